Source: an optimization exercise on an open RTL-to-GDS flow (aim: small area). Production flows keep margins and buffers that such runs may drop. At most, simulation tests tie the RTL to the original design; equivalence was not proved. Order is by start time. A run may have started before the one above it ended, and the first run may already hold edits. The series may have gaps, and a smaller design here may also do less where the tests do not look. For runs 1 to 4, 7, 11, 15, 17, 18, 27, 34, 36 and 41, only the layout was checked, not whether the RTL still works. Power and IR drop assume default switching activity.

$ cat flow/design.v
module exponent_subtractor(input [7:0] first_ex, input [7:0] second_ex, output [7:0] max_ex, output [7:0] ex_subtract, output p_is_greater);
    assign max_ex = first_ex > second_ex ? first_ex : second_ex;
    assign ex_subtract = first_ex > second_ex ? first_ex - second_ex : second_ex - first_ex;
    assign p_is_greater = first_ex > second_ex;
endmodule
module add_leading_one(input [22:0] my_number, output reg [23:0] result);
  always @(*) begin
    result = {1'b1, my_number};  
  end
endmodule
module mantissa_selector(input [22:0] first_man, input [22:0] second_man, input p_is_greater, output [23:0] min_man, output [23:0] max_man);
    wire [23:0] first, second;
    add_leading_one f(first_man, first);
    add_leading_one s(second_man, second);
    assign max_man = p_is_greater ? first : second;
    assign min_man = p_is_greater ? second : first;
endmodule
module right_shifter(input [23:0] num, input [7:0] amount, output [23:0] shifter_out);
    assign shifter_out = num >> amount;
endmodule
module dff_23bit(input clk, input rst, input [22:0] d, output reg [22:0] out);
    always @(posedge clk) begin
        if (rst) begin
            out <= 0;
        end else begin
            out <= d;
        end
    end
endmodule
module dff_24bit(input clk, input rst, input [23:0] d, output reg [23:0] out);
    always @(posedge clk) begin
        if (rst) begin
            out <= 0;
        end else begin
            out <= d;
        end
    end
endmodule
module dff_8bit(input clk, input rst, input [7:0] d, output reg [7:0] out);
    always @(posedge clk) begin
        if (rst) begin
            out <= 0;
        end else begin
            out <= d;
        end
    end
endmodule
module dff_1bit(input clk, input rst, input d, output reg out);
    always @(posedge clk) begin
        if (rst) begin
            out <= 0;
        end else begin
            out <= d;
        end
    end
endmodule
module first_stage(
    input clk,
    input rst,
    input [22:0] a,
    input [7:0] p,
    input [22:0] b,
    input [7:0] q,
    output [7:0] max_exponent_out,
    output [23:0] max_mantissa_out,
    output [23:0] shifted_mantissa_out
);
    wire [7:0] exponent_subtract;
    wire p_is_greater;
    wire [7:0] max_exponent;
    exponent_subtractor ex_sub(p, q, max_exponent, exponent_subtract, p_is_greater);
    wire [23:0] min_mantissa;
    wire [23:0] max_mantissa;
    mantissa_selector man_sel(a, b, p_is_greater, min_mantissa, max_mantissa);
    wire [23:0] shifted_mantissa;
    right_shifter shifter(min_mantissa, exponent_subtract, shifted_mantissa);
    dff_8bit max_ex(clk, rst, max_exponent, max_exponent_out);
    dff_24bit max_mnt(clk, rst, max_mantissa, max_mantissa_out);
    dff_24bit shift_mnt(clk, rst, shifted_mantissa, shifted_mantissa_out);
endmodule
module adder (
    input [23:0] a,
    input [23:0] b,
    input m,
    output reg [23:0] sum,
    output reg carry
);
    always @* begin
        {carry, sum} = m ? a - b : a + b;
    end
endmodule
module mantissa_adder(input [23:0] max_man, input [23:0] shifted_man, input m, output [23:0] man_sum, output carry);
    adder add(max_man, shifted_man, m, man_sum, carry);
endmodule
module second_stage(
    input clk,
    input rst,
    input [7:0] max_ex,
    input [23:0] max_man,
    input [23:0] shifted_man,
    input m,
    output [7:0] max_exponent_out,
    output [23:0] mantissa_sum_out,
    output carry_out
);
    wire [23:0] mantissa_sum;
    wire carry;
    mantissa_adder man_sum(max_man, shifted_man, m, mantissa_sum, carry);
    dff_8bit max_exponent(clk, rst, max_ex, max_exponent_out);
    dff_24bit sum_mantissa(clk, rst, mantissa_sum, mantissa_sum_out);
    dff_1bit carry_o(clk, rst, carry, carry_out);
endmodule
module leading_zero_counter(input [23:0] num, output [7:0] count);
    assign count = (num[23] == 1) ? 0 :
                (num[22] == 1) ? 1 :
                (num[21] == 1) ? 2 :
                (num[20] == 1) ? 3 :
                (num[19] == 1) ? 4 :
                (num[18] == 1) ? 5 :
                (num[17] == 1) ? 6 :
                (num[16] == 1) ? 7 :
                (num[15] == 1) ? 8 :
                (num[14] == 1) ? 9 :
                (num[13] == 1) ? 10 :
                (num[12] == 1) ? 11 :
                (num[11] == 1) ? 12 :
                (num[10] == 1) ? 13 :
                (num[9] == 1) ? 14 :
                (num[8] == 1) ? 15 :
                (num[7] == 1) ? 16 :
                (num[6] == 1) ? 17 :
                (num[5] == 1) ? 18 :
                (num[4] == 1) ? 19 :
                (num[3] == 1) ? 20 :
                (num[2] == 1) ? 21 :
                (num[1] == 1) ? 22 :
                (num[0] == 1) ? 23 : 24;
endmodule
module left_shifter(input [23:0] num, input [7:0] amount, output [23:0] shifter_out);
    assign shifter_out = num << amount;
endmodule
module get_one(output [7:0] out);
    assign out = 8'b00000001;
endmodule
module third_stage(
    input clk,
    input rst,
    input [7:0] max_exponent,
    input [23:0] mantissa_sum,
    input carry,
    output [7:0] max_exponent_out,
    output [7:0] shift_count_out,
    output [23:0] shifted_mantissa_sum_out
);
    wire [7:0] count_of_zero;
    leading_zero_counter lzc(mantissa_sum, count_of_zero);
    wire [7:0] shift_count;
    wire [7:0] one;
    get_one o(one);
    assign shift_count = carry ? one : count_of_zero;
    wire [23:0] shifted_mantissa_sum;
    left_shifter shifter(mantissa_sum, shift_count, shifted_mantissa_sum);
    dff_8bit max_exp(clk, rst, max_exponent, max_exponent_out);
    dff_8bit count_zero(clk, rst, shift_count, shift_count_out);
    dff_24bit shift_mnt_sum(clk, rst, shifted_mantissa_sum, shifted_mantissa_sum_out);
endmodule
module exponent_adder(input [7:0] first_ex, input [7:0] second_ex, input carry, output [7:0] ex_sum);
    assign ex_sum = carry ? first_ex + second_ex : first_ex - second_ex;
endmodule
module number_modifier (
    input [23:0] inputNumber,
    output [22:0] outputNumber
);
    assign outputNumber = inputNumber[22:0];
endmodule
module fourth_stage(
    input clk,
    input rst,
    input [7:0] max_exponent,
    input [7:0] shift_amount,
    input [23:0] shifted_mantissa_sum,
    input carry,
    output [7:0] exponent_sum_out,
    output [22:0] shifted_mantissa_sum_out
);
    wire [7:0] exponent_sum;
    exponent_adder ex_sum(max_exponent, shift_amount, carry, exponent_sum);
    wire [22:0] bit_22_sum;
    number_modifier out(shifted_mantissa_sum, bit_22_sum);
    dff_8bit max_exp(clk, rst, exponent_sum, exponent_sum_out);
    dff_23bit shift_mnt_sum(clk, rst, bit_22_sum, shifted_mantissa_sum_out);
endmodule
module twos_complement (
    input signed [22:0] num,
    output signed [22:0] twos_comp
);
    wire [23:0] inverted_num;
    assign inverted_num = ~num;
    assign twos_comp = inverted_num + 1;
endmodule
module pipeline(
    input clk,
    input rst,
    input [22:0] a,
    input [7:0] p,
    input [22:0] b,
    input [7:0] q,
    input m,
    output [7:0] final_exponent,
    output [22:0] normal_mantissa_sum
);
    wire [7:0] max_ex1;
    wire [7:0] max_ex2;
    wire [7:0] max_ex3;
    wire [23:0] max_man;
    wire [23:0] shifted_man;
    wire [23:0] mantissa_sum;
    wire [7:0] shift_amount;
    wire [23:0] shifted_mantissa_sum;
    wire [22:0] a_dff;
    dff_23bit dffa(clk, rst, a, a_dff);
    wire [7:0] p_dff;
    dff_8bit dffp(clk, rst, p, p_dff);
    wire [22:0] b_dff, b_temp, b_comp;
    twos_complement twos_comp(b, b_comp);
    assign b_temp = m ? b_comp : b;
    dff_23bit dffb(clk, rst, b_temp, b_dff);
    wire [7:0] q_dff;
    dff_8bit dffq(clk, rst, q, q_dff);
    wire carry;
    first_stage s1(clk, rst, a_dff, p_dff, b_dff, q_dff, max_ex1, max_man, shifted_man);
    second_stage s2(clk, rst, max_ex1, max_man, shifted_man, m, max_ex2, mantissa_sum, carry);
    third_stage s3(clk, rst, max_ex2, mantissa_sum, carry, max_ex3, shift_amount, shifted_mantissa_sum);
    fourth_stage s4(clk, rst, max_ex3, shift_amount, shifted_mantissa_sum, carry, final_exponent, normal_mantissa_sum);
endmodule
$ cat flow/run.sh
#!/bin/bash
# synth_recipe.tcl (not shown) runs the flow's synth.tcl, then flattens the netlist and writes it again
# the make line also repeats each setting of config.mk as NAME=value (left out here)
make -C /OpenROAD-flow-scripts/flow DESIGN_CONFIG=/design/flow/config.mk WORK_HOME=/design/flow/orfs CLKGATE_MAP_FILE= SYNTH_SCRIPT=/design/flow/synth_recipe.tcl finish
$ cat flow/config.mk
export PLATFORM = sky130hd
export DESIGN_NAME = pipeline
export DESIGN_NICKNAME = pipeline
export VERILOG_FILES = /design/flow/design.v
export SDC_FILE = /design/flow/constraint.sdc
export NUM_CORES = 4
export LEC_CHECK = 0
export CAP_MARGIN = 20
export CORE_MARGIN = 2
export CORE_UTILIZATION = 40
export SLEW_MARGIN = 20
$ cat flow/constraint.sdc
create_clock -name core_clock -period 4.0 [get_ports {clk}]
set_input_delay 0.8000 -clock core_clock [delete_from_list [all_inputs] [get_ports {clk}]]
set_output_delay 0.8000 -clock core_clock [all_outputs]
set_load 0.01 [all_outputs]
==> results.json, run 1 <==
{
  "status": "finished clean",
  "via_per_inst": 5.15,
  "wl_per_cell_um": 14.9,
  "holdPathStages": 1,
  "reg2reg_slack_ns": 0.37,
  "total_power_mw": 9.74,
  "rows": 62,
  "async_flop_share_pct": 0,
  "swShare_pct": 38.2,
  "synth_cell_types": 77,
  "fin_nets": 1593,
  "yosysWarnings": 6,
  "synth_area_leader_cell": "dfxtp_1",
  "cpPeakStageDelay_ns": 0.46,
  "ys.flop_type": "dfxtp_1",
  "worst_setup_path_start_kind": "input port",
  "start_util_pct": 40.6,
  "clock_sinks": 218,
  "grt_pass1_vias": 9258,
  "gp_congestion": 0.990,
  "place_hpwl_um": 21800,
  "cts_tree": "built",
  "pwr-share-clk_pct": 23.5,
  "cts.htree.levels": 1,
  "grt_overflow": 0,
  "maxSlewHeadroom_pct": 52.2,
  "seq_power_share_pct": 28.2,
  "drc": 0,
  "grt_max_degree": 84,
  "track_usage_pct": 18.2,
  "ys_seq_elements": 218,
  "first_pass_iters": 6,
  "cts.path.max_buffers": 3,
  "cts_buffers": 25,
  "drt_iter0_markers": 559,
  "netlist_instances": 1326,
  "die-area_mm2": 0.0305,
  "core_mm2": 0.0287,
  "antenna_found_initial": 0,
  "drtAntennaViolNets": 0,
  "fin_crit_ns": 3.65,
  "insertedDiodeCount": 0,
  "worstMarginPinSlew_ns": 0.710,
  "fillers": 2749,
  "r2r-end": "s1.shift_mnt.out[4]$_SDFF_PP0_",
  "power_density_mw_per_mm2": 679,
  "synth.avg_cell_area_um2": 8.79,
  "grt_pass1_wl_um": 46200,
  "min_period_over_period_pct": 91.4,
  "areaGrowthSynthToFinish_pct": 23.0,
  "synth_top_area_share_pct": 37.4,
  "worstPathCellList": "clkdlybuf4s50_1 -> buf_4 -> mux2i_1 -> ha_1 -> nor2b_1 -> o21ai_0 -> a21boi_0 -> o311ai_0 -> buf_4 -> a31oi_1 -> o31a_1 -> o211ai_1 -> o21ai_0 -> mux2_2",
  "cts_root_buf": "clkbuf_16",
  "peakVddDrop_uv": 408,
  "hold_end": "s4.shift_mnt_sum.out[7]$_SDFF_PP0_",
  "p_leak_nw": 5.69,
  "hp-class": "reg -> reg",
  "arrival_ns": 4.05,
  "regArea_mm2": 0.00436,
  "die_h_um": 175,
  "max_cap_viol_count": 0,
  "cp.required_ns": 4.40,
  "reg2reg_depth": 12,
  "synth_edf_count": 0,
  "hold_viol_final": 0,
  "clk_pin_slew_worst_paths_ns": 0.06,
  "fin_skew_ns": 0.0115,
  "holdWs_ns": 0.430,
  "synthTopCellsByArea": "dfxtp_1 37%, ha_1 5.3%, nor2b_1 5.0%, mux2i_1 4.9%, nand2_1 4.2%",
  "max_freq_ghz": 0.274,
  "clock_latency_ns": 0.52,
  "io_buffer_count": 95,
  "pwr-share-comb_pct": 48.3,
  "power.internal_mw": 6.02,
  "critPathMaxFanout": 3,
  "end_kind": "register",
  "syn_area_mm2": 0.0117,
  "p_switching_mw": 3.72,
  "drive_gt1_share_pct": 12.7,
  "setup_viol": 0,
  "die_w_um": 175,
  "hold_start": "s3.shift_mnt_sum.out[7]$_SDFF_PP0_",
  "path_class": "in -> reg",
  "multi_input_area_mm2": 0.00679,
  "rsz0062_at_grt": "no",
  "slowest_stage": "clkdlybuf4s50_1",
  "drv_slew": 0,
  "ys_seq_area_share_pct": 37.4,
  "vias": 9650,
  "pin_count": 96,
  "wl_um": 27800,
  "path_buf_inv": 3,
  "regToRegStartpoint": "dffq.out[7]$_SDFF_PP0_",
  "crit_family": "compound AO/OA/AOI/OAI gates",
  "ctsHoldBuffers": 0
}
[state kept, by name, indices dropped and copies added, names as in the netlist]
name and flops:
dffb.out 23, s3.shift_mnt_sum.out 23, s2.sum_mantissa.out 24, dffq.out 8, s3.max_exp.out 8, dffp.out 8
s2.carry_o.out 1, dffa.out 23, s1.max_ex.out 8, s4.max_exp.out 8, s4.shift_mnt_sum.out 23, s2.max_exponent.out 8
s1.shift_mnt.out 24, s3.count_zero.out 5, s1.max_mnt.out 24
[logic make-up after synthesis]
group	Yosys count	share of synthesized area (%)
AOI/OAI and AO/OA	290	16.4
buffers and inverters	120	4.60
adders and majority gates	53	5.94
and+or+nand+nor	484	19.9
xor gates and xnor gates	74	5.75
DFF	218	37.4
muxes	87	9.92
[power by group through the flow]
stage / logic, mW / clock network [mW] / registers, mW
2_1_floorplan: 3.26 / 0 / 2.74
3_3_place_gp: 4.67 / 0 / 2.78
3_5_place_dp: 4.68 / 0 / 2.79
4_1_cts: 4.71 / 2.36 / 2.74
5_1_grt: 5.20 / 2.46 / 2.79
6_report: 4.71 / 2.29 / 2.74
[cell usage in the layout, fill, tap and decap left out, types with 5 or more instances in the layout]
master / instances
a211oi_1: 24
dfxtp_1: 218
a21o_1: 12
inv_1: 54
a22oi_1: 7
nand2b_1: 7
nor3b_1: 5
or3_1: 8
clkinv_2: 5
nor3_1: 42
a21oi_1: 93
nor2_1: 131
clkbuf_16: 25
mux2_2: 8
xor2_1: 31
mux2i_1: 57
nand2_1: 131
nor2b_1: 94
a311oi_1: 11
xnor2_1: 40
o22ai_1: 9
buf_4: 92
nand3_1: 19
o21a_1: 7
o21bai_1: 9
mux4_2: 20
nand3b_1: 5
ha_1: 49
nor4_1: 14
clkdlybuf4s50_1: 94
o31ai_1: 13
nand4_1: 5
a31oi_1: 18
o21ai_0: 39
[per-layer routing]
| metal | vias up | share of wire (%) | track usage (%) |
|---|---|---|---|
| met5 | - | 0 | 0 |
| met4 | 0 | 3.8 | 7.29 |
| met3 | 61 | 4.3 | 2.46 |
| met2 | 240 | 47 | 31.4 |
| met1 | 4374 | 45 | 23.0 |
| li1 | 4975 | - | - |
[metrics by stage]
| step | cells | TNS, ns | cell area, µm² | setup WS [ns] | util (%) |
|---|---|---|---|---|---|
| 4_1_cts | 1875 | 0 | 14300 | 0.228 | 49.9 |
| 6_report | 1875 | 0 | 14300 | 0.346 | 50.0 |
| 3_3_place_gp | 1832 | -0.618 | 13500 | -0.170 | 47.0 |
| 3_5_place_dp | 1832 | -1.10 | 13500 | -0.224 | 47.0 |
| 5_1_grt | 1875 | 0 | 14300 | 0.0751 | 50.0 |
| 2_1_floorplan | 1326 | 0 | 11700 | 0.0551 | - |
[final cells by class]
cell class / instances / area share [%]
multi-input combinational: 988 / 47.3
sequential: 218 / 30.4
timing repair buffer: 188 / 11.6
clock buffer: 28 / 4.51
tap: 384 / 3.35
inverter: 54 / 1.41
clock inverter: 15 / 1.34
[how the worst max path moves through the flow]
| stage | start | to | slack [ns] | cells after the start |
|---|---|---|---|---|
| floorplan | m | s2.sum_mantissa.out[21]$_SDFF_PP0_ | 0.06 | 13 |
| global placement | m | s2.sum_mantissa.out[23]$_SDFF_PP0_ | -0.17 | 14 |
| detailed placement | m | s2.sum_mantissa.out[23]$_SDFF_PP0_ | -0.22 | 14 |
| CTS | dffq.out[7]$_SDFF_PP0_ | s1.shift_mnt.out[10]$_SDFF_PP0_ | 0.23 | 12 |
| global route | m | s2.sum_mantissa.out[23]$_SDFF_PP0_ | 0.08 | 14 |
| finish | m | s2.sum_mantissa.out[23]$_SDFF_PP0_ | 0.35 | 14 |
[synthesized netlist by cell type, types with 4 or more instances]
library cell	instances
buf_2	10
a22oi_1	7
dfxtp_1	218
fa_1	4
o31ai_1	13
o211ai_1	4
mux2i_1	57
nor2b_1	94
xor2_1	31
nand2_1	131
o21bai_1	9
a21o_1	12
a311oi_1	11
o21a_1	7
xnor2_1	40
nand4_1	5
inv_1	54
buf_4	4
nor3b_1	5
o22ai_1	9
a21oi_1	93
nor2_1	131
a211oi_1	24
o21ai_0	40
or3_1	8
o311ai_0	4
nand3b_1	5
o221ai_1	4
mux2_2	8
buf_6	4
nand3_1	19
clkbuf_1	41
nor4_1	16
nand2b_1	7
mux4_2	20
buf_1	4
and2_1	4
ha_1	49
nor3_1	42
a31oi_1	18
[repair_timing]
item | CTS | global route
buffers inserted | 0 | 0
setup endpoints to repair | 0 | 6
endpoints found under the hold margin | 0 | 0
resized for setup | 0 | 4
==> run 2: changes to the inputs <==
==> flow/design.v (replaced) <==
module pipeline(
    input clk,
    input rst,
    input [22:0] a,
    input [7:0] p,
    input [22:0] b,
    input [7:0] q,
    input m,
    output reg [7:0] final_exponent,
    output reg [22:0] normal_mantissa_sum
);
    wire [22:0] orp;
    assign orp[0] = 1'b0;
    genvar i;
    generate
        for (i = 1; i < 23; i = i + 1) begin : g_orp
            assign orp[i] = orp[i-1] | b[i-1];
        end
    endgenerate
    wire [22:0] bn = b ^ ({23{m}} & orp);
    wire       g   = p > q;
    wire [7:0] d   = g ? p - q : q - p;
    wire [7:0] e   = g ? p : q;
    wire [22:0] mx = g ? a : bn;
    wire [22:0] mn = g ? bn : a;
    wire [23:0] sh = {1'b1, mn} >> d;
    reg [7:0]  e0;
    reg [22:0] m0;
    reg [23:0] s0;
    always @(posedge clk) begin
        e0 <= e;
        m0 <= mx;
        s0 <= sh;
    end
    reg [7:0]  e1;
    reg [22:0] m1;
    reg [23:0] s1;
    always @(posedge clk) begin
        e1 <= e0;
        m1 <= m0;
        s1 <= s0;
    end
    reg r1, r2;
    always @(posedge clk) begin
        r1 <= rst;
        r2 <= r1;
    end
    wire [24:0] sum = {2'b01, m1} + ({1'b0, s1} ^ {25{m}}) + {24'd0, m};
    wire c2n = (rst | r1) ? 1'b0 : (r2 ? ~m : sum[24]);
    reg        c2;
    reg [23:0] r2v;
    reg [7:0]  e2;
    always @(posedge clk) begin
        c2 <= c2n;
        if (rst | r1 | r2) begin
            r2v <= 24'd0;
            e2  <= 8'd0;
        end else begin
            r2v <= sum[23:0];
            e2  <= e1;
        end
    end
    wire z16 = ~|r2v[23:8];
    wire k16 = ~c2 & z16;
    wire [23:0] t16 = k16 ? {r2v[7:0], 16'd0} : r2v;
    wire z8 = ~|t16[23:16];
    wire k8 = ~c2 & z8;
    wire [23:0] t8 = k8 ? {t16[15:0], 8'd0} : t16;
    wire z4 = ~|t8[23:20];
    wire k4 = ~c2 & z4;
    wire [23:0] t4 = k4 ? {t8[19:0], 4'd0} : t8;
    wire z2 = ~|t4[23:22];
    wire k2 = ~c2 & z2;
    wire [23:0] t2 = k2 ? {t4[21:0], 2'd0} : t4;
    wire k1 = c2 | ~t2[23];
    wire [22:0] t1 = k1 ? {t2[21:0], 1'b0} : t2[22:0];
    wire zz = k16 & k8;
    wire [7:0] n = {3'd0, k16, k8, k4 & ~zz, k2 & ~zz, k1 & ~zz};
    wire [7:0] fn = c2n ? e2 + n : e2 - n;
    reg [7:0]  f3;
    reg [22:0] r3;
    always @(posedge clk) begin
        if (rst) begin
            f3 <= 8'd0;
            r3 <= 23'd0;
        end else begin
            f3 <= fn;
            r3 <= t1;
        end
    end
    always @(posedge clk) begin
        if (rst) begin
            final_exponent <= 8'd0;
            normal_mantissa_sum <= 23'd0;
        end else begin
            final_exponent <= f3;
            normal_mantissa_sum <= r3;
        end
    end
endmodule
==> run 2 against run 1 <==
Against the previous run: the layout now fails its checks (setup timing); clock power decreased by 15%; utilization increased by 6.7 points; register-to-register slack got worse by 0.66 ns; synthesized cell count decreased by 9.4%; hold slack got worse by 0.11 ns; die area decreased by 6.5%; combinational power decreased by about 20%; largest cell class unchanged.
==> results.json, run 2 <==
{
  "status": "failed layout checks",
  "so_faults": "setup timing",
  "clk_pin_slew_worst_paths_ns": 0.07,
  "synth_cell_types": 86,
  "synth_top_area_share_pct": 38.1,
  "setup_viol": 2,
  "cpPeakStageDelay_ns": 0.33,
  "setup_ws_ns": -0.306,
  "p_leak_nw": 6.64,
  "gp_congestion": 0.903,
  "synth_top_family_by_area": "compound AO/OA/AOI/OAI gates",
  "drt_iter0_markers": 595,
  "synthMuxAreaShare_pct": 8.95,
  "arrival_ns": 4.66,
  "place_hpwl_um": 22300,
  "rows": 60,
  "yosysWarnings": 1,
  "synth-simple-area-share_pct": 17.5,
  "synth_most_common_cell": "dfxtp_1",
  "ys_seq_elements": 207,
  "grt_max_degree": 58,
  "maxSlewHeadroom_pct": 61.8,
  "worst_setup_path_start_kind": "input port",
  "wl_per_cell_um": 15.0,
  "antenna_found_initial": 0,
  "synth_compound_gate_area_share_pct": 18.9,
  "final_cell_area_mm2": 0.0152,
  "worstMarginPinSlew_ns": 0.568,
  "slowest_stage": "ha_1",
  "cts.htree.levels": 1,
  "reg2reg_slack_ns": -0.29,
  "cp.required_ns": 4.36,
  "tns_ns": -0.419,
  "die_h_um": 169,
  "first_pass_iters": 5,
  "max_cap_viol_count": 0,
  "ys.flop_type": "dfxtp_1",
  "min_period_over_period_pct": 108,
  "insertedDiodeCount": 0,
  "fin_nets": 1659,
  "grt_pass1_vias": 9411,
  "pin_count": 96,
  "final_cell_mix": "277 x buf_4, 206 x dfxtp_1, 115 x nand2_1",
  "swShare_pct": 33.1,
  "ys_seq_area_share_pct": 38.1,
  "pwr-share-comb_pct": 46.2,
  "die-area_mm2": 0.0285,
  "synth-xor-area-share_pct": 6.52,
  "p_switching_mw": 2.71,
  "drc": 0,
  "power_density_mw_per_mm2": 539,
  "reg_top3": "r2v (24), s0 (24), s1 (24)",
  "synth_area_leader_cell": "dfxtp_1",
  "max_freq_ghz": 0.232,
  "peakVddDrop_uv": 255,
  "crit_family": "compound AO/OA/AOI/OAI gates",
  "track_usage_pct": 19.6,
  "holdWs_ns": 0.323,
  "hp-class": "reg -> reg",
  "fin_util_pct": 56.7,
  "rsz0062_at_grt": "yes",
  "fin_skew_ns": 0.00809,
  "cts_tree": "built",
  "via_per_inst": 5.14,
  "final_common_cell": "buf_4",
  "ctsHoldBuffers": 0,
  "grt_pass1_wl_um": 45900,
  "synth_fa_ha_area_share_pct": 6.03,
  "areaGrowthSynthToFinish_pct": 39.7,
  "core_mm2": 0.0268,
  "fin_crit_ns": 4.31,
  "critPathMaxFanout": 7,
  "synth.avg_cell_area_um2": 9.06,
  "drive_gt1_share_pct": 27.5,
  "place_area_mm2": 0.0140,
  "clock_sinks": 207,
  "end_kind": "register",
  "path_class": "in -> reg",
  "cts_buffers": 19,
  "synth_common_cells": "207 x dfxtp_1, 115 x nand2_1, 92 x nor2_1",
  "io_buffer_count": 95,
  "synthTopCellsByArea": "dfxtp_1 38%, ha_1 5.3%, nand2_1 4.0%, mux2i_1 3.8%, xor2_1 3.4%",
  "drtAntennaViolNets": 0,
  "power.internal_mw": 5.48,
  "hold_viol_final": 0,
  "die_w_um": 169,
  "netlist_instances": 1201,
  "async_flop_share_pct": 0,
  "syn_area_mm2": 0.0109,
  "seq_power_share_pct": 30.0,
  "synth_edf_count": 0,
  "path_buf_inv": 3,
  "vias": 9754,
  "cts.path.max_buffers": 3,
  "grt_overflow": 0,
  "cts_root_buf": "clkbuf_16",
  "pwr-share-clk_pct": 23.8,
  "clock_latency_ns": 0.48,
  "wl_um": 28400,
  "start_util_pct": 40.6,
  "total_power_mw": 8.20,
  "worstPathCellList": "buf_12 -> buf_8 -> xor2_2 -> ha_1 -> a21o_1 -> a21oi_2 -> a21boi_2 -> o31a_1 -> a221oi_2 -> buf_4 -> o21ai_4 -> and3_4 -> nor2_4 -> mux2i_1 -> ha_1 -> a21boi_2 -> o21ai_1 -> nand2b_1 -> a21o_1 -> a21oi_2 -> xnor2_1 -> xnor2_1 -> nor2_1",
  "drv_slew": 0
}
run 2: worst paths after layout:
check | startpoint | end | depth (start not counted)
setup / recovery | m | f3[7]$_SDFF_PP0_ | 23
hold / removal | m0[19]$_DFF_P_ | m1[19]$_DFF_P_ | 0
setup reg to reg | s1[0]$_DFF_P_ | f3[7]$_SDFF_PP0_ | 22
hold reg to reg | m0[19]$_DFF_P_ | m1[19]$_DFF_P_ | 0
run 2: through the flow:
step,instances,worst slack [ns]
floorplan,1201,-1.01
global placement,1824,-0.870
detailed placement,1824,-1.00
CTS,1897,-0.264
global route,1897,-0.488
finish,1897,-0.306
run 2: routing by layer:
layer	track usage (%)	wire [µm]
met1	23.1	12400
met5	0	0
met2	36.4	14100
met3	1.89	887
met4	7.91	975
run 2: final cells by class:
cell class                      instances  area [µm²]
Clock buffer                           26         552
Tap cell                              341         427
Fill cell                            2394       11600
Multi-Input combinational cell        889        6540
Sequential cell                       207        4150
Timing Repair Buffer                  389        3250
Clock inverter                          7         139
Inverter                               38         143
run 2: timing repair:
item                       CTS  global route
pin swaps                   22            37
setup endpoints to repair    5            17
setup buffers               40             8
gates resized for setup     25            33
gates cloned                 0             0
run 2: power groups by stage:
stage	clock, mW	combinational (mW)	sequential, mW
floorplan	0	2.13	2.50
global placement	0	3.45	2.50
detailed placement	0	3.47	2.50
CTS	2.00	3.66	2.46
global route	2.08	4.13	2.48
finish	1.95	3.79	2.46
run 2: logic make-up after synthesis:
family,after synthesis
adders and majority gates,50
AOI/OAI and AO/OA,294
buffers and inverters,105
muxes,77
xor gates and xnor gates,81
and+or+nand+nor,387
DFF,207
==> run 3: changes to the inputs <==
==> flow/design.v: back to that of run 1 <==
--- a/flow/config.mk
+++ b/flow/config.mk
@@ -10,2 +10,3 @@
 export CORE_UTILIZATION = 40
+export GPL_TIMING_DRIVEN = 0
 export SLEW_MARGIN = 20
==> run 3 against run 2 <==
Against the previous run: now clean on timing, DRC and antenna; via count is 0.35% lower; register-to-register slack improved by 0.40 ns; routed wire length increased by 13%; clock-buffer cell count increased by 4; area after synthesis rose by 7.2%; clock skew increased by 0.010 ns; sequential power grew 11%; utilization shrank 7.9 points; critical path depth down 8; design area down 7.8%.
==> results.json, run 3 <==
{
  "fin_util_pct": 48.8,
  "clock_sinks": 218,
  "total_power_mw": 9.66,
  "hold_viol_final": 0,
  "gp_congestion": 0.916,
  "die-area_mm2": 0.0305,
  "fin_nets": 1563,
  "drtAntennaViolNets": 0,
  "worstMarginPinSlew_ns": 0.994,
  "clock_latency_ns": 0.53,
  "synth_most_common_cell": "dfxtp_1",
  "reg2reg_slack_ns": 0.11,
  "areaGrowthSynthToFinish_pct": 20.1,
  "synth_area_leader_cell": "dfxtp_1",
  "ys_seq_area_share_pct": 37.4,
  "final_common_cell": "dfxtp_1",
  "yosysWarnings": 6,
  "max_cap_viol_count": 0,
  "peakVddDrop_uv": 368,
  "fin_skew_ns": 0.0181,
  "core_mm2": 0.0287,
  "grt_pass1_vias": 9727,
  "clk_pin_slew_worst_paths_ns": 0.06,
  "p_leak_nw": 5.43,
  "met1_usage_pct": 24.4,
  "crit_family": "compound AO/OA/AOI/OAI gates",
  "cts.path.max_buffers": 3,
  "grt_pass1_wl_um": 51000,
  "drv_slew": 0,
  "cts_root_buf": "clkbuf_16",
  "netlist_instances": 1326,
  "final_cell_mix": "218 x dfxtp_1, 131 x nor2_1, 131 x nand2_1",
  "ys_seq_elements": 218,
  "maxSlewHeadroom_pct": 33.4,
  "cp.required_ns": 4.38,
  "grt_most_used_layer": "met2",
  "vias": 9720,
  "wl_um": 32000,
  "synth_top_area_share_pct": 37.4,
  "path_buf_inv": 4,
  "antenna_found_initial": 0,
  "path_class": "reg -> reg",
  "status": "finished clean",
  "cp-endpoint": "s1.shift_mnt.out[2]$_SDFF_PP0_",
  "rows": 62,
  "insertedDiodeCount": 0,
  "p_switching_mw": 3.86,
  "worst_setup_path_start_kind": "register",
  "cts_tree": "built",
  "cpPeakStageDelay_ns": 0.44,
  "worstPathCellList": "inv_1 -> ha_1 -> inv_1 -> fa_1 -> nand3_1 -> a21boi_4 -> o31ai_2 -> buf_4 -> mux2i_2 -> xnor2_2 -> o21ai_2 -> buf_2 -> nor3_1 -> nand3_1 -> a31oi_1",
  "syn_area_mm2": 0.0117,
  "critPathMaxFanout": 10,
  "reg2reg_depth": 15,
  "holdWs_ns": 0.434,
  "grtUsageMet3_pct": 2.37,
  "min_period_over_period_pct": 97.2,
  "wl_per_cell_um": 17.3,
  "cts_buffers": 24,
  "drive_gt1_share_pct": 8.54,
  "synth_edf_count": 0,
  "max_freq_ghz": 0.257,
  "r2r-end": "s1.shift_mnt.out[2]$_SDFF_PP0_",
  "swShare_pct": 39.9,
  "cts.htree.levels": 1,
  "end_kind": "register",
  "slowest_stage": "fa_1",
  "async_flop_share_pct": 0,
  "grt_max_degree": 15,
  "rsz0062_at_grt": "no",
  "ys.flop_type": "dfxtp_1",
  "fin_crit_ns": 3.89,
  "drt_iter0_markers": 587,
  "first_pass_iters": 5,
  "reg_top3": "s1.max_mnt.out (24), s1.shift_mnt.out (24), s2.sum_mantissa.out (24)",
  "setup_ws_ns": 0.111,
  "power_density_mw_per_mm2": 689,
  "ctsHoldBuffers": 0,
  "synth_cell_types": 77,
  "setup_viol": 0,
  "synthTopCellsByArea": "dfxtp_1 37%, ha_1 5.3%, nor2b_1 5.0%, mux2i_1 4.9%, nand2_1 4.2%",
  "pwr-share-clk_pct": 24.6,
  "dp_slack_ns": -1.21,
  "via_per_inst": 5.26,
  "synth.avg_cell_area_um2": 8.79,
  "pin_count": 96,
  "regToRegStartpoint": "dffp.out[0]$_SDFF_PP0_",
  "die_h_um": 175,
  "die_w_um": 175,
  "power.internal_mw": 5.80,
  "grt_overflow": 0,
  "track_usage_pct": 20.9,
  "place_hpwl_um": 25700,
  "arrival_ns": 4.27,
  "seq_power_share_pct": 28.4,
  "crit_start": "dffp.out[0]$_SDFF_PP0_",
  "io_buffer_count": 93,
  "synth_common_cells": "218 x dfxtp_1, 131 x nand2_1, 131 x nor2_1",
  "start_util_pct": 40.6,
  "pwr-share-comb_pct": 47.0,
  "post_cts_buffers": 0,
  "hp-class": "reg -> reg",
  "use_met2_pct": 38.2,
  "drc": 0,
  "ctsResizeCount": 5,
  "crit_cells": 15
}
run 3: cell types whose count changed after synthesis, sizes merged, moves of 11 or more:
cell | before | now
dfxtp | 207 | 218
mux2 | 22 | 8
nor2 | 92 | 133
nor2b | 39 | 94
and2 | 19 | 4
o21ai | 58 | 42
a21oi | 64 | 94
nor3 | 27 | 42
inv | 38 | 54
mux2i | 41 | 59
nand2 | 117 | 132
run 3: worst min-delay path by stage:
stage | slack, ns | startpoint | cells after the start | endpoint
global placement | 0.42 | s3.shift_mnt_sum.out[12]$_SDFF_PP0_ | 1 | s4.shift_mnt_sum.out[12]$_SDFF_PP0_
detailed placement | 0.42 | s3.shift_mnt_sum.out[17]$_SDFF_PP0_ | 1 | s4.shift_mnt_sum.out[17]$_SDFF_PP0_
floorplan | 0.41 | s1.max_ex.out[0]$_SDFF_PP0_ | 1 | s2.max_exponent.out[0]$_SDFF_PP0_
CTS | 0.44 | s3.shift_mnt_sum.out[17]$_SDFF_PP0_ | 1 | s4.shift_mnt_sum.out[17]$_SDFF_PP0_
global route | 0.45 | s3.shift_mnt_sum.out[14]$_SDFF_PP0_ | 1 | s4.shift_mnt_sum.out[14]$_SDFF_PP0_
finish | 0.43 | s3.shift_mnt_sum.out[17]$_SDFF_PP0_ | 1 | s4.shift_mnt_sum.out[17]$_SDFF_PP0_
run 3: power by group through the flow:
stage | registers (mW) | logic (mW) | clock network [mW]
after global placement | 2.77 | 4.47 | 0
after CTS | 2.73 | 4.50 | 2.44
after detailed placement | 2.78 | 4.47 | 0
after global routing | 2.78 | 5.01 | 2.54
final | 2.74 | 4.54 | 2.38
after floorplan | 2.74 | 3.26 | 0
run 3: layer usage:
layer  vias up  part of all wire, %
met5         -                    0
met4         0                  4.3
met3        76                  3.8
met2       272                   49
met1      4464                   43
li1       4908                    -
run 3: cells by family (layout without fill, tap and decap cells):
family | count (synthesis) | count (layout) | synth area share [%]
muxes | 87 | 87 | 9.92
DFF | 218 | 218 | 37.4
xor gates and xnor gates | 74 | 74 | 5.75
and+or+nand+nor | 484 | 484 | 19.9
AOI/OAI and AO/OA | 290 | 290 | 16.4
adders and majority gates | 53 | 53 | 5.94
buffers and inverters | 120 | 257 | 4.60
run 3: layout make-up:
type	count	area, µm²
Sequential cell	218	4360
Multi-Input combinational cell	988	6810
Buffer	66	339
Tap cell	384	480
Inverter	54	203
Fill cell	2801	14700
Clock inverter	14	191
Clock buffer	30	684
Timing Repair Buffer	93	931
run 3: per-stage QoR:
| step | cells | TNS [ns] | area, µm² |
|---|---|---|---|
| after CTS | 1847 | 0 | 14000 |
| after global placement | 1803 | -10.28 | 13100 |
| after detailed placement | 1803 | -10.55 | 13100 |
| after floorplan | 1326 | 0 | 11700 |
| after global routing | 1847 | 0 | 14000 |
| final | 1847 | 0 | 14000 |
run 3: worst reg2reg max path: stages, from the launching register on:
cell      delay, ns
dfxtp_1        0.32
inv_1          0.06
ha_1           0.17
inv_1          0.06
fa_1           0.44
nand3_1        0.19
a21boi_4       0.09
o31ai_2        0.28
buf_4          0.25
mux2i_2        0.33
xnor2_2        0.27
o21ai_2        0.21
buf_2          0.25
nor3_1         0.27
nand3_1        0.14
a31oi_1        0.42
==> run 4: changes to the inputs <==
==> flow/design.v (replaced) <==
module pipeline(
    input clk,
    input rst,
    input [22:0] a,
    input [7:0] p,
    input [22:0] b,
    input [7:0] q,
    input m,
    output reg [7:0] final_exponent,
    output reg [22:0] normal_mantissa_sum
);
    wire [22:0] orp;
    assign orp[0] = 1'b0;
    genvar i;
    generate
        for (i = 1; i < 23; i = i + 1) begin : g_orp
            assign orp[i] = orp[i-1] | b[i-1];
        end
    endgenerate
    wire [22:0] bn = b ^ ({23{m}} & orp);
    wire       g   = p > q;
    wire [7:0] d   = g ? p - q : q - p;
    wire [7:0] e   = g ? p : q;
    wire [22:0] mx = g ? a : bn;
    wire [22:0] mn = g ? bn : a;
    wire [23:0] sh = {1'b1, mn} >> d;
    reg [7:0]  e0;
    reg [22:0] m0;
    reg [23:0] s0;
    always @(posedge clk) begin
        e0 <= e;
        m0 <= mx;
        s0 <= sh;
    end
    reg [7:0]  e1;
    reg [22:0] m1;
    reg [23:0] s1;
    always @(posedge clk) begin
        e1 <= e0;
        m1 <= m0;
        s1 <= s0;
    end
    reg r1, r2;
    always @(posedge clk) begin
        r1 <= rst;
        r2 <= r1;
    end
    wire [24:0] sum = {2'b01, m1} + ({1'b0, s1} ^ {25{m}}) + {24'd0, m};
    wire c2n = (rst | r1) ? 1'b0 : (r2 ? ~m : sum[24]);
    reg        c2;
    reg [23:0] r2v;
    reg [7:0]  e2;
    always @(posedge clk) begin
        c2 <= c2n;
        if (rst | r1 | r2) begin
            r2v <= 24'd0;
            e2  <= 8'd0;
        end else begin
            r2v <= sum[23:0];
            e2  <= e1;
        end
    end
    wire z16 = ~|r2v[23:8];
    wire k16 = ~c2 & z16;
    wire [23:0] t16 = k16 ? {r2v[7:0], 16'd0} : r2v;
    wire z8 = ~|t16[23:16];
    wire k8 = ~c2 & z8;
    wire [23:0] t8 = k8 ? {t16[15:0], 8'd0} : t16;
    wire z4 = ~|t8[23:20];
    wire k4 = ~c2 & z4;
    wire [23:0] t4 = k4 ? {t8[19:0], 4'd0} : t8;
    wire z2 = ~|t4[23:22];
    wire k2 = ~c2 & z2;
    wire [23:0] t2 = k2 ? {t4[21:0], 2'd0} : t4;
    wire k1 = c2 | ~t2[23];
    wire [22:0] t1 = k1 ? {t2[21:0], 1'b0} : t2[22:0];
    wire zz = k16 & k8;
    wire [7:0] n = {3'd0, k16, k8, k4 & ~zz, k2 & ~zz, k1 & ~zz};
    wire [7:0] fa = e2 + n;
    wire [7:0] fs = e2 - n;
    wire [7:0] fn = ({8{c2n}} & fa) | ({8{~c2n}} & fs);
    reg [7:0]  f3;
    reg [22:0] r3;
    always @(posedge clk) begin
        if (rst) begin
            f3 <= 8'd0;
            r3 <= 23'd0;
        end else begin
            f3 <= fn;
            r3 <= t1;
        end
    end
    always @(posedge clk) begin
        if (rst) begin
            final_exponent <= 8'd0;
            normal_mantissa_sum <= 23'd0;
        end else begin
            final_exponent <= f3;
            normal_mantissa_sum <= r3;
        end
    end
endmodule
==> run 4 against run 3 <==
Against the previous run: the layout now fails its checks (setup timing); first-iteration DRC count shrank 32%; register-to-register slack lost 0.23 ns; clock skew shrank 0.0081 ns; largest power group unchanged.
==> results.json, run 4 <==
{
  "setup_ws_ns": -0.121,
  "synth.avg_cell_area_um2": 8.92,
  "start_util_pct": 40.6,
  "maxSlewHeadroom_pct": 53.7,
  "wl_um": 28200,
  "cts_root_buf": "clkbuf_16",
  "vias": 8945,
  "final_cell_mix": "205 x dfxtp_1, 134 x nor2_1, 88 x nand2_1",
  "ys_seq_area_share_pct": 39.4,
  "critPathMaxFanout": 6,
  "reg2reg_depth": 19,
  "netlist_instances": 1179,
  "drc": 0,
  "max_freq_ghz": 0.243,
  "reg2reg_slack_ns": -0.12,
  "path_class": "reg -> reg",
  "grt_pass1_vias": 8740,
  "async_flop_share_pct": 0,
  "so_faults": "setup timing",
  "hold_start": "s0[18]$_SDFF_PP0_",
  "clock_latency_ns": 0.49,
  "worstMarginPinSlew_ns": 0.687,
  "rsz0062_at_grt": "yes",
  "critPathMostFrequentCell": "nor2_1",
  "synth_top_area_share_pct": 39.4,
  "syn_area_mm2": 0.0105,
  "use_met2_pct": 36.3,
  "areaGrowthSynthToFinish_pct": 31.9,
  "regToRegStartpoint": "r2v[11]$_SDFF_PP0_",
  "via_per_inst": 5.26,
  "max_cap_viol_count": 0,
  "clk_pin_slew_worst_paths_ns": 0.06,
  "holdPathStages": 0,
  "track_usage_pct": 19.5,
  "synth_top_family_by_area": "compound AO/OA/AOI/OAI gates",
  "synth_common_cells": "207 x dfxtp_1, 138 x nor2_1, 92 x nand2_1",
  "grt_max_degree": 16,
  "grt_pass1_wl_um": 44400,
  "yosysWarnings": 1,
  "dp_slack_ns": -1.33,
  "synth_most_common_cell": "dfxtp_1",
  "first_pass_iters": 5,
  "drv_slew": 0,
  "grt_overflow": 0,
  "drtAntennaViolNets": 0,
  "antenna_found_initial": 0,
  "ctsHoldBuffers": 0,
  "place_hpwl_um": 21700,
  "reg_top3": "r2v (24), s0 (24), s1 (24)",
  "gp_congestion": 0.907,
  "drive_gt1_share_pct": 18.0,
  "worstPathCellList": "or4_4 -> nor3_4 -> nand3_2 -> o211a_1 -> buf_6 -> a221o_1 -> buf_6 -> a211oi_4 -> nand3_2 -> ha_4 -> inv_4 -> a21oi_2 -> o21bai_1 -> a21oi_1 -> nor2_1 -> nor2_1 -> nor2_1 -> mux2i_2 -> mux2_4",
  "hp-class": "reg -> reg",
  "worst_setup_path_start_kind": "register",
  "hold_viol_final": 0,
  "synth-simple-area-share_pct": 17.8,
  "power_density_mw_per_mm2": 586,
  "tns_ns": -0.328,
  "r2r-end": "f3[7]$_SDFF_PP0_",
  "synthMuxAreaShare_pct": 8.13,
  "peakVddDrop_uv": 471,
  "cts.htree.levels": 1,
  "io_buffer_count": 95,
  "status": "failed layout checks",
  "slowest_stage": "or4_4",
  "pin_count": 96,
  "grt_most_used_layer": "met2",
  "fin_skew_ns": 0.00996,
  "ys_seq_elements": 207,
  "fin_crit_ns": 4.12,
  "die_h_um": 166,
  "synth-xor-area-share_pct": 5.83,
  "synth_area_leader_cell": "dfxtp_1",
  "cts.path.max_buffers": 3,
  "synthTopCellsByArea": "dfxtp_1 39%, ha_1 5.6%, mux2i_1 5.4%, nor2_1 4.9%, xor2_1 4.1%",
  "final_common_cell": "dfxtp_1",
  "end_kind": "register",
  "cpPeakStageDelay_ns": 0.54,
  "setup_viol": 3,
  "wl_per_cell_um": 16.6,
  "cp.required_ns": 4.38,
  "ys.flop_type": "dfxtp_1",
  "min_period_over_period_pct": 103,
  "synth_cell_types": 85,
  "synth_fa_ha_area_share_pct": 6.54,
  "cts_tree": "built",
  "total_power_mw": 8.13,
  "fin_nets": 1465,
  "hold_end": "s1[18]$_DFF_P_",
  "grtUsageMet3_pct": 2.29,
  "met1_usage_pct": 22.9,
  "rows": 59,
  "synth_edf_count": 0,
  "die_w_um": 166,
  "clock_sinks": 207,
  "synth_compound_gate_area_share_pct": 18.4,
  "drt_iter0_markers": 397,
  "core_mm2": 0.0259,
  "cts_buffers": 22,
  "p_leak_nw": 5.78,
  "holdWs_ns": 0.321,
  "die-area_mm2": 0.0276,
  "arrival_ns": 4.50
}
-- run 4: where the power goes --
| part | internal [mW] | switching [mW] |
|---|---|---|
| Sequential | 2.39 | 0.125 |
| Combinational | 1.55 | 1.92 |
| Clock | 1.33 | 0.814 |
| Total | 5.27 | 2.86 |
-- run 4: timing repair --
action,CTS,global route
pin swaps,29,23
endpoints found under the setup margin,63,42
buffers inserted,43,11
gates resized for setup,70,78
-- run 4: layout make-up --
class	instances	area, µm²
Fill cell	2376	12000
Multi-Input combinational cell	873	6590
Sequential cell	207	4150
Timing Repair Buffer	148	1390
Clock buffer	27	631
Tap cell	335	419
Buffer	59	368
Clock inverter	13	175
Inverter	37	141
Antenna cell	1	2.50
-- run 4: logic make-up (layout without fill, tap and decap cells) --
kind of cell,count (synthesis),count (layout)
buffers and inverters,99,284
adder cells (fa/ha/maj),52,52
AND/OR/NAND/NOR,396,396
other,0,1
XOR/XNOR,70,70
multiplexers,77,77
AO/OA/AOI/OAI,278,278
flip-flops,207,207
-- run 4: metrics by stage --
| stage | instance area [µm²] | instances | utilization (%) |
|---|---|---|---|
| detailed placement | 12100 | 1609 | 46.6 |
| CTS | 13500 | 1689 | 52.0 |
| global route | 13900 | 1699 | 53.5 |
| global placement | 12100 | 1609 | 46.6 |
| finish | 13900 | 1700 | 53.5 |
| floorplan | 10700 | 1179 | - |
-- run 4: routing by layer --
| metal | vias to the layer above | routed length [µm] |
|---|---|---|
| li1 | 4505 | - |
| met1 | 4098 | 12000 |
| met2 | 269 | 14100 |
| met3 | 73 | 1170 |
| met4 | 0 | 974 |
| met5 | - | 0 |
-- run 4: worst max-delay path: cells and delay by family, from the launching register on --
| kind | cells | cell delay (ns) |
|---|---|---|
| flip-flops | 1 | 0.34 |
| multiplexers | 2 | 0.55 |
| AND/OR/NAND/NOR | 7 | 1.26 |
| adder cells (fa/ha/maj) | 1 | 0.31 |
| buffers and inverters | 3 | 0.30 |
| AO/OA/AOI/OAI | 6 | 1.26 |
-- run 4: worst max path at each step --
| stage | cells after the start | to | from |
|---|---|---|---|
| 2_1_floorplan | 19 | f3[6]$_SDFF_PP0_ | r2v[23]$_SDFF_PP0_ |
| 4_1_cts | 19 | f3[7]$_SDFF_PP0_ | r2v[11]$_SDFF_PP0_ |
| 3_5_place_dp | 13 | s0[7]$_SDFF_PP0_ | p[4] |
| 3_3_place_gp | 13 | s0[7]$_SDFF_PP0_ | p[4] |
| 5_1_grt | 19 | f3[7]$_SDFF_PP0_ | r2v[11]$_SDFF_PP0_ |
| 6_report | 19 | f3[7]$_SDFF_PP0_ | r2v[11]$_SDFF_PP0_ |
==> run 5: changes to the inputs <==
--- a/flow/design.v
+++ b/flow/design.v
@@ -78,6 +78,4 @@
     wire [7:0] n = {3'd0, k16, k8, k4 & ~zz, k2 & ~zz, k1 & ~zz};
-    wire [7:0] fa = e2 + n;
-    wire [7:0] fs = e2 - n;
-    wire [7:0] fn = ({8{c2n}} & fa) | ({8{~c2n}} & fs);
-    reg [7:0]  f3;
+    reg [7:0]  e3;
+    reg [4:0]  n3;
     reg [22:0] r3;
@@ -85,6 +83,8 @@
         if (rst) begin
-            f3 <= 8'd0;
+            e3 <= 8'd0;
+            n3 <= 5'd0;
             r3 <= 23'd0;
         end else begin
-            f3 <= fn;
+            e3 <= e2;
+            n3 <= n[4:0];
             r3 <= t1;
@@ -97,3 +97,3 @@
         end else begin
-            final_exponent <= f3;
+            final_exponent <= c2 ? e3 + {3'd0, n3} : e3 - {3'd0, n3};
             normal_mantissa_sum <= r3;
--- a/flow/config.mk
+++ b/flow/config.mk
@@ -7,2 +7,3 @@
 export LEC_CHECK = 0
+export ABC_AREA = 1
 export CAP_MARGIN = 20
==> run 5 against run 4 <==
Against the previous run: critical path type is now in -> reg; global-route usage increased by 1.2 points; die area grew 0.73%; non-clock buffer count is 45 lower; hold slack worse by 0.0034 ns; clock-buffer cell count unchanged; clock skew increased by 0.0043 ns; the run now finishes clean.
==> results.json, run 5 <==
{
  "status": "finished clean",
  "cts.path.max_buffers": 3,
  "start_util_pct": 40.7,
  "antenna_found_initial": 0,
  "wl_per_cell_um": 15.0,
  "synth_common_cells": "319 x nand2_1, 212 x dfxtp_1, 193 x inv_1",
  "die_h_um": 167,
  "holdPathStages": 0,
  "cts.htree.levels": 1,
  "drive_gt1_share_pct": 9.41,
  "worst_setup_path_start_kind": "input port",
  "vias": 9413,
  "p_switching_mw": 3.24,
  "insertedDiodeCount": 0,
  "reg2reg_slack_ns": 0.83,
  "track_usage_pct": 20.7,
  "clock_sinks": 212,
  "clock_latency_ns": 0.50,
  "grt_overflow": 0,
  "areaGrowthSynthToFinish_pct": 23.3,
  "fin_skew_ns": 0.0143,
  "hold_end": "m1[9]$_DFF_P_",
  "drv_slew": 0,
  "synth_cell_types": 52,
  "rows": 59,
  "hp-class": "reg -> reg",
  "pwr-share-comb_pct": 42.3,
  "ys_seq_elements": 212,
  "place_hpwl_um": 23400,
  "power.internal_mw": 5.34,
  "drt_iter0_markers": 649,
  "die-area_mm2": 0.0278,
  "synth_most_common_cell": "nand2_1",
  "ys_seq_area_share_pct": 40.1,
  "maxSlewHeadroom_pct": 57.5,
  "drtAntennaViolNets": 0,
  "die_w_um": 167,
  "crit_start": "p[5]",
  "reg2reg_depth": 20,
  "clk_pin_slew_worst_paths_ns": 0.06,
  "drc": 0,
  "max_freq_ghz": 0.262,
  "max_cap_viol_count": 0,
  "path_class": "in -> reg",
  "pin_count": 96,
  "synth.avg_cell_area_um2": 7.31,
  "hold_viol_final": 0,
  "synth_edf_count": 0,
  "cts_buffers": 23,
  "first_pass_iters": 4,
  "async_flop_share_pct": 0,
  "synth_top_area_share_pct": 40.1,
  "regToRegStartpoint": "c2$_SDFF_PP0_",
  "peakVddDrop_uv": 412,
  "ys.flop_type": "dfxtp_1",
  "dp_cells": 1880,
  "r2r-end": "r3[8]$_SDFF_PP0_",
  "fin_nets": 1693,
  "synthTopCellsByArea": "dfxtp_1 40%, nand2_1 11%, inv_1 6.8%, ha_1 5.3%, a21oi_1 5.3%",
  "pwr-share-clk_pct": 26.3,
  "grt_pass1_vias": 9078,
  "fillers": 2600,
  "synth_area_leader_cell": "dfxtp_1",
  "syn_area_mm2": 0.0106,
  "gp_congestion": 0.939,
  "place_area_mm2": 0.0120,
  "cp.required_ns": 4.42,
  "swShare_pct": 37.8,
  "yosysWarnings": 1,
  "fin_crit_ns": 3.81,
  "grt_pass1_wl_um": 46400,
  "p_leak_nw": 6.19,
  "core_mm2": 0.0261,
  "fin_cells": 1929,
  "hold_start": "m0[9]$_DFF_P_",
  "cts_tree": "built",
  "final_common_cell": "nand2_1",
  "final_cell_mix": "318 x nand2_1, 212 x dfxtp_1, 192 x inv_1",
  "io_buffer_count": 95,
  "netlist_instances": 1450,
  "reg_top3": "r2v (24), s0 (24), s1 (24)",
  "final_cell_area_mm2": 0.0131,
  "power_density_mw_per_mm2": 657,
  "min_period_over_period_pct": 95.3,
  "seq_power_share_pct": 31.5,
  "end_kind": "register",
  "via_per_inst": 4.88,
  "critPathMaxFanout": 10,
  "grt_max_degree": 16,
  "setup_viol": 0,
  "wl_um": 28900,
  "cts_root_buf": "clkbuf_16",
  "worstMarginPinSlew_ns": 0.638,
  "arrival_ns": 4.23
}
[run 5: cell count changes in the layout (fill, tap and decap cells not counted), sizes merged, moves of 42 or more]
cell / change
nand2: +231
inv: +165
o21ai: +82
mux2i: -54
a21oi: +52
nor2b: -42
[run 5: metrics by stage]
step                      hold WS [ns]  setup slack, ns  power [mW]  utilization [%]  setup TNS (ns)
after global placement           0.310            -1.72        6.18             45.9          -36.33
final                            0.318            0.189        8.58             50.1               0
after detailed placement         0.312            -1.77        6.21             45.9          -36.84
after CTS                        0.319          -0.0451        8.52             49.3          -0.163
after global routing             0.321          -0.0373        9.23             50.1         -0.0417
after floorplan                  0.310           0.0162        5.23                -               0
[run 5: cells by family after synthesis]
family	share of synthesized area [%]
mux	0.378
flops	40.1
buf+inv	10.3
fa+ha+maj	6.07
simple gates	22.5
xor+xnor	4.53
compound gates	16.1
[run 5: worst max path at each step]
stage / end / slack (ns) / depth (start not counted)
detailed placement: c2$_SDFF_PP0_ / -1.77 / 20
global route: s0[2]$_SDFF_PP0_ / -0.04 / 23
global placement: c2$_SDFF_PP0_ / -1.72 / 20
finish: s0[3]$_SDFF_PP0_ / 0.19 / 22
floorplan: c2$_SDFF_PP0_ / 0.02 / 19
CTS: s0[3]$_SDFF_PP0_ / -0.05 / 22
[run 5: cell type report]
type	instances	area, µm²	area share (%)
clock inverters	13	219	1.68
repair buffers	104	1010	7.76
clock buffers	27	611	4.67
flip-flops and latches	212	4240	32.5
plain buffers	58	389	2.98
well taps	335	419	3.21
multi-input cells	979	5410	41.4
inverters	201	759	5.81
[run 5: power by group through the flow]
stage          sequential [mW]  combinational [mW]  clock (mW)
2_1_floorplan             2.73                2.50           0
3_3_place_gp              2.74                3.45           0
4_1_cts                   2.71                3.51        2.30
5_1_grt                   2.74                4.09        2.41
3_5_place_dp              2.75                3.46           0
6_report                  2.70                3.62        2.25
[run 5: layer usage]
metal  wire (µm)  up-vias  part of all wire [%]  GRT usage (%)
met5           0        -                     0              0
met2       14400      242                    50           37.5
met4        1380        0                   4.8           10.1
met1       12100     4185                    42           24.3
li1            -     4918                     -              -
met3        1060       68                   3.7           2.31
[run 5: timing repair]
item,in CTS,in global routing
pin swaps,0,9
hold buffers,0,0
endpoints found under the setup margin,22,48
buffers inserted,0,9
gates resized for setup,16,53
[run 5: worst max-delay path, stage by stage]
cell,delay [ns]
clkdlybuf4s50_1,0.49
inv_1,0.07
ha_1,0.44
nand2_1,0.16
nor2_1,0.13
nand2_1,0.06
o211ai_1,0.10
nand2_2,0.12
inv_4,0.13
nand2_1,0.07
nand2_1,0.10
nand3_4,0.13
nor2_4,0.21
inv_1,0.13
o22ai_1,0.18
inv_1,0.07
nand2_1,0.06
o21ai_1,0.12
or2_1,0.26
nand3_1,0.09
nand3_1,0.09
a21oi_2,0.21
==> run 6: changes to the inputs <==
==> flow/flow/run.sh (new file) <==
#!/bin/bash
set -euo pipefail
bash standard.sh "BUFFER_PORTS_ARGS=-buffer_cell sky130_fd_sc_hd__buf_1" finish > standard_flow.log 2>&1
==> flow/standard.sh (new file) <==
#!/bin/bash
# synth_recipe.tcl (not shown) runs the flow's synth.tcl, then flattens the netlist and writes it again
# the make line also repeats each setting of config.mk as NAME=value (left out here)
make -C /OpenROAD-flow-scripts/flow DESIGN_CONFIG=/design/flow/config.mk WORK_HOME=/design/flow/orfs CLKGATE_MAP_FILE= SYNTH_SCRIPT=/design/flow/synth_recipe.tcl "${@:-finish}"
--- a/flow/config.mk
+++ b/flow/config.mk
@@ -11,2 +11,3 @@
 export CORE_UTILIZATION = 40
+export CTS_BUF_LIST = sky130_fd_sc_hd__clkbuf_4 sky130_fd_sc_hd__clkbuf_8
 export GPL_TIMING_DRIVEN = 0
removed: flow/run.sh
==> run 6 against run 5 <==
Against the previous run: still clean on timing, DRC and antenna; utilization down 3.4 points; via count is 0.19% higher; global-route usage is 0.70 points lower; critical path type unchanged; largest cell class unchanged.
==> results.json, run 6 <==
{
  "power_density_mw_per_mm2": 656,
  "worstMarginPinSlew_ns": 0.623,
  "seq_power_share_pct": 33.7,
  "arrival_ns": 4.16,
  "reg2reg_slack_ns": 0.80,
  "synth.avg_cell_area_um2": 7.31,
  "first_pass_iters": 5,
  "final_cell_area_mm2": 0.0122,
  "path_class": "in -> reg",
  "die-area_mm2": 0.0278,
  "via_per_inst": 4.87,
  "cts.path.max_buffers": 3,
  "core_mm2": 0.0261,
  "fin_cells": 1937,
  "post_cts_buffers": 0,
  "insertedDiodeCount": 0,
  "hp-class": "reg -> reg",
  "max_freq_ghz": 0.266,
  "drtAntennaViolNets": 0,
  "peakVddDrop_uv": 363,
  "synth_most_common_cell": "nand2_1",
  "grt_overflow": 0,
  "wl_um": 28200,
  "setup_ws_ns": 0.241,
  "vias": 9431,
  "grt_pass1_wl_um": 45000,
  "fin_nets": 1695,
  "p_leak_nw": 5.84,
  "io_buffer_count": 95,
  "clock_sinks": 212,
  "track_usage_pct": 20.0,
  "place_hpwl_um": 23000,
  "ctsHoldBuffers": 0,
  "final_cell_mix": "319 x nand2_1, 212 x dfxtp_1, 193 x inv_1",
  "power.internal_mw": 4.86,
  "cts_buffers": 34,
  "drc": 0,
  "dp_slack_ns": -1.37,
  "ys.flop_type": "dfxtp_1",
  "dp_cells": 1880,
  "grt_max_degree": 11,
  "synth_area_leader_cell": "dfxtp_1",
  "clock_latency_ns": 0.53,
  "cts_tree": "built",
  "synth_edf_count": 0,
  "yosysWarnings": 1,
  "ys_seq_elements": 212,
  "synthTopCellsByArea": "dfxtp_1 40%, nand2_1 11%, inv_1 6.8%, ha_1 5.3%, a21oi_1 5.3%",
  "drv_slew": 0,
  "syn_area_mm2": 0.0106,
  "p_switching_mw": 3.13,
  "pin_count": 96,
  "cts.htree.levels": 2,
  "critPathMaxFanout": 10,
  "swShare_pct": 39.2,
  "grt_pass1_vias": 9016,
  "pwr-share-comb_pct": 42.2,
  "areaGrowthSynthToFinish_pct": 15.0,
  "min_period_over_period_pct": 94.0,
  "status": "finished clean",
  "async_flop_share_pct": 0,
  "start_util_pct": 40.7,
  "reg_top3": "r2v (24), s0 (24), s1 (24)",
  "max_cap_viol_count": 0,
  "antenna_found_initial": 0,
  "fin_crit_ns": 3.76,
  "end_kind": "register",
  "synth_top_area_share_pct": 40.1,
  "fin_skew_ns": 0.0371,
  "place_area_mm2": 0.0114,
  "ctsResizeCount": 9,
  "holdWs_ns": 0.307,
  "synth_cell_types": 52,
  "die_w_um": 167,
  "hold_viol_final": 0,
  "rows": 59,
  "die_h_um": 167,
  "wl_per_cell_um": 14.6,
  "synth_common_cells": "319 x nand2_1, 212 x dfxtp_1, 193 x inv_1",
  "clk_pin_slew_worst_paths_ns": 0.06,
  "rsz0062_at_grt": "yes",
  "cts_root_buf": "clkbuf_8",
  "final_common_cell": "nand2_1",
  "gp_congestion": 0.943,
  "drive_gt1_share_pct": 8.36,
  "cp.required_ns": 4.40,
  "ys_seq_area_share_pct": 40.1,
  "worst_setup_path_start_kind": "input port",
  "drt_iter0_markers": 501,
  "maxSlewHeadroom_pct": 58.2,
  "pwr-share-clk_pct": 24.1,
  "netlist_instances": 1450,
  "setup_viol": 0
}
[run 6: cell count changes in the layout (fill, tap and decap cells not counted), sizes merged]
cell / before / now
clkdlybuf4s50: 94 / 0
buf: 36 / 123
clkbuf: 59 / 79
bufinv: 5 / 2
inv: 203 / 201
[run 6: cells by family (layout without fill, tap and decap cells)]
logic type,count (synthesis),after routing,share of synthesized area [%]
DFF,212,212,40.1
and+or+nand+nor,561,561,22.5
xor gates and xnor gates,54,54,4.53
adders and majority gates,49,49,6.07
AOI/OAI and AO/OA,311,311,16.1
buffers and inverters,259,411,10.3
muxes,4,4,0.378
[run 6: per-layer routing]
layer	vias to the layer above	GRT usage, %	part of all wire [%]
li1	4912	-	-
met1	4216	22.6	43
met2	231	36.7	49
met3	72	2.92	3.8
met4	0	10.0	4.4
met5	-	0	0
[run 6: layout make-up]
type | count | area (µm²)
multi-input cells | 979 | 5320
inverters | 201 | 757
clock inverters | 8 | 98.8
plain buffers | 58 | 359
clock buffers | 49 | 631
well taps | 335 | 419
repair buffers | 95 | 358
fillers | 2766 | 13900
flip-flops and latches | 212 | 4240
[run 6: path summary, 6_finish.rpt]
kind | from | endpoint | cells after the start
max | p[0] | s0[21]$_SDFF_PP0_ | 18
min | s0[4]$_SDFF_PP0_ | s1[4]$_DFF_P_ | 0
max reg2reg | c2$_SDFF_PP0_ | r3[8]$_SDFF_PP0_ | 20
min reg2reg | s0[4]$_SDFF_PP0_ | s1[4]$_DFF_P_ | 0
[run 6: critical path, stage by stage]
cell	delay (ns)
buf_1	0.09
inv_1	0.07
ha_1	0.18
inv_1	0.06
fa_1	0.36
inv_1	0.11
o21ai_1	0.10
nand2_1	0.07
o211ai_1	0.07
nand2_1	0.12
buf_4	0.19
mux2i_1	0.36
o21ai_0	0.19
xor2_2	0.23
nor2_1	0.51
inv_1	0.15
buf_2	0.22
nor3_1	0.27
[run 6: metrics by stage]
| step | setup TNS [ns] | util [%] | power, mW |
|---|---|---|---|
| floorplan | 0 | - | 5.23 |
| global placement | -14.60 | 43.7 | 6.04 |
| detailed placement | -15.38 | 43.7 | 6.06 |
| CTS | 0 | 46.6 | 8.03 |
| global route | -0.0956 | 46.7 | 8.66 |
| finish | 0 | 46.7 | 7.99 |
[run 6: power groups by stage]
stage / clock [mW] / sequential, mW / combinational [mW]
2_1_floorplan: 0 / 2.73 / 2.50
3_3_place_gp: 0 / 2.74 / 3.30
3_5_place_dp: 0 / 2.74 / 3.32
4_1_cts: 1.98 / 2.70 / 3.35
5_1_grt: 2.08 / 2.74 / 3.84
6_report: 1.93 / 2.69 / 3.37
==> run 7: changes to the inputs <==
--- a/flow/design.v
+++ b/flow/design.v
@@ -11,5 +11,5 @@
 );
+    genvar i;
     wire [22:0] orp;
     assign orp[0] = 1'b0;
-    genvar i;
     generate
@@ -20,11 +20,24 @@
     wire [22:0] bn = b ^ ({23{m}} & orp);
-    wire       g   = p > q;
-    wire [7:0] d   = g ? p - q : q - p;
-    wire [7:0] e   = g ? p : q;
+    wire [7:0] eh = ~(p ^ q);
+    wire [7:0] eg = p & ~q;
+    wire [8:0] c0, c1;
+    assign c0[0] = 1'b0;
+    assign c1[0] = 1'b1;
+    generate
+        for (i = 0; i < 8; i = i + 1) begin : g_exc
+            assign c0[i+1] = eg[i] | (eh[i] & c0[i]);
+            assign c1[i+1] = eg[i] | (eh[i] & c1[i]);
+        end
+    endgenerate
+    wire       g  = c0[8];                        
+    wire [7:0] d  = g ? (eh ^ c1[7:0]) : ~(eh ^ c0[7:0]);    
+    wire       dz = |d[7:5];                      
+    wire [4:0] ds = {d[4:3] | {2{dz}}, d[2:0]};   
+    wire [7:0] e  = g ? p : q;
     wire [22:0] mx = g ? a : bn;
     wire [22:0] mn = g ? bn : a;
-    wire [23:0] sh = {1'b1, mn} >> d;
     reg [7:0]  e0;
     reg [22:0] m0;
-    reg [23:0] s0;
+    reg [22:0] n0;
+    reg [4:0]  d0;
     always @(posedge clk) begin
@@ -32,4 +45,11 @@
         m0 <= mx;
-        s0 <= sh;
-    end
+        n0 <= mn;
+        d0 <= ds;
+    end
+    wire [23:0] a0 = {1'b1, n0};
+    wire [23:0] a1 = d0[0] ? {1'b0, a0[23:1]}  : a0;
+    wire [23:0] a2 = d0[1] ? {2'b0, a1[23:2]}  : a1;
+    wire [23:0] a4 = d0[2] ? {4'b0, a2[23:4]}  : a2;
+    wire [23:0] a8 = d0[3] ? {8'b0, a4[23:8]}  : a4;
+    wire [23:0] sh = d0[4] ? {16'b0, a8[23:16]} : a8;
     reg [7:0]  e1;
@@ -40,3 +60,3 @@
         m1 <= m0;
-        s1 <= s0;
+        s1 <= sh;
     end
@@ -47,4 +67,6 @@
     end
-    wire [24:0] sum = {2'b01, m1} + ({1'b0, s1} ^ {25{m}}) + {24'd0, m};
-    wire c2n = (rst | r1) ? 1'b0 : (r2 ? ~m : sum[24]);
+    wire [23:0] sum;
+    wire co;
+    bk_add24 add(.x({1'b1, m1}), .y(s1 ^ {24{m}}), .ci(m), .s(sum), .co(co));
+    wire c2n = (rst | r1) ? 1'b0 : (r2 ? ~m : co ^ m);
     reg        c2;
@@ -58,3 +80,3 @@
         end else begin
-            r2v <= sum[23:0];
+            r2v <= sum;
             e2  <= e1;
@@ -76,4 +98,4 @@
     wire [22:0] t1 = k1 ? {t2[21:0], 1'b0} : t2[22:0];
-    wire zz = k16 & k8;
-    wire [7:0] n = {3'd0, k16, k8, k4 & ~zz, k2 & ~zz, k1 & ~zz};
+    wire zz = k16 & k8;                           
+    wire [4:0] n = {k16, k8, k4 & ~zz, k2 & ~zz, k1 & ~zz};
     reg [7:0]  e3;
@@ -88,3 +110,3 @@
             e3 <= e2;
-            n3 <= n[4:0];
+            n3 <= n;
             r3 <= t1;
@@ -92,2 +114,11 @@
     end
+    wire [7:0] fy = {3'd0, n3} ^ {8{~c2}};
+    wire [8:0] fc;
+    assign fc[0] = ~c2;
+    generate
+        for (i = 0; i < 8; i = i + 1) begin : g_fe
+            assign fc[i+1] = (e3[i] & fy[i]) | ((e3[i] ^ fy[i]) & fc[i]);
+        end
+    endgenerate
+    wire [7:0] fe = e3 ^ fy ^ fc[7:0];
     always @(posedge clk) begin
@@ -97,3 +128,3 @@
         end else begin
-            final_exponent <= c2 ? e3 + {3'd0, n3} : e3 - {3'd0, n3};
+            final_exponent <= fe;
             normal_mantissa_sum <= r3;
@@ -102 +133,90 @@
 endmodule
+module bk_add24(input [23:0] x, input [23:0] y, input ci, output [23:0] s, output co);
+    wire [23:0] hp = x ^ y;
+    wire [23:0] hg = x & y;
+    wire g_1 = hg[0] | (hp[0] & ci);
+    wire g_2 = hg[2] | (hp[2] & hg[1]);
+    wire p_2 = hp[2] & hp[1];
+    wire g_3 = hg[4] | (hp[4] & hg[3]);
+    wire p_3 = hp[4] & hp[3];
+    wire g_4 = hg[6] | (hp[6] & hg[5]);
+    wire p_4 = hp[6] & hp[5];
+    wire g_5 = hg[8] | (hp[8] & hg[7]);
+    wire p_5 = hp[8] & hp[7];
+    wire g_6 = hg[10] | (hp[10] & hg[9]);
+    wire p_6 = hp[10] & hp[9];
+    wire g_7 = hg[12] | (hp[12] & hg[11]);
+    wire p_7 = hp[12] & hp[11];
+    wire g_8 = hg[14] | (hp[14] & hg[13]);
+    wire p_8 = hp[14] & hp[13];
+    wire g_9 = hg[16] | (hp[16] & hg[15]);
+    wire p_9 = hp[16] & hp[15];
+    wire g_10 = hg[18] | (hp[18] & hg[17]);
+    wire p_10 = hp[18] & hp[17];
+    wire g_11 = hg[20] | (hp[20] & hg[19]);
+    wire p_11 = hp[20] & hp[19];
+    wire g_12 = hg[22] | (hp[22] & hg[21]);
+    wire p_12 = hp[22] & hp[21];
+    wire g_13 = g_2 | (p_2 & g_1);
+    wire g_14 = g_4 | (p_4 & g_3);
+    wire p_14 = p_4 & p_3;
+    wire g_15 = g_6 | (p_6 & g_5);
+    wire p_15 = p_6 & p_5;
+    wire g_16 = g_8 | (p_8 & g_7);
+    wire p_16 = p_8 & p_7;
+    wire g_17 = g_10 | (p_10 & g_9);
+    wire p_17 = p_10 & p_9;
+    wire g_18 = g_12 | (p_12 & g_11);
+    wire p_18 = p_12 & p_11;
+    wire g_19 = g_14 | (p_14 & g_13);
+    wire g_20 = g_16 | (p_16 & g_15);
+    wire p_20 = p_16 & p_15;
+    wire g_21 = g_18 | (p_18 & g_17);
+    wire p_21 = p_18 & p_17;
+    wire g_22 = g_20 | (p_20 & g_19);
+    wire g_23 = g_21 | (p_21 & g_22);
+    wire g_24 = g_15 | (p_15 & g_19);
+    wire g_25 = g_17 | (p_17 & g_22);
+    wire g_26 = g_3 | (p_3 & g_13);
+    wire g_27 = g_5 | (p_5 & g_19);
+    wire g_28 = g_7 | (p_7 & g_24);
+    wire g_29 = g_9 | (p_9 & g_22);
+    wire g_30 = g_11 | (p_11 & g_25);
+    wire g_31 = hg[1] | (hp[1] & g_1);
+    wire g_32 = hg[3] | (hp[3] & g_13);
+    wire g_33 = hg[5] | (hp[5] & g_26);
+    wire g_34 = hg[7] | (hp[7] & g_19);
+    wire g_35 = hg[9] | (hp[9] & g_27);
+    wire g_36 = hg[11] | (hp[11] & g_24);
+    wire g_37 = hg[13] | (hp[13] & g_28);
+    wire g_38 = hg[15] | (hp[15] & g_22);
+    wire g_39 = hg[17] | (hp[17] & g_29);
+    wire g_40 = hg[19] | (hp[19] & g_25);
+    wire g_41 = hg[21] | (hp[21] & g_30);
+    wire g_42 = hg[23] | (hp[23] & g_23);
+    assign s[0] = hp[0] ^ ci;
+    assign s[1] = hp[1] ^ g_1;
+    assign s[2] = hp[2] ^ g_31;
+    assign s[3] = hp[3] ^ g_13;
+    assign s[4] = hp[4] ^ g_32;
+    assign s[5] = hp[5] ^ g_26;
+    assign s[6] = hp[6] ^ g_33;
+    assign s[7] = hp[7] ^ g_19;
+    assign s[8] = hp[8] ^ g_34;
+    assign s[9] = hp[9] ^ g_27;
+    assign s[10] = hp[10] ^ g_35;
+    assign s[11] = hp[11] ^ g_24;
+    assign s[12] = hp[12] ^ g_36;
+    assign s[13] = hp[13] ^ g_28;
+    assign s[14] = hp[14] ^ g_37;
+    assign s[15] = hp[15] ^ g_22;
+    assign s[16] = hp[16] ^ g_38;
+    assign s[17] = hp[17] ^ g_29;
+    assign s[18] = hp[18] ^ g_39;
+    assign s[19] = hp[19] ^ g_25;
+    assign s[20] = hp[20] ^ g_40;
+    assign s[21] = hp[21] ^ g_30;
+    assign s[22] = hp[22] ^ g_41;
+    assign s[23] = hp[23] ^ g_23;
+    assign co = g_42;
+endmodule
--- a/flow/config.mk
+++ b/flow/config.mk
@@ -7,3 +7,2 @@
 export LEC_CHECK = 0
-export ABC_AREA = 1
 export CAP_MARGIN = 20
@@ -11,3 +10,5 @@
 export CORE_UTILIZATION = 40
-export CTS_BUF_LIST = sky130_fd_sc_hd__clkbuf_4 sky130_fd_sc_hd__clkbuf_8
+export CTS_BUF_LIST = sky130_fd_sc_hd__clkbuf_16
+export CTS_CLUSTER_DIAMETER = 80
+export CTS_CLUSTER_SIZE = 30
 export GPL_TIMING_DRIVEN = 0
==> run 7 against run 6 <==
Against the previous run: still clean; area after synthesis shrank 3.0%; combinational power shrank 34%; first-iteration DRC count shrank 17%; global-route usage shrank 1.6 points; clock skew shrank 0.016 ns; maximum frequency shrank 2.1%; clock-buffer cell count shrank 36; flip-flop and latch count grew 4; critical endpoint is now m0[13]$_DFF_P_.
==> results.json, run 7 <==
{
  "grt_overflow": 0,
  "clock_latency_ns": 0.49,
  "place_hpwl_um": 19200,
  "ctsHoldBuffers": 0,
  "hold_end": "m1[1]$_DFF_P_",
  "drt_iter0_markers": 414,
  "cpPeakStageDelay_ns": 0.41,
  "io_buffer_count": 95,
  "core_mm2": 0.0252,
  "insertedDiodeCount": 0,
  "hp-class": "reg -> reg",
  "met2_length_um": 11900,
  "ys.flop_type": "dfxtp_1",
  "min_period_over_period_pct": 96.0,
  "worst_setup_path_start_kind": "input port",
  "synth_area_leader_cell": "dfxtp_1",
  "max_cap_viol_count": 0,
  "hold_viol_final": 0,
  "cts_tree": "built",
  "met3_length_um": 956,
  "critPathMaxFanout": 10,
  "met1_length_um": 10300,
  "fin_nets": 1315,
  "reg2reg_depth": 12,
  "cts_buffers": 13,
  "rsz0062_at_grt": "no",
  "worstPathCellList": "buf_1 -> inv_1 -> ha_1 -> inv_1 -> fa_1 -> inv_1 -> fa_2 -> fa_2 -> fa_2 -> fa_2 -> fa_2 -> fa_2 -> clkbuf_8 -> buf_8 -> mux2i_1",
  "path_buf_inv": 6,
  "syn_area_mm2": 0.0103,
  "holdPathStages": 0,
  "end_kind": "register",
  "first_pass_iters": 5,
  "pin_count": 96,
  "start_util_pct": 40.8,
  "path_class": "in -> reg",
  "ys_seq_area_share_pct": 42.1,
  "hold_start": "m0[1]$_DFF_P_",
  "power_density_mw_per_mm2": 538,
  "synth_top_area_share_pct": 42.1,
  "rows": 58,
  "reg_top3": "r2v (24), s1 (24)",
  "cts.path.max_buffers": 3,
  "grt_pass1_wl_um": 39800,
  "slowest_stage": "fa_2",
  "yosysWarnings": 1,
  "wl_per_cell_um": 15.7,
  "drive_gt1_share_pct": 8.32,
  "final_cell_area_mm2": 0.0116,
  "areaGrowthSynthToFinish_pct": 13.0,
  "fillers": 2492,
  "grt_pass1_vias": 7651,
  "peakVddDrop_uv": 410,
  "die-area_mm2": 0.0270,
  "synth.avg_cell_area_um2": 9.47,
  "regToRegStartpoint": "c2$_SDFF_PP0_",
  "netlist_instances": 1085,
  "gp_congestion": 0.945,
  "max_freq_ghz": 0.260,
  "status": "finished clean",
  "setup_viol": 0,
  "synth_cell_types": 71,
  "worstMarginPinSlew_ns": 0.853,
  "wl_um": 24000,
  "drtAntennaViolNets": 0,
  "crit_family": "adder cells",
  "total_power_mw": 6.25,
  "synth_edf_count": 0,
  "track_usage_pct": 18.5,
  "cts.htree.levels": 1,
  "antenna_found_initial": 0,
  "fin_crit_ns": 3.84,
  "drc": 0,
  "ys_seq_elements": 216,
  "synth_most_common_cell": "dfxtp_1",
  "vias": 7630,
  "synthTopCellsByArea": "dfxtp_1 42%, mux2i_1 6.0%, fa_1 5.8%, xor2_1 4.7%, nor2_1 3.8%",
  "via_per_inst": 4.98,
  "p_leak_nw": 4.84,
  "die_w_um": 164,
  "async_flop_share_pct": 0,
  "die_h_um": 164,
  "maxSlewHeadroom_pct": 42.8,
  "highest_layer": "met4",
  "cp.required_ns": 4.38,
  "clock_sinks": 216,
  "final_common_cell": "dfxtp_1",
  "grt_max_degree": 31,
  "reg2reg_slack_ns": 0.29,
  "place_area_mm2": 0.0111,
  "arrival_ns": 4.22,
  "final_cell_mix": "215 x dfxtp_1, 105 x nor2_1, 102 x buf_1",
  "fin_skew_ns": 0.0213,
  "synth_common_cells": "216 x dfxtp_1, 105 x nor2_1, 71 x inv_1",
  "drv_slew": 0,
  "critPathMostFrequentCell": "fa_2",
  "cts_root_buf": "clkbuf_16",
  "r2r-end": "final_exponent[7]$_SDFF_PP0_",
  "clk_pin_slew_worst_paths_ns": 0.10
}
[run 7: changes by cell type after synthesis, sizes merged, moves of 20 or more]
cell    previous run  this run
inv              200        71
fa                 4        30
o21ai            143        50
nand2            324        62
ha                45        25
nor2b              0        35
a211oi             0        20
mux2i              4        62
a21oi            117        64
and2               1        21
nand3             71        13
[run 7: layer usage]
metal / track usage [%] / vias to the layer above
li1: - / 3917
met5: 0 / -
met2: 33.4 / 208
met4: 6.38 / 0
met1: 22.5 / 3451
met3: 2.35 / 54
[run 7: kinds of logic (layout without fill, tap and decap cells)]
kind of cell	count (synthesis)	in the layout	share of synthesized area, %
AO/OA/AOI/OAI	213	213	13.7
XOR/XNOR	65	65	5.54
adder cells (fa/ha/maj)	55	55	8.89
flip-flops	216	216	42.1
AND/OR/NAND/NOR	316	316	15.5
multiplexers	86	86	9.21
buffers and inverters	134	251	5.15
[run 7: layout make-up]
cell class / instances / area, µm² / share of cell area [%]
Multi-Input combinational cell: 735 / 5470 / 47.0
Buffer: 59 / 334 / 2.88
Inverter: 73 / 274 / 2.36
Tap cell: 330 / 413 / 3.55
Clock inverter: 9 / 109 / 0.937
Sequential cell: 216 / 4330 / 37.2
Clock buffer: 13 / 325 / 2.80
Timing Repair Buffer: 97 / 372 / 3.20
[run 7: timing repair]
item                       in CTS  in global routing
gates resized for setup         8                 13
pin swaps                       0                  1
setup endpoints to repair      10                 27
setup buffers                   0                  2
[run 7: worst max-delay path by stage]
stage	endpoint	cells past startpoint	slack [ns]	start
2_1_floorplan	r2v[21]$_SDFF_PP0_	15	-0.03	m
3_3_place_gp	r2v[21]$_SDFF_PP0_	16	-0.90	m
3_5_place_dp	r2v[21]$_SDFF_PP0_	16	-0.95	m
4_1_cts	e0[5]$_DFF_P_	16	0.001	q[0]
5_1_grt	final_exponent[7]$_SDFF_PP0_	12	0.05	c2$_SDFF_PP0_
6_report	m0[13]$_DFF_P_	15	0.16	q[0]
[run 7: worst reg2reg max path, stage by stage, from the launching register on]
cell and delay [ns]:
dfxtp_2 0.38, clkbuf_4 0.22, nor2_1 0.12, a21oi_1 0.06
fa_1 0.41, fa_1 0.42, fa_1 0.42, fa_1 0.42
fa_1 0.39, fa_1 0.39, xor2_1 0.17, xnor2_1 0.13
nor2_1 0.06
[run 7: power by group]
part           internal [mW]  switching (mW)
registers               2.45           0.133
logic                  0.865            1.36
clock network          0.652           0.778
[run 7: metrics by stage]
step	TNS, ns	setup slack (ns)	util, %	std cells	hold slack (ns)
finish	0	0.160	46.1	1532	0.334
global route	0	0.0470	46.1	1532	0.341
CTS	0	0.00133	46.0	1531	0.336
detailed placement	-28.15	-0.952	44.2	1510	0.312
global placement	-24.33	-0.898	44.2	1510	0.310
floorplan	-0.0347	-0.0347	-	1085	0.310
==> run 8: changes to the inputs <==
--- a/flow/design.v
+++ b/flow/design.v
@@ -62,3 +62,3 @@
     end
-    reg r1, r2;
+    reg r1, r2, r3, r4;
     always @(posedge clk) begin
@@ -66,2 +66,4 @@
         r2 <= r1;
+        r3 <= r2;
+        r4 <= r3;
     end
@@ -75,10 +77,5 @@
     always @(posedge clk) begin
-        c2 <= c2n;
-        if (rst | r1 | r2) begin
-            r2v <= 24'd0;
-            e2  <= 8'd0;
-        end else begin
-            r2v <= sum;
-            e2  <= e1;
-        end
+        c2  <= c2n;
+        r2v <= sum;
+        e2  <= e1;
     end
@@ -100,15 +97,10 @@
     wire [4:0] n = {k16, k8, k4 & ~zz, k2 & ~zz, k1 & ~zz};
+    wire z2r = r1 | r2 | r3;
     reg [7:0]  e3;
     reg [4:0]  n3;
-    reg [22:0] r3;
-    always @(posedge clk) begin
-        if (rst) begin
-            e3 <= 8'd0;
-            n3 <= 5'd0;
-            r3 <= 23'd0;
-        end else begin
-            e3 <= e2;
-            n3 <= n;
-            r3 <= t1;
-        end
+    reg [22:0] m3;
+    always @(posedge clk) begin
+        e3 <= z2r ? 8'd0 : e2;
+        n3 <= (z2r & ~c2) ? 5'd24 : n;
+        m3 <= t1;
     end
@@ -124,9 +116,4 @@
     always @(posedge clk) begin
-        if (rst) begin
-            final_exponent <= 8'd0;
-            normal_mantissa_sum <= 23'd0;
-        end else begin
-            final_exponent <= fe;
-            normal_mantissa_sum <= r3;
-        end
+        final_exponent <= (rst | r1) ? 8'd0 : fe;
+        normal_mantissa_sum <= (rst | r1 | r2 | r3 | r4) ? 23'd0 : m3;
     end
==> flow/flow/run.sh (replaced) <==
#!/bin/bash
set -euo pipefail
bash standard.sh \
  "BUFFER_PORTS_ARGS=-buffer_cell sky130_fd_sc_hd__buf_1" \
  "CTS_ARGS=-sink_clustering_enable -repair_clock_nets -sink_clustering_size 30 -sink_clustering_max_diameter 80 -buf_list sky130_fd_sc_hd__clkbuf_16 -dont_use_dummy_load" \
  "RECOVER_POWER=100" \
  finish > standard_flow.log 2>&1
--- a/flow/config.mk
+++ b/flow/config.mk
@@ -10,5 +10,2 @@
 export CORE_UTILIZATION = 40
-export CTS_BUF_LIST = sky130_fd_sc_hd__clkbuf_16
-export CTS_CLUSTER_DIAMETER = 80
-export CTS_CLUSTER_SIZE = 30
 export GPL_TIMING_DRIVEN = 0
==> run 8 against run 7 <==
Against the previous run: maximum frequency fell by 0.72%; worst setup slack got worse by 0.028 ns; sequential power increased by 12%; utilization decreased by 0.55 points; power is 1.4% lower; clock-buffer cell count unchanged; non-clock buffer count decreased by 13; clock skew rose by 0.038 ns; still clean on timing, DRC and antenna; critical path depth grew 1; via count down 9.8%.
==> results.json, run 8 <==
{
  "arrival_ns": 4.24,
  "core_mm2": 0.0243,
  "rsz0062_at_grt": "yes",
  "die_h_um": 161,
  "cts.htree.levels": 1,
  "drt_iter0_markers": 281,
  "grt_overflow": 0,
  "path_class": "in -> reg",
  "cts_buffers": 13,
  "dp_cells": 1421,
  "hp-class": "reg -> reg",
  "antenna_found_initial": 0,
  "ys_seq_area_share_pct": 44.1,
  "setup_ws_ns": 0.132,
  "worstPathCellList": "buf_1 -> inv_1 -> ha_1 -> inv_1 -> fa_1 -> inv_1 -> fa_2 -> fa_2 -> fa_2 -> fa_2 -> fa_2 -> fa_2 -> clkbuf_2 -> clkbuf_8 -> buf_4 -> mux2i_1",
  "rows": 57,
  "die-area_mm2": 0.0260,
  "async_flop_share_pct": 0,
  "fin_util_pct": 45.6,
  "via_per_inst": 4.80,
  "peakVddDrop_uv": 227,
  "synth.avg_cell_area_um2": 9.88,
  "cts.path.max_buffers": 3,
  "fin_skew_ns": 0.0589,
  "min_period_over_period_pct": 96.7,
  "drc": 0,
  "grt_pass1_wl_um": 34700,
  "synth_edf_count": 0,
  "synth_area_leader_cell": "dfxtp_1",
  "clk_pin_slew_worst_paths_ns": 0.10,
  "max_cap_viol_count": 0,
  "crit_family": "adder cells",
  "netlist_instances": 1002,
  "final_common_cell": "dfxtp_1",
  "dp_slack_ns": -1.14,
  "grt_max_degree": 31,
  "setup_viol": 0,
  "regArea_mm2": 0.00437,
  "regToRegStartpoint": "c2$_SDFF_PP0_",
  "crit_cells": 16,
  "drive_gt1_share_pct": 8.38,
  "maxSlewHeadroom_pct": 45.8,
  "syn_area_mm2": 0.00990,
  "cp.required_ns": 4.38,
  "reg2reg_depth": 11,
  "path_buf_inv": 7,
  "ys.flop_type": "dfxtp_1",
  "reg2reg_slack_ns": 0.28,
  "met3_length_um": 722,
  "tns_ns": 0,
  "io_buffer_count": 95,
  "synth_cell_types": 59,
  "critPathMostFrequentCell": "fa_2",
  "cpPeakStageDelay_ns": 0.34,
  "cp-endpoint": "m0[15]$_DFF_P_",
  "gp_congestion": 0.873,
  "drtAntennaViolNets": 0,
  "multi_input_area_mm2": 0.00509,
  "track_usage_pct": 16.6,
  "met2_length_um": 10200,
  "clock_latency_ns": 0.49,
  "fin_crit_ns": 3.87,
  "cts_root_buf": "clkbuf_16",
  "fillers": 2364,
  "fin_nets": 1232,
  "synth_most_common_cell": "dfxtp_1",
  "die_w_um": 161,
  "reg_top3": "r2v (24), s1 (24)",
  "place_hpwl_um": 17000,
  "worstMarginPinSlew_ns": 0.805,
  "insertedDiodeCount": 0,
  "pin_count": 96,
  "cts_tree": "built",
  "final_cell_mix": "217 x dfxtp_1, 100 x buf_1, 81 x nor2_1",
  "total_power_mw": 6.16,
  "slowest_stage": "fa_2",
  "power_density_mw_per_mm2": 555,
  "met1_length_um": 9770,
  "clock_sinks": 218,
  "critPathMaxFanout": 10,
  "synth_common_cells": "218 x dfxtp_1, 83 x nor2_1, 77 x inv_1",
  "wl_um": 21400,
  "synth_top_area_share_pct": 44.1,
  "grt_pass1_vias": 6700,
  "highest_layer": "met4",
  "vias": 6880,
  "max_freq_ghz": 0.259,
  "worst_setup_path_start_kind": "input port",
  "p_leak_nw": 4.74,
  "end_kind": "register",
  "fin_cells": 1434,
  "r2r-end": "final_exponent[7]$_SDFF_PP0_",
  "drv_slew": 0,
  "status": "finished clean",
  "yosysWarnings": 1,
  "crit_start": "q[0]",
  "first_pass_iters": 4,
  "synthTopCellsByArea": "dfxtp_1 44%, mux2i_1 7.7%, fa_1 6.1%, xor2_1 4.6%, mux2_2 3.6%",
  "ys_seq_elements": 218,
  "start_util_pct": 40.7,
  "ctsHoldBuffers": 0,
  "wl_per_cell_um": 14.9,
  "hold_viol_final": 0,
  "areaGrowthSynthToFinish_pct": 12.0
}
[run 8: changes by cell type after synthesis, sizes merged, moves of 10 or more]
cell	previous run	this run
nor2b	35	8
mux2i	62	76
nor2	106	83
mux2	19	32
and2	21	37
a21oi	64	54
nor3	25	8
a211oi	20	10
[run 8: worst reg2reg max path, stage by stage, from the launching register on]
cell	delay, ns
dfxtp_2	0.44
buf_2	0.27
xor2_1	0.11
fa_1	0.40
fa_1	0.43
fa_1	0.42
fa_1	0.42
fa_1	0.39
fa_1	0.38
xor2_1	0.16
xnor2_1	0.13
nor2_1	0.05
[run 8: metrics by stage]
stage	hold WS, ns	area (µm²)
2_1_floorplan	0.310	9970
3_3_place_gp	0.311	10700
3_5_place_dp	0.312	10700
4_1_cts	0.297	11100
5_1_grt	0.300	11100
6_report	0.293	11100
[run 8: timing repair]
action,CTS,global route
setup buffers,1,0
pin swaps,1,0
setup endpoints to repair,16,24
gates resized for setup,5,17
[run 8: area by class of cell]
type	instances	area share [%]
multi-input cells	657	45.9
flip-flops and latches	218	39.4
well taps	324	3.66
repair buffers	96	3.28
clock buffers	13	2.93
inverters	79	2.67
plain buffers	47	2.13
[run 8: how the worst min path moves through the flow]
stage               slack [ns]            from              to  depth (start not counted)
floorplan                 0.31   e0[0]$_DFF_P_   e1[0]$_DFF_P_                          0
global placement          0.31  m0[21]$_DFF_P_  m1[21]$_DFF_P_                          0
detailed placement        0.31   m0[2]$_DFF_P_   m1[2]$_DFF_P_                          0
CTS                       0.30   e0[7]$_DFF_P_   e1[7]$_DFF_P_                          0
global route              0.30   e0[5]$_DFF_P_   e1[5]$_DFF_P_                          0
finish                    0.29   e0[5]$_DFF_P_   e1[5]$_DFF_P_                          0
[run 8: report_power, final]
part           total (mW)  switching (mW)  internal (mW)
clock                1.25           0.668          0.583
combinational        2.02            1.12          0.901
sequential           2.89           0.295           2.59
total                6.16            2.08           4.08
[run 8: logic make-up (layout without fill, tap and decap cells)]
kind of cell    Yosys count  count (layout)  share of synthesized area (%)
flops                   218             218                           44.1
xor+xnor                 66              66                           5.84
compound gates          174             174                           10.9
buf+inv                 127             235                           4.85
mux                     113             113                           12.5
simple gates            249             249                           12.6
fa+ha+maj                55              55                           9.23
[run 8: layer usage]
metal | up-vias | global-route usage [%]
li1 | 3587 | -
met1 | 3104 | 21.1
met2 | 147 | 29.1
met3 | 42 | 2.16
met4 | 0 | 5.93
met5 | - | 0
==> run 9: changes to the inputs <==
--- a/flow/flow/run.sh
+++ b/flow/flow/run.sh
@@ -5,3 +5,2 @@
   "CTS_ARGS=-sink_clustering_enable -repair_clock_nets -sink_clustering_size 30 -sink_clustering_max_diameter 80 -buf_list sky130_fd_sc_hd__clkbuf_16 -dont_use_dummy_load" \
-  "RECOVER_POWER=100" \
   finish > standard_flow.log 2>&1
==> run 9 against run 8 <==
Against the previous run: still clean on timing, DRC and antenna; register-to-register slack about the same; sequential share of layout area hardly changed; area after synthesis did not move; die area stayed put; synthesized cell count did not move; final cell count unchanged; clock skew decreased by 0.0017 ns; routed wire length is essentially flat; power is essentially flat; clock power barely moved; largest cell class unchanged.
==> results.json, run 9 <==
{
  "place_hpwl_um": 17000,
  "cpPeakStageDelay_ns": 0.34,
  "cts_tree": "built",
  "hold_viol_final": 0,
  "fin_skew_ns": 0.0572,
  "slowest_stage": "fa_2",
  "drc": 0,
  "min_period_over_period_pct": 97.2,
  "synth.avg_cell_area_um2": 9.88,
  "fin_crit_ns": 3.89,
  "power_density_mw_per_mm2": 555,
  "seq_power_share_pct": 46.9,
  "drive_gt1_share_pct": 8.56,
  "dp_slack_ns": -1.14,
  "swShare_pct": 33.8,
  "die_w_um": 161,
  "ys_seq_area_share_pct": 44.1,
  "crit_family": "adder cells",
  "vias": 6873,
  "p_switching_mw": 2.08,
  "gp_congestion": 0.873,
  "rsz0062_at_grt": "yes",
  "hold_end": "e1[5]$_DFF_P_",
  "final_common_cell": "dfxtp_1",
  "track_usage_pct": 16.6,
  "cts_root_buf": "clkbuf_16",
  "areaGrowthSynthToFinish_pct": 12.0,
  "grt_pass1_wl_um": 34700,
  "io_buffer_count": 95,
  "wl_per_cell_um": 14.9,
  "setup_viol": 0,
  "reg2reg_depth": 11,
  "drt_iter0_markers": 279,
  "synthTopCellsByArea": "dfxtp_1 44%, mux2i_1 7.7%, fa_1 6.1%, xor2_1 4.6%, mux2_2 3.6%",
  "max_cap_viol_count": 0,
  "grt_max_degree": 31,
  "worst_setup_path_start_kind": "input port",
  "max_freq_ghz": 0.257,
  "total_power_mw": 6.16,
  "clock_sinks": 218,
  "pwr-share-comb_pct": 32.8,
  "die-area_mm2": 0.0260,
  "cts.htree.levels": 1,
  "path_class": "in -> reg",
  "maxSlewHeadroom_pct": 45.1,
  "ys_seq_elements": 218,
  "tns_ns": 0,
  "synth_cell_types": 59,
  "worstMarginPinSlew_ns": 0.817,
  "wl_um": 21300,
  "status": "finished clean",
  "power.internal_mw": 4.08,
  "hp-class": "reg -> reg",
  "grt_overflow": 0,
  "cts_buffers": 13,
  "clk_pin_slew_worst_paths_ns": 0.10,
  "reg_top3": "r2v (24), s1 (24)",
  "insertedDiodeCount": 0,
  "via_per_inst": 4.79,
  "critPathMaxFanout": 10,
  "drv_slew": 0,
  "synth_top_area_share_pct": 44.1,
  "fin_nets": 1232,
  "holdWs_ns": 0.294,
  "pwr-share-clk_pct": 20.3,
  "synth_most_common_cell": "dfxtp_1",
  "grt_pass1_vias": 6700,
  "die_h_um": 161,
  "r2r-end": "final_exponent[7]$_SDFF_PP0_",
  "hold_start": "e0[5]$_DFF_P_",
  "setup_ws_ns": 0.113,
  "reg2reg_slack_ns": 0.28,
  "netlist_instances": 1002,
  "peakVddDrop_uv": 227,
  "ctsHoldBuffers": 0,
  "path_buf_inv": 7,
  "synth_common_cells": "218 x dfxtp_1, 83 x nor2_1, 77 x inv_1",
  "rows": 57,
  "first_pass_iters": 4,
  "worstPathCellList": "buf_1 -> inv_1 -> ha_1 -> inv_1 -> fa_1 -> inv_1 -> fa_2 -> fa_2 -> fa_2 -> fa_2 -> fa_2 -> fa_2 -> clkbuf_2 -> clkbuf_8 -> buf_4 -> mux2i_1",
  "drtAntennaViolNets": 0,
  "core_mm2": 0.0243,
  "start_util_pct": 40.7,
  "cts.path.max_buffers": 3,
  "syn_area_mm2": 0.00990,
  "p_leak_nw": 4.76,
  "arrival_ns": 4.26,
  "ys.flop_type": "dfxtp_1",
  "final_cell_mix": "217 x dfxtp_1, 101 x buf_1, 81 x nor2_1",
  "critPathMostFrequentCell": "fa_2",
  "end_kind": "register",
  "holdPathStages": 0,
  "pin_count": 96,
  "synth_area_leader_cell": "dfxtp_1",
  "regToRegStartpoint": "c2$_SDFF_PP0_",
  "yosysWarnings": 1,
  "antenna_found_initial": 0,
  "synth_edf_count": 0,
  "cp.required_ns": 4.37,
  "clock_latency_ns": 0.48,
  "async_flop_share_pct": 0,
  "fin_util_pct": 45.6
}
==> run 9: final cells by class <==
cell class | count | area [µm²]
Fill cell | 2366 | 13200
Multi-Input combinational cell | 657 | 5090
Sequential cell | 218 | 4370
Tap cell | 324 | 405
Timing Repair Buffer | 96 | 364
Clock buffer | 13 | 325
Inverter | 79 | 297
Buffer | 47 | 238
==> run 9: cell families after synthesis <==
family                   Yosys count  share of synthesized area [%]
AND/OR/NAND/NOR                  249                           12.6
XOR/XNOR                          66                           5.84
AO/OA/AOI/OAI                    174                           10.9
buffers and inverters            127                           4.85
flip-flops                       218                           44.1
multiplexers                     113                           12.5
adder cells (fa/ha/maj)           55                           9.23
==> run 9: per-stage QoR <==
step                      std cells  area [µm²]
after floorplan                1002        9970
after global placement         1421       10700
after detailed placement       1421       10700
after CTS                      1435       11100
after global routing           1434       11100
final                          1434       11100
==> run 9: worst max-delay path by stage <==
| stage | startpoint | end | cells after the start |
|---|---|---|---|
| after global routing | q[0] | d0[3]$_DFF_P_ | 17 |
| after global placement | m | r2v[21]$_DFF_P_ | 15 |
| after floorplan | m | r2v[16]$_DFF_P_ | 13 |
| after CTS | m | r2v[21]$_DFF_P_ | 15 |
| after detailed placement | m | c2$_SDFF_PP0_ | 14 |
| final | q[0] | m0[15]$_DFF_P_ | 16 |
==> run 9: metal layers <==
layer / vias to the layer above / share of wire, % / GRT usage [%]
met5: - / 0 / 0
met3: 46 / 3.0 / 2.16
met2: 138 / 47 / 29.1
met1: 3099 / 46 / 21.1
met4: 0 / 3.6 / 5.93
li1: 3590 / - / -
==> run 9: timing repair <==
action / CTS / global route
endpoints found under the hold margin: 0 / 0
setup endpoints to repair: 16 / 24
pin swaps: 1 / 0
gates cloned: 0 / 0
resized for setup: 5 / 17
setup buffers: 1 / 0
==> run 9: worst register-to-register path, stage by stage, from the launching register on <==
cell     delay (ns)
dfxtp_2        0.44
buf_2          0.27
xor2_1         0.11
fa_1           0.40
fa_1           0.43
fa_1           0.42
fa_1           0.42
fa_1           0.39
fa_1           0.38
xor2_1         0.16
xnor2_1        0.13
nor2_1         0.05
==> run 9: power groups by stage <==
| stage | Combinational [mW] | Clock [mW] | Sequential (mW) |
|---|---|---|---|
| 2_1_floorplan | 1.55 | 0 | 2.81 |
| 3_3_place_gp | 2.00 | 0 | 2.93 |
| 3_5_place_dp | 2.00 | 0 | 2.94 |
| 4_1_cts | 2.03 | 1.30 | 2.88 |
| 5_1_grt | 2.28 | 1.38 | 2.93 |
| 6_report | 2.02 | 1.25 | 2.89 |
==> run 10: changes to the inputs <==
--- a/flow/config.mk
+++ b/flow/config.mk
@@ -7,2 +7,3 @@
 export LEC_CHECK = 0
+export ABC_AREA = 1
 export CAP_MARGIN = 20
==> run 10 against run 9 <==
Against the previous run: power rose by 3.1%; sequential share of layout area fell by 1.1 points; hold slack improved by 0.038 ns; design area rose by 2.8%; largest power group unchanged.
==> results.json, run 10 <==
{
  "synth_top_family_by_area": "simple AND/OR/NAND/NOR gates",
  "ys.flop_type": "dfxtp_1",
  "place_area_mm2": 0.0110,
  "regToRegStartpoint": "c2$_SDFF_PP0_",
  "synth-xor-area-share_pct": 5.24,
  "critPathMaxFanout": 10,
  "synth_compound_gate_area_share_pct": 9.21,
  "wl_per_cell_um": 12.8,
  "pwr-share-clk_pct": 19.4,
  "vias": 7961,
  "gp_congestion": 0.937,
  "reg_top3": "r2v (24), s1 (24)",
  "final_cell_mix": "384 x nand2_1, 218 x dfxtp_1, 160 x inv_1",
  "pin_count": 96,
  "synth_common_cells": "384 x nand2_1, 218 x dfxtp_1, 161 x inv_1",
  "reg2reg_slack_ns": 0.20,
  "cts.path.max_buffers": 3,
  "fin_skew_ns": 0.0675,
  "peakVddDrop_uv": 373,
  "synth_fa_ha_area_share_pct": 8.96,
  "cts.htree.levels": 1,
  "drt_iter0_markers": 374,
  "clock_sinks": 218,
  "die_w_um": 164,
  "synth_most_common_cell": "nand2_1",
  "insertedDiodeCount": 0,
  "synthTopCellsByArea": "dfxtp_1 43%, nand2_1 14%, inv_1 5.9%, fa_1 5.9%, o21ai_0 5.4%",
  "path_class": "in -> reg",
  "crit_start": "q[0]",
  "holdWs_ns": 0.333,
  "io_buffer_count": 94,
  "arrival_ns": 4.29,
  "max_cap_viol_count": 0,
  "final_common_cell": "nand2_1",
  "place_hpwl_um": 18500,
  "status": "finished clean",
  "wl_um": 22500,
  "max_freq_ghz": 0.254,
  "hp-class": "reg -> reg",
  "start_util_pct": 40.6,
  "clk_pin_slew_worst_paths_ns": 0.10,
  "min_period_over_period_pct": 98.3,
  "synth_edf_count": 0,
  "antenna_found_initial": 0,
  "end_kind": "register",
  "final_cell_area_mm2": 0.0114,
  "async_flop_share_pct": 0,
  "synth-simple-area-share_pct": 24.5,
  "drtAntennaViolNets": 0,
  "power_density_mw_per_mm2": 557,
  "worstMarginPinSlew_ns": 0.615,
  "rows": 58,
  "holdPathStages": 0,
  "core_mm2": 0.0251,
  "total_power_mw": 6.35,
  "worst_setup_path_start_kind": "input port",
  "via_per_inst": 4.54,
  "synth.avg_cell_area_um2": 7.76,
  "grt_overflow": 0,
  "clock_latency_ns": 0.49,
  "reg2reg_depth": 12,
  "drv_slew": 0,
  "yosysWarnings": 1,
  "grt_pass1_wl_um": 36600,
  "cp-endpoint": "m0[11]$_DFF_P_",
  "rsz0062_at_grt": "yes",
  "grt_max_degree": 30,
  "hold_viol_final": 0,
  "maxSlewHeadroom_pct": 58.6,
  "syn_area_mm2": 0.0102,
  "pwr-share-comb_pct": 36.9,
  "ys_seq_elements": 218,
  "die-area_mm2": 0.0268,
  "r2r-end": "final_exponent[7]$_SDFF_PP0_",
  "grt_pass1_vias": 7506,
  "synthMuxAreaShare_pct": 0.687,
  "synth_area_leader_cell": "dfxtp_1",
  "p_leak_nw": 5.47,
  "synth_cell_types": 47,
  "cts_root_buf": "clkbuf_16",
  "seq_power_share_pct": 43.7,
  "die_h_um": 164,
  "track_usage_pct": 17.1,
  "power.internal_mw": 4.01,
  "cts_buffers": 13,
  "drc": 0,
  "areaGrowthSynthToFinish_pct": 11.9,
  "netlist_instances": 1313,
  "ys_seq_area_share_pct": 42.8,
  "synth_top_area_share_pct": 42.8,
  "fin_nets": 1544,
  "swShare_pct": 36.9,
  "p_switching_mw": 2.34,
  "fin_crit_ns": 3.93,
  "drive_gt1_share_pct": 6.26,
  "setup_viol": 0,
  "cp.required_ns": 4.35,
  "first_pass_iters": 5,
  "cts_tree": "built"
}
==> run 10: layer usage <==
metal	part of all wire (%)	GRT usage, %	vias to the layer above
met5	0	0	-
li1	-	-	4274
met4	2.5	4.39	0
met2	51	32.6	160
met3	3.8	2.01	32
met1	43	20.3	3495
==> run 10: cell families (layout without fill, tap and decap cells) <==
group                      after synthesis  count (layout)
AOI/OAI and AO/OA                      167             167
xor gates and xnor gates                61              61
adders and majority gates               55              55
buffers and inverters                  218             327
DFF                                    218             218
muxes                                    7               7
and+or+nand+nor                        587             587
==> run 10: power by group through the flow <==
stage / logic, mW / clock network (mW) / registers, mW
after floorplan: 1.78 / 0 / 2.77
after global placement: 2.30 / 0 / 2.83
after detailed placement: 2.33 / 0 / 2.83
after CTS: 2.34 / 1.29 / 2.78
after global routing: 2.70 / 1.37 / 2.82
final: 2.34 / 1.23 / 2.78
==> run 10: final cells by class <==
type,count,area [µm²]
Inverter,167,634
Sequential cell,218,4360
Tap cell,330,413
Multi-Input combinational cell,877,5010
Buffer,51,292
Clock buffer,13,325
Fill cell,2635,13700
Timing Repair Buffer,96,368
==> run 10: through the flow <==
step	setup TNS (ns)	util (%)	cells	worst slack [ns]
2_1_floorplan	0	-	1313	0.0159
3_3_place_gp	-23.56	43.8	1737	-0.545
3_5_place_dp	-26.70	43.8	1737	-0.616
4_1_cts	0	45.2	1750	0.00895
5_1_grt	-0.247	45.4	1752	-0.0394
6_report	0	45.4	1752	0.0661
==> run 10: worst min path at each step <==
stage,startpoint,endpoint
final,m0[1]$_DFF_P_,m1[1]$_DFF_P_
after floorplan,e0[0]$_DFF_P_,e1[0]$_DFF_P_
after global placement,m0[5]$_DFF_P_,m1[5]$_DFF_P_
after global routing,e1[4]$_DFF_P_,e2[4]$_DFF_P_
after detailed placement,m0[12]$_DFF_P_,m1[12]$_DFF_P_
after CTS,m0[1]$_DFF_P_,m1[1]$_DFF_P_
==> run 10: what timing repair did <==
item                                    CTS  global route
endpoints found under the setup margin    7            44
hold buffers                              0             0
buffers inserted                          0             2
gates resized for setup                   2            34
==> run 10: critical path, stage by stage <==
cell and delay, ns:
buf_1 0.09, inv_1 0.06, ha_1 0.17, inv_1 0.06, fa_1 0.16, inv_1 0.05, fa_2 0.36, fa_2 0.40
fa_2 0.35, fa_2 0.35, fa_2 0.34, fa_2 0.34, clkbuf_8 0.18, clkbuf_1 0.23, o21ai_1 0.33
==> run 11: changes to the inputs <==
--- a/flow/design.v
+++ b/flow/design.v
@@ -36,7 +36,6 @@
     wire [7:0] e  = g ? p : q;
-    wire [22:0] mx = g ? a : bn;
-    wire [22:0] mn = g ? bn : a;
     reg [7:0]  e0;
-    reg [22:0] m0;
-    reg [22:0] n0;
+    reg [22:0] a0;
+    reg [22:0] b0;
+    reg        g0;
     reg [4:0]  d0;
@@ -44,8 +43,11 @@
         e0 <= e;
-        m0 <= mx;
-        n0 <= mn;
+        a0 <= a;
+        b0 <= bn;
+        g0 <= g;
         d0 <= ds;
     end
-    wire [23:0] a0 = {1'b1, n0};
-    wire [23:0] a1 = d0[0] ? {1'b0, a0[23:1]}  : a0;
+    wire [22:0] mx = g0 ? a0 : b0;
+    wire [22:0] mn = g0 ? b0 : a0;
+    wire [23:0] x0 = {1'b1, mn};
+    wire [23:0] a1 = d0[0] ? {1'b0, x0[23:1]}  : x0;
     wire [23:0] a2 = d0[1] ? {2'b0, a1[23:2]}  : a1;
@@ -59,3 +61,3 @@
         e1 <= e0;
-        m1 <= m0;
+        m1 <= mx;
         s1 <= sh;
--- a/flow/config.mk
+++ b/flow/config.mk
@@ -7,3 +7,2 @@
 export LEC_CHECK = 0
-export ABC_AREA = 1
 export CAP_MARGIN = 20
==> run 11 against run 10 <==
Against the previous run: hold slack hardly changed; critical path depth decreased by 1; routed wire length is 1.5% lower; clock skew down 0.032 ns; sequential share of layout area up 0.92 points; clock power hardly changed; worst setup slack better by 0.12 ns.
==> results.json, run 11 <==
{
  "status": "finished clean",
  "min_period_over_period_pct": 95.5,
  "fin_crit_ns": 3.82,
  "syn_area_mm2": 0.0100,
  "use_met2_pct": 29.9,
  "end_kind": "register",
  "ys_seq_area_share_pct": 43.8,
  "grt_pass1_wl_um": 35600,
  "rows": 57,
  "fin_skew_ns": 0.0360,
  "final_cell_area_mm2": 0.0112,
  "pin_count": 96,
  "die-area_mm2": 0.0263,
  "track_usage_pct": 16.9,
  "synth_most_common_cell": "dfxtp_1",
  "path_class": "in -> reg",
  "grt_max_degree": 31,
  "vias": 6797,
  "synth.avg_cell_area_um2": 10.7,
  "cp.required_ns": 4.36,
  "cts_root_buf": "clkbuf_16",
  "p_leak_nw": 4.50,
  "cts.path.max_buffers": 3,
  "start_util_pct": 40.9,
  "final_common_cell": "dfxtp_1",
  "hp-class": "reg -> reg",
  "cts.htree.levels": 1,
  "worstMarginPinSlew_ns": 0.871,
  "drc": 0,
  "maxSlewHeadroom_pct": 41.9,
  "final_cell_mix": "218 x dfxtp_1, 101 x buf_1, 58 x inv_1",
  "ys_seq_elements": 219,
  "grt_pass1_vias": 6844,
  "gp_congestion": 0.925,
  "clock_latency_ns": 0.48,
  "synth_top_area_share_pct": 43.8,
  "met1_usage_pct": 20.8,
  "synth_cell_types": 61,
  "async_flop_share_pct": 0,
  "grt_overflow": 0,
  "synth_area_leader_cell": "dfxtp_1",
  "wl_um": 22100,
  "drive_gt1_share_pct": 12.2,
  "power_density_mw_per_mm2": 547,
  "fin_nets": 1167,
  "insertedDiodeCount": 0,
  "wl_per_cell_um": 16.2,
  "dp_slack_ns": -0.963,
  "grt_most_used_layer": "met2",
  "yosysWarnings": 1,
  "critPathMaxFanout": 10,
  "setup_viol": 0,
  "synthTopCellsByArea": "dfxtp_1 44%, fa_1 6.0%, mux2_2 5.6%, mux2i_1 5.5%, mux4_2 4.7%",
  "drv_slew": 0,
  "ys.flop_type": "dfxtp_1",
  "ctsHoldBuffers": 0,
  "synth_edf_count": 0,
  "arrival_ns": 4.18,
  "total_power_mw": 6.13,
  "via_per_inst": 4.96,
  "areaGrowthSynthToFinish_pct": 11.7,
  "hold_viol_final": 0,
  "cts_tree": "built",
  "drt_iter0_markers": 344,
  "grtUsageMet3_pct": 2.30,
  "place_hpwl_um": 17500,
  "first_pass_iters": 6,
  "reg_top3": "r2v (24), s1 (24)",
  "die_h_um": 162,
  "max_freq_ghz": 0.262,
  "antenna_found_initial": 0,
  "max_cap_viol_count": 0,
  "synth_common_cells": "219 x dfxtp_1, 59 x inv_1, 55 x mux2i_1",
  "clock_sinks": 219,
  "peakVddDrop_uv": 342,
  "cts_buffers": 13,
  "setup_ws_ns": 0.182,
  "netlist_instances": 936,
  "io_buffer_count": 95,
  "die_w_um": 162,
  "core_mm2": 0.0245,
  "rsz0062_at_grt": "no",
  "worst_setup_path_start_kind": "input port",
  "drtAntennaViolNets": 0,
  "clk_pin_slew_worst_paths_ns": 0.10,
  "place_area_mm2": 0.0108
}
## run 11: cell count changes in the layout (fill, tap and decap cells not counted), sizes merged, moves of 50 or more
cell | previous run | this run
mux2 | 0 | 50
inv | 164 | 59
nor2 | 116 | 50
nand2 | 392 | 39
o21ai | 116 | 43
## run 11: area by class of cell
cell class,count,area (µm²)
fillers,2376,13300
multi-input cells,609,5270
flip-flops and latches,219,4390
well taps,324,405
repair buffers,96,365
clock buffers,13,325
inverters,60,228
plain buffers,48,215
## run 11: report_power, final
part           switching (mW)  internal, mW
clock network           0.665         0.583
logic                    1.13         0.901
registers               0.266          2.58
## run 11: critical path: stages
cell,delay [ns]
clkbuf_2,0.12
inv_4,0.04
ha_4,0.15
fa_2,0.33
fa_2,0.34
fa_2,0.35
fa_2,0.35
fa_2,0.34
fa_2,0.36
fa_2,0.43
clkbuf_8,0.19
nand4b_1,0.19
o31ai_2,0.09
nand2_1,0.09
## run 11: logic make-up (layout without fill, tap and decap cells)
kind of cell	after synthesis	after routing	synth area share, %
flops	219	219	43.8
mux	126	126	15.8
fa+ha+maj	55	55	9.12
compound gates	162	162	10.7
simple gates	201	201	10.8
xor+xnor	65	65	5.68
buf+inv	108	217	4.12
## run 11: stage by stage
stage          hold slack, ns  util [%]  cells  setup TNS [ns]
2_1_floorplan           0.310         -    936               0
3_3_place_gp            0.311      44.3   1355          -11.52
3_5_place_dp            0.312      44.3   1355          -12.41
4_1_cts                 0.331      45.7   1369               0
5_1_grt                 0.333      45.7   1369               0
6_report                0.333      45.7   1369               0
## run 11: worst paths after layout
kind                                  end          start  slack, ns  depth (start not counted)
max reg2reg  final_exponent[7]$_SDFF_PP0_  c2$_SDFF_PP0_       0.20                         11
min                         e1[3]$_DFF_P_  e0[3]$_DFF_P_       0.33                          0
min reg2reg                 e1[3]$_DFF_P_  e0[3]$_DFF_P_       0.33                          0
max                         d0[4]$_DFF_P_           q[0]       0.18                         14
## run 11: per-layer routing
metal  vias to the layer above  wire [µm]
met5                         -          0
met4                         0        882
met3                        64        886
met2                       181      10800
met1                      3075       9600
li1                       3477          -
## run 11: what timing repair did
item / in CTS / in global routing
pin swaps: 1 / 0
resized for setup: 5 / 5
endpoints found under the hold margin: 0 / 0
setup endpoints to repair: 11 / 2
buffers inserted: 1 / 0
gates cloned: 0 / 0
==> run 12: changes to the inputs <==
--- a/flow/design.v
+++ b/flow/design.v
@@ -36,6 +36,7 @@
     wire [7:0] e  = g ? p : q;
+    wire [22:0] mx = g ? a : bn;
+    wire [22:0] mn = g ? bn : a;
     reg [7:0]  e0;
-    reg [22:0] a0;
-    reg [22:0] b0;
-    reg        g0;
+    reg [22:0] m0;
+    reg [22:0] n0;
     reg [4:0]  d0;
@@ -43,11 +44,8 @@
         e0 <= e;
-        a0 <= a;
-        b0 <= bn;
-        g0 <= g;
+        m0 <= mx;
+        n0 <= mn;
         d0 <= ds;
     end
-    wire [22:0] mx = g0 ? a0 : b0;
-    wire [22:0] mn = g0 ? b0 : a0;
-    wire [23:0] x0 = {1'b1, mn};
-    wire [23:0] a1 = d0[0] ? {1'b0, x0[23:1]}  : x0;
+    wire [23:0] a0 = {1'b1, n0};
+    wire [23:0] a1 = d0[0] ? {1'b0, a0[23:1]}  : a0;
     wire [23:0] a2 = d0[1] ? {2'b0, a1[23:2]}  : a1;
@@ -61,3 +59,3 @@
         e1 <= e0;
-        m1 <= mx;
+        m1 <= m0;
         s1 <= sh;
==> flow/flow/run.sh (replaced) <==
#!/bin/bash
set -euo pipefail
bash standard.sh \
  "BUFFER_PORTS_ARGS=-buffer_cell sky130_fd_sc_hd__buf_1" \
  "CTS_ARGS=-sink_clustering_enable -repair_clock_nets -sink_clustering_size 35 -sink_clustering_max_diameter 90 -buf_list sky130_fd_sc_hd__clkbuf_16 -dont_use_dummy_load" \
  finish > standard_flow.log 2>&1
==> run 12 against run 11 <==
Against the previous run: non-clock buffer count down 1; critical path depth grew 2; critical endpoint is now m0[11]$_DFF_P_; register-to-register slack improved by 0.08 ns; clock power shrank 14%; highest routed layer unchanged; final cell count rose by 4.5%; routed wire length is 5.0% lower.
==> results.json, run 12 <==
{
  "synth_top_area_share_pct": 44.1,
  "cts.htree.levels": 1,
  "grt_pass1_wl_um": 34300,
  "die_h_um": 161,
  "fillers": 2363,
  "die-area_mm2": 0.0260,
  "end_kind": "register",
  "syn_area_mm2": 0.00990,
  "hold_viol_final": 0,
  "wl_per_cell_um": 14.7,
  "power_density_mw_per_mm2": 543,
  "synth_edf_count": 0,
  "clock_sinks": 218,
  "place_hpwl_um": 17000,
  "arrival_ns": 4.27,
  "hp-class": "reg -> reg",
  "min_period_over_period_pct": 97.2,
  "areaGrowthSynthToFinish_pct": 11.1,
  "ctsHoldBuffers": 0,
  "max_freq_ghz": 0.257,
  "final_cell_mix": "217 x dfxtp_1, 101 x buf_1, 83 x nor2_1",
  "drc": 0,
  "drive_gt1_share_pct": 8.04,
  "crit_start": "q[0]",
  "fin_crit_ns": 3.89,
  "drv_slew": 0,
  "regToRegStartpoint": "c2$_SDFF_PP0_",
  "antenna_found_initial": 0,
  "wl_um": 21000,
  "first_pass_iters": 4,
  "insertedDiodeCount": 0,
  "grt_max_degree": 36,
  "synth_cell_types": 59,
  "synth.avg_cell_area_um2": 9.88,
  "grt_overflow": 0,
  "status": "finished clean",
  "yosysWarnings": 1,
  "track_usage_pct": 16.4,
  "synth_area_leader_cell": "dfxtp_1",
  "ys.flop_type": "dfxtp_1",
  "worst_setup_path_start_kind": "input port",
  "fin_nets": 1229,
  "start_util_pct": 40.7,
  "reg2reg_slack_ns": 0.28,
  "peakVddDrop_uv": 272,
  "netlist_instances": 1002,
  "maxSlewHeadroom_pct": 47.3,
  "cts_tree": "built",
  "cts.path.max_buffers": 3,
  "final_common_cell": "dfxtp_1",
  "ys_seq_elements": 218,
  "core_mm2": 0.0243,
  "vias": 6811,
  "path_class": "in -> reg",
  "setup_ws_ns": 0.113,
  "synth_most_common_cell": "dfxtp_1",
  "grt_pass1_vias": 6650,
  "setup_viol": 0,
  "reg_top3": "r2v (24), s1 (24)",
  "async_flop_share_pct": 0,
  "dp_slack_ns": -1.14,
  "synth_common_cells": "218 x dfxtp_1, 83 x nor2_1, 77 x inv_1",
  "cp.required_ns": 4.38,
  "rsz0062_at_grt": "no",
  "p_leak_nw": 4.72,
  "tns_ns": 0,
  "io_buffer_count": 95,
  "synthTopCellsByArea": "dfxtp_1 44%, mux2i_1 7.7%, fa_1 6.1%, xor2_1 4.6%, mux2_2 3.6%",
  "pin_count": 96,
  "rows": 57,
  "max_cap_viol_count": 0,
  "cts_root_buf": "clkbuf_16",
  "cts_buffers": 10,
  "clock_latency_ns": 0.47,
  "critPathMaxFanout": 10,
  "clk_pin_slew_worst_paths_ns": 0.11,
  "hold_start": "m0[1]$_DFF_P_",
  "fin_skew_ns": 0.0245,
  "gp_congestion": 0.873,
  "via_per_inst": 4.76,
  "ys_seq_area_share_pct": 44.1,
  "worstMarginPinSlew_ns": 0.784,
  "drtAntennaViolNets": 0,
  "die_w_um": 161,
  "drt_iter0_markers": 293
}
## run 12: cell types whose count changed in the layout (fill, tap and decap cells not counted), sizes merged, moves of 19 or more
cell   previous run  this run
nor2             50        83
mux2i            55        76
xor2             32        52
xnor2            33        14
## run 12: kinds of logic after synthesis
logic type	after synthesis	share of synthesized area, %
AOI/OAI and AO/OA	174	10.9
xor gates and xnor gates	66	5.84
adders and majority gates	55	9.23
buffers and inverters	127	4.85
DFF	218	44.1
muxes	113	12.5
and+or+nand+nor	249	12.6
## run 12: cell type report
type                       count  area, µm²  share of cell area [%]
clock buffer                  10        250                    2.28
tap                          324        405                    3.69
buffer                        47        233                    2.12
multi-input combinational    657       5080                    46.2
inverter                      79        297                    2.70
timing repair buffer          96        364                    3.31
sequential                   218       4370                    39.7
## run 12: final timing paths
check	endpoint	depth (start not counted)
worst max-delay path	m0[11]$_DFF_P_	16
worst max register to register	final_exponent[7]$_SDFF_PP0_	11
worst min-delay path	m1[1]$_DFF_P_	0
worst min register to register	m1[1]$_DFF_P_	0
## run 12: what timing repair did
| item | CTS | global route |
|---|---|---|
| gates resized for setup | 4 | 11 |
| setup endpoints to repair | 16 | 24 |
| pin swaps | 1 | 0 |
| setup buffers | 1 | 0 |
| cloned | 0 | 0 |
## run 12: stage by stage
| step | utilization [%] | hold WS [ns] | cells | instance area (µm²) | power [mW] |
|---|---|---|---|---|---|
| detailed placement | 44.1 | 0.312 | 1421 | 10700 | 4.94 |
| finish | 45.2 | 0.337 | 1431 | 11000 | 5.97 |
| floorplan | - | 0.310 | 1002 | 9970 | 4.36 |
| global placement | 44.1 | 0.311 | 1421 | 10700 | 4.93 |
| CTS | 45.2 | 0.338 | 1432 | 11000 | 6.02 |
| global route | 45.2 | 0.344 | 1431 | 11000 | 6.39 |
## run 12: layer usage
metal,vias up,GRT usage (%),part of all wire (%)
li1,3581,-,-
met1,3059,20.7,45
met2,135,29.1,48
met3,36,2.08,3.0
met4,0,5.15,3.1
met5,-,0,0
## run 12: worst max-delay path: stages
cell and delay, ns:
buf_1 0.12, inv_1 0.07, ha_1 0.17, inv_1 0.06, fa_1 0.16, inv_1 0.05, fa_2 0.33, fa_2 0.34
fa_2 0.34, fa_2 0.34, fa_2 0.34, fa_2 0.32, clkbuf_2 0.15, clkbuf_8 0.19, buf_4 0.21, mux2i_1 0.24
## run 12: report_power, final
part | switching (mW) | leakage [nW] | total (mW) | internal, mW
registers | 0.295 | 1.82 | 2.89 | 2.59
logic | 1.11 | 2.78 | 2.01 | 0.901
clock network | 0.615 | 0.123 | 1.07 | 0.454
total | 2.02 | 4.72 | 5.97 | 3.95
==> run 13: changes to the inputs <==
==> flow/flow/run.sh (replaced) <==
#!/bin/bash
set -euo pipefail
bash standard.sh \
  "BUFFER_PORTS_ARGS=-buffer_cell sky130_fd_sc_hd__buf_1" \
  "CTS_ARGS=-sink_clustering_enable -repair_clock_nets -sink_clustering_size 18 -sink_clustering_max_diameter 60 -buf_list sky130_fd_sc_hd__clkbuf_8 -dont_use_dummy_load" \
  finish > standard_flow.log 2>&1
==> run 13 against run 12 <==
Against the previous run: maximum frequency rose by 1.6%; synthesized cell count unchanged; clock skew grew 0.052 ns; largest power group unchanged; routed wire length up 1.0%; combinational power about the same; clock power hardly changed; largest cell class unchanged; still clean; first-iteration DRC count decreased by 7.2%; critical path type unchanged; non-clock buffer count did not move; power is 0.46% higher; global-route usage rose by 0.20 points; design area increased by 0.22%.
==> results.json, run 13 <==
{
  "status": "finished clean",
  "first_pass_iters": 4,
  "wl_per_cell_um": 14.7,
  "die-area_mm2": 0.0260,
  "track_usage_pct": 16.6,
  "cts_tree": "built",
  "syn_area_mm2": 0.00990,
  "synth_edf_count": 0,
  "synth_top_family_by_area": "simple AND/OR/NAND/NOR gates",
  "synth.avg_cell_area_um2": 9.88,
  "drv_slew": 0,
  "hp-class": "reg -> reg",
  "end_kind": "register",
  "worstMarginPinSlew_ns": 0.794,
  "regToRegStartpoint": "c2$_SDFF_PP0_",
  "gp_congestion": 0.873,
  "p_switching_mw": 2.06,
  "pwr-share-comb_pct": 33.6,
  "fin_skew_ns": 0.0764,
  "fin_util_pct": 45.3,
  "async_flop_share_pct": 0,
  "worstPathCellList": "buf_1 -> inv_1 -> ha_1 -> inv_1 -> fa_1 -> inv_1 -> fa_2 -> fa_2 -> fa_2 -> fa_2 -> fa_2 -> fa_2 -> clkbuf_2 -> clkbuf_8 -> buf_2 -> o21ai_1",
  "areaGrowthSynthToFinish_pct": 11.4,
  "cpPeakStageDelay_ns": 0.34,
  "core_mm2": 0.0243,
  "antenna_found_initial": 0,
  "max_cap_viol_count": 0,
  "synth-simple-area-share_pct": 12.6,
  "drive_gt1_share_pct": 8.77,
  "yosysWarnings": 1,
  "path_class": "in -> reg",
  "cts.path.max_buffers": 3,
  "synth_most_common_cell": "dfxtp_1",
  "max_freq_ghz": 0.261,
  "fillers": 2373,
  "power_density_mw_per_mm2": 544,
  "start_util_pct": 40.7,
  "cp.required_ns": 4.42,
  "r2r-end": "final_exponent[7]$_SDFF_PP0_",
  "clock_sinks": 218,
  "cts.htree.levels": 1,
  "insertedDiodeCount": 0,
  "multi_input_area_mm2": 0.00508,
  "slowest_stage": "fa_2",
  "synth_area_leader_cell": "dfxtp_1",
  "drtAntennaViolNets": 0,
  "cts_buffers": 20,
  "ys_seq_elements": 218,
  "reg2reg_slack_ns": 0.25,
  "seq_power_share_pct": 48.1,
  "place_hpwl_um": 17000,
  "fin_crit_ns": 3.83,
  "synth_fa_ha_area_share_pct": 9.23,
  "ys_seq_area_share_pct": 44.1,
  "critPathMostFrequentCell": "fa_2",
  "synthTopCellsByArea": "dfxtp_1 44%, mux2i_1 7.7%, fa_1 6.1%, xor2_1 4.6%, mux2_2 3.6%",
  "rsz0062_at_grt": "no",
  "reg2reg_depth": 12,
  "p_leak_nw": 4.74,
  "dp_slack_ns": -1.14,
  "die_h_um": 161,
  "maxSlewHeadroom_pct": 46.6,
  "final_cell_mix": "217 x dfxtp_1, 101 x buf_1, 83 x nor2_1",
  "drc": 0,
  "drt_iter0_markers": 272,
  "grt_max_degree": 19,
  "clock_latency_ns": 0.54,
  "synth_common_cells": "218 x dfxtp_1, 83 x nor2_1, 77 x inv_1",
  "final_common_cell": "dfxtp_1",
  "crit_start": "q[0]",
  "synth_top_area_share_pct": 44.1,
  "netlist_instances": 1002,
  "grt_overflow": 0,
  "synth_cell_types": 59,
  "vias": 6859,
  "cp-endpoint": "e0[6]$_DFF_P_",
  "fin_nets": 1239,
  "hold_viol_final": 0,
  "final_cell_area_mm2": 0.0110,
  "critPathMaxFanout": 10,
  "grt_pass1_wl_um": 34700,
  "peakVddDrop_uv": 235,
  "regArea_mm2": 0.00437,
  "cts_root_buf": "clkbuf_8",
  "io_buffer_count": 95,
  "pin_count": 96,
  "worst_setup_path_start_kind": "input port",
  "wl_um": 21200,
  "power.internal_mw": 3.94,
  "pwr-share-clk_pct": 18.3,
  "arrival_ns": 4.25,
  "min_period_over_period_pct": 95.7,
  "tns_ns": 0,
  "via_per_inst": 4.76,
  "synth_compound_gate_area_share_pct": 10.9,
  "ys.flop_type": "dfxtp_1",
  "die_w_um": 161,
  "rows": 57,
  "clk_pin_slew_worst_paths_ns": 0.10,
  "place_area_mm2": 0.0107,
  "synth-xor-area-share_pct": 5.84,
  "synthMuxAreaShare_pct": 12.5,
  "grt_pass1_vias": 6766,
  "swShare_pct": 34.3,
  "setup_viol": 0,
  "reg_top3": "r2v (24), s1 (24)",
  "holdPathStages": 0,
  "setup_ws_ns": 0.173
}
-- run 13: cell counts after synthesis --
Identical to the previous run, type by type.
-- run 13: what timing repair did --
| action | CTS | global route |
|---|---|---|
| setup buffers | 1 | 0 |
| resized for setup | 3 | 10 |
| pin swaps | 1 | 0 |
| hold buffers | 0 | 0 |
| setup endpoints to repair | 15 | 13 |
-- run 13: power by group through the flow --
stage | clock [mW] | combinational [mW] | sequential, mW
after floorplan | 0 | 1.55 | 2.81
after global placement | 0 | 2.00 | 2.93
after detailed placement | 0 | 2.00 | 2.94
after CTS | 1.14 | 2.02 | 2.88
after global routing | 1.23 | 2.27 | 2.93
final | 1.10 | 2.01 | 2.89
-- run 13: worst min-delay path by stage --
stage / slack (ns) / end / start
after CTS: 0.29 / e1[7]$_DFF_P_ / e0[7]$_DFF_P_
after floorplan: 0.31 / e1[0]$_DFF_P_ / e0[0]$_DFF_P_
after detailed placement: 0.31 / m1[2]$_DFF_P_ / m0[2]$_DFF_P_
after global placement: 0.31 / m1[21]$_DFF_P_ / m0[21]$_DFF_P_
after global routing: 0.28 / m1[22]$_DFF_P_ / m0[22]$_DFF_P_
final: 0.29 / e1[5]$_DFF_P_ / e0[5]$_DFF_P_
-- run 13: kinds of logic after synthesis --
kind of cell	Yosys count
AND/OR/NAND/NOR	249
AO/OA/AOI/OAI	174
flip-flops	218
adder cells (fa/ha/maj)	55
buffers and inverters	127
XOR/XNOR	66
multiplexers	113
-- run 13: through the flow --
step                      hold slack, ns  cells  power [mW]
after floorplan                    0.310   1002        4.36
after global placement             0.311   1421        4.93
after detailed placement           0.312   1421        4.94
after CTS                          0.290   1442        6.05
after global routing               0.280   1441        6.43
final                              0.292   1441        6.00
-- run 13: metal layers --
metal  share of wire (%)  track usage, %
met1                  45            20.6
met2                  47            29.0
met3                 4.0            2.59
met4                 3.6            5.93
met5                   0               0
-- run 13: final cells by class --
cell class | count | area share [%]
Sequential cell | 218 | 39.6
Buffer | 47 | 2.13
Inverter | 79 | 2.69
Tap cell | 324 | 3.68
Timing Repair Buffer | 96 | 3.30
Clock buffer | 20 | 2.50
Multi-Input combinational cell | 657 | 46.1
-- run 13: critical path: cells and delay by family --
kind                     cells  cell delay, ns
buffers and inverters        7            0.85
adder cells (fa/ha/maj)      8            2.34
AO/OA/AOI/OAI                1            0.23
==> run 14: changes to the inputs <==
--- a/flow/design.v
+++ b/flow/design.v
@@ -39,12 +39,12 @@
     reg [7:0]  e0;
-    reg [22:0] m0;
-    reg [22:0] n0;
+    reg [22:0] m0n;
+    reg [22:0] n0n;
     reg [4:0]  d0;
     always @(posedge clk) begin
-        e0 <= e;
-        m0 <= mx;
-        n0 <= mn;
-        d0 <= ds;
-    end
-    wire [23:0] a0 = {1'b1, n0};
+        e0  <= e;
+        m0n <= ~mx;
+        n0n <= ~mn;
+        d0  <= ds;
+    end
+    wire [23:0] a0 = {1'b1, ~n0n};
     wire [23:0] a1 = d0[0] ? {1'b0, a0[23:1]}  : a0;
@@ -55,8 +55,8 @@
     reg [7:0]  e1;
-    reg [22:0] m1;
+    reg [22:0] m1n;
     reg [23:0] s1;
     always @(posedge clk) begin
-        e1 <= e0;
-        m1 <= m0;
-        s1 <= sh;
+        e1  <= e0;
+        m1n <= m0n;
+        s1  <= sh;
     end
@@ -71,3 +71,3 @@
     wire co;
-    bk_add24 add(.x({1'b1, m1}), .y(s1 ^ {24{m}}), .ci(m), .s(sum), .co(co));
+    bk_add24 add(.x({1'b1, ~m1n}), .y(s1 ^ {24{m}}), .ci(m), .s(sum), .co(co));
     wire c2n = (rst | r1) ? 1'b0 : (r2 ? ~m : co ^ m);
@@ -100,7 +100,7 @@
     reg [4:0]  n3;
-    reg [22:0] m3;
-    always @(posedge clk) begin
-        e3 <= z2r ? 8'd0 : e2;
-        n3 <= (z2r & ~c2) ? 5'd24 : n;
-        m3 <= t1;
+    reg [22:0] m3n;                               
+    always @(posedge clk) begin
+        e3  <= z2r ? 8'd0 : e2;
+        n3  <= (z2r & ~c2) ? 5'd24 : n;
+        m3n <= ~t1;
     end
@@ -117,3 +117,3 @@
         final_exponent <= (rst | r1) ? 8'd0 : fe;
-        normal_mantissa_sum <= (rst | r1 | r2 | r3 | r4) ? 23'd0 : m3;
+        normal_mantissa_sum <= ~(m3n | {23{rst | r1 | r2 | r3 | r4}});
     end
==> flow/flow/run.sh (replaced) <==
#!/bin/bash
set -euo pipefail
bash standard.sh \
  "BUFFER_PORTS_ARGS=-buffer_cell sky130_fd_sc_hd__buf_1" \
  "CTS_ARGS=-sink_clustering_enable -repair_clock_nets -sink_clustering_size 30 -sink_clustering_max_diameter 80 -buf_list sky130_fd_sc_hd__clkbuf_16 -dont_use_dummy_load" \
  finish > standard_flow.log 2>&1
==> run 14 against run 13 <==
Against the previous run: final cell count down 0.83%; clock power grew 12%; power grew 0.47%; non-clock buffer count grew 7; via count increased by 0.42%; area after synthesis is 2.1% lower; design area shrank 0.89%; largest cell class unchanged; worst setup slack got worse by 0.053 ns; global-route usage shrank 0.46 points; sequential share of layout area grew 0.34 points; critical endpoint is now m0n[7]$_DFF_P_.
==> results.json, run 14 <==
{
  "cts_root_buf": "clkbuf_16",
  "hold_viol_final": 0,
  "tns_ns": 0,
  "worst_setup_path_start_kind": "input port",
  "cts.htree.levels": 1,
  "clock_sinks": 218,
  "maxSlewHeadroom_pct": 54.7,
  "setup_viol": 0,
  "critPathMaxFanout": 10,
  "gp_congestion": 0.893,
  "path_class": "in -> reg",
  "clk_pin_slew_worst_paths_ns": 0.10,
  "cp.required_ns": 4.39,
  "fillers": 2357,
  "die-area_mm2": 0.0255,
  "p_leak_nw": 4.70,
  "holdWs_ns": 0.293,
  "start_util_pct": 41.0,
  "place_hpwl_um": 16500,
  "place_area_mm2": 0.0105,
  "ys_seq_elements": 218,
  "grt_overflow": 0,
  "peakVddDrop_uv": 295,
  "drc": 0,
  "min_period_over_period_pct": 97.0,
  "synth_area_leader_cell": "dfxtp_1",
  "wl_um": 20800,
  "synth_edf_count": 0,
  "power_density_mw_per_mm2": 551,
  "fin_crit_ns": 3.88,
  "cts_tree": "built",
  "die_h_um": 160,
  "end_kind": "register",
  "syn_area_mm2": 0.00969,
  "via_per_inst": 4.82,
  "rows": 56,
  "vias": 6888,
  "cts.path.max_buffers": 3,
  "areaGrowthSynthToFinish_pct": 12.8,
  "core_mm2": 0.0236,
  "drv_slew": 0,
  "antenna_found_initial": 0,
  "max_cap_viol_count": 0,
  "track_usage_pct": 16.1,
  "synthTopCellsByArea": "dfxtp_1 45%, mux2i_1 8.0%, fa_1 6.2%, xor2_1 4.4%, nand2_1 3.9%",
  "arrival_ns": 4.27,
  "insertedDiodeCount": 0,
  "ys_seq_area_share_pct": 45.1,
  "final_common_cell": "dfxtp_1",
  "ctsHoldBuffers": 0,
  "async_flop_share_pct": 0,
  "fin_skew_ns": 0.0663,
  "drive_gt1_share_pct": 7.75,
  "grt_pass1_wl_um": 33700,
  "synth_most_common_cell": "dfxtp_1",
  "synth.avg_cell_area_um2": 9.70,
  "max_freq_ghz": 0.258,
  "drtAntennaViolNets": 0,
  "first_pass_iters": 5,
  "pin_count": 96,
  "ys.flop_type": "dfxtp_1",
  "yosysWarnings": 1,
  "final_cell_mix": "218 x dfxtp_1, 100 x nand2_1, 98 x buf_1",
  "cts_buffers": 13,
  "hp-class": "reg -> reg",
  "netlist_instances": 999,
  "fin_nets": 1232,
  "clock_latency_ns": 0.50,
  "die_w_um": 160,
  "wl_per_cell_um": 14.5,
  "final_cell_area_mm2": 0.0109,
  "io_buffer_count": 95,
  "drt_iter0_markers": 293,
  "synth_top_area_share_pct": 45.1,
  "worstMarginPinSlew_ns": 0.680,
  "grt_pass1_vias": 6699,
  "synth_cell_types": 66,
  "reg_top3": "r2v (24), s1 (24)",
  "total_power_mw": 6.02,
  "synth_common_cells": "218 x dfxtp_1, 100 x nand2_1, 93 x nor2_1",
  "grt_max_degree": 31,
  "status": "finished clean"
}
run 14: cell count changes after synthesis, moves of 6 or more:
cell	previous run	this run
a31oi_1	2	8
nor3_1	8	15
buf_1	11	4
nor2_1	83	93
and2_1	37	12
a211oi_1	10	4
nand2_1	57	100
inv_1	77	58
mux2_2	32	21
run 14: worst paths after layout:
kind | from | to | slack, ns | depth (start not counted)
setup / recovery | q[0] | m0n[7]$_DFF_P_ | 0.12 | 16
hold / removal | e0[7]$_DFF_P_ | e1[7]$_DFF_P_ | 0.29 | 0
setup reg to reg | c2$_SDFF_PP0_ | final_exponent[7]$_SDFF_PP0_ | 0.21 | 11
hold reg to reg | e0[7]$_DFF_P_ | e1[7]$_DFF_P_ | 0.29 | 0
run 14: kinds of logic after synthesis:
kind of cell	after synthesis	synth area share [%]
compound gates	177	11.5
simple gates	269	12.3
xor+xnor	66	5.97
mux	102	11.1
fa+ha+maj	55	9.43
flops	218	45.1
buf+inv	112	4.55
run 14: per-layer routing:
layer  track usage (%)  part of all wire [%]
met5                 0                     0
met4              5.33                   3.0
met2              28.4                    48
met1              20.3                    45
met3              2.21                   3.5
run 14: area by class of cell:
class	count	area (µm²)	area share, %
plain buffers	52	303	2.77
clock buffers	13	325	2.98
inverters	60	230	2.11
multi-input cells	669	4920	45.0
flip-flops and latches	218	4360	39.9
well taps	319	399	3.65
repair buffers	98	384	3.52
run 14: report_power, final:
part,internal [mW],switching [mW]
logic,0.838,1.12
clock network,0.582,0.652
registers,2.59,0.243
total,4.01,2.02
run 14: per-stage QoR:
step | setup WS, ns | utilization (%) | std cells
2_1_floorplan | -0.0217 | - | 999
3_3_place_gp | -1.15 | 44.5 | 1413
3_5_place_dp | -1.17 | 44.5 | 1413
4_1_cts | 0.00584 | 46.0 | 1426
5_1_grt | -0.00128 | 46.3 | 1429
6_report | 0.120 | 46.3 | 1429
run 14: worst max-delay path, stage by stage:
cell and delay, ns:
clkbuf_2 0.10, inv_1 0.05, ha_1 0.17, inv_1 0.07, fa_1 0.16, inv_1 0.06, fa_2 0.37, fa_2 0.38
fa_2 0.35, fa_2 0.35, fa_2 0.34, fa_2 0.35, buf_8 0.16, inv_6 0.09, clkbuf_16 0.16, mux2i_2 0.30
run 14: timing repair:
action | in CTS | in global routing
gates resized for setup | 9 | 20
endpoints found under the setup margin | 19 | 48
pin swaps | 0 | 2
buffers inserted | 0 | 2
gates cloned | 0 | 1
==> run 15: changes to the inputs <==
--- a/flow/design.v
+++ b/flow/design.v
@@ -69,6 +69,8 @@
     end
-    wire [23:0] sum;
-    wire co;
-    bk_add24 add(.x({1'b1, ~m1n}), .y(s1 ^ {24{m}}), .ci(m), .s(sum), .co(co));
-    wire c2n = (rst | r1) ? 1'b0 : (r2 ? ~m : co ^ m);
+    wire [23:0] tsum;
+    wire tco;
+    bk_add24 add(.x({1'b0, m1n}), .y(s1 ^ {24{~m}}), .ci(~m), .s(tsum), .co(tco));
+    wire [23:0] sum = ~tsum;
+    wire co_m = ~(m ^ tco);                       
+    wire c2n = (rst | r1) ? 1'b0 : (r2 ? ~m : co_m);
     reg        c2;
@@ -98,3 +100,3 @@
     wire z2r = r1 | r2 | r3;
-    reg [7:0]  e3;
+    reg [7:0]  e3n;                               
     reg [4:0]  n3;
@@ -102,3 +104,3 @@
     always @(posedge clk) begin
-        e3  <= z2r ? 8'd0 : e2;
+        e3n <= z2r ? 8'hff : ~e2;
         n3  <= (z2r & ~c2) ? 5'd24 : n;
@@ -106,13 +108,13 @@
     end
-    wire [7:0] fy = {3'd0, n3} ^ {8{~c2}};
+    wire [7:0] fy = {3'd0, n3} ^ {8{c2}};
     wire [8:0] fc;
-    assign fc[0] = ~c2;
+    assign fc[0] = c2;
     generate
         for (i = 0; i < 8; i = i + 1) begin : g_fe
-            assign fc[i+1] = (e3[i] & fy[i]) | ((e3[i] ^ fy[i]) & fc[i]);
+            assign fc[i+1] = (e3n[i] & fy[i]) | ((e3n[i] ^ fy[i]) & fc[i]);
         end
     endgenerate
-    wire [7:0] fe = e3 ^ fy ^ fc[7:0];
-    always @(posedge clk) begin
-        final_exponent <= (rst | r1) ? 8'd0 : fe;
+    wire [7:0] fen = e3n ^ fy ^ fc[7:0];           
+    always @(posedge clk) begin
+        final_exponent <= ~(fen | {8{rst | r1}});
         normal_mantissa_sum <= ~(m3n | {23{rst | r1 | r2 | r3 | r4}});
==> flow/flow/run.sh (replaced) <==
#!/bin/bash
set -euo pipefail
bash standard.sh \
  "BUFFER_PORTS_ARGS=-buffer_cell sky130_fd_sc_hd__buf_1" \
  "CTS_ARGS=-sink_clustering_enable -repair_clock_nets -sink_clustering_size 35 -sink_clustering_max_diameter 90 -buf_list sky130_fd_sc_hd__clkbuf_16 -dont_use_dummy_load" \
  finish > standard_flow.log 2>&1
==> run 15 against run 14 <==
Against the previous run: still clean on timing, DRC and antenna; power fell by 1.5%; largest cell class unchanged; final cell count fell by 1.8%; critical path type unchanged; die area rose by 0.51%; critical endpoint is now m0n[9]$_DFF_P_.
==> results.json, run 15 <==
{
  "grt_max_degree": 36,
  "place_area_mm2": 0.0106,
  "io_buffer_count": 95,
  "synth-xor-area-share_pct": 5.94,
  "drv_slew": 0,
  "max_freq_ghz": 0.259,
  "clock_latency_ns": 0.48,
  "total_power_mw": 5.94,
  "final_cell_mix": "218 x dfxtp_1, 99 x buf_1, 89 x nand2_1",
  "areaGrowthSynthToFinish_pct": 12.1,
  "cpPeakStageDelay_ns": 0.40,
  "met1_length_um": 9430,
  "gp_congestion": 0.884,
  "synth-simple-area-share_pct": 11.6,
  "drive_gt1_share_pct": 8.53,
  "clock_sinks": 218,
  "vias": 6672,
  "die_h_um": 160,
  "worstPathCellList": "buf_1 -> inv_1 -> ha_1 -> inv_1 -> fa_1 -> inv_1 -> fa_2 -> fa_2 -> fa_2 -> fa_2 -> fa_2 -> fa_2 -> clkbuf_8 -> clkinv_4 -> clkbuf_16 -> mux2i_4",
  "min_period_over_period_pct": 96.6,
  "worstMarginPinSlew_ns": 0.689,
  "tns_ns": 0,
  "peakVddDrop_uv": 258,
  "synth_compound_gate_area_share_pct": 11.0,
  "core_mm2": 0.0241,
  "cts_buffers": 11,
  "die-area_mm2": 0.0256,
  "hp-class": "reg -> reg",
  "final_cell_area_mm2": 0.0109,
  "cts.path.max_buffers": 3,
  "rows": 57,
  "first_pass_iters": 5,
  "path_class": "in -> reg",
  "insertedDiodeCount": 0,
  "synth_area_leader_cell": "dfxtp_1",
  "critPathMaxFanout": 10,
  "track_usage_pct": 16.2,
  "worst_setup_path_start_kind": "input port",
  "arrival_ns": 4.23,
  "netlist_instances": 974,
  "holdWs_ns": 0.310,
  "place_hpwl_um": 16400,
  "cp.required_ns": 4.36,
  "pin_count": 96,
  "cts_root_buf": "clkbuf_16",
  "async_flop_share_pct": 0,
  "clk_pin_slew_worst_paths_ns": 0.11,
  "synthMuxAreaShare_pct": 12.9,
  "highest_layer": "met4",
  "maxSlewHeadroom_pct": 54.0,
  "drtAntennaViolNets": 0,
  "max_cap_viol_count": 0,
  "setup_viol": 0,
  "final_common_cell": "dfxtp_1",
  "synth_top_area_share_pct": 44.8,
  "ys_seq_elements": 218,
  "grt_pass1_wl_um": 34000,
  "ys.flop_type": "dfxtp_1",
  "fin_crit_ns": 3.87,
  "hold_viol_final": 0,
  "grt_overflow": 0,
  "wl_per_cell_um": 14.5,
  "synth_most_common_cell": "dfxtp_1",
  "power_density_mw_per_mm2": 544,
  "grt_pass1_vias": 6677,
  "synth_edf_count": 0,
  "syn_area_mm2": 0.00974,
  "synth_common_cells": "218 x dfxtp_1, 89 x nand2_1, 88 x mux2i_1",
  "yosysWarnings": 1,
  "reg2reg_slack_ns": 0.64,
  "cts.htree.levels": 1,
  "start_util_pct": 40.4,
  "antenna_found_initial": 0,
  "met2_length_um": 9830,
  "fin_skew_ns": 0.0415,
  "drc": 0,
  "fin_nets": 1201,
  "ys_seq_area_share_pct": 44.8,
  "synth.avg_cell_area_um2": 10.0,
  "wl_um": 20300,
  "reg_top3": "r2v (24), s1 (24)",
  "met3_length_um": 631,
  "cts_tree": "built",
  "critPathMostFrequentCell": "fa_2",
  "slowest_stage": "fa_2",
  "synth_fa_ha_area_share_pct": 9.38,
  "die_w_um": 160,
  "synth_cell_types": 68,
  "status": "finished clean",
  "synth_top_family_by_area": "multiplexers",
  "synthTopCellsByArea": "dfxtp_1 45%, mux2i_1 9.0%, fa_1 6.2%, xnor2_1 3.8%, nand2_1 3.4%",
  "via_per_inst": 4.76,
  "fin_util_pct": 45.3,
  "p_leak_nw": 4.54,
  "end_kind": "register",
  "drt_iter0_markers": 288
}
[run 15: worst paths after layout]
kind / startpoint / cells past startpoint / end
worst min register to register: m0n[22]$_DFF_P_ / 0 / m1n[22]$_DFF_P_
worst max register to register: c2$_SDFF_PN0_ / 10 / final_exponent[6]$_DFF_P_
worst max-delay path: q[0] / 16 / m0n[9]$_DFF_P_
worst min-delay path: m0n[22]$_DFF_P_ / 0 / m1n[22]$_DFF_P_
[run 15: what timing repair did]
action / CTS / global route
resized for setup: 7 / 13
hold buffers: 0 / 0
pin swaps: 1 / 1
setup endpoints to repair: 13 / 21
setup buffers: 1 / 0
[run 15: per-stage QoR]
stage	setup WS (ns)	instances
floorplan	-0.00461	974
detailed placement	-1.07	1393
global route	-0.000597	1403
CTS	0.000561	1405
finish	0.134	1403
global placement	-1.05	1393
[run 15: worst max-delay path: cells and delay by family]
| family | cells | cell delay, ns |
|---|---|---|
| buffers and inverters | 7 | 0.72 |
| muxes | 1 | 0.26 |
| adders and majority gates | 8 | 2.45 |
[run 15: area by class of cell]
cell class                 instances  area [µm²]
clock buffer                      11         275
inverter                          54         208
tap                              324         405
buffer                            47         295
timing repair buffer              96         364
sequential                       218        4360
fill                            2415       13200
multi-input combinational        653        5000
[run 15: kinds of logic (layout without fill, tap and decap cells)]
family                     count (synthesis)  in the layout
AOI/OAI and AO/OA                        163            163
xor gates and xnor gates                  66             66
adders and majority gates                 55             55
buffers and inverters                    103            208
and+or+nand+nor                          250            250
DFF                                      218            218
muxes                                    119            119
[run 15: power by group]
group	leakage, nW	internal (mW)	switching (mW)
combinational	2.59	0.869	1.08
sequential	1.82	2.59	0.279
clock	0.136	0.497	0.627
total	4.54	3.95	1.98
[run 15: per-layer routing]
| metal | global-route usage [%] | up-vias |
|---|---|---|
| li1 | - | 3509 |
| met1 | 20.9 | 3022 |
| met2 | 28.7 | 119 |
| met3 | 1.97 | 22 |
| met4 | 4.59 | 0 |
| met5 | 0 | - |
==> run 16: changes to the inputs <==
--- a/flow/design.v
+++ b/flow/design.v
@@ -69,8 +69,6 @@
     end
-    wire [23:0] tsum;
-    wire tco;
-    bk_add24 add(.x({1'b0, m1n}), .y(s1 ^ {24{~m}}), .ci(~m), .s(tsum), .co(tco));
-    wire [23:0] sum = ~tsum;
-    wire co_m = ~(m ^ tco);                       
-    wire c2n = (rst | r1) ? 1'b0 : (r2 ? ~m : co_m);
+    wire [23:0] sum;
+    wire co;
+    bk_add24 add(.x({1'b1, ~m1n}), .y(s1 ^ {24{m}}), .ci(m), .s(sum), .co(co));
+    wire c2n = (rst | r1) ? 1'b0 : (r2 ? ~m : co ^ m);
     reg        c2;
@@ -100,3 +98,3 @@
     wire z2r = r1 | r2 | r3;
-    reg [7:0]  e3n;                               
+    reg [7:0]  e3;
     reg [4:0]  n3;
@@ -104,3 +102,3 @@
     always @(posedge clk) begin
-        e3n <= z2r ? 8'hff : ~e2;
+        e3  <= z2r ? 8'd0 : e2;
         n3  <= (z2r & ~c2) ? 5'd24 : n;
@@ -108,13 +106,13 @@
     end
-    wire [7:0] fy = {3'd0, n3} ^ {8{c2}};
+    wire [7:0] fy = {3'd0, n3} ^ {8{~c2}};
     wire [8:0] fc;
-    assign fc[0] = c2;
+    assign fc[0] = ~c2;
     generate
         for (i = 0; i < 8; i = i + 1) begin : g_fe
-            assign fc[i+1] = (e3n[i] & fy[i]) | ((e3n[i] ^ fy[i]) & fc[i]);
+            assign fc[i+1] = (e3[i] & fy[i]) | ((e3[i] ^ fy[i]) & fc[i]);
         end
     endgenerate
-    wire [7:0] fen = e3n ^ fy ^ fc[7:0];           
-    always @(posedge clk) begin
-        final_exponent <= ~(fen | {8{rst | r1}});
+    wire [7:0] fe = e3 ^ fy ^ fc[7:0];
+    always @(posedge clk) begin
+        final_exponent <= (rst | r1) ? 8'd0 : fe;
         normal_mantissa_sum <= ~(m3n | {23{rst | r1 | r2 | r3 | r4}});
==> run 16 against run 15 <==
Against the previous run: still clean on timing, DRC and antenna; area after synthesis is 0.51% lower; maximum frequency hardly changed; utilization is 0.88 points higher; register-to-register slack worse by 0.42 ns; clock power hardly changed; flip-flop and latch count stayed put; final cell count is 1.7% higher; critical path depth stayed put; critical endpoint is now m0n[7]$_DFF_P_; largest cell class unchanged; largest power group unchanged.
==> results.json, run 16 <==
{
  "fillers": 2372,
  "drtAntennaViolNets": 0,
  "place_area_mm2": 0.0105,
  "grt_pass1_vias": 6677,
  "drive_gt1_share_pct": 7.85,
  "cp.required_ns": 4.37,
  "drt_iter0_markers": 329,
  "netlist_instances": 999,
  "fin_skew_ns": 0.0522,
  "cts_tree": "built",
  "cts.htree.levels": 1,
  "peakVddDrop_uv": 333,
  "wl_per_cell_um": 14.5,
  "grt_pass1_wl_um": 33500,
  "track_usage_pct": 16.1,
  "synth_area_leader_cell": "dfxtp_1",
  "first_pass_iters": 5,
  "yosysWarnings": 1,
  "synth_most_common_cell": "dfxtp_1",
  "drc": 0,
  "min_period_over_period_pct": 96.7,
  "fin_crit_ns": 3.87,
  "place_hpwl_um": 16500,
  "final_cell_area_mm2": 0.0109,
  "synthTopCellsByArea": "dfxtp_1 45%, mux2i_1 8.0%, fa_1 6.2%, xor2_1 4.4%, nand2_1 3.9%",
  "gp_congestion": 0.893,
  "setup_viol": 0,
  "die_h_um": 160,
  "clk_pin_slew_worst_paths_ns": 0.11,
  "die_w_um": 160,
  "p_leak_nw": 4.67,
  "rsz0062_at_grt": "yes",
  "path_class": "in -> reg",
  "cts_root_buf": "clkbuf_16",
  "insertedDiodeCount": 0,
  "synth_cell_types": 66,
  "synth.avg_cell_area_um2": 9.70,
  "grt_most_used_layer": "met2",
  "grt_max_degree": 36,
  "drv_slew": 0,
  "reg_top3": "r2v (24), s1 (24)",
  "ys_seq_area_share_pct": 45.1,
  "power_density_mw_per_mm2": 544,
  "cpPeakStageDelay_ns": 0.38,
  "hold_viol_final": 0,
  "tns_ns": 0,
  "via_per_inst": 4.85,
  "arrival_ns": 4.23,
  "areaGrowthSynthToFinish_pct": 12.5,
  "synth_top_area_share_pct": 45.1,
  "start_util_pct": 41.0,
  "critPathMostFrequentCell": "fa_2",
  "met1_usage_pct": 20.4,
  "worst_setup_path_start_kind": "input port",
  "rows": 56,
  "io_buffer_count": 95,
  "async_flop_share_pct": 0,
  "wl_um": 20700,
  "grt_overflow": 0,
  "antenna_found_initial": 0,
  "clock_sinks": 218,
  "ys_seq_elements": 218,
  "grtUsageMet3_pct": 2.08,
  "use_met2_pct": 28.3,
  "max_freq_ghz": 0.259,
  "critPathMaxFanout": 10,
  "clock_latency_ns": 0.48,
  "core_mm2": 0.0236,
  "final_common_cell": "dfxtp_1",
  "vias": 6923,
  "worstPathCellList": "clkbuf_2 -> inv_1 -> ha_1 -> inv_1 -> fa_1 -> inv_1 -> fa_2 -> fa_2 -> fa_2 -> fa_2 -> fa_2 -> fa_2 -> buf_8 -> inv_8 -> clkbuf_16 -> mux2i_4",
  "dp_cells": 1413,
  "slowest_stage": "fa_2",
  "cts.path.max_buffers": 3,
  "maxSlewHeadroom_pct": 53.5,
  "pin_count": 96,
  "final_cell_mix": "218 x dfxtp_1, 100 x nand2_1, 98 x buf_1",
  "end_kind": "register",
  "synth_edf_count": 0,
  "cts_buffers": 11,
  "hp-class": "reg -> reg",
  "fin_nets": 1230,
  "max_cap_viol_count": 0,
  "worstMarginPinSlew_ns": 0.698,
  "status": "finished clean",
  "syn_area_mm2": 0.00969,
  "ys.flop_type": "dfxtp_1",
  "die-area_mm2": 0.0255,
  "fin_cells": 1427,
  "synth_common_cells": "218 x dfxtp_1, 100 x nand2_1, 93 x nor2_1"
}
==> run 16: cell type report <==
| type | count | area, µm² | area share [%] |
|---|---|---|---|
| plain buffers | 52 | 303 | 2.78 |
| clock buffers | 11 | 275 | 2.53 |
| inverters | 60 | 233 | 2.14 |
| multi-input cells | 669 | 4940 | 45.3 |
| flip-flops and latches | 218 | 4360 | 40.0 |
| well taps | 319 | 399 | 3.66 |
| repair buffers | 98 | 384 | 3.52 |
==> run 16: metrics by stage <==
| step | hold WS [ns] | power, mW | utilization [%] | setup slack, ns |
|---|---|---|---|---|
| 2_1_floorplan | 0.310 | 4.27 | - | -0.0217 |
| 3_3_place_gp | 0.310 | 4.81 | 44.5 | -1.15 |
| 3_5_place_dp | 0.312 | 4.81 | 44.5 | -1.17 |
| 4_1_cts | 0.308 | 5.95 | 45.8 | -0.00740 |
| 5_1_grt | 0.312 | 6.34 | 46.2 | -0.00210 |
| 6_report | 0.308 | 5.93 | 46.2 | 0.134 |
==> run 16: worst paths after layout <==
kind	startpoint	slack [ns]	cells past startpoint	end
worst max register to register	c2$_SDFF_PP0_	0.22	11	final_exponent[7]$_SDFF_PP0_
worst min-delay path	m0n[21]$_DFF_P_	0.31	0	m1n[21]$_DFF_P_
worst min register to register	m0n[21]$_DFF_P_	0.31	0	m1n[21]$_DFF_P_
worst max-delay path	q[0]	0.13	16	m0n[7]$_DFF_P_
==> run 16: report_power, final <==
| part | internal, mW | switching, mW |
|---|---|---|
| combinational | 0.843 | 1.13 |
| clock | 0.497 | 0.635 |
| sequential | 2.59 | 0.242 |
| total | 3.92 | 2.00 |
==> run 16: what timing repair did <==
| action | CTS | global route |
|---|---|---|
| buffers inserted | 0 | 2 |
| hold buffers | 0 | 0 |
| pin swaps | 0 | 2 |
| cloned | 0 | 1 |
| setup endpoints to repair | 21 | 57 |
| gates resized for setup | 8 | 29 |
==> run 16: cell families (layout without fill, tap and decap cells) <==
family / Yosys count / in the layout / synth area share (%)
DFF: 218 / 218 / 45.1
adders and majority gates: 55 / 55 / 9.43
and+or+nand+nor: 269 / 269 / 12.3
xor gates and xnor gates: 66 / 66 / 5.97
muxes: 102 / 102 / 11.1
AOI/OAI and AO/OA: 177 / 177 / 11.5
buffers and inverters: 112 / 221 / 4.55
==> run 16: metal layers <==
metal	wire [µm]	vias to the layer above
met3	759	37
met4	570	0
met5	0	-
li1	-	3581
met2	9980	173
met1	9420	3132
==> run 16: critical path, delay by kind of cell <==
| family | cells | cell delay, ns |
|---|---|---|
| buf+inv | 7 | 0.68 |
| fa+ha+maj | 8 | 2.47 |
| mux | 1 | 0.26 |
==> run 17: changes to the inputs <==
--- a/flow/design.v
+++ b/flow/design.v
@@ -62,3 +62,3 @@
     end
-    reg r1, r2, r3, r4;
+    reg r1, r2, r3;
     always @(posedge clk) begin
@@ -67,8 +67,9 @@
         r3 <= r2;
-        r4 <= r3;
-    end
-    wire [23:0] sum;
-    wire co;
-    bk_add24 add(.x({1'b1, ~m1n}), .y(s1 ^ {24{m}}), .ci(m), .s(sum), .co(co));
-    wire c2n = (rst | r1) ? 1'b0 : (r2 ? ~m : co ^ m);
+    end
+    wire [23:0] tsum;
+    wire tco;
+    bk_add24 add(.x({1'b0, m1n}), .y(s1 ^ {24{~m}}), .ci(~m), .s(tsum), .co(tco));
+    wire [23:0] sum = ~tsum;
+    wire co_m = ~(m ^ tco);                       
+    wire c2n = (rst | r1) ? 1'b0 : (r2 ? ~m : co_m);
     reg        c2;
@@ -81,8 +82,9 @@
     end
+    wire z2r = r1 | r2 | r3;
     wire z16 = ~|r2v[23:8];
     wire k16 = ~c2 & z16;
-    wire [23:0] t16 = k16 ? {r2v[7:0], 16'd0} : r2v;
+    wire [23:0] t16 = (k16 | z2r) ? {r2v[7:0], 16'd0} : r2v;
     wire z8 = ~|t16[23:16];
     wire k8 = ~c2 & z8;
-    wire [23:0] t8 = k8 ? {t16[15:0], 8'd0} : t16;
+    wire [23:0] t8 = (k8 | z2r) ? {t16[15:0], 8'd0} : t16;
     wire z4 = ~|t8[23:20];
@@ -97,4 +99,3 @@
     wire [4:0] n = {k16, k8, k4 & ~zz, k2 & ~zz, k1 & ~zz};
-    wire z2r = r1 | r2 | r3;
-    reg [7:0]  e3;
+    reg [7:0]  e3n;                               
     reg [4:0]  n3;
@@ -102,3 +103,3 @@
     always @(posedge clk) begin
-        e3  <= z2r ? 8'd0 : e2;
+        e3n <= z2r ? 8'hff : ~e2;
         n3  <= (z2r & ~c2) ? 5'd24 : n;
@@ -106,14 +107,14 @@
     end
-    wire [7:0] fy = {3'd0, n3} ^ {8{~c2}};
+    wire [7:0] fy = {3'd0, n3} ^ {8{c2}};
     wire [8:0] fc;
-    assign fc[0] = ~c2;
+    assign fc[0] = c2;
     generate
         for (i = 0; i < 8; i = i + 1) begin : g_fe
-            assign fc[i+1] = (e3[i] & fy[i]) | ((e3[i] ^ fy[i]) & fc[i]);
+            assign fc[i+1] = (e3n[i] & fy[i]) | ((e3n[i] ^ fy[i]) & fc[i]);
         end
     endgenerate
-    wire [7:0] fe = e3 ^ fy ^ fc[7:0];
-    always @(posedge clk) begin
-        final_exponent <= (rst | r1) ? 8'd0 : fe;
-        normal_mantissa_sum <= ~(m3n | {23{rst | r1 | r2 | r3 | r4}});
+    wire [7:0] fen = e3n ^ fy ^ fc[7:0];           
+    always @(posedge clk) begin
+        final_exponent <= ~(fen | {8{rst | r1}});
+        normal_mantissa_sum <= ~(m3n | {23{rst | r1}});
     end
==> run 17 against run 16 <==
Against the previous run: highest routed layer unchanged; clock power about the same; still clean on timing, DRC and antenna; global-route usage up 0.68 points; register-to-register slack gained 0.02 ns; routed wire length increased by 3.3%; sequential power decreased by 5%; critical path type unchanged.
==> results.json, run 17 <==
{
  "fin_util_pct": 46.0,
  "holdPathStages": 0,
  "p_leak_nw": 4.67,
  "hp-class": "reg -> reg",
  "synth_cell_types": 73,
  "grt_overflow": 0,
  "fin_crit_ns": 3.86,
  "cpPeakStageDelay_ns": 0.40,
  "drc": 0,
  "multi_input_area_mm2": 0.00523,
  "die_h_um": 162,
  "worstPathCellList": "buf_1 -> inv_1 -> ha_1 -> inv_1 -> fa_1 -> inv_1 -> fa_2 -> fa_2 -> fa_2 -> fa_2 -> fa_2 -> fa_2 -> buf_8 -> clkinv_4 -> clkbuf_16 -> mux2i_2",
  "antenna_found_initial": 0,
  "via_per_inst": 4.91,
  "async_flop_share_pct": 0,
  "grt_pass1_vias": 6963,
  "cts_tree": "built",
  "yosysWarnings": 1,
  "reg2reg_depth": 13,
  "cts_buffers": 11,
  "synthTopCellsByArea": "dfxtp_1 44%, mux2i_1 8.7%, fa_1 6.1%, xnor2_1 3.9%, nand2_1 3.6%",
  "synth_edf_count": 0,
  "arrival_ns": 4.24,
  "hold_end": "e2[4]$_DFF_P_",
  "maxSlewHeadroom_pct": 56.6,
  "r2r-end": "m3n[22]$_DFF_P_",
  "final_common_cell": "dfxtp_1",
  "cp.required_ns": 4.38,
  "pin_count": 96,
  "drv_slew": 0,
  "fin_nets": 1246,
  "regArea_mm2": 0.00434,
  "fin_skew_ns": 0.0411,
  "synth.avg_cell_area_um2": 9.78,
  "drt_iter0_markers": 365,
  "reg2reg_slack_ns": 0.24,
  "max_freq_ghz": 0.259,
  "die-area_mm2": 0.0261,
  "slowest_stage": "fa_2",
  "worstMarginPinSlew_ns": 0.652,
  "grt_pass1_wl_um": 35600,
  "place_hpwl_um": 17100,
  "drtAntennaViolNets": 0,
  "clk_pin_slew_worst_paths_ns": 0.12,
  "max_cap_viol_count": 0,
  "ys_seq_elements": 217,
  "crit_family": "adder cells",
  "final_cell_mix": "217 x dfxtp_1, 100 x buf_1, 96 x nand2_1",
  "hold_start": "e1[4]$_DFF_P_",
  "first_pass_iters": 5,
  "holdWs_ns": 0.296,
  "swShare_pct": 33.0,
  "ctsHoldBuffers": 0,
  "synth_most_common_cell": "dfxtp_1",
  "power.internal_mw": 3.67,
  "path_buf_inv": 7,
  "insertedDiodeCount": 0,
  "dp_cells": 1434,
  "vias": 7112,
  "clock_latency_ns": 0.47,
  "die_w_um": 162,
  "track_usage_pct": 16.7,
  "critPathMostFrequentCell": "fa_2",
  "rsz0062_at_grt": "no",
  "power_density_mw_per_mm2": 490,
  "netlist_instances": 1015,
  "areaGrowthSynthToFinish_pct": 12.6,
  "worst_setup_path_start_kind": "input port",
  "cts_root_buf": "clkbuf_16",
  "status": "finished clean",
  "synth_common_cells": "217 x dfxtp_1, 96 x nand2_1, 95 x nor2_1",
  "ys.flop_type": "dfxtp_1",
  "cts.htree.levels": 1,
  "clock_sinks": 217,
  "peakVddDrop_uv": 286,
  "setup_viol": 0,
  "pwr-share-comb_pct": 30.1,
  "reg_top3": "r2v (24), s1 (24)",
  "fillers": 2406,
  "regToRegStartpoint": "c2$_SDFF_PN0_",
  "wl_per_cell_um": 14.8,
  "syn_area_mm2": 0.00992,
  "cts.path.max_buffers": 3,
  "min_period_over_period_pct": 96.5,
  "gp_congestion": 0.884,
  "grt_max_degree": 36,
  "path_class": "in -> reg",
  "end_kind": "register",
  "crit_start": "q[0]",
  "critPathMaxFanout": 10,
  "ys_seq_area_share_pct": 43.8,
  "fin_cells": 1448,
  "hold_viol_final": 0,
  "pwr-share-clk_pct": 20.6,
  "p_switching_mw": 1.80,
  "io_buffer_count": 95,
  "wl_um": 21400,
  "synth_top_area_share_pct": 43.8,
  "synth_area_leader_cell": "dfxtp_1",
  "drive_gt1_share_pct": 8.72,
  "seq_power_share_pct": 49.3,
  "core_mm2": 0.0243,
  "rows": 57,
  "start_util_pct": 40.8
}
## run 17: cell types whose count changed in the layout (fill, tap and decap cells not counted), sizes merged, moves of 4 or more
cell / before / now
xnor2: 17 / 44
xor2: 49 / 22
o211ai: 1 / 5
mux2i: 77 / 86
o21ai: 49 / 44
a21o: 12 / 6
inv: 59 / 54
a221o: 4 / 0
buf: 115 / 119
a21oi: 52 / 46
and2: 13 / 9
nand3: 7 / 14
nand2: 100 / 96
## run 17: final cells by class
cell class | instances | area share, %
Buffer | 54 | 2.84
Clock buffer | 11 | 2.46
Inverter | 56 | 1.93
Multi-Input combinational cell | 687 | 46.8
Sequential cell | 217 | 38.9
Tap cell | 324 | 3.63
Timing Repair Buffer | 99 | 3.46
## run 17: timing repair
action	4_1_cts	5_1_grt
endpoints found under the setup margin	13	47
setup buffers	0	4
pin swaps	0	3
hold endpoints to repair	0	0
gates resized for setup	7	24
## run 17: logic make-up (layout without fill, tap and decap cells)
kind of cell | count (synthesis) | in the layout | share of synthesized area [%]
XOR/XNOR | 66 | 66 | 5.82
multiplexers | 114 | 114 | 12.3
buffers and inverters | 111 | 220 | 4.58
adder cells (fa/ha/maj) | 55 | 55 | 9.20
AO/OA/AOI/OAI | 172 | 172 | 11.5
AND/OR/NAND/NOR | 280 | 280 | 12.8
flip-flops | 217 | 217 | 43.8
## run 17: stage by stage
| step | instance area (µm²) | setup slack [ns] | setup TNS (ns) | power (mW) |
|---|---|---|---|---|
| CTS | 11100 | 0.0469 | 0 | 5.49 |
| global placement | 10800 | -1.04 | -25.44 | 4.33 |
| floorplan | 10000 | -0.00461 | -0.00461 | 3.88 |
| global route | 11200 | 0.0160 | 0 | 5.82 |
| finish | 11200 | 0.139 | 0 | 5.47 |
| detailed placement | 10800 | -1.09 | -31.14 | 4.35 |
## run 17: per-layer routing
metal,GRT usage [%],share of wire [%],up-vias,wire [µm]
met4,4.63,1.9,0,403
met1,21.9,46,3262,9910
met3,2.11,3.6,36,777
li1,-,-,3662,-
met2,29.1,48,152,10300
met5,0,0,-,0
## run 17: power by group through the flow
stage / sequential, mW / clock, mW / combinational [mW]
4_1_cts: 2.69 / 1.17 / 1.62
5_1_grt: 2.74 / 1.25 / 1.84
3_3_place_gp: 2.74 / 0 / 1.59
2_1_floorplan: 2.66 / 0 / 1.22
6_report: 2.70 / 1.13 / 1.65
3_5_place_dp: 2.74 / 0 / 1.61
## run 17: worst max-delay path by stage
stage / to / cells past startpoint
detailed placement: r2v[22]$_DFF_P_ / 15
finish: m0n[9]$_DFF_P_ / 16
floorplan: d0[1]$_DFF_P_ / 16
global placement: r2v[22]$_DFF_P_ / 15
global route: m0n[5]$_DFF_P_ / 18
CTS: m3n[8]$_DFF_P_ / 10
==> run 18: changes to the inputs <==
--- a/flow/design.v
+++ b/flow/design.v
@@ -36,16 +36,18 @@
     wire [7:0] e  = g ? p : q;
-    wire [22:0] mx = g ? a : bn;
-    wire [22:0] mn = g ? bn : a;
     reg [7:0]  e0;
-    reg [22:0] m0n;
-    reg [22:0] n0n;
+    reg [22:0] a0;
+    reg [22:0] b0;
+    reg        g0;
     reg [4:0]  d0;
     always @(posedge clk) begin
-        e0  <= e;
-        m0n <= ~mx;
-        n0n <= ~mn;
-        d0  <= ds;
-    end
-    wire [23:0] a0 = {1'b1, ~n0n};
-    wire [23:0] a1 = d0[0] ? {1'b0, a0[23:1]}  : a0;
+        e0 <= e;
+        a0 <= a;
+        b0 <= bn;
+        g0 <= g;
+        d0 <= ds;
+    end
+    wire [22:0] mx = g0 ? a0 : b0;
+    wire [22:0] mn = g0 ? b0 : a0;
+    wire [23:0] x0 = {1'b1, mn};
+    wire [23:0] a1 = d0[0] ? {1'b0, x0[23:1]}  : x0;
     wire [23:0] a2 = d0[1] ? {2'b0, a1[23:2]}  : a1;
@@ -59,6 +61,6 @@
         e1  <= e0;
-        m1n <= m0n;
+        m1n <= ~mx;
         s1  <= sh;
     end
-    reg r1, r2, r3;
+    reg r1, r2, r3, r4;
     always @(posedge clk) begin
@@ -67,2 +69,3 @@
         r3 <= r2;
+        r4 <= r3;
     end
@@ -82,9 +85,8 @@
     end
-    wire z2r = r1 | r2 | r3;
     wire z16 = ~|r2v[23:8];
     wire k16 = ~c2 & z16;
-    wire [23:0] t16 = (k16 | z2r) ? {r2v[7:0], 16'd0} : r2v;
+    wire [23:0] t16 = k16 ? {r2v[7:0], 16'd0} : r2v;
     wire z8 = ~|t16[23:16];
     wire k8 = ~c2 & z8;
-    wire [23:0] t8 = (k8 | z2r) ? {t16[15:0], 8'd0} : t16;
+    wire [23:0] t8 = k8 ? {t16[15:0], 8'd0} : t16;
     wire z4 = ~|t8[23:20];
@@ -99,2 +101,3 @@
     wire [4:0] n = {k16, k8, k4 & ~zz, k2 & ~zz, k1 & ~zz};
+    wire z2r = r1 | r2 | r3;
     reg [7:0]  e3n;                               
@@ -118,3 +121,3 @@
         final_exponent <= ~(fen | {8{rst | r1}});
-        normal_mantissa_sum <= ~(m3n | {23{rst | r1}});
+        normal_mantissa_sum <= ~(m3n | {23{rst | r1 | r2 | r3 | r4}});
     end
==> run 18 against run 17 <==
Against the previous run: still clean; via count is 7.9% lower; area after synthesis is 2.7% lower; worst setup slack better by 0.031 ns; register-to-register slack improved by 0.04 ns; utilization down 0.28 points; sequential power rose by 6%; clock power increased by 9.7%; clock-buffer cell count rose by 2; synthesized cell count decreased by 11%; non-clock buffer count is 12 lower; sequential share of layout area up 1.8 points; largest cell class unchanged; highest routed layer unchanged.
==> results.json, run 18 <==
{
  "status": "finished clean",
  "post_cts_buffers": 0,
  "final_common_cell": "dfxtp_1",
  "grt_most_used_layer": "met2",
  "hold_start": "e1[4]$_DFF_P_",
  "place_hpwl_um": 17100,
  "max_freq_ghz": 0.261,
  "synth_area_leader_cell": "dfxtp_1",
  "ys_seq_elements": 219,
  "via_per_inst": 4.91,
  "p_switching_mw": 2.00,
  "tns_ns": 0,
  "worstPathCellList": "buf_1 -> inv_1 -> ha_1 -> fa_1 -> fa_2 -> fa_2 -> fa_2 -> fa_2 -> fa_2 -> fa_2 -> clkbuf_8 -> nand4b_1 -> o31ai_1 -> nand2_1",
  "core_mm2": 0.0236,
  "ys_seq_area_share_pct": 45.4,
  "arrival_ns": 4.17,
  "wl_per_cell_um": 16.1,
  "synthTopCellsByArea": "dfxtp_1 45%, mux2i_1 8.1%, fa_1 6.2%, mux4_2 5.4%, xnor2_1 5.0%",
  "grt_pass1_vias": 6534,
  "fin_crit_ns": 3.83,
  "reg_top3": "r2v (24), s1 (24)",
  "drc": 0,
  "reg2reg_depth": 12,
  "pwr-share-clk_pct": 20.8,
  "first_pass_iters": 4,
  "synth_cell_types": 62,
  "worstMarginPinSlew_ns": 0.937,
  "cp.required_ns": 4.35,
  "peakVddDrop_uv": 323,
  "pin_count": 96,
  "synth_most_common_cell": "dfxtp_1",
  "cts_tree": "built",
  "holdPathStages": 0,
  "hp-class": "reg -> reg",
  "critPathMostFrequentCell": "fa_2",
  "p_leak_nw": 4.35,
  "reg2reg_slack_ns": 0.28,
  "cpPeakStageDelay_ns": 0.38,
  "track_usage_pct": 16.8,
  "met1_usage_pct": 20.5,
  "hold_viol_final": 0,
  "drt_iter0_markers": 295,
  "hold_end": "e2[4]$_DFF_P_",
  "rsz0062_at_grt": "no",
  "r2r-end": "final_exponent[7]$_DFF_P_",
  "power.internal_mw": 3.97,
  "max_cap_viol_count": 0,
  "clock_sinks": 219,
  "yosysWarnings": 1,
  "grt_overflow": 0,
  "setup_viol": 0,
  "insertedDiodeCount": 0,
  "synth_top_area_share_pct": 45.4,
  "regToRegStartpoint": "c2$_SDFF_PN0_",
  "die-area_mm2": 0.0254,
  "rows": 56,
  "drtAntennaViolNets": 0,
  "async_flop_share_pct": 0,
  "fin_util_pct": 45.7,
  "maxSlewHeadroom_pct": 37.5,
  "pwr-share-comb_pct": 31.1,
  "gp_congestion": 0.897,
  "synth.avg_cell_area_um2": 10.6,
  "min_period_over_period_pct": 95.7,
  "slowest_stage": "fa_1",
  "die_h_um": 159,
  "critPathMaxFanout": 10,
  "drive_gt1_share_pct": 7.88,
  "synth_edf_count": 0,
  "grt_max_degree": 36,
  "ys.flop_type": "dfxtp_1",
  "antenna_found_initial": 0,
  "wl_um": 21500,
  "seq_power_share_pct": 48.1,
  "fillers": 2300,
  "netlist_instances": 907,
  "final_cell_mix": "219 x dfxtp_1, 98 x buf_1, 78 x mux2i_1",
  "swShare_pct": 33.5,
  "start_util_pct": 40.9,
  "ctsHoldBuffers": 0,
  "cts.path.max_buffers": 3,
  "syn_area_mm2": 0.00966,
  "fin_skew_ns": 0.0563,
  "io_buffer_count": 95,
  "die_w_um": 159,
  "path_class": "in -> reg",
  "cts.htree.levels": 1,
  "vias": 6551,
  "clock_latency_ns": 0.49,
  "grtUsageMet3_pct": 2.40,
  "grt_pass1_wl_um": 34400,
  "power_density_mw_per_mm2": 554,
  "clk_pin_slew_worst_paths_ns": 0.12,
  "cts_root_buf": "clkbuf_16",
  "synth_common_cells": "219 x dfxtp_1, 78 x mux2i_1, 77 x nor2_1",
  "cts_buffers": 13,
  "end_kind": "register",
  "areaGrowthSynthToFinish_pct": 11.7,
  "worst_setup_path_start_kind": "input port",
  "use_met2_pct": 30.4,
  "fin_nets": 1137,
  "drv_slew": 0
}
==> run 18: worst max-delay path, delay by kind of cell <==
kind	cells	cell delay [ns]
buf+inv	3	0.33
compound gates	1	0.12
fa+ha+maj	8	2.66
simple gates	2	0.26
==> run 18: cell families (layout without fill, tap and decap cells) <==
kind of cell,count (synthesis),in the layout,synth area share [%]
buf+inv,98,206,3.86
simple gates,209,209,10.4
mux,112,112,14.7
fa+ha+maj,55,55,9.46
compound gates,149,149,10.2
flops,219,219,45.4
xor+xnor,65,65,5.90
==> run 18: power groups by stage <==
stage          clock network [mW]  logic, mW  registers (mW)
2_1_floorplan                   0       1.41            2.80
3_3_place_gp                    0       1.85            2.92
3_5_place_dp                    0       1.86            2.92
4_1_cts                      1.30       1.87            2.87
5_1_grt                      1.36       2.10            2.92
6_report                     1.24       1.86            2.87
==> run 18: routing by layer <==
metal | wire, µm | part of all wire, %
met3 | 802 | 3.7
met2 | 10600 | 49
met5 | 0 | 0
met1 | 9410 | 44
met4 | 667 | 3.1
==> run 18: cell type report <==
cell class	instances	area [µm²]	area share (%)
inverters	52	195	1.81
clock buffers	13	325	3.02
plain buffers	46	195	1.81
flip-flops and latches	219	4380	40.6
repair buffers	95	357	3.31
multi-input cells	590	4930	45.7
well taps	319	399	3.70
==> run 18: worst max-delay path by stage <==
stage / from / end / slack (ns) / cells past startpoint
global placement: m / r2v[21]$_DFF_P_ / -0.94 / 13
floorplan: q[0] / d0[3]$_DFF_P_ / -0.03 / 13
CTS: m / r2v[21]$_DFF_P_ / 0.13 / 13
detailed placement: m / r2v[21]$_DFF_P_ / -0.95 / 13
finish: q[0] / d0[4]$_DFF_P_ / 0.17 / 14
global route: q[0] / d0[4]$_DFF_P_ / 0.03 / 14
==> run 18: metrics by stage <==
step	cells	total power, mW	cell area [µm²]	worst slack [ns]	hold slack (ns)
after floorplan	907	4.20	9680	-0.0290	0.310
after global placement	1321	4.77	10400	-0.941	0.312
after detailed placement	1321	4.78	10400	-0.952	0.312
after CTS	1334	6.04	10800	0.129	0.303
after global routing	1334	6.38	10800	0.0280	0.307
final	1334	5.97	10800	0.170	0.308
==> run 18: what timing repair did <==
| action | 4_1_cts | 5_1_grt |
|---|---|---|
| setup endpoints to repair | 11 | 19 |
| gates resized for setup | 3 | 4 |
| gates cloned | 0 | 0 |
==> run 19: changes to the inputs <==
--- a/flow/design.v
+++ b/flow/design.v
@@ -22,5 +22,4 @@
     wire [7:0] eg = p & ~q;
-    wire [8:0] c0, c1;
+    wire [8:0] c0;
     assign c0[0] = 1'b0;
-    assign c1[0] = 1'b1;
     generate
@@ -28,3 +27,2 @@
             assign c0[i+1] = eg[i] | (eh[i] & c0[i]);
-            assign c1[i+1] = eg[i] | (eh[i] & c1[i]);
         end
@@ -32,3 +30,11 @@
     wire       g  = c0[8];                        
-    wire [7:0] d  = g ? (eh ^ c1[7:0]) : ~(eh ^ c0[7:0]);    
+    wire [7:0] t0 = eh ^ c0[7:0];
+    wire [7:0] ta;                                
+    assign ta[0] = 1'b1;
+    generate
+        for (i = 1; i < 8; i = i + 1) begin : g_inc
+            assign ta[i] = ta[i-1] & t0[i-1];
+        end
+    endgenerate
+    wire [7:0] d  = ~(t0 ^ ({8{g}} & ~ta));       
     wire       dz = |d[7:5];                      
@@ -36,18 +42,16 @@
     wire [7:0] e  = g ? p : q;
+    wire [22:0] mx = g ? a : bn;
+    wire [22:0] mn = g ? bn : a;
     reg [7:0]  e0;
-    reg [22:0] a0;
-    reg [22:0] b0;
-    reg        g0;
+    reg [22:0] m0n;
+    reg [22:0] n0n;
     reg [4:0]  d0;
     always @(posedge clk) begin
-        e0 <= e;
-        a0 <= a;
-        b0 <= bn;
-        g0 <= g;
-        d0 <= ds;
-    end
-    wire [22:0] mx = g0 ? a0 : b0;
-    wire [22:0] mn = g0 ? b0 : a0;
-    wire [23:0] x0 = {1'b1, mn};
-    wire [23:0] a1 = d0[0] ? {1'b0, x0[23:1]}  : x0;
+        e0  <= e;
+        m0n <= ~mx;
+        n0n <= ~mn;
+        d0  <= ds;
+    end
+    wire [23:0] a0 = {1'b1, ~n0n};
+    wire [23:0] a1 = d0[0] ? {1'b0, a0[23:1]}  : a0;
     wire [23:0] a2 = d0[1] ? {2'b0, a1[23:2]}  : a1;
@@ -61,3 +65,3 @@
         e1  <= e0;
-        m1n <= ~mx;
+        m1n <= m0n;
         s1  <= sh;
==> run 19 against run 18 <==
Against the previous run: still clean; clock power fell by 9%; final cell count rose by 4.9%; register-to-register slack got worse by 0.02 ns; utilization fell by 0.56 points; sequential power barely moved; non-clock buffer count rose by 1; critical path depth did not move.
==> results.json, run 19 <==
{
  "place_hpwl_um": 16400,
  "final_cell_mix": "218 x dfxtp_1, 100 x mux2i_1, 100 x buf_1",
  "synth.avg_cell_area_um2": 10.1,
  "rsz0062_at_grt": "no",
  "drc": 0,
  "grt_pass1_wl_um": 34100,
  "hold_end": "m1n[21]$_DFF_P_",
  "holdPathStages": 0,
  "hold_viol_final": 0,
  "yosysWarnings": 1,
  "r2r-end": "m3n[21]$_DFF_P_",
  "cts_buffers": 11,
  "hp-class": "reg -> reg",
  "final_cell_area_mm2": 0.0109,
  "critPathMaxFanout": 10,
  "track_usage_pct": 16.3,
  "fin_skew_ns": 0.0591,
  "drtAntennaViolNets": 0,
  "synth_cell_types": 69,
  "synthTopCellsByArea": "dfxtp_1 45%, mux2i_1 10%, fa_1 4.9%, xnor2_1 4.4%, mux2_2 3.6%",
  "min_period_over_period_pct": 98.2,
  "max_freq_ghz": 0.255,
  "cts.path.max_buffers": 3,
  "hold_start": "m0n[21]$_DFF_P_",
  "grt_max_degree": 36,
  "netlist_instances": 969,
  "cts.htree.levels": 1,
  "clock_latency_ns": 0.48,
  "cp.required_ns": 4.37,
  "start_util_pct": 40.5,
  "die_w_um": 160,
  "synth_area_leader_cell": "dfxtp_1",
  "setup_ws_ns": 0.0739,
  "fin_cells": 1399,
  "io_buffer_count": 95,
  "regToRegStartpoint": "c2$_SDFF_PN0_",
  "wl_per_cell_um": 14.8,
  "grt_pass1_vias": 6674,
  "areaGrowthSynthToFinish_pct": 11.4,
  "setup_viol": 0,
  "path_class": "in -> reg",
  "slowest_stage": "fa_1",
  "p_leak_nw": 4.53,
  "path_buf_inv": 5,
  "power_density_mw_per_mm2": 567,
  "fin_nets": 1190,
  "cts_root_buf": "clkbuf_16",
  "clock_sinks": 218,
  "wl_um": 20700,
  "vias": 6816,
  "status": "finished clean",
  "ctsHoldBuffers": 0,
  "ys_seq_area_share_pct": 44.7,
  "crit_family": "adder cells",
  "max_cap_viol_count": 0,
  "tns_ns": 0,
  "die-area_mm2": 0.0257,
  "first_pass_iters": 5,
  "dp_cells": 1388,
  "via_per_inst": 4.87,
  "ys.flop_type": "dfxtp_1",
  "core_mm2": 0.0241,
  "peakVddDrop_uv": 269,
  "synth_common_cells": "218 x dfxtp_1, 100 x mux2i_1, 88 x nor2_1",
  "drive_gt1_share_pct": 8.65,
  "crit_start": "q[0]",
  "drv_slew": 0,
  "place_area_mm2": 0.0106,
  "holdWs_ns": 0.278,
  "reg_top3": "r2v (24), s1 (24)",
  "dp_slack_ns": -1.33,
  "async_flop_share_pct": 0,
  "cpPeakStageDelay_ns": 0.36,
  "reg2reg_slack_ns": 0.26,
  "total_power_mw": 6.16,
  "final_common_cell": "dfxtp_1",
  "drt_iter0_markers": 322,
  "antenna_found_initial": 0,
  "worst_setup_path_start_kind": "input port",
  "synth_most_common_cell": "dfxtp_1",
  "worstMarginPinSlew_ns": 0.939,
  "clk_pin_slew_worst_paths_ns": 0.12,
  "synth_top_area_share_pct": 44.7,
  "gp_congestion": 0.911,
  "critPathMostFrequentCell": "fa_2",
  "maxSlewHeadroom_pct": 36.9,
  "die_h_um": 160,
  "grt_overflow": 0,
  "ys_seq_elements": 218,
  "end_kind": "register",
  "cts_tree": "built",
  "syn_area_mm2": 0.00976,
  "worstPathCellList": "buf_1 -> inv_1 -> ha_1 -> fa_2 -> fa_2 -> fa_2 -> fa_2 -> fa_2 -> fa_1 -> inv_1 -> fa_2 -> buf_8 -> buf_4 -> mux2i_1",
  "arrival_ns": 4.30,
  "pin_count": 96,
  "synth_edf_count": 0,
  "fin_util_pct": 45.1,
  "reg2reg_depth": 8,
  "insertedDiodeCount": 0,
  "fillers": 2374,
  "fin_crit_ns": 3.93,
  "rows": 57
}
==> run 19: power breakdown <==
group	total [mW]	internal, mW	leakage [nW]	switching, mW
sequential	2.87	2.59	1.82	0.276
clock	1.13	0.497	0.136	0.630
combinational	2.17	0.943	2.58	1.23
==> run 19: what timing repair did <==
item | 4_1_cts | 5_1_grt
endpoints found under the setup margin | 19 | 12
resized for setup | 11 | 6
pin swaps | 0 | 1
buffers inserted | 0 | 1
==> run 19: worst max-delay path by stage <==
stage | endpoint | slack (ns) | cells after the start
floorplan | e0[5]$_DFF_P_ | -0.06 | 13
global route | m0n[15]$_DFF_P_ | 0.007 | 14
global placement | r2v[21]$_DFF_P_ | -1.28 | 14
finish | m0n[15]$_DFF_P_ | 0.07 | 14
detailed placement | r2v[21]$_DFF_P_ | -1.33 | 14
CTS | r2v[21]$_DFF_P_ | 0.02 | 14
==> run 19: logic make-up (layout without fill, tap and decap cells) <==
kind of cell | Yosys count | after routing | share of synthesized area, %
AND/OR/NAND/NOR | 235 | 235 | 11.0
flip-flops | 218 | 218 | 44.7
AO/OA/AOI/OAI | 169 | 169 | 11.7
multiplexers | 134 | 134 | 14.4
buffers and inverters | 96 | 202 | 3.92
XOR/XNOR | 69 | 69 | 6.19
adder cells (fa/ha/maj) | 48 | 48 | 8.00
==> run 19: routing by layer <==
| metal | vias up | wire length [µm] | GRT usage (%) |
|---|---|---|---|
| met1 | 3078 | 9460 | 20.5 |
| li1 | 3528 | - | - |
| met4 | 0 | 665 | 5.41 |
| met2 | 164 | 9760 | 28.6 |
| met3 | 46 | 860 | 2.52 |
| met5 | - | 0 | 0 |
==> run 19: area by class of cell <==
cell class	count	area, µm²	share of cell area, %
Sequential cell	218	4360	40.1
Inverter	49	184	1.69
Buffer	46	244	2.24
Tap cell	324	405	3.73
Clock buffer	11	275	2.53
Timing Repair Buffer	96	364	3.35
Multi-Input combinational cell	655	5040	46.3
==> run 20: changes to the inputs <==
--- a/flow/design.v
+++ b/flow/design.v
@@ -42,20 +42,28 @@
     wire [7:0] e  = g ? p : q;
-    wire [22:0] mx = g ? a : bn;
-    wire [22:0] mn = g ? bn : a;
     reg [7:0]  e0;
-    reg [22:0] m0n;
-    reg [22:0] n0n;
-    reg [4:0]  d0;
+    reg [22:0] a0;
+    reg [22:0] b0;
+    reg        g0, g0n;
+    reg [4:0]  d0, d0n;
     always @(posedge clk) begin
         e0  <= e;
-        m0n <= ~mx;
-        n0n <= ~mn;
+        a0  <= a;
+        b0  <= bn;
+        g0  <= g;
+        g0n <= ~g;
         d0  <= ds;
-    end
-    wire [23:0] a0 = {1'b1, ~n0n};
-    wire [23:0] a1 = d0[0] ? {1'b0, a0[23:1]}  : a0;
-    wire [23:0] a2 = d0[1] ? {2'b0, a1[23:2]}  : a1;
-    wire [23:0] a4 = d0[2] ? {4'b0, a2[23:4]}  : a2;
-    wire [23:0] a8 = d0[3] ? {8'b0, a4[23:8]}  : a4;
-    wire [23:0] sh = d0[4] ? {16'b0, a8[23:16]} : a8;
+        d0n <= ~ds;
+    end
+    wire [22:0] m1d = ~((a0 | {23{g0n}}) & (b0 | {23{g0}}));
+    wire [23:0] v0  = {1'b0, ~((b0 | {23{g0n}}) & (a0 | {23{g0}}))};
+    wire [23:0] v1 = {~(v0[23] | d0[0]),
+                      ~((v0[22:0] | {23{d0[0]}}) & (v0[23:1] | {23{d0n[0]}}))};
+    wire [23:0] v2 = {~(v1[23:22] & {2{d0n[1]}}),
+                      ~((v1[21:0] | {22{d0[1]}}) & (v1[23:2] | {22{d0n[1]}}))};
+    wire [23:0] v4 = {~(v2[23:20] | {4{d0[2]}}),
+                      ~((v2[19:0] | {20{d0[2]}}) & (v2[23:4] | {20{d0n[2]}}))};
+    wire [23:0] v8 = {~(v4[23:16] & {8{d0n[3]}}),
+                      ~((v4[15:0] | {16{d0[3]}}) & (v4[23:8] | {16{d0n[3]}}))};
+    wire [23:0] sh = {~(v8[23:8] | {16{d0[4]}}),
+                      ~((v8[7:0] | {8{d0[4]}}) & (v8[23:16] | {8{d0n[4]}}))};
     reg [7:0]  e1;
@@ -65,3 +73,3 @@
         e1  <= e0;
-        m1n <= m0n;
+        m1n <= m1d;
         s1  <= sh;
==> run 20 against run 19 <==
Against the previous run: power up 0.60%; die area decreased by 3.3%; hold slack better by 0.017 ns; register-to-register slack about the same; critical endpoint is now e0[6]$_DFF_P_; largest cell class unchanged.
==> results.json, run 20 <==
{
  "slowest_stage": "mux2_2",
  "syn_area_mm2": 0.00943,
  "via_per_inst": 4.98,
  "drtAntennaViolNets": 0,
  "drt_iter0_markers": 369,
  "first_pass_iters": 5,
  "arrival_ns": 4.18,
  "worst_setup_path_start_kind": "input port",
  "maxSlewHeadroom_pct": 37.4,
  "pin_count": 96,
  "io_buffer_count": 95,
  "cts_tree": "built",
  "cp.required_ns": 4.36,
  "rsz0062_at_grt": "no",
  "synth_cell_types": 62,
  "setup_ws_ns": 0.183,
  "drive_gt1_share_pct": 6.58,
  "cts_buffers": 12,
  "post_cts_buffers": 0,
  "grt_pass1_wl_um": 34100,
  "cpPeakStageDelay_ns": 0.37,
  "synth_common_cells": "225 x dfxtp_1, 109 x o22ai_1, 95 x nor2_1",
  "tns_ns": 0,
  "clock_sinks": 225,
  "pwr-share-comb_pct": 33.0,
  "path_class": "in -> reg",
  "max_cap_viol_count": 0,
  "drv_slew": 0,
  "areaGrowthSynthToFinish_pct": 11.8,
  "vias": 6894,
  "synthTopCellsByArea": "dfxtp_1 48%, o22ai_1 7.2%, xnor2_1 5.3%, fa_1 5.1%, mux2i_1 3.8%",
  "worstMarginPinSlew_ns": 0.931,
  "end_kind": "register",
  "ctsResizeCount": 4,
  "final_common_cell": "dfxtp_1",
  "core_mm2": 0.0233,
  "power.internal_mw": 4.06,
  "fin_crit_ns": 3.82,
  "p_leak_nw": 4.11,
  "wl_um": 21300,
  "hold_viol_final": 0,
  "async_flop_share_pct": 0,
  "seq_power_share_pct": 47.7,
  "power_density_mw_per_mm2": 588,
  "place_hpwl_um": 16800,
  "peakVddDrop_uv": 373,
  "pwr-share-clk_pct": 19.4,
  "synth_top_area_share_pct": 47.8,
  "yosysWarnings": 1,
  "clk_pin_slew_worst_paths_ns": 0.12,
  "swShare_pct": 34.6,
  "die_h_um": 158,
  "antenna_found_initial": 0,
  "dp_slack_ns": -0.826,
  "drc": 0,
  "die-area_mm2": 0.0248,
  "final_cell_mix": "225 x dfxtp_1, 109 x o22ai_1, 103 x buf_1",
  "min_period_over_period_pct": 95.4,
  "clock_latency_ns": 0.50,
  "track_usage_pct": 17.3,
  "synth.avg_cell_area_um2": 9.86,
  "hp-class": "reg -> reg",
  "setup_viol": 0,
  "critPathMostFrequentCell": "fa_2",
  "die_w_um": 158,
  "gp_congestion": 0.943,
  "reg_top3": "r2v (24), s1 (24)",
  "grt_pass1_vias": 6682,
  "grt_max_degree": 36,
  "rows": 56,
  "start_util_pct": 40.4,
  "ys_seq_elements": 225,
  "fin_nets": 1179,
  "synth_edf_count": 0,
  "max_freq_ghz": 0.262,
  "insertedDiodeCount": 0,
  "fin_skew_ns": 0.0875,
  "ctsHoldBuffers": 0,
  "status": "finished clean",
  "critPathMaxFanout": 10,
  "cts_root_buf": "clkbuf_16",
  "grt_overflow": 0,
  "p_switching_mw": 2.14,
  "wl_per_cell_um": 15.4,
  "netlist_instances": 957,
  "synth_area_leader_cell": "dfxtp_1",
  "ys_seq_area_share_pct": 47.8,
  "cts.path.max_buffers": 3,
  "cts.htree.levels": 1,
  "worstPathCellList": "buf_1 -> inv_6 -> ha_4 -> fa_2 -> fa_2 -> fa_2 -> fa_2 -> fa_2 -> fa_2 -> inv_2 -> fa_1 -> buf_2 -> mux2_2",
  "ys.flop_type": "dfxtp_1",
  "synth_most_common_cell": "dfxtp_1"
}
-- run 20: final cells by class --
cell class	count	area, µm²
Clock buffer	12	300
Tap cell	319	399
Multi-Input combinational cell	625	4560
Fill cell	2294	12800
Buffer	54	218
Inverter	53	204
Sequential cell	225	4500
Timing Repair Buffer	95	357
-- run 20: per-layer routing --
| layer | track usage (%) | vias to the layer above | routed length [µm] |
|---|---|---|---|
| met5 | 0 | - | 0 |
| met4 | 4.50 | 0 | 512 |
| met3 | 2.31 | 33 | 838 |
| met2 | 31.8 | 172 | 10400 |
| met1 | 21.1 | 3113 | 9550 |
| li1 | - | 3576 | - |
-- run 20: kinds of logic (layout without fill, tap and decap cells) --
group                      count (synthesis)  in the layout  synth area share (%)
and+or+nand+nor                          220            220                  10.9
xor gates and xnor gates                  69             69                  6.41
adders and majority gates                 48             48                  8.28
AOI/OAI and AO/OA                        234            234                  16.4
buffers and inverters                    107            214                  4.34
DFF                                      225            225                  47.8
muxes                                     54             54                  5.97
-- run 20: final timing paths --
kind | depth (start not counted) | slack (ns) | start | endpoint
max | 13 | 0.18 | q[0] | e0[6]$_DFF_P_
min | 0 | 0.30 | e0[6]$_DFF_P_ | e1[6]$_DFF_P_
max reg2reg | 7 | 0.25 | c2$_SDFF_PN0_ | m3n[13]$_DFF_P_
min reg2reg | 0 | 0.30 | e0[6]$_DFF_P_ | e1[6]$_DFF_P_
-- run 20: stage by stage --
step | power (mW) | utilization, % | hold slack [ns] | cells | cell area (µm²)
after global placement | 5.01 | 43.8 | 0.311 | 1371 | 10200
after detailed placement | 5.03 | 43.8 | 0.312 | 1371 | 10200
after global routing | 6.62 | 45.2 | 0.305 | 1383 | 10500
after floorplan | 4.44 | - | 0.310 | 957 | 9470
after CTS | 6.24 | 45.1 | 0.301 | 1383 | 10500
final | 6.20 | 45.2 | 0.296 | 1383 | 10500
-- run 20: worst max-delay path, delay by kind of cell --
family / cells / cell delay (ns)
adders and majority gates: 8 / 2.46
buffers and inverters: 4 / 0.55
muxes: 1 / 0.37
-- run 20: power by group through the flow --
stage               registers, mW  clock network, mW  logic [mW]
floorplan                    2.88                  0        1.56
detailed placement           3.00                  0        2.03
global placement             3.00                  0        2.01
CTS                          2.95               1.25        2.04
global route                 3.00               1.33        2.30
finish                       2.96               1.20        2.04
==> run 21: changes to the inputs <==
--- a/flow/design.v
+++ b/flow/design.v
@@ -105,8 +105,8 @@
     wire k4 = ~c2 & z4;
-    wire [23:0] t4 = k4 ? {t8[19:0], 4'd0} : t8;
-    wire z2 = ~|t4[23:22];
+    wire [1:0] t4h = k4 ? t8[19:18] : t8[23:22];   
+    wire t4l = k4 ? t8[17] : t8[21];
+    wire z2 = ~|t4h;
     wire k2 = ~c2 & z2;
-    wire [23:0] t2 = k2 ? {t4[21:0], 2'd0} : t4;
-    wire k1 = c2 | ~t2[23];
-    wire [22:0] t1 = k1 ? {t2[21:0], 1'b0} : t2[22:0];
+    wire t2h = k2 ? t4l : t4h[1];                  
+    wire k1 = c2 | ~t2h;
     wire zz = k16 & k8;                           
@@ -116,3 +116,4 @@
     reg [4:0]  n3;
-    reg [22:0] m3n;                               
+    reg [2:0]  n3n;                               
+    reg [23:0] t3;                                
     always @(posedge clk) begin
@@ -120,3 +121,4 @@
         n3  <= (z2r & ~c2) ? 5'd24 : n;
-        m3n <= ~t1;
+        n3n <= ~n[2:0];
+        t3  <= t8;
     end
@@ -131,5 +133,8 @@
     wire [7:0] fen = e3n ^ fy ^ fc[7:0];           
+    wire [22:0] u4 = ~((t3[22:0] | {23{n3[2]}}) & ({t3[18:0], 4'h0} | {23{n3n[2]}}));   
+    wire [22:0] u2 = ~((u4 | {23{n3[1]}}) & ({u4[20:0], 2'b11} | {23{n3n[1]}}));        
+    wire [22:0] u1 = ~((u2 | {23{n3[0]}}) & ({u2[21:0], 1'b0} | {23{n3n[0]}}));         
     always @(posedge clk) begin
         final_exponent <= ~(fen | {8{rst | r1}});
-        normal_mantissa_sum <= ~(m3n | {23{rst | r1 | r2 | r3 | r4}});
+        normal_mantissa_sum <= ~(u1 | {23{rst | r1 | r2 | r3 | r4}});
     end
==> run 21 against run 20 <==
Against the previous run: global-route usage rose by 0.24 points; non-clock buffer count grew 6; sequential share of layout area is 1.8 points higher; clock skew shrank 0.039 ns; clock-buffer cell count unchanged; final cell count shrank 2.7%; routed wire length down 1.7%; worst setup slack lost 0.057 ns; sequential power about the same; flip-flop and latch count grew 3; utilization grew 0.14 points; critical path type unchanged; critical endpoint is now d0[4]$_DFF_P_; highest routed layer unchanged.
==> results.json, run 21 <==
{
  "syn_area_mm2": 0.00921,
  "regArea_mm2": 0.00456,
  "track_usage_pct": 17.5,
  "synth.avg_cell_area_um2": 9.65,
  "vias": 6936,
  "total_power_mw": 6.02,
  "drtAntennaViolNets": 0,
  "drv_slew": 0,
  "end_kind": "register",
  "drt_iter0_markers": 285,
  "cts_buffers": 12,
  "synth_area_leader_cell": "dfxtp_1",
  "worstMarginPinSlew_ns": 0.811,
  "place_area_mm2": 0.00996,
  "areaGrowthSynthToFinish_pct": 11.5,
  "fin_cells": 1346,
  "final_cell_mix": "228 x dfxtp_1, 166 x o22ai_1, 106 x nor2_1, 106 x buf_1, 57 x xnor2_1",
  "hp-class": "reg -> reg",
  "synth_top_area_share_pct": 49.6,
  "synth_cell_types": 51,
  "grt_max_degree": 36,
  "final_cell_area_mm2": 0.0103,
  "cts.htree.levels": 1,
  "max_freq_ghz": 0.258,
  "grt_overflow": 0,
  "setup_ws_ns": 0.126,
  "cts_tree": "built",
  "arrival_ns": 4.22,
  "critPathMaxFanout": 2,
  "worst_setup_path_start_kind": "input port",
  "cts.path.max_buffers": 3,
  "rsz0062_at_grt": "no",
  "fillers": 2195,
  "p_leak_nw": 3.98,
  "setup_viol": 0,
  "die_w_um": 156,
  "maxSlewHeadroom_pct": 45.9,
  "path_class": "in -> reg",
  "status": "finished clean",
  "antenna_found_initial": 0,
  "ys.flop_type": "dfxtp_1",
  "synthMuxAreaShare_pct": 1.07,
  "die_h_um": 156,
  "first_pass_iters": 5,
  "slowest_stage": "fa_1",
  "wl_um": 21000,
  "insertedDiodeCount": 0,
  "grt_pass1_wl_um": 34300,
  "dp_slack_ns": -0.766,
  "dp_cells": 1334,
  "via_per_inst": 5.15,
  "tns_ns": 0,
  "reg_top3": "r2v (24), s1 (24)",
  "multi_input_area_mm2": 0.00427,
  "critPathMostFrequentCell": "fa_2",
  "fin_nets": 1176,
  "synth_top_family_by_area": "compound AO/OA/AOI/OAI gates",
  "grt_pass1_vias": 6869,
  "io_buffer_count": 95,
  "synthTopCellsByArea": "dfxtp_1 50%, o22ai_1 11%, xnor2_1 5.4%, fa_1 5.2%, nor2_1 4.3%",
  "clock_sinks": 228,
  "cpPeakStageDelay_ns": 0.42,
  "holdWs_ns": 0.292,
  "fin_skew_ns": 0.0485,
  "async_flop_share_pct": 0,
  "post_cts_buffers": 0,
  "worstPathCellList": "buf_1 -> inv_6 -> ha_4 -> fa_2 -> fa_2 -> fa_2 -> fa_2 -> fa_2 -> fa_2 -> inv_2 -> fa_1 -> nor3_1 -> a31oi_1 -> or2_4",
  "synth-xor-area-share_pct": 6.56,
  "yosysWarnings": 1,
  "cts_root_buf": "clkbuf_16",
  "drive_gt1_share_pct": 4.43,
  "max_cap_viol_count": 0,
  "path_buf_inv": 3,
  "synth_edf_count": 0,
  "die-area_mm2": 0.0243,
  "rows": 55,
  "fin_util_pct": 45.3,
  "hold_viol_final": 0,
  "clock_latency_ns": 0.49,
  "clk_pin_slew_worst_paths_ns": 0.12,
  "synth_fa_ha_area_share_pct": 8.48,
  "pin_count": 96,
  "cp.required_ns": 4.34,
  "wl_per_cell_um": 15.6,
  "synth_most_common_cell": "dfxtp_1",
  "fin_crit_ns": 3.87,
  "core_mm2": 0.0226,
  "crit_family": "adder cells",
  "peakVddDrop_uv": 355,
  "drc": 0,
  "ys_seq_area_share_pct": 49.6,
  "gp_congestion": 0.943,
  "power_density_mw_per_mm2": 586,
  "synth-simple-area-share_pct": 11.7,
  "start_util_pct": 40.7,
  "netlist_instances": 954,
  "synth_compound_gate_area_share_pct": 18.2,
  "place_hpwl_um": 16900,
  "ys_seq_elements": 228,
  "final_common_cell": "dfxtp_1",
  "synth_common_cells": "228 x dfxtp_1, 166 x o22ai_1, 106 x nor2_1",
  "min_period_over_period_pct": 96.9
}
## run 21: cell type report
type                            count  share of cell area [%]
Inverter                           49                    1.84
Buffer                             60                    2.24
Tap cell                          285                    3.47
Sequential cell                   228                    44.5
Timing Repair Buffer               95                    3.47
Multi-Input combinational cell    617                    41.6
Clock buffer                       12                    2.93
## run 21: cells by family (layout without fill, tap and decap cells)
group,count (synthesis),after routing
AOI/OAI and AO/OA,257,257
xor gates and xnor gates,69,69
adders and majority gates,48,48
buffers and inverters,109,216
DFF,228,228
muxes,9,9
and+or+nand+nor,234,234
## run 21: timing repair
action,in CTS,in global routing
endpoints found under the setup margin,4,3
resized for setup,1,4
hold buffers,0,0
## run 21: per-layer routing
metal  track usage (%)  part of all wire [%]  vias up  wire [µm]
met3              2.03                   3.0       35        635
met4              5.20                   2.9        0        605
met2              32.6                    50      153      10500
li1                  -                     -     3587          -
met5                 0                     0        -          0
met1              21.2                    44     3161       9240
## run 21: path summary, 6_finish.rpt
| check | end | slack [ns] | depth (start not counted) | startpoint |
|---|---|---|---|---|
| setup / recovery | d0[4]$_DFF_P_ | 0.13 | 14 | q[0] |
| hold / removal | e1[6]$_DFF_P_ | 0.29 | 0 | e0[6]$_DFF_P_ |
| setup reg to reg | final_exponent[7]$_DFF_P_ | 0.31 | 13 | n3[0]$_SDFF_PP0_ |
| hold reg to reg | e1[6]$_DFF_P_ | 0.29 | 0 | e0[6]$_DFF_P_ |
## run 21: power by group
part	internal (mW)	switching, mW
sequential	2.68	0.315
combinational	0.771	1.04
clock	0.541	0.670
==> run 22: changes to the inputs <==
--- a/flow/flow/run.sh
+++ b/flow/flow/run.sh
@@ -2,3 +2,7 @@
 set -euo pipefail
+rm -rf scripts_abc
+cp -r "$FLOW_HOME/scripts" scripts_abc
+cp flow/abc_area_nf.script scripts_abc/abc_speed.script
 bash standard.sh \
+  "SCRIPTS_DIR=$PWD/scripts_abc" \
   "BUFFER_PORTS_ARGS=-buffer_cell sky130_fd_sc_hd__buf_1" \
==> flow/flow/abc_area_nf.script (new file) <==
&get -n
&st
&dch
&nf -R 1000 -p -F 8 -C 32
&st
&syn2
&if -g -K 6
&synch2
&nf -R 1000 -p -F 8 -C 32
&st
&syn2
&if -g -K 6
&synch2
&nf -R 1000 -p -F 8 -C 32
&put
buffer -c
topo
stime -c
upsize -c
dnsize -c
==> run 22 against run 21 <==
Against the previous run: non-clock buffer count up 10; critical path type unchanged; clock skew up 0.021 ns; sequential power about the same; highest routed layer unchanged; combinational power up 2%; maximum frequency down 2.5%.
==> results.json, run 22 <==
{
  "syn_area_mm2": 0.00912,
  "hp-class": "reg -> reg",
  "rows": 55,
  "io_buffer_count": 95,
  "vias": 6757,
  "drt_iter0_markers": 276,
  "cts.path.max_buffers": 3,
  "max_freq_ghz": 0.252,
  "clock_sinks": 228,
  "cts_root_buf": "clkbuf_16",
  "cts.htree.levels": 1,
  "worst_setup_path_start_kind": "input port",
  "synthTopCellsByArea": "dfxtp_1 50%, o22ai_1 12%, xnor2_1 5.5%, fa_1 5.3%, nor2_1 4.2%",
  "setup_viol": 0,
  "wl_per_cell_um": 15.0,
  "min_period_over_period_pct": 99.4,
  "track_usage_pct": 16.6,
  "reg2reg_slack_ns": 0.29,
  "die-area_mm2": 0.0240,
  "dp_cells": 1321,
  "peakVddDrop_uv": 329,
  "fin_cells": 1343,
  "async_flop_share_pct": 0,
  "arrival_ns": 4.37,
  "synth_top_area_share_pct": 50.1,
  "place_area_mm2": 0.00994,
  "antenna_found_initial": 0,
  "critPathMaxFanout": 4,
  "synth_common_cells": "228 x dfxtp_1, 169 x o22ai_1, 102 x nor2_1",
  "synth_area_leader_cell": "dfxtp_1",
  "clk_pin_slew_worst_paths_ns": 0.11,
  "synth_edf_count": 0,
  "r2r-end": "c2$_SDFF_PN0_",
  "drive_gt1_share_pct": 7.47,
  "hold_viol_final": 0,
  "cp.required_ns": 4.39,
  "max_cap_viol_count": 0,
  "first_pass_iters": 4,
  "path_class": "in -> reg",
  "via_per_inst": 5.03,
  "grt_overflow": 0,
  "drtAntennaViolNets": 0,
  "final_cell_mix": "228 x dfxtp_1, 169 x o22ai_1, 100 x nor2_1",
  "drv_slew": 0,
  "setup_ws_ns": 0.0254,
  "maxSlewHeadroom_pct": 49.1,
  "core_mm2": 0.0225,
  "wl_um": 20200,
  "synth.avg_cell_area_um2": 9.69,
  "die_h_um": 155,
  "crit_start": "b[3]",
  "power_density_mw_per_mm2": 573,
  "dp_slack_ns": -0.890,
  "ys.flop_type": "dfxtp_1",
  "holdPathStages": 0,
  "grt_pass1_vias": 6611,
  "cp-endpoint": "b0[22]$_DFF_P_",
  "grt_pass1_wl_um": 32400,
  "areaGrowthSynthToFinish_pct": 14.1,
  "status": "finished clean",
  "final_common_cell": "dfxtp_1",
  "fin_crit_ns": 3.97,
  "rsz0062_at_grt": "yes",
  "fin_skew_ns": 0.0699,
  "gp_congestion": 0.921,
  "fin_nets": 1173,
  "synth_most_common_cell": "dfxtp_1",
  "end_kind": "register",
  "ys_seq_area_share_pct": 50.1,
  "pin_count": 96,
  "cts_buffers": 11,
  "ys_seq_elements": 228,
  "die_w_um": 155,
  "grt_max_degree": 36,
  "worstMarginPinSlew_ns": 0.764,
  "drc": 0,
  "p_leak_nw": 3.96,
  "ctsHoldBuffers": 0,
  "regToRegStartpoint": "s1[2]$_DFF_P_",
  "reg_top3": "r2v (24), s1 (24)",
  "cts_tree": "built",
  "total_power_mw": 5.96,
  "final_cell_area_mm2": 0.0104,
  "yosysWarnings": 1,
  "place_hpwl_um": 16100,
  "synth_cell_types": 52,
  "reg2reg_depth": 21,
  "netlist_instances": 941,
  "start_util_pct": 40.5,
  "insertedDiodeCount": 0,
  "clock_latency_ns": 0.47
}
run 22: cell types whose count changed in the layout (fill, tap and decap cells not counted), sizes merged, moves of 5 or more:
| cell | before | now |
|---|---|---|
| nand3 | 17 | 12 |
| buf | 107 | 114 |
| inv | 49 | 55 |
| o21ai | 21 | 29 |
| a211oi | 7 | 1 |
| and3 | 10 | 2 |
| nand2 | 52 | 37 |
| nor2b | 2 | 12 |
run 22: logic make-up after synthesis:
group	synth area share [%]
buffers and inverters	4.69
AND/OR/NAND/NOR	11.3
multiplexers	0.974
XOR/XNOR	6.63
adder cells (fa/ha/maj)	8.56
AO/OA/AOI/OAI	17.8
flip-flops	50.1
run 22: how the worst min path moves through the flow:
| stage | from | to | slack, ns |
|---|---|---|---|
| after floorplan | e0[0]$_DFF_P_ | e1[0]$_DFF_P_ | 0.31 |
| after global placement | e0[7]$_DFF_P_ | e1[7]$_DFF_P_ | 0.32 |
| after detailed placement | e1[1]$_DFF_P_ | e2[1]$_DFF_P_ | 0.31 |
| after CTS | e1[1]$_DFF_P_ | e2[1]$_DFF_P_ | 0.34 |
| after global routing | e1[2]$_DFF_P_ | e2[2]$_DFF_P_ | 0.35 |
| final | e1[2]$_DFF_P_ | e2[2]$_DFF_P_ | 0.34 |
run 22: what timing repair did:
action,in CTS,in global routing
resized for setup,10,21
buffers inserted,6,7
pin swaps,6,22
setup endpoints to repair,6,8
cloned,0,0
run 22: area by class of cell:
type | instances | area (µm²)
repair buffers | 107 | 478
multi-input cells | 599 | 4280
inverters | 55 | 206
plain buffers | 58 | 248
flip-flops and latches | 228 | 4560
well taps | 285 | 357
fillers | 2237 | 12100
clock buffers | 11 | 275
run 22: layer usage:
layer | vias up | GRT usage [%] | wire length, µm
met4 | 0 | 7.28 | 888
met1 | 2992 | 19.6 | 8760
met2 | 178 | 30.0 | 9740
li1 | 3538 | - | -
met3 | 49 | 2.48 | 773
met5 | - | 0 | 0
run 22: power by group:
group	switching, mW	leakage (nW)	internal, mW	total [mW]
Combinational	1.03	1.93	0.813	1.85
Clock	0.636	0.136	0.497	1.13
Sequential	0.312	1.90	2.67	2.99
run 22: worst max-delay path, cell delays in order:
cell and delay, ns:
buf_6 0.09, or4_4 0.54, or3_4 0.36, or4_4 0.43
or4_4 0.43, or2_1 0.24, or3_4 0.35, or4_4 0.43
or3_4 0.37, o31ai_4 0.18, xnor2_1 0.14
run 22: per-stage QoR:
stage               TNS, ns  utilization (%)  hold slack (ns)
CTS                 -0.0360             45.9            0.340
global route         -0.200             46.2            0.345
floorplan            -0.894                -            0.310
global placement      -7.26             44.2            0.316
finish                    0             46.2            0.338
detailed placement    -8.73             44.2            0.312
==> run 23: changes to the inputs <==
==> flow/flow/run.sh (replaced) <==
#!/bin/bash
set -euo pipefail
bash standard.sh \
  "BUFFER_PORTS_ARGS=-buffer_cell sky130_fd_sc_hd__buf_1" \
  "CTS_ARGS=-sink_clustering_enable -repair_clock_nets -sink_clustering_size 32 -sink_clustering_max_diameter 150 -buf_list sky130_fd_sc_hd__clkbuf_16 -dont_use_dummy_load" \
  finish > standard_flow.log 2>&1
removed: flow/flow/abc_area_nf.script
==> run 23 against run 22 <==
Against the previous run: sequential power about the same; register-to-register slack hardly changed; final cell count rose by 0.15%; sequential share of layout area increased by 0.72 points; area after synthesis up 0.99%; non-clock buffer count is 10 lower; clock-buffer cell count stayed put; largest power group unchanged.
==> results.json, run 23 <==
{
  "final_cell_mix": "228 x dfxtp_1, 166 x o22ai_1, 106 x nor2_1, 106 x buf_1, 57 x xnor2_1",
  "rows": 55,
  "synth.avg_cell_area_um2": 9.65,
  "netlist_instances": 954,
  "cpPeakStageDelay_ns": 0.37,
  "final_common_cell": "dfxtp_1",
  "synth_most_common_cell": "dfxtp_1",
  "hp-class": "reg -> reg",
  "r2r-end": "final_exponent[7]$_DFF_P_",
  "slowest_stage": "mux2_2",
  "ys_seq_area_share_pct": 49.6,
  "drive_gt1_share_pct": 4.34,
  "io_buffer_count": 95,
  "antenna_found_initial": 0,
  "drv_slew": 0,
  "hold_start": "e1[5]$_DFF_P_",
  "wl_um": 21000,
  "core_mm2": 0.0226,
  "total_power_mw": 5.97,
  "fin_cells": 1345,
  "end_kind": "register",
  "start_util_pct": 40.7,
  "critPathMostFrequentCell": "fa_2",
  "setup_viol": 0,
  "synthTopCellsByArea": "dfxtp_1 50%, o22ai_1 11%, xnor2_1 5.4%, fa_1 5.2%, nor2_1 4.3%",
  "clock_latency_ns": 0.48,
  "tns_ns": 0,
  "grt_max_degree": 33,
  "setup_ws_ns": 0.163,
  "hold_viol_final": 0,
  "arrival_ns": 4.19,
  "insertedDiodeCount": 0,
  "p_leak_nw": 3.97,
  "synth_area_leader_cell": "dfxtp_1",
  "final_cell_area_mm2": 0.0102,
  "via_per_inst": 5.20,
  "areaGrowthSynthToFinish_pct": 11.2,
  "clk_pin_slew_worst_paths_ns": 0.10,
  "reg_top3": "r2v (24), s1 (24)",
  "rsz0062_at_grt": "no",
  "worstMarginPinSlew_ns": 0.834,
  "fin_crit_ns": 3.84,
  "ctsResizeCount": 1,
  "cts_tree": "built",
  "min_period_over_period_pct": 95.9,
  "fin_skew_ns": 0.0742,
  "dp_cells": 1334,
  "synth_cell_types": 51,
  "power_density_mw_per_mm2": 583,
  "holdPathStages": 0,
  "die-area_mm2": 0.0243,
  "gp_congestion": 0.943,
  "drt_iter0_markers": 360,
  "cts.path.max_buffers": 3,
  "drc": 0,
  "first_pass_iters": 5,
  "fin_nets": 1175,
  "ys.flop_type": "dfxtp_1",
  "synth_edf_count": 0,
  "pin_count": 96,
  "vias": 6993,
  "drtAntennaViolNets": 0,
  "grt_overflow": 0,
  "syn_area_mm2": 0.00921,
  "die_h_um": 156,
  "multi_input_area_mm2": 0.00427,
  "grt_pass1_wl_um": 34400,
  "max_freq_ghz": 0.261,
  "cts.htree.levels": 1,
  "reg2reg_slack_ns": 0.29,
  "cts_root_buf": "clkbuf_16",
  "synth_top_area_share_pct": 49.6,
  "clock_sinks": 228,
  "fin_util_pct": 45.2,
  "place_area_mm2": 0.00996,
  "status": "finished clean",
  "yosysWarnings": 1,
  "die_w_um": 156,
  "synth_common_cells": "228 x dfxtp_1, 166 x o22ai_1, 106 x nor2_1",
  "holdWs_ns": 0.337,
  "track_usage_pct": 17.6,
  "path_class": "in -> reg",
  "wl_per_cell_um": 15.6,
  "regArea_mm2": 0.00456,
  "reg2reg_depth": 13,
  "worstPathCellList": "buf_1 -> inv_6 -> ha_4 -> fa_2 -> fa_2 -> fa_2 -> fa_2 -> fa_2 -> fa_2 -> inv_2 -> fa_1 -> buf_2 -> mux2_2",
  "post_cts_buffers": 0,
  "place_hpwl_um": 16900,
  "grt_pass1_vias": 6871,
  "ys_seq_elements": 228,
  "max_cap_viol_count": 0,
  "worst_setup_path_start_kind": "input port",
  "regToRegStartpoint": "n3[0]$_SDFF_PP0_",
  "cp.required_ns": 4.36,
  "cts_buffers": 11,
  "critPathMaxFanout": 10,
  "peakVddDrop_uv": 338,
  "maxSlewHeadroom_pct": 44.4,
  "fillers": 2194,
  "async_flop_share_pct": 0,
  "dp_slack_ns": -0.766,
  "ctsHoldBuffers": 0,
  "hold_end": "e2[5]$_DFF_P_"
}
[run 23: layer usage]
| layer | track usage [%] | part of all wire [%] |
|---|---|---|
| met5 | 0 | 0 |
| met4 | 5.50 | 2.8 |
| met3 | 2.08 | 3.5 |
| met2 | 32.8 | 50 |
| met1 | 21.2 | 43 |
[run 23: worst max-delay path by stage]
stage                           from                   endpoint  slack, ns  cells past startpoint
floorplan                       q[0]              d0[3]$_DFF_P_     -0.005                     13
global placement                   m            r2v[14]$_DFF_P_      -0.77                     15
CTS                                m            r2v[14]$_DFF_P_       0.04                     15
global route        n3[0]$_SDFF_PP0_  final_exponent[7]$_DFF_P_       0.02                     13
finish                          q[0]              e0[4]$_DFF_P_       0.16                     13
detailed placement                 m            r2v[14]$_DFF_P_      -0.77                     15
[run 23: kinds of logic after synthesis]
kind of cell / Yosys count / synth area share, %
fa+ha+maj: 48 / 8.48
flops: 228 / 49.6
mux: 9 / 1.07
xor+xnor: 69 / 6.56
simple gates: 234 / 11.7
compound gates: 257 / 18.2
buf+inv: 109 / 4.44
[run 23: power breakdown]
group / internal, mW / switching [mW] / leakage [nW]
sequential: 2.68 / 0.312 / 1.90
combinational: 0.771 / 1.04 / 1.93
clock: 0.498 / 0.667 / 0.136
[run 23: final cells by class]
| class | instances | area share [%] |
|---|---|---|
| Clock buffer | 11 | 2.69 |
| Inverter | 49 | 1.85 |
| Timing Repair Buffer | 95 | 3.48 |
| Sequential cell | 228 | 44.6 |
| Tap cell | 285 | 3.48 |
| Multi-Input combinational cell | 617 | 41.7 |
| Buffer | 60 | 2.25 |
[run 23: critical path, delay by kind of cell]
kind,cells,cell delay [ns]
adder cells (fa/ha/maj),8,2.44
buffers and inverters,4,0.57
multiplexers,1,0.37
==> run 24: changes to the inputs <==
==> flow/flow/run.sh (replaced) <==
#!/bin/bash
set -euo pipefail
bash standard.sh \
  "BUFFER_PORTS_ARGS=-buffer_cell sky130_fd_sc_hd__buf_1" \
  "CTS_ARGS=-sink_clustering_enable -repair_clock_nets -sink_clustering_size 32 -sink_clustering_max_diameter 150 -buf_list {sky130_fd_sc_hd__clkbuf_8 sky130_fd_sc_hd__clkbuf_16} -dont_use_dummy_load" \
  finish > standard_flow.log 2>&1
==> run 24 against run 23 <==
Against the previous run: largest power group unchanged; critical path depth unchanged; clock power about the same; register-to-register slack about the same; synthesized cell count unchanged; routed wire length unchanged; worst setup slack unchanged; sequential power about the same; global-route usage unchanged; critical endpoint unchanged; highest routed layer unchanged; utilization unchanged.
==> results.json, run 24 <==
{
  "status": "finished clean",
  "clock_sinks": 228,
  "place_hpwl_um": 16900,
  "io_buffer_count": 95,
  "worst_setup_path_start_kind": "input port",
  "holdWs_ns": 0.337,
  "fin_nets": 1175,
  "hold_start": "e1[5]$_DFF_P_",
  "maxSlewHeadroom_pct": 44.4,
  "antenna_found_initial": 0,
  "setup_viol": 0,
  "die_w_um": 156,
  "synth_edf_count": 0,
  "arrival_ns": 4.19,
  "drive_gt1_share_pct": 4.34,
  "max_cap_viol_count": 0,
  "synth_top_area_share_pct": 49.6,
  "synthTopCellsByArea": "dfxtp_1 50%, o22ai_1 11%, xnor2_1 5.4%, fa_1 5.2%, nor2_1 4.3%",
  "max_freq_ghz": 0.261,
  "fin_skew_ns": 0.0742,
  "multi_input_area_mm2": 0.00427,
  "cts_tree": "built",
  "ys_seq_area_share_pct": 49.6,
  "final_cell_mix": "228 x dfxtp_1, 166 x o22ai_1, 106 x nor2_1, 106 x buf_1, 57 x xnor2_1",
  "reg2reg_depth": 13,
  "hold_end": "e2[5]$_DFF_P_",
  "worstMarginPinSlew_ns": 0.834,
  "cts_root_buf": "clkbuf_16",
  "path_class": "in -> reg",
  "r2r-end": "final_exponent[7]$_DFF_P_",
  "fin_crit_ns": 3.84,
  "peakVddDrop_uv": 338,
  "die-area_mm2": 0.0243,
  "synth_most_common_cell": "dfxtp_1",
  "grt_pass1_vias": 6871,
  "start_util_pct": 40.7,
  "clock_latency_ns": 0.48,
  "drc": 0,
  "fillers": 2194,
  "synth.avg_cell_area_um2": 9.65,
  "wl_um": 21000,
  "regToRegStartpoint": "n3[0]$_SDFF_PP0_",
  "power_density_mw_per_mm2": 583,
  "grt_overflow": 0,
  "track_usage_pct": 17.6,
  "end_kind": "register",
  "cts.path.max_buffers": 3,
  "drtAntennaViolNets": 0,
  "setup_ws_ns": 0.163,
  "first_pass_iters": 5,
  "core_mm2": 0.0226,
  "insertedDiodeCount": 0,
  "cts_buffers": 11,
  "cts.htree.levels": 1,
  "critPathMaxFanout": 10,
  "holdPathStages": 0,
  "hp-class": "reg -> reg",
  "final_common_cell": "dfxtp_1",
  "rows": 55,
  "grt_pass1_wl_um": 34400,
  "drt_iter0_markers": 360,
  "reg_top3": "r2v (24), s1 (24)",
  "async_flop_share_pct": 0,
  "ys.flop_type": "dfxtp_1",
  "gp_congestion": 0.943,
  "ctsResizeCount": 1,
  "cp.required_ns": 4.36,
  "synth_common_cells": "228 x dfxtp_1, 166 x o22ai_1, 106 x nor2_1",
  "clk_pin_slew_worst_paths_ns": 0.10,
  "rsz0062_at_grt": "no",
  "min_period_over_period_pct": 95.9,
  "synth_area_leader_cell": "dfxtp_1",
  "yosysWarnings": 1,
  "vias": 6993,
  "drv_slew": 0,
  "pin_count": 96,
  "wl_per_cell_um": 15.6,
  "hold_viol_final": 0,
  "p_leak_nw": 3.97,
  "areaGrowthSynthToFinish_pct": 11.2,
  "synth_cell_types": 51,
  "ctsHoldBuffers": 0,
  "syn_area_mm2": 0.00921,
  "die_h_um": 156,
  "via_per_inst": 5.20,
  "post_cts_buffers": 0,
  "netlist_instances": 954,
  "dp_slack_ns": -0.766,
  "ys_seq_elements": 228,
  "grt_max_degree": 33,
  "regArea_mm2": 0.00456,
  "reg2reg_slack_ns": 0.29
}
==> run 24: cell type report <==
class	instances	share of cell area (%)
sequential	228	44.6
multi-input combinational	617	41.7
timing repair buffer	95	3.48
tap	285	3.48
clock buffer	11	2.69
buffer	60	2.25
inverter	49	1.85
==> run 24: logic make-up (layout without fill, tap and decap cells) <==
| family | Yosys count | after routing | synth area share [%] |
|---|---|---|---|
| xor gates and xnor gates | 69 | 69 | 6.56 |
| muxes | 9 | 9 | 1.07 |
| AOI/OAI and AO/OA | 257 | 257 | 18.2 |
| adders and majority gates | 48 | 48 | 8.48 |
| and+or+nand+nor | 234 | 234 | 11.7 |
| DFF | 228 | 228 | 49.6 |
| buffers and inverters | 109 | 215 | 4.44 |
==> run 24: layer usage <==
layer	track usage, %	routed length (µm)	up-vias
li1	-	-	3584
met1	21.2	9090	3206
met2	32.8	10600	168
met3	2.08	724	35
met4	5.50	595	0
met5	0	0	-
==> run 24: power breakdown <==
group | internal [mW] | switching [mW]
Sequential | 2.68 | 0.312
Combinational | 0.771 | 1.04
Clock | 0.498 | 0.667
==> run 24: worst max-delay path, cell delays in order <==
cell and delay (ns):
buf_1 0.19, inv_6 0.04, ha_4 0.15, fa_2 0.33, fa_2 0.34, fa_2 0.34
fa_2 0.34, fa_2 0.35, fa_2 0.35, inv_2 0.06, fa_1 0.24, buf_2 0.28
mux2_2 0.37
==> run 24: how the worst max path moves through the flow <==
stage | start | to
floorplan | q[0] | d0[3]$_DFF_P_
global placement | m | r2v[14]$_DFF_P_
detailed placement | m | r2v[14]$_DFF_P_
CTS | m | r2v[14]$_DFF_P_
global route | n3[0]$_SDFF_PP0_ | final_exponent[7]$_DFF_P_
finish | q[0] | e0[4]$_DFF_P_
==> run 24: metrics by stage <==
stage	setup TNS (ns)	instances	util, %	area [µm²]	power, mW
after floorplan	-0.0106	954	-	9250	4.31
after global placement	-11.68	1334	44.0	9960	4.83
after detailed placement	-12.70	1334	44.0	9960	4.84
after CTS	0	1345	45.2	10200	6.01
after global routing	0	1345	45.2	10200	6.37
final	0	1345	45.2	10200	5.97
==> run 25: changes to the inputs <==
--- a/flow/design.v
+++ b/flow/design.v
@@ -117,3 +117,3 @@
     reg [2:0]  n3n;                               
-    reg [23:0] t3;                                
+    reg [22:0] t3n;                               
     always @(posedge clk) begin
@@ -122,3 +122,3 @@
         n3n <= ~n[2:0];
-        t3  <= t8;
+        t3n <= ~t8[22:0];
     end
@@ -133,8 +133,11 @@
     wire [7:0] fen = e3n ^ fy ^ fc[7:0];           
-    wire [22:0] u4 = ~((t3[22:0] | {23{n3[2]}}) & ({t3[18:0], 4'h0} | {23{n3n[2]}}));   
-    wire [22:0] u2 = ~((u4 | {23{n3[1]}}) & ({u4[20:0], 2'b11} | {23{n3n[1]}}));        
-    wire [22:0] u1 = ~((u2 | {23{n3[0]}}) & ({u2[21:0], 1'b0} | {23{n3n[0]}}));         
+    wire zo = rst | r1 | r2 | r3 | r4;
+    wire s1e  = n3[0] | zo;
+    wire s1en = n3n[0] | zo;
+    wire [22:0] u4 = ~((t3n | {23{n3[2]}}) & ({t3n[18:0], 4'hf} | {23{n3n[2]}}));   
+    wire [22:0] u2 = ~((u4 | {23{n3[1]}}) & ({u4[20:0], 2'b00} | {23{n3n[1]}}));     
+    wire [22:0] u1 = ~((u2 | {23{s1e}}) & ({u2[21:0], 1'b1} | {23{s1en}}));          
     always @(posedge clk) begin
         final_exponent <= ~(fen | {8{rst | r1}});
-        normal_mantissa_sum <= ~(u1 | {23{rst | r1 | r2 | r3 | r4}});
+        normal_mantissa_sum <= u1;
     end
==> flow/flow/run.sh (replaced) <==
#!/bin/bash
set -euo pipefail
bash standard.sh \
  "BUFFER_PORTS_ARGS=-buffer_cell sky130_fd_sc_hd__buf_1" \
  "CTS_ARGS=-sink_clustering_enable -repair_clock_nets -sink_clustering_size 32 -sink_clustering_max_diameter 150 -buf_list sky130_fd_sc_hd__clkbuf_16 -dont_use_dummy_load" \
  finish > standard_flow.log 2>&1
==> run 25 against run 24 <==
Against the previous run: clock power barely moved; area after synthesis down 1.1%; clock-buffer cell count unchanged; synthesized cell count decreased by 3.4%; hold slack improved by 0.0016 ns; sequential power about the same; global-route usage is 0.90 points lower; largest cell class unchanged; largest power group unchanged; highest routed layer unchanged.
==> results.json, run 25 <==
{
  "worstMarginPinSlew_ns": 0.795,
  "synthTopCellsByArea": "dfxtp_1 50%, o22ai_1 11%, xnor2_1 5.5%, fa_1 5.3%, ha_1 3.3%",
  "synth.avg_cell_area_um2": 9.88,
  "via_per_inst": 5.16,
  "fin_nets": 1143,
  "vias": 6773,
  "wl_per_cell_um": 15.5,
  "max_freq_ghz": 0.265,
  "p_leak_nw": 3.90,
  "hold_end": "e1[7]$_DFF_P_",
  "final_cell_mix": "228 x dfxtp_1, 167 x o22ai_1, 100 x buf_1",
  "grt_most_used_layer": "met2",
  "reg2reg_slack_ns": 0.28,
  "netlist_instances": 922,
  "ys_seq_elements": 228,
  "total_power_mw": 5.79,
  "synth_area_leader_cell": "dfxtp_1",
  "clk_pin_slew_worst_paths_ns": 0.11,
  "hold_start": "e0[7]$_DFF_P_",
  "clock_sinks": 228,
  "grtUsageMet3_pct": 2.45,
  "use_met2_pct": 31.0,
  "yosysWarnings": 1,
  "drive_gt1_share_pct": 5.35,
  "fin_skew_ns": 0.0705,
  "regToRegStartpoint": "n3[1]$_SDFF_PP0_",
  "ys_seq_area_share_pct": 50.1,
  "die_h_um": 155,
  "pin_count": 96,
  "grt_max_degree": 33,
  "fillers": 2210,
  "worst_setup_path_start_kind": "input port",
  "fin_crit_ns": 3.77,
  "synth_common_cells": "228 x dfxtp_1, 167 x o22ai_1, 75 x nor2_1",
  "final_common_cell": "dfxtp_1",
  "grt_pass1_wl_um": 32500,
  "drc": 0,
  "power_density_mw_per_mm2": 570,
  "path_class": "in -> reg",
  "drt_iter0_markers": 335,
  "gp_congestion": 0.958,
  "cts_tree": "built",
  "worstPathCellList": "buf_1 -> clkbuf_4 -> clkbuf_4 -> xnor2_1 -> ha_1 -> a2111oi_2 -> nand3b_1 -> a32o_1 -> a21o_1 -> a41o_1 -> or2_2 -> a31oi_1 -> fa_1",
  "setup_viol": 0,
  "grt_pass1_vias": 6516,
  "holdPathStages": 0,
  "slowest_stage": "fa_1",
  "maxSlewHeadroom_pct": 47.0,
  "end_kind": "register",
  "cts.htree.levels": 1,
  "cp.required_ns": 4.36,
  "drv_slew": 0,
  "die_w_um": 155,
  "async_flop_share_pct": 0,
  "cts.path.max_buffers": 3,
  "critPathMaxFanout": 10,
  "synth_cell_types": 54,
  "critPathMostFrequentCell": "clkbuf_4",
  "areaGrowthSynthToFinish_pct": 11.4,
  "ys.flop_type": "dfxtp_1",
  "arrival_ns": 4.13,
  "cts_root_buf": "clkbuf_16",
  "first_pass_iters": 4,
  "r2r-end": "final_exponent[7]$_DFF_P_",
  "min_period_over_period_pct": 94.4,
  "post_cts_buffers": 0,
  "grt_overflow": 0,
  "cpPeakStageDelay_ns": 0.44,
  "met1_usage_pct": 20.0,
  "place_hpwl_um": 16400,
  "track_usage_pct": 16.7,
  "drtAntennaViolNets": 0,
  "io_buffer_count": 95,
  "clock_latency_ns": 0.48,
  "synth_top_area_share_pct": 50.1,
  "status": "finished clean",
  "core_mm2": 0.0225,
  "hp-class": "reg -> reg",
  "peakVddDrop_uv": 247,
  "insertedDiodeCount": 0,
  "synth_edf_count": 0,
  "setup_ws_ns": 0.225,
  "die-area_mm2": 0.0240,
  "reg_top3": "r2v (24), s1 (24)",
  "cts_buffers": 11,
  "dp_slack_ns": -1.06,
  "rsz0062_at_grt": "no",
  "reg2reg_depth": 14,
  "wl_um": 20400,
  "synth_most_common_cell": "dfxtp_1",
  "rows": 55,
  "hold_viol_final": 0,
  "start_util_pct": 40.5,
  "syn_area_mm2": 0.00910,
  "antenna_found_initial": 0,
  "max_cap_viol_count": 0
}
## run 25: cell count changes after synthesis, moves of 7 or more
cell and change:
nor2_1 -31, inv_1 +10, nand2_1 -8, nand3_1 -12, a22oi_1 +8, o21ai_0 +7
## run 25: worst max path at each step
| stage | to | startpoint |
|---|---|---|
| global route | final_exponent[7]$_DFF_P_ | n3[1]$_SDFF_PP0_ |
| global placement | r2v[21]$_DFF_P_ | m |
| finish | r2v[21]$_DFF_P_ | m |
| floorplan | d0[4]$_DFF_P_ | q[0] |
| detailed placement | r2v[21]$_DFF_P_ | m |
| CTS | final_exponent[7]$_DFF_P_ | n3[1]$_SDFF_PP0_ |
## run 25: report_power, final
part,switching (mW),leakage (nW),total (mW),internal [mW]
logic,0.951,1.87,1.64,0.689
registers,0.311,1.90,2.99,2.68
clock network,0.659,0.136,1.16,0.497
total,1.92,3.90,5.79,3.87
## run 25: cell type report
class | count | area (µm²) | share of cell area (%)
Inverter | 59 | 221 | 2.18
Multi-Input combinational cell | 581 | 4160 | 41.0
Clock buffer | 11 | 275 | 2.71
Sequential cell | 228 | 4560 | 45.0
Buffer | 54 | 216 | 2.13
Tap cell | 285 | 357 | 3.51
Timing Repair Buffer | 95 | 357 | 3.51
## run 25: routing by layer
| layer | up-vias | part of all wire, % |
|---|---|---|
| met5 | - | 0 |
| met4 | 0 | 3.0 |
| met3 | 40 | 4.0 |
| met2 | 166 | 49 |
| met1 | 3071 | 44 |
| li1 | 3496 | - |
## run 25: repair_timing
| item | CTS | global route |
|---|---|---|
| hold buffers | 0 | 0 |
| resized for setup | 5 | 6 |
| pin swaps | 0 | 0 |
| endpoints found under the setup margin | 5 | 3 |
## run 25: kinds of logic after synthesis
kind of cell / after synthesis / share of synthesized area [%]
xor+xnor: 69 / 6.64
compound gates: 273 / 19.3
fa+ha+maj: 48 / 8.57
simple gates: 182 / 9.58
buf+inv: 113 / 4.66
mux: 9 / 1.09
flops: 228 / 50.1
## run 25: critical path: cells and delay by family
kind                       cells  cell delay, ns
AOI/OAI and AO/OA              5            1.35
xor gates and xnor gates       1            0.10
adders and majority gates      2            0.77
buffers and inverters          3            0.67
and+or+nand+nor                2            0.44
## run 25: through the flow
step	util (%)	cells	TNS, ns	hold slack (ns)	area [µm²]
final	45.1	1313	0	0.338	10100
after global routing	45.1	1313	0	0.346	10100
after CTS	45.0	1313	0	0.339	10100
after detailed placement	43.8	1302	-11.95	0.312	9850
after global placement	43.8	1302	-10.59	0.312	9850
after floorplan	-	922	-0.0238	0.310	9140
==> run 26: changes to the inputs <==
==> flow/flow/run.sh (replaced) <==
#!/bin/bash
set -euo pipefail
bash standard.sh \
  "BUFFER_PORTS_ARGS=-buffer_cell sky130_fd_sc_hd__buf_1" \
  "CTS_ARGS=-sink_clustering_enable -repair_clock_nets -sink_clustering_size 30 -sink_clustering_max_diameter 300 -buf_list sky130_fd_sc_hd__clkbuf_16 -dont_use_dummy_load" \
  finish > standard_flow.log 2>&1
==> run 26 against run 25 <==
Against the previous run: area after synthesis unchanged; synthesized cell count unchanged; combinational power about the same; global-route usage about the same; utilization unchanged; still clean; final cell count unchanged; clock-buffer cell count unchanged; register-to-register slack about the same.
==> results.json, run 26 <==
{
  "worstMarginPinSlew_ns": 0.766,
  "reg_top3": "r2v (24), s1 (24)",
  "synth_top_area_share_pct": 50.1,
  "total_power_mw": 5.78,
  "cts_buffers": 11,
  "io_buffer_count": 95,
  "setup_viol": 0,
  "synth.avg_cell_area_um2": 9.88,
  "maxSlewHeadroom_pct": 48.5,
  "yosysWarnings": 1,
  "clk_pin_slew_worst_paths_ns": 0.10,
  "grt_pass1_vias": 6534,
  "fin_nets": 1143,
  "drive_gt1_share_pct": 5.35,
  "tns_ns": 0,
  "vias": 6763,
  "peakVddDrop_uv": 258,
  "ys_seq_elements": 228,
  "max_freq_ghz": 0.264,
  "die-area_mm2": 0.0240,
  "gp_congestion": 0.958,
  "async_flop_share_pct": 0,
  "drv_slew": 0,
  "hold_viol_final": 0,
  "rows": 55,
  "status": "finished clean",
  "start_util_pct": 40.5,
  "min_period_over_period_pct": 94.8,
  "synth_area_leader_cell": "dfxtp_1",
  "cp.required_ns": 4.33,
  "antenna_found_initial": 0,
  "power_density_mw_per_mm2": 570,
  "synth_common_cells": "228 x dfxtp_1, 167 x o22ai_1, 75 x nor2_1",
  "ys_seq_area_share_pct": 50.1,
  "pin_count": 96,
  "rsz0062_at_grt": "no",
  "ctsHoldBuffers": 0,
  "max_cap_viol_count": 0,
  "die_w_um": 155,
  "track_usage_pct": 16.7,
  "end_kind": "register",
  "grt_max_degree": 31,
  "first_pass_iters": 4,
  "wl_um": 20400,
  "cts.htree.levels": 1,
  "critPathMaxFanout": 2,
  "synth_cell_types": 54,
  "fin_crit_ns": 3.79,
  "fin_skew_ns": 0.0378,
  "worst_setup_path_start_kind": "input port",
  "final_common_cell": "dfxtp_1",
  "die_h_um": 155,
  "wl_per_cell_um": 15.5,
  "ys.flop_type": "dfxtp_1",
  "syn_area_mm2": 0.00910,
  "cts_tree": "built",
  "synth_edf_count": 0,
  "hp-class": "reg -> reg",
  "core_mm2": 0.0225,
  "clock_sinks": 228,
  "place_hpwl_um": 16400,
  "post_cts_buffers": 0,
  "drtAntennaViolNets": 0,
  "synth_most_common_cell": "dfxtp_1",
  "drc": 0,
  "insertedDiodeCount": 0,
  "netlist_instances": 922,
  "p_leak_nw": 3.90,
  "final_cell_mix": "228 x dfxtp_1, 167 x o22ai_1, 100 x buf_1",
  "path_class": "in -> reg",
  "grt_pass1_wl_um": 32400,
  "grt_overflow": 0,
  "areaGrowthSynthToFinish_pct": 11.4,
  "reg2reg_slack_ns": 0.27,
  "holdWs_ns": 0.309,
  "via_per_inst": 5.15,
  "clock_latency_ns": 0.47,
  "synthTopCellsByArea": "dfxtp_1 50%, o22ai_1 11%, xnor2_1 5.5%, fa_1 5.3%, ha_1 3.3%",
  "cts.path.max_buffers": 3,
  "drt_iter0_markers": 314,
  "cts_root_buf": "clkbuf_16",
  "arrival_ns": 4.12
}
==> run 26: cell counts in the layout (fill, tap and decap cells not counted) <==
No cell type changed its count.
==> run 26: repair_timing <==
action | 4_1_cts | 5_1_grt
pin swaps | 0 | 0
gates resized for setup | 5 | 6
setup endpoints to repair | 5 | 3
==> run 26: worst max-delay path, stage by stage <==
cell,delay (ns)
buf_1,0.11
inv_2,0.05
ha_4,0.15
fa_2,0.33
fa_2,0.34
fa_2,0.35
fa_2,0.35
fa_2,0.34
fa_2,0.34
inv_2,0.06
fa_1,0.41
nor3_1,0.14
a31oi_1,0.08
or2_4,0.27
==> run 26: area by class of cell <==
class / count / area, µm²
inverter: 59 / 221
tap: 285 / 357
sequential: 228 / 4560
buffer: 54 / 216
timing repair buffer: 95 / 357
clock buffer: 11 / 275
fill: 2209 / 12400
multi-input combinational: 581 / 4160
==> run 26: per-stage QoR <==
step / setup WS, ns / std cells / instance area [µm²] / utilization [%]
finish: 0.209 / 1313 / 10100 / 45.1
detailed placement: -1.06 / 1302 / 9850 / 43.8
floorplan: -0.0238 / 922 / 9140 / -
CTS: 0.0404 / 1313 / 10100 / 45.0
global route: 0.00718 / 1313 / 10100 / 45.1
global placement: -1.03 / 1302 / 9850 / 43.8
==> run 26: logic make-up (layout without fill, tap and decap cells) <==
logic type	count (synthesis)	after routing	synth area share (%)
muxes	9	9	1.09
buffers and inverters	113	219	4.66
DFF	228	228	50.1
AOI/OAI and AO/OA	273	273	19.3
xor gates and xnor gates	69	69	6.64
adders and majority gates	48	48	8.57
and+or+nand+nor	182	182	9.58
==> run 26: worst paths after layout <==
kind,end,depth (start not counted),start
setup / recovery,d0[4]$_DFF_P_,14,q[0]
hold / removal,e1[5]$_DFF_P_,0,e0[5]$_DFF_P_
setup reg to reg,final_exponent[7]$_DFF_P_,14,n3[1]$_SDFF_PP0_
hold reg to reg,e1[5]$_DFF_P_,0,e0[5]$_DFF_P_
==> run 26: power breakdown <==
| group | switching, mW | leakage [nW] | internal (mW) |
|---|---|---|---|
| sequential | 0.313 | 1.90 | 2.68 |
| combinational | 0.950 | 1.87 | 0.689 |
| clock | 0.654 | 0.136 | 0.498 |
| total | 1.92 | 3.90 | 3.87 |
==> run 26: per-layer routing <==
| metal | GRT usage (%) | vias to the layer above | wire, µm | part of all wire [%] |
|---|---|---|---|---|
| met5 | 0 | - | 0 | 0 |
| met2 | 30.9 | 159 | 9980 | 49 |
| met1 | 19.9 | 3069 | 8990 | 44 |
| met4 | 5.56 | 0 | 679 | 3.3 |
| met3 | 2.45 | 42 | 714 | 3.5 |
| li1 | - | 3493 | - | - |
==> run 27: changes to the inputs <==
--- a/flow/design.v
+++ b/flow/design.v
@@ -76,3 +76,3 @@
     end
-    reg r1, r2, r3, r4;
+    reg r1, r2, r3;
     always @(posedge clk) begin
@@ -81,3 +81,2 @@
         r3 <= r2;
-        r4 <= r3;
     end
@@ -97,8 +96,9 @@
     end
+    wire z2r = r1 | r2 | r3;
     wire z16 = ~|r2v[23:8];
     wire k16 = ~c2 & z16;
-    wire [23:0] t16 = k16 ? {r2v[7:0], 16'd0} : r2v;
+    wire [23:0] t16 = (k16 | z2r) ? {r2v[7:0], 16'd0} : r2v;
     wire z8 = ~|t16[23:16];
     wire k8 = ~c2 & z8;
-    wire [23:0] t8 = k8 ? {t16[15:0], 8'd0} : t16;
+    wire [23:0] t8 = (k8 | z2r) ? {t16[15:0], 8'd0} : t16;
     wire z4 = ~|t8[23:20];
@@ -113,3 +113,2 @@
     wire [4:0] n = {k16, k8, k4 & ~zz, k2 & ~zz, k1 & ~zz};
-    wire z2r = r1 | r2 | r3;
     reg [7:0]  e3n;                               
@@ -133,3 +132,3 @@
     wire [7:0] fen = e3n ^ fy ^ fc[7:0];           
-    wire zo = rst | r1 | r2 | r3 | r4;
+    wire zo = rst | r1;
     wire s1e  = n3[0] | zo;
==> flow/flow/run.sh (replaced) <==
#!/bin/bash
set -euo pipefail
bash standard.sh \
  "BUFFER_PORTS_ARGS=-buffer_cell sky130_fd_sc_hd__buf_1" \
  "CTS_ARGS=-sink_clustering_enable -repair_clock_nets -sink_clustering_size 32 -sink_clustering_max_diameter 150 -buf_list sky130_fd_sc_hd__clkbuf_16 -dont_use_dummy_load" \
  finish > standard_flow.log 2>&1
==> run 27 against run 26 <==
Against the previous run: utilization increased by 0.22 points; die area increased by 1.2%; global-route usage increased by 0.28 points; design area increased by 1.1%; final cell count increased by 2.6%; clock-buffer cell count unchanged; routed wire length increased by 1.1%; clock power about the same; clock skew increased by 0.036 ns; area after synthesis increased by 1.3%; critical path type unchanged; largest cell class unchanged.
==> results.json, run 27 <==
{
  "synth.avg_cell_area_um2": 9.63,
  "insertedDiodeCount": 0,
  "maxSlewHeadroom_pct": 43.3,
  "hold_start": "e1[0]$_DFF_P_",
  "rsz0062_at_grt": "no",
  "fillers": 2217,
  "fin_crit_ns": 3.85,
  "hp-class": "reg -> reg",
  "synth_common_cells": "227 x dfxtp_1, 170 x o22ai_1, 78 x nand2_1",
  "netlist_instances": 957,
  "synthTopCellsByArea": "dfxtp_1 49%, o22ai_1 12%, xnor2_1 5.4%, fa_1 5.2%, ha_1 3.3%",
  "synth_top_area_share_pct": 49.3,
  "final_common_cell": "dfxtp_1",
  "reg2reg_slack_ns": 0.29,
  "dp_cells": 1337,
  "power.internal_mw": 3.67,
  "place_hpwl_um": 16400,
  "die_h_um": 156,
  "yosysWarnings": 1,
  "hold_viol_final": 0,
  "track_usage_pct": 17.0,
  "ys_seq_elements": 227,
  "r2r-end": "final_exponent[7]$_DFF_P_",
  "fin_nets": 1177,
  "critPathMaxFanout": 2,
  "p_leak_nw": 3.90,
  "swShare_pct": 32.6,
  "clk_pin_slew_worst_paths_ns": 0.12,
  "clock_sinks": 227,
  "min_period_over_period_pct": 96.3,
  "synth_cell_types": 50,
  "p_switching_mw": 1.77,
  "cts.htree.levels": 1,
  "arrival_ns": 4.22,
  "die_w_um": 156,
  "core_mm2": 0.0226,
  "pwr-share-clk_pct": 21.3,
  "die-area_mm2": 0.0243,
  "synth_most_common_cell": "dfxtp_1",
  "regToRegStartpoint": "c2$_SDFF_PN0_",
  "synth_edf_count": 0,
  "worst_setup_path_start_kind": "input port",
  "wl_per_cell_um": 15.3,
  "pwr-share-comb_pct": 26.5,
  "async_flop_share_pct": 0,
  "clock_latency_ns": 0.48,
  "reg2reg_depth": 13,
  "grt_overflow": 0,
  "cts_tree": "built",
  "drv_slew": 0,
  "drt_iter0_markers": 274,
  "drtAntennaViolNets": 0,
  "post_cts_buffers": 0,
  "final_cell_mix": "227 x dfxtp_1, 170 x o22ai_1, 104 x buf_1",
  "end_kind": "register",
  "reg_top3": "r2v (24), s1 (24)",
  "io_buffer_count": 95,
  "drive_gt1_share_pct": 5.46,
  "cts.path.max_buffers": 3,
  "pin_count": 96,
  "cts_root_buf": "clkbuf_16",
  "drc": 0,
  "peakVddDrop_uv": 235,
  "worstMarginPinSlew_ns": 0.845,
  "seq_power_share_pct": 52.2,
  "ctsHoldBuffers": 0,
  "power_density_mw_per_mm2": 530,
  "fin_cells": 1347,
  "wl_um": 20600,
  "antenna_found_initial": 0,
  "rows": 55,
  "path_class": "in -> reg",
  "cp.required_ns": 4.37,
  "grt_max_degree": 33,
  "total_power_mw": 5.44,
  "setup_viol": 0,
  "first_pass_iters": 5,
  "vias": 6971,
  "ys_seq_area_share_pct": 49.3,
  "synth_area_leader_cell": "dfxtp_1",
  "ys.flop_type": "dfxtp_1",
  "grt_pass1_vias": 6707,
  "grt_pass1_wl_um": 33300,
  "holdPathStages": 0,
  "status": "finished clean",
  "max_freq_ghz": 0.260,
  "via_per_inst": 5.18,
  "syn_area_mm2": 0.00922,
  "max_cap_viol_count": 0,
  "areaGrowthSynthToFinish_pct": 11.3,
  "gp_congestion": 0.911,
  "start_util_pct": 40.7,
  "cts_buffers": 11,
  "fin_skew_ns": 0.0736,
  "hold_end": "e2[0]$_DFF_P_"
}
[run 27: power groups by stage]
stage | sequential [mW] | clock, mW | combinational [mW]
floorplan | 2.78 | 0 | 1.08
global placement | 2.88 | 0 | 1.42
detailed placement | 2.88 | 0 | 1.43
CTS | 2.83 | 1.20 | 1.44
global route | 2.86 | 1.27 | 1.63
finish | 2.84 | 1.16 | 1.44
[run 27: cell type report]
| class | count | area (µm²) | area share, % |
|---|---|---|---|
| Buffer | 59 | 234 | 2.28 |
| Sequential cell | 227 | 4540 | 44.3 |
| Clock buffer | 11 | 275 | 2.68 |
| Multi-Input combinational cell | 614 | 4280 | 41.7 |
| Tap cell | 285 | 357 | 3.48 |
| Timing Repair Buffer | 95 | 357 | 3.48 |
| Inverter | 56 | 215 | 2.10 |
[run 27: cell families (layout without fill, tap and decap cells)]
group / count (synthesis) / in the layout / synth area share, %
AOI/OAI and AO/OA: 273 / 273 / 18.9
xor gates and xnor gates: 69 / 69 / 6.56
adders and majority gates: 48 / 48 / 8.47
buffers and inverters: 116 / 221 / 4.72
DFF: 227 / 227 / 49.3
muxes: 9 / 9 / 1.07
and+or+nand+nor: 215 / 215 / 11.0
[run 27: critical path, stage by stage]
cell and delay [ns]:
buf_1 0.19, inv_6 0.04, ha_4 0.16, fa_2 0.33
fa_2 0.34, fa_2 0.35, fa_2 0.34, fa_2 0.34
fa_2 0.34, inv_2 0.06, fa_1 0.41, nor3_1 0.15
a31oi_1 0.08, or2_4 0.27
[run 27: stage by stage]
| step | setup TNS (ns) | hold WS [ns] | setup slack, ns | instance area, µm² | utilization (%) |
|---|---|---|---|---|---|
| finish | 0 | 0.323 | 0.147 | 10300 | 45.3 |
| global route | 0 | 0.328 | 0.00814 | 10300 | 45.3 |
| CTS | 0 | 0.324 | 0.0951 | 10300 | 45.3 |
| detailed placement | -15.33 | 0.312 | -1.00 | 9970 | 44.0 |
| global placement | -13.46 | 0.314 | -0.958 | 9970 | 44.0 |
| floorplan | -0.0106 | 0.310 | -0.00529 | 9260 | - |
[run 27: what timing repair did]
action / CTS / global route
endpoints found under the setup margin: 12 / 4
resized for setup: 5 / 4
hold endpoints to repair: 0 / 0
[run 27: how the worst max path moves through the flow]
stage          start              end  depth (start not counted)
6_report        q[0]    d0[4]$_DFF_P_                         14
5_1_grt         q[0]    d0[1]$_DFF_P_                         15
4_1_cts            m  r2v[17]$_DFF_P_                         13
3_5_place_dp       m  r2v[17]$_DFF_P_                         13
3_3_place_gp       m  r2v[17]$_DFF_P_                         13
2_1_floorplan   q[0]    d0[3]$_DFF_P_                         13
[run 27: metal layers]
metal / track usage [%] / vias to the layer above / part of all wire [%]
li1: - / 3594 / -
met1: 20.5 / 3123 / 44
met4: 5.68 / 0 / 3.5
met5: 0 / - / 0
met2: 31.2 / 202 / 48
met3: 2.25 / 52 / 3.8
==> run 28: changes to the inputs <==
--- a/flow/design.v
+++ b/flow/design.v
@@ -76,3 +76,3 @@
     end
-    reg r1, r2, r3;
+    reg r1, r2, r3, r4;
     always @(posedge clk) begin
@@ -81,2 +81,3 @@
         r3 <= r2;
+        r4 <= r3;
     end
@@ -96,9 +97,8 @@
     end
-    wire z2r = r1 | r2 | r3;
     wire z16 = ~|r2v[23:8];
     wire k16 = ~c2 & z16;
-    wire [23:0] t16 = (k16 | z2r) ? {r2v[7:0], 16'd0} : r2v;
+    wire [23:0] t16 = k16 ? {r2v[7:0], 16'd0} : r2v;
     wire z8 = ~|t16[23:16];
     wire k8 = ~c2 & z8;
-    wire [23:0] t8 = (k8 | z2r) ? {t16[15:0], 8'd0} : t16;
+    wire [23:0] t8 = k8 ? {t16[15:0], 8'd0} : t16;
     wire z4 = ~|t8[23:20];
@@ -113,2 +113,3 @@
     wire [4:0] n = {k16, k8, k4 & ~zz, k2 & ~zz, k1 & ~zz};
+    wire z2r = r1 | r2 | r3;
     reg [7:0]  e3n;                               
@@ -132,3 +133,3 @@
     wire [7:0] fen = e3n ^ fy ^ fc[7:0];           
-    wire zo = rst | r1;
+    wire zo = rst | r1 | r2 | r3 | r4;
     wire s1e  = n3[0] | zo;
==> flow/flow/run.sh (replaced) <==
#!/bin/bash
set -euo pipefail
bash standard.sh \
  "BUFFER_PORTS_ARGS=-buffer_cell sky130_fd_sc_hd__buf_1" \
  "CTS_ARGS=-sink_clustering_enable -repair_clock_nets -sink_clustering_size 30 -sink_clustering_max_diameter 300 -distance_between_buffers 2000 -branching_point_buffers_distance 2000 -buf_list sky130_fd_sc_hd__clkbuf_16 -dont_use_dummy_load" \
  finish > standard_flow.log 2>&1
==> run 28 against run 27 <==
Against the previous run: still clean on timing, DRC and antenna; flip-flop and latch count rose by 1; maximum frequency rose by 1.6%; clock-buffer cell count is the same; final cell count fell by 2.5%; global-route usage decreased by 0.28 points; largest cell class unchanged.
==> results.json, run 28 <==
{
  "status": "finished clean",
  "die_w_um": 155,
  "die-area_mm2": 0.0240,
  "drtAntennaViolNets": 0,
  "rsz0062_at_grt": "no",
  "synth.avg_cell_area_um2": 9.88,
  "crit_family": "adder cells",
  "p_leak_nw": 3.90,
  "grt_max_degree": 31,
  "cts_root_buf": "clkbuf_16",
  "highest_layer": "met4",
  "drt_iter0_markers": 314,
  "vias": 6763,
  "max_freq_ghz": 0.264,
  "met2_length_um": 9980,
  "via_per_inst": 5.15,
  "power.internal_mw": 3.87,
  "die_h_um": 155,
  "insertedDiodeCount": 0,
  "synthTopCellsByArea": "dfxtp_1 50%, o22ai_1 11%, xnor2_1 5.5%, fa_1 5.3%, ha_1 3.3%",
  "core_mm2": 0.0225,
  "drive_gt1_share_pct": 5.35,
  "pwr-share-comb_pct": 28.3,
  "syn_area_mm2": 0.00910,
  "cts.path.max_buffers": 3,
  "peakVddDrop_uv": 258,
  "hold_viol_final": 0,
  "cts.htree.levels": 1,
  "fin_skew_ns": 0.0378,
  "cts_tree": "built",
  "clock_sinks": 228,
  "synth_common_cells": "228 x dfxtp_1, 167 x o22ai_1, 75 x nor2_1",
  "cpPeakStageDelay_ns": 0.41,
  "ys_seq_area_share_pct": 50.1,
  "tns_ns": 0,
  "max_cap_viol_count": 0,
  "p_switching_mw": 1.92,
  "worstMarginPinSlew_ns": 0.766,
  "met1_length_um": 8990,
  "antenna_found_initial": 0,
  "synth_most_common_cell": "dfxtp_1",
  "async_flop_share_pct": 0,
  "synth_top_area_share_pct": 50.1,
  "clock_latency_ns": 0.47,
  "reg_top3": "r2v (24), s1 (24)",
  "ys.flop_type": "dfxtp_1",
  "end_kind": "register",
  "final_cell_mix": "228 x dfxtp_1, 167 x o22ai_1, 100 x buf_1",
  "areaGrowthSynthToFinish_pct": 11.4,
  "ys_seq_elements": 228,
  "worstPathCellList": "buf_1 -> inv_2 -> ha_4 -> fa_2 -> fa_2 -> fa_2 -> fa_2 -> fa_2 -> fa_2 -> inv_2 -> fa_1 -> nor3_1 -> a31oi_1 -> or2_4",
  "start_util_pct": 40.5,
  "synth_area_leader_cell": "dfxtp_1",
  "worst_setup_path_start_kind": "input port",
  "critPathMaxFanout": 2,
  "place_area_mm2": 0.00985,
  "slowest_stage": "fa_1",
  "cts_buffers": 11,
  "min_period_over_period_pct": 94.8,
  "wl_um": 20400,
  "fin_crit_ns": 3.79,
  "yosysWarnings": 1,
  "maxSlewHeadroom_pct": 48.5,
  "clk_pin_slew_worst_paths_ns": 0.10,
  "critPathMostFrequentCell": "fa_2",
  "synth_edf_count": 0,
  "synth_cell_types": 54,
  "pwr-share-clk_pct": 19.9,
  "ctsResizeCount": 5,
  "first_pass_iters": 4,
  "place_hpwl_um": 16400,
  "met3_length_um": 714,
  "wl_per_cell_um": 15.5,
  "track_usage_pct": 16.7,
  "final_cell_area_mm2": 0.0101,
  "rows": 55,
  "drv_slew": 0,
  "path_buf_inv": 3,
  "seq_power_share_pct": 51.8,
  "drc": 0,
  "grt_pass1_vias": 6534,
  "grt_pass1_wl_um": 32400,
  "gp_congestion": 0.958,
  "hp-class": "reg -> reg",
  "io_buffer_count": 95,
  "arrival_ns": 4.12,
  "ctsHoldBuffers": 0,
  "netlist_instances": 922,
  "pin_count": 96,
  "setup_viol": 0,
  "grt_overflow": 0,
  "final_common_cell": "dfxtp_1",
  "cp.required_ns": 4.33,
  "path_class": "in -> reg",
  "swShare_pct": 33.1,
  "power_density_mw_per_mm2": 570,
  "fin_nets": 1143,
  "post_cts_buffers": 0
}
[run 28: cell types whose count changed after synthesis, sizes merged, moves of 5 or more]
cell,previous run,this run
a211oi,1,6
a21oi,29,20
a22oi,0,8
nand2,78,44
nor2,55,75
nor3,20,6
o21ba,7,0
[run 28: metrics by stage]
step                setup WS [ns]  hold WS [ns]  util (%)  power, mW  instances
detailed placement          -1.06         0.312      43.8       4.66       1302
CTS                        0.0404         0.303      45.0       5.82       1313
floorplan                 -0.0238         0.310         -       4.16        922
global route              0.00718         0.311      45.1       6.15       1313
finish                      0.209         0.309      45.1       5.78       1313
global placement            -1.03         0.312      43.8       4.65       1302
[run 28: cells by family (layout without fill, tap and decap cells)]
family / Yosys count / after routing / share of synthesized area [%]
compound gates: 273 / 273 / 19.3
xor+xnor: 69 / 69 / 6.64
simple gates: 182 / 182 / 9.58
buf+inv: 113 / 219 / 4.66
flops: 228 / 228 / 50.1
mux: 9 / 9 / 1.09
fa+ha+maj: 48 / 48 / 8.57
[run 28: power groups by stage]
stage | sequential [mW] | combinational [mW] | clock, mW
2_1_floorplan | 2.92 | 1.24 | 0
5_1_grt | 3.03 | 1.84 | 1.28
4_1_cts | 2.99 | 1.63 | 1.20
3_5_place_dp | 3.04 | 1.62 | 0
6_report | 2.99 | 1.64 | 1.15
3_3_place_gp | 3.04 | 1.61 | 0
[run 28: routing by layer]
| layer | vias up | GRT usage [%] |
|---|---|---|
| li1 | 3493 | - |
| met1 | 3069 | 19.9 |
| met2 | 159 | 30.9 |
| met3 | 42 | 2.45 |
| met4 | 0 | 5.56 |
| met5 | - | 0 |
[run 28: worst paths after layout]
check | start | endpoint | slack [ns] | depth (start not counted)
worst min register to register | e0[5]$_DFF_P_ | e1[5]$_DFF_P_ | 0.31 | 0
worst min-delay path | e0[5]$_DFF_P_ | e1[5]$_DFF_P_ | 0.31 | 0
worst max register to register | n3[1]$_SDFF_PP0_ | final_exponent[7]$_DFF_P_ | 0.27 | 14
worst max-delay path | q[0] | d0[4]$_DFF_P_ | 0.21 | 14
[run 28: area by class of cell]
cell class,instances,area [µm²]
Sequential cell,228,4560
Fill cell,2209,12400
Inverter,59,221
Multi-Input combinational cell,581,4160
Timing Repair Buffer,95,357
Clock buffer,11,275
Buffer,54,216
Tap cell,285,357
==> run 29: changes to the inputs <==
--- a/flow/design.v
+++ b/flow/design.v
@@ -31,10 +31,3 @@
     wire [7:0] t0 = eh ^ c0[7:0];
-    wire [7:0] ta;                                
-    assign ta[0] = 1'b1;
-    generate
-        for (i = 1; i < 8; i = i + 1) begin : g_inc
-            assign ta[i] = ta[i-1] & t0[i-1];
-        end
-    endgenerate
-    wire [7:0] d  = ~(t0 ^ ({8{g}} & ~ta));       
+    wire [7:0] d  = t0 ^ {8{~g}};                 
     wire       dz = |d[7:5];                      
@@ -57,3 +50,4 @@
     wire [22:0] m1d = ~((a0 | {23{g0n}}) & (b0 | {23{g0}}));
-    wire [23:0] v0  = {1'b0, ~((b0 | {23{g0n}}) & (a0 | {23{g0}}))};
+    wire [23:0] v0  = {g0, ~(g0 | a0[22]),
+                       ~((b0[22:1] | {22{g0n}}) & (a0[21:0] | {22{g0}}))};
     wire [23:0] v1 = {~(v0[23] | d0[0]),
==> flow/flow/run.sh (replaced) <==
#!/bin/bash
set -euo pipefail
bash standard.sh \
  "BUFFER_PORTS_ARGS=-buffer_cell sky130_fd_sc_hd__buf_1" \
  "CTS_ARGS=-sink_clustering_enable -repair_clock_nets -sink_clustering_size 32 -sink_clustering_max_diameter 150 -buf_list sky130_fd_sc_hd__clkbuf_16 -dont_use_dummy_load" \
  finish > standard_flow.log 2>&1
==> run 29 against run 28 <==
Against the previous run: die area down 0.37%; clock skew grew 0.023 ns; global-route usage is 0.14 points lower; power decreased by 0.29%; final cell count grew 0.23%; combinational power hardly changed; utilization down 0.068 points; maximum frequency is 0.25% higher; design area decreased by 0.46%; flip-flop and latch count unchanged; clock-buffer cell count did not move; critical endpoint is now r2v[21]$_DFF_P_.
==> results.json, run 29 <==
{
  "tns_ns": 0,
  "cts.path.max_buffers": 3,
  "worstMarginPinSlew_ns": 0.743,
  "synth_top_area_share_pct": 50.3,
  "setup_ws_ns": 0.218,
  "place_area_mm2": 0.00981,
  "cp.required_ns": 4.35,
  "pin_count": 96,
  "via_per_inst": 5.13,
  "io_buffer_count": 95,
  "synth_most_common_cell": "dfxtp_1",
  "p_switching_mw": 1.91,
  "hold_viol_final": 0,
  "fin_crit_ns": 3.78,
  "max_freq_ghz": 0.264,
  "end_kind": "register",
  "cts.htree.levels": 1,
  "pwr-share-clk_pct": 19.9,
  "status": "finished clean",
  "synth_cell_types": 48,
  "holdWs_ns": 0.337,
  "wl_um": 20100,
  "areaGrowthSynthToFinish_pct": 11.4,
  "pwr-share-comb_pct": 28.3,
  "first_pass_iters": 4,
  "total_power_mw": 5.77,
  "clock_latency_ns": 0.47,
  "dp_slack_ns": -1.05,
  "reg_top3": "r2v (24), s1 (24)",
  "final_common_cell": "dfxtp_1",
  "swShare_pct": 33.1,
  "synth_common_cells": "228 x dfxtp_1, 170 x o22ai_1, 70 x nor2_1",
  "final_cell_mix": "228 x dfxtp_1, 170 x o22ai_1, 101 x buf_1",
  "insertedDiodeCount": 0,
  "met1_usage_pct": 20.4,
  "grt_most_used_layer": "met2",
  "hp-class": "reg -> reg",
  "wl_per_cell_um": 15.3,
  "final_cell_area_mm2": 0.0101,
  "post_cts_buffers": 0,
  "place_hpwl_um": 16100,
  "path_class": "in -> reg",
  "setup_viol": 0,
  "fin_nets": 1146,
  "fillers": 2243,
  "antenna_found_initial": 0,
  "cts_buffers": 11,
  "grt_overflow": 0,
  "grtUsageMet3_pct": 2.35,
  "cts_root_buf": "clkbuf_16",
  "drtAntennaViolNets": 0,
  "ys_seq_elements": 228,
  "ctsHoldBuffers": 0,
  "drive_gt1_share_pct": 4.66,
  "rsz0062_at_grt": "no",
  "drv_slew": 0,
  "syn_area_mm2": 0.00907,
  "critPathMaxFanout": 10,
  "drc": 0,
  "yosysWarnings": 1,
  "seq_power_share_pct": 51.8,
  "power.internal_mw": 3.85,
  "core_mm2": 0.0224,
  "ys.flop_type": "dfxtp_1",
  "arrival_ns": 4.13,
  "gp_congestion": 0.935,
  "fin_skew_ns": 0.0605,
  "drt_iter0_markers": 335,
  "die-area_mm2": 0.0239,
  "synthTopCellsByArea": "dfxtp_1 50%, o22ai_1 12%, xnor2_1 5.3%, fa_1 5.3%, ha_1 3.3%",
  "clock_sinks": 228,
  "vias": 6754,
  "grt_pass1_vias": 6617,
  "netlist_instances": 926,
  "start_util_pct": 40.4,
  "max_cap_viol_count": 0,
  "min_period_over_period_pct": 94.5,
  "synth_area_leader_cell": "dfxtp_1",
  "die_h_um": 155,
  "grt_max_degree": 33,
  "async_flop_share_pct": 0,
  "use_met2_pct": 30.0,
  "die_w_um": 155,
  "grt_pass1_wl_um": 32500,
  "clk_pin_slew_worst_paths_ns": 0.10,
  "synth_edf_count": 0,
  "reg2reg_depth": 13,
  "cts_tree": "built",
  "maxSlewHeadroom_pct": 49.2,
  "ys_seq_area_share_pct": 50.3,
  "holdPathStages": 0,
  "worst_setup_path_start_kind": "input port",
  "synth.avg_cell_area_um2": 9.79,
  "power_density_mw_per_mm2": 571,
  "track_usage_pct": 16.6,
  "rows": 55,
  "p_leak_nw": 3.91,
  "peakVddDrop_uv": 260
}
[run 29: metal layers]
| layer | wire, µm | part of all wire, % |
|---|---|---|
| met1 | 8990 | 45 |
| met2 | 9770 | 49 |
| met3 | 764 | 3.8 |
| met4 | 586 | 2.9 |
| met5 | 0 | 0 |
[run 29: cell type report]
class / instances / area (µm²) / share of cell area, %
Buffer: 55 / 231 / 2.29
Clock buffer: 11 / 275 / 2.73
Inverter: 58 / 218 / 2.16
Multi-Input combinational cell: 584 / 4100 / 40.6
Sequential cell: 228 / 4560 / 45.2
Tap cell: 285 / 357 / 3.53
Timing Repair Buffer: 95 / 357 / 3.53
[run 29: kinds of logic after synthesis]
| family | Yosys count | synth area share, % |
|---|---|---|
| compound gates | 264 | 18.3 |
| flops | 228 | 50.3 |
| simple gates | 195 | 10.4 |
| buf+inv | 114 | 4.72 |
| xor+xnor | 68 | 6.57 |
| fa+ha+maj | 48 | 8.61 |
| mux | 9 | 1.09 |
[run 29: worst paths after layout]
| check | slack [ns] | start | end |
|---|---|---|---|
| max reg2reg | 0.32 | n3[1]$_SDFF_PP0_ | final_exponent[7]$_DFF_P_ |
| min reg2reg | 0.34 | e0[3]$_DFF_P_ | e1[3]$_DFF_P_ |
| max | 0.22 | m | r2v[21]$_DFF_P_ |
| min | 0.34 | e0[3]$_DFF_P_ | e1[3]$_DFF_P_ |
[run 29: critical path, cell delays in order]
cell and delay, ns:
buf_1 0.09, clkbuf_4 0.26, buf_4 0.26, xnor2_1 0.14, ha_1 0.28, a2111oi_0 0.42
nand3b_1 0.15, a32o_1 0.28, a21o_1 0.19, a41o_1 0.28, or2_2 0.29, a31oi_1 0.23
fa_1 0.45
[run 29: through the flow]
| stage | instances | utilization, % |
|---|---|---|
| detailed placement | 1306 | 43.7 |
| finish | 1316 | 45.0 |
| floorplan | 926 | - |
| CTS | 1317 | 45.0 |
| global placement | 1306 | 43.7 |
| global route | 1316 | 45.0 |
[run 29: what timing repair did]
| action | CTS | global route |
|---|---|---|
| hold endpoints to repair | 0 | 0 |
| resized for setup | 5 | 5 |
| setup endpoints to repair | 5 | 2 |
[run 29: power by group through the flow]
| stage | combinational, mW | clock [mW] | sequential (mW) |
|---|---|---|---|
| floorplan | 1.24 | 0 | 2.92 |
| global placement | 1.60 | 0 | 3.03 |
| detailed placement | 1.62 | 0 | 3.03 |
| finish | 1.63 | 1.15 | 2.98 |
| global route | 1.83 | 1.27 | 3.02 |
| CTS | 1.62 | 1.19 | 2.98 |
==> run 30: changes to the inputs <==
--- a/flow/design.v
+++ b/flow/design.v
@@ -31,3 +31,10 @@
     wire [7:0] t0 = eh ^ c0[7:0];
-    wire [7:0] d  = t0 ^ {8{~g}};                 
+    wire [7:0] ta;                                
+    assign ta[0] = 1'b1;
+    generate
+        for (i = 1; i < 8; i = i + 1) begin : g_inc
+            assign ta[i] = ta[i-1] & t0[i-1];
+        end
+    endgenerate
+    wire [7:0] d  = ~(t0 ^ ({8{g}} & ~ta));       
     wire       dz = |d[7:5];                      
@@ -50,4 +57,3 @@
     wire [22:0] m1d = ~((a0 | {23{g0n}}) & (b0 | {23{g0}}));
-    wire [23:0] v0  = {g0, ~(g0 | a0[22]),
-                       ~((b0[22:1] | {22{g0n}}) & (a0[21:0] | {22{g0}}))};
+    wire [23:0] v0  = {1'b0, ~((b0 | {23{g0n}}) & (a0 | {23{g0}}))};
     wire [23:0] v1 = {~(v0[23] | d0[0]),
--- a/flow/config.mk
+++ b/flow/config.mk
@@ -10,3 +10,3 @@
 export CORE_UTILIZATION = 40
-export GPL_TIMING_DRIVEN = 0
+export GPL_TIMING_DRIVEN = 1
 export SLEW_MARGIN = 20
==> run 30 against run 29 <==
Against the previous run: final cell count is 3.3% lower; area after synthesis grew 0.39%; clock skew rose by 0.0063 ns; clock power barely moved; global-route usage down 2.0 points; sequential share of layout area is 0.32 points higher; clock-buffer cell count unchanged; still clean on timing, DRC and antenna; flip-flop and latch count unchanged; utilization decreased by 0.45 points; largest cell class unchanged.
==> results.json, run 30 <==
{
  "cts_buffers": 11,
  "final_common_cell": "dfxtp_1",
  "place_area_mm2": 0.00975,
  "min_period_over_period_pct": 94.3,
  "wl_um": 17600,
  "power_density_mw_per_mm2": 566,
  "post_cts_buffers": 0,
  "via_per_inst": 5.15,
  "setup_viol": 0,
  "drt_iter0_markers": 267,
  "vias": 6557,
  "synth_area_leader_cell": "dfxtp_1",
  "cts_root_buf": "clkbuf_16",
  "async_flop_share_pct": 0,
  "worstMarginPinSlew_ns": 0.934,
  "synth.avg_cell_area_um2": 9.88,
  "cts.htree.levels": 1,
  "rsz0062_at_grt": "no",
  "drtAntennaViolNets": 0,
  "die_h_um": 155,
  "holdWs_ns": 0.335,
  "reg2reg_slack_ns": 0.65,
  "max_cap_viol_count": 0,
  "insertedDiodeCount": 0,
  "grt_pass1_wl_um": 29300,
  "fillers": 2176,
  "gp_congestion": 0.875,
  "ys.flop_type": "dfxtp_1",
  "synth_top_area_share_pct": 50.1,
  "slowest_stage": "fa_1",
  "synth-simple-area-share_pct": 9.58,
  "regToRegStartpoint": "c2$_SDFF_PN0_",
  "max_freq_ghz": 0.265,
  "final_cell_mix": "228 x dfxtp_1, 167 x o22ai_1, 94 x buf_1",
  "critPathMaxFanout": 2,
  "ctsResizeCount": 0,
  "final_cell_area_mm2": 0.0100,
  "grt_overflow": 0,
  "synth_top_family_by_area": "compound AO/OA/AOI/OAI gates",
  "start_util_pct": 40.5,
  "cp-endpoint": "d0[4]$_DFF_P_",
  "crit_family": "adder cells",
  "critPathMostFrequentCell": "fa_2",
  "pin_count": 96,
  "synthMuxAreaShare_pct": 1.09,
  "met1_length_um": 8430,
  "met3_length_um": 667,
  "met2_length_um": 8130,
  "synthTopCellsByArea": "dfxtp_1 50%, o22ai_1 11%, xnor2_1 5.5%, fa_1 5.3%, ha_1 3.3%",
  "arrival_ns": 4.14,
  "hold_viol_final": 0,
  "cp.required_ns": 4.37,
  "worst_setup_path_start_kind": "input port",
  "rows": 55,
  "highest_layer": "met4",
  "hp-class": "reg -> reg",
  "status": "finished clean",
  "crit_cells": 14,
  "grt_max_degree": 47,
  "ys_seq_elements": 228,
  "worstPathCellList": "buf_1 -> inv_2 -> ha_4 -> fa_2 -> fa_2 -> fa_2 -> fa_2 -> fa_2 -> fa_2 -> inv_2 -> fa_1 -> nor3_1 -> a31oi_1 -> or2_4",
  "synth_edf_count": 0,
  "ctsHoldBuffers": 0,
  "synth-xor-area-share_pct": 6.64,
  "cpPeakStageDelay_ns": 0.42,
  "cts.path.max_buffers": 3,
  "first_pass_iters": 4,
  "path_buf_inv": 3,
  "reg_top3": "r2v (24), s1 (24)",
  "p_leak_nw": 3.89,
  "synth_cell_types": 54,
  "fin_util_pct": 44.6,
  "netlist_instances": 922,
  "clock_latency_ns": 0.47,
  "synth_common_cells": "228 x dfxtp_1, 167 x o22ai_1, 75 x nor2_1",
  "drc": 0,
  "ys_seq_area_share_pct": 50.1,
  "fin_nets": 1103,
  "drive_gt1_share_pct": 6.28,
  "synth_fa_ha_area_share_pct": 8.57,
  "fin_skew_ns": 0.0668,
  "cts_tree": "built",
  "setup_ws_ns": 0.229,
  "regArea_mm2": 0.00456,
  "clk_pin_slew_worst_paths_ns": 0.11,
  "grt_pass1_vias": 6191,
  "antenna_found_initial": 0,
  "total_power_mw": 5.68,
  "reg2reg_depth": 12,
  "drv_slew": 0,
  "place_hpwl_um": 13900,
  "dp_slack_ns": -0.286,
  "crit_start": "q[0]",
  "path_class": "in -> reg",
  "synth_most_common_cell": "dfxtp_1",
  "die_w_um": 155,
  "multi_input_area_mm2": 0.00415,
  "syn_area_mm2": 0.00910,
  "areaGrowthSynthToFinish_pct": 10.2,
  "clock_sinks": 228,
  "track_usage_pct": 14.6,
  "io_buffer_count": 95,
  "fin_crit_ns": 3.77,
  "yosysWarnings": 1,
  "peakVddDrop_uv": 223,
  "wl_per_cell_um": 13.8,
  "maxSlewHeadroom_pct": 37.7,
  "core_mm2": 0.0225,
  "r2r-end": "final_exponent[7]$_DFF_P_",
  "synth_compound_gate_area_share_pct": 19.3,
  "end_kind": "register",
  "die-area_mm2": 0.0240
}
run 30: changes by cell type in the layout (fill, tap and decap cells not counted), sizes merged, moves of 7 or more:
cell,delta
clkbuf,-47
a21oi,-13
a22oi,+8
o21ai,+7
nor3,-8
run 30: logic make-up after synthesis:
| logic type | count (synthesis) |
|---|---|
| compound gates | 273 |
| xor+xnor | 69 |
| fa+ha+maj | 48 |
| buf+inv | 113 |
| flops | 228 |
| mux | 9 |
| simple gates | 182 |
run 30: report_power, final:
group	switching [mW]	internal (mW)	leakage, nW
sequential	0.421	2.68	1.90
clock	0.642	0.497	0.136
combinational	0.765	0.672	1.85
total	1.83	3.85	3.89
run 30: area by class of cell:
type,count,area share (%)
clock buffer,11,2.74
inverter,59,2.21
multi-input combinational,581,41.4
sequential,228,45.5
tap,285,3.56
timing repair buffer,109,4.62
run 30: worst min path at each step:
stage	slack, ns	end	from	cells after the start
6_report	0.33	e2[7]$_DFF_P_	e1[7]$_DFF_P_	0
3_5_place_dp	0.31	e2[1]$_DFF_P_	e1[1]$_DFF_P_	0
2_1_floorplan	0.31	e1[0]$_DFF_P_	e0[0]$_DFF_P_	0
5_1_grt	0.34	e2[4]$_DFF_P_	e1[4]$_DFF_P_	0
3_3_place_gp	0.31	e1[2]$_DFF_P_	e0[2]$_DFF_P_	0
4_1_cts	0.33	e2[7]$_DFF_P_	e1[7]$_DFF_P_	0
run 30: stage by stage:
step	setup TNS, ns	std cells
after global routing	0	1273
after global placement	-0.846	1262
after CTS	0	1273
after floorplan	-0.0238	922
final	0	1273
after detailed placement	-1.86	1262
run 30: per-layer routing:
metal,GRT usage (%),vias to the layer above
met2,24.8,138
met4,3.66,0
met5,0,-
met1,19.4,2983
li1,-,3412
met3,2.28,24
run 30: worst reg2reg max path: stages (launching register included):
cell     delay (ns)
dfxtp_1        0.42
mux2i_1        0.13
fa_1           0.42
fa_1           0.42
fa_1           0.42
fa_1           0.39
inv_1          0.07
fa_1           0.15
inv_1          0.04
fa_1           0.37
xnor2_1        0.15
xnor2_1        0.12
nor3_1         0.15
==> run 31: changes to the inputs <==
--- a/flow/flow/run.sh
+++ b/flow/flow/run.sh
@@ -5,2 +5,3 @@
   "CTS_ARGS=-sink_clustering_enable -repair_clock_nets -sink_clustering_size 32 -sink_clustering_max_diameter 150 -buf_list sky130_fd_sc_hd__clkbuf_16 -dont_use_dummy_load" \
+  "REMOVE_ABC_BUFFERS=1" \
   finish > standard_flow.log 2>&1
--- a/flow/config.mk
+++ b/flow/config.mk
@@ -10,3 +10,3 @@
 export CORE_UTILIZATION = 40
-export GPL_TIMING_DRIVEN = 1
+export GPL_TIMING_DRIVEN = 0
 export SLEW_MARGIN = 20
==> run 31 against run 30 <==
Against the previous run: still clean; combinational power fell by 3%; final cell count down 0.63%; clock power about the same; critical path type unchanged.
==> results.json, run 31 <==
{
  "synth_most_common_cell": "dfxtp_1",
  "ys_seq_elements": 228,
  "clk_pin_slew_worst_paths_ns": 0.11,
  "synth_area_leader_cell": "dfxtp_1",
  "peakVddDrop_uv": 237,
  "wl_per_cell_um": 13.6,
  "cts_root_buf": "clkbuf_16",
  "hp-class": "reg -> reg",
  "pin_count": 96,
  "drt_iter0_markers": 361,
  "grt_max_degree": 47,
  "critPathMostFrequentCell": "fa_2",
  "cts_tree": "built",
  "path_class": "in -> reg",
  "worstMarginPinSlew_ns": 0.921,
  "vias": 6457,
  "arrival_ns": 4.27,
  "clock_latency_ns": 0.48,
  "via_per_inst": 5.10,
  "wl_um": 17300,
  "maxSlewHeadroom_pct": 38.2,
  "synth_cell_types": 54,
  "hold_viol_final": 0,
  "ys.flop_type": "dfxtp_1",
  "synthTopCellsByArea": "dfxtp_1 50%, o22ai_1 11%, xnor2_1 5.5%, fa_1 5.3%, ha_1 3.3%",
  "drtAntennaViolNets": 0,
  "total_power_mw": 5.66,
  "gp_congestion": 0.917,
  "cp.required_ns": 4.36,
  "synth_common_cells": "228 x dfxtp_1, 167 x o22ai_1, 75 x nor2_1",
  "worst_setup_path_start_kind": "input port",
  "fin_skew_ns": 0.0820,
  "grt_pass1_vias": 6126,
  "yosysWarnings": 1,
  "multi_input_area_mm2": 0.00414,
  "areaGrowthSynthToFinish_pct": 9.66,
  "clock_sinks": 228,
  "rsz0062_at_grt": "yes",
  "final_cell_mix": "224 x dfxtp_1, 167 x o22ai_1, 94 x buf_1",
  "fin_crit_ns": 3.92,
  "regArea_mm2": 0.00457,
  "crit_family": "adder cells",
  "max_freq_ghz": 0.255,
  "async_flop_share_pct": 0,
  "drc": 0,
  "core_mm2": 0.0225,
  "cts.htree.levels": 1,
  "synth_top_area_share_pct": 50.1,
  "ys_seq_area_share_pct": 50.1,
  "p_leak_nw": 3.86,
  "die_h_um": 155,
  "first_pass_iters": 4,
  "cpPeakStageDelay_ns": 0.43,
  "fillers": 2219,
  "worstPathCellList": "buf_1 -> inv_1 -> ha_1 -> fa_2 -> fa_2 -> fa_2 -> fa_2 -> fa_2 -> fa_2 -> inv_2 -> fa_2 -> nor3_2 -> a31oi_1 -> or2_2",
  "start_util_pct": 40.5,
  "insertedDiodeCount": 0,
  "rows": 55,
  "antenna_found_initial": 0,
  "drv_slew": 0,
  "final_common_cell": "dfxtp_1",
  "grt_overflow": 0,
  "status": "finished clean",
  "drive_gt1_share_pct": 5.92,
  "path_buf_inv": 3,
  "io_buffer_count": 95,
  "cts.path.max_buffers": 3,
  "track_usage_pct": 14.4,
  "synth.avg_cell_area_um2": 9.88,
  "die_w_um": 155,
  "syn_area_mm2": 0.00910,
  "synth_edf_count": 0,
  "power_density_mw_per_mm2": 567,
  "setup_viol": 0,
  "cts_buffers": 11,
  "critPathMaxFanout": 2,
  "die-area_mm2": 0.0240,
  "slowest_stage": "fa_2",
  "grt_pass1_wl_um": 29000,
  "fin_util_pct": 44.4,
  "place_hpwl_um": 13400,
  "min_period_over_period_pct": 97.9,
  "end_kind": "register",
  "reg_top3": "r2v (24), s1 (24)",
  "fin_nets": 1095,
  "max_cap_viol_count": 0,
  "netlist_instances": 922
}
## run 31: cell counts after synthesis
No cell type changed its count.
## run 31: cell families after synthesis
logic type / synth area share (%)
xor gates and xnor gates: 6.64
muxes: 1.09
buffers and inverters: 4.66
adders and majority gates: 8.57
and+or+nand+nor: 9.58
DFF: 50.1
AOI/OAI and AO/OA: 19.3
## run 31: layout make-up
cell class              count  area share, %
flip-flops and latches    228           45.8
multi-input cells         581           41.5
repair buffers            101           4.19
well taps                 285           3.57
clock buffers              11           2.76
inverters                  59           2.22
## run 31: final timing paths
path              slack, ns  depth (start not counted)             start                        end
setup / recovery       0.08                         14              q[0]              d0[3]$_DFF_P_
hold / removal         0.33                          0     e1[0]$_DFF_P_              e2[0]$_DFF_P_
setup reg to reg       0.46                         12  n3[1]$_SDFF_PP0_  final_exponent[7]$_DFF_P_
hold reg to reg        0.33                          0     e1[0]$_DFF_P_              e2[0]$_DFF_P_
## run 31: what timing repair did
item | CTS | global route
setup buffers | 5 | 0
pin swaps | 1 | 0
hold buffers | 0 | 0
resized for setup | 7 | 5
setup endpoints to repair | 13 | 6
## run 31: per-stage QoR
step / std cells / TNS, ns / hold slack, ns / setup slack [ns] / instance area, µm²
2_1_floorplan: 868 / -3.72 / 0.310 / -0.465 / 8900
3_3_place_gp: 1248 / -29.24 / 0.314 / -1.64 / 9620
3_5_place_dp: 1249 / -11.11 / 0.312 / -0.924 / 9640
4_1_cts: 1265 / 0 / 0.330 / 0.0428 / 9970
5_1_grt: 1265 / -0.241 / 0.345 / -0.0647 / 9980
6_report: 1265 / 0 / 0.334 / 0.0845 / 9980
## run 31: metal layers
metal  track usage, %  up-vias  part of all wire (%)
li1                 -     3398                     -
met1             19.2     2896                    48
met2             24.8      141                    47
met3             1.92       22                   3.5
met4             3.26        0                   1.9
met5                0        -                     0
## run 31: report_power, final
group	total, mW	switching, mW	internal (mW)
logic	1.40	0.738	0.665
clock network	1.14	0.647	0.497
registers	3.12	0.437	2.68
total	5.66	1.82	3.84
==> run 32: changes to the inputs <==
--- a/flow/design.v
+++ b/flow/design.v
@@ -31,10 +31,3 @@
     wire [7:0] t0 = eh ^ c0[7:0];
-    wire [7:0] ta;                                
-    assign ta[0] = 1'b1;
-    generate
-        for (i = 1; i < 8; i = i + 1) begin : g_inc
-            assign ta[i] = ta[i-1] & t0[i-1];
-        end
-    endgenerate
-    wire [7:0] d  = ~(t0 ^ ({8{g}} & ~ta));       
+    wire [7:0] d  = t0 ^ {8{~g}};                 
     wire       dz = |d[7:5];                      
@@ -57,3 +50,4 @@
     wire [22:0] m1d = ~((a0 | {23{g0n}}) & (b0 | {23{g0}}));
-    wire [23:0] v0  = {1'b0, ~((b0 | {23{g0n}}) & (a0 | {23{g0}}))};
+    wire [23:0] v0  = {g0, ~(g0 | a0[22]),
+                       ~((b0[22:1] | {22{g0n}}) & (a0[21:0] | {22{g0}}))};
     wire [23:0] v1 = {~(v0[23] | d0[0]),
--- a/flow/flow/run.sh
+++ b/flow/flow/run.sh
@@ -5,3 +5,2 @@
   "CTS_ARGS=-sink_clustering_enable -repair_clock_nets -sink_clustering_size 32 -sink_clustering_max_diameter 150 -buf_list sky130_fd_sc_hd__clkbuf_16 -dont_use_dummy_load" \
-  "REMOVE_ABC_BUFFERS=1" \
   finish > standard_flow.log 2>&1
--- a/flow/config.mk
+++ b/flow/config.mk
@@ -10,3 +10,3 @@
 export CORE_UTILIZATION = 40
-export GPL_TIMING_DRIVEN = 0
+export GPL_TIMING_DRIVEN = 1
 export SLEW_MARGIN = 20
==> run 32 against run 31 <==
Against the previous run: first-iteration DRC count shrank 12%; still clean; maximum frequency increased by 6.1%; die area fell by 0.37%; clock-buffer cell count did not move; largest power group unchanged; flip-flop and latch count unchanged.
==> results.json, run 32 <==
{
  "dp_cells": 1264,
  "max_cap_viol_count": 0,
  "worst_setup_path_start_kind": "input port",
  "holdWs_ns": 0.335,
  "final_cell_mix": "227 x dfxtp_1, 170 x o22ai_1, 94 x buf_1",
  "fin_skew_ns": 0.0679,
  "tns_ns": 0,
  "synth_top_area_share_pct": 50.3,
  "fin_util_pct": 44.5,
  "drt_iter0_markers": 319,
  "path_buf_inv": 3,
  "die_w_um": 155,
  "worstPathCellList": "buf_1 -> inv_1 -> ha_1 -> fa_2 -> fa_2 -> fa_2 -> fa_2 -> fa_2 -> fa_1 -> inv_1 -> fa_2 -> nor3_2 -> nand2_1 -> o21a_1",
  "die_h_um": 155,
  "synthTopCellsByArea": "dfxtp_1 50%, o22ai_1 12%, xnor2_1 5.3%, fa_1 5.3%, ha_1 3.3%",
  "drive_gt1_share_pct": 5.86,
  "io_buffer_count": 95,
  "synth-xor-area-share_pct": 6.57,
  "max_freq_ghz": 0.271,
  "first_pass_iters": 5,
  "drv_slew": 0,
  "cpPeakStageDelay_ns": 0.44,
  "r2r-end": "final_exponent[7]$_DFF_P_",
  "synth_fa_ha_area_share_pct": 8.61,
  "critPathMaxFanout": 2,
  "clk_pin_slew_worst_paths_ns": 0.11,
  "fillers": 2223,
  "cts.htree.levels": 1,
  "ctsResizeCount": 0,
  "rsz0062_at_grt": "no",
  "yosysWarnings": 1,
  "grt_max_degree": 38,
  "fin_crit_ns": 3.69,
  "grt_overflow": 0,
  "clock_sinks": 228,
  "min_period_over_period_pct": 92.3,
  "critPathMostFrequentCell": "fa_2",
  "cts.path.max_buffers": 3,
  "cp-endpoint": "d0[3]$_DFF_P_",
  "p_leak_nw": 3.90,
  "synth.avg_cell_area_um2": 9.79,
  "setup_viol": 0,
  "ys_seq_area_share_pct": 50.3,
  "reg2reg_depth": 12,
  "synth_top_family_by_area": "compound AO/OA/AOI/OAI gates",
  "netlist_instances": 926,
  "multi_input_area_mm2": 0.00410,
  "ys_seq_elements": 228,
  "clock_latency_ns": 0.47,
  "drtAntennaViolNets": 0,
  "reg_top3": "r2v (24), s1 (24)",
  "hp-class": "reg -> reg",
  "cts_buffers": 11,
  "fin_cells": 1275,
  "post_cts_buffers": 0,
  "synth-simple-area-share_pct": 10.4,
  "peakVddDrop_uv": 307,
  "start_util_pct": 40.4,
  "areaGrowthSynthToFinish_pct": 10.2,
  "grt_pass1_vias": 6070,
  "holdPathStages": 0,
  "via_per_inst": 5.07,
  "async_flop_share_pct": 0,
  "synth_common_cells": "228 x dfxtp_1, 170 x o22ai_1, 70 x nor2_1",
  "synth_edf_count": 0,
  "gp_congestion": 0.871,
  "cp.required_ns": 4.36,
  "die-area_mm2": 0.0239,
  "synth_area_leader_cell": "dfxtp_1",
  "maxSlewHeadroom_pct": 48.4,
  "end_kind": "register",
  "final_common_cell": "dfxtp_1",
  "synth_compound_gate_area_share_pct": 18.3,
  "insertedDiodeCount": 0,
  "pin_count": 96,
  "status": "finished clean",
  "crit_start": "q[0]",
  "path_class": "in -> reg",
  "core_mm2": 0.0224,
  "ctsHoldBuffers": 0,
  "vias": 6468,
  "reg2reg_slack_ns": 0.65,
  "wl_per_cell_um": 13.7,
  "hold_viol_final": 0,
  "synth_most_common_cell": "dfxtp_1",
  "cts_root_buf": "clkbuf_16",
  "synthMuxAreaShare_pct": 1.09,
  "antenna_found_initial": 0,
  "regArea_mm2": 0.00457,
  "fin_nets": 1105,
  "place_hpwl_um": 13700,
  "ys.flop_type": "dfxtp_1",
  "crit_family": "adder cells",
  "grt_pass1_wl_um": 28900,
  "power_density_mw_per_mm2": 567,
  "syn_area_mm2": 0.00907,
  "crit_cells": 14,
  "cts_tree": "built",
  "arrival_ns": 4.05,
  "drc": 0,
  "worstMarginPinSlew_ns": 0.771,
  "track_usage_pct": 14.4,
  "wl_um": 17500,
  "rows": 55,
  "slowest_stage": "fa_2",
  "synth_cell_types": 48,
  "regToRegStartpoint": "c2$_SDFF_PN0_"
}
[run 32: kinds of logic after synthesis]
| logic type | Yosys count |
|---|---|
| buffers and inverters | 114 |
| muxes | 9 |
| AOI/OAI and AO/OA | 264 |
| xor gates and xnor gates | 68 |
| and+or+nand+nor | 195 |
| DFF | 228 |
| adders and majority gates | 48 |
[run 32: cell type report]
type	count	area share [%]
inverters	58	2.18
flip-flops and latches	228	45.7
clock buffers	11	2.75
repair buffers	109	4.76
multi-input cells	584	41.1
well taps	285	3.57
[run 32: metrics by stage]
stage / worst slack [ns] / total power [mW] / area [µm²]
5_1_grt: 0.180 / 6.05 / 9990
3_3_place_gp: -0.118 / 4.55 / 9710
2_1_floorplan: 0.0262 / 4.15 / 9100
6_report: 0.310 / 5.66 / 9990
4_1_cts: 0.324 / 5.72 / 9990
3_5_place_dp: -0.206 / 4.57 / 9710
[run 32: power breakdown]
part	total [mW]	internal [mW]	switching, mW
clock	1.14	0.497	0.641
sequential	3.09	2.68	0.419
combinational	1.43	0.666	0.765
[run 32: layer usage]
layer  up-vias  wire (µm)  global-route usage [%]
li1       3399          -                       -
met1      2867       8380                    19.4
met2       177       8010                    24.7
met3        25        737                    2.19
met4         0        380                    3.31
met5         -          0                       0
[run 32: worst min-delay path by stage]
stage | from | end | slack [ns]
6_report | e1[7]$_DFF_P_ | e2[7]$_DFF_P_ | 0.33
5_1_grt | e0[1]$_DFF_P_ | e1[1]$_DFF_P_ | 0.34
4_1_cts | e1[7]$_DFF_P_ | e2[7]$_DFF_P_ | 0.33
3_5_place_dp | e0[1]$_DFF_P_ | e1[1]$_DFF_P_ | 0.31
3_3_place_gp | e1[5]$_DFF_P_ | e2[5]$_DFF_P_ | 0.31
2_1_floorplan | e0[0]$_DFF_P_ | e1[0]$_DFF_P_ | 0.31
[run 32: worst reg2reg max path: cells and delay by family, from the launching register on]
family,cells,cell delay (ns)
fa+ha+maj,6,2.18
flops,1,0.43
xor+xnor,2,0.26
simple gates,1,0.15
buf+inv,2,0.12
mux,1,0.12
==> run 33: changes to the inputs <==
--- a/flow/flow/run.sh
+++ b/flow/flow/run.sh
@@ -5,2 +5,3 @@
   "CTS_ARGS=-sink_clustering_enable -repair_clock_nets -sink_clustering_size 32 -sink_clustering_max_diameter 150 -buf_list sky130_fd_sc_hd__clkbuf_16 -dont_use_dummy_load" \
+  "REMOVE_ABC_BUFFERS=1" \
   finish > standard_flow.log 2>&1
--- a/flow/config.mk
+++ b/flow/config.mk
@@ -10,3 +10,3 @@
 export CORE_UTILIZATION = 40
-export GPL_TIMING_DRIVEN = 1
+export GPL_TIMING_DRIVEN = 0
 export SLEW_MARGIN = 20
==> run 33 against run 32 <==
Against the previous run: clock skew down 0.0067 ns; final cell count down 0.94%; register-to-register slack worse by 0.30 ns; first-iteration DRC count down 7.2%; design area down 0.93%; clock power about the same; maximum frequency down 4.7%; critical path depth unchanged; global-route usage up 0.13 points; sequential power about the same; area after synthesis unchanged.
==> results.json, run 33 <==
{
  "critPathMaxFanout": 2,
  "drtAntennaViolNets": 0,
  "power.internal_mw": 3.83,
  "pwr-share-comb_pct": 24.8,
  "drt_iter0_markers": 296,
  "gp_congestion": 0.887,
  "wl_per_cell_um": 13.9,
  "dp_cells": 1251,
  "peakVddDrop_uv": 287,
  "clk_pin_slew_worst_paths_ns": 0.11,
  "start_util_pct": 40.4,
  "synth-simple-area-share_pct": 10.4,
  "synthTopCellsByArea": "dfxtp_1 50%, o22ai_1 12%, xnor2_1 5.3%, fa_1 5.3%, ha_1 3.3%",
  "final_common_cell": "dfxtp_1",
  "max_cap_viol_count": 0,
  "drive_gt1_share_pct": 4.81,
  "pwr-share-clk_pct": 20.3,
  "wl_um": 17600,
  "setup_viol": 0,
  "clock_latency_ns": 0.46,
  "swShare_pct": 32.4,
  "place_hpwl_um": 13500,
  "fin_crit_ns": 3.87,
  "via_per_inst": 5.11,
  "io_buffer_count": 95,
  "fin_util_pct": 44.1,
  "cts.path.max_buffers": 3,
  "pin_count": 96,
  "synth_top_family_by_area": "compound AO/OA/AOI/OAI gates",
  "synth_most_common_cell": "dfxtp_1",
  "core_mm2": 0.0224,
  "dp_slack_ns": -0.863,
  "syn_area_mm2": 0.00907,
  "synthMuxAreaShare_pct": 1.09,
  "antenna_found_initial": 0,
  "yosysWarnings": 1,
  "end_kind": "register",
  "status": "finished clean",
  "grt_pass1_wl_um": 29300,
  "synth_area_leader_cell": "dfxtp_1",
  "cts_buffers": 11,
  "min_period_over_period_pct": 96.8,
  "cp.required_ns": 4.36,
  "synth_compound_gate_area_share_pct": 18.3,
  "grt_max_degree": 49,
  "cts_tree": "built",
  "hold_viol_final": 0,
  "p_leak_nw": 3.84,
  "insertedDiodeCount": 0,
  "cts.htree.levels": 1,
  "ys_seq_elements": 228,
  "final_cell_mix": "225 x dfxtp_1, 170 x o22ai_1, 94 x buf_1",
  "die_w_um": 155,
  "rows": 55,
  "synth_top_area_share_pct": 50.3,
  "fin_skew_ns": 0.0612,
  "seq_power_share_pct": 55.0,
  "drv_slew": 0,
  "power_density_mw_per_mm2": 572,
  "fin_cells": 1263,
  "maxSlewHeadroom_pct": 45.8,
  "synth_fa_ha_area_share_pct": 8.61,
  "track_usage_pct": 14.6,
  "clock_sinks": 228,
  "p_switching_mw": 1.84,
  "max_freq_ghz": 0.258,
  "synth.avg_cell_area_um2": 9.79,
  "synth-xor-area-share_pct": 6.57,
  "drc": 0,
  "tns_ns": 0,
  "vias": 6459,
  "arrival_ns": 4.23,
  "areaGrowthSynthToFinish_pct": 9.16,
  "reg_top3": "r2v (24), s1 (24)",
  "setup_ws_ns": 0.127,
  "cts_root_buf": "clkbuf_16",
  "die_h_um": 155,
  "synth_edf_count": 0,
  "ys.flop_type": "dfxtp_1",
  "netlist_instances": 926,
  "grt_overflow": 0,
  "path_class": "in -> reg",
  "rsz0062_at_grt": "no",
  "holdWs_ns": 0.335,
  "grt_pass1_vias": 6173,
  "ys_seq_area_share_pct": 50.3,
  "synth_cell_types": 48,
  "worstMarginPinSlew_ns": 0.813,
  "async_flop_share_pct": 0,
  "hp-class": "reg -> reg",
  "first_pass_iters": 5,
  "fin_nets": 1093,
  "synth_common_cells": "228 x dfxtp_1, 170 x o22ai_1, 70 x nor2_1",
  "die-area_mm2": 0.0239,
  "worst_setup_path_start_kind": "input port"
}
-- run 33: cell counts after synthesis --
Identical to the previous run, type by type.
-- run 33: stage by stage --
stage / power (mW) / instance area [µm²]
3_3_place_gp: 4.53 / 9570
5_1_grt: 6.05 / 9900
2_1_floorplan: 4.11 / 8860
4_1_cts: 5.71 / 9890
3_5_place_dp: 4.56 / 9600
6_report: 5.67 / 9900
-- run 33: cells by family (layout without fill, tap and decap cells) --
| logic type | count (synthesis) | in the layout |
|---|---|---|
| AO/OA/AOI/OAI | 264 | 264 |
| flip-flops | 228 | 228 |
| AND/OR/NAND/NOR | 195 | 195 |
| buffers and inverters | 114 | 166 |
| XOR/XNOR | 68 | 68 |
| adder cells (fa/ha/maj) | 48 | 48 |
| multiplexers | 9 | 9 |
-- run 33: critical path: stages --
cell and delay [ns]:
buf_1 0.08, inv_1 0.04, ha_1 0.19, fa_2 0.35, fa_2 0.34, fa_1 0.38
fa_1 0.39, fa_2 0.35, fa_1 0.38, inv_2 0.07, fa_2 0.43, nor3_2 0.19
nand2_1 0.07, o21a_1 0.14
-- run 33: what timing repair did --
action,CTS,global route
resized for setup,2,5
pin swaps,2,1
setup endpoints to repair,11,12
setup buffers,1,0
hold buffers,0,0
-- run 33: path summary, 6_finish.rpt --
path | end | startpoint | slack [ns] | cells past startpoint
hold / removal | e2[1]$_DFF_P_ | e1[1]$_DFF_P_ | 0.33 | 0
setup reg to reg | final_exponent[7]$_DFF_P_ | c2$_SDFF_PN0_ | 0.35 | 12
setup / recovery | d0[4]$_DFF_P_ | q[0] | 0.13 | 14
hold reg to reg | e2[1]$_DFF_P_ | e1[1]$_DFF_P_ | 0.33 | 0
-- run 33: layout make-up --
type,count,area (µm²)
repair buffers,97,385
clock buffers,11,275
fillers,2238,12500
flip-flops and latches,228,4570
multi-input cells,584,4100
inverters,58,218
well taps,285,357
-- run 33: power groups by stage --
stage	combinational [mW]	clock [mW]	sequential [mW]
2_1_floorplan	1.09	0	3.02
5_1_grt	1.60	1.28	3.17
4_1_cts	1.41	1.20	3.11
3_5_place_dp	1.39	0	3.16
3_3_place_gp	1.38	0	3.15
6_report	1.40	1.15	3.11
-- run 33: per-layer routing --
metal	routed length (µm)	track usage (%)	share of wire [%]
met4	200	3.00	1.1
met1	8370	19.2	48
met3	634	2.10	3.6
met5	0	0	0
met2	8350	25.6	48
==> run 34: changes to the inputs <==
--- a/flow/design.v
+++ b/flow/design.v
@@ -108,3 +108,3 @@
     wire z2r = r1 | r2 | r3;
-    reg [7:0]  e3n;                               
+    reg [7:0]  e3;
     reg [4:0]  n3;
@@ -113,3 +113,3 @@
     always @(posedge clk) begin
-        e3n <= z2r ? 8'hff : ~e2;
+        e3  <= z2r ? 8'd0 : e2;
         n3  <= (z2r & ~c2) ? 5'd24 : n;
@@ -118,11 +118,11 @@
     end
-    wire [7:0] fy = {3'd0, n3} ^ {8{c2}};
+    wire [7:0] fy = {3'd0, n3} ^ {8{~c2}};
     wire [8:0] fc;
-    assign fc[0] = c2;
+    assign fc[0] = ~c2;
     generate
         for (i = 0; i < 8; i = i + 1) begin : g_fe
-            assign fc[i+1] = (e3n[i] & fy[i]) | ((e3n[i] ^ fy[i]) & fc[i]);
+            assign fc[i+1] = (e3[i] & fy[i]) | ((e3[i] ^ fy[i]) & fc[i]);
         end
     endgenerate
-    wire [7:0] fen = e3n ^ fy ^ fc[7:0];           
+    wire [7:0] fe = e3 ^ fy ^ fc[7:0];
     wire zo = rst | r1 | r2 | r3 | r4;
@@ -134,3 +134,3 @@
     always @(posedge clk) begin
-        final_exponent <= ~(fen | {8{rst | r1}});
+        final_exponent <= fe & ~{8{rst | r1}};
         normal_mantissa_sum <= u1;
==> run 34 against run 33 <==
Against the previous run: global-route usage fell by 0.066 points; sequential power barely moved; clock-buffer cell count did not move; maximum frequency fell by 0.31%; largest power group unchanged; register-to-register slack barely moved; synthesized cell count fell by 2.6%; design area barely moved; flip-flop and latch count did not move.
==> results.json, run 34 <==
{
  "worstPathCellList": "buf_1 -> inv_1 -> ha_1 -> fa_2 -> fa_2 -> fa_1 -> fa_1 -> fa_2 -> fa_2 -> inv_1 -> fa_2 -> nor3_4 -> nand2_1 -> o21a_1",
  "drc": 0,
  "max_cap_viol_count": 0,
  "grt_pass1_vias": 5950,
  "synth_edf_count": 0,
  "cts_tree": "built",
  "clock_latency_ns": 0.47,
  "max_freq_ghz": 0.257,
  "io_buffer_count": 95,
  "die_w_um": 155,
  "die_h_um": 155,
  "worst_setup_path_start_kind": "input port",
  "reg2reg_slack_ns": 0.36,
  "antenna_found_initial": 0,
  "hp-class": "reg -> reg",
  "ys.flop_type": "dfxtp_1",
  "critPathMaxFanout": 2,
  "peakVddDrop_uv": 298,
  "cts_root_buf": "clkbuf_16",
  "r2r-end": "final_exponent[7]$_DFF_P_",
  "tns_ns": 0,
  "setup_ws_ns": 0.115,
  "hold_end": "e2[6]$_DFF_P_",
  "wl_per_cell_um": 14.2,
  "path_buf_inv": 3,
  "critPathMostFrequentCell": "fa_2",
  "grt_pass1_wl_um": 28800,
  "holdWs_ns": 0.329,
  "synth_cell_types": 51,
  "grt_max_degree": 49,
  "status": "finished clean",
  "hold_start": "e1[6]$_DFF_P_",
  "core_mm2": 0.0224,
  "netlist_instances": 902,
  "vias": 6368,
  "drv_slew": 0,
  "wl_um": 17600,
  "hold_viol_final": 0,
  "via_per_inst": 5.13,
  "path_class": "in -> reg",
  "p_leak_nw": 3.71,
  "drtAntennaViolNets": 0,
  "maxSlewHeadroom_pct": 44.6,
  "rows": 55,
  "pin_count": 96,
  "cts_buffers": 11,
  "setup_viol": 0,
  "slowest_stage": "fa_2",
  "cts.htree.levels": 1,
  "clk_pin_slew_worst_paths_ns": 0.12,
  "holdPathStages": 0,
  "first_pass_iters": 6,
  "synth_most_common_cell": "dfxtp_1",
  "place_area_mm2": 0.00960,
  "fin_skew_ns": 0.0680,
  "synth_area_leader_cell": "dfxtp_1",
  "final_common_cell": "dfxtp_1",
  "fin_nets": 1071,
  "arrival_ns": 4.25,
  "grt_overflow": 0,
  "worstMarginPinSlew_ns": 0.830,
  "areaGrowthSynthToFinish_pct": 9.29,
  "start_util_pct": 40.4,
  "fin_crit_ns": 3.89,
  "cpPeakStageDelay_ns": 0.45,
  "crit_family": "adder cells",
  "fin_util_pct": 44.1,
  "track_usage_pct": 14.5,
  "yosysWarnings": 1,
  "final_cell_mix": "225 x dfxtp_1, 168 x o22ai_1, 94 x buf_1",
  "final_cell_area_mm2": 0.00990,
  "insertedDiodeCount": 0,
  "syn_area_mm2": 0.00906,
  "ys_seq_area_share_pct": 50.4,
  "synth.avg_cell_area_um2": 10.0,
  "gp_congestion": 0.882,
  "regToRegStartpoint": "c2$_SDFF_PN0_",
  "power_density_mw_per_mm2": 572,
  "cp.required_ns": 4.36,
  "reg_top3": "r2v (24), s1 (24)",
  "min_period_over_period_pct": 97.1,
  "dp_slack_ns": -0.877,
  "ys_seq_elements": 228,
  "async_flop_share_pct": 0,
  "clock_sinks": 228,
  "drt_iter0_markers": 230,
  "total_power_mw": 5.67,
  "drive_gt1_share_pct": 4.92,
  "place_hpwl_um": 13700,
  "die-area_mm2": 0.0239,
  "synthTopCellsByArea": "dfxtp_1 50%, o22ai_1 12%, xnor2_1 5.5%, fa_1 5.3%, ha_1 3.3%",
  "ctsHoldBuffers": 0,
  "cts.path.max_buffers": 3,
  "dp_cells": 1229,
  "fin_cells": 1241,
  "end_kind": "register",
  "reg2reg_depth": 11,
  "synth_common_cells": "228 x dfxtp_1, 168 x o22ai_1, 62 x nor2_1",
  "synth_top_area_share_pct": 50.4,
  "rsz0062_at_grt": "no"
}
run 34: changes by cell type after synthesis, moves of 6 or more:
cell	change
and3_1	-6
inv_1	-6
a32oi_1	+6
nor2_1	-8
and2_1	+8
a21oi_1	-13
a211oi_1	+9
o21a_1	+8
nor2b_1	-6
nand2_1	-16
run 34: how the worst max path moves through the flow:
stage | startpoint | endpoint | cells after the start
floorplan | q[0] | d0[3]$_DFF_P_ | 14
global placement | m | r2v[19]$_DFF_P_ | 10
finish | q[0] | d0[3]$_DFF_P_ | 14
global route | q[0] | d0n[4]$_DFF_P_ | 15
CTS | q[0] | d0[3]$_DFF_P_ | 14
detailed placement | q[0] | d0[3]$_DFF_P_ | 15
run 34: kinds of logic after synthesis:
family,after synthesis,synth area share [%]
xor gates and xnor gates,68,6.57
muxes,8,0.980
AOI/OAI and AO/OA,278,20.1
DFF,228,50.4
and+or+nand+nor,166,9.00
buffers and inverters,106,4.39
adders and majority gates,48,8.62
run 34: power breakdown:
group | total [mW] | switching (mW) | internal [mW]
registers | 3.10 | 0.426 | 2.68
logic | 1.42 | 0.765 | 0.653
clock network | 1.15 | 0.651 | 0.497
run 34: per-layer routing:
metal	wire, µm	track usage [%]	share of wire [%]
met1	8260	19.1	47
met3	696	2.21	4.0
met4	315	3.22	1.8
met2	8310	25.3	47
met5	0	0	0
run 34: timing repair:
| action | in CTS | in global routing |
|---|---|---|
| buffers inserted | 1 | 0 |
| gates resized for setup | 3 | 5 |
| pin swaps | 1 | 0 |
| setup endpoints to repair | 12 | 13 |
run 34: final cells by class:
cell class | instances | area (µm²)
fill | 2243 | 12500
sequential | 228 | 4570
multi-input combinational | 568 | 4120
timing repair buffer | 97 | 385
tap | 285 | 357
clock buffer | 11 | 275
inverter | 52 | 195
run 34: worst register-to-register path, stage by stage (launching register included):
cell	delay (ns)
dfxtp_1	0.67
o21ai_0	0.23
fa_1	0.45
fa_1	0.42
fa_1	0.42
fa_1	0.41
fa_1	0.36
inv_1	0.07
fa_1	0.17
xnor2_1	0.13
xnor2_1	0.13
nor3_1	0.05
==> run 35: changes to the inputs <==
--- a/flow/design.v
+++ b/flow/design.v
@@ -108,3 +108,3 @@
     wire z2r = r1 | r2 | r3;
-    reg [7:0]  e3;
+    reg [7:0]  e3n;                               
     reg [4:0]  n3;
@@ -113,3 +113,3 @@
     always @(posedge clk) begin
-        e3  <= z2r ? 8'd0 : e2;
+        e3n <= z2r ? 8'hff : ~e2;
         n3  <= (z2r & ~c2) ? 5'd24 : n;
@@ -118,11 +118,11 @@
     end
-    wire [7:0] fy = {3'd0, n3} ^ {8{~c2}};
+    wire [7:0] fy = {3'd0, n3} ^ {8{c2}};
     wire [8:0] fc;
-    assign fc[0] = ~c2;
+    assign fc[0] = c2;
     generate
         for (i = 0; i < 8; i = i + 1) begin : g_fe
-            assign fc[i+1] = (e3[i] & fy[i]) | ((e3[i] ^ fy[i]) & fc[i]);
+            assign fc[i+1] = (e3n[i] & fy[i]) | ((e3n[i] ^ fy[i]) & fc[i]);
         end
     endgenerate
-    wire [7:0] fe = e3 ^ fy ^ fc[7:0];
+    wire [7:0] fen = e3n ^ fy ^ fc[7:0];           
     wire zo = rst | r1 | r2 | r3 | r4;
@@ -134,3 +134,3 @@
     always @(posedge clk) begin
-        final_exponent <= fe & ~{8{rst | r1}};
+        final_exponent <= ~(fen | {8{rst | r1}});
         normal_mantissa_sum <= u1;
==> flow/flow/run.sh (replaced) <==
#!/bin/bash
set -euo pipefail
bash standard.sh \
  "BUFFER_PORTS_ARGS=-buffer_cell sky130_fd_sc_hd__buf_1" \
  "CTS_ARGS=-sink_clustering_enable -repair_clock_nets -sink_clustering_size 33 -sink_clustering_max_diameter 200 -buf_list sky130_fd_sc_hd__clkbuf_16 -dont_use_dummy_load" \
  "REMOVE_ABC_BUFFERS=1" \
  finish > standard_flow.log 2>&1
==> run 35 against run 34 <==
Against the previous run: still clean; synthesized cell count rose by 2.7%; area after synthesis about the same; register-to-register slack about the same; die area hardly changed.
==> results.json, run 35 <==
{
  "yosysWarnings": 1,
  "cts.htree.levels": 1,
  "cts_tree": "built",
  "worstPathCellList": "buf_1 -> inv_1 -> ha_1 -> fa_2 -> fa_2 -> fa_2 -> fa_1 -> fa_2 -> fa_1 -> inv_2 -> fa_2 -> nor3_2 -> nand2_1 -> o21a_1",
  "synth_most_common_cell": "dfxtp_1",
  "grt_pass1_vias": 6148,
  "antenna_found_initial": 0,
  "drt_iter0_markers": 288,
  "fin_nets": 1092,
  "die-area_mm2": 0.0239,
  "first_pass_iters": 5,
  "fin_crit_ns": 3.85,
  "ys_seq_elements": 228,
  "clk_pin_slew_worst_paths_ns": 0.11,
  "critPathMaxFanout": 2,
  "final_cell_mix": "225 x dfxtp_1, 170 x o22ai_1, 94 x buf_1",
  "drtAntennaViolNets": 0,
  "peakVddDrop_uv": 284,
  "fin_util_pct": 44.0,
  "critPathMostFrequentCell": "fa_2",
  "track_usage_pct": 14.6,
  "die_h_um": 155,
  "grt_max_degree": 49,
  "grt_overflow": 0,
  "syn_area_mm2": 0.00907,
  "pin_count": 96,
  "cpPeakStageDelay_ns": 0.43,
  "holdPathStages": 0,
  "clock_sinks": 228,
  "end_kind": "register",
  "crit_cells": 14,
  "wl_per_cell_um": 13.8,
  "synth_area_leader_cell": "dfxtp_1",
  "hold_viol_final": 0,
  "reg_top3": "r2v (24), s1 (24)",
  "min_period_over_period_pct": 96.3,
  "maxSlewHeadroom_pct": 45.3,
  "drc": 0,
  "clock_latency_ns": 0.47,
  "p_leak_nw": 3.83,
  "areaGrowthSynthToFinish_pct": 8.91,
  "cts_buffers": 10,
  "power_density_mw_per_mm2": 568,
  "core_mm2": 0.0224,
  "synth_top_area_share_pct": 50.3,
  "cts_root_buf": "clkbuf_16",
  "path_class": "in -> reg",
  "synthTopCellsByArea": "dfxtp_1 50%, o22ai_1 12%, xnor2_1 5.3%, fa_1 5.3%, ha_1 3.3%",
  "netlist_instances": 926,
  "setup_viol": 0,
  "async_flop_share_pct": 0,
  "fillers": 2230,
  "status": "finished clean",
  "wl_um": 17500,
  "vias": 6449,
  "arrival_ns": 4.20,
  "crit_family": "adder cells",
  "cp.required_ns": 4.34,
  "ys.flop_type": "dfxtp_1",
  "grt_pass1_wl_um": 29400,
  "cts.path.max_buffers": 3,
  "ys_seq_area_share_pct": 50.3,
  "fin_skew_ns": 0.0300,
  "slowest_stage": "fa_2",
  "worst_setup_path_start_kind": "input port",
  "synth_common_cells": "228 x dfxtp_1, 170 x o22ai_1, 70 x nor2_1",
  "worstMarginPinSlew_ns": 0.819,
  "path_buf_inv": 3,
  "place_hpwl_um": 13500,
  "insertedDiodeCount": 0,
  "start_util_pct": 40.4,
  "io_buffer_count": 95,
  "rsz0062_at_grt": "no",
  "rows": 55,
  "hp-class": "reg -> reg",
  "synth.avg_cell_area_um2": 9.79,
  "drv_slew": 0,
  "max_cap_viol_count": 0,
  "max_freq_ghz": 0.260,
  "synth_edf_count": 0,
  "via_per_inst": 5.11,
  "drive_gt1_share_pct": 4.81,
  "reg2reg_depth": 12,
  "final_common_cell": "dfxtp_1",
  "die_w_um": 155,
  "ctsHoldBuffers": 0,
  "fin_cells": 1262,
  "synth_cell_types": 48,
  "gp_congestion": 0.887,
  "dp_cells": 1251
}
-- run 35: repair_timing --
item                                    CTS  global route
pin swaps                                 2             1
endpoints found under the setup margin   11            13
gates resized for setup                   2             6
setup buffers                             1             0
-- run 35: layer usage --
layer | part of all wire (%) | vias up | global-route usage [%] | wire length, µm
met3 | 3.6 | 14 | 2.13 | 636
met2 | 48 | 140 | 25.8 | 8390
met4 | 1.2 | 0 | 2.51 | 216
met5 | 0 | - | 0 | 0
met1 | 47 | 2920 | 19.3 | 8220
li1 | - | 3375 | - | -
-- run 35: layout make-up --
cell class                 instances  area, µm²  area share [%]
clock buffer                      10        250            2.53
inverter                          58        218            2.20
multi-input combinational        584       4100            41.5
sequential                       228       4570            46.2
tap                              285        357            3.61
timing repair buffer              97        385            3.90
-- run 35: worst register-to-register path, delay by kind of cell, from the launching register on --
family | cells | cell delay [ns]
fa+ha+maj | 6 | 2.22
simple gates | 1 | 0.06
flops | 1 | 0.66
xor+xnor | 2 | 0.31
buf+inv | 2 | 0.12
mux | 1 | 0.18
-- run 35: where the power goes --
part	total (mW)	internal (mW)	switching (mW)
Combinational	1.40	0.657	0.744
Sequential	3.12	2.68	0.442
Clock	1.09	0.455	0.638
Total	5.61	3.79	1.82
-- run 35: logic make-up after synthesis --
kind of cell	Yosys count	synth area share (%)
AO/OA/AOI/OAI	264	18.3
flip-flops	228	50.3
AND/OR/NAND/NOR	195	10.4
buffers and inverters	114	4.72
XOR/XNOR	68	6.57
adder cells (fa/ha/maj)	48	8.61
multiplexers	9	1.09
-- run 35: stage by stage --
step / power, mW / hold slack, ns / setup WS (ns) / setup TNS (ns) / instance area [µm²]
2_1_floorplan: 4.11 / 0.310 / -0.368 / -3.20 / 8860
3_3_place_gp: 4.53 / 0.312 / -1.66 / -29.26 / 9570
3_5_place_dp: 4.56 / 0.313 / -0.863 / -11.18 / 9600
4_1_cts: 5.65 / 0.321 / 0.0128 / 0 / 9860
5_1_grt: 6.00 / 0.315 / 0.0349 / 0 / 9880
6_report: 5.61 / 0.323 / 0.147 / 0 / 9880
-- run 35: worst paths after layout --
kind	from	end	slack, ns
setup / recovery	q[0]	d0[4]$_DFF_P_	0.15
hold / removal	e1[1]$_DFF_P_	e2[1]$_DFF_P_	0.32
setup reg to reg	c2$_SDFF_PN0_	final_exponent[7]$_DFF_P_	0.35
hold reg to reg	e1[1]$_DFF_P_	e2[1]$_DFF_P_	0.32
==> run 36: changes to the inputs <==
--- a/flow/design.v
+++ b/flow/design.v
@@ -12,10 +12,2 @@
     genvar i;
-    wire [22:0] orp;
-    assign orp[0] = 1'b0;
-    generate
-        for (i = 1; i < 23; i = i + 1) begin : g_orp
-            assign orp[i] = orp[i-1] | b[i-1];
-        end
-    endgenerate
-    wire [22:0] bn = b ^ ({23{m}} & orp);
     wire [7:0] eh = ~(p ^ q);
@@ -38,2 +30,3 @@
     reg [22:0] b0;
+    reg        m0;
     reg        g0, g0n;
@@ -43,3 +36,4 @@
         a0  <= a;
-        b0  <= bn;
+        b0  <= b;
+        m0  <= m;
         g0  <= g;
@@ -49,5 +43,13 @@
     end
-    wire [22:0] m1d = ~((a0 | {23{g0n}}) & (b0 | {23{g0}}));
+    wire [22:0] orp;
+    assign orp[0] = 1'b0;
+    generate
+        for (i = 1; i < 23; i = i + 1) begin : g_orp
+            assign orp[i] = orp[i-1] | b0[i-1];
+        end
+    endgenerate
+    wire [22:0] bn = b0 ^ ({23{m0}} & orp);
+    wire [22:0] m1d = ~((a0 | {23{g0n}}) & (bn | {23{g0}}));
     wire [23:0] v0  = {g0, ~(g0 | a0[22]),
-                       ~((b0[22:1] | {22{g0n}}) & (a0[21:0] | {22{g0}}))};
+                       ~((bn[22:1] | {22{g0n}}) & (a0[21:0] | {22{g0}}))};
     wire [23:0] v1 = {~(v0[23] | d0[0]),
==> run 36 against run 35 <==
Against the previous run: combinational power up 23%; sequential power about the same; global-route usage up 2.7 points; area after synthesis up 17%; critical endpoint is now d0[3]$_DFF_P_; highest routed layer unchanged; synthesized cell count up 23%; flip-flop and latch count up 1; via count up 28%; register-to-register slack better by 0.12 ns; maximum frequency down 2.2%; design area up 16%; clock power about the same; worst setup slack worse by 0.088 ns.
==> results.json, run 36 <==
{
  "status": "finished clean",
  "ctsHoldBuffers": 0,
  "first_pass_iters": 5,
  "total_power_mw": 5.95,
  "gp_congestion": 0.902,
  "synth_area_leader_cell": "dfxtp_1",
  "synthTopCellsByArea": "dfxtp_1 43%, o22ai_1 4.8%, fa_1 4.5%, xnor2_1 4.0%, nor2_1 2.9%",
  "peakVddDrop_uv": 320,
  "setup_viol": 0,
  "path_class": "in -> reg",
  "regArea_mm2": 0.00459,
  "place_hpwl_um": 18600,
  "ys_seq_area_share_pct": 43.2,
  "pin_count": 96,
  "final_common_cell": "dfxtp_1",
  "p_leak_nw": 4.32,
  "antenna_found_initial": 0,
  "end_kind": "register",
  "cts.htree.levels": 1,
  "vias": 8257,
  "via_per_inst": 5.51,
  "synth.avg_cell_area_um2": 9.32,
  "track_usage_pct": 17.3,
  "tns_ns": 0,
  "synth_cell_types": 85,
  "grt_pass1_vias": 7861,
  "min_period_over_period_pct": 98.5,
  "cts_tree": "built",
  "async_flop_share_pct": 0,
  "synth_most_common_cell": "dfxtp_1",
  "fin_crit_ns": 3.94,
  "worst_setup_path_start_kind": "input port",
  "fin_nets": 1279,
  "clock_latency_ns": 0.47,
  "hp-class": "reg -> reg",
  "maxSlewHeadroom_pct": 24.8,
  "clock_sinks": 229,
  "cts_buffers": 10,
  "rows": 59,
  "hold_viol_final": 0,
  "max_freq_ghz": 0.254,
  "ys.flop_type": "dfxtp_1",
  "arrival_ns": 4.30,
  "max_cap_viol_count": 0,
  "cp.required_ns": 4.36,
  "grt_overflow": 0,
  "synth_top_area_share_pct": 43.2,
  "grt_max_degree": 45,
  "wl_um": 24700,
  "die-area_mm2": 0.0278,
  "final_cell_mix": "224 x dfxtp_1, 92 x buf_1, 81 x nor2_1, 81 x o22ai_1, 64 x inv_1",
  "io_buffer_count": 95,
  "drtAntennaViolNets": 0,
  "drive_gt1_share_pct": 6.27,
  "fin_util_pct": 43.8,
  "areaGrowthSynthToFinish_pct": 7.69,
  "power_density_mw_per_mm2": 521,
  "fin_skew_ns": 0.0127,
  "wl_per_cell_um": 16.4,
  "ys_seq_elements": 229,
  "grt_pass1_wl_um": 40300,
  "reg_top3": "r2v (24), s1 (24)",
  "multi_input_area_mm2": 0.00548,
  "synth_edf_count": 0,
  "die_h_um": 167,
  "start_util_pct": 40.7,
  "syn_area_mm2": 0.0106,
  "insertedDiodeCount": 0,
  "die_w_um": 167,
  "drc": 0,
  "clk_pin_slew_worst_paths_ns": 0.12,
  "cts_root_buf": "clkbuf_16",
  "netlist_instances": 1138,
  "drv_slew": 0,
  "synth_common_cells": "229 x dfxtp_1, 82 x nor2_1, 81 x o22ai_1",
  "core_mm2": 0.0261,
  "drt_iter0_markers": 532,
  "cts.path.max_buffers": 3,
  "fillers": 2593,
  "critPathMaxFanout": 2,
  "yosysWarnings": 1,
  "worstMarginPinSlew_ns": 1.10
}
==> run 36: per-stage QoR <==
step	instances	hold slack [ns]	instance area [µm²]	worst slack, ns
after floorplan	1056	0.310	10300	-0.316
after global placement	1486	0.311	11100	-0.905
after detailed placement	1489	0.312	11100	-0.644
after CTS	1499	0.340	11400	0.0141
after global routing	1499	0.348	11400	-0.0266
final	1499	0.339	11400	0.0590
==> run 36: layer usage <==
metal	GRT usage, %	wire length, µm	up-vias
met5	0	0	-
met4	4.09	480	0
met3	1.92	790	32
met2	30.3	12000	169
met1	22.8	11300	3874
li1	-	-	4182
==> run 36: worst paths after layout <==
path	from	end	slack, ns	depth (start not counted)
hold / removal	e1[4]$_DFF_P_	e2[4]$_DFF_P_	0.34	0
setup reg to reg	c2$_SDFF_PN0_	final_exponent[7]$_DFF_P_	0.47	12
setup / recovery	q[0]	d0[3]$_DFF_P_	0.06	16
hold reg to reg	e1[4]$_DFF_P_	e2[4]$_DFF_P_	0.34	0
==> run 36: worst max-delay path: stages <==
cell	delay, ns
clkbuf_2	0.10
inv_2	0.07
ha_4	0.12
inv_2	0.03
fa_2	0.32
inv_2	0.06
fa_2	0.19
fa_2	0.18
inv_1	0.05
fa_2	0.34
fa_2	0.40
fa_2	0.34
fa_2	0.43
or4_4	0.49
or2_4	0.24
o21a_1	0.14
==> run 36: final cells by class <==
| class | count | share of cell area [%] |
|---|---|---|
| multi-input combinational | 757 | 48.0 |
| clock buffer | 10 | 2.19 |
| timing repair buffer | 98 | 3.68 |
| inverter | 70 | 2.30 |
| tap | 335 | 3.67 |
| sequential | 229 | 40.2 |
==> run 36: logic make-up (layout without fill, tap and decap cells) <==
logic type / count (synthesis) / after routing / synth area share, %
compound gates: 323 / 323 / 22.1
simple gates: 301 / 301 / 14.4
flops: 229 / 229 / 43.2
buf+inv: 152 / 178 / 5.58
xor+xnor: 67 / 67 / 5.53
fa+ha+maj: 48 / 48 / 7.36
mux: 18 / 18 / 1.84
==> run 36: power by group <==
| part | internal (mW) | total [mW] | switching, mW |
|---|---|---|---|
| Sequential | 2.68 | 3.13 | 0.448 |
| Clock | 0.455 | 1.10 | 0.646 |
| Combinational | 0.748 | 1.72 | 0.968 |
| Total | 3.88 | 5.95 | 2.06 |
==> run 36: repair_timing <==
item / 4_1_cts / 5_1_grt
pin swaps: 0 / 1
buffers inserted: 0 / 0
hold endpoints to repair: 0 / 0
endpoints found under the setup margin: 4 / 8
resized for setup: 3 / 16
==> run 37: changes to the inputs <==
--- a/flow/design.v
+++ b/flow/design.v
@@ -12,2 +12,10 @@
     genvar i;
+    wire [22:0] orp;
+    assign orp[0] = 1'b0;
+    generate
+        for (i = 1; i < 23; i = i + 1) begin : g_orp
+            assign orp[i] = orp[i-1] | b[i-1];
+        end
+    endgenerate
+    wire [22:0] bn = b ^ ({23{m}} & orp);
     wire [7:0] eh = ~(p ^ q);
@@ -30,3 +38,2 @@
     reg [22:0] b0;
-    reg        m0;
     reg        g0, g0n;
@@ -36,4 +43,3 @@
         a0  <= a;
-        b0  <= b;
-        m0  <= m;
+        b0  <= bn;
         g0  <= g;
@@ -43,13 +49,5 @@
     end
-    wire [22:0] orp;
-    assign orp[0] = 1'b0;
-    generate
-        for (i = 1; i < 23; i = i + 1) begin : g_orp
-            assign orp[i] = orp[i-1] | b0[i-1];
-        end
-    endgenerate
-    wire [22:0] bn = b0 ^ ({23{m0}} & orp);
-    wire [22:0] m1d = ~((a0 | {23{g0n}}) & (bn | {23{g0}}));
+    wire [22:0] m1d = ~((a0 | {23{g0n}}) & (b0 | {23{g0}}));
     wire [23:0] v0  = {g0, ~(g0 | a0[22]),
-                       ~((bn[22:1] | {22{g0n}}) & (a0[21:0] | {22{g0}}))};
+                       ~((b0[22:1] | {22{g0n}}) & (a0[21:0] | {22{g0}}))};
     wire [23:0] v1 = {~(v0[23] | d0[0]),
--- a/flow/config.mk
+++ b/flow/config.mk
@@ -9,3 +9,3 @@
 export CORE_MARGIN = 2
-export CORE_UTILIZATION = 40
+export CORE_UTILIZATION = 55
 export GPL_TIMING_DRIVEN = 0
==> run 37 against run 36 <==
Against the previous run: sequential power barely moved; critical endpoint is now d0[4]$_DFF_P_; final cell count fell by 20%; largest cell class is now sequential cells; still clean; register-to-register slack got worse by 0.13 ns; largest power group unchanged; maximum frequency rose by 1.7%; flip-flop and latch count fell by 1; clock skew rose by 0.0075 ns; routed wire length fell by 27%; synthesized cell count fell by 19%; combinational power fell by 17%; critical path depth fell by 2; power fell by 5.4%.
==> results.json, run 37 <==
{
  "status": "finished clean",
  "r2r-end": "final_exponent[7]$_DFF_P_",
  "dp_slack_ns": -0.814,
  "die_h_um": 132,
  "final_common_cell": "dfxtp_1",
  "reg2reg_slack_ns": 0.34,
  "synth_common_cells": "228 x dfxtp_1, 170 x o22ai_1, 70 x nor2_1",
  "cts_tree": "built",
  "drive_gt1_share_pct": 4.60,
  "grt_max_degree": 49,
  "reg2reg_depth": 12,
  "worst_setup_path_start_kind": "input port",
  "synth_edf_count": 0,
  "synthTopCellsByArea": "dfxtp_1 50%, o22ai_1 12%, xnor2_1 5.3%, fa_1 5.3%, ha_1 3.3%",
  "regToRegStartpoint": "c2$_SDFF_PN0_",
  "pin_count": 96,
  "multi_input_area_mm2": 0.00410,
  "yosysWarnings": 1,
  "fin_nets": 1093,
  "syn_area_mm2": 0.00907,
  "hold_start": "e0[0]$_DFF_P_",
  "cts_root_buf": "clkbuf_16",
  "vias": 6600,
  "holdPathStages": 0,
  "core_mm2": 0.0160,
  "via_per_inst": 5.53,
  "cp.required_ns": 4.36,
  "setup_viol": 0,
  "worstMarginPinSlew_ns": 0.972,
  "io_buffer_count": 95,
  "regArea_mm2": 0.00457,
  "ys.flop_type": "dfxtp_1",
  "cts_buffers": 10,
  "setup_ws_ns": 0.124,
  "drt_iter0_markers": 272,
  "max_cap_viol_count": 0,
  "first_pass_iters": 4,
  "arrival_ns": 4.24,
  "rows": 46,
  "peakVddDrop_uv": 379,
  "fillers": 1455,
  "die-area_mm2": 0.0175,
  "fin_util_pct": 61.3,
  "wl_um": 17900,
  "drc": 0,
  "fin_skew_ns": 0.0201,
  "ys_seq_area_share_pct": 50.3,
  "synth_cell_types": 48,
  "min_period_over_period_pct": 96.9,
  "ys_seq_elements": 228,
  "clock_latency_ns": 0.46,
  "start_util_pct": 56.7,
  "maxSlewHeadroom_pct": 34.7,
  "synth.avg_cell_area_um2": 9.79,
  "hold_end": "e1[0]$_DFF_P_",
  "die_w_um": 132,
  "hold_viol_final": 0,
  "synth_most_common_cell": "dfxtp_1",
  "grt_pass1_wl_um": 29500,
  "grt_overflow": 0,
  "async_flop_share_pct": 0,
  "path_class": "in -> reg",
  "p_leak_nw": 3.84,
  "wl_per_cell_um": 15.0,
  "antenna_found_initial": 0,
  "clock_sinks": 228,
  "track_usage_pct": 20.1,
  "place_hpwl_um": 14100,
  "reg_top3": "r2v (24), s1 (24)",
  "fin_crit_ns": 3.88,
  "max_freq_ghz": 0.258,
  "grt_pass1_vias": 6421,
  "netlist_instances": 926,
  "gp_congestion": 0.898,
  "drtAntennaViolNets": 0,
  "end_kind": "register",
  "drv_slew": 0,
  "final_cell_mix": "225 x dfxtp_1, 170 x o22ai_1, 94 x buf_1",
  "cts.htree.levels": 1,
  "cts.path.max_buffers": 3,
  "synth_top_area_share_pct": 50.3,
  "critPathMaxFanout": 2,
  "power_density_mw_per_mm2": 574,
  "insertedDiodeCount": 0,
  "synth_area_leader_cell": "dfxtp_1",
  "hp-class": "reg -> reg",
  "ctsHoldBuffers": 0,
  "areaGrowthSynthToFinish_pct": 8.06,
  "clk_pin_slew_worst_paths_ns": 0.11
}
[run 37: per-stage QoR]
step | TNS, ns | area, µm² | instances | hold WS, ns | power (mW)
floorplan | -3.20 | 8860 | 870 | 0.310 | 4.11
global placement | -26.48 | 9490 | 1181 | 0.314 | 4.54
detailed placement | -11.34 | 9510 | 1182 | 0.313 | 4.57
CTS | 0 | 9780 | 1194 | 0.341 | 5.65
global route | -0.0191 | 9800 | 1194 | 0.347 | 5.98
finish | 0 | 9800 | 1194 | 0.339 | 5.62
[run 37: how the worst max path moves through the flow]
| stage | to | slack [ns] | from |
|---|---|---|---|
| floorplan | d0[3]$_DFF_P_ | -0.37 | q[0] |
| global placement | r2v[21]$_DFF_P_ | -1.59 | m |
| detailed placement | d0[3]$_DFF_P_ | -0.81 | q[0] |
| CTS | d0[4]$_DFF_P_ | 0.04 | q[0] |
| global route | d0[3]$_DFF_P_ | -0.01 | q[0] |
| finish | d0[4]$_DFF_P_ | 0.12 | q[0] |
[run 37: area by class of cell]
class / count / share of cell area [%]
clock buffer: 10 / 2.55
inverter: 58 / 2.22
multi-input combinational: 584 / 41.8
sequential: 228 / 46.6
tap: 216 / 2.76
timing repair buffer: 98 / 4.03
[run 37: power by group]
part	switching [mW]	total, mW	internal, mW
Combinational	0.764	1.42	0.659
Clock	0.628	1.08	0.454
Sequential	0.442	3.12	2.68
[run 37: kinds of logic after synthesis]
family,count (synthesis),share of synthesized area [%]
compound gates,264,18.3
xor+xnor,68,6.57
fa+ha+maj,48,8.61
buf+inv,114,4.72
flops,228,50.3
mux,9,1.09
simple gates,195,10.4
[run 37: critical path, stage by stage]
cell     delay (ns)
buf_1          0.11
inv_1          0.06
ha_1           0.19
fa_2           0.35
fa_1           0.39
fa_2           0.36
fa_2           0.35
fa_1           0.38
fa_1           0.36
inv_1          0.09
fa_2           0.46
nor3_4         0.15
nand2_1        0.07
o21a_1         0.11
[run 37: layer usage]
layer	vias to the layer above	share of wire [%]	GRT usage, %
li1	3377	-	-
met1	3061	43	24.0
met2	139	52	38.2
met3	23	3.7	2.95
met4	0	1.4	4.42
met5	-	0	0
[run 37: timing repair]
| item | in CTS | in global routing |
|---|---|---|
| buffers inserted | 2 | 0 |
| resized for setup | 2 | 6 |
| pin swaps | 2 | 0 |
| setup endpoints to repair | 13 | 15 |
==> run 38: changes to the inputs <==
==> flow/flow/run.sh (replaced) <==
#!/bin/bash
set -euo pipefail
bash standard.sh \
  "BUFFER_PORTS_ARGS=-buffer_cell sky130_fd_sc_hd__buf_1" \
  "CTS_ARGS=-sink_clustering_enable -repair_clock_nets -sink_clustering_size 33 -sink_clustering_max_diameter 200 -buf_list sky130_fd_sc_hd__clkbuf_16 -root_buf sky130_fd_sc_hd__clkbuf_8 -dont_use_dummy_load" \
  "REMOVE_ABC_BUFFERS=1" \
  finish > standard_flow.log 2>&1
--- a/flow/config.mk
+++ b/flow/config.mk
@@ -9,3 +9,3 @@
 export CORE_MARGIN = 2
-export CORE_UTILIZATION = 55
+export CORE_UTILIZATION = 40
 export GPL_TIMING_DRIVEN = 0
==> run 38 against run 37 <==
Against the previous run: combinational power hardly changed; design area is 0.42% higher; worst setup slack better by 0.043 ns; global-route usage is 5.5 points lower; non-clock buffer count decreased by 1; area after synthesis stayed put; final cell count is 5.7% higher; sequential share of layout area fell by 0.20 points; clock-buffer cell count unchanged; critical path type unchanged; critical endpoint unchanged; largest cell class unchanged.
==> results.json, run 38 <==
{
  "netlist_instances": 926,
  "holdPathStages": 0,
  "clock_latency_ns": 0.51,
  "synthMuxAreaShare_pct": 1.09,
  "die-area_mm2": 0.0239,
  "grt_max_degree": 49,
  "track_usage_pct": 14.6,
  "reg2reg_slack_ns": 0.35,
  "peakVddDrop_uv": 266,
  "synth.avg_cell_area_um2": 9.79,
  "cts_tree": "built",
  "arrival_ns": 4.20,
  "worstMarginPinSlew_ns": 0.817,
  "pwr-share-clk_pct": 18.5,
  "vias": 6443,
  "end_kind": "register",
  "cpPeakStageDelay_ns": 0.44,
  "via_per_inst": 5.11,
  "worstPathCellList": "buf_1 -> inv_1 -> ha_1 -> fa_2 -> fa_2 -> fa_1 -> fa_1 -> fa_2 -> fa_1 -> inv_1 -> fa_2 -> nor3_2 -> nand2_1 -> o21a_1",
  "synth-simple-area-share_pct": 10.4,
  "power.internal_mw": 3.72,
  "pin_count": 96,
  "cts.htree.levels": 1,
  "synth_compound_gate_area_share_pct": 18.3,
  "wl_per_cell_um": 13.8,
  "reg_top3": "r2v (24), s1 (24)",
  "p_leak_nw": 3.81,
  "holdWs_ns": 0.316,
  "critPathMaxFanout": 2,
  "hold_viol_final": 0,
  "core_mm2": 0.0224,
  "cts_buffers": 10,
  "worst_setup_path_start_kind": "input port",
  "critPathMostFrequentCell": "fa_2",
  "insertedDiodeCount": 0,
  "start_util_pct": 40.4,
  "maxSlewHeadroom_pct": 45.5,
  "drv_slew": 0,
  "wl_um": 17400,
  "ys_seq_elements": 228,
  "clock_sinks": 228,
  "synth_top_family_by_area": "compound AO/OA/AOI/OAI gates",
  "synth-xor-area-share_pct": 6.57,
  "seq_power_share_pct": 56.3,
  "die_h_um": 155,
  "final_common_cell": "dfxtp_1",
  "hold_end": "e2[1]$_DFF_P_",
  "synth_cell_types": 48,
  "cts_root_buf": "clkbuf_8",
  "grt_overflow": 0,
  "max_freq_ghz": 0.261,
  "synth_edf_count": 0,
  "synthTopCellsByArea": "dfxtp_1 50%, o22ai_1 12%, xnor2_1 5.3%, fa_1 5.3%, ha_1 3.3%",
  "rows": 55,
  "reg2reg_depth": 12,
  "gp_congestion": 0.887,
  "synth_most_common_cell": "dfxtp_1",
  "io_buffer_count": 95,
  "p_switching_mw": 1.82,
  "syn_area_mm2": 0.00907,
  "first_pass_iters": 5,
  "synth_common_cells": "228 x dfxtp_1, 170 x o22ai_1, 70 x nor2_1",
  "ys_seq_area_share_pct": 50.3,
  "slowest_stage": "fa_2",
  "dp_cells": 1251,
  "final_cell_mix": "225 x dfxtp_1, 170 x o22ai_1, 94 x buf_1",
  "cp.required_ns": 4.37,
  "max_cap_viol_count": 0,
  "grt_pass1_wl_um": 29300,
  "power_density_mw_per_mm2": 562,
  "async_flop_share_pct": 0,
  "fin_crit_ns": 3.83,
  "yosysWarnings": 1,
  "regToRegStartpoint": "c2$_SDFF_PN0_",
  "pwr-share-comb_pct": 25.3,
  "drc": 0,
  "synth_top_area_share_pct": 50.3,
  "hp-class": "reg -> reg",
  "min_period_over_period_pct": 95.8,
  "r2r-end": "final_exponent[7]$_DFF_P_",
  "swShare_pct": 32.8,
  "fin_skew_ns": 0.0376,
  "rsz0062_at_grt": "no",
  "drtAntennaViolNets": 0,
  "cts.path.max_buffers": 3,
  "total_power_mw": 5.54,
  "ys.flop_type": "dfxtp_1",
  "synth_area_leader_cell": "dfxtp_1",
  "areaGrowthSynthToFinish_pct": 8.51,
  "clk_pin_slew_worst_paths_ns": 0.11,
  "drive_gt1_share_pct": 4.61,
  "status": "finished clean",
  "drt_iter0_markers": 290,
  "place_hpwl_um": 13500,
  "path_class": "in -> reg",
  "die_w_um": 155,
  "synth_fa_ha_area_share_pct": 8.61,
  "grt_pass1_vias": 6146,
  "setup_viol": 0,
  "hold_start": "e1[1]$_DFF_P_",
  "antenna_found_initial": 0,
  "fin_cells": 1262,
  "fin_nets": 1092
}
-- run 38: cell types whose count changed in the layout (fill, tap and decap cells not counted), sizes merged --
| cell | previous run | this run |
|---|---|---|
| clkbuf | 11 | 10 |
-- run 38: kinds of logic after synthesis --
| logic type | after synthesis |
|---|---|
| AND/OR/NAND/NOR | 195 |
| buffers and inverters | 114 |
| multiplexers | 9 |
| XOR/XNOR | 68 |
| AO/OA/AOI/OAI | 264 |
| flip-flops | 228 |
| adder cells (fa/ha/maj) | 48 |
-- run 38: layout make-up --
cell class | instances | area (µm²)
Clock buffer | 10 | 216
Timing Repair Buffer | 97 | 385
Inverter | 58 | 218
Multi-Input combinational cell | 584 | 4100
Sequential cell | 228 | 4570
Tap cell | 285 | 357
Fill cell | 2238 | 12600
-- run 38: power by group through the flow --
stage / combinational (mW) / clock (mW) / sequential [mW]
2_1_floorplan: 1.09 / 0 / 3.02
3_3_place_gp: 1.38 / 0 / 3.15
3_5_place_dp: 1.39 / 0 / 3.16
4_1_cts: 1.41 / 1.07 / 3.11
5_1_grt: 1.59 / 1.16 / 3.17
6_report: 1.40 / 1.02 / 3.12
-- run 38: how the worst max path moves through the flow --
stage | start | to | depth (start not counted)
after floorplan | q[0] | d0[3]$_DFF_P_ | 14
after detailed placement | q[0] | d0[4]$_DFF_P_ | 15
after global routing | q[0] | d0n[4]$_DFF_P_ | 15
after CTS | q[0] | d0[4]$_DFF_P_ | 14
final | q[0] | d0[4]$_DFF_P_ | 14
after global placement | m | r2v[21]$_DFF_P_ | 11
-- run 38: timing repair --
action                                  CTS  global route
pin swaps                                 1             1
hold buffers                              0             0
endpoints found under the setup margin   11            12
resized for setup                         2             4
buffers inserted                          1             0
-- run 38: through the flow --
| stage | TNS (ns) | worst slack [ns] | util, % | cell area [µm²] |
|---|---|---|---|---|
| 3_5_place_dp | -11.18 | -0.863 | 42.8 | 9600 |
| 4_1_cts | 0 | 0.000711 | 43.8 | 9830 |
| 5_1_grt | 0 | 0.0416 | 43.9 | 9840 |
| 2_1_floorplan | -3.20 | -0.368 | - | 8860 |
| 6_report | 0 | 0.167 | 43.9 | 9840 |
| 3_3_place_gp | -29.26 | -1.66 | 42.7 | 9570 |
-- run 38: layer usage --
metal,GRT usage (%),share of wire [%],up-vias
li1,-,-,3374
met1,19.3,47,2916
met2,25.7,48,138
met3,2.21,3.6,15
met4,2.60,1.5,0
met5,0,0,-
-- run 38: worst max-delay path, delay by kind of cell --
| family | cells | cell delay [ns] |
|---|---|---|
| and+or+nand+nor | 2 | 0.21 |
| adders and majority gates | 8 | 2.80 |
| AOI/OAI and AO/OA | 1 | 0.14 |
| buffers and inverters | 3 | 0.23 |
==> run 39: changes to the inputs <==
==> flow/flow/run.sh (replaced) <==
#!/bin/bash
set -euo pipefail
bash standard.sh \
  "BUFFER_PORTS_ARGS=-buffer_cell sky130_fd_sc_hd__buf_1" \
  "CTS_ARGS=-sink_clustering_enable -repair_clock_nets -sink_clustering_size 33 -sink_clustering_max_diameter 200 -buf_list sky130_fd_sc_hd__clkbuf_16 -root_buf sky130_fd_sc_hd__clkbuf_8 -tree_buf sky130_fd_sc_hd__clkbuf_8 -dont_use_dummy_load" \
  "REMOVE_ABC_BUFFERS=1" \
  finish > standard_flow.log 2>&1
==> run 39 against run 38 <==
Against the previous run: critical path type unchanged; routed wire length is the same; largest cell class unchanged; still clean; final cell count is the same; clock power is essentially flat.
==> results.json, run 39 <==
{
  "critPathMostFrequentCell": "fa_2",
  "drtAntennaViolNets": 0,
  "areaGrowthSynthToFinish_pct": 8.51,
  "crit_family": "adder cells",
  "ys_seq_area_share_pct": 50.3,
  "reg2reg_depth": 12,
  "maxSlewHeadroom_pct": 45.5,
  "synth_cell_types": 48,
  "arrival_ns": 4.20,
  "yosysWarnings": 1,
  "grt_pass1_vias": 6146,
  "holdWs_ns": 0.316,
  "reg_top3": "r2v (24), s1 (24)",
  "max_freq_ghz": 0.261,
  "place_area_mm2": 0.00960,
  "antenna_found_initial": 0,
  "gp_congestion": 0.887,
  "clock_sinks": 228,
  "grt_overflow": 0,
  "ys.flop_type": "dfxtp_1",
  "setup_viol": 0,
  "synth.avg_cell_area_um2": 9.79,
  "cp.required_ns": 4.37,
  "final_common_cell": "dfxtp_1",
  "rows": 55,
  "drv_slew": 0,
  "io_buffer_count": 95,
  "cts.htree.levels": 1,
  "max_cap_viol_count": 0,
  "regToRegStartpoint": "c2$_SDFF_PN0_",
  "cts_buffers": 10,
  "syn_area_mm2": 0.00907,
  "final_cell_area_mm2": 0.00984,
  "worstPathCellList": "buf_1 -> inv_1 -> ha_1 -> fa_2 -> fa_2 -> fa_1 -> fa_1 -> fa_2 -> fa_1 -> inv_1 -> fa_2 -> nor3_2 -> nand2_1 -> o21a_1",
  "power_density_mw_per_mm2": 562,
  "cpPeakStageDelay_ns": 0.44,
  "die-area_mm2": 0.0239,
  "via_per_inst": 5.11,
  "p_leak_nw": 3.81,
  "clock_latency_ns": 0.51,
  "cts_tree": "built",
  "drc": 0,
  "holdPathStages": 0,
  "synth_top_area_share_pct": 50.3,
  "cts.path.max_buffers": 3,
  "hold_end": "e2[1]$_DFF_P_",
  "status": "finished clean",
  "track_usage_pct": 14.6,
  "core_mm2": 0.0224,
  "vias": 6443,
  "path_class": "in -> reg",
  "path_buf_inv": 3,
  "peakVddDrop_uv": 266,
  "synth_area_leader_cell": "dfxtp_1",
  "ctsHoldBuffers": 0,
  "synth_edf_count": 0,
  "synth_most_common_cell": "dfxtp_1",
  "synth_common_cells": "228 x dfxtp_1, 170 x o22ai_1, 70 x nor2_1",
  "worstMarginPinSlew_ns": 0.817,
  "hp-class": "reg -> reg",
  "synthTopCellsByArea": "dfxtp_1 50%, o22ai_1 12%, xnor2_1 5.3%, fa_1 5.3%, ha_1 3.3%",
  "min_period_over_period_pct": 95.8,
  "clk_pin_slew_worst_paths_ns": 0.11,
  "die_w_um": 155,
  "final_cell_mix": "225 x dfxtp_1, 170 x o22ai_1, 94 x buf_1",
  "fin_skew_ns": 0.0376,
  "die_h_um": 155,
  "hold_start": "e1[1]$_DFF_P_",
  "fin_crit_ns": 3.83,
  "first_pass_iters": 5,
  "wl_um": 17400,
  "pin_count": 96,
  "grt_max_degree": 49,
  "start_util_pct": 40.4,
  "slowest_stage": "fa_2",
  "wl_per_cell_um": 13.8,
  "reg2reg_slack_ns": 0.35,
  "worst_setup_path_start_kind": "input port",
  "insertedDiodeCount": 0,
  "rsz0062_at_grt": "no",
  "async_flop_share_pct": 0,
  "critPathMaxFanout": 2,
  "netlist_instances": 926,
  "hold_viol_final": 0,
  "place_hpwl_um": 13500,
  "r2r-end": "final_exponent[7]$_DFF_P_",
  "fin_nets": 1092,
  "ys_seq_elements": 228,
  "drt_iter0_markers": 290,
  "cts_root_buf": "clkbuf_8",
  "grt_pass1_wl_um": 29300,
  "end_kind": "register",
  "fin_util_pct": 43.9,
  "drive_gt1_share_pct": 4.61
}
## run 39: cell counts after synthesis
Identical to the previous run, type by type.
## run 39: final cells by class
class	count	area, µm²
clock buffers	10	216
fillers	2238	12600
inverters	58	218
multi-input cells	584	4100
flip-flops and latches	228	4570
well taps	285	357
repair buffers	97	385
## run 39: how the worst max path moves through the flow
stage | start | to | slack [ns] | cells after the start
6_report | q[0] | d0[4]$_DFF_P_ | 0.17 | 14
5_1_grt | q[0] | d0n[4]$_DFF_P_ | 0.04 | 15
4_1_cts | q[0] | d0[4]$_DFF_P_ | 0.0007 | 14
3_5_place_dp | q[0] | d0[4]$_DFF_P_ | -0.86 | 15
3_3_place_gp | m | r2v[21]$_DFF_P_ | -1.66 | 11
2_1_floorplan | q[0] | d0[3]$_DFF_P_ | -0.37 | 14
## run 39: timing repair
item                                    in CTS  in global routing
pin swaps                                    1                  1
endpoints found under the setup margin      11                 12
buffers inserted                             1                  0
resized for setup                            2                  4
## run 39: where the power goes
| part | internal [mW] | total (mW) | switching, mW |
|---|---|---|---|
| clock | 0.388 | 1.02 | 0.633 |
| sequential | 2.68 | 3.12 | 0.440 |
| combinational | 0.656 | 1.40 | 0.742 |
| total | 3.72 | 5.54 | 1.82 |
## run 39: metrics by stage
stage,std cells,power [mW],setup slack (ns),TNS (ns)
6_report,1262,5.54,0.167,0
5_1_grt,1262,5.93,0.0416,0
4_1_cts,1262,5.58,0.000711,0
3_5_place_dp,1251,4.56,-0.863,-11.18
3_3_place_gp,1250,4.53,-1.66,-29.26
2_1_floorplan,870,4.11,-0.368,-3.20
## run 39: per-layer routing
| metal | up-vias | track usage [%] | wire length [µm] |
|---|---|---|---|
| met4 | 0 | 2.60 | 257 |
| met3 | 15 | 2.21 | 627 |
| met2 | 138 | 25.7 | 8310 |
| met1 | 2916 | 19.3 | 8190 |
| met5 | - | 0 | 0 |
| li1 | 3374 | - | - |
## run 39: cell families after synthesis
group                    share of synthesized area, %
AND/OR/NAND/NOR                                  10.4
XOR/XNOR                                         6.57
AO/OA/AOI/OAI                                    18.3
adder cells (fa/ha/maj)                          8.61
flip-flops                                       50.3
buffers and inverters                            4.72
multiplexers                                     1.09
==> run 40: changes to the inputs <==
==> flow/flow/run.sh (replaced) <==
#!/bin/bash
# The standard layout (standard.sh, unchanged synthesis) with three
# layout choices:
#  - port buffers made from the smallest buffer cell (buf_1);
#  - a coarser clock tree: clusters of up to 33 flip-flops, each driven by a
#    clkbuf_16, a clkbuf_8 at the root, no dummy clock loads;
#  - the buffers ABC inserts during synthesis are removed at floorplan;
#    the resizer adds back only what slew, capacitance and timing need.
# All tool output goes to standard_flow.log here (ORFS's own per-step logs
# are under orfs/logs).
set -euo pipefail
bash standard.sh \
  "BUFFER_PORTS_ARGS=-buffer_cell sky130_fd_sc_hd__buf_1" \
  "CTS_ARGS=-sink_clustering_enable -repair_clock_nets -sink_clustering_size 33 -sink_clustering_max_diameter 200 -buf_list sky130_fd_sc_hd__clkbuf_16 -root_buf sky130_fd_sc_hd__clkbuf_8 -dont_use_dummy_load" \
  "REMOVE_ABC_BUFFERS=1" \
  finish > standard_flow.log 2>&1
==> run 40 against run 39 <==
Against the previous run: still clean on timing, DRC and antenna; routed wire length unchanged; flip-flop and latch count unchanged; synthesized cell count unchanged; area after synthesis unchanged; hold slack unchanged; clock skew unchanged; die area unchanged; clock-buffer cell count unchanged; sequential share of layout area unchanged; final cell count unchanged; utilization unchanged; critical path depth unchanged; critical endpoint unchanged; largest cell class unchanged; largest power group unchanged.
==> results.json, run 40 <==
{
  "cp.required_ns": 4.37,
  "areaGrowthSynthToFinish_pct": 8.51,
  "cts_tree": "built",
  "yosysWarnings": 1,
  "die_w_um": 155,
  "synth_fa_ha_area_share_pct": 8.61,
  "swShare_pct": 32.8,
  "seq_power_share_pct": 56.3,
  "hold_viol_final": 0,
  "die-area_mm2": 0.0239,
  "status": "finished clean",
  "maxSlewHeadroom_pct": 45.5,
  "io_buffer_count": 95,
  "synth-xor-area-share_pct": 6.57,
  "hold_end": "e2[1]$_DFF_P_",
  "clock_latency_ns": 0.51,
  "hp-class": "reg -> reg",
  "drv_slew": 0,
  "r2r-end": "final_exponent[7]$_DFF_P_",
  "fin_skew_ns": 0.0376,
  "die_h_um": 155,
  "reg2reg_depth": 12,
  "ys_seq_elements": 228,
  "via_per_inst": 5.11,
  "pwr-share-comb_pct": 25.3,
  "p_switching_mw": 1.82,
  "reg_top3": "r2v (24), s1 (24)",
  "drt_iter0_markers": 290,
  "cts_root_buf": "clkbuf_8",
  "final_cell_mix": "225 x dfxtp_1, 170 x o22ai_1, 94 x buf_1",
  "synth-simple-area-share_pct": 10.4,
  "power.internal_mw": 3.72,
  "wl_per_cell_um": 13.8,
  "synth_top_area_share_pct": 50.3,
  "ys_seq_area_share_pct": 50.3,
  "netlist_instances": 926,
  "max_cap_viol_count": 0,
  "min_period_over_period_pct": 95.8,
  "holdWs_ns": 0.316,
  "pwr-share-clk_pct": 18.5,
  "critPathMaxFanout": 2,
  "setup_viol": 0,
  "pin_count": 96,
  "hold_start": "e1[1]$_DFF_P_",
  "grt_pass1_wl_um": 29300,
  "first_pass_iters": 5,
  "vias": 6443,
  "synth_cell_types": 48,
  "insertedDiodeCount": 0,
  "peakVddDrop_uv": 266,
  "p_leak_nw": 3.81,
  "regToRegStartpoint": "c2$_SDFF_PN0_",
  "max_freq_ghz": 0.261,
  "async_flop_share_pct": 0,
  "reg2reg_slack_ns": 0.35,
  "cts.path.max_buffers": 3,
  "synth_edf_count": 0,
  "ctsHoldBuffers": 0,
  "grt_pass1_vias": 6146,
  "cts.htree.levels": 1,
  "syn_area_mm2": 0.00907,
  "total_power_mw": 5.54,
  "cts_buffers": 10,
  "worstMarginPinSlew_ns": 0.817,
  "synthTopCellsByArea": "dfxtp_1 50%, o22ai_1 12%, xnor2_1 5.3%, fa_1 5.3%, ha_1 3.3%",
  "power_density_mw_per_mm2": 562,
  "synth_compound_gate_area_share_pct": 18.3,
  "ys.flop_type": "dfxtp_1",
  "rows": 55,
  "gp_congestion": 0.887,
  "drtAntennaViolNets": 0,
  "grt_max_degree": 49,
  "fin_nets": 1092,
  "synth_most_common_cell": "dfxtp_1",
  "antenna_found_initial": 0,
  "start_util_pct": 40.4,
  "synth.avg_cell_area_um2": 9.79,
  "core_mm2": 0.0224,
  "synth_area_leader_cell": "dfxtp_1",
  "arrival_ns": 4.20,
  "holdPathStages": 0,
  "clock_sinks": 228,
  "clk_pin_slew_worst_paths_ns": 0.11,
  "final_common_cell": "dfxtp_1",
  "synth_common_cells": "228 x dfxtp_1, 170 x o22ai_1, 70 x nor2_1",
  "drc": 0,
  "track_usage_pct": 14.6,
  "path_class": "in -> reg",
  "end_kind": "register",
  "rsz0062_at_grt": "no",
  "worst_setup_path_start_kind": "input port",
  "place_hpwl_um": 13500,
  "synthMuxAreaShare_pct": 1.09,
  "wl_um": 17400,
  "fin_crit_ns": 3.83,
  "grt_overflow": 0,
  "drive_gt1_share_pct": 4.61,
  "synth_top_family_by_area": "compound AO/OA/AOI/OAI gates"
}
## run 40: cell counts after synthesis
Identical to the previous run, type by type.
## run 40: cells by family after synthesis
kind of cell    count (synthesis)
fa+ha+maj                      48
xor+xnor                       68
compound gates                264
simple gates                  195
flops                         228
buf+inv                       114
mux                             9
## run 40: power groups by stage
stage | logic, mW | clock network (mW) | registers [mW]
floorplan | 1.09 | 0 | 3.02
global placement | 1.38 | 0 | 3.15
detailed placement | 1.39 | 0 | 3.16
CTS | 1.41 | 1.07 | 3.11
global route | 1.59 | 1.16 | 3.17
finish | 1.40 | 1.02 | 3.12
## run 40: layer usage
layer / vias to the layer above / global-route usage, % / part of all wire (%) / wire length [µm]
met5: - / 0 / 0 / 0
met4: 0 / 2.60 / 1.5 / 257
met3: 15 / 2.21 / 3.6 / 627
met2: 138 / 25.7 / 48 / 8310
met1: 2916 / 19.3 / 47 / 8190
li1: 3374 / - / - / -
## run 40: stage by stage
stage                     cell area, µm²  utilization, %  setup WS [ns]  TNS (ns)  cells
after floorplan                     8860               -         -0.368     -3.20    870
after global placement              9570            42.7          -1.66    -29.26   1250
after detailed placement            9600            42.8         -0.863    -11.18   1251
after CTS                           9830            43.8       0.000711         0   1262
after global routing                9840            43.9         0.0416         0   1262
final                               9840            43.9          0.167         0   1262
## run 40: worst max-delay path: stages
cell,delay (ns)
buf_1,0.09
inv_1,0.05
ha_1,0.19
fa_2,0.35
fa_2,0.34
fa_1,0.38
fa_1,0.39
fa_2,0.35
fa_1,0.36
inv_1,0.09
fa_2,0.44
nor3_2,0.14
nand2_1,0.07
o21a_1,0.14
## run 40: final cells by class
cell class	count	area (µm²)
Fill cell	2238	12600
Sequential cell	228	4570
Multi-Input combinational cell	584	4100
Timing Repair Buffer	97	385
Tap cell	285	357
Inverter	58	218
Clock buffer	10	216
## run 40: what timing repair did
action	in CTS	in global routing
setup buffers	1	0
endpoints found under the setup margin	11	12
hold endpoints to repair	0	0
resized for setup	2	4
pin swaps	1	1
## run 40: worst max-delay path by stage
| stage | from | endpoint | slack [ns] | cells past startpoint |
|---|---|---|---|---|
| detailed placement | q[0] | d0[4]$_DFF_P_ | -0.86 | 15 |
| finish | q[0] | d0[4]$_DFF_P_ | 0.17 | 14 |
| global route | q[0] | d0n[4]$_DFF_P_ | 0.04 | 15 |
| floorplan | q[0] | d0[3]$_DFF_P_ | -0.37 | 14 |
| CTS | q[0] | d0[4]$_DFF_P_ | 0.0007 | 14 |
| global placement | m | r2v[21]$_DFF_P_ | -1.66 | 11 |
==> run 41: changes to the inputs <==
--- a/flow/design.v
+++ b/flow/design.v
@@ -80,3 +80,2 @@
     bk_add24 add(.x({1'b0, m1n}), .y(s1 ^ {24{~m}}), .ci(~m), .s(tsum), .co(tco));
-    wire [23:0] sum = ~tsum;
     wire co_m = ~(m ^ tco);                       
@@ -84,3 +83,3 @@
     reg        c2;
-    reg [23:0] r2v;
+    reg [23:0] r2vn;
     reg [7:0]  e2;
@@ -88,5 +87,6 @@
         c2  <= c2n;
-        r2v <= sum;
+        r2vn <= tsum;
         e2  <= e1;
     end
+    wire [23:0] r2v = ~r2vn;
     wire z16 = ~|r2v[23:8];
==> run 41 against run 40 <==
Against the previous run: sequential power barely moved; utilization grew 0.18 points; non-clock buffer count rose by 1; clock-buffer cell count unchanged; flip-flop and latch count unchanged; register-to-register slack lost 0.03 ns; power increased by 1.3%; hold slack better by 0.024 ns; area after synthesis grew 0.90%; maximum frequency up 0.28%; critical path type unchanged; critical endpoint is now d0[3]$_DFF_P_.
==> results.json, run 41 <==
{
  "peakVddDrop_uv": 259,
  "clk_pin_slew_worst_paths_ns": 0.12,
  "hold_viol_final": 0,
  "clock_latency_ns": 0.52,
  "critPathMostFrequentCell": "fa_1",
  "drtAntennaViolNets": 0,
  "fin_nets": 1113,
  "regToRegStartpoint": "c2$_SDFF_PN0_",
  "drt_iter0_markers": 302,
  "wl_per_cell_um": 13.6,
  "max_freq_ghz": 0.262,
  "async_flop_share_pct": 0,
  "grt_max_degree": 49,
  "yosysWarnings": 1,
  "drv_slew": 0,
  "fin_skew_ns": 0.0397,
  "synth_common_cells": "228 x dfxtp_1, 170 x o22ai_1, 69 x nor2_1",
  "final_common_cell": "dfxtp_1",
  "reg2reg_depth": 12,
  "wl_um": 17500,
  "reg2reg_slack_ns": 0.32,
  "ys_seq_area_share_pct": 49.9,
  "max_cap_viol_count": 0,
  "maxSlewHeadroom_pct": 45.2,
  "worstPathCellList": "buf_1 -> inv_1 -> ha_1 -> fa_1 -> fa_2 -> fa_1 -> fa_1 -> fa_1 -> fa_2 -> inv_2 -> fa_2 -> nor3_4 -> nand2_1 -> o21a_1",
  "synth_top_area_share_pct": 49.9,
  "track_usage_pct": 14.5,
  "final_cell_mix": "225 x dfxtp_1, 170 x o22ai_1, 94 x buf_1",
  "reg_top3": "r2vn (24), s1 (24)",
  "status": "finished clean",
  "grt_overflow": 0,
  "cts_tree": "built",
  "rsz0062_at_grt": "no",
  "synth.avg_cell_area_um2": 9.69,
  "drive_gt1_share_pct": 5.81,
  "rows": 55,
  "start_util_pct": 40.5,
  "crit_start": "q[0]",
  "synth_cell_types": 54,
  "grt_pass1_wl_um": 29000,
  "clock_sinks": 228,
  "grt_pass1_vias": 6119,
  "ctsHoldBuffers": 0,
  "p_leak_nw": 3.83,
  "worst_setup_path_start_kind": "input port",
  "gp_congestion": 0.890,
  "drc": 0,
  "cts_buffers": 10,
  "antenna_found_initial": 0,
  "insertedDiodeCount": 0,
  "path_class": "in -> reg",
  "worstMarginPinSlew_ns": 0.821,
  "end_kind": "register",
  "syn_area_mm2": 0.00915,
  "io_buffer_count": 95,
  "arrival_ns": 4.23,
  "ys_seq_elements": 228,
  "die_w_um": 155,
  "synth_area_leader_cell": "dfxtp_1",
  "synth_edf_count": 0,
  "vias": 6478,
  "r2r-end": "final_exponent[7]$_DFF_P_",
  "cts.path.max_buffers": 3,
  "critPathMaxFanout": 2,
  "setup_viol": 0,
  "tns_ns": 0,
  "cp.required_ns": 4.40,
  "fin_cells": 1283,
  "min_period_over_period_pct": 95.6,
  "place_hpwl_um": 13800,
  "synth_most_common_cell": "dfxtp_1",
  "via_per_inst": 5.05,
  "first_pass_iters": 5,
  "synthTopCellsByArea": "dfxtp_1 50%, o22ai_1 12%, xnor2_1 5.6%, fa_1 5.3%, ha_1 3.3%",
  "die_h_um": 155,
  "slowest_stage": "fa_2",
  "die-area_mm2": 0.0241,
  "netlist_instances": 944,
  "core_mm2": 0.0226,
  "cts_root_buf": "clkbuf_8",
  "cp-endpoint": "d0[3]$_DFF_P_",
  "cts.htree.levels": 1,
  "cpPeakStageDelay_ns": 0.45,
  "hp-class": "reg -> reg",
  "dp_cells": 1271,
  "areaGrowthSynthToFinish_pct": 8.64,
  "fin_crit_ns": 3.82,
  "holdWs_ns": 0.340,
  "pin_count": 96,
  "power_density_mw_per_mm2": 564,
  "ys.flop_type": "dfxtp_1"
}
-- run 41: cell families after synthesis --
logic type      count (synthesis)  share of synthesized area [%]
simple gates                  204                           10.7
compound gates                270                           18.5
fa+ha+maj                      48                           8.53
buf+inv                       118                           4.84
xor+xnor                       68                           6.51
mux                             8                          0.971
flops                         228                           49.9
-- run 41: metal layers --
layer  GRT usage [%]  up-vias  part of all wire [%]
met1            18.8     2893                    47
li1                -     3435                     -
met5               0        -                     0
met2            25.3      129                    47
met3            2.06       21                   3.5
met4            3.71        0                   1.9
-- run 41: timing repair --
action,4_1_cts,5_1_grt
gates cloned,0,0
setup endpoints to repair,8,10
gates resized for setup,1,6
hold endpoints to repair,0,0
pin swaps,1,1
setup buffers,2,0
-- run 41: how the worst min path moves through the flow --
stage	slack [ns]	start	endpoint	cells past startpoint
3_5_place_dp	0.31	e0[5]$_DFF_P_	e1[5]$_DFF_P_	0
4_1_cts	0.34	a[11]	a0[11]$_DFF_P_	1
5_1_grt	0.34	a[22]	a0[22]$_DFF_P_	1
2_1_floorplan	0.31	e0[0]$_DFF_P_	e1[0]$_DFF_P_	0
6_report	0.34	e1[4]$_DFF_P_	e2[4]$_DFF_P_	0
3_3_place_gp	0.31	e0[6]$_DFF_P_	e1[6]$_DFF_P_	0
-- run 41: final cells by class --
| cell class | count | area, µm² |
|---|---|---|
| Timing Repair Buffer | 98 | 393 |
| Multi-Input combinational cell | 598 | 4170 |
| Clock buffer | 10 | 216 |
| Fill cell | 2247 | 12600 |
| Sequential cell | 228 | 4570 |
| Tap cell | 285 | 357 |
| Inverter | 64 | 240 |
-- run 41: critical path, delay by kind of cell --
family,cells,cell delay [ns]
fa+ha+maj,8,2.86
simple gates,2,0.20
compound gates,1,0.13
buf+inv,3,0.22
-- run 41: stage by stage --
step,setup slack [ns],utilization (%),cell area (µm²),power (mW)
finish,0.177,44.0,9940,5.61
global route,0.0148,44.0,9940,5.98
CTS,0.00566,44.0,9920,5.65
detailed placement,-0.773,42.9,9690,4.63
global placement,-1.51,42.8,9660,4.62
floorplan,-0.353,-,8950,4.17
-- run 41: report_power, final --
group / total, mW / switching (mW) / internal (mW)
combinational: 1.48 / 0.789 / 0.694
sequential: 3.10 / 0.428 / 2.68
clock: 1.02 / 0.634 / 0.388

## port drivers added, routing unchanged
The flow's constraints put no driver on any port. The routed layouts listed below were extracted and timed again, unchanged, in two steps.
Step 1: set_driving_cell puts a clkbuf_16 on clk and a buf_2 on each other input, an assumption about the parent block.
Step 2, shift: input delay + t, output delay - t, t = (earliest + latest rising clock arrival at the registers) / 2. This alone moves slack from input paths to output paths.
Slacks: ideal ports / drivers / drivers and shift; pairs: ideal ports / drivers.
run	shift t [ns]	setup WS [ns]	worst setup path at the end
run 1	0.554	0.346 / 0.368 / -0.186	input to register
run 2	0.524	-0.306 / -0.310 / -0.834	input to register
run 3	0.567	0.111 / 0.111 / -0.281	input to register
run 4	0.534	-0.121 / -0.121 / -0.452	input to register
run 5	0.543	0.189 / 0.213 / -0.330	input to register
run 6	0.554	0.241 / 0.258 / -0.296	input to register
run 7	0.526	0.160 / 0.187 / -0.338	input to register
run 8	0.504	0.132 / 0.156 / -0.349	input to register
run 9	0.504	0.113 / 0.137 / -0.367	input to register
run 10	0.505	0.066 / 0.090 / -0.415	input to register
run 11	0.508	0.182 / 0.200 / -0.299	input to register
run 12	0.504	0.113 / 0.138 / -0.366	input to register
run 13	0.546	0.173 / 0.190 / -0.356	input to register
run 14	0.508	0.120 / 0.139 / -0.369	input to register
run 15	0.503	0.134 / 0.155 / -0.348	input to register
run 16	0.504	0.134 / 0.152 / -0.351	input to register
run 17	0.500	0.139 / 0.166 / -0.334	input to register
run 18	0.510	0.170 / 0.194 / -0.317	input to register
run 19	0.500	0.074 / 0.098 / -0.402	input to register
run 20	0.508	0.183 / 0.204 / -0.304	input to register
run 21	0.507	0.126 / 0.151 / -0.356	input to register
run 22	0.485	0.025 / 0.039 / -0.445	input to register
run 23	0.493	0.163 / 0.192 / -0.301	input to register
run 24	0.493	0.163 / 0.192 / -0.301	input to register
run 25	0.493	0.225 / 0.248 / -0.244	input to register
run 26	0.500	0.209 / 0.227 / -0.273	input to register
run 27	0.484	0.147 / 0.166 / -0.318	input to register
run 28	0.500	0.209 / 0.227 / -0.273	input to register
run 29	0.484	0.218 / 0.234 / -0.250	input to register
run 30	0.483	0.229 / 0.248 / -0.235	input to register
run 31	0.480	0.084 / 0.101 / -0.379	input to register
run 32	0.476	0.310 / 0.331 / -0.145	input to register
run 33	0.481	0.127 / 0.137 / -0.344	input to register
run 34	0.485	0.115 / 0.129 / -0.356	input to register
run 35	0.503	0.147 / 0.153 / -0.350	input to register
run 36	0.508	0.059 / 0.085 / -0.424	input to register
run 37	0.497	0.124 / 0.143 / -0.355	input to register
run 38	0.530	0.167 / 0.171 / -0.359	input to register
run 39	0.530	0.167 / 0.171 / -0.359	input to register
run 40	0.530	0.167 / 0.171 / -0.359	input to register
run 41	0.532	0.177 / 0.189 / -0.343	input to register
With both steps, setup timing fails in 39 of these runs, where it was met with ideal ports. For run 6, which loses most, drivers alone change the setup slack by +0.017 ns; drivers and shift together by -0.537 ns.
